What follows belongs to an exercise in optimizing a design on an open flow for small area, a short achievable clock period and few clock cycles; a production flow would make more cautious choices.
At most, simulation tests tie the RTL to the original design; equivalence was not proved.
Order is by start time. A run may have started before the one above it ended, and the first run may already hold edits.
Some runs may be left out. An edit can pass the tests and still lose a function that they never use.
Function not checked in runs 3 to 6, 8, 9, 12, 14 and 15: the RTL went through the layout flow alone.

[flow/run.sh]
#!/bin/bash
# synth_recipe.tcl (not shown) runs the flow's synth.tcl, then flattens the netlist and writes it again
# the make line also repeats each setting of config.mk as NAME=value (left out here)
make -C /OpenROAD-flow-scripts/flow DESIGN_CONFIG=/design/flow/config.mk WORK_HOME=/design/flow/orfs CLKGATE_MAP_FILE= SYNTH_SCRIPT=/design/flow/synth_recipe.tcl finish
[flow/config.mk]
export PLATFORM = sky130hd
export DESIGN_NAME = viterbi_top
export DESIGN_NICKNAME = viterbi_top
export VERILOG_FILES = /design/flow/design.v
export SDC_FILE = /design/flow/constraint.sdc
export NUM_CORES = 4
export LEC_CHECK = 0
export CAP_MARGIN = 20
export CORE_MARGIN = 2
export CORE_UTILIZATION = 40
export SLEW_MARGIN = 20
[flow/constraint.sdc]
create_clock -name core_clock -period 12.0 [get_ports {clk}]
set_input_delay 2.4000 -clock core_clock [delete_from_list [all_inputs] [get_ports {clk}]]
set_output_delay 2.4000 -clock core_clock [all_outputs]
set_load 0.01 [all_outputs]
[flow/design.v]
`timescale 1ns/1ps
module viterbi_top #(
    parameter N = 8,    
    parameter I = 3,    
    parameter K = 3,    
    parameter W = 16    
)(
    input                      clk,
    input                      rst_n,
    input                      start,
    input  [2:0]               length,
    input  [1:0]               obs_in,
    input                      obs_valid,
    input  signed [W-1:0]      logA_0,  logA_1,  logA_2,
    input  signed [W-1:0]      logA_3,  logA_4,  logA_5,
    input  signed [W-1:0]      logA_6,  logA_7,  logA_8,
    input  signed [W-1:0]      logC_0,  logC_1,  logC_2,
    input  signed [W-1:0]      logB_0,  logB_1,  logB_2,
    input  signed [W-1:0]      logB_3,  logB_4,  logB_5,
    input  signed [W-1:0]      logB_6,  logB_7,  logB_8,
    output reg [1:0]           path_0,
    output reg [1:0]           path_1,
    output reg [1:0]           path_2,
    output reg [1:0]           path_3,
    output reg [1:0]           path_4,
    output reg [1:0]           path_5,
    output reg [1:0]           path_6,
    output reg [1:0]           path_7,
    output reg                 done
);
  localparam IDLE = 2'd0, FORWARD = 2'd1, BACKWARD = 2'd2, DONE = 2'd3;
  reg [1:0] state;
  reg [3:0] t;                    
  reg [2:0] back_t;               
  reg signed [W-1:0] delta_0, delta_1, delta_2;
  reg [1:0] psi_1_0, psi_1_1, psi_1_2;  
  reg [1:0] psi_2_0, psi_2_1, psi_2_2;  
  reg [1:0] psi_3_0, psi_3_1, psi_3_2;  
  reg [1:0] psi_4_0, psi_4_1, psi_4_2;  
  reg [1:0] psi_5_0, psi_5_1, psi_5_2;  
  reg [1:0] psi_6_0, psi_6_1, psi_6_2;  
  reg [1:0] psi_7_0, psi_7_1, psi_7_2;  
  always @(posedge clk or negedge rst_n) begin
    if (!rst_n) begin
      state <= IDLE;
      done <= 0;
      t <= 0;
      back_t <= 0;
      delta_0 <= 0;
      delta_1 <= 0;
      delta_2 <= 0;
      path_0 <= 0; path_1 <= 0; path_2 <= 0; path_3 <= 0;
      path_4 <= 0; path_5 <= 0; path_6 <= 0; path_7 <= 0;
      psi_1_0 <= 0; psi_1_1 <= 0; psi_1_2 <= 0;
      psi_2_0 <= 0; psi_2_1 <= 0; psi_2_2 <= 0;
      psi_3_0 <= 0; psi_3_1 <= 0; psi_3_2 <= 0;
      psi_4_0 <= 0; psi_4_1 <= 0; psi_4_2 <= 0;
      psi_5_0 <= 0; psi_5_1 <= 0; psi_5_2 <= 0;
      psi_6_0 <= 0; psi_6_1 <= 0; psi_6_2 <= 0;
      psi_7_0 <= 0; psi_7_1 <= 0; psi_7_2 <= 0;
    end else begin
      case (state)
        IDLE: begin
          done <= 0;
          if (start) begin
            case (obs_in)
              2'd0: begin
                delta_0 <= logC_0 + logB_0;   
                delta_1 <= logC_1 + logB_3;   
                delta_2 <= logC_2 + logB_6;   
              end
              2'd1: begin
                delta_0 <= logC_0 + logB_1;   
                delta_1 <= logC_1 + logB_4;   
                delta_2 <= logC_2 + logB_7;   
              end
              2'd2: begin
                delta_0 <= logC_0 + logB_2;   
                delta_1 <= logC_1 + logB_5;   
                delta_2 <= logC_2 + logB_8;   
              end
              default: begin
                delta_0 <= logC_0 + logB_0;
                delta_1 <= logC_1 + logB_3;
                delta_2 <= logC_2 + logB_6;
              end
            endcase
            t <= 1;
            state <= FORWARD;
          end
        end
        FORWARD: begin
          if (t >= ((length == 3'd0) ? 4'd8 : {1'b0, length})) begin
            if (delta_0 >= delta_1 && delta_0 >= delta_2) begin
              case (length)
                3'd1: path_0 <= 0;
                3'd2: path_1 <= 0;
                3'd3: path_2 <= 0;
                3'd4: path_3 <= 0;
                3'd5: path_4 <= 0;
                3'd6: path_5 <= 0;
                3'd7: path_6 <= 0;
                default: path_7 <= 0;
              endcase
            end else if (delta_1 >= delta_2) begin
              case (length)
                3'd1: path_0 <= 1;
                3'd2: path_1 <= 1;
                3'd3: path_2 <= 1;
                3'd4: path_3 <= 1;
                3'd5: path_4 <= 1;
                3'd6: path_5 <= 1;
                3'd7: path_6 <= 1;
                default: path_7 <= 1;
              endcase
            end else begin
              case (length)
                3'd1: path_0 <= 2;
                3'd2: path_1 <= 2;
                3'd3: path_2 <= 2;
                3'd4: path_3 <= 2;
                3'd5: path_4 <= 2;
                3'd6: path_5 <= 2;
                3'd7: path_6 <= 2;
                default: path_7 <= 2;
              endcase
            end
            back_t <= length - 1;
            state <= BACKWARD;
          end else if (obs_valid) begin
            reg signed [W-1:0] new_delta_0, new_delta_1, new_delta_2;
            reg [1:0] new_psi_0, new_psi_1, new_psi_2;
            reg signed [W-1:0] emission_0, emission_1, emission_2;
            case (obs_in)
              2'd0: begin
                emission_0 = logB_0; emission_1 = logB_3; emission_2 = logB_6;
              end
              2'd1: begin
                emission_0 = logB_1; emission_1 = logB_4; emission_2 = logB_7;
              end
              2'd2: begin
                emission_0 = logB_2; emission_1 = logB_5; emission_2 = logB_8;
              end
              default: begin
                emission_0 = logB_0; emission_1 = logB_3; emission_2 = logB_6;
              end
            endcase
            new_delta_0 = delta_0 + logA_0;  
            new_psi_0 = 0;
            if (delta_1 + logA_3 > new_delta_0) begin  
              new_delta_0 = delta_1 + logA_3;
              new_psi_0 = 1;
            end
            if (delta_2 + logA_6 > new_delta_0) begin  
              new_delta_0 = delta_2 + logA_6;
              new_psi_0 = 2;
            end
            new_delta_0 = new_delta_0 + emission_0;
            new_delta_1 = delta_0 + logA_1;  
            new_psi_1 = 0;
            if (delta_1 + logA_4 > new_delta_1) begin  
              new_delta_1 = delta_1 + logA_4;
              new_psi_1 = 1;
            end
            if (delta_2 + logA_7 > new_delta_1) begin  
              new_delta_1 = delta_2 + logA_7;
              new_psi_1 = 2;
            end
            new_delta_1 = new_delta_1 + emission_1;
            new_delta_2 = delta_0 + logA_2;  
            new_psi_2 = 0;
            if (delta_1 + logA_5 > new_delta_2) begin  
              new_delta_2 = delta_1 + logA_5;
              new_psi_2 = 1;
            end
            if (delta_2 + logA_8 > new_delta_2) begin  
              new_delta_2 = delta_2 + logA_8;
              new_psi_2 = 2;
            end
            new_delta_2 = new_delta_2 + emission_2;
            delta_0 <= new_delta_0;
            delta_1 <= new_delta_1;
            delta_2 <= new_delta_2;
            case (t)
              3'd1: begin
                psi_1_0 <= new_psi_0; psi_1_1 <= new_psi_1; psi_1_2 <= new_psi_2;
              end
              3'd2: begin
                psi_2_0 <= new_psi_0; psi_2_1 <= new_psi_1; psi_2_2 <= new_psi_2;
              end
              3'd3: begin
                psi_3_0 <= new_psi_0; psi_3_1 <= new_psi_1; psi_3_2 <= new_psi_2;
              end
              3'd4: begin
                psi_4_0 <= new_psi_0; psi_4_1 <= new_psi_1; psi_4_2 <= new_psi_2;
              end
              3'd5: begin
                psi_5_0 <= new_psi_0; psi_5_1 <= new_psi_1; psi_5_2 <= new_psi_2;
              end
              3'd6: begin
                psi_6_0 <= new_psi_0; psi_6_1 <= new_psi_1; psi_6_2 <= new_psi_2;
              end
              3'd7: begin
                psi_7_0 <= new_psi_0; psi_7_1 <= new_psi_1; psi_7_2 <= new_psi_2;
              end
            endcase
            t <= t + 1;
          end
        end
        BACKWARD: begin
          if (back_t == 0) begin
            state <= DONE;
            done <= 1;
          end else begin
            case (back_t)
              3'd1: begin
                case (path_1)
                  2'd0: path_0 <= psi_1_0;
                  2'd1: path_0 <= psi_1_1;
                  2'd2: path_0 <= psi_1_2;
                  default: path_0 <= 0;
                endcase
              end
              3'd2: begin
                case (path_2)
                  2'd0: path_1 <= psi_2_0;
                  2'd1: path_1 <= psi_2_1;
                  2'd2: path_1 <= psi_2_2;
                  default: path_1 <= 0;
                endcase
              end
              3'd3: begin
                case (path_3)
                  2'd0: path_2 <= psi_3_0;
                  2'd1: path_2 <= psi_3_1;
                  2'd2: path_2 <= psi_3_2;
                  default: path_2 <= 0;
                endcase
              end
              3'd4: begin
                case (path_4)
                  2'd0: path_3 <= psi_4_0;
                  2'd1: path_3 <= psi_4_1;
                  2'd2: path_3 <= psi_4_2;
                  default: path_3 <= 0;
                endcase
              end
              3'd5: begin
                case (path_5)
                  2'd0: path_4 <= psi_5_0;
                  2'd1: path_4 <= psi_5_1;
                  2'd2: path_4 <= psi_5_2;
                  default: path_4 <= 0;
                endcase
              end
              3'd6: begin
                case (path_6)
                  2'd0: path_5 <= psi_6_0;
                  2'd1: path_5 <= psi_6_1;
                  2'd2: path_5 <= psi_6_2;
                  default: path_5 <= 0;
                endcase
              end
              3'd7: begin
                case (path_7)
                  2'd0: path_6 <= psi_7_0;
                  2'd1: path_6 <= psi_7_1;
                  2'd2: path_6 <= psi_7_2;
                  default: path_6 <= 0;
                endcase
              end
            endcase
            back_t <= back_t - 1;
          end
        end
        DONE: begin
          if (!start) begin
            state <= IDLE;
            t <= 0;
            back_t <= 0;
          end
        end
      endcase
    end
  end
endmodule
==> parameters.txt, run 1 <==
Parameter                              Value

Outcome
  Status    finished clean

Cells and area
  Post-Route Utilization    50.79%
  # nets final    3480
  Fill cell count    4627
  Area delta synth->final    25.36%
  Fraction of final layout cells with drive strength greater than 1    5.163%

Detailed routing
  First-pass iteration count of the detailed router    5
  Detailed-route via count    19840
  Drt total wl    77800 um
  Via-per-instance ratio    5.825
  DRC    0
  Drt first-iter violations    1415
  Remaining antenna violation count after routing    0
  Detail-routed net length per standard cell    22.85 um

Floorplanning
  Core footprint    47750 um2
  # rows    80
  I/O Pins    362
  Horizontal die dimension    223.9 um
  Die outline area    50130 um2
  Die span in y    223.9 um
  Starting utilization of the core area    40.51%

Clock network
  Clock insertion delay at the later pin of the skew report    440 ps
  Clock buffers created by TritonCTS    17
  Clock Root Buffer    sky130_fd_sc_hd__clkbuf_16
  Post-CTS Hold Buffers    0
  Clock slew at the register clock pins of the worst setup and hold paths    60 ps
  Number of sinks handled by clock tree synthesis    116
  Number of H-tree levels    4
  CTS tree    yes
  Worst-case clock buffer depth    2

Hold path
  Startpoint of the lowest-slack hold path    psi_1_2[0]$_DFFE_PN0P_
  Depth of the worst hold-timing path    2
  Terminating pin of the worst hold path    psi_1_2[0]$_DFFE_PN0P_
  Hold Path Class    flop to flop

GRT
  Maximum number of pins on one net before global-route repair    94
  All-layer global routing usage    30.50%
  Global-route wire length before repair    115200 um
  Via count of the first global-routing pass    19650
  Total grt overflow    0
  Initial antenna violation count    2

Critical path
  Max incr delay on CP    490 ps
  Cell count of the worst reg-to-reg path    44
  Arrival time at the worst endpoint    11720 ps
  Kind of start point of the critical path    input port
  Crit path capture type    flop
  Reg2reg start    delta_0[0]$_DFFE_PN0P_
  Most Frequent Cell on Critical Path    sky130_fd_sc_hd__a21o_1
  Maximum fanout along the worst path    20
  Critical path start-end classification    input port to flop
  Worst-case register-to-register setup slack    2360 ps
  Critical-path cell with the highest stage delay    sky130_fd_sc_hd__or4_1
  Critical path required time    12370 ps
  RR Endpoint    delta_1[14]$_DFFE_PN0P_

Run
  Max-Cap Viols    0

Logic synthesis
  Post-Synthesis Cell Area    19340 um2
  Synthesized instance count    2439
  EDFF count, synth    0
  Share of synthesized registers carrying an async set or reset    100.0%
  Syn Area/Cell    7.931 um2
  #FFs+latches synth    116
  Sequential fraction of the synthesis area    15.01%
  Total number of yosys warnings    1
  Main flop type after synthesis    sky130_fd_sc_hd__dfrtp_1
  Post-Syn Nets    3142
  Number of unique standard cell types used by synthesis    91

Timing
  Final critical delay including setup and external delays    11350 ps
  Clock tree skew after final layout    17.10 ps
  Final-report max-slew violation count    0
  Final period util    94.56%
  Post-Route Setup TNS    0 ps
  Maximum clock frequency    0.08813 GHz
  Worst path setup slack after routing    653.3 ps
  Worst Tran Pin Value    1028 ps
  Tightest slew margin relative to the limit    31.46%
  Worst hold slack    476.2 ps
  Setup violation total in the final timing report    0
  Final hold viol count    0
  RSZ-0062 raised after global routing    false

Placement
  DP Wirelength    64340 um
  Weighted congestion reported at the end of routability-driven placement    0.9693
  Place WS    197.1 ps
  Count of buffers from port buffering    361
cell type report:
class                           count  area, um2  area share, %
Sequential cell                   116       2903          11.97
Antenna cell                        1      2.502        0.01032
Inverter                          165      619.3          2.554
Clock inverter                     12      98.84         0.4076
Clock buffer                       19      442.9          1.827
Timing Repair Buffer              389       3837          15.82
Tap cell                          615      769.5          3.173
Multi-Input combinational cell   2088      15580          64.23
cells in the mapped netlist (8+ instances only):
cell,count,area [um2]
sky130_fd_sc_hd__a22oi_1,52,390.4
sky130_fd_sc_hd__nand3b_1,16,120.1
sky130_fd_sc_hd__a21o_1,77,578.1
sky130_fd_sc_hd__o21ai_0,211,1056
sky130_fd_sc_hd__a211oi_1,21,157.7
sky130_fd_sc_hd__a31oi_1,16,100.1
sky130_fd_sc_hd__o21ai_1,22,110.1
sky130_fd_sc_hd__nand2_1,260,975.9
sky130_fd_sc_hd__or3_1,8,50.05
sky130_fd_sc_hd__nand2b_1,24,150.1
sky130_fd_sc_hd__dfrtp_1,116,2903
sky130_fd_sc_hd__nand4_1,29,181.4
sky130_fd_sc_hd__nor2_1,122,457.9
sky130_fd_sc_hd__xnor2_1,100,875.8
sky130_fd_sc_hd__o21a_1,50,375.4
sky130_fd_sc_hd__o221ai_1,8,70.07
sky130_fd_sc_hd__nor2b_1,32,200.2
sky130_fd_sc_hd__xor2_1,56,490.5
sky130_fd_sc_hd__o211ai_1,13,97.59
sky130_fd_sc_hd__nor3b_1,11,82.58
sky130_fd_sc_hd__nor3_1,44,220.2
sky130_fd_sc_hd__ha_1,346,4329
sky130_fd_sc_hd__nand3_1,58,290.3
sky130_fd_sc_hd__mux2_2,31,349.1
sky130_fd_sc_hd__inv_1,165,619.3
sky130_fd_sc_hd__and3_1,14,87.58
sky130_fd_sc_hd__and2_1,13,81.33
sky130_fd_sc_hd__clkbuf_1,58,217.7
sky130_fd_sc_hd__fa_1,12,240.2
sky130_fd_sc_hd__o21bai_1,33,247.7
sky130_fd_sc_hd__mux2i_1,58,580.6
sky130_fd_sc_hd__o31ai_1,37,277.8
sky130_fd_sc_hd__a21oi_1,168,840.8
cell families after synthesis:
logic type	share of synthesized area, %
AOI/OAI and AO/OA	27.68
xor gates and xnor gates	7.290
adders and majority gates	23.68
buffers and inverters	4.735
DFF	15.01
muxes	5.162
and+or+nand+nor	16.44
layer usage:
metal,part of all wire [%],wire (um),global-route usage (%)
met5,0.033,26,0
met1,42,32530,37.26
met3,5.6,4337,3.909
met2,48,37060,53.11
met4,4.9,3843,14.32
worst max-delay path, delay by kind of cell:
| family | cells | cell delay [ps] |
|---|---|---|
| fa+ha+maj | 6 | 1630 |
| mux | 2 | 320 |
| simple gates | 9 | 1890 |
| compound gates | 23 | 4320 |
| buf+inv | 5 | 920 |
| xor+xnor | 1 | 220 |
worst max path at each step:
stage | startpoint | depth (start not counted) | end | slack, ps
global route | logA_4[0] | 48 | delta_1[12]$_DFFE_PN0P_ | 20
floorplan | logA_4[0] | 46 | delta_1[14]$_DFFE_PN0P_ | 1060
global placement | logA_4[0] | 48 | delta_1[14]$_DFFE_PN0P_ | 330
detailed placement | logA_2[0] | 42 | delta_2[15]$_DFFE_PN0P_ | 200
finish | logA_4[0] | 46 | delta_1[14]$_DFFE_PN0P_ | 650
CTS | logA_2[0] | 42 | delta_2[15]$_DFFE_PN0P_ | 610
sequential cells by signal (all words and copies together), names as in the netlist, 3 cells and up:
| signal | cells |
|---|---|
| delta_0 | 16 |
| t | 4 |
| delta_2 | 16 |
| delta_1 | 16 |
| back_t | 3 |
cell usage in the layout (no fill, tap or decap), drive strengths merged, types with 14 or more instances in the layout:
master,instances
inv,170
nand4,29
o21bai,33
xor2,57
nor3,45
a21oi,169
buf,29
nand2b,24
nand3,58
mux2,34
nor2,122
xnor2,101
a21o,77
and2,14
nor2b,32
ha,346
o21a,50
o211ai,15
and3,14
o21ai,236
a31oi,18
a211oi,22
a22oi,52
clkbuf,19
nand3b,16
mux2i,60
nand2,260
clkdlybuf4s50,360
dfrtp,116
o31ai,37
per-stage QoR:
stage	instance area, um2	instances
finish	24250	3405
global route	24250	3404
CTS	24170	3399
detailed placement	23630	3368
global placement	23630	3368
floorplan	19340	2439
what timing repair did:
item                       in CTS  in global routing
resized for setup               0                  7
setup endpoints to repair       0                  5
buffers inserted                0                  5
Testbench counts, summed over its fixed seeds: cycles 88,444.
Power of run 1 is left out: the tool's default activity adds up to more than one toggle a clock period on the data nets, which glitch-free logic cannot reach.
==> run 2, diff against run 1 <==
==> flow/design.v (replaced) <==
`timescale 1ns/1ps
module viterbi_top #(
    parameter N = 8,    
    parameter I = 3,    
    parameter K = 3,    
    parameter W = 16    
)(
    input                      clk,
    input                      rst_n,
    input                      start,
    input  [2:0]               length,
    input  [1:0]               obs_in,
    input                      obs_valid,
    input  signed [W-1:0]      logA_0,  logA_1,  logA_2,
    input  signed [W-1:0]      logA_3,  logA_4,  logA_5,
    input  signed [W-1:0]      logA_6,  logA_7,  logA_8,
    input  signed [W-1:0]      logC_0,  logC_1,  logC_2,
    input  signed [W-1:0]      logB_0,  logB_1,  logB_2,
    input  signed [W-1:0]      logB_3,  logB_4,  logB_5,
    input  signed [W-1:0]      logB_6,  logB_7,  logB_8,
    output [1:0]               path_0,
    output [1:0]               path_1,
    output [1:0]               path_2,
    output [1:0]               path_3,
    output [1:0]               path_4,
    output [1:0]               path_5,
    output [1:0]               path_6,
    output [1:0]               path_7,
    output reg                 done
);
  reg        busy;           
  reg  [2:0] cnt;            
  reg signed [W-1:0] delta_0, delta_1, delta_2;
  reg [13:0] surv_0, surv_1, surv_2;
  wire step = busy & obs_valid;
  wire last = ((cnt + 3'd1) == length);
  wire load = start | step;
  always @(posedge clk or negedge rst_n) begin
    if (!rst_n) begin
      busy <= 1'b0;
      done <= 1'b0;
      cnt  <= 3'd0;
    end else if (start) begin
      busy <= (length != 3'd1);
      done <= (length == 3'd1);
      cnt  <= 3'd1;
    end else if (step) begin
      cnt <= cnt + 3'd1;
      if (last) begin
        busy <= 1'b0;
        done <= 1'b1;
      end
    end
  end
  reg signed [W-1:0] e_0, e_1, e_2;
  always @(*) begin
    case (obs_in)
      2'd1:    begin e_0 = logB_1; e_1 = logB_4; e_2 = logB_7; end
      2'd2:    begin e_0 = logB_2; e_1 = logB_5; e_2 = logB_8; end
      default: begin e_0 = logB_0; e_1 = logB_3; e_2 = logB_6; end
    endcase
  end
  wire signed [W-1:0] c00 = delta_0 + logA_0;
  wire signed [W-1:0] c01 = delta_0 + logA_1;
  wire signed [W-1:0] c02 = delta_0 + logA_2;
  wire signed [W-1:0] c10 = delta_1 + logA_3;
  wire signed [W-1:0] c11 = delta_1 + logA_4;
  wire signed [W-1:0] c12 = delta_1 + logA_5;
  wire signed [W-1:0] c20 = delta_2 + logA_6;
  wire signed [W-1:0] c21 = delta_2 + logA_7;
  wire signed [W-1:0] c22 = delta_2 + logA_8;
  wire g10_0 = c10 > c00, g20_0 = c20 > c00, g21_0 = c20 > c10;
  wire g10_1 = c11 > c01, g20_1 = c21 > c01, g21_1 = c21 > c11;
  wire g10_2 = c12 > c02, g20_2 = c22 > c02, g21_2 = c22 > c12;
  wire s2_0 = g10_0 ? g21_0 : g20_0;
  wire s1_0 = g10_0 & ~g21_0;
  wire s2_1 = g10_1 ? g21_1 : g20_1;
  wire s1_1 = g10_1 & ~g21_1;
  wire s2_2 = g10_2 ? g21_2 : g20_2;
  wire s1_2 = g10_2 & ~g21_2;
  wire signed [W-1:0] m_0 = s2_0 ? c20 : s1_0 ? c10 : c00;
  wire signed [W-1:0] m_1 = s2_1 ? c21 : s1_1 ? c11 : c01;
  wire signed [W-1:0] m_2 = s2_2 ? c22 : s1_2 ? c12 : c02;
  wire signed [W-1:0] b_0 = busy ? m_0 : logC_0;
  wire signed [W-1:0] b_1 = busy ? m_1 : logC_1;
  wire signed [W-1:0] b_2 = busy ? m_2 : logC_2;
  wire [13:0] mask = busy ? {{2{cnt > 3'd6}}, {2{cnt > 3'd5}}, {2{cnt > 3'd4}},
                             {2{cnt > 3'd3}}, {2{cnt > 3'd2}}, {2{cnt > 3'd1}},
                             2'b11} : 14'd0;
  wire [13:0] p_0 = s2_0 ? surv_2 : s1_0 ? surv_1 : surv_0;
  wire [13:0] p_1 = s2_1 ? surv_2 : s1_1 ? surv_1 : surv_0;
  wire [13:0] p_2 = s2_2 ? surv_2 : s1_2 ? surv_1 : surv_0;
  always @(posedge clk) begin
    if (load) begin
      delta_0 <= b_0 + e_0;
      delta_1 <= b_1 + e_1;
      delta_2 <= b_2 + e_2;
      surv_0 <= p_0 & mask;
      surv_1 <= (p_1 & mask) | (~mask & {7{2'd1}});
      surv_2 <= (p_2 & mask) | (~mask & {7{2'd2}});
    end
  end
  wire best0 = (delta_0 >= delta_1) && (delta_0 >= delta_2);
  wire best1 = ~best0 && (delta_1 >= delta_2);
  wire [1:0] best = best0 ? 2'd0 : best1 ? 2'd1 : 2'd2;
  wire [13:0] sp = best0 ? surv_0 : best1 ? surv_1 : surv_2;
  assign path_0 = sp[1:0];
  assign path_1 = sp[3:2];
  assign path_2 = sp[5:4];
  assign path_3 = sp[7:6];
  assign path_4 = sp[9:8];
  assign path_5 = sp[11:10];
  assign path_6 = sp[13:12];
  assign path_7 = best;
endmodule
==> parameters.txt, run 2 <==
Parameter                              Value

Cells and area
  Most frequent standard cell in the layout excluding fill and tap cells    sky130_fd_sc_hd__clkdlybuf4s50_1
  Fill cell count    4890 (+5.7%)
  Number of standard cells in the final layout excluding fillers    3480 (+2.2%)
  Sequential cell area    2829 um2 (-2.5%)
  Post-Route Utilization    49.57% (-1.2 points)
  Total area of multi-input combinational cells    16220 um2 (+4.1%)
  Fraction of final layout cells with drive strength greater than 1    5.561% (+0.40 points)
  Most frequent cells in the layout    361 x sky130_fd_sc_hd__clkdlybuf4s50_1, 345 x sky130_fd_sc_hd__ha_1, 194 x sky130_fd_sc_hd__inv_1, 181 x sky130_fd_sc_hd__o21ai_0, 166 x sky130_fd_sc_hd__a21oi_1
  # nets final    3504 (+0.69%)
  Area delta synth->final    23.29%
  Top Registers    delta_0 x16, delta_1 x16, delta_2 x16

Logic synthesis
  Number of unique standard cell types used by synthesis    100 (+9.9%)
  Post-Syn Nets    3178 (+1.1%)
  Top cells by count, synth    347 x sky130_fd_sc_hd__ha_1, 195 x sky130_fd_sc_hd__inv_1, 181 x sky130_fd_sc_hd__o21ai_0, 166 x sky130_fd_sc_hd__a21oi_1, 164 x sky130_fd_sc_hd__nand2_1
  Post-Synthesis Cell Area    20050 um2 (+3.6%)
  Total number of yosys warnings    1 (unchanged)
  EDFF count, synth    90 (+90)
  Share of synthesized registers carrying an async set or reset    5.263% (-95 points)
  Top cell type by total area after synthesis    sky130_fd_sc_hd__ha_1
  Sequential fraction of the synthesis area    14.11% (-0.90 points)
  Main flop type after synthesis    sky130_fd_sc_hd__edfxtp_1
  #FFs+latches synth    95 (-18%)
  Cell types with the largest area share after synthesis    sky130_fd_sc_hd__ha_1 22%, sky130_fd_sc_hd__edfxtp_1 13%, sky130_fd_sc_hd__xnor2_1 4.8%
  Yosys top cell area share    21.66% (-0.72 points)
  Most used standard cell by instance count after synthesis    sky130_fd_sc_hd__ha_1
  Syn Area/Cell    8.103 um2 (+2.2%)
  Synthesized instance count    2474 (+1.4%)

GRT
  Met1 demand-to-capacity share in global routing    39.81% (+2.6 points)
  Total grt overflow    0 (unchanged)
  Routing layer with the top usage in global route    met2
  Global-route wire length before repair    123200 um (+6.9%)
  Global-route met2 utilization    51.91% (-1.2 points)
  All-layer global routing usage    31.15% (+0.65 points)
  Via count of the first global-routing pass    20060 (+2.1%)
  Maximum number of pins on one net before global-route repair    56 (-40%)
  GR Util met3    5.000% (+1.1 points)
  Initial antenna violation count    6 (+4)

Critical path
  Most Frequent Cell on Critical Path    sky130_fd_sc_hd__o21ai_0
  Critical path start-end classification    input port to flop
  Critical-path cell with the highest stage delay    sky130_fd_sc_hd__or4_1
  Largest delay share family, worst path    compound AO/OA/AOI/OAI gates
  Crit path capture type    flop
  Kind of start point of the critical path    input port
  Arrival time at the worst endpoint    10880 ps (-840 ps)
  Number of buffer and inverter stages on the critical path    5 (unchanged)
  Max incr delay on CP    530 ps (+40 ps)
  Critical path required time    12240 ps (-130 ps)
  Worst-case register-to-register setup slack    3090 ps (+730 ps)
  Maximum fanout along the worst path    13 (-35%)

Clock network
  CTS tree    yes
  Worst-case clock buffer depth    2 (unchanged)
  Clock insertion delay at the later pin of the skew report    400 ps (-40 ps)
  Clock Root Buffer    sky130_fd_sc_hd__clkbuf_16
  Number of H-tree levels    3 (-1)
  Setup Buffers After CTS    0 (unchanged)
  Number of sinks handled by clock tree synthesis    95 (-18%)
  Clock slew at the register clock pins of the worst setup and hold paths    70 ps (about the same)
  Quantity of gates resized following cts    0 (unchanged)
  Post-CTS Hold Buffers    0 (unchanged)
  Clock buffers created by TritonCTS    9 (-8)

Run
  Max-Cap Viols    0 (unchanged)

Floorplanning
  I/O Pins    362 (unchanged)
  Die span in y    227.9 um (+1.8%)
  # rows    82 (+2.5%)
  Horizontal die dimension    227.9 um (+1.8%)
  Starting utilization of the core area    40.20% (-0.31 points)
  Core footprint    49860 um2 (+4.4%)
  Die outline area    51920 um2 (+3.6%)

Timing
  Final-report max-slew violation count    0 (unchanged)
  Final hold viol count    0 (unchanged)
  RSZ-0062 raised after global routing    false
  Clock tree skew after final layout    12.41 ps (-4.689 ps)
  Final critical delay including setup and external delays    10640 ps (-709.5 ps)
  Tightest slew margin relative to the limit    19.65% (-12 points)
  Post-Route Setup TNS    0 ps (unchanged)
  Maximum clock frequency    0.09401 GHz (+6.7%)
  Worst Tran Pin Value    1204 ps (+176.1 ps)
  Final period util    88.64% (-5.9 points)
  Setup violation total in the final timing report    0 (unchanged)

Detailed routing
  Detailed-route via count    20730 (+4.5%)
  Via-per-instance ratio    5.956 (+2.2%)
  Drt first-iter violations    1844 (+30%)
  First-pass iteration count of the detailed router    6 (+1)
  Detail-routed net length per standard cell    23.81 um (+4.2%)
  Remaining antenna violation count after routing    0 (unchanged)
  Drt total wl    82860 um (+6.5%)
  DRC    0 (unchanged)

Placement
  DP Wirelength    66660 um (+3.6%)
  Weighted congestion reported at the end of routability-driven placement    0.9519 (-1.8%)
  Count of buffers from port buffering    361 (unchanged)
  Number of placed instances with taps included    3461 (+2.8%)

Outcome
  Status    finished clean

Hold path
  Hold Path Class    flop to flop
## run 2: logic make-up after synthesis
group	share of synthesized area (%)
DFF	14.11
and+or+nand+nor	15.20
AOI/OAI and AO/OA	28.69
muxes	5.817
xor gates and xnor gates	7.658
adders and majority gates	23.31
buffers and inverters	5.218
## run 2: path summary, 6_finish.rpt
| kind | start | end | cells past startpoint |
|---|---|---|---|
| hold / removal | done$_DFFE_PN0P_ | done$_DFFE_PN0P_ | 1 |
| setup reg to reg | delta_0[0]$_DFFE_PP_ | delta_0[14]$_DFFE_PP_ | 36 |
| setup / recovery | logA_0[0] | delta_0[14]$_DFFE_PP_ | 37 |
| min in group asynchronous | rst_n | cnt[0]$_DFFE_PN0P_ | 1 |
| max in group asynchronous | rst_n | busy$_DFFE_PN0P_ | 1 |
| hold reg to reg | done$_DFFE_PN0P_ | done$_DFFE_PN0P_ | 1 |
## run 2: per-layer routing
metal	wire, um	vias up	share of wire (%)
li1	-	9962	-
met1	34430	9742	42
met2	38050	889	46
met3	7001	135	8.4
met4	3383	0	4.1
met5	0	-	0
## run 2: area by class of cell
| cell class | count | share of cell area (%) |
|---|---|---|
| inverter | 195 | 2.962 |
| timing repair buffer | 388 | 15.44 |
| clock inverter | 5 | 0.1671 |
| multi-input combinational | 2111 | 65.61 |
| antenna | 3 | 0.03038 |
| sequential | 95 | 11.45 |
| clock buffer | 11 | 0.9416 |
| tap | 672 | 3.402 |
## run 2: through the flow
step | hold WS [ps] | setup WS [ps] | cell area (um2)
floorplan | 538.3 | 2547 | 20050
global placement | 513.7 | 1118 | 24430
detailed placement | 508.2 | 1035 | 24430
CTS | 525.2 | 1400 | 24710
global route | 545.2 | 640.3 | 24710
finish | 525.2 | 1363 | 24720
Testbench counts for the RTL of run 2, summed over its fixed seeds: cycles 44,222.
Power of run 2 is left out for the same reason.
==> run 3: too many edits to list; what changed since run 2 <==
flow/design.v: 115 -> 1840 lines; modules unchanged: 0
  viterbi_top: edited, 114 -> 1839 lines, shown in part
==> module viterbi_top, changes in run 3, first 40 of 1796 lines <==
@@ -61,26 +61,1751 @@
   end
-  wire signed [W-1:0] c00 = delta_0 + logA_0;
-  wire signed [W-1:0] c01 = delta_0 + logA_1;
-  wire signed [W-1:0] c02 = delta_0 + logA_2;
-  wire signed [W-1:0] c10 = delta_1 + logA_3;
-  wire signed [W-1:0] c11 = delta_1 + logA_4;
-  wire signed [W-1:0] c12 = delta_1 + logA_5;
-  wire signed [W-1:0] c20 = delta_2 + logA_6;
-  wire signed [W-1:0] c21 = delta_2 + logA_7;
-  wire signed [W-1:0] c22 = delta_2 + logA_8;
-  wire g10_0 = c10 > c00, g20_0 = c20 > c00, g21_0 = c20 > c10;
-  wire g10_1 = c11 > c01, g20_1 = c21 > c01, g21_1 = c21 > c11;
-  wire g10_2 = c12 > c02, g20_2 = c22 > c02, g21_2 = c22 > c12;
-  wire s2_0 = g10_0 ? g21_0 : g20_0;
-  wire s1_0 = g10_0 & ~g21_0;
-  wire s2_1 = g10_1 ? g21_1 : g20_1;
-  wire s1_1 = g10_1 & ~g21_1;
-  wire s2_2 = g10_2 ? g21_2 : g20_2;
-  wire s1_2 = g10_2 & ~g21_2;
-  wire signed [W-1:0] m_0 = s2_0 ? c20 : s1_0 ? c10 : c00;
-  wire signed [W-1:0] m_1 = s2_1 ? c21 : s1_1 ? c11 : c01;
-  wire signed [W-1:0] m_2 = s2_2 ? c22 : s1_2 ? c12 : c02;
-  wire signed [W-1:0] b_0 = busy ? m_0 : logC_0;
-  wire signed [W-1:0] b_1 = busy ? m_1 : logC_1;
-  wire signed [W-1:0] b_2 = busy ? m_2 : logC_2;
+  wire [15:0] a00 = busy ? logA_0 : logC_0;
+  wire [15:0] d00 = busy ? delta_0 : 16'd0;
+  wire [15:0] c00;
+  wire [15:0] c00_p = d00 ^ a00;
+  wire [15:0] c00_g = d00 & a00;
+  wire c00_G0_1 = c00_g[1] | (c00_p[1] & c00_g[0]);
+  wire c00_P0_1 = c00_p[1] & c00_p[0];
+  wire c00_G0_3 = c00_g[3] | (c00_p[3] & c00_g[2]);
+  wire c00_P0_3 = c00_p[3] & c00_p[2];
+  wire c00_G0_5 = c00_g[5] | (c00_p[5] & c00_g[4]);
+  wire c00_P0_5 = c00_p[5] & c00_p[4];
+  wire c00_G0_7 = c00_g[7] | (c00_p[7] & c00_g[6]);
+  wire c00_P0_7 = c00_p[7] & c00_p[6];
+  wire c00_G0_9 = c00_g[9] | (c00_p[9] & c00_g[8]);
--- a/flow/config.mk
+++ b/flow/config.mk
@@ -7,2 +7,3 @@
 export LEC_CHECK = 0
+export ABC_AREA = 1
 export CAP_MARGIN = 20
==> parameters.txt, run 3 <==
Parameter                              Value

Outcome
  Status    finished clean

GRT
  Maximum number of pins on one net before global-route repair    66 (+18%)
  Initial antenna violation count    2 (-4)
  Via count of the first global-routing pass    22440 (+12%)
  Global-route wire length before repair    129300 um (+5.0%)
  Total grt overflow    0 (unchanged)
  All-layer global routing usage    29.38% (-1.8 points)

Cells and area
  Top Registers    delta_0 x16, delta_1 x16, delta_2 x16
  Area delta synth->final    20.47%
  Most frequent standard cell in the layout excluding fill and tap cells    sky130_fd_sc_hd__nand2_1
  # nets final    4583 (+31%)
  Fill cell count    5789 (+18%)
  Most frequent cells in the layout    1216 x sky130_fd_sc_hd__nand2_1, 554 x sky130_fd_sc_hd__inv_1, 361 x sky130_fd_sc_hd__clkdlybuf4s50_1, 265 x sky130_fd_sc_hd__nand3_1, 254 x sky130_fd_sc_hd__nor2_1
  Fraction of final layout cells with drive strength greater than 1    3.492% (-2.1 points)

Logic synthesis
  Main flop type after synthesis    sky130_fd_sc_hd__edfxtp_1
  Cell types with the largest area share after synthesis    sky130_fd_sc_hd__nand2_1 21%, sky130_fd_sc_hd__ha_1 14%, sky130_fd_sc_hd__edfxtp_1 12%
  Total number of yosys warnings    1 (unchanged)
  Number of unique standard cell types used by synthesis    60 (-40%)
  Yosys top cell area share    20.60% (-1.1 points)
  Synthesized instance count    3609 (+46%)
  EDFF count, synth    90 (unchanged)
  Top cells by count, synth    1217 x sky130_fd_sc_hd__nand2_1, 556 x sky130_fd_sc_hd__inv_1, 265 x sky130_fd_sc_hd__nand3_1, 254 x sky130_fd_sc_hd__nor2_1, 251 x sky130_fd_sc_hd__ha_1
  Sequential fraction of the synthesis area    12.75% (-1.4 points)
  Syn Area/Cell    6.145 um2 (-24%)
  #FFs+latches synth    95 (unchanged)
  Top cell type by total area after synthesis    sky130_fd_sc_hd__nand2_1
  Most used standard cell by instance count after synthesis    sky130_fd_sc_hd__nand2_1
  Post-Syn Nets    4274 (+34%)
  Post-Synthesis Cell Area    22180 um2 (+11%)
  Share of synthesized registers carrying an async set or reset    5.263% (unchanged)

Clock network
  Clock Root Buffer    sky130_fd_sc_hd__clkbuf_16
  Clock slew at the register clock pins of the worst setup and hold paths    70 ps (about the same)
  Quantity of gates resized following cts    0 (unchanged)
  Worst-case clock buffer depth    2 (unchanged)
  CTS tree    yes
  Clock buffers created by TritonCTS    9 (unchanged)
  Number of sinks handled by clock tree synthesis    95 (unchanged)
  Post-CTS Hold Buffers    0 (unchanged)
  Number of H-tree levels    3 (unchanged)
  Setup Buffers After CTS    0 (unchanged)
  Clock insertion delay at the later pin of the skew report    380 ps (-20 ps)

Detailed routing
  Drt total wl    84650 um (+2.2%)
  Detailed-route via count    24220 (+17%)
  Via-per-instance ratio    5.184 (-13%)
  Detail-routed net length per standard cell    18.12 um (-24%)
  DRC    0 (unchanged)
  Remaining antenna violation count after routing    0 (unchanged)
  First-pass iteration count of the detailed router    6 (unchanged)
  Drt first-iter violations    2236 (+21%)

Timing
  Final-report max-slew violation count    0 (unchanged)
  Post-Route Setup TNS    0 ps (unchanged)
  Setup violation total in the final timing report    0 (unchanged)
  Maximum clock frequency    0.1341 GHz (+43%)
  Worst path setup slack after routing    4544 ps (+3181 ps)
  RSZ-0062 raised after global routing    false
  Final hold viol count    0 (unchanged)
  Worst Tran Pin Value    1099 ps (-105.1 ps)
  Tightest slew margin relative to the limit    26.65% (+7.0 points)
  Final period util    62.13% (-27 points)
  Clock tree skew after final layout    16.29 ps (+3.885 ps)
  Final critical delay including setup and external delays    7456 ps (-3181 ps)

Critical path
  Crit path capture type    flop
  RR Endpoint    delta_0[1]$_DFFE_PP_
  Cell count of the worst reg-to-reg path    28 (-22%)
  Worst-case register-to-register setup slack    5450 ps (+2360 ps)
  Critical path required time    12120 ps (-120 ps)
  Maximum fanout along the worst path    41 (+28)
  Critical path start-end classification    input port to flop
  Kind of start point of the critical path    input port
  Reg2reg start    busy$_DFFE_PN0P_
  Arrival time at the worst endpoint    7580 ps (-3300 ps)

Hold path
  Hold Path Class    flop to flop
  Depth of the worst hold-timing path    1 (unchanged)
  Startpoint of the lowest-slack hold path    done$_DFFE_PN0P_
  Terminating pin of the worst hold path    done$_DFFE_PN0P_

Floorplanning
  Horizontal die dimension    239.5 um (+5.1%)
  Die span in y    239.5 um (+5.1%)
  Core footprint    54990 um2 (+10%)
  I/O Pins    362 (unchanged)
  Die outline area    57350 um2 (+10%)
  # rows    86 (+4.9%)
  Starting utilization of the core area    40.34% (+0.13 points)

Placement
  Place WS    4257 ps (+3223 ps)
  Count of buffers from port buffering    361 (unchanged)
  DP Wirelength    69120 um (+3.7%)
  Weighted congestion reported at the end of routability-driven placement    0.9495 (-0.25%)

Run
  Max-Cap Viols    0 (unchanged)
==> run 3: changes by cell type after synthesis, sizes merged, moves of 49 or more <==
cell	previous run	this run
fa	12	69
nand3	49	283
nand2	166	1252
a22oi	54	4
mux2	57	0
mux2i	52	3
a21o	64	6
xnor2	111	52
nor2	155	266
inv	195	566
o21a	59	7
ha	347	251
==> run 3: cells by family (layout without fill, tap and decap cells) <==
logic type                 after synthesis  in the layout  share of synthesized area [%]
xor gates and xnor gates               118            118                          4.660
DFF                                     95             95                          12.75
AOI/OAI and AO/OA                      522            522                          13.93
muxes                                    3              3                         0.1354
and+or+nand+nor                       1908           1908                          36.71
buffers and inverters                  643            957                          11.42
adders and majority gates              320            320                          20.39
other                                    0              1                              0
==> run 3: worst max path at each step <==
stage | from | endpoint | slack, ps | cells after the start
CTS | logA_7[0] | delta_1[1]$_DFFE_PP_ | 4660 | 24
global route | obs_in[0] | delta_2[15]$_DFFE_PP_ | 4270 | 22
detailed placement | logA_7[0] | delta_1[1]$_DFFE_PP_ | 4260 | 24
global placement | logA_7[0] | delta_1[1]$_DFFE_PP_ | 4320 | 24
finish | logA_7[0] | delta_1[1]$_DFFE_PP_ | 4540 | 24
floorplan | obs_in[0] | delta_0[9]$_DFFE_PP_ | 5750 | 23
==> run 3: per-layer routing <==
metal / part of all wire (%) / vias to the layer above / track usage, %
li1: - / 12340 / -
met1: 46 / 10860 / 40.22
met2: 45 / 918 / 48.67
met3: 6.8 / 104 / 3.480
met4: 2.8 / 0 / 8.144
met5: 0 / - / 0
==> run 3: final cells by class <==
cell class,count,area (um2),share of cell area (%)
multi-input combinational,2871,16830,62.99
timing repair buffer,374,3711,13.89
sequential,95,2831,10.60
inverter,567,2131,7.975
tap,748,935.9,3.503
clock buffer,12,246.5,0.9225
clock inverter,4,31.28,0.1171
antenna,1,2.502,0.009365
==> run 3: worst max-delay path, stage by stage <==
cell and delay, ps:
sky130_fd_sc_hd__clkdlybuf4s50_1 460, sky130_fd_sc_hd__ha_1 140, sky130_fd_sc_hd__inv_1 50, sky130_fd_sc_hd__fa_1 390, sky130_fd_sc_hd__nand3b_1 170, sky130_fd_sc_hd__nand2_1 160
sky130_fd_sc_hd__nand3_1 90, sky130_fd_sc_hd__nand2_1 370, sky130_fd_sc_hd__inv_1 110, sky130_fd_sc_hd__fa_1 620, sky130_fd_sc_hd__inv_1 120, sky130_fd_sc_hd__o21ai_0 230
sky130_fd_sc_hd__a21oi_1 60, sky130_fd_sc_hd__nand2_1 100, sky130_fd_sc_hd__nor2_1 60, sky130_fd_sc_hd__nand2_1 60, sky130_fd_sc_hd__nand2_1 60, sky130_fd_sc_hd__nor2_2 820
sky130_fd_sc_hd__nand3_2 120, sky130_fd_sc_hd__buf_4 330, sky130_fd_sc_hd__inv_1 300, sky130_fd_sc_hd__nand2_1 150, sky130_fd_sc_hd__nand3_1 120, sky130_fd_sc_hd__nand2_1 70
==> run 3: stage by stage <==
step                utilization, %  instances  cell area [um2]  hold slack (ps)
finish                       48.59       4672            26720            509.2
global placement             48.08       4655            26440            490.3
floorplan                        -       3609            22180            530.5
detailed placement           48.08       4655            26440            489.5
CTS                          48.59       4671            26720            509.6
global route                 48.59       4672            26720            540.6
Power of run 3 is left out for the same reason.
==> run 4, diff against run 3 <==
--- a/flow/config.mk
+++ b/flow/config.mk
@@ -11,2 +11,3 @@
 export CORE_UTILIZATION = 40
+export SETUP_SLACK_MARGIN = 4
 export SLEW_MARGIN = 20
==> parameters.txt, run 4 <==
Parameter                              Value

Outcome
  Status    finished clean

Logic synthesis
  Number of unique standard cell types used by synthesis    60 (unchanged)
  Yosys top cell area share    20.60% (unchanged)
  Cell types with the largest area share after synthesis    sky130_fd_sc_hd__nand2_1 21%, sky130_fd_sc_hd__ha_1 14%, sky130_fd_sc_hd__edfxtp_1 12%
  Main flop type after synthesis    sky130_fd_sc_hd__edfxtp_1
  Post-Synthesis Cell Area    22180 um2 (unchanged)
  Sequential fraction of the synthesis area    12.75% (unchanged)
  EDFF count, synth    90 (unchanged)
  Most used standard cell by instance count after synthesis    sky130_fd_sc_hd__nand2_1
  #FFs+latches synth    95 (unchanged)
  Top cells by count, synth    1217 x sky130_fd_sc_hd__nand2_1, 556 x sky130_fd_sc_hd__inv_1, 265 x sky130_fd_sc_hd__nand3_1, 254 x sky130_fd_sc_hd__nor2_1, 251 x sky130_fd_sc_hd__ha_1
  Synthesized instance count    3609 (unchanged)
  Post-Syn Nets    4274 (unchanged)
  Syn Area/Cell    6.145 um2 (unchanged)
  Top cell type by total area after synthesis    sky130_fd_sc_hd__nand2_1
  Share of synthesized registers carrying an async set or reset    5.263% (unchanged)
  Total number of yosys warnings    1 (unchanged)

Timing
  Tightest slew margin relative to the limit    26.65% (unchanged)
  RSZ-0062 raised after global routing    false
  Final period util    62.13% (unchanged)
  Maximum clock frequency    0.1341 GHz (unchanged)
  Worst Tran Pin Value    1099 ps (unchanged)
  Final-report max-slew violation count    0 (unchanged)
  Clock tree skew after final layout    16.29 ps (unchanged)
  Post-Route Setup TNS    0 ps (unchanged)
  Setup violation total in the final timing report    0 (unchanged)
  Final critical delay including setup and external delays    7456 ps (unchanged)
  Final hold viol count    0 (unchanged)

Floorplanning
  # rows    86 (unchanged)
  I/O Pins    362 (unchanged)
  Horizontal die dimension    239.5 um (unchanged)
  Starting utilization of the core area    40.34% (unchanged)
  Core footprint    54990 um2 (unchanged)
  Die outline area    57350 um2 (unchanged)
  Die span in y    239.5 um (unchanged)

Clock network
  Clock insertion delay at the later pin of the skew report    380 ps (about the same)
  CTS tree    yes
  Number of sinks handled by clock tree synthesis    95 (unchanged)
  Clock Root Buffer    sky130_fd_sc_hd__clkbuf_16
  Worst-case clock buffer depth    2 (unchanged)
  Setup Buffers After CTS    0 (unchanged)
  Clock slew at the register clock pins of the worst setup and hold paths    70 ps (about the same)
  Quantity of gates resized following cts    0 (unchanged)
  Number of H-tree levels    3 (unchanged)
  Clock buffers created by TritonCTS    9 (unchanged)
  Post-CTS Hold Buffers    0 (unchanged)

Placement
  Count of buffers from port buffering    361 (unchanged)
  DP Wirelength    69120 um (unchanged)
  Weighted congestion reported at the end of routability-driven placement    0.9495 (unchanged)

GRT
  Via count of the first global-routing pass    22440 (unchanged)
  All-layer global routing usage    29.38% (unchanged)
  Global-route wire length before repair    129300 um (unchanged)
  Initial antenna violation count    2 (unchanged)
  Total grt overflow    0 (unchanged)
  Maximum number of pins on one net before global-route repair    66 (unchanged)

Cells and area
  # nets final    4583 (unchanged)
  Fill cell count    5789 (unchanged)
  Post-Route Utilization    48.59% (unchanged)
  Top Registers    delta_0 x16, delta_1 x16, delta_2 x16
  Most frequent standard cell in the layout excluding fill and tap cells    sky130_fd_sc_hd__nand2_1
  Fraction of final layout cells with drive strength greater than 1    3.492% (unchanged)
  Most frequent cells in the layout    1216 x sky130_fd_sc_hd__nand2_1, 554 x sky130_fd_sc_hd__inv_1, 361 x sky130_fd_sc_hd__clkdlybuf4s50_1, 265 x sky130_fd_sc_hd__nand3_1, 254 x sky130_fd_sc_hd__nor2_1
  Area delta synth->final    20.47% (unchanged)

Critical path
  Most Frequent Cell on Critical Path    sky130_fd_sc_hd__nand2_1
  Critical path required time    12120 ps (about the same)
  Cell-by-cell listing of the critical path    clkdlybuf4s50_1 -> ha_1 -> inv_1 -> fa_1 -> nand3b_1 -> nand2_1 -> nand3_1 -> nand2_1 -> inv_1 -> fa_1 -> inv_1 -> o21ai_0 -> a21oi_1 -> nand2_1 -> nor2_1 -> nand2_1 -> nand2_1 -> nor2_2 -> nand3_2 -> buf_4 -> inv_1 -> nand2_1 -> nand3_1 -> nand2_1
  Maximum fanout along the worst path    41 (unchanged)
  Max incr delay on CP    820 ps (about the same)
  Kind of start point of the critical path    input port
  Critical-path cell with the highest stage delay    sky130_fd_sc_hd__nor2_2
  Arrival time at the worst endpoint    7580 ps (about the same)
  Crit path capture type    flop
  Critical path start-end classification    input port to flop

Detailed routing
  Drt total wl    84650 um (unchanged)
  DRC    0 (unchanged)
  Detail-routed net length per standard cell    18.12 um (unchanged)
  First-pass iteration count of the detailed router    6 (unchanged)
  Drt first-iter violations    2236 (unchanged)
  Remaining antenna violation count after routing    0 (unchanged)
  Detailed-route via count    24220 (unchanged)
  Via-per-instance ratio    5.184 (unchanged)

Run
  Max-Cap Viols    0 (unchanged)

Hold path
  Hold Path Class    flop to flop
run 4: cell counts in the layout (fill, tap and decap cells not counted):
Identical to the previous run, type by type.
run 4: kinds of logic after synthesis:
logic type               synth area share [%]
multiplexers                           0.1354
flip-flops                              12.75
buffers and inverters                   11.42
AO/OA/AOI/OAI                           13.93
adder cells (fa/ha/maj)                 20.39
XOR/XNOR                                4.660
AND/OR/NAND/NOR                         36.71
run 4: critical path: cells and delay by family:
family          cells  cell delay, ps
buf+inv             6            1370
compound gates      2             290
simple gates       13            2350
fa+ha+maj           3            1150
run 4: metrics by stage:
stage	cell area (um2)	setup WS, ps	hold slack (ps)	cells
after floorplan	22180	5748	530.5	3609
after global placement	26440	4325	490.3	4655
after detailed placement	26440	4257	489.5	4655
after CTS	26720	4660	509.6	4671
after global routing	26720	4275	540.6	4672
final	26720	4544	509.2	4672
run 4: layer usage:
layer / share of wire, % / vias to the layer above / GRT usage, %
met5: 0 / - / 0
li1: - / 12340 / -
met2: 45 / 918 / 48.67
met1: 46 / 10860 / 40.22
met4: 2.8 / 0 / 8.144
met3: 6.8 / 104 / 3.480
run 4: path summary, 6_finish.rpt:
check | cells past startpoint | endpoint | startpoint | slack (ps)
worst min register to register | 1 | done$_DFFE_PN0P_ | done$_DFFE_PN0P_ | 510
worst max register to register | 28 | delta_0[1]$_DFFE_PP_ | busy$_DFFE_PN0P_ | 5450
max in group asynchronous | 1 | busy$_DFFE_PN0P_ | rst_n | 9520
min in group asynchronous | 1 | done$_DFFE_PN0P_ | rst_n | 2250
worst max-delay path | 24 | delta_1[1]$_DFFE_PP_ | logA_7[0] | 4540
worst min-delay path | 1 | done$_DFFE_PN0P_ | done$_DFFE_PN0P_ | 510
run 4: final cells by class:
| type | count | area (um2) | area share, % |
|---|---|---|---|
| clock inverter | 4 | 31.28 | 0.1171 |
| inverter | 567 | 2131 | 7.975 |
| tap | 748 | 935.9 | 3.503 |
| timing repair buffer | 374 | 3711 | 13.89 |
| sequential | 95 | 2831 | 10.60 |
| antenna | 1 | 2.502 | 0.009365 |
| multi-input combinational | 2871 | 16830 | 62.99 |
| clock buffer | 12 | 246.5 | 0.9225 |
Power of run 4 is left out for the same reason.
==> run 5, diff against run 4 <==
==> flow/flow/run.sh (new file) <==
#!/bin/bash
# Standard layout, with plain buffers on the ports and timing repair aimed
# below the clock period.
set -euo pipefail
bash standard.sh \
  "BUFFER_PORTS_ARGS=-buffer_cell sky130_fd_sc_hd__buf_2" \
  SETUP_SLACK_MARGIN=6.5 \
  finish > standard.log 2>&1
==> flow/standard.sh (new file) <==
#!/bin/bash
# synth_recipe.tcl (not shown) runs the flow's synth.tcl, then flattens the netlist and writes it again
# the make line also repeats each setting of config.mk as NAME=value (left out here)
make -C /OpenROAD-flow-scripts/flow DESIGN_CONFIG=/design/flow/config.mk WORK_HOME=/design/flow/orfs CLKGATE_MAP_FILE= SYNTH_SCRIPT=/design/flow/synth_recipe.tcl "${@:-finish}"
--- a/flow/config.mk
+++ b/flow/config.mk
@@ -11,3 +11,2 @@
 export CORE_UTILIZATION = 40
-export SETUP_SLACK_MARGIN = 4
 export SLEW_MARGIN = 20
removed: flow/run.sh
==> parameters.txt, run 5 <==
Parameter                              Value

Outcome
  Status    finished clean

Logic synthesis
  #FFs+latches synth    95 (unchanged)
  Top cells by count, synth    1217 x sky130_fd_sc_hd__nand2_1, 556 x sky130_fd_sc_hd__inv_1, 265 x sky130_fd_sc_hd__nand3_1, 254 x sky130_fd_sc_hd__nor2_1, 251 x sky130_fd_sc_hd__ha_1
  Post-Syn Nets    4274 (unchanged)
  Top cell type by total area after synthesis    sky130_fd_sc_hd__nand2_1
  Total number of yosys warnings    1 (unchanged)
  Yosys top cell area share    20.60% (unchanged)
  Share of synthesized registers carrying an async set or reset    5.263% (unchanged)
  Main flop type after synthesis    sky130_fd_sc_hd__edfxtp_1
  Synthesized instance count    3609 (unchanged)
  Number of unique standard cell types used by synthesis    60 (unchanged)
  Sequential fraction of the synthesis area    12.75% (unchanged)
  Post-Synthesis Cell Area    22180 um2 (unchanged)
  Syn Area/Cell    6.145 um2 (unchanged)
  Most used standard cell by instance count after synthesis    sky130_fd_sc_hd__nand2_1
  Cell types with the largest area share after synthesis    sky130_fd_sc_hd__nand2_1 21%, sky130_fd_sc_hd__ha_1 14%, sky130_fd_sc_hd__edfxtp_1 12%
  EDFF count, synth    90 (unchanged)

Floorplanning
  Die outline area    57350 um2 (unchanged)
  I/O Pins    362 (unchanged)
  Core footprint    54990 um2 (unchanged)
  # rows    86 (unchanged)
  Die span in y    239.5 um (unchanged)
  Horizontal die dimension    239.5 um (unchanged)
  Starting utilization of the core area    40.34% (unchanged)

Placement
  DP Wirelength    68010 um (-1.6%)
  Place WS    4805 ps (+548.4 ps)
  Weighted congestion reported at the end of routability-driven placement    0.9367 (-1.3%)
  Count of buffers from port buffering    361 (unchanged)

GRT
  All-layer global routing usage    32.62% (+3.2 points)
  Maximum number of pins on one net before global-route repair    74 (+12%)
  Global-route wire length before repair    141400 um (+9.3%)
  Total grt overflow    0 (unchanged)
  Via count of the first global-routing pass    24320 (+8.4%)
  Initial antenna violation count    0 (-2)

Cells and area
  Most frequent cells in the layout    1042 x sky130_fd_sc_hd__nand2_1, 476 x sky130_fd_sc_hd__inv_1, 350 x sky130_fd_sc_hd__buf_2, 222 x sky130_fd_sc_hd__ha_1, 220 x sky130_fd_sc_hd__nor2_1
  # nets final    4861 (+6.1%)
  Fill cell count    5277 (-8.8%)
  Fraction of final layout cells with drive strength greater than 1    31.14% (+28 points)
  Area delta synth->final    39.55%
  Top Registers    delta_0 x16, delta_1 x16, delta_2 x16
  Most frequent standard cell in the layout excluding fill and tap cells    sky130_fd_sc_hd__nand2_1

Timing
  Maximum clock frequency    0.1730 GHz (+29%)
  Final critical delay including setup and external delays    5779 ps (-1677 ps)
  Final hold viol count    0 (unchanged)
  Final-report max-slew violation count    0 (unchanged)
  Worst Tran Pin Value    953.8 ps (-145.3 ps)
  Tightest slew margin relative to the limit    35.74% (+9.1 points)
  Clock tree skew after final layout    19.42 ps (+3.129 ps)
  Setup violation total in the final timing report    0 (unchanged)
  Final period util    48.16% (-14 points)
  RSZ-0062 raised after global routing    true
  Post-Route Setup TNS    0 ps (unchanged)
  Worst path setup slack after routing    6221 ps (+1677 ps)

Critical path
  Crit path capture type    flop
  Arrival time at the worst endpoint    5890 ps (-1690 ps)
  Critical path required time    12110 ps (about the same)
  Maximum fanout along the worst path    5 (-88%)
  Critical path start-end classification    input port to flop
  Kind of start point of the critical path    input port
  Cell count of the worst reg-to-reg path    25 (-11%)

Run
  Max-Cap Viols    0 (unchanged)

Detailed routing
  First-pass iteration count of the detailed router    6 (unchanged)
  DRC    0 (unchanged)
  Detail-routed net length per standard cell    19.88 um (+9.7%)
  Via-per-instance ratio    5.390 (+4.0%)
  Drt first-iter violations    2618 (+17%)
  Drt total wl    98440 um (+16%)
  Detailed-route via count    26680 (+10%)
  Remaining antenna violation count after routing    0 (unchanged)

Hold path
  Hold Path Class    flop to flop
  Depth of the worst hold-timing path    1 (unchanged)

Clock network
  Clock slew at the register clock pins of the worst setup and hold paths    80 ps (about the same)
  Clock insertion delay at the later pin of the skew report    400 ps (+20 ps)
  CTS tree    yes
  Number of sinks handled by clock tree synthesis    95 (unchanged)
  Clock Root Buffer    sky130_fd_sc_hd__clkbuf_16
  Worst-case clock buffer depth    2 (unchanged)
  Clock buffers created by TritonCTS    9 (unchanged)
  Number of H-tree levels    3 (unchanged)
==> run 5: cell counts after synthesis <==
Identical to the previous run, type by type.
==> run 5: critical path, cell delays in order <==
cell and delay [ps]:
sky130_fd_sc_hd__buf_6 80, sky130_fd_sc_hd__nand2_4 50, sky130_fd_sc_hd__nand2_2 100, sky130_fd_sc_hd__ha_2 170, sky130_fd_sc_hd__inv_2 40, sky130_fd_sc_hd__fa_2 350, sky130_fd_sc_hd__nor2_2 80, sky130_fd_sc_hd__nand4_1 140
sky130_fd_sc_hd__nand2_4 160, sky130_fd_sc_hd__fa_2 510, sky130_fd_sc_hd__inv_2 120, sky130_fd_sc_hd__o22ai_1 90, sky130_fd_sc_hd__a31oi_1 320, sky130_fd_sc_hd__nand3_1 120, sky130_fd_sc_hd__nand2_1 80, sky130_fd_sc_hd__nor2_1 90
sky130_fd_sc_hd__nor2_2 170, sky130_fd_sc_hd__nor2_4 60, sky130_fd_sc_hd__nand2_8 110, sky130_fd_sc_hd__buf_6 130, sky130_fd_sc_hd__nand3_4 170, sky130_fd_sc_hd__buf_12 230, sky130_fd_sc_hd__nand3_4 50, sky130_fd_sc_hd__nand3_2 60
==> run 5: metrics by stage <==
step | hold slack [ps] | utilization, % | area (um2) | cells
finish | 495.4 | 56.29 | 30950 | 4951
global route | 527.3 | 56.28 | 30950 | 4949
CTS | 498.7 | 52.62 | 28930 | 4859
detailed placement | 478.7 | 45.92 | 25250 | 4654
global placement | 478.7 | 45.92 | 25250 | 4654
floorplan | 530.5 | - | 22950 | 3609
==> run 5: cell families after synthesis <==
family	count (synthesis)	synth area share (%)
xor+xnor	118	4.660
buf+inv	643	11.42
mux	3	0.1354
simple gates	1908	36.71
compound gates	522	13.93
flops	95	12.75
fa+ha+maj	320	20.39
==> run 5: metal layers <==
| layer | vias to the layer above | wire length [um] | global-route usage (%) |
|---|---|---|---|
| li1 | 12930 | - | - |
| met1 | 12210 | 40570 | 43.42 |
| met2 | 1303 | 43700 | 52.97 |
| met3 | 248 | 8966 | 4.575 |
| met4 | 0 | 5199 | 13.48 |
| met5 | - | 0 | 0 |
==> run 5: cell type report <==
| cell class | instances | area (um2) | area share (%) |
|---|---|---|---|
| multi-input combinational | 2884 | 19630 | 63.43 |
| timing repair inverter | 4 | 47.55 | 0.1536 |
| tap | 748 | 935.9 | 3.024 |
| timing repair buffer | 635 | 4990 | 16.12 |
| antenna | 2 | 5.005 | 0.01617 |
| sequential | 95 | 2831 | 9.148 |
| clock inverter | 6 | 52.55 | 0.1698 |
| clock buffer | 10 | 229.0 | 0.7398 |
| inverter | 567 | 2227 | 7.196 |
==> run 5: worst paths after layout <==
kind	from	to	slack, ps
max in group asynchronous	rst_n	busy$_DFFE_PN0P_	10030
max	logA_2[0]	surv_2[11]$_DFFE_PP_	6220
min	done$_DFFE_PN0P_	done$_DFFE_PN0P_	500
min in group asynchronous	rst_n	cnt[0]$_DFFE_PN0P_	1820
max reg2reg	busy$_DFFE_PN0P_	surv_2[11]$_DFFE_PP_	6530
min reg2reg	done$_DFFE_PN0P_	done$_DFFE_PN0P_	500
==> run 5: timing repair <==
action | 4_1_cts | 5_1_grt
resized for setup | 358 | 337
gates cloned | 28 | 6
buffers inserted | 161 | 83
endpoints found under the setup margin | 106 | 104
hold buffers | 0 | 0
pin swaps | 153 | 226
Power of run 5 is left out for the same reason.
==> run 6, diff against run 5 <==
==> flow/run.sh (new file) <==
#!/bin/bash
# synth_recipe.tcl (not shown) runs the flow's synth.tcl, then flattens the netlist and writes it again
# the make line also repeats each setting of config.mk as NAME=value (left out here)
make -C /OpenROAD-flow-scripts/flow DESIGN_CONFIG=/design/flow/config.mk WORK_HOME=/design/flow/orfs CLKGATE_MAP_FILE= SYNTH_SCRIPT=/design/flow/synth_recipe.tcl finish
--- a/flow/config.mk
+++ b/flow/config.mk
@@ -11,2 +11,3 @@
 export CORE_UTILIZATION = 40
+export SETUP_SLACK_MARGIN = 5
 export SLEW_MARGIN = 20
removed: flow/flow/run.sh
removed: flow/standard.sh
==> parameters.txt, run 6 <==
Parameter                              Value

Floorplanning
  Starting utilization of the core area    40.34% (unchanged)
  Horizontal die dimension    239.5 um (unchanged)
  Die span in y    239.5 um (unchanged)
  # rows    86 (unchanged)
  Core footprint    54990 um2 (unchanged)
  Die outline area    57350 um2 (unchanged)
  I/O Pins    362 (unchanged)

Clock network
  Clock insertion delay at the later pin of the skew report    380 ps (-20 ps)
  Number of H-tree levels    3 (unchanged)
  Number of sinks handled by clock tree synthesis    95 (unchanged)
  Post-CTS Hold Buffers    0 (unchanged)
  Worst-case clock buffer depth    2 (unchanged)
  CTS tree    yes
  Clock slew at the register clock pins of the worst setup and hold paths    80 ps (about the same)
  Clock buffers created by TritonCTS    9 (unchanged)
  Clock Root Buffer    sky130_fd_sc_hd__clkbuf_16

GRT
  All-layer global routing usage    29.52% (-3.1 points)
  Initial antenna violation count    2 (+2)
  Total grt overflow    0 (unchanged)
  Via count of the first global-routing pass    22480 (-7.6%)
  Maximum number of pins on one net before global-route repair    66 (-11%)
  Global-route wire length before repair    129700 um (-8.3%)

Timing
  Final hold viol count    0 (unchanged)
  Final critical delay including setup and external delays    6732 ps (+953.3 ps)
  Final period util    56.10% (+7.9 points)
  Tightest slew margin relative to the limit    31.33% (-4.4 points)
  Clock tree skew after final layout    13.78 ps (-5.643 ps)
  Setup violation total in the final timing report    0 (unchanged)
  Maximum clock frequency    0.1485 GHz (-14%)
  Worst Tran Pin Value    1019 ps (+65.44 ps)
  Post-Route Setup TNS    0 ps (unchanged)
  Final-report max-slew violation count    0 (unchanged)
  RSZ-0062 raised after global routing    false

Logic synthesis
  EDFF count, synth    90 (unchanged)
  Number of unique standard cell types used by synthesis    60 (unchanged)
  Syn Area/Cell    6.145 um2 (unchanged)
  Most used standard cell by instance count after synthesis    sky130_fd_sc_hd__nand2_1
  Top cells by count, synth    1217 x sky130_fd_sc_hd__nand2_1, 556 x sky130_fd_sc_hd__inv_1, 265 x sky130_fd_sc_hd__nand3_1, 254 x sky130_fd_sc_hd__nor2_1, 251 x sky130_fd_sc_hd__ha_1
  Post-Synthesis Cell Area    22180 um2 (unchanged)
  Yosys top cell area share    20.60% (unchanged)
  Cell types with the largest area share after synthesis    sky130_fd_sc_hd__nand2_1 21%, sky130_fd_sc_hd__ha_1 14%, sky130_fd_sc_hd__edfxtp_1 12%
  Share of synthesized registers carrying an async set or reset    5.263% (unchanged)
  Total number of yosys warnings    1 (unchanged)
  #FFs+latches synth    95 (unchanged)
  Sequential fraction of the synthesis area    12.75% (unchanged)
  Post-Syn Nets    4274 (unchanged)
  Top cell type by total area after synthesis    sky130_fd_sc_hd__nand2_1
  Synthesized instance count    3609 (unchanged)
  Main flop type after synthesis    sky130_fd_sc_hd__edfxtp_1

Detailed routing
  Detail-routed net length per standard cell    18.41 um (-7.4%)
  Remaining antenna violation count after routing    0 (unchanged)
  DRC    0 (unchanged)
  Drt total wl    86490 um (-12%)
  Detailed-route via count    24580 (-7.9%)
  First-pass iteration count of the detailed router    5 (-1)
  Via-per-instance ratio    5.234 (-2.9%)
  Drt first-iter violations    2214 (-15%)

Critical path
  Cell count of the worst reg-to-reg path    27 (+8.0%)
  RR Endpoint    delta_2[2]$_DFFE_PP_
  Reg2reg start    busy$_DFFE_PN0P_
  Arrival time at the worst endpoint    6970 ps (+1080 ps)
  Crit path capture type    flop
  Critical path required time    12240 ps (+130 ps)
  Maximum fanout along the worst path    6 (+1)
  Critical Path Sink    delta_0[15]$_DFFE_PP_
  Worst-case register-to-register setup slack    5920 ps (-610 ps)
  Worst setup path start    logA_6[0]
  Kind of start point of the critical path    input port
  Critical path start-end classification    input port to flop

Cells and area
  Area delta synth->final    22.70%
  Fraction of final layout cells with drive strength greater than 1    4.509% (-27 points)
  Most frequent cells in the layout    1214 x sky130_fd_sc_hd__nand2_1, 554 x sky130_fd_sc_hd__inv_1, 361 x sky130_fd_sc_hd__clkdlybuf4s50_1, 265 x sky130_fd_sc_hd__nand3_1, 252 x sky130_fd_sc_hd__nor2_1
  Most frequent standard cell in the layout excluding fill and tap cells    sky130_fd_sc_hd__nand2_1
  Post-Route Utilization    49.49% (-6.8 points)
  # nets final    4608 (-5.2%)
  Top Registers    delta_0 x16, delta_1 x16, delta_2 x16

Hold path
  Hold Path Class    flop to flop

Outcome
  Status    finished clean

Placement
  Weighted congestion reported at the end of routability-driven placement    0.9495 (+1.4%)
  DP Wirelength    69120 um (+1.6%)
  Count of buffers from port buffering    361 (unchanged)

Run
  Max-Cap Viols    0 (unchanged)
[run 6: cell counts after synthesis]
Identical to the previous run, type by type.
[run 6: worst min path at each step]
stage                          start                to  slack [ps]  cells past startpoint
floorplan           done$_DFFE_PN0P_  done$_DFFE_PN0P_         530                      1
global placement    done$_DFFE_PN0P_  done$_DFFE_PN0P_         490                      1
detailed placement  done$_DFFE_PN0P_  done$_DFFE_PN0P_         490                      1
CTS                 done$_DFFE_PN0P_  done$_DFFE_PN0P_         510                      1
global route        done$_DFFE_PN0P_  done$_DFFE_PN0P_         540                      1
finish              done$_DFFE_PN0P_  done$_DFFE_PN0P_         510                      1
[run 6: final cells by class]
type / count / area [um2]
clock buffer: 12 / 246.5
tap: 748 / 935.9
sequential: 95 / 2831
inverter: 567 / 2142
clock inverter: 4 / 31.28
fill: 5730 / 27770
timing repair buffer: 393 / 3973
multi-input combinational: 2877 / 17050
antenna: 1 / 2.502
[run 6: kinds of logic after synthesis]
group / count (synthesis) / share of synthesized area [%]
simple gates: 1908 / 36.71
flops: 95 / 12.75
xor+xnor: 118 / 4.660
compound gates: 522 / 13.93
mux: 3 / 0.1354
buf+inv: 643 / 11.42
fa+ha+maj: 320 / 20.39
[run 6: timing repair]
| item | 4_1_cts | 5_1_grt |
|---|---|---|
| cloned | 1 | 5 |
| setup endpoints to repair | 67 | 97 |
| resized for setup | 12 | 40 |
| setup buffers | 0 | 19 |
| pin swaps | 0 | 10 |
[run 6: stage by stage]
| stage | hold WS [ps] | instance area, um2 | std cells | setup WS, ps |
|---|---|---|---|---|
| floorplan | 530.5 | 22180 | 3609 | 5748 |
| global placement | 490.3 | 26440 | 4655 | 4325 |
| detailed placement | 489.5 | 26440 | 4655 | 4257 |
| CTS | 509.6 | 26770 | 4672 | 5001 |
| global route | 540.6 | 27210 | 4697 | 5002 |
| finish | 509.1 | 27210 | 4697 | 5268 |
[run 6: worst max-delay path, stage by stage]
cell and delay (ps):
sky130_fd_sc_hd__clkdlybuf4s50_1 470, sky130_fd_sc_hd__ha_1 150, sky130_fd_sc_hd__inv_1 50, sky130_fd_sc_hd__fa_1 430, sky130_fd_sc_hd__nand3b_1 190, sky130_fd_sc_hd__nand2_1 160, sky130_fd_sc_hd__inv_1 70, sky130_fd_sc_hd__fa_1 400
sky130_fd_sc_hd__xor2_2 260, sky130_fd_sc_hd__inv_1 80, sky130_fd_sc_hd__ha_1 320, sky130_fd_sc_hd__a21oi_1 160, sky130_fd_sc_hd__nand2_1 120, sky130_fd_sc_hd__a21oi_1 230, sky130_fd_sc_hd__inv_1 60, sky130_fd_sc_hd__a21oi_1 300
sky130_fd_sc_hd__inv_1 90, sky130_fd_sc_hd__a21oi_2 270, sky130_fd_sc_hd__o21ai_0 180, sky130_fd_sc_hd__a21oi_1 190, sky130_fd_sc_hd__xor2_1 220, sky130_fd_sc_hd__nand2_1 70, sky130_fd_sc_hd__o21ai_1 70
[run 6: routing by layer]
metal | share of wire (%) | vias up | GRT usage [%]
met5 | 0 | - | 0
met4 | 3.0 | 0 | 8.125
met3 | 7.1 | 113 | 3.584
met2 | 44 | 976 | 48.92
met1 | 45 | 11090 | 40.35
li1 | - | 12410 | -
Power of run 6 is left out for the same reason.
==> run 7, diff against run 6 <==
--- a/flow/design.v
+++ b/flow/design.v
@@ -62,7 +62,25 @@
   end
-  wire [15:0] a00 = busy ? logA_0 : logC_0;
-  wire [15:0] d00 = busy ? delta_0 : 16'd0;
+  reg [15:0] ra_0;
+  reg [15:0] ra_1;
+  reg [15:0] ra_2;
+  reg [15:0] ra_3;
+  reg [15:0] ra_4;
+  reg [15:0] ra_5;
+  reg [15:0] ra_6;
+  reg [15:0] ra_7;
+  reg [15:0] ra_8;
+  always @(posedge clk) begin
+    ra_0 <= logA_0;
+    ra_1 <= logA_1;
+    ra_2 <= logA_2;
+    ra_3 <= logA_3;
+    ra_4 <= logA_4;
+    ra_5 <= logA_5;
+    ra_6 <= logA_6;
+    ra_7 <= logA_7;
+    ra_8 <= logA_8;
+  end
   wire [15:0] c00;
-  wire [15:0] c00_p = d00 ^ a00;
-  wire [15:0] c00_g = d00 & a00;
+  wire [15:0] c00_p = delta_0 ^ ra_0;
+  wire [15:0] c00_g = delta_0 & ra_0;
   wire c00_G0_1 = c00_g[1] | (c00_p[1] & c00_g[0]);
@@ -139,7 +157,5 @@
   assign c00[15] = c00_p[15] ^ c00_G3_14;
-  wire [15:0] a01 = busy ? logA_1 : logC_1;
-  wire [15:0] d01 = busy ? delta_0 : 16'd0;
   wire [15:0] c01;
-  wire [15:0] c01_p = d01 ^ a01;
-  wire [15:0] c01_g = d01 & a01;
+  wire [15:0] c01_p = delta_0 ^ ra_1;
+  wire [15:0] c01_g = delta_0 & ra_1;
   wire c01_G0_1 = c01_g[1] | (c01_p[1] & c01_g[0]);
@@ -216,7 +232,5 @@
   assign c01[15] = c01_p[15] ^ c01_G3_14;
-  wire [15:0] a02 = busy ? logA_2 : logC_2;
-  wire [15:0] d02 = busy ? delta_0 : 16'd0;
   wire [15:0] c02;
-  wire [15:0] c02_p = d02 ^ a02;
-  wire [15:0] c02_g = d02 & a02;
+  wire [15:0] c02_p = delta_0 ^ ra_2;
+  wire [15:0] c02_g = delta_0 & ra_2;
   wire c02_G0_1 = c02_g[1] | (c02_p[1] & c02_g[0]);
@@ -294,4 +308,4 @@
   wire [15:0] c10;
-  wire [15:0] c10_p = delta_1 ^ logA_3;
-  wire [15:0] c10_g = delta_1 & logA_3;
+  wire [15:0] c10_p = delta_1 ^ ra_3;
+  wire [15:0] c10_g = delta_1 & ra_3;
   wire c10_G0_1 = c10_g[1] | (c10_p[1] & c10_g[0]);
@@ -369,4 +383,4 @@
   wire [15:0] c11;
-  wire [15:0] c11_p = delta_1 ^ logA_4;
-  wire [15:0] c11_g = delta_1 & logA_4;
+  wire [15:0] c11_p = delta_1 ^ ra_4;
+  wire [15:0] c11_g = delta_1 & ra_4;
   wire c11_G0_1 = c11_g[1] | (c11_p[1] & c11_g[0]);
@@ -444,4 +458,4 @@
   wire [15:0] c12;
-  wire [15:0] c12_p = delta_1 ^ logA_5;
-  wire [15:0] c12_g = delta_1 & logA_5;
+  wire [15:0] c12_p = delta_1 ^ ra_5;
+  wire [15:0] c12_g = delta_1 & ra_5;
   wire c12_G0_1 = c12_g[1] | (c12_p[1] & c12_g[0]);
@@ -519,4 +533,4 @@
   wire [15:0] c20;
-  wire [15:0] c20_p = delta_2 ^ logA_6;
-  wire [15:0] c20_g = delta_2 & logA_6;
+  wire [15:0] c20_p = delta_2 ^ ra_6;
+  wire [15:0] c20_g = delta_2 & ra_6;
   wire c20_G0_1 = c20_g[1] | (c20_p[1] & c20_g[0]);
@@ -594,4 +608,4 @@
   wire [15:0] c21;
-  wire [15:0] c21_p = delta_2 ^ logA_7;
-  wire [15:0] c21_g = delta_2 & logA_7;
+  wire [15:0] c21_p = delta_2 ^ ra_7;
+  wire [15:0] c21_g = delta_2 & ra_7;
   wire c21_G0_1 = c21_g[1] | (c21_p[1] & c21_g[0]);
@@ -669,4 +683,4 @@
   wire [15:0] c22;
-  wire [15:0] c22_p = delta_2 ^ logA_8;
-  wire [15:0] c22_g = delta_2 & logA_8;
+  wire [15:0] c22_p = delta_2 ^ ra_8;
+  wire [15:0] c22_g = delta_2 & ra_8;
   wire c22_G0_1 = c22_g[1] | (c22_p[1] & c22_g[0]);
@@ -841,228 +855,78 @@
   wire s1_0 = busy & g10_0 & ~g21_0;
-  wire [15:0] t00;
-  wire [15:0] t00_p = c00 ^ e_0;
-  wire [15:0] t00_g = c00 & e_0;
-  wire t00_G0_1 = t00_g[1] | (t00_p[1] & t00_g[0]);
-  wire t00_P0_1 = t00_p[1] & t00_p[0];
-  wire t00_G0_3 = t00_g[3] | (t00_p[3] & t00_g[2]);
-  wire t00_P0_3 = t00_p[3] & t00_p[2];
-  wire t00_G0_5 = t00_g[5] | (t00_p[5] & t00_g[4]);
-  wire t00_P0_5 = t00_p[5] & t00_p[4];
-  wire t00_G0_7 = t00_g[7] | (t00_p[7] & t00_g[6]);
-  wire t00_P0_7 = t00_p[7] & t00_p[6];
-  wire t00_G0_9 = t00_g[9] | (t00_p[9] & t00_g[8]);
-  wire t00_P0_9 = t00_p[9] & t00_p[8];
-  wire t00_G0_11 = t00_g[11] | (t00_p[11] & t00_g[10]);
-  wire t00_P0_11 = t00_p[11] & t00_p[10];
-  wire t00_G0_13 = t00_g[13] | (t00_p[13] & t00_g[12]);
-  wire t00_P0_13 = t00_p[13] & t00_p[12];
-  wire t00_G1_2 = t00_g[2] | (t00_p[2] & t00_G0_1);
-  wire t00_P1_2 = t00_p[2] & t00_P0_1;
-  wire t00_G1_3 = t00_G0_3 | (t00_P0_3 & t00_G0_1);
-  wire t00_P1_3 = t00_P0_3 & t00_P0_1;
-  wire t00_G1_6 = t00_g[6] | (t00_p[6] & t00_G0_5);
-  wire t00_P1_6 = t00_p[6] & t00_P0_5;
-  wire t00_G1_7 = t00_G0_7 | (t00_P0_7 & t00_G0_5);
-  wire t00_P1_7 = t00_P0_7 & t00_P0_5;
-  wire t00_G1_10 = t00_g[10] | (t00_p[10] & t00_G0_9);
-  wire t00_P1_10 = t00_p[10] & t00_P0_9;
-  wire t00_G1_11 = t00_G0_11 | (t00_P0_11 & t00_G0_9);
-  wire t00_P1_11 = t00_P0_11 & t00_P0_9;
-  wire t00_G1_14 = t00_g[14] | (t00_p[14] & t00_G0_13);
-  wire t00_P1_14 = t00_p[14] & t00_P0_13;
-  wire t00_G2_4 = t00_g[4] | (t00_p[4] & t00_G1_3);
-  wire t00_P2_4 = t00_p[4] & t00_P1_3;
-  wire t00_G2_5 = t00_G0_5 | (t00_P0_5 & t00_G1_3);
-  wire t00_P2_5 = t00_P0_5 & t00_P1_3;
-  wire t00_G2_6 = t00_G1_6 | (t00_P1_6 & t00_G1_3);
-  wire t00_P2_6 = t00_P1_6 & t00_P1_3;
-  wire t00_G2_7 = t00_G1_7 | (t00_P1_7 & t00_G1_3);
-  wire t00_P2_7 = t00_P1_7 & t00_P1_3;
-  wire t00_G2_12 = t00_g[12] | (t00_p[12] & t00_G1_11);
-  wire t00_P2_12 = t00_p[12] & t00_P1_11;
-  wire t00_G2_13 = t00_G0_13 | (t00_P0_13 & t00_G1_11);
-  wire t00_P2_13 = t00_P0_13 & t00_P1_11;
-  wire t00_G2_14 = t00_G1_14 | (t00_P1_14 & t00_G1_11);
-  wire t00_P2_14 = t00_P1_14 & t00_P1_11;
-  wire t00_G3_8 = t00_g[8] | (t00_p[8] & t00_G2_7);
-  wire t00_P3_8 = t00_p[8] & t00_P2_7;
-  wire t00_G3_9 = t00_G0_9 | (t00_P0_9 & t00_G2_7);
-  wire t00_P3_9 = t00_P0_9 & t00_P2_7;
-  wire t00_G3_10 = t00_G1_10 | (t00_P1_10 & t00_G2_7);
-  wire t00_P3_10 = t00_P1_10 & t00_P2_7;
-  wire t00_G3_11 = t00_G1_11 | (t00_P1_11 & t00_G2_7);
-  wire t00_P3_11 = t00_P1_11 & t00_P2_7;
-  wire t00_G3_12 = t00_G2_12 | (t00_P2_12 & t00_G2_7);
-  wire t00_P3_12 = t00_P2_12 & t00_P2_7;
-  wire t00_G3_13 = t00_G2_13 | (t00_P2_13 & t00_G2_7);
-  wire t00_P3_13 = t00_P2_13 & t00_P2_7;
-  wire t00_G3_14 = t00_G2_14 | (t00_P2_14 & t00_G2_7);
-  wire t00_P3_14 = t00_P2_14 & t00_P2_7;
-  assign t00[0] = t00_p[0];
-  assign t00[1] = t00_p[1] ^ t00_g[0];
-  assign t00[2] = t00_p[2] ^ t00_G0_1;
-  assign t00[3] = t00_p[3] ^ t00_G1_2;
-  assign t00[4] = t00_p[4] ^ t00_G1_3;
-  assign t00[5] = t00_p[5] ^ t00_G2_4;
-  assign t00[6] = t00_p[6] ^ t00_G2_5;
-  assign t00[7] = t00_p[7] ^ t00_G2_6;
-  assign t00[8] = t00_p[8] ^ t00_G2_7;
-  assign t00[9] = t00_p[9] ^ t00_G3_8;
-  assign t00[10] = t00_p[10] ^ t00_G3_9;
-  assign t00[11] = t00_p[11] ^ t00_G3_10;
-  assign t00[12] = t00_p[12] ^ t00_G3_11;
-  assign t00[13] = t00_p[13] ^ t00_G3_12;
-  assign t00[14] = t00_p[14] ^ t00_G3_13;
-  assign t00[15] = t00_p[15] ^ t00_G3_14;
-  wire [15:0] t10;
-  wire [15:0] t10_p = c10 ^ e_0;
-  wire [15:0] t10_g = c10 & e_0;
-  wire t10_G0_1 = t10_g[1] | (t10_p[1] & t10_g[0]);
-  wire t10_P0_1 = t10_p[1] & t10_p[0];
-  wire t10_G0_3 = t10_g[3] | (t10_p[3] & t10_g[2]);
-  wire t10_P0_3 = t10_p[3] & t10_p[2];
-  wire t10_G0_5 = t10_g[5] | (t10_p[5] & t10_g[4]);
-  wire t10_P0_5 = t10_p[5] & t10_p[4];
-  wire t10_G0_7 = t10_g[7] | (t10_p[7] & t10_g[6]);
-  wire t10_P0_7 = t10_p[7] & t10_p[6];
-  wire t10_G0_9 = t10_g[9] | (t10_p[9] & t10_g[8]);
-  wire t10_P0_9 = t10_p[9] & t10_p[8];
-  wire t10_G0_11 = t10_g[11] | (t10_p[11] & t10_g[10]);
-  wire t10_P0_11 = t10_p[11] & t10_p[10];
-  wire t10_G0_13 = t10_g[13] | (t10_p[13] & t10_g[12]);
-  wire t10_P0_13 = t10_p[13] & t10_p[12];
-  wire t10_G1_2 = t10_g[2] | (t10_p[2] & t10_G0_1);
-  wire t10_P1_2 = t10_p[2] & t10_P0_1;
-  wire t10_G1_3 = t10_G0_3 | (t10_P0_3 & t10_G0_1);
-  wire t10_P1_3 = t10_P0_3 & t10_P0_1;
-  wire t10_G1_6 = t10_g[6] | (t10_p[6] & t10_G0_5);
-  wire t10_P1_6 = t10_p[6] & t10_P0_5;
-  wire t10_G1_7 = t10_G0_7 | (t10_P0_7 & t10_G0_5);
-  wire t10_P1_7 = t10_P0_7 & t10_P0_5;
-  wire t10_G1_10 = t10_g[10] | (t10_p[10] & t10_G0_9);
-  wire t10_P1_10 = t10_p[10] & t10_P0_9;
-  wire t10_G1_11 = t10_G0_11 | (t10_P0_11 & t10_G0_9);
-  wire t10_P1_11 = t10_P0_11 & t10_P0_9;
-  wire t10_G1_14 = t10_g[14] | (t10_p[14] & t10_G0_13);
-  wire t10_P1_14 = t10_p[14] & t10_P0_13;
-  wire t10_G2_4 = t10_g[4] | (t10_p[4] & t10_G1_3);
-  wire t10_P2_4 = t10_p[4] & t10_P1_3;
-  wire t10_G2_5 = t10_G0_5 | (t10_P0_5 & t10_G1_3);
-  wire t10_P2_5 = t10_P0_5 & t10_P1_3;
-  wire t10_G2_6 = t10_G1_6 | (t10_P1_6 & t10_G1_3);
-  wire t10_P2_6 = t10_P1_6 & t10_P1_3;
-  wire t10_G2_7 = t10_G1_7 | (t10_P1_7 & t10_G1_3);
-  wire t10_P2_7 = t10_P1_7 & t10_P1_3;
-  wire t10_G2_12 = t10_g[12] | (t10_p[12] & t10_G1_11);
-  wire t10_P2_12 = t10_p[12] & t10_P1_11;
-  wire t10_G2_13 = t10_G0_13 | (t10_P0_13 & t10_G1_11);
-  wire t10_P2_13 = t10_P0_13 & t10_P1_11;
-  wire t10_G2_14 = t10_G1_14 | (t10_P1_14 & t10_G1_11);
-  wire t10_P2_14 = t10_P1_14 & t10_P1_11;
-  wire t10_G3_8 = t10_g[8] | (t10_p[8] & t10_G2_7);
-  wire t10_P3_8 = t10_p[8] & t10_P2_7;
-  wire t10_G3_9 = t10_G0_9 | (t10_P0_9 & t10_G2_7);
-  wire t10_P3_9 = t10_P0_9 & t10_P2_7;
-  wire t10_G3_10 = t10_G1_10 | (t10_P1_10 & t10_G2_7);
-  wire t10_P3_10 = t10_P1_10 & t10_P2_7;
-  wire t10_G3_11 = t10_G1_11 | (t10_P1_11 & t10_G2_7);
-  wire t10_P3_11 = t10_P1_11 & t10_P2_7;
-  wire t10_G3_12 = t10_G2_12 | (t10_P2_12 & t10_G2_7);
-  wire t10_P3_12 = t10_P2_12 & t10_P2_7;
-  wire t10_G3_13 = t10_G2_13 | (t10_P2_13 & t10_G2_7);
-  wire t10_P3_13 = t10_P2_13 & t10_P2_7;
-  wire t10_G3_14 = t10_G2_14 | (t10_P2_14 & t10_G2_7);
-  wire t10_P3_14 = t10_P2_14 & t10_P2_7;
-  assign t10[0] = t10_p[0];
-  assign t10[1] = t10_p[1] ^ t10_g[0];
-  assign t10[2] = t10_p[2] ^ t10_G0_1;
-  assign t10[3] = t10_p[3] ^ t10_G1_2;
-  assign t10[4] = t10_p[4] ^ t10_G1_3;
-  assign t10[5] = t10_p[5] ^ t10_G2_4;
-  assign t10[6] = t10_p[6] ^ t10_G2_5;
-  assign t10[7] = t10_p[7] ^ t10_G2_6;
-  assign t10[8] = t10_p[8] ^ t10_G2_7;
-  assign t10[9] = t10_p[9] ^ t10_G3_8;
-  assign t10[10] = t10_p[10] ^ t10_G3_9;
-  assign t10[11] = t10_p[11] ^ t10_G3_10;
-  assign t10[12] = t10_p[12] ^ t10_G3_11;
-  assign t10[13] = t10_p[13] ^ t10_G3_12;
-  assign t10[14] = t10_p[14] ^ t10_G3_13;
-  assign t10[15] = t10_p[15] ^ t10_G3_14;
-  wire [15:0] t20;
-  wire [15:0] t20_p = c20 ^ e_0;
-  wire [15:0] t20_g = c20 & e_0;
-  wire t20_G0_1 = t20_g[1] | (t20_p[1] & t20_g[0]);
-  wire t20_P0_1 = t20_p[1] & t20_p[0];
-  wire t20_G0_3 = t20_g[3] | (t20_p[3] & t20_g[2]);
-  wire t20_P0_3 = t20_p[3] & t20_p[2];
-  wire t20_G0_5 = t20_g[5] | (t20_p[5] & t20_g[4]);
-  wire t20_P0_5 = t20_p[5] & t20_p[4];
-  wire t20_G0_7 = t20_g[7] | (t20_p[7] & t20_g[6]);
-  wire t20_P0_7 = t20_p[7] & t20_p[6];
-  wire t20_G0_9 = t20_g[9] | (t20_p[9] & t20_g[8]);
-  wire t20_P0_9 = t20_p[9] & t20_p[8];
-  wire t20_G0_11 = t20_g[11] | (t20_p[11] & t20_g[10]);
-  wire t20_P0_11 = t20_p[11] & t20_p[10];
-  wire t20_G0_13 = t20_g[13] | (t20_p[13] & t20_g[12]);
-  wire t20_P0_13 = t20_p[13] & t20_p[12];
-  wire t20_G1_2 = t20_g[2] | (t20_p[2] & t20_G0_1);
-  wire t20_P1_2 = t20_p[2] & t20_P0_1;
-  wire t20_G1_3 = t20_G0_3 | (t20_P0_3 & t20_G0_1);
-  wire t20_P1_3 = t20_P0_3 & t20_P0_1;
-  wire t20_G1_6 = t20_g[6] | (t20_p[6] & t20_G0_5);
-  wire t20_P1_6 = t20_p[6] & t20_P0_5;
-  wire t20_G1_7 = t20_G0_7 | (t20_P0_7 & t20_G0_5);
-  wire t20_P1_7 = t20_P0_7 & t20_P0_5;
-  wire t20_G1_10 = t20_g[10] | (t20_p[10] & t20_G0_9);
-  wire t20_P1_10 = t20_p[10] & t20_P0_9;
-  wire t20_G1_11 = t20_G0_11 | (t20_P0_11 & t20_G0_9);
-  wire t20_P1_11 = t20_P0_11 & t20_P0_9;
-  wire t20_G1_14 = t20_g[14] | (t20_p[14] & t20_G0_13);
-  wire t20_P1_14 = t20_p[14] & t20_P0_13;
-  wire t20_G2_4 = t20_g[4] | (t20_p[4] & t20_G1_3);
-  wire t20_P2_4 = t20_p[4] & t20_P1_3;
-  wire t20_G2_5 = t20_G0_5 | (t20_P0_5 & t20_G1_3);
-  wire t20_P2_5 = t20_P0_5 & t20_P1_3;
-  wire t20_G2_6 = t20_G1_6 | (t20_P1_6 & t20_G1_3);
-  wire t20_P2_6 = t20_P1_6 & t20_P1_3;
-  wire t20_G2_7 = t20_G1_7 | (t20_P1_7 & t20_G1_3);
-  wire t20_P2_7 = t20_P1_7 & t20_P1_3;
-  wire t20_G2_12 = t20_g[12] | (t20_p[12] & t20_G1_11);
-  wire t20_P2_12 = t20_p[12] & t20_P1_11;
-  wire t20_G2_13 = t20_G0_13 | (t20_P0_13 & t20_G1_11);
-  wire t20_P2_13 = t20_P0_13 & t20_P1_11;
-  wire t20_G2_14 = t20_G1_14 | (t20_P1_14 & t20_G1_11);
-  wire t20_P2_14 = t20_P1_14 & t20_P1_11;
-  wire t20_G3_8 = t20_g[8] | (t20_p[8] & t20_G2_7);
-  wire t20_P3_8 = t20_p[8] & t20_P2_7;
-  wire t20_G3_9 = t20_G0_9 | (t20_P0_9 & t20_G2_7);
-  wire t20_P3_9 = t20_P0_9 & t20_P2_7;
-  wire t20_G3_10 = t20_G1_10 | (t20_P1_10 & t20_G2_7);
-  wire t20_P3_10 = t20_P1_10 & t20_P2_7;
-  wire t20_G3_11 = t20_G1_11 | (t20_P1_11 & t20_G2_7);
-  wire t20_P3_11 = t20_P1_11 & t20_P2_7;
-  wire t20_G3_12 = t20_G2_12 | (t20_P2_12 & t20_G2_7);
-  wire t20_P3_12 = t20_P2_12 & t20_P2_7;
-  wire t20_G3_13 = t20_G2_13 | (t20_P2_13 & t20_G2_7);
-  wire t20_P3_13 = t20_P2_13 & t20_P2_7;
-  wire t20_G3_14 = t20_G2_14 | (t20_P2_14 & t20_G2_7);
-  wire t20_P3_14 = t20_P2_14 & t20_P2_7;
-  assign t20[0] = t20_p[0];
-  assign t20[1] = t20_p[1] ^ t20_g[0];
-  assign t20[2] = t20_p[2] ^ t20_G0_1;
-  assign t20[3] = t20_p[3] ^ t20_G1_2;
-  assign t20[4] = t20_p[4] ^ t20_G1_3;
-  assign t20[5] = t20_p[5] ^ t20_G2_4;
-  assign t20[6] = t20_p[6] ^ t20_G2_5;
-  assign t20[7] = t20_p[7] ^ t20_G2_6;
-  assign t20[8] = t20_p[8] ^ t20_G2_7;
-  assign t20[9] = t20_p[9] ^ t20_G3_8;
-  assign t20[10] = t20_p[10] ^ t20_G3_9;
-  assign t20[11] = t20_p[11] ^ t20_G3_10;
-  assign t20[12] = t20_p[12] ^ t20_G3_11;
-  assign t20[13] = t20_p[13] ^ t20_G3_12;
-  assign t20[14] = t20_p[14] ^ t20_G3_13;
-  assign t20[15] = t20_p[15] ^ t20_G3_14;
-  wire [15:0] m_0 = s2_0 ? t20 : s1_0 ? t10 : t00;
+  wire [15:0] x_0 = s2_0 ? c20 : s1_0 ? c10 : busy ? c00 : logC_0;
+  wire [15:0] m_0;
+  wire [15:0] m_0_p = x_0 ^ e_0;
+  wire [15:0] m_0_g = x_0 & e_0;
+  wire m_0_G0_1 = m_0_g[1] | (m_0_p[1] & m_0_g[0]);
+  wire m_0_P0_1 = m_0_p[1] & m_0_p[0];
+  wire m_0_G0_3 = m_0_g[3] | (m_0_p[3] & m_0_g[2]);
+  wire m_0_P0_3 = m_0_p[3] & m_0_p[2];
+  wire m_0_G0_5 = m_0_g[5] | (m_0_p[5] & m_0_g[4]);
+  wire m_0_P0_5 = m_0_p[5] & m_0_p[4];
+  wire m_0_G0_7 = m_0_g[7] | (m_0_p[7] & m_0_g[6]);
+  wire m_0_P0_7 = m_0_p[7] & m_0_p[6];
+  wire m_0_G0_9 = m_0_g[9] | (m_0_p[9] & m_0_g[8]);
+  wire m_0_P0_9 = m_0_p[9] & m_0_p[8];
+  wire m_0_G0_11 = m_0_g[11] | (m_0_p[11] & m_0_g[10]);
+  wire m_0_P0_11 = m_0_p[11] & m_0_p[10];
+  wire m_0_G0_13 = m_0_g[13] | (m_0_p[13] & m_0_g[12]);
+  wire m_0_P0_13 = m_0_p[13] & m_0_p[12];
+  wire m_0_G1_2 = m_0_g[2] | (m_0_p[2] & m_0_G0_1);
+  wire m_0_P1_2 = m_0_p[2] & m_0_P0_1;
+  wire m_0_G1_3 = m_0_G0_3 | (m_0_P0_3 & m_0_G0_1);
+  wire m_0_P1_3 = m_0_P0_3 & m_0_P0_1;
+  wire m_0_G1_6 = m_0_g[6] | (m_0_p[6] & m_0_G0_5);
+  wire m_0_P1_6 = m_0_p[6] & m_0_P0_5;
+  wire m_0_G1_7 = m_0_G0_7 | (m_0_P0_7 & m_0_G0_5);
+  wire m_0_P1_7 = m_0_P0_7 & m_0_P0_5;
+  wire m_0_G1_10 = m_0_g[10] | (m_0_p[10] & m_0_G0_9);
+  wire m_0_P1_10 = m_0_p[10] & m_0_P0_9;
+  wire m_0_G1_11 = m_0_G0_11 | (m_0_P0_11 & m_0_G0_9);
+  wire m_0_P1_11 = m_0_P0_11 & m_0_P0_9;
+  wire m_0_G1_14 = m_0_g[14] | (m_0_p[14] & m_0_G0_13);
+  wire m_0_P1_14 = m_0_p[14] & m_0_P0_13;
+  wire m_0_G2_4 = m_0_g[4] | (m_0_p[4] & m_0_G1_3);
+  wire m_0_P2_4 = m_0_p[4] & m_0_P1_3;
+  wire m_0_G2_5 = m_0_G0_5 | (m_0_P0_5 & m_0_G1_3);
+  wire m_0_P2_5 = m_0_P0_5 & m_0_P1_3;
+  wire m_0_G2_6 = m_0_G1_6 | (m_0_P1_6 & m_0_G1_3);
+  wire m_0_P2_6 = m_0_P1_6 & m_0_P1_3;
+  wire m_0_G2_7 = m_0_G1_7 | (m_0_P1_7 & m_0_G1_3);
+  wire m_0_P2_7 = m_0_P1_7 & m_0_P1_3;
+  wire m_0_G2_12 = m_0_g[12] | (m_0_p[12] & m_0_G1_11);
+  wire m_0_P2_12 = m_0_p[12] & m_0_P1_11;
+  wire m_0_G2_13 = m_0_G0_13 | (m_0_P0_13 & m_0_G1_11);
+  wire m_0_P2_13 = m_0_P0_13 & m_0_P1_11;
+  wire m_0_G2_14 = m_0_G1_14 | (m_0_P1_14 & m_0_G1_11);
+  wire m_0_P2_14 = m_0_P1_14 & m_0_P1_11;
+  wire m_0_G3_8 = m_0_g[8] | (m_0_p[8] & m_0_G2_7);
+  wire m_0_P3_8 = m_0_p[8] & m_0_P2_7;
+  wire m_0_G3_9 = m_0_G0_9 | (m_0_P0_9 & m_0_G2_7);
+  wire m_0_P3_9 = m_0_P0_9 & m_0_P2_7;
+  wire m_0_G3_10 = m_0_G1_10 | (m_0_P1_10 & m_0_G2_7);
+  wire m_0_P3_10 = m_0_P1_10 & m_0_P2_7;
+  wire m_0_G3_11 = m_0_G1_11 | (m_0_P1_11 & m_0_G2_7);
+  wire m_0_P3_11 = m_0_P1_11 & m_0_P2_7;
+  wire m_0_G3_12 = m_0_G2_12 | (m_0_P2_12 & m_0_G2_7);
+  wire m_0_P3_12 = m_0_P2_12 & m_0_P2_7;
+  wire m_0_G3_13 = m_0_G2_13 | (m_0_P2_13 & m_0_G2_7);
+  wire m_0_P3_13 = m_0_P2_13 & m_0_P2_7;
+  wire m_0_G3_14 = m_0_G2_14 | (m_0_P2_14 & m_0_G2_7);
+  wire m_0_P3_14 = m_0_P2_14 & m_0_P2_7;
+  assign m_0[0] = m_0_p[0];
+  assign m_0[1] = m_0_p[1] ^ m_0_g[0];
+  assign m_0[2] = m_0_p[2] ^ m_0_G0_1;
+  assign m_0[3] = m_0_p[3] ^ m_0_G1_2;
+  assign m_0[4] = m_0_p[4] ^ m_0_G1_3;
+  assign m_0[5] = m_0_p[5] ^ m_0_G2_4;
+  assign m_0[6] = m_0_p[6] ^ m_0_G2_5;
+  assign m_0[7] = m_0_p[7] ^ m_0_G2_6;
+  assign m_0[8] = m_0_p[8] ^ m_0_G2_7;
+  assign m_0[9] = m_0_p[9] ^ m_0_G3_8;
+  assign m_0[10] = m_0_p[10] ^ m_0_G3_9;
+  assign m_0[11] = m_0_p[11] ^ m_0_G3_10;
+  assign m_0[12] = m_0_p[12] ^ m_0_G3_11;
+  assign m_0[13] = m_0_p[13] ^ m_0_G3_12;
+  assign m_0[14] = m_0_p[14] ^ m_0_G3_13;
+  assign m_0[15] = m_0_p[15] ^ m_0_G3_14;
   wire [15:0] g10_1_x = {~c11[15], c11[14:0]};
@@ -1165,228 +1029,78 @@
   wire s1_1 = busy & g10_1 & ~g21_1;
-  wire [15:0] t01;
-  wire [15:0] t01_p = c01 ^ e_1;
-  wire [15:0] t01_g = c01 & e_1;
-  wire t01_G0_1 = t01_g[1] | (t01_p[1] & t01_g[0]);
-  wire t01_P0_1 = t01_p[1] & t01_p[0];
-  wire t01_G0_3 = t01_g[3] | (t01_p[3] & t01_g[2]);
-  wire t01_P0_3 = t01_p[3] & t01_p[2];
-  wire t01_G0_5 = t01_g[5] | (t01_p[5] & t01_g[4]);
-  wire t01_P0_5 = t01_p[5] & t01_p[4];
-  wire t01_G0_7 = t01_g[7] | (t01_p[7] & t01_g[6]);
-  wire t01_P0_7 = t01_p[7] & t01_p[6];
-  wire t01_G0_9 = t01_g[9] | (t01_p[9] & t01_g[8]);
-  wire t01_P0_9 = t01_p[9] & t01_p[8];
-  wire t01_G0_11 = t01_g[11] | (t01_p[11] & t01_g[10]);
-  wire t01_P0_11 = t01_p[11] & t01_p[10];
-  wire t01_G0_13 = t01_g[13] | (t01_p[13] & t01_g[12]);
-  wire t01_P0_13 = t01_p[13] & t01_p[12];
-  wire t01_G1_2 = t01_g[2] | (t01_p[2] & t01_G0_1);
-  wire t01_P1_2 = t01_p[2] & t01_P0_1;
-  wire t01_G1_3 = t01_G0_3 | (t01_P0_3 & t01_G0_1);
-  wire t01_P1_3 = t01_P0_3 & t01_P0_1;
-  wire t01_G1_6 = t01_g[6] | (t01_p[6] & t01_G0_5);
-  wire t01_P1_6 = t01_p[6] & t01_P0_5;
-  wire t01_G1_7 = t01_G0_7 | (t01_P0_7 & t01_G0_5);
-  wire t01_P1_7 = t01_P0_7 & t01_P0_5;
-  wire t01_G1_10 = t01_g[10] | (t01_p[10] & t01_G0_9);
-  wire t01_P1_10 = t01_p[10] & t01_P0_9;
-  wire t01_G1_11 = t01_G0_11 | (t01_P0_11 & t01_G0_9);
-  wire t01_P1_11 = t01_P0_11 & t01_P0_9;
-  wire t01_G1_14 = t01_g[14] | (t01_p[14] & t01_G0_13);
-  wire t01_P1_14 = t01_p[14] & t01_P0_13;
-  wire t01_G2_4 = t01_g[4] | (t01_p[4] & t01_G1_3);
-  wire t01_P2_4 = t01_p[4] & t01_P1_3;
-  wire t01_G2_5 = t01_G0_5 | (t01_P0_5 & t01_G1_3);
-  wire t01_P2_5 = t01_P0_5 & t01_P1_3;
-  wire t01_G2_6 = t01_G1_6 | (t01_P1_6 & t01_G1_3);
-  wire t01_P2_6 = t01_P1_6 & t01_P1_3;
-  wire t01_G2_7 = t01_G1_7 | (t01_P1_7 & t01_G1_3);
-  wire t01_P2_7 = t01_P1_7 & t01_P1_3;
-  wire t01_G2_12 = t01_g[12] | (t01_p[12] & t01_G1_11);
-  wire t01_P2_12 = t01_p[12] & t01_P1_11;
-  wire t01_G2_13 = t01_G0_13 | (t01_P0_13 & t01_G1_11);
-  wire t01_P2_13 = t01_P0_13 & t01_P1_11;
-  wire t01_G2_14 = t01_G1_14 | (t01_P1_14 & t01_G1_11);
-  wire t01_P2_14 = t01_P1_14 & t01_P1_11;
-  wire t01_G3_8 = t01_g[8] | (t01_p[8] & t01_G2_7);
-  wire t01_P3_8 = t01_p[8] & t01_P2_7;
-  wire t01_G3_9 = t01_G0_9 | (t01_P0_9 & t01_G2_7);
-  wire t01_P3_9 = t01_P0_9 & t01_P2_7;
-  wire t01_G3_10 = t01_G1_10 | (t01_P1_10 & t01_G2_7);
-  wire t01_P3_10 = t01_P1_10 & t01_P2_7;
-  wire t01_G3_11 = t01_G1_11 | (t01_P1_11 & t01_G2_7);
-  wire t01_P3_11 = t01_P1_11 & t01_P2_7;
-  wire t01_G3_12 = t01_G2_12 | (t01_P2_12 & t01_G2_7);
-  wire t01_P3_12 = t01_P2_12 & t01_P2_7;
-  wire t01_G3_13 = t01_G2_13 | (t01_P2_13 & t01_G2_7);
-  wire t01_P3_13 = t01_P2_13 & t01_P2_7;
-  wire t01_G3_14 = t01_G2_14 | (t01_P2_14 & t01_G2_7);
-  wire t01_P3_14 = t01_P2_14 & t01_P2_7;
-  assign t01[0] = t01_p[0];
-  assign t01[1] = t01_p[1] ^ t01_g[0];
-  assign t01[2] = t01_p[2] ^ t01_G0_1;
-  assign t01[3] = t01_p[3] ^ t01_G1_2;
-  assign t01[4] = t01_p[4] ^ t01_G1_3;
-  assign t01[5] = t01_p[5] ^ t01_G2_4;
-  assign t01[6] = t01_p[6] ^ t01_G2_5;
-  assign t01[7] = t01_p[7] ^ t01_G2_6;
-  assign t01[8] = t01_p[8] ^ t01_G2_7;
-  assign t01[9] = t01_p[9] ^ t01_G3_8;
-  assign t01[10] = t01_p[10] ^ t01_G3_9;
-  assign t01[11] = t01_p[11] ^ t01_G3_10;
-  assign t01[12] = t01_p[12] ^ t01_G3_11;
-  assign t01[13] = t01_p[13] ^ t01_G3_12;
-  assign t01[14] = t01_p[14] ^ t01_G3_13;
-  assign t01[15] = t01_p[15] ^ t01_G3_14;
-  wire [15:0] t11;
-  wire [15:0] t11_p = c11 ^ e_1;
-  wire [15:0] t11_g = c11 & e_1;
-  wire t11_G0_1 = t11_g[1] | (t11_p[1] & t11_g[0]);
-  wire t11_P0_1 = t11_p[1] & t11_p[0];
-  wire t11_G0_3 = t11_g[3] | (t11_p[3] & t11_g[2]);
-  wire t11_P0_3 = t11_p[3] & t11_p[2];
-  wire t11_G0_5 = t11_g[5] | (t11_p[5] & t11_g[4]);
-  wire t11_P0_5 = t11_p[5] & t11_p[4];
-  wire t11_G0_7 = t11_g[7] | (t11_p[7] & t11_g[6]);
-  wire t11_P0_7 = t11_p[7] & t11_p[6];
-  wire t11_G0_9 = t11_g[9] | (t11_p[9] & t11_g[8]);
-  wire t11_P0_9 = t11_p[9] & t11_p[8];
-  wire t11_G0_11 = t11_g[11] | (t11_p[11] & t11_g[10]);
-  wire t11_P0_11 = t11_p[11] & t11_p[10];
-  wire t11_G0_13 = t11_g[13] | (t11_p[13] & t11_g[12]);
-  wire t11_P0_13 = t11_p[13] & t11_p[12];
-  wire t11_G1_2 = t11_g[2] | (t11_p[2] & t11_G0_1);
-  wire t11_P1_2 = t11_p[2] & t11_P0_1;
-  wire t11_G1_3 = t11_G0_3 | (t11_P0_3 & t11_G0_1);
-  wire t11_P1_3 = t11_P0_3 & t11_P0_1;
-  wire t11_G1_6 = t11_g[6] | (t11_p[6] & t11_G0_5);
-  wire t11_P1_6 = t11_p[6] & t11_P0_5;
-  wire t11_G1_7 = t11_G0_7 | (t11_P0_7 & t11_G0_5);
-  wire t11_P1_7 = t11_P0_7 & t11_P0_5;
-  wire t11_G1_10 = t11_g[10] | (t11_p[10] & t11_G0_9);
-  wire t11_P1_10 = t11_p[10] & t11_P0_9;
-  wire t11_G1_11 = t11_G0_11 | (t11_P0_11 & t11_G0_9);
-  wire t11_P1_11 = t11_P0_11 & t11_P0_9;
-  wire t11_G1_14 = t11_g[14] | (t11_p[14] & t11_G0_13);
-  wire t11_P1_14 = t11_p[14] & t11_P0_13;
-  wire t11_G2_4 = t11_g[4] | (t11_p[4] & t11_G1_3);
-  wire t11_P2_4 = t11_p[4] & t11_P1_3;
-  wire t11_G2_5 = t11_G0_5 | (t11_P0_5 & t11_G1_3);
-  wire t11_P2_5 = t11_P0_5 & t11_P1_3;
-  wire t11_G2_6 = t11_G1_6 | (t11_P1_6 & t11_G1_3);
-  wire t11_P2_6 = t11_P1_6 & t11_P1_3;
-  wire t11_G2_7 = t11_G1_7 | (t11_P1_7 & t11_G1_3);
-  wire t11_P2_7 = t11_P1_7 & t11_P1_3;
-  wire t11_G2_12 = t11_g[12] | (t11_p[12] & t11_G1_11);
-  wire t11_P2_12 = t11_p[12] & t11_P1_11;
-  wire t11_G2_13 = t11_G0_13 | (t11_P0_13 & t11_G1_11);
-  wire t11_P2_13 = t11_P0_13 & t11_P1_11;
-  wire t11_G2_14 = t11_G1_14 | (t11_P1_14 & t11_G1_11);
-  wire t11_P2_14 = t11_P1_14 & t11_P1_11;
-  wire t11_G3_8 = t11_g[8] | (t11_p[8] & t11_G2_7);
-  wire t11_P3_8 = t11_p[8] & t11_P2_7;
-  wire t11_G3_9 = t11_G0_9 | (t11_P0_9 & t11_G2_7);
-  wire t11_P3_9 = t11_P0_9 & t11_P2_7;
-  wire t11_G3_10 = t11_G1_10 | (t11_P1_10 & t11_G2_7);
-  wire t11_P3_10 = t11_P1_10 & t11_P2_7;
-  wire t11_G3_11 = t11_G1_11 | (t11_P1_11 & t11_G2_7);
-  wire t11_P3_11 = t11_P1_11 & t11_P2_7;
-  wire t11_G3_12 = t11_G2_12 | (t11_P2_12 & t11_G2_7);
-  wire t11_P3_12 = t11_P2_12 & t11_P2_7;
-  wire t11_G3_13 = t11_G2_13 | (t11_P2_13 & t11_G2_7);
-  wire t11_P3_13 = t11_P2_13 & t11_P2_7;
-  wire t11_G3_14 = t11_G2_14 | (t11_P2_14 & t11_G2_7);
-  wire t11_P3_14 = t11_P2_14 & t11_P2_7;
-  assign t11[0] = t11_p[0];
-  assign t11[1] = t11_p[1] ^ t11_g[0];
-  assign t11[2] = t11_p[2] ^ t11_G0_1;
-  assign t11[3] = t11_p[3] ^ t11_G1_2;
-  assign t11[4] = t11_p[4] ^ t11_G1_3;
-  assign t11[5] = t11_p[5] ^ t11_G2_4;
-  assign t11[6] = t11_p[6] ^ t11_G2_5;
-  assign t11[7] = t11_p[7] ^ t11_G2_6;
-  assign t11[8] = t11_p[8] ^ t11_G2_7;
-  assign t11[9] = t11_p[9] ^ t11_G3_8;
-  assign t11[10] = t11_p[10] ^ t11_G3_9;
-  assign t11[11] = t11_p[11] ^ t11_G3_10;
-  assign t11[12] = t11_p[12] ^ t11_G3_11;
-  assign t11[13] = t11_p[13] ^ t11_G3_12;
-  assign t11[14] = t11_p[14] ^ t11_G3_13;
-  assign t11[15] = t11_p[15] ^ t11_G3_14;
-  wire [15:0] t21;
-  wire [15:0] t21_p = c21 ^ e_1;
-  wire [15:0] t21_g = c21 & e_1;
-  wire t21_G0_1 = t21_g[1] | (t21_p[1] & t21_g[0]);
-  wire t21_P0_1 = t21_p[1] & t21_p[0];
-  wire t21_G0_3 = t21_g[3] | (t21_p[3] & t21_g[2]);
-  wire t21_P0_3 = t21_p[3] & t21_p[2];
-  wire t21_G0_5 = t21_g[5] | (t21_p[5] & t21_g[4]);
-  wire t21_P0_5 = t21_p[5] & t21_p[4];
-  wire t21_G0_7 = t21_g[7] | (t21_p[7] & t21_g[6]);
-  wire t21_P0_7 = t21_p[7] & t21_p[6];
-  wire t21_G0_9 = t21_g[9] | (t21_p[9] & t21_g[8]);
-  wire t21_P0_9 = t21_p[9] & t21_p[8];
-  wire t21_G0_11 = t21_g[11] | (t21_p[11] & t21_g[10]);
-  wire t21_P0_11 = t21_p[11] & t21_p[10];
-  wire t21_G0_13 = t21_g[13] | (t21_p[13] & t21_g[12]);
-  wire t21_P0_13 = t21_p[13] & t21_p[12];
-  wire t21_G1_2 = t21_g[2] | (t21_p[2] & t21_G0_1);
-  wire t21_P1_2 = t21_p[2] & t21_P0_1;
-  wire t21_G1_3 = t21_G0_3 | (t21_P0_3 & t21_G0_1);
-  wire t21_P1_3 = t21_P0_3 & t21_P0_1;
-  wire t21_G1_6 = t21_g[6] | (t21_p[6] & t21_G0_5);
-  wire t21_P1_6 = t21_p[6] & t21_P0_5;
-  wire t21_G1_7 = t21_G0_7 | (t21_P0_7 & t21_G0_5);
-  wire t21_P1_7 = t21_P0_7 & t21_P0_5;
-  wire t21_G1_10 = t21_g[10] | (t21_p[10] & t21_G0_9);
-  wire t21_P1_10 = t21_p[10] & t21_P0_9;
-  wire t21_G1_11 = t21_G0_11 | (t21_P0_11 & t21_G0_9);
-  wire t21_P1_11 = t21_P0_11 & t21_P0_9;
-  wire t21_G1_14 = t21_g[14] | (t21_p[14] & t21_G0_13);
-  wire t21_P1_14 = t21_p[14] & t21_P0_13;
-  wire t21_G2_4 = t21_g[4] | (t21_p[4] & t21_G1_3);
-  wire t21_P2_4 = t21_p[4] & t21_P1_3;
-  wire t21_G2_5 = t21_G0_5 | (t21_P0_5 & t21_G1_3);
-  wire t21_P2_5 = t21_P0_5 & t21_P1_3;
-  wire t21_G2_6 = t21_G1_6 | (t21_P1_6 & t21_G1_3);
-  wire t21_P2_6 = t21_P1_6 & t21_P1_3;
-  wire t21_G2_7 = t21_G1_7 | (t21_P1_7 & t21_G1_3);
-  wire t21_P2_7 = t21_P1_7 & t21_P1_3;
-  wire t21_G2_12 = t21_g[12] | (t21_p[12] & t21_G1_11);
-  wire t21_P2_12 = t21_p[12] & t21_P1_11;
-  wire t21_G2_13 = t21_G0_13 | (t21_P0_13 & t21_G1_11);
-  wire t21_P2_13 = t21_P0_13 & t21_P1_11;
-  wire t21_G2_14 = t21_G1_14 | (t21_P1_14 & t21_G1_11);
-  wire t21_P2_14 = t21_P1_14 & t21_P1_11;
-  wire t21_G3_8 = t21_g[8] | (t21_p[8] & t21_G2_7);
-  wire t21_P3_8 = t21_p[8] & t21_P2_7;
-  wire t21_G3_9 = t21_G0_9 | (t21_P0_9 & t21_G2_7);
-  wire t21_P3_9 = t21_P0_9 & t21_P2_7;
-  wire t21_G3_10 = t21_G1_10 | (t21_P1_10 & t21_G2_7);
-  wire t21_P3_10 = t21_P1_10 & t21_P2_7;
-  wire t21_G3_11 = t21_G1_11 | (t21_P1_11 & t21_G2_7);
-  wire t21_P3_11 = t21_P1_11 & t21_P2_7;
-  wire t21_G3_12 = t21_G2_12 | (t21_P2_12 & t21_G2_7);
-  wire t21_P3_12 = t21_P2_12 & t21_P2_7;
-  wire t21_G3_13 = t21_G2_13 | (t21_P2_13 & t21_G2_7);
-  wire t21_P3_13 = t21_P2_13 & t21_P2_7;
-  wire t21_G3_14 = t21_G2_14 | (t21_P2_14 & t21_G2_7);
-  wire t21_P3_14 = t21_P2_14 & t21_P2_7;
-  assign t21[0] = t21_p[0];
-  assign t21[1] = t21_p[1] ^ t21_g[0];
-  assign t21[2] = t21_p[2] ^ t21_G0_1;
-  assign t21[3] = t21_p[3] ^ t21_G1_2;
-  assign t21[4] = t21_p[4] ^ t21_G1_3;
-  assign t21[5] = t21_p[5] ^ t21_G2_4;
-  assign t21[6] = t21_p[6] ^ t21_G2_5;
-  assign t21[7] = t21_p[7] ^ t21_G2_6;
-  assign t21[8] = t21_p[8] ^ t21_G2_7;
-  assign t21[9] = t21_p[9] ^ t21_G3_8;
-  assign t21[10] = t21_p[10] ^ t21_G3_9;
-  assign t21[11] = t21_p[11] ^ t21_G3_10;
-  assign t21[12] = t21_p[12] ^ t21_G3_11;
-  assign t21[13] = t21_p[13] ^ t21_G3_12;
-  assign t21[14] = t21_p[14] ^ t21_G3_13;
-  assign t21[15] = t21_p[15] ^ t21_G3_14;
-  wire [15:0] m_1 = s2_1 ? t21 : s1_1 ? t11 : t01;
+  wire [15:0] x_1 = s2_1 ? c21 : s1_1 ? c11 : busy ? c01 : logC_1;
+  wire [15:0] m_1;
+  wire [15:0] m_1_p = x_1 ^ e_1;
+  wire [15:0] m_1_g = x_1 & e_1;
+  wire m_1_G0_1 = m_1_g[1] | (m_1_p[1] & m_1_g[0]);
+  wire m_1_P0_1 = m_1_p[1] & m_1_p[0];
+  wire m_1_G0_3 = m_1_g[3] | (m_1_p[3] & m_1_g[2]);
+  wire m_1_P0_3 = m_1_p[3] & m_1_p[2];
+  wire m_1_G0_5 = m_1_g[5] | (m_1_p[5] & m_1_g[4]);
+  wire m_1_P0_5 = m_1_p[5] & m_1_p[4];
+  wire m_1_G0_7 = m_1_g[7] | (m_1_p[7] & m_1_g[6]);
+  wire m_1_P0_7 = m_1_p[7] & m_1_p[6];
+  wire m_1_G0_9 = m_1_g[9] | (m_1_p[9] & m_1_g[8]);
+  wire m_1_P0_9 = m_1_p[9] & m_1_p[8];
+  wire m_1_G0_11 = m_1_g[11] | (m_1_p[11] & m_1_g[10]);
+  wire m_1_P0_11 = m_1_p[11] & m_1_p[10];
+  wire m_1_G0_13 = m_1_g[13] | (m_1_p[13] & m_1_g[12]);
+  wire m_1_P0_13 = m_1_p[13] & m_1_p[12];
+  wire m_1_G1_2 = m_1_g[2] | (m_1_p[2] & m_1_G0_1);
+  wire m_1_P1_2 = m_1_p[2] & m_1_P0_1;
+  wire m_1_G1_3 = m_1_G0_3 | (m_1_P0_3 & m_1_G0_1);
+  wire m_1_P1_3 = m_1_P0_3 & m_1_P0_1;
+  wire m_1_G1_6 = m_1_g[6] | (m_1_p[6] & m_1_G0_5);
+  wire m_1_P1_6 = m_1_p[6] & m_1_P0_5;
+  wire m_1_G1_7 = m_1_G0_7 | (m_1_P0_7 & m_1_G0_5);
+  wire m_1_P1_7 = m_1_P0_7 & m_1_P0_5;
+  wire m_1_G1_10 = m_1_g[10] | (m_1_p[10] & m_1_G0_9);
+  wire m_1_P1_10 = m_1_p[10] & m_1_P0_9;
+  wire m_1_G1_11 = m_1_G0_11 | (m_1_P0_11 & m_1_G0_9);
+  wire m_1_P1_11 = m_1_P0_11 & m_1_P0_9;
+  wire m_1_G1_14 = m_1_g[14] | (m_1_p[14] & m_1_G0_13);
+  wire m_1_P1_14 = m_1_p[14] & m_1_P0_13;
+  wire m_1_G2_4 = m_1_g[4] | (m_1_p[4] & m_1_G1_3);
+  wire m_1_P2_4 = m_1_p[4] & m_1_P1_3;
+  wire m_1_G2_5 = m_1_G0_5 | (m_1_P0_5 & m_1_G1_3);
+  wire m_1_P2_5 = m_1_P0_5 & m_1_P1_3;
+  wire m_1_G2_6 = m_1_G1_6 | (m_1_P1_6 & m_1_G1_3);
+  wire m_1_P2_6 = m_1_P1_6 & m_1_P1_3;
+  wire m_1_G2_7 = m_1_G1_7 | (m_1_P1_7 & m_1_G1_3);
+  wire m_1_P2_7 = m_1_P1_7 & m_1_P1_3;
+  wire m_1_G2_12 = m_1_g[12] | (m_1_p[12] & m_1_G1_11);
+  wire m_1_P2_12 = m_1_p[12] & m_1_P1_11;
+  wire m_1_G2_13 = m_1_G0_13 | (m_1_P0_13 & m_1_G1_11);
+  wire m_1_P2_13 = m_1_P0_13 & m_1_P1_11;
+  wire m_1_G2_14 = m_1_G1_14 | (m_1_P1_14 & m_1_G1_11);
+  wire m_1_P2_14 = m_1_P1_14 & m_1_P1_11;
+  wire m_1_G3_8 = m_1_g[8] | (m_1_p[8] & m_1_G2_7);
+  wire m_1_P3_8 = m_1_p[8] & m_1_P2_7;
+  wire m_1_G3_9 = m_1_G0_9 | (m_1_P0_9 & m_1_G2_7);
+  wire m_1_P3_9 = m_1_P0_9 & m_1_P2_7;
+  wire m_1_G3_10 = m_1_G1_10 | (m_1_P1_10 & m_1_G2_7);
+  wire m_1_P3_10 = m_1_P1_10 & m_1_P2_7;
+  wire m_1_G3_11 = m_1_G1_11 | (m_1_P1_11 & m_1_G2_7);
+  wire m_1_P3_11 = m_1_P1_11 & m_1_P2_7;
+  wire m_1_G3_12 = m_1_G2_12 | (m_1_P2_12 & m_1_G2_7);
+  wire m_1_P3_12 = m_1_P2_12 & m_1_P2_7;
+  wire m_1_G3_13 = m_1_G2_13 | (m_1_P2_13 & m_1_G2_7);
+  wire m_1_P3_13 = m_1_P2_13 & m_1_P2_7;
+  wire m_1_G3_14 = m_1_G2_14 | (m_1_P2_14 & m_1_G2_7);
+  wire m_1_P3_14 = m_1_P2_14 & m_1_P2_7;
+  assign m_1[0] = m_1_p[0];
+  assign m_1[1] = m_1_p[1] ^ m_1_g[0];
+  assign m_1[2] = m_1_p[2] ^ m_1_G0_1;
+  assign m_1[3] = m_1_p[3] ^ m_1_G1_2;
+  assign m_1[4] = m_1_p[4] ^ m_1_G1_3;
+  assign m_1[5] = m_1_p[5] ^ m_1_G2_4;
+  assign m_1[6] = m_1_p[6] ^ m_1_G2_5;
+  assign m_1[7] = m_1_p[7] ^ m_1_G2_6;
+  assign m_1[8] = m_1_p[8] ^ m_1_G2_7;
+  assign m_1[9] = m_1_p[9] ^ m_1_G3_8;
+  assign m_1[10] = m_1_p[10] ^ m_1_G3_9;
+  assign m_1[11] = m_1_p[11] ^ m_1_G3_10;
+  assign m_1[12] = m_1_p[12] ^ m_1_G3_11;
+  assign m_1[13] = m_1_p[13] ^ m_1_G3_12;
+  assign m_1[14] = m_1_p[14] ^ m_1_G3_13;
+  assign m_1[15] = m_1_p[15] ^ m_1_G3_14;
   wire [15:0] g10_2_x = {~c12[15], c12[14:0]};
@@ -1489,228 +1203,78 @@
   wire s1_2 = busy & g10_2 & ~g21_2;
-  wire [15:0] t02;
-  wire [15:0] t02_p = c02 ^ e_2;
-  wire [15:0] t02_g = c02 & e_2;
-  wire t02_G0_1 = t02_g[1] | (t02_p[1] & t02_g[0]);
-  wire t02_P0_1 = t02_p[1] & t02_p[0];
-  wire t02_G0_3 = t02_g[3] | (t02_p[3] & t02_g[2]);
-  wire t02_P0_3 = t02_p[3] & t02_p[2];
-  wire t02_G0_5 = t02_g[5] | (t02_p[5] & t02_g[4]);
-  wire t02_P0_5 = t02_p[5] & t02_p[4];
-  wire t02_G0_7 = t02_g[7] | (t02_p[7] & t02_g[6]);
-  wire t02_P0_7 = t02_p[7] & t02_p[6];
-  wire t02_G0_9 = t02_g[9] | (t02_p[9] & t02_g[8]);
-  wire t02_P0_9 = t02_p[9] & t02_p[8];
-  wire t02_G0_11 = t02_g[11] | (t02_p[11] & t02_g[10]);
-  wire t02_P0_11 = t02_p[11] & t02_p[10];
-  wire t02_G0_13 = t02_g[13] | (t02_p[13] & t02_g[12]);
-  wire t02_P0_13 = t02_p[13] & t02_p[12];
-  wire t02_G1_2 = t02_g[2] | (t02_p[2] & t02_G0_1);
-  wire t02_P1_2 = t02_p[2] & t02_P0_1;
-  wire t02_G1_3 = t02_G0_3 | (t02_P0_3 & t02_G0_1);
-  wire t02_P1_3 = t02_P0_3 & t02_P0_1;
-  wire t02_G1_6 = t02_g[6] | (t02_p[6] & t02_G0_5);
-  wire t02_P1_6 = t02_p[6] & t02_P0_5;
-  wire t02_G1_7 = t02_G0_7 | (t02_P0_7 & t02_G0_5);
-  wire t02_P1_7 = t02_P0_7 & t02_P0_5;
-  wire t02_G1_10 = t02_g[10] | (t02_p[10] & t02_G0_9);
-  wire t02_P1_10 = t02_p[10] & t02_P0_9;
-  wire t02_G1_11 = t02_G0_11 | (t02_P0_11 & t02_G0_9);
-  wire t02_P1_11 = t02_P0_11 & t02_P0_9;
-  wire t02_G1_14 = t02_g[14] | (t02_p[14] & t02_G0_13);
-  wire t02_P1_14 = t02_p[14] & t02_P0_13;
-  wire t02_G2_4 = t02_g[4] | (t02_p[4] & t02_G1_3);
-  wire t02_P2_4 = t02_p[4] & t02_P1_3;
-  wire t02_G2_5 = t02_G0_5 | (t02_P0_5 & t02_G1_3);
-  wire t02_P2_5 = t02_P0_5 & t02_P1_3;
-  wire t02_G2_6 = t02_G1_6 | (t02_P1_6 & t02_G1_3);
-  wire t02_P2_6 = t02_P1_6 & t02_P1_3;
-  wire t02_G2_7 = t02_G1_7 | (t02_P1_7 & t02_G1_3);
-  wire t02_P2_7 = t02_P1_7 & t02_P1_3;
-  wire t02_G2_12 = t02_g[12] | (t02_p[12] & t02_G1_11);
-  wire t02_P2_12 = t02_p[12] & t02_P1_11;
-  wire t02_G2_13 = t02_G0_13 | (t02_P0_13 & t02_G1_11);
-  wire t02_P2_13 = t02_P0_13 & t02_P1_11;
-  wire t02_G2_14 = t02_G1_14 | (t02_P1_14 & t02_G1_11);
-  wire t02_P2_14 = t02_P1_14 & t02_P1_11;
-  wire t02_G3_8 = t02_g[8] | (t02_p[8] & t02_G2_7);
-  wire t02_P3_8 = t02_p[8] & t02_P2_7;
-  wire t02_G3_9 = t02_G0_9 | (t02_P0_9 & t02_G2_7);
-  wire t02_P3_9 = t02_P0_9 & t02_P2_7;
-  wire t02_G3_10 = t02_G1_10 | (t02_P1_10 & t02_G2_7);
-  wire t02_P3_10 = t02_P1_10 & t02_P2_7;
-  wire t02_G3_11 = t02_G1_11 | (t02_P1_11 & t02_G2_7);
-  wire t02_P3_11 = t02_P1_11 & t02_P2_7;
-  wire t02_G3_12 = t02_G2_12 | (t02_P2_12 & t02_G2_7);
-  wire t02_P3_12 = t02_P2_12 & t02_P2_7;
-  wire t02_G3_13 = t02_G2_13 | (t02_P2_13 & t02_G2_7);
-  wire t02_P3_13 = t02_P2_13 & t02_P2_7;
-  wire t02_G3_14 = t02_G2_14 | (t02_P2_14 & t02_G2_7);
-  wire t02_P3_14 = t02_P2_14 & t02_P2_7;
-  assign t02[0] = t02_p[0];
-  assign t02[1] = t02_p[1] ^ t02_g[0];
-  assign t02[2] = t02_p[2] ^ t02_G0_1;
-  assign t02[3] = t02_p[3] ^ t02_G1_2;
-  assign t02[4] = t02_p[4] ^ t02_G1_3;
-  assign t02[5] = t02_p[5] ^ t02_G2_4;
-  assign t02[6] = t02_p[6] ^ t02_G2_5;
-  assign t02[7] = t02_p[7] ^ t02_G2_6;
-  assign t02[8] = t02_p[8] ^ t02_G2_7;
-  assign t02[9] = t02_p[9] ^ t02_G3_8;
-  assign t02[10] = t02_p[10] ^ t02_G3_9;
-  assign t02[11] = t02_p[11] ^ t02_G3_10;
-  assign t02[12] = t02_p[12] ^ t02_G3_11;
-  assign t02[13] = t02_p[13] ^ t02_G3_12;
-  assign t02[14] = t02_p[14] ^ t02_G3_13;
-  assign t02[15] = t02_p[15] ^ t02_G3_14;
-  wire [15:0] t12;
-  wire [15:0] t12_p = c12 ^ e_2;
-  wire [15:0] t12_g = c12 & e_2;
-  wire t12_G0_1 = t12_g[1] | (t12_p[1] & t12_g[0]);
-  wire t12_P0_1 = t12_p[1] & t12_p[0];
-  wire t12_G0_3 = t12_g[3] | (t12_p[3] & t12_g[2]);
-  wire t12_P0_3 = t12_p[3] & t12_p[2];
-  wire t12_G0_5 = t12_g[5] | (t12_p[5] & t12_g[4]);
-  wire t12_P0_5 = t12_p[5] & t12_p[4];
-  wire t12_G0_7 = t12_g[7] | (t12_p[7] & t12_g[6]);
-  wire t12_P0_7 = t12_p[7] & t12_p[6];
-  wire t12_G0_9 = t12_g[9] | (t12_p[9] & t12_g[8]);
-  wire t12_P0_9 = t12_p[9] & t12_p[8];
-  wire t12_G0_11 = t12_g[11] | (t12_p[11] & t12_g[10]);
-  wire t12_P0_11 = t12_p[11] & t12_p[10];
-  wire t12_G0_13 = t12_g[13] | (t12_p[13] & t12_g[12]);
-  wire t12_P0_13 = t12_p[13] & t12_p[12];
-  wire t12_G1_2 = t12_g[2] | (t12_p[2] & t12_G0_1);
-  wire t12_P1_2 = t12_p[2] & t12_P0_1;
-  wire t12_G1_3 = t12_G0_3 | (t12_P0_3 & t12_G0_1);
-  wire t12_P1_3 = t12_P0_3 & t12_P0_1;
-  wire t12_G1_6 = t12_g[6] | (t12_p[6] & t12_G0_5);
-  wire t12_P1_6 = t12_p[6] & t12_P0_5;
-  wire t12_G1_7 = t12_G0_7 | (t12_P0_7 & t12_G0_5);
-  wire t12_P1_7 = t12_P0_7 & t12_P0_5;
-  wire t12_G1_10 = t12_g[10] | (t12_p[10] & t12_G0_9);
-  wire t12_P1_10 = t12_p[10] & t12_P0_9;
-  wire t12_G1_11 = t12_G0_11 | (t12_P0_11 & t12_G0_9);
-  wire t12_P1_11 = t12_P0_11 & t12_P0_9;
-  wire t12_G1_14 = t12_g[14] | (t12_p[14] & t12_G0_13);
-  wire t12_P1_14 = t12_p[14] & t12_P0_13;
-  wire t12_G2_4 = t12_g[4] | (t12_p[4] & t12_G1_3);
-  wire t12_P2_4 = t12_p[4] & t12_P1_3;
-  wire t12_G2_5 = t12_G0_5 | (t12_P0_5 & t12_G1_3);
-  wire t12_P2_5 = t12_P0_5 & t12_P1_3;
-  wire t12_G2_6 = t12_G1_6 | (t12_P1_6 & t12_G1_3);
-  wire t12_P2_6 = t12_P1_6 & t12_P1_3;
-  wire t12_G2_7 = t12_G1_7 | (t12_P1_7 & t12_G1_3);
-  wire t12_P2_7 = t12_P1_7 & t12_P1_3;
-  wire t12_G2_12 = t12_g[12] | (t12_p[12] & t12_G1_11);
-  wire t12_P2_12 = t12_p[12] & t12_P1_11;
-  wire t12_G2_13 = t12_G0_13 | (t12_P0_13 & t12_G1_11);
-  wire t12_P2_13 = t12_P0_13 & t12_P1_11;
-  wire t12_G2_14 = t12_G1_14 | (t12_P1_14 & t12_G1_11);
-  wire t12_P2_14 = t12_P1_14 & t12_P1_11;
-  wire t12_G3_8 = t12_g[8] | (t12_p[8] & t12_G2_7);
-  wire t12_P3_8 = t12_p[8] & t12_P2_7;
-  wire t12_G3_9 = t12_G0_9 | (t12_P0_9 & t12_G2_7);
-  wire t12_P3_9 = t12_P0_9 & t12_P2_7;
-  wire t12_G3_10 = t12_G1_10 | (t12_P1_10 & t12_G2_7);
-  wire t12_P3_10 = t12_P1_10 & t12_P2_7;
-  wire t12_G3_11 = t12_G1_11 | (t12_P1_11 & t12_G2_7);
-  wire t12_P3_11 = t12_P1_11 & t12_P2_7;
-  wire t12_G3_12 = t12_G2_12 | (t12_P2_12 & t12_G2_7);
-  wire t12_P3_12 = t12_P2_12 & t12_P2_7;
-  wire t12_G3_13 = t12_G2_13 | (t12_P2_13 & t12_G2_7);
-  wire t12_P3_13 = t12_P2_13 & t12_P2_7;
-  wire t12_G3_14 = t12_G2_14 | (t12_P2_14 & t12_G2_7);
-  wire t12_P3_14 = t12_P2_14 & t12_P2_7;
-  assign t12[0] = t12_p[0];
-  assign t12[1] = t12_p[1] ^ t12_g[0];
-  assign t12[2] = t12_p[2] ^ t12_G0_1;
-  assign t12[3] = t12_p[3] ^ t12_G1_2;
-  assign t12[4] = t12_p[4] ^ t12_G1_3;
-  assign t12[5] = t12_p[5] ^ t12_G2_4;
-  assign t12[6] = t12_p[6] ^ t12_G2_5;
-  assign t12[7] = t12_p[7] ^ t12_G2_6;
-  assign t12[8] = t12_p[8] ^ t12_G2_7;
-  assign t12[9] = t12_p[9] ^ t12_G3_8;
-  assign t12[10] = t12_p[10] ^ t12_G3_9;
-  assign t12[11] = t12_p[11] ^ t12_G3_10;
-  assign t12[12] = t12_p[12] ^ t12_G3_11;
-  assign t12[13] = t12_p[13] ^ t12_G3_12;
-  assign t12[14] = t12_p[14] ^ t12_G3_13;
-  assign t12[15] = t12_p[15] ^ t12_G3_14;
-  wire [15:0] t22;
-  wire [15:0] t22_p = c22 ^ e_2;
-  wire [15:0] t22_g = c22 & e_2;
-  wire t22_G0_1 = t22_g[1] | (t22_p[1] & t22_g[0]);
-  wire t22_P0_1 = t22_p[1] & t22_p[0];
-  wire t22_G0_3 = t22_g[3] | (t22_p[3] & t22_g[2]);
-  wire t22_P0_3 = t22_p[3] & t22_p[2];
-  wire t22_G0_5 = t22_g[5] | (t22_p[5] & t22_g[4]);
-  wire t22_P0_5 = t22_p[5] & t22_p[4];
-  wire t22_G0_7 = t22_g[7] | (t22_p[7] & t22_g[6]);
-  wire t22_P0_7 = t22_p[7] & t22_p[6];
-  wire t22_G0_9 = t22_g[9] | (t22_p[9] & t22_g[8]);
-  wire t22_P0_9 = t22_p[9] & t22_p[8];
-  wire t22_G0_11 = t22_g[11] | (t22_p[11] & t22_g[10]);
-  wire t22_P0_11 = t22_p[11] & t22_p[10];
-  wire t22_G0_13 = t22_g[13] | (t22_p[13] & t22_g[12]);
-  wire t22_P0_13 = t22_p[13] & t22_p[12];
-  wire t22_G1_2 = t22_g[2] | (t22_p[2] & t22_G0_1);
-  wire t22_P1_2 = t22_p[2] & t22_P0_1;
-  wire t22_G1_3 = t22_G0_3 | (t22_P0_3 & t22_G0_1);
-  wire t22_P1_3 = t22_P0_3 & t22_P0_1;
-  wire t22_G1_6 = t22_g[6] | (t22_p[6] & t22_G0_5);
-  wire t22_P1_6 = t22_p[6] & t22_P0_5;
-  wire t22_G1_7 = t22_G0_7 | (t22_P0_7 & t22_G0_5);
-  wire t22_P1_7 = t22_P0_7 & t22_P0_5;
-  wire t22_G1_10 = t22_g[10] | (t22_p[10] & t22_G0_9);
-  wire t22_P1_10 = t22_p[10] & t22_P0_9;
-  wire t22_G1_11 = t22_G0_11 | (t22_P0_11 & t22_G0_9);
-  wire t22_P1_11 = t22_P0_11 & t22_P0_9;
-  wire t22_G1_14 = t22_g[14] | (t22_p[14] & t22_G0_13);
-  wire t22_P1_14 = t22_p[14] & t22_P0_13;
-  wire t22_G2_4 = t22_g[4] | (t22_p[4] & t22_G1_3);
-  wire t22_P2_4 = t22_p[4] & t22_P1_3;
-  wire t22_G2_5 = t22_G0_5 | (t22_P0_5 & t22_G1_3);
-  wire t22_P2_5 = t22_P0_5 & t22_P1_3;
-  wire t22_G2_6 = t22_G1_6 | (t22_P1_6 & t22_G1_3);
-  wire t22_P2_6 = t22_P1_6 & t22_P1_3;
-  wire t22_G2_7 = t22_G1_7 | (t22_P1_7 & t22_G1_3);
-  wire t22_P2_7 = t22_P1_7 & t22_P1_3;
-  wire t22_G2_12 = t22_g[12] | (t22_p[12] & t22_G1_11);
-  wire t22_P2_12 = t22_p[12] & t22_P1_11;
-  wire t22_G2_13 = t22_G0_13 | (t22_P0_13 & t22_G1_11);
-  wire t22_P2_13 = t22_P0_13 & t22_P1_11;
-  wire t22_G2_14 = t22_G1_14 | (t22_P1_14 & t22_G1_11);
-  wire t22_P2_14 = t22_P1_14 & t22_P1_11;
-  wire t22_G3_8 = t22_g[8] | (t22_p[8] & t22_G2_7);
-  wire t22_P3_8 = t22_p[8] & t22_P2_7;
-  wire t22_G3_9 = t22_G0_9 | (t22_P0_9 & t22_G2_7);
-  wire t22_P3_9 = t22_P0_9 & t22_P2_7;
-  wire t22_G3_10 = t22_G1_10 | (t22_P1_10 & t22_G2_7);
-  wire t22_P3_10 = t22_P1_10 & t22_P2_7;
-  wire t22_G3_11 = t22_G1_11 | (t22_P1_11 & t22_G2_7);
-  wire t22_P3_11 = t22_P1_11 & t22_P2_7;
-  wire t22_G3_12 = t22_G2_12 | (t22_P2_12 & t22_G2_7);
-  wire t22_P3_12 = t22_P2_12 & t22_P2_7;
-  wire t22_G3_13 = t22_G2_13 | (t22_P2_13 & t22_G2_7);
-  wire t22_P3_13 = t22_P2_13 & t22_P2_7;
-  wire t22_G3_14 = t22_G2_14 | (t22_P2_14 & t22_G2_7);
-  wire t22_P3_14 = t22_P2_14 & t22_P2_7;
-  assign t22[0] = t22_p[0];
-  assign t22[1] = t22_p[1] ^ t22_g[0];
-  assign t22[2] = t22_p[2] ^ t22_G0_1;
-  assign t22[3] = t22_p[3] ^ t22_G1_2;
-  assign t22[4] = t22_p[4] ^ t22_G1_3;
-  assign t22[5] = t22_p[5] ^ t22_G2_4;
-  assign t22[6] = t22_p[6] ^ t22_G2_5;
-  assign t22[7] = t22_p[7] ^ t22_G2_6;
-  assign t22[8] = t22_p[8] ^ t22_G2_7;
-  assign t22[9] = t22_p[9] ^ t22_G3_8;
-  assign t22[10] = t22_p[10] ^ t22_G3_9;
-  assign t22[11] = t22_p[11] ^ t22_G3_10;
-  assign t22[12] = t22_p[12] ^ t22_G3_11;
-  assign t22[13] = t22_p[13] ^ t22_G3_12;
-  assign t22[14] = t22_p[14] ^ t22_G3_13;
-  assign t22[15] = t22_p[15] ^ t22_G3_14;
-  wire [15:0] m_2 = s2_2 ? t22 : s1_2 ? t12 : t02;
+  wire [15:0] x_2 = s2_2 ? c22 : s1_2 ? c12 : busy ? c02 : logC_2;
+  wire [15:0] m_2;
+  wire [15:0] m_2_p = x_2 ^ e_2;
+  wire [15:0] m_2_g = x_2 & e_2;
+  wire m_2_G0_1 = m_2_g[1] | (m_2_p[1] & m_2_g[0]);
+  wire m_2_P0_1 = m_2_p[1] & m_2_p[0];
+  wire m_2_G0_3 = m_2_g[3] | (m_2_p[3] & m_2_g[2]);
+  wire m_2_P0_3 = m_2_p[3] & m_2_p[2];
+  wire m_2_G0_5 = m_2_g[5] | (m_2_p[5] & m_2_g[4]);
+  wire m_2_P0_5 = m_2_p[5] & m_2_p[4];
+  wire m_2_G0_7 = m_2_g[7] | (m_2_p[7] & m_2_g[6]);
+  wire m_2_P0_7 = m_2_p[7] & m_2_p[6];
+  wire m_2_G0_9 = m_2_g[9] | (m_2_p[9] & m_2_g[8]);
+  wire m_2_P0_9 = m_2_p[9] & m_2_p[8];
+  wire m_2_G0_11 = m_2_g[11] | (m_2_p[11] & m_2_g[10]);
+  wire m_2_P0_11 = m_2_p[11] & m_2_p[10];
+  wire m_2_G0_13 = m_2_g[13] | (m_2_p[13] & m_2_g[12]);
+  wire m_2_P0_13 = m_2_p[13] & m_2_p[12];
+  wire m_2_G1_2 = m_2_g[2] | (m_2_p[2] & m_2_G0_1);
+  wire m_2_P1_2 = m_2_p[2] & m_2_P0_1;
+  wire m_2_G1_3 = m_2_G0_3 | (m_2_P0_3 & m_2_G0_1);
+  wire m_2_P1_3 = m_2_P0_3 & m_2_P0_1;
+  wire m_2_G1_6 = m_2_g[6] | (m_2_p[6] & m_2_G0_5);
+  wire m_2_P1_6 = m_2_p[6] & m_2_P0_5;
+  wire m_2_G1_7 = m_2_G0_7 | (m_2_P0_7 & m_2_G0_5);
+  wire m_2_P1_7 = m_2_P0_7 & m_2_P0_5;
+  wire m_2_G1_10 = m_2_g[10] | (m_2_p[10] & m_2_G0_9);
+  wire m_2_P1_10 = m_2_p[10] & m_2_P0_9;
+  wire m_2_G1_11 = m_2_G0_11 | (m_2_P0_11 & m_2_G0_9);
+  wire m_2_P1_11 = m_2_P0_11 & m_2_P0_9;
+  wire m_2_G1_14 = m_2_g[14] | (m_2_p[14] & m_2_G0_13);
+  wire m_2_P1_14 = m_2_p[14] & m_2_P0_13;
+  wire m_2_G2_4 = m_2_g[4] | (m_2_p[4] & m_2_G1_3);
+  wire m_2_P2_4 = m_2_p[4] & m_2_P1_3;
+  wire m_2_G2_5 = m_2_G0_5 | (m_2_P0_5 & m_2_G1_3);
+  wire m_2_P2_5 = m_2_P0_5 & m_2_P1_3;
+  wire m_2_G2_6 = m_2_G1_6 | (m_2_P1_6 & m_2_G1_3);
+  wire m_2_P2_6 = m_2_P1_6 & m_2_P1_3;
+  wire m_2_G2_7 = m_2_G1_7 | (m_2_P1_7 & m_2_G1_3);
+  wire m_2_P2_7 = m_2_P1_7 & m_2_P1_3;
+  wire m_2_G2_12 = m_2_g[12] | (m_2_p[12] & m_2_G1_11);
+  wire m_2_P2_12 = m_2_p[12] & m_2_P1_11;
+  wire m_2_G2_13 = m_2_G0_13 | (m_2_P0_13 & m_2_G1_11);
+  wire m_2_P2_13 = m_2_P0_13 & m_2_P1_11;
+  wire m_2_G2_14 = m_2_G1_14 | (m_2_P1_14 & m_2_G1_11);
+  wire m_2_P2_14 = m_2_P1_14 & m_2_P1_11;
+  wire m_2_G3_8 = m_2_g[8] | (m_2_p[8] & m_2_G2_7);
+  wire m_2_P3_8 = m_2_p[8] & m_2_P2_7;
+  wire m_2_G3_9 = m_2_G0_9 | (m_2_P0_9 & m_2_G2_7);
+  wire m_2_P3_9 = m_2_P0_9 & m_2_P2_7;
+  wire m_2_G3_10 = m_2_G1_10 | (m_2_P1_10 & m_2_G2_7);
+  wire m_2_P3_10 = m_2_P1_10 & m_2_P2_7;
+  wire m_2_G3_11 = m_2_G1_11 | (m_2_P1_11 & m_2_G2_7);
+  wire m_2_P3_11 = m_2_P1_11 & m_2_P2_7;
+  wire m_2_G3_12 = m_2_G2_12 | (m_2_P2_12 & m_2_G2_7);
+  wire m_2_P3_12 = m_2_P2_12 & m_2_P2_7;
+  wire m_2_G3_13 = m_2_G2_13 | (m_2_P2_13 & m_2_G2_7);
+  wire m_2_P3_13 = m_2_P2_13 & m_2_P2_7;
+  wire m_2_G3_14 = m_2_G2_14 | (m_2_P2_14 & m_2_G2_7);
+  wire m_2_P3_14 = m_2_P2_14 & m_2_P2_7;
+  assign m_2[0] = m_2_p[0];
+  assign m_2[1] = m_2_p[1] ^ m_2_g[0];
+  assign m_2[2] = m_2_p[2] ^ m_2_G0_1;
+  assign m_2[3] = m_2_p[3] ^ m_2_G1_2;
+  assign m_2[4] = m_2_p[4] ^ m_2_G1_3;
+  assign m_2[5] = m_2_p[5] ^ m_2_G2_4;
+  assign m_2[6] = m_2_p[6] ^ m_2_G2_5;
+  assign m_2[7] = m_2_p[7] ^ m_2_G2_6;
+  assign m_2[8] = m_2_p[8] ^ m_2_G2_7;
+  assign m_2[9] = m_2_p[9] ^ m_2_G3_8;
+  assign m_2[10] = m_2_p[10] ^ m_2_G3_9;
+  assign m_2[11] = m_2_p[11] ^ m_2_G3_10;
+  assign m_2[12] = m_2_p[12] ^ m_2_G3_11;
+  assign m_2[13] = m_2_p[13] ^ m_2_G3_12;
+  assign m_2[14] = m_2_p[14] ^ m_2_G3_13;
+  assign m_2[15] = m_2_p[15] ^ m_2_G3_14;
   wire [15:0] f10_x = {~delta_1[15], delta_1[14:0]};
==> flow/flow/run.sh (new file) <==
#!/bin/bash
# The standard layout (standard.sh), with plain buffers on the ports and
# timing repair aimed below the clock period.
set -euo pipefail
bash standard.sh \
  "BUFFER_PORTS_ARGS=-buffer_cell sky130_fd_sc_hd__buf_2" \
  SETUP_SLACK_MARGIN=6.5  \
  finish > standard.log 2>&1
==> flow/standard.sh (new file) <==
#!/bin/bash
# synth_recipe.tcl (not shown) runs the flow's synth.tcl, then flattens the netlist and writes it again
# the make line also repeats each setting of config.mk as NAME=value (left out here)
make -C /OpenROAD-flow-scripts/flow DESIGN_CONFIG=/design/flow/config.mk WORK_HOME=/design/flow/orfs CLKGATE_MAP_FILE= SYNTH_SCRIPT=/design/flow/synth_recipe.tcl "${@:-finish}"
--- a/flow/config.mk
+++ b/flow/config.mk
@@ -11,3 +11,2 @@
 export CORE_UTILIZATION = 40
-export SETUP_SLACK_MARGIN = 5
 export SLEW_MARGIN = 20
removed: flow/run.sh
==> parameters.txt, run 7 <==
Parameter                              Value

GRT
  Initial antenna violation count    0 (-2)
  All-layer global routing usage    29.04% (-0.47 points)
  Total grt overflow    0 (unchanged)
  Global-route wire length before repair    123600 um (-4.7%)
  Maximum number of pins on one net before global-route repair    68 (+3.0%)
  Via count of the first global-routing pass    21310 (-5.2%)

Detailed routing
  DRC    0 (unchanged)
  Via-per-instance ratio    5.244 (+0.19%)
  Drt first-iter violations    2284 (+3.2%)
  Detailed-route via count    23360 (-5.0%)
  Drt total wl    85070 um (-1.6%)
  Detail-routed net length per standard cell    19.10 um (+3.7%)
  First-pass iteration count of the detailed router    6 (+1)
  Remaining antenna violation count after routing    0 (unchanged)

Clock network
  Post-CTS Hold Buffers    0 (unchanged)
  Worst-case clock buffer depth    3 (+1)
  CTS tree    yes
  Number of H-tree levels    1 (-2)
  Number of sinks handled by clock tree synthesis    239 (+150%)
  Clock Root Buffer    sky130_fd_sc_hd__clkbuf_16
  Clock insertion delay at the later pin of the skew report    610 ps (+230 ps)
  Clock slew at the register clock pins of the worst setup and hold paths    60 ps (-20 ps)
  Clock buffers created by TritonCTS    29 (+20)

Logic synthesis
  Cell types with the largest area share after synthesis    sky130_fd_sc_hd__nand2_1 17%, sky130_fd_sc_hd__dfxtp_1 13%, sky130_fd_sc_hd__edfxtp_1 13%
  Synthesized instance count    3183 (-12%)
  Post-Synthesis Cell Area    21520 um2 (-3.0%)
  Yosys top cell area share    16.80% (-3.8 points)
  Most used standard cell by instance count after synthesis    sky130_fd_sc_hd__nand2_1
  Sequential fraction of the synthesis area    26.54% (+14 points)
  Top cells by count, synth    963 x sky130_fd_sc_hd__nand2_1, 502 x sky130_fd_sc_hd__inv_1, 234 x sky130_fd_sc_hd__nor2_1, 216 x sky130_fd_sc_hd__o21ai_0, 173 x sky130_fd_sc_hd__ha_1
  Number of unique standard cell types used by synthesis    60 (unchanged)
  EDFF count, synth    90 (unchanged)
  #FFs+latches synth    239 (+150%)
  Syn Area/Cell    6.760 um2 (+10%)
  Top cell type by total area after synthesis    sky130_fd_sc_hd__nand2_1
  Share of synthesized registers carrying an async set or reset    2.092% (-3.2 points)
  Post-Syn Nets    3749 (-12%)
  Main flop type after synthesis    sky130_fd_sc_hd__dfxtp_1
  Total number of yosys warnings    1 (unchanged)

Hold path
  Startpoint of the lowest-slack hold path    done$_DFFE_PN0P_
  Terminating pin of the worst hold path    done$_DFFE_PN0P_
  Depth of the worst hold-timing path    1 (unchanged)
  Hold Path Class    flop to flop

Cells and area
  # nets final    4302 (-6.6%)
  Most frequent cells in the layout    908 x sky130_fd_sc_hd__nand2_1, 450 x sky130_fd_sc_hd__inv_1, 359 x sky130_fd_sc_hd__buf_2, 219 x sky130_fd_sc_hd__nor2_1, 182 x sky130_fd_sc_hd__buf_4
  Final instance area    28230 um2 (+3.7%)
  Number of diodes    0 (-1)
  Area delta synth->final    31.19%
  Fraction of final layout cells with drive strength greater than 1    27.59% (+23 points)
  Most frequent standard cell in the layout excluding fill and tap cells    sky130_fd_sc_hd__nand2_1
  Fill cell count    5255 (-8.3%)
  Post-Route Utilization    52.77% (+3.3 points)

Floorplanning
  # rows    85 (-1.2%)
  Die span in y    235.9 um (-1.5%)
  Starting utilization of the core area    40.22% (-0.12 points)
  I/O Pins    362 (unchanged)
  Horizontal die dimension    235.9 um (-1.5%)
  Core footprint    53500 um2 (-2.7%)
  Die outline area    55660 um2 (-2.9%)

Critical path
  Cell count of the worst reg-to-reg path    39 (+44%)
  Worst-case register-to-register setup slack    6320 ps (+400 ps)
  Reg2reg start    delta_1[0]$_DFFE_PP_
  Critical-path cell with the highest stage delay    sky130_fd_sc_hd__fa_2
  Crit path capture type    flop
  Critical path start-end classification    flop to flop
  Arrival time at the worst endpoint    6040 ps (-930 ps)
  Max incr delay on CP    510 ps (+40 ps)
  Critical path required time    12360 ps (+120 ps)
  Kind of start point of the critical path    flop
  Maximum fanout along the worst path    5 (-1)
  RR Endpoint    delta_2[8]$_DFFE_PP_

Timing
  Final critical delay including setup and external delays    5676 ps (-1056 ps)
  Clock tree skew after final layout    16.84 ps (+3.063 ps)
  Final hold viol count    0 (unchanged)
  Tightest slew margin relative to the limit    31.38% (+0.052 points)
  Final-report max-slew violation count    0 (unchanged)
  Worst Tran Pin Value    1029 ps (+9.986 ps)
  RSZ-0062 raised after global routing    true
  Maximum clock frequency    0.1762 GHz (+19%)
  Setup violation total in the final timing report    0 (unchanged)
  Final period util    47.30% (-8.8 points)
  Post-Route Setup TNS    0 ps (unchanged)

Placement
  Area post-placement    23850 um2 (-9.8%)
  Weighted congestion reported at the end of routability-driven placement    0.9569 (+0.78%)
  DP Wirelength    60400 um (-13%)
  Count of buffers from port buffering    361 (unchanged)

Run
  Max-Cap Viols    0 (unchanged)

Outcome
  Status    finished clean
## run 7: cell types whose count changed in the layout (fill, tap and decap cells not counted), moves of 43 or more
cell | before | now
sky130_fd_sc_hd__nand3_1 | 265 | 148
sky130_fd_sc_hd__buf_2 | 0 | 359
sky130_fd_sc_hd__dfxtp_1 | 0 | 143
sky130_fd_sc_hd__nand2_1 | 1214 | 908
sky130_fd_sc_hd__inv_2 | 9 | 57
sky130_fd_sc_hd__fa_1 | 69 | 17
sky130_fd_sc_hd__inv_1 | 554 | 450
sky130_fd_sc_hd__buf_4 | 20 | 182
sky130_fd_sc_hd__ha_1 | 249 | 157
sky130_fd_sc_hd__nand2_2 | 26 | 69
sky130_fd_sc_hd__clkdlybuf4s50_1 | 361 | 0
## run 7: routing by layer
layer | global-route usage, % | part of all wire, %
met1 | 39.27 | 43
met2 | 47.02 | 45
met4 | 10.23 | 3.9
met5 | 0 | 0
met3 | 4.529 | 8.2
## run 7: area by class of cell
class / count / area [um2] / area share [%]
tap: 696 / 870.8 / 3.085
multi-input combinational: 2362 / 14820 / 52.52
timing repair inverter: 3 / 21.27 / 0.07535
sequential: 239 / 5713 / 20.24
clock buffer: 32 / 789.5 / 2.797
timing repair buffer: 582 / 3847 / 13.63
inverter: 519 / 2006 / 7.105
clock inverter: 22 / 155.1 / 0.5496
## run 7: worst max path at each step
stage / start / endpoint / slack, ps / cells after the start
2_1_floorplan: obs_in[0] / delta_1[9]$_DFFE_PP_ / 6510 / 20
3_3_place_gp: obs_in[0] / delta_2[14]$_DFFE_PP_ / 4920 / 21
3_5_place_dp: obs_in[0] / delta_2[14]$_DFFE_PP_ / 4890 / 21
4_1_cts: delta_0[0]$_DFFE_PP_ / delta_1[14]$_DFFE_PP_ / 6410 / 39
5_1_grt: delta_1[0]$_DFFE_PP_ / delta_2[14]$_DFFE_PP_ / 6070 / 42
6_report: delta_1[0]$_DFFE_PP_ / delta_2[8]$_DFFE_PP_ / 6320 / 39
## run 7: worst max-delay path, delay by kind of cell, from the launching register on
kind | cells | cell delay, ps
fa+ha+maj | 6 | 2020
simple gates | 16 | 1500
compound gates | 6 | 700
buf+inv | 10 | 670
flops | 1 | 350
xor+xnor | 1 | 180
## run 7: through the flow
stage,setup WS (ps),hold slack [ps],instances
final,6324,523.8,4455
after global routing,6074,558.3,4455
after CTS,6413,523.9,4374
after detailed placement,4890,509.7,4176
after global placement,4924,514.9,4176
after floorplan,6505,530.5,3183
## run 7: kinds of logic (layout without fill, tap and decap cells)
| family | Yosys count | after routing | share of synthesized area, % |
|---|---|---|---|
| simple gates | 1470 | 1481 | 28.35 |
| buf+inv | 593 | 1158 | 11.16 |
| compound gates | 577 | 577 | 16.01 |
| flops | 239 | 239 | 26.54 |
| fa+ha+maj | 225 | 225 | 14.71 |
| xor+xnor | 77 | 77 | 3.134 |
| mux | 2 | 2 | 0.09305 |
## run 7: timing repair
| action | 4_1_cts | 5_1_grt |
|---|---|---|
| buffers inserted | 129 | 78 |
| pin swaps | 116 | 141 |
| gates cloned | 15 | 3 |
| resized for setup | 249 | 193 |
| endpoints found under the setup margin | 58 | 44 |
Testbench counts for the RTL of run 7, summed over its fixed seeds: cycles 44,222.
Power of run 7 is left out for the same reason.
==> run 8, diff against run 7 <==
--- a/flow/design.v
+++ b/flow/design.v
@@ -62,25 +62,5 @@
   end
-  reg [15:0] ra_0;
-  reg [15:0] ra_1;
-  reg [15:0] ra_2;
-  reg [15:0] ra_3;
-  reg [15:0] ra_4;
-  reg [15:0] ra_5;
-  reg [15:0] ra_6;
-  reg [15:0] ra_7;
-  reg [15:0] ra_8;
-  always @(posedge clk) begin
-    ra_0 <= logA_0;
-    ra_1 <= logA_1;
-    ra_2 <= logA_2;
-    ra_3 <= logA_3;
-    ra_4 <= logA_4;
-    ra_5 <= logA_5;
-    ra_6 <= logA_6;
-    ra_7 <= logA_7;
-    ra_8 <= logA_8;
-  end
   wire [15:0] c00;
-  wire [15:0] c00_p = delta_0 ^ ra_0;
-  wire [15:0] c00_g = delta_0 & ra_0;
+  wire [15:0] c00_p = delta_0 ^ logA_0;
+  wire [15:0] c00_g = delta_0 & logA_0;
   wire c00_G0_1 = c00_g[1] | (c00_p[1] & c00_g[0]);
@@ -158,4 +138,4 @@
   wire [15:0] c01;
-  wire [15:0] c01_p = delta_0 ^ ra_1;
-  wire [15:0] c01_g = delta_0 & ra_1;
+  wire [15:0] c01_p = delta_0 ^ logA_1;
+  wire [15:0] c01_g = delta_0 & logA_1;
   wire c01_G0_1 = c01_g[1] | (c01_p[1] & c01_g[0]);
@@ -233,4 +213,4 @@
   wire [15:0] c02;
-  wire [15:0] c02_p = delta_0 ^ ra_2;
-  wire [15:0] c02_g = delta_0 & ra_2;
+  wire [15:0] c02_p = delta_0 ^ logA_2;
+  wire [15:0] c02_g = delta_0 & logA_2;
   wire c02_G0_1 = c02_g[1] | (c02_p[1] & c02_g[0]);
@@ -308,4 +288,4 @@
   wire [15:0] c10;
-  wire [15:0] c10_p = delta_1 ^ ra_3;
-  wire [15:0] c10_g = delta_1 & ra_3;
+  wire [15:0] c10_p = delta_1 ^ logA_3;
+  wire [15:0] c10_g = delta_1 & logA_3;
   wire c10_G0_1 = c10_g[1] | (c10_p[1] & c10_g[0]);
@@ -383,4 +363,4 @@
   wire [15:0] c11;
-  wire [15:0] c11_p = delta_1 ^ ra_4;
-  wire [15:0] c11_g = delta_1 & ra_4;
+  wire [15:0] c11_p = delta_1 ^ logA_4;
+  wire [15:0] c11_g = delta_1 & logA_4;
   wire c11_G0_1 = c11_g[1] | (c11_p[1] & c11_g[0]);
@@ -458,4 +438,4 @@
   wire [15:0] c12;
-  wire [15:0] c12_p = delta_1 ^ ra_5;
-  wire [15:0] c12_g = delta_1 & ra_5;
+  wire [15:0] c12_p = delta_1 ^ logA_5;
+  wire [15:0] c12_g = delta_1 & logA_5;
   wire c12_G0_1 = c12_g[1] | (c12_p[1] & c12_g[0]);
@@ -533,4 +513,4 @@
   wire [15:0] c20;
-  wire [15:0] c20_p = delta_2 ^ ra_6;
-  wire [15:0] c20_g = delta_2 & ra_6;
+  wire [15:0] c20_p = delta_2 ^ logA_6;
+  wire [15:0] c20_g = delta_2 & logA_6;
   wire c20_G0_1 = c20_g[1] | (c20_p[1] & c20_g[0]);
@@ -608,4 +588,4 @@
   wire [15:0] c21;
-  wire [15:0] c21_p = delta_2 ^ ra_7;
-  wire [15:0] c21_g = delta_2 & ra_7;
+  wire [15:0] c21_p = delta_2 ^ logA_7;
+  wire [15:0] c21_g = delta_2 & logA_7;
   wire c21_G0_1 = c21_g[1] | (c21_p[1] & c21_g[0]);
@@ -683,4 +663,4 @@
   wire [15:0] c22;
-  wire [15:0] c22_p = delta_2 ^ ra_8;
-  wire [15:0] c22_g = delta_2 & ra_8;
+  wire [15:0] c22_p = delta_2 ^ logA_8;
+  wire [15:0] c22_g = delta_2 & logA_8;
   wire c22_G0_1 = c22_g[1] | (c22_p[1] & c22_g[0]);
@@ -855,78 +835,229 @@
   wire s1_0 = busy & g10_0 & ~g21_0;
-  wire [15:0] x_0 = s2_0 ? c20 : s1_0 ? c10 : busy ? c00 : logC_0;
-  wire [15:0] m_0;
-  wire [15:0] m_0_p = x_0 ^ e_0;
-  wire [15:0] m_0_g = x_0 & e_0;
-  wire m_0_G0_1 = m_0_g[1] | (m_0_p[1] & m_0_g[0]);
-  wire m_0_P0_1 = m_0_p[1] & m_0_p[0];
-  wire m_0_G0_3 = m_0_g[3] | (m_0_p[3] & m_0_g[2]);
-  wire m_0_P0_3 = m_0_p[3] & m_0_p[2];
-  wire m_0_G0_5 = m_0_g[5] | (m_0_p[5] & m_0_g[4]);
-  wire m_0_P0_5 = m_0_p[5] & m_0_p[4];
-  wire m_0_G0_7 = m_0_g[7] | (m_0_p[7] & m_0_g[6]);
-  wire m_0_P0_7 = m_0_p[7] & m_0_p[6];
-  wire m_0_G0_9 = m_0_g[9] | (m_0_p[9] & m_0_g[8]);
-  wire m_0_P0_9 = m_0_p[9] & m_0_p[8];
-  wire m_0_G0_11 = m_0_g[11] | (m_0_p[11] & m_0_g[10]);
-  wire m_0_P0_11 = m_0_p[11] & m_0_p[10];
-  wire m_0_G0_13 = m_0_g[13] | (m_0_p[13] & m_0_g[12]);
-  wire m_0_P0_13 = m_0_p[13] & m_0_p[12];
-  wire m_0_G1_2 = m_0_g[2] | (m_0_p[2] & m_0_G0_1);
-  wire m_0_P1_2 = m_0_p[2] & m_0_P0_1;
-  wire m_0_G1_3 = m_0_G0_3 | (m_0_P0_3 & m_0_G0_1);
-  wire m_0_P1_3 = m_0_P0_3 & m_0_P0_1;
-  wire m_0_G1_6 = m_0_g[6] | (m_0_p[6] & m_0_G0_5);
-  wire m_0_P1_6 = m_0_p[6] & m_0_P0_5;
-  wire m_0_G1_7 = m_0_G0_7 | (m_0_P0_7 & m_0_G0_5);
-  wire m_0_P1_7 = m_0_P0_7 & m_0_P0_5;
-  wire m_0_G1_10 = m_0_g[10] | (m_0_p[10] & m_0_G0_9);
-  wire m_0_P1_10 = m_0_p[10] & m_0_P0_9;
-  wire m_0_G1_11 = m_0_G0_11 | (m_0_P0_11 & m_0_G0_9);
-  wire m_0_P1_11 = m_0_P0_11 & m_0_P0_9;
-  wire m_0_G1_14 = m_0_g[14] | (m_0_p[14] & m_0_G0_13);
-  wire m_0_P1_14 = m_0_p[14] & m_0_P0_13;
-  wire m_0_G2_4 = m_0_g[4] | (m_0_p[4] & m_0_G1_3);
-  wire m_0_P2_4 = m_0_p[4] & m_0_P1_3;
-  wire m_0_G2_5 = m_0_G0_5 | (m_0_P0_5 & m_0_G1_3);
-  wire m_0_P2_5 = m_0_P0_5 & m_0_P1_3;
-  wire m_0_G2_6 = m_0_G1_6 | (m_0_P1_6 & m_0_G1_3);
-  wire m_0_P2_6 = m_0_P1_6 & m_0_P1_3;
-  wire m_0_G2_7 = m_0_G1_7 | (m_0_P1_7 & m_0_G1_3);
-  wire m_0_P2_7 = m_0_P1_7 & m_0_P1_3;
-  wire m_0_G2_12 = m_0_g[12] | (m_0_p[12] & m_0_G1_11);
-  wire m_0_P2_12 = m_0_p[12] & m_0_P1_11;
-  wire m_0_G2_13 = m_0_G0_13 | (m_0_P0_13 & m_0_G1_11);
-  wire m_0_P2_13 = m_0_P0_13 & m_0_P1_11;
-  wire m_0_G2_14 = m_0_G1_14 | (m_0_P1_14 & m_0_G1_11);
-  wire m_0_P2_14 = m_0_P1_14 & m_0_P1_11;
-  wire m_0_G3_8 = m_0_g[8] | (m_0_p[8] & m_0_G2_7);
-  wire m_0_P3_8 = m_0_p[8] & m_0_P2_7;
-  wire m_0_G3_9 = m_0_G0_9 | (m_0_P0_9 & m_0_G2_7);
-  wire m_0_P3_9 = m_0_P0_9 & m_0_P2_7;
-  wire m_0_G3_10 = m_0_G1_10 | (m_0_P1_10 & m_0_G2_7);
-  wire m_0_P3_10 = m_0_P1_10 & m_0_P2_7;
-  wire m_0_G3_11 = m_0_G1_11 | (m_0_P1_11 & m_0_G2_7);
-  wire m_0_P3_11 = m_0_P1_11 & m_0_P2_7;
-  wire m_0_G3_12 = m_0_G2_12 | (m_0_P2_12 & m_0_G2_7);
-  wire m_0_P3_12 = m_0_P2_12 & m_0_P2_7;
-  wire m_0_G3_13 = m_0_G2_13 | (m_0_P2_13 & m_0_G2_7);
-  wire m_0_P3_13 = m_0_P2_13 & m_0_P2_7;
-  wire m_0_G3_14 = m_0_G2_14 | (m_0_P2_14 & m_0_G2_7);
-  wire m_0_P3_14 = m_0_P2_14 & m_0_P2_7;
-  assign m_0[0] = m_0_p[0];
-  assign m_0[1] = m_0_p[1] ^ m_0_g[0];
-  assign m_0[2] = m_0_p[2] ^ m_0_G0_1;
-  assign m_0[3] = m_0_p[3] ^ m_0_G1_2;
-  assign m_0[4] = m_0_p[4] ^ m_0_G1_3;
-  assign m_0[5] = m_0_p[5] ^ m_0_G2_4;
-  assign m_0[6] = m_0_p[6] ^ m_0_G2_5;
-  assign m_0[7] = m_0_p[7] ^ m_0_G2_6;
-  assign m_0[8] = m_0_p[8] ^ m_0_G2_7;
-  assign m_0[9] = m_0_p[9] ^ m_0_G3_8;
-  assign m_0[10] = m_0_p[10] ^ m_0_G3_9;
-  assign m_0[11] = m_0_p[11] ^ m_0_G3_10;
-  assign m_0[12] = m_0_p[12] ^ m_0_G3_11;
-  assign m_0[13] = m_0_p[13] ^ m_0_G3_12;
-  assign m_0[14] = m_0_p[14] ^ m_0_G3_13;
-  assign m_0[15] = m_0_p[15] ^ m_0_G3_14;
+  wire [15:0] u00 = busy ? c00 : logC_0;
+  wire [15:0] t00;
+  wire [15:0] t00_p = u00 ^ e_0;
+  wire [15:0] t00_g = u00 & e_0;
+  wire t00_G0_1 = t00_g[1] | (t00_p[1] & t00_g[0]);
+  wire t00_P0_1 = t00_p[1] & t00_p[0];
+  wire t00_G0_3 = t00_g[3] | (t00_p[3] & t00_g[2]);
+  wire t00_P0_3 = t00_p[3] & t00_p[2];
+  wire t00_G0_5 = t00_g[5] | (t00_p[5] & t00_g[4]);
+  wire t00_P0_5 = t00_p[5] & t00_p[4];
+  wire t00_G0_7 = t00_g[7] | (t00_p[7] & t00_g[6]);
+  wire t00_P0_7 = t00_p[7] & t00_p[6];
+  wire t00_G0_9 = t00_g[9] | (t00_p[9] & t00_g[8]);
+  wire t00_P0_9 = t00_p[9] & t00_p[8];
+  wire t00_G0_11 = t00_g[11] | (t00_p[11] & t00_g[10]);
+  wire t00_P0_11 = t00_p[11] & t00_p[10];
+  wire t00_G0_13 = t00_g[13] | (t00_p[13] & t00_g[12]);
+  wire t00_P0_13 = t00_p[13] & t00_p[12];
+  wire t00_G1_2 = t00_g[2] | (t00_p[2] & t00_G0_1);
+  wire t00_P1_2 = t00_p[2] & t00_P0_1;
+  wire t00_G1_3 = t00_G0_3 | (t00_P0_3 & t00_G0_1);
+  wire t00_P1_3 = t00_P0_3 & t00_P0_1;
+  wire t00_G1_6 = t00_g[6] | (t00_p[6] & t00_G0_5);
+  wire t00_P1_6 = t00_p[6] & t00_P0_5;
+  wire t00_G1_7 = t00_G0_7 | (t00_P0_7 & t00_G0_5);
+  wire t00_P1_7 = t00_P0_7 & t00_P0_5;
+  wire t00_G1_10 = t00_g[10] | (t00_p[10] & t00_G0_9);
+  wire t00_P1_10 = t00_p[10] & t00_P0_9;
+  wire t00_G1_11 = t00_G0_11 | (t00_P0_11 & t00_G0_9);
+  wire t00_P1_11 = t00_P0_11 & t00_P0_9;
+  wire t00_G1_14 = t00_g[14] | (t00_p[14] & t00_G0_13);
+  wire t00_P1_14 = t00_p[14] & t00_P0_13;
+  wire t00_G2_4 = t00_g[4] | (t00_p[4] & t00_G1_3);
+  wire t00_P2_4 = t00_p[4] & t00_P1_3;
+  wire t00_G2_5 = t00_G0_5 | (t00_P0_5 & t00_G1_3);
+  wire t00_P2_5 = t00_P0_5 & t00_P1_3;
+  wire t00_G2_6 = t00_G1_6 | (t00_P1_6 & t00_G1_3);
+  wire t00_P2_6 = t00_P1_6 & t00_P1_3;
+  wire t00_G2_7 = t00_G1_7 | (t00_P1_7 & t00_G1_3);
+  wire t00_P2_7 = t00_P1_7 & t00_P1_3;
+  wire t00_G2_12 = t00_g[12] | (t00_p[12] & t00_G1_11);
+  wire t00_P2_12 = t00_p[12] & t00_P1_11;
+  wire t00_G2_13 = t00_G0_13 | (t00_P0_13 & t00_G1_11);
+  wire t00_P2_13 = t00_P0_13 & t00_P1_11;
+  wire t00_G2_14 = t00_G1_14 | (t00_P1_14 & t00_G1_11);
+  wire t00_P2_14 = t00_P1_14 & t00_P1_11;
+  wire t00_G3_8 = t00_g[8] | (t00_p[8] & t00_G2_7);
+  wire t00_P3_8 = t00_p[8] & t00_P2_7;
+  wire t00_G3_9 = t00_G0_9 | (t00_P0_9 & t00_G2_7);
+  wire t00_P3_9 = t00_P0_9 & t00_P2_7;
+  wire t00_G3_10 = t00_G1_10 | (t00_P1_10 & t00_G2_7);
+  wire t00_P3_10 = t00_P1_10 & t00_P2_7;
+  wire t00_G3_11 = t00_G1_11 | (t00_P1_11 & t00_G2_7);
+  wire t00_P3_11 = t00_P1_11 & t00_P2_7;
+  wire t00_G3_12 = t00_G2_12 | (t00_P2_12 & t00_G2_7);
+  wire t00_P3_12 = t00_P2_12 & t00_P2_7;
+  wire t00_G3_13 = t00_G2_13 | (t00_P2_13 & t00_G2_7);
+  wire t00_P3_13 = t00_P2_13 & t00_P2_7;
+  wire t00_G3_14 = t00_G2_14 | (t00_P2_14 & t00_G2_7);
+  wire t00_P3_14 = t00_P2_14 & t00_P2_7;
+  assign t00[0] = t00_p[0];
+  assign t00[1] = t00_p[1] ^ t00_g[0];
+  assign t00[2] = t00_p[2] ^ t00_G0_1;
+  assign t00[3] = t00_p[3] ^ t00_G1_2;
+  assign t00[4] = t00_p[4] ^ t00_G1_3;
+  assign t00[5] = t00_p[5] ^ t00_G2_4;
+  assign t00[6] = t00_p[6] ^ t00_G2_5;
+  assign t00[7] = t00_p[7] ^ t00_G2_6;
+  assign t00[8] = t00_p[8] ^ t00_G2_7;
+  assign t00[9] = t00_p[9] ^ t00_G3_8;
+  assign t00[10] = t00_p[10] ^ t00_G3_9;
+  assign t00[11] = t00_p[11] ^ t00_G3_10;
+  assign t00[12] = t00_p[12] ^ t00_G3_11;
+  assign t00[13] = t00_p[13] ^ t00_G3_12;
+  assign t00[14] = t00_p[14] ^ t00_G3_13;
+  assign t00[15] = t00_p[15] ^ t00_G3_14;
+  wire [15:0] t10;
+  wire [15:0] t10_p = c10 ^ e_0;
+  wire [15:0] t10_g = c10 & e_0;
+  wire t10_G0_1 = t10_g[1] | (t10_p[1] & t10_g[0]);
+  wire t10_P0_1 = t10_p[1] & t10_p[0];
+  wire t10_G0_3 = t10_g[3] | (t10_p[3] & t10_g[2]);
+  wire t10_P0_3 = t10_p[3] & t10_p[2];
+  wire t10_G0_5 = t10_g[5] | (t10_p[5] & t10_g[4]);
+  wire t10_P0_5 = t10_p[5] & t10_p[4];
+  wire t10_G0_7 = t10_g[7] | (t10_p[7] & t10_g[6]);
+  wire t10_P0_7 = t10_p[7] & t10_p[6];
+  wire t10_G0_9 = t10_g[9] | (t10_p[9] & t10_g[8]);
+  wire t10_P0_9 = t10_p[9] & t10_p[8];
+  wire t10_G0_11 = t10_g[11] | (t10_p[11] & t10_g[10]);
+  wire t10_P0_11 = t10_p[11] & t10_p[10];
+  wire t10_G0_13 = t10_g[13] | (t10_p[13] & t10_g[12]);
+  wire t10_P0_13 = t10_p[13] & t10_p[12];
+  wire t10_G1_2 = t10_g[2] | (t10_p[2] & t10_G0_1);
+  wire t10_P1_2 = t10_p[2] & t10_P0_1;
+  wire t10_G1_3 = t10_G0_3 | (t10_P0_3 & t10_G0_1);
+  wire t10_P1_3 = t10_P0_3 & t10_P0_1;
+  wire t10_G1_6 = t10_g[6] | (t10_p[6] & t10_G0_5);
+  wire t10_P1_6 = t10_p[6] & t10_P0_5;
+  wire t10_G1_7 = t10_G0_7 | (t10_P0_7 & t10_G0_5);
+  wire t10_P1_7 = t10_P0_7 & t10_P0_5;
+  wire t10_G1_10 = t10_g[10] | (t10_p[10] & t10_G0_9);
+  wire t10_P1_10 = t10_p[10] & t10_P0_9;
+  wire t10_G1_11 = t10_G0_11 | (t10_P0_11 & t10_G0_9);
+  wire t10_P1_11 = t10_P0_11 & t10_P0_9;
+  wire t10_G1_14 = t10_g[14] | (t10_p[14] & t10_G0_13);
+  wire t10_P1_14 = t10_p[14] & t10_P0_13;
+  wire t10_G2_4 = t10_g[4] | (t10_p[4] & t10_G1_3);
+  wire t10_P2_4 = t10_p[4] & t10_P1_3;
+  wire t10_G2_5 = t10_G0_5 | (t10_P0_5 & t10_G1_3);
+  wire t10_P2_5 = t10_P0_5 & t10_P1_3;
+  wire t10_G2_6 = t10_G1_6 | (t10_P1_6 & t10_G1_3);
+  wire t10_P2_6 = t10_P1_6 & t10_P1_3;
+  wire t10_G2_7 = t10_G1_7 | (t10_P1_7 & t10_G1_3);
+  wire t10_P2_7 = t10_P1_7 & t10_P1_3;
+  wire t10_G2_12 = t10_g[12] | (t10_p[12] & t10_G1_11);
+  wire t10_P2_12 = t10_p[12] & t10_P1_11;
+  wire t10_G2_13 = t10_G0_13 | (t10_P0_13 & t10_G1_11);
+  wire t10_P2_13 = t10_P0_13 & t10_P1_11;
+  wire t10_G2_14 = t10_G1_14 | (t10_P1_14 & t10_G1_11);
+  wire t10_P2_14 = t10_P1_14 & t10_P1_11;
+  wire t10_G3_8 = t10_g[8] | (t10_p[8] & t10_G2_7);
+  wire t10_P3_8 = t10_p[8] & t10_P2_7;
+  wire t10_G3_9 = t10_G0_9 | (t10_P0_9 & t10_G2_7);
+  wire t10_P3_9 = t10_P0_9 & t10_P2_7;
+  wire t10_G3_10 = t10_G1_10 | (t10_P1_10 & t10_G2_7);
+  wire t10_P3_10 = t10_P1_10 & t10_P2_7;
+  wire t10_G3_11 = t10_G1_11 | (t10_P1_11 & t10_G2_7);
+  wire t10_P3_11 = t10_P1_11 & t10_P2_7;
+  wire t10_G3_12 = t10_G2_12 | (t10_P2_12 & t10_G2_7);
+  wire t10_P3_12 = t10_P2_12 & t10_P2_7;
+  wire t10_G3_13 = t10_G2_13 | (t10_P2_13 & t10_G2_7);
+  wire t10_P3_13 = t10_P2_13 & t10_P2_7;
+  wire t10_G3_14 = t10_G2_14 | (t10_P2_14 & t10_G2_7);
+  wire t10_P3_14 = t10_P2_14 & t10_P2_7;
+  assign t10[0] = t10_p[0];
+  assign t10[1] = t10_p[1] ^ t10_g[0];
+  assign t10[2] = t10_p[2] ^ t10_G0_1;
+  assign t10[3] = t10_p[3] ^ t10_G1_2;
+  assign t10[4] = t10_p[4] ^ t10_G1_3;
+  assign t10[5] = t10_p[5] ^ t10_G2_4;
+  assign t10[6] = t10_p[6] ^ t10_G2_5;
+  assign t10[7] = t10_p[7] ^ t10_G2_6;
+  assign t10[8] = t10_p[8] ^ t10_G2_7;
+  assign t10[9] = t10_p[9] ^ t10_G3_8;
+  assign t10[10] = t10_p[10] ^ t10_G3_9;
+  assign t10[11] = t10_p[11] ^ t10_G3_10;
+  assign t10[12] = t10_p[12] ^ t10_G3_11;
+  assign t10[13] = t10_p[13] ^ t10_G3_12;
+  assign t10[14] = t10_p[14] ^ t10_G3_13;
+  assign t10[15] = t10_p[15] ^ t10_G3_14;
+  wire [15:0] t20;
+  wire [15:0] t20_p = c20 ^ e_0;
+  wire [15:0] t20_g = c20 & e_0;
+  wire t20_G0_1 = t20_g[1] | (t20_p[1] & t20_g[0]);
+  wire t20_P0_1 = t20_p[1] & t20_p[0];
+  wire t20_G0_3 = t20_g[3] | (t20_p[3] & t20_g[2]);
+  wire t20_P0_3 = t20_p[3] & t20_p[2];
+  wire t20_G0_5 = t20_g[5] | (t20_p[5] & t20_g[4]);
+  wire t20_P0_5 = t20_p[5] & t20_p[4];
+  wire t20_G0_7 = t20_g[7] | (t20_p[7] & t20_g[6]);
+  wire t20_P0_7 = t20_p[7] & t20_p[6];
+  wire t20_G0_9 = t20_g[9] | (t20_p[9] & t20_g[8]);
+  wire t20_P0_9 = t20_p[9] & t20_p[8];
+  wire t20_G0_11 = t20_g[11] | (t20_p[11] & t20_g[10]);
+  wire t20_P0_11 = t20_p[11] & t20_p[10];
+  wire t20_G0_13 = t20_g[13] | (t20_p[13] & t20_g[12]);
+  wire t20_P0_13 = t20_p[13] & t20_p[12];
+  wire t20_G1_2 = t20_g[2] | (t20_p[2] & t20_G0_1);
+  wire t20_P1_2 = t20_p[2] & t20_P0_1;
+  wire t20_G1_3 = t20_G0_3 | (t20_P0_3 & t20_G0_1);
+  wire t20_P1_3 = t20_P0_3 & t20_P0_1;
+  wire t20_G1_6 = t20_g[6] | (t20_p[6] & t20_G0_5);
+  wire t20_P1_6 = t20_p[6] & t20_P0_5;
+  wire t20_G1_7 = t20_G0_7 | (t20_P0_7 & t20_G0_5);
+  wire t20_P1_7 = t20_P0_7 & t20_P0_5;
+  wire t20_G1_10 = t20_g[10] | (t20_p[10] & t20_G0_9);
+  wire t20_P1_10 = t20_p[10] & t20_P0_9;
+  wire t20_G1_11 = t20_G0_11 | (t20_P0_11 & t20_G0_9);
+  wire t20_P1_11 = t20_P0_11 & t20_P0_9;
+  wire t20_G1_14 = t20_g[14] | (t20_p[14] & t20_G0_13);
+  wire t20_P1_14 = t20_p[14] & t20_P0_13;
+  wire t20_G2_4 = t20_g[4] | (t20_p[4] & t20_G1_3);
+  wire t20_P2_4 = t20_p[4] & t20_P1_3;
+  wire t20_G2_5 = t20_G0_5 | (t20_P0_5 & t20_G1_3);
+  wire t20_P2_5 = t20_P0_5 & t20_P1_3;
+  wire t20_G2_6 = t20_G1_6 | (t20_P1_6 & t20_G1_3);
+  wire t20_P2_6 = t20_P1_6 & t20_P1_3;
+  wire t20_G2_7 = t20_G1_7 | (t20_P1_7 & t20_G1_3);
+  wire t20_P2_7 = t20_P1_7 & t20_P1_3;
+  wire t20_G2_12 = t20_g[12] | (t20_p[12] & t20_G1_11);
+  wire t20_P2_12 = t20_p[12] & t20_P1_11;
+  wire t20_G2_13 = t20_G0_13 | (t20_P0_13 & t20_G1_11);
+  wire t20_P2_13 = t20_P0_13 & t20_P1_11;
+  wire t20_G2_14 = t20_G1_14 | (t20_P1_14 & t20_G1_11);
+  wire t20_P2_14 = t20_P1_14 & t20_P1_11;
+  wire t20_G3_8 = t20_g[8] | (t20_p[8] & t20_G2_7);
+  wire t20_P3_8 = t20_p[8] & t20_P2_7;
+  wire t20_G3_9 = t20_G0_9 | (t20_P0_9 & t20_G2_7);
+  wire t20_P3_9 = t20_P0_9 & t20_P2_7;
+  wire t20_G3_10 = t20_G1_10 | (t20_P1_10 & t20_G2_7);
+  wire t20_P3_10 = t20_P1_10 & t20_P2_7;
+  wire t20_G3_11 = t20_G1_11 | (t20_P1_11 & t20_G2_7);
+  wire t20_P3_11 = t20_P1_11 & t20_P2_7;
+  wire t20_G3_12 = t20_G2_12 | (t20_P2_12 & t20_G2_7);
+  wire t20_P3_12 = t20_P2_12 & t20_P2_7;
+  wire t20_G3_13 = t20_G2_13 | (t20_P2_13 & t20_G2_7);
+  wire t20_P3_13 = t20_P2_13 & t20_P2_7;
+  wire t20_G3_14 = t20_G2_14 | (t20_P2_14 & t20_G2_7);
+  wire t20_P3_14 = t20_P2_14 & t20_P2_7;
+  assign t20[0] = t20_p[0];
+  assign t20[1] = t20_p[1] ^ t20_g[0];
+  assign t20[2] = t20_p[2] ^ t20_G0_1;
+  assign t20[3] = t20_p[3] ^ t20_G1_2;
+  assign t20[4] = t20_p[4] ^ t20_G1_3;
+  assign t20[5] = t20_p[5] ^ t20_G2_4;
+  assign t20[6] = t20_p[6] ^ t20_G2_5;
+  assign t20[7] = t20_p[7] ^ t20_G2_6;
+  assign t20[8] = t20_p[8] ^ t20_G2_7;
+  assign t20[9] = t20_p[9] ^ t20_G3_8;
+  assign t20[10] = t20_p[10] ^ t20_G3_9;
+  assign t20[11] = t20_p[11] ^ t20_G3_10;
+  assign t20[12] = t20_p[12] ^ t20_G3_11;
+  assign t20[13] = t20_p[13] ^ t20_G3_12;
+  assign t20[14] = t20_p[14] ^ t20_G3_13;
+  assign t20[15] = t20_p[15] ^ t20_G3_14;
+  wire [15:0] m_0 = s2_0 ? t20 : s1_0 ? t10 : t00;
   wire [15:0] g10_1_x = {~c11[15], c11[14:0]};
@@ -1029,78 +1160,229 @@
   wire s1_1 = busy & g10_1 & ~g21_1;
-  wire [15:0] x_1 = s2_1 ? c21 : s1_1 ? c11 : busy ? c01 : logC_1;
-  wire [15:0] m_1;
-  wire [15:0] m_1_p = x_1 ^ e_1;
-  wire [15:0] m_1_g = x_1 & e_1;
-  wire m_1_G0_1 = m_1_g[1] | (m_1_p[1] & m_1_g[0]);
-  wire m_1_P0_1 = m_1_p[1] & m_1_p[0];
-  wire m_1_G0_3 = m_1_g[3] | (m_1_p[3] & m_1_g[2]);
-  wire m_1_P0_3 = m_1_p[3] & m_1_p[2];
-  wire m_1_G0_5 = m_1_g[5] | (m_1_p[5] & m_1_g[4]);
-  wire m_1_P0_5 = m_1_p[5] & m_1_p[4];
-  wire m_1_G0_7 = m_1_g[7] | (m_1_p[7] & m_1_g[6]);
-  wire m_1_P0_7 = m_1_p[7] & m_1_p[6];
-  wire m_1_G0_9 = m_1_g[9] | (m_1_p[9] & m_1_g[8]);
-  wire m_1_P0_9 = m_1_p[9] & m_1_p[8];
-  wire m_1_G0_11 = m_1_g[11] | (m_1_p[11] & m_1_g[10]);
-  wire m_1_P0_11 = m_1_p[11] & m_1_p[10];
-  wire m_1_G0_13 = m_1_g[13] | (m_1_p[13] & m_1_g[12]);
-  wire m_1_P0_13 = m_1_p[13] & m_1_p[12];
-  wire m_1_G1_2 = m_1_g[2] | (m_1_p[2] & m_1_G0_1);
-  wire m_1_P1_2 = m_1_p[2] & m_1_P0_1;
-  wire m_1_G1_3 = m_1_G0_3 | (m_1_P0_3 & m_1_G0_1);
-  wire m_1_P1_3 = m_1_P0_3 & m_1_P0_1;
-  wire m_1_G1_6 = m_1_g[6] | (m_1_p[6] & m_1_G0_5);
-  wire m_1_P1_6 = m_1_p[6] & m_1_P0_5;
-  wire m_1_G1_7 = m_1_G0_7 | (m_1_P0_7 & m_1_G0_5);
-  wire m_1_P1_7 = m_1_P0_7 & m_1_P0_5;
-  wire m_1_G1_10 = m_1_g[10] | (m_1_p[10] & m_1_G0_9);
-  wire m_1_P1_10 = m_1_p[10] & m_1_P0_9;
-  wire m_1_G1_11 = m_1_G0_11 | (m_1_P0_11 & m_1_G0_9);
-  wire m_1_P1_11 = m_1_P0_11 & m_1_P0_9;
-  wire m_1_G1_14 = m_1_g[14] | (m_1_p[14] & m_1_G0_13);
-  wire m_1_P1_14 = m_1_p[14] & m_1_P0_13;
-  wire m_1_G2_4 = m_1_g[4] | (m_1_p[4] & m_1_G1_3);
-  wire m_1_P2_4 = m_1_p[4] & m_1_P1_3;
-  wire m_1_G2_5 = m_1_G0_5 | (m_1_P0_5 & m_1_G1_3);
-  wire m_1_P2_5 = m_1_P0_5 & m_1_P1_3;
-  wire m_1_G2_6 = m_1_G1_6 | (m_1_P1_6 & m_1_G1_3);
-  wire m_1_P2_6 = m_1_P1_6 & m_1_P1_3;
-  wire m_1_G2_7 = m_1_G1_7 | (m_1_P1_7 & m_1_G1_3);
-  wire m_1_P2_7 = m_1_P1_7 & m_1_P1_3;
-  wire m_1_G2_12 = m_1_g[12] | (m_1_p[12] & m_1_G1_11);
-  wire m_1_P2_12 = m_1_p[12] & m_1_P1_11;
-  wire m_1_G2_13 = m_1_G0_13 | (m_1_P0_13 & m_1_G1_11);
-  wire m_1_P2_13 = m_1_P0_13 & m_1_P1_11;
-  wire m_1_G2_14 = m_1_G1_14 | (m_1_P1_14 & m_1_G1_11);
-  wire m_1_P2_14 = m_1_P1_14 & m_1_P1_11;
-  wire m_1_G3_8 = m_1_g[8] | (m_1_p[8] & m_1_G2_7);
-  wire m_1_P3_8 = m_1_p[8] & m_1_P2_7;
-  wire m_1_G3_9 = m_1_G0_9 | (m_1_P0_9 & m_1_G2_7);
-  wire m_1_P3_9 = m_1_P0_9 & m_1_P2_7;
-  wire m_1_G3_10 = m_1_G1_10 | (m_1_P1_10 & m_1_G2_7);
-  wire m_1_P3_10 = m_1_P1_10 & m_1_P2_7;
-  wire m_1_G3_11 = m_1_G1_11 | (m_1_P1_11 & m_1_G2_7);
-  wire m_1_P3_11 = m_1_P1_11 & m_1_P2_7;
-  wire m_1_G3_12 = m_1_G2_12 | (m_1_P2_12 & m_1_G2_7);
-  wire m_1_P3_12 = m_1_P2_12 & m_1_P2_7;
-  wire m_1_G3_13 = m_1_G2_13 | (m_1_P2_13 & m_1_G2_7);
-  wire m_1_P3_13 = m_1_P2_13 & m_1_P2_7;
-  wire m_1_G3_14 = m_1_G2_14 | (m_1_P2_14 & m_1_G2_7);
-  wire m_1_P3_14 = m_1_P2_14 & m_1_P2_7;
-  assign m_1[0] = m_1_p[0];
-  assign m_1[1] = m_1_p[1] ^ m_1_g[0];
-  assign m_1[2] = m_1_p[2] ^ m_1_G0_1;
-  assign m_1[3] = m_1_p[3] ^ m_1_G1_2;
-  assign m_1[4] = m_1_p[4] ^ m_1_G1_3;
-  assign m_1[5] = m_1_p[5] ^ m_1_G2_4;
-  assign m_1[6] = m_1_p[6] ^ m_1_G2_5;
-  assign m_1[7] = m_1_p[7] ^ m_1_G2_6;
-  assign m_1[8] = m_1_p[8] ^ m_1_G2_7;
-  assign m_1[9] = m_1_p[9] ^ m_1_G3_8;
-  assign m_1[10] = m_1_p[10] ^ m_1_G3_9;
-  assign m_1[11] = m_1_p[11] ^ m_1_G3_10;
-  assign m_1[12] = m_1_p[12] ^ m_1_G3_11;
-  assign m_1[13] = m_1_p[13] ^ m_1_G3_12;
-  assign m_1[14] = m_1_p[14] ^ m_1_G3_13;
-  assign m_1[15] = m_1_p[15] ^ m_1_G3_14;
+  wire [15:0] u01 = busy ? c01 : logC_1;
+  wire [15:0] t01;
+  wire [15:0] t01_p = u01 ^ e_1;
+  wire [15:0] t01_g = u01 & e_1;
+  wire t01_G0_1 = t01_g[1] | (t01_p[1] & t01_g[0]);
+  wire t01_P0_1 = t01_p[1] & t01_p[0];
+  wire t01_G0_3 = t01_g[3] | (t01_p[3] & t01_g[2]);
+  wire t01_P0_3 = t01_p[3] & t01_p[2];
+  wire t01_G0_5 = t01_g[5] | (t01_p[5] & t01_g[4]);
+  wire t01_P0_5 = t01_p[5] & t01_p[4];
+  wire t01_G0_7 = t01_g[7] | (t01_p[7] & t01_g[6]);
+  wire t01_P0_7 = t01_p[7] & t01_p[6];
+  wire t01_G0_9 = t01_g[9] | (t01_p[9] & t01_g[8]);
+  wire t01_P0_9 = t01_p[9] & t01_p[8];
+  wire t01_G0_11 = t01_g[11] | (t01_p[11] & t01_g[10]);
+  wire t01_P0_11 = t01_p[11] & t01_p[10];
+  wire t01_G0_13 = t01_g[13] | (t01_p[13] & t01_g[12]);
+  wire t01_P0_13 = t01_p[13] & t01_p[12];
+  wire t01_G1_2 = t01_g[2] | (t01_p[2] & t01_G0_1);
+  wire t01_P1_2 = t01_p[2] & t01_P0_1;
+  wire t01_G1_3 = t01_G0_3 | (t01_P0_3 & t01_G0_1);
+  wire t01_P1_3 = t01_P0_3 & t01_P0_1;
+  wire t01_G1_6 = t01_g[6] | (t01_p[6] & t01_G0_5);
+  wire t01_P1_6 = t01_p[6] & t01_P0_5;
+  wire t01_G1_7 = t01_G0_7 | (t01_P0_7 & t01_G0_5);
+  wire t01_P1_7 = t01_P0_7 & t01_P0_5;
+  wire t01_G1_10 = t01_g[10] | (t01_p[10] & t01_G0_9);
+  wire t01_P1_10 = t01_p[10] & t01_P0_9;
+  wire t01_G1_11 = t01_G0_11 | (t01_P0_11 & t01_G0_9);
+  wire t01_P1_11 = t01_P0_11 & t01_P0_9;
+  wire t01_G1_14 = t01_g[14] | (t01_p[14] & t01_G0_13);
+  wire t01_P1_14 = t01_p[14] & t01_P0_13;
+  wire t01_G2_4 = t01_g[4] | (t01_p[4] & t01_G1_3);
+  wire t01_P2_4 = t01_p[4] & t01_P1_3;
+  wire t01_G2_5 = t01_G0_5 | (t01_P0_5 & t01_G1_3);
+  wire t01_P2_5 = t01_P0_5 & t01_P1_3;
+  wire t01_G2_6 = t01_G1_6 | (t01_P1_6 & t01_G1_3);
+  wire t01_P2_6 = t01_P1_6 & t01_P1_3;
+  wire t01_G2_7 = t01_G1_7 | (t01_P1_7 & t01_G1_3);
+  wire t01_P2_7 = t01_P1_7 & t01_P1_3;
+  wire t01_G2_12 = t01_g[12] | (t01_p[12] & t01_G1_11);
+  wire t01_P2_12 = t01_p[12] & t01_P1_11;
+  wire t01_G2_13 = t01_G0_13 | (t01_P0_13 & t01_G1_11);
+  wire t01_P2_13 = t01_P0_13 & t01_P1_11;
+  wire t01_G2_14 = t01_G1_14 | (t01_P1_14 & t01_G1_11);
+  wire t01_P2_14 = t01_P1_14 & t01_P1_11;
+  wire t01_G3_8 = t01_g[8] | (t01_p[8] & t01_G2_7);
+  wire t01_P3_8 = t01_p[8] & t01_P2_7;
+  wire t01_G3_9 = t01_G0_9 | (t01_P0_9 & t01_G2_7);
+  wire t01_P3_9 = t01_P0_9 & t01_P2_7;
+  wire t01_G3_10 = t01_G1_10 | (t01_P1_10 & t01_G2_7);
+  wire t01_P3_10 = t01_P1_10 & t01_P2_7;
+  wire t01_G3_11 = t01_G1_11 | (t01_P1_11 & t01_G2_7);
+  wire t01_P3_11 = t01_P1_11 & t01_P2_7;
+  wire t01_G3_12 = t01_G2_12 | (t01_P2_12 & t01_G2_7);
+  wire t01_P3_12 = t01_P2_12 & t01_P2_7;
+  wire t01_G3_13 = t01_G2_13 | (t01_P2_13 & t01_G2_7);
+  wire t01_P3_13 = t01_P2_13 & t01_P2_7;
+  wire t01_G3_14 = t01_G2_14 | (t01_P2_14 & t01_G2_7);
+  wire t01_P3_14 = t01_P2_14 & t01_P2_7;
+  assign t01[0] = t01_p[0];
+  assign t01[1] = t01_p[1] ^ t01_g[0];
+  assign t01[2] = t01_p[2] ^ t01_G0_1;
+  assign t01[3] = t01_p[3] ^ t01_G1_2;
+  assign t01[4] = t01_p[4] ^ t01_G1_3;
+  assign t01[5] = t01_p[5] ^ t01_G2_4;
+  assign t01[6] = t01_p[6] ^ t01_G2_5;
+  assign t01[7] = t01_p[7] ^ t01_G2_6;
+  assign t01[8] = t01_p[8] ^ t01_G2_7;
+  assign t01[9] = t01_p[9] ^ t01_G3_8;
+  assign t01[10] = t01_p[10] ^ t01_G3_9;
+  assign t01[11] = t01_p[11] ^ t01_G3_10;
+  assign t01[12] = t01_p[12] ^ t01_G3_11;
+  assign t01[13] = t01_p[13] ^ t01_G3_12;
+  assign t01[14] = t01_p[14] ^ t01_G3_13;
+  assign t01[15] = t01_p[15] ^ t01_G3_14;
+  wire [15:0] t11;
+  wire [15:0] t11_p = c11 ^ e_1;
+  wire [15:0] t11_g = c11 & e_1;
+  wire t11_G0_1 = t11_g[1] | (t11_p[1] & t11_g[0]);
+  wire t11_P0_1 = t11_p[1] & t11_p[0];
+  wire t11_G0_3 = t11_g[3] | (t11_p[3] & t11_g[2]);
+  wire t11_P0_3 = t11_p[3] & t11_p[2];
+  wire t11_G0_5 = t11_g[5] | (t11_p[5] & t11_g[4]);
+  wire t11_P0_5 = t11_p[5] & t11_p[4];
+  wire t11_G0_7 = t11_g[7] | (t11_p[7] & t11_g[6]);
+  wire t11_P0_7 = t11_p[7] & t11_p[6];
+  wire t11_G0_9 = t11_g[9] | (t11_p[9] & t11_g[8]);
+  wire t11_P0_9 = t11_p[9] & t11_p[8];
+  wire t11_G0_11 = t11_g[11] | (t11_p[11] & t11_g[10]);
+  wire t11_P0_11 = t11_p[11] & t11_p[10];
+  wire t11_G0_13 = t11_g[13] | (t11_p[13] & t11_g[12]);
+  wire t11_P0_13 = t11_p[13] & t11_p[12];
+  wire t11_G1_2 = t11_g[2] | (t11_p[2] & t11_G0_1);
+  wire t11_P1_2 = t11_p[2] & t11_P0_1;
+  wire t11_G1_3 = t11_G0_3 | (t11_P0_3 & t11_G0_1);
+  wire t11_P1_3 = t11_P0_3 & t11_P0_1;
+  wire t11_G1_6 = t11_g[6] | (t11_p[6] & t11_G0_5);
+  wire t11_P1_6 = t11_p[6] & t11_P0_5;
+  wire t11_G1_7 = t11_G0_7 | (t11_P0_7 & t11_G0_5);
+  wire t11_P1_7 = t11_P0_7 & t11_P0_5;
+  wire t11_G1_10 = t11_g[10] | (t11_p[10] & t11_G0_9);
+  wire t11_P1_10 = t11_p[10] & t11_P0_9;
+  wire t11_G1_11 = t11_G0_11 | (t11_P0_11 & t11_G0_9);
+  wire t11_P1_11 = t11_P0_11 & t11_P0_9;
+  wire t11_G1_14 = t11_g[14] | (t11_p[14] & t11_G0_13);
+  wire t11_P1_14 = t11_p[14] & t11_P0_13;
+  wire t11_G2_4 = t11_g[4] | (t11_p[4] & t11_G1_3);
+  wire t11_P2_4 = t11_p[4] & t11_P1_3;
+  wire t11_G2_5 = t11_G0_5 | (t11_P0_5 & t11_G1_3);
+  wire t11_P2_5 = t11_P0_5 & t11_P1_3;
+  wire t11_G2_6 = t11_G1_6 | (t11_P1_6 & t11_G1_3);
+  wire t11_P2_6 = t11_P1_6 & t11_P1_3;
+  wire t11_G2_7 = t11_G1_7 | (t11_P1_7 & t11_G1_3);
+  wire t11_P2_7 = t11_P1_7 & t11_P1_3;
+  wire t11_G2_12 = t11_g[12] | (t11_p[12] & t11_G1_11);
+  wire t11_P2_12 = t11_p[12] & t11_P1_11;
+  wire t11_G2_13 = t11_G0_13 | (t11_P0_13 & t11_G1_11);
+  wire t11_P2_13 = t11_P0_13 & t11_P1_11;
+  wire t11_G2_14 = t11_G1_14 | (t11_P1_14 & t11_G1_11);
+  wire t11_P2_14 = t11_P1_14 & t11_P1_11;
+  wire t11_G3_8 = t11_g[8] | (t11_p[8] & t11_G2_7);
+  wire t11_P3_8 = t11_p[8] & t11_P2_7;
+  wire t11_G3_9 = t11_G0_9 | (t11_P0_9 & t11_G2_7);
+  wire t11_P3_9 = t11_P0_9 & t11_P2_7;
+  wire t11_G3_10 = t11_G1_10 | (t11_P1_10 & t11_G2_7);
+  wire t11_P3_10 = t11_P1_10 & t11_P2_7;
+  wire t11_G3_11 = t11_G1_11 | (t11_P1_11 & t11_G2_7);
+  wire t11_P3_11 = t11_P1_11 & t11_P2_7;
+  wire t11_G3_12 = t11_G2_12 | (t11_P2_12 & t11_G2_7);
+  wire t11_P3_12 = t11_P2_12 & t11_P2_7;
+  wire t11_G3_13 = t11_G2_13 | (t11_P2_13 & t11_G2_7);
+  wire t11_P3_13 = t11_P2_13 & t11_P2_7;
+  wire t11_G3_14 = t11_G2_14 | (t11_P2_14 & t11_G2_7);
+  wire t11_P3_14 = t11_P2_14 & t11_P2_7;
+  assign t11[0] = t11_p[0];
+  assign t11[1] = t11_p[1] ^ t11_g[0];
+  assign t11[2] = t11_p[2] ^ t11_G0_1;
+  assign t11[3] = t11_p[3] ^ t11_G1_2;
+  assign t11[4] = t11_p[4] ^ t11_G1_3;
+  assign t11[5] = t11_p[5] ^ t11_G2_4;
+  assign t11[6] = t11_p[6] ^ t11_G2_5;
+  assign t11[7] = t11_p[7] ^ t11_G2_6;
+  assign t11[8] = t11_p[8] ^ t11_G2_7;
+  assign t11[9] = t11_p[9] ^ t11_G3_8;
+  assign t11[10] = t11_p[10] ^ t11_G3_9;
+  assign t11[11] = t11_p[11] ^ t11_G3_10;
+  assign t11[12] = t11_p[12] ^ t11_G3_11;
+  assign t11[13] = t11_p[13] ^ t11_G3_12;
+  assign t11[14] = t11_p[14] ^ t11_G3_13;
+  assign t11[15] = t11_p[15] ^ t11_G3_14;
+  wire [15:0] t21;
+  wire [15:0] t21_p = c21 ^ e_1;
+  wire [15:0] t21_g = c21 & e_1;
+  wire t21_G0_1 = t21_g[1] | (t21_p[1] & t21_g[0]);
+  wire t21_P0_1 = t21_p[1] & t21_p[0];
+  wire t21_G0_3 = t21_g[3] | (t21_p[3] & t21_g[2]);
+  wire t21_P0_3 = t21_p[3] & t21_p[2];
+  wire t21_G0_5 = t21_g[5] | (t21_p[5] & t21_g[4]);
+  wire t21_P0_5 = t21_p[5] & t21_p[4];
+  wire t21_G0_7 = t21_g[7] | (t21_p[7] & t21_g[6]);
+  wire t21_P0_7 = t21_p[7] & t21_p[6];
+  wire t21_G0_9 = t21_g[9] | (t21_p[9] & t21_g[8]);
+  wire t21_P0_9 = t21_p[9] & t21_p[8];
+  wire t21_G0_11 = t21_g[11] | (t21_p[11] & t21_g[10]);
+  wire t21_P0_11 = t21_p[11] & t21_p[10];
+  wire t21_G0_13 = t21_g[13] | (t21_p[13] & t21_g[12]);
+  wire t21_P0_13 = t21_p[13] & t21_p[12];
+  wire t21_G1_2 = t21_g[2] | (t21_p[2] & t21_G0_1);
+  wire t21_P1_2 = t21_p[2] & t21_P0_1;
+  wire t21_G1_3 = t21_G0_3 | (t21_P0_3 & t21_G0_1);
+  wire t21_P1_3 = t21_P0_3 & t21_P0_1;
+  wire t21_G1_6 = t21_g[6] | (t21_p[6] & t21_G0_5);
+  wire t21_P1_6 = t21_p[6] & t21_P0_5;
+  wire t21_G1_7 = t21_G0_7 | (t21_P0_7 & t21_G0_5);
+  wire t21_P1_7 = t21_P0_7 & t21_P0_5;
+  wire t21_G1_10 = t21_g[10] | (t21_p[10] & t21_G0_9);
+  wire t21_P1_10 = t21_p[10] & t21_P0_9;
+  wire t21_G1_11 = t21_G0_11 | (t21_P0_11 & t21_G0_9);
+  wire t21_P1_11 = t21_P0_11 & t21_P0_9;
+  wire t21_G1_14 = t21_g[14] | (t21_p[14] & t21_G0_13);
+  wire t21_P1_14 = t21_p[14] & t21_P0_13;
+  wire t21_G2_4 = t21_g[4] | (t21_p[4] & t21_G1_3);
+  wire t21_P2_4 = t21_p[4] & t21_P1_3;
+  wire t21_G2_5 = t21_G0_5 | (t21_P0_5 & t21_G1_3);
+  wire t21_P2_5 = t21_P0_5 & t21_P1_3;
+  wire t21_G2_6 = t21_G1_6 | (t21_P1_6 & t21_G1_3);
+  wire t21_P2_6 = t21_P1_6 & t21_P1_3;
+  wire t21_G2_7 = t21_G1_7 | (t21_P1_7 & t21_G1_3);
+  wire t21_P2_7 = t21_P1_7 & t21_P1_3;
+  wire t21_G2_12 = t21_g[12] | (t21_p[12] & t21_G1_11);
+  wire t21_P2_12 = t21_p[12] & t21_P1_11;
+  wire t21_G2_13 = t21_G0_13 | (t21_P0_13 & t21_G1_11);
+  wire t21_P2_13 = t21_P0_13 & t21_P1_11;
+  wire t21_G2_14 = t21_G1_14 | (t21_P1_14 & t21_G1_11);
+  wire t21_P2_14 = t21_P1_14 & t21_P1_11;
+  wire t21_G3_8 = t21_g[8] | (t21_p[8] & t21_G2_7);
+  wire t21_P3_8 = t21_p[8] & t21_P2_7;
+  wire t21_G3_9 = t21_G0_9 | (t21_P0_9 & t21_G2_7);
+  wire t21_P3_9 = t21_P0_9 & t21_P2_7;
+  wire t21_G3_10 = t21_G1_10 | (t21_P1_10 & t21_G2_7);
+  wire t21_P3_10 = t21_P1_10 & t21_P2_7;
+  wire t21_G3_11 = t21_G1_11 | (t21_P1_11 & t21_G2_7);
+  wire t21_P3_11 = t21_P1_11 & t21_P2_7;
+  wire t21_G3_12 = t21_G2_12 | (t21_P2_12 & t21_G2_7);
+  wire t21_P3_12 = t21_P2_12 & t21_P2_7;
+  wire t21_G3_13 = t21_G2_13 | (t21_P2_13 & t21_G2_7);
+  wire t21_P3_13 = t21_P2_13 & t21_P2_7;
+  wire t21_G3_14 = t21_G2_14 | (t21_P2_14 & t21_G2_7);
+  wire t21_P3_14 = t21_P2_14 & t21_P2_7;
+  assign t21[0] = t21_p[0];
+  assign t21[1] = t21_p[1] ^ t21_g[0];
+  assign t21[2] = t21_p[2] ^ t21_G0_1;
+  assign t21[3] = t21_p[3] ^ t21_G1_2;
+  assign t21[4] = t21_p[4] ^ t21_G1_3;
+  assign t21[5] = t21_p[5] ^ t21_G2_4;
+  assign t21[6] = t21_p[6] ^ t21_G2_5;
+  assign t21[7] = t21_p[7] ^ t21_G2_6;
+  assign t21[8] = t21_p[8] ^ t21_G2_7;
+  assign t21[9] = t21_p[9] ^ t21_G3_8;
+  assign t21[10] = t21_p[10] ^ t21_G3_9;
+  assign t21[11] = t21_p[11] ^ t21_G3_10;
+  assign t21[12] = t21_p[12] ^ t21_G3_11;
+  assign t21[13] = t21_p[13] ^ t21_G3_12;
+  assign t21[14] = t21_p[14] ^ t21_G3_13;
+  assign t21[15] = t21_p[15] ^ t21_G3_14;
+  wire [15:0] m_1 = s2_1 ? t21 : s1_1 ? t11 : t01;
   wire [15:0] g10_2_x = {~c12[15], c12[14:0]};
@@ -1203,78 +1485,229 @@
   wire s1_2 = busy & g10_2 & ~g21_2;
-  wire [15:0] x_2 = s2_2 ? c22 : s1_2 ? c12 : busy ? c02 : logC_2;
-  wire [15:0] m_2;
-  wire [15:0] m_2_p = x_2 ^ e_2;
-  wire [15:0] m_2_g = x_2 & e_2;
-  wire m_2_G0_1 = m_2_g[1] | (m_2_p[1] & m_2_g[0]);
-  wire m_2_P0_1 = m_2_p[1] & m_2_p[0];
-  wire m_2_G0_3 = m_2_g[3] | (m_2_p[3] & m_2_g[2]);
-  wire m_2_P0_3 = m_2_p[3] & m_2_p[2];
-  wire m_2_G0_5 = m_2_g[5] | (m_2_p[5] & m_2_g[4]);
-  wire m_2_P0_5 = m_2_p[5] & m_2_p[4];
-  wire m_2_G0_7 = m_2_g[7] | (m_2_p[7] & m_2_g[6]);
-  wire m_2_P0_7 = m_2_p[7] & m_2_p[6];
-  wire m_2_G0_9 = m_2_g[9] | (m_2_p[9] & m_2_g[8]);
-  wire m_2_P0_9 = m_2_p[9] & m_2_p[8];
-  wire m_2_G0_11 = m_2_g[11] | (m_2_p[11] & m_2_g[10]);
-  wire m_2_P0_11 = m_2_p[11] & m_2_p[10];
-  wire m_2_G0_13 = m_2_g[13] | (m_2_p[13] & m_2_g[12]);
-  wire m_2_P0_13 = m_2_p[13] & m_2_p[12];
-  wire m_2_G1_2 = m_2_g[2] | (m_2_p[2] & m_2_G0_1);
-  wire m_2_P1_2 = m_2_p[2] & m_2_P0_1;
-  wire m_2_G1_3 = m_2_G0_3 | (m_2_P0_3 & m_2_G0_1);
-  wire m_2_P1_3 = m_2_P0_3 & m_2_P0_1;
-  wire m_2_G1_6 = m_2_g[6] | (m_2_p[6] & m_2_G0_5);
-  wire m_2_P1_6 = m_2_p[6] & m_2_P0_5;
-  wire m_2_G1_7 = m_2_G0_7 | (m_2_P0_7 & m_2_G0_5);
-  wire m_2_P1_7 = m_2_P0_7 & m_2_P0_5;
-  wire m_2_G1_10 = m_2_g[10] | (m_2_p[10] & m_2_G0_9);
-  wire m_2_P1_10 = m_2_p[10] & m_2_P0_9;
-  wire m_2_G1_11 = m_2_G0_11 | (m_2_P0_11 & m_2_G0_9);
-  wire m_2_P1_11 = m_2_P0_11 & m_2_P0_9;
-  wire m_2_G1_14 = m_2_g[14] | (m_2_p[14] & m_2_G0_13);
-  wire m_2_P1_14 = m_2_p[14] & m_2_P0_13;
-  wire m_2_G2_4 = m_2_g[4] | (m_2_p[4] & m_2_G1_3);
-  wire m_2_P2_4 = m_2_p[4] & m_2_P1_3;
-  wire m_2_G2_5 = m_2_G0_5 | (m_2_P0_5 & m_2_G1_3);
-  wire m_2_P2_5 = m_2_P0_5 & m_2_P1_3;
-  wire m_2_G2_6 = m_2_G1_6 | (m_2_P1_6 & m_2_G1_3);
-  wire m_2_P2_6 = m_2_P1_6 & m_2_P1_3;
-  wire m_2_G2_7 = m_2_G1_7 | (m_2_P1_7 & m_2_G1_3);
-  wire m_2_P2_7 = m_2_P1_7 & m_2_P1_3;
-  wire m_2_G2_12 = m_2_g[12] | (m_2_p[12] & m_2_G1_11);
-  wire m_2_P2_12 = m_2_p[12] & m_2_P1_11;
-  wire m_2_G2_13 = m_2_G0_13 | (m_2_P0_13 & m_2_G1_11);
-  wire m_2_P2_13 = m_2_P0_13 & m_2_P1_11;
-  wire m_2_G2_14 = m_2_G1_14 | (m_2_P1_14 & m_2_G1_11);
-  wire m_2_P2_14 = m_2_P1_14 & m_2_P1_11;
-  wire m_2_G3_8 = m_2_g[8] | (m_2_p[8] & m_2_G2_7);
-  wire m_2_P3_8 = m_2_p[8] & m_2_P2_7;
-  wire m_2_G3_9 = m_2_G0_9 | (m_2_P0_9 & m_2_G2_7);
-  wire m_2_P3_9 = m_2_P0_9 & m_2_P2_7;
-  wire m_2_G3_10 = m_2_G1_10 | (m_2_P1_10 & m_2_G2_7);
-  wire m_2_P3_10 = m_2_P1_10 & m_2_P2_7;
-  wire m_2_G3_11 = m_2_G1_11 | (m_2_P1_11 & m_2_G2_7);
-  wire m_2_P3_11 = m_2_P1_11 & m_2_P2_7;
-  wire m_2_G3_12 = m_2_G2_12 | (m_2_P2_12 & m_2_G2_7);
-  wire m_2_P3_12 = m_2_P2_12 & m_2_P2_7;
-  wire m_2_G3_13 = m_2_G2_13 | (m_2_P2_13 & m_2_G2_7);
-  wire m_2_P3_13 = m_2_P2_13 & m_2_P2_7;
-  wire m_2_G3_14 = m_2_G2_14 | (m_2_P2_14 & m_2_G2_7);
-  wire m_2_P3_14 = m_2_P2_14 & m_2_P2_7;
-  assign m_2[0] = m_2_p[0];
-  assign m_2[1] = m_2_p[1] ^ m_2_g[0];
-  assign m_2[2] = m_2_p[2] ^ m_2_G0_1;
-  assign m_2[3] = m_2_p[3] ^ m_2_G1_2;
-  assign m_2[4] = m_2_p[4] ^ m_2_G1_3;
-  assign m_2[5] = m_2_p[5] ^ m_2_G2_4;
-  assign m_2[6] = m_2_p[6] ^ m_2_G2_5;
-  assign m_2[7] = m_2_p[7] ^ m_2_G2_6;
-  assign m_2[8] = m_2_p[8] ^ m_2_G2_7;
-  assign m_2[9] = m_2_p[9] ^ m_2_G3_8;
-  assign m_2[10] = m_2_p[10] ^ m_2_G3_9;
-  assign m_2[11] = m_2_p[11] ^ m_2_G3_10;
-  assign m_2[12] = m_2_p[12] ^ m_2_G3_11;
-  assign m_2[13] = m_2_p[13] ^ m_2_G3_12;
-  assign m_2[14] = m_2_p[14] ^ m_2_G3_13;
-  assign m_2[15] = m_2_p[15] ^ m_2_G3_14;
+  wire [15:0] u02 = busy ? c02 : logC_2;
+  wire [15:0] t02;
+  wire [15:0] t02_p = u02 ^ e_2;
+  wire [15:0] t02_g = u02 & e_2;
+  wire t02_G0_1 = t02_g[1] | (t02_p[1] & t02_g[0]);
+  wire t02_P0_1 = t02_p[1] & t02_p[0];
+  wire t02_G0_3 = t02_g[3] | (t02_p[3] & t02_g[2]);
+  wire t02_P0_3 = t02_p[3] & t02_p[2];
+  wire t02_G0_5 = t02_g[5] | (t02_p[5] & t02_g[4]);
+  wire t02_P0_5 = t02_p[5] & t02_p[4];
+  wire t02_G0_7 = t02_g[7] | (t02_p[7] & t02_g[6]);
+  wire t02_P0_7 = t02_p[7] & t02_p[6];
+  wire t02_G0_9 = t02_g[9] | (t02_p[9] & t02_g[8]);
+  wire t02_P0_9 = t02_p[9] & t02_p[8];
+  wire t02_G0_11 = t02_g[11] | (t02_p[11] & t02_g[10]);
+  wire t02_P0_11 = t02_p[11] & t02_p[10];
+  wire t02_G0_13 = t02_g[13] | (t02_p[13] & t02_g[12]);
+  wire t02_P0_13 = t02_p[13] & t02_p[12];
+  wire t02_G1_2 = t02_g[2] | (t02_p[2] & t02_G0_1);
+  wire t02_P1_2 = t02_p[2] & t02_P0_1;
+  wire t02_G1_3 = t02_G0_3 | (t02_P0_3 & t02_G0_1);
+  wire t02_P1_3 = t02_P0_3 & t02_P0_1;
+  wire t02_G1_6 = t02_g[6] | (t02_p[6] & t02_G0_5);
+  wire t02_P1_6 = t02_p[6] & t02_P0_5;
+  wire t02_G1_7 = t02_G0_7 | (t02_P0_7 & t02_G0_5);
+  wire t02_P1_7 = t02_P0_7 & t02_P0_5;
+  wire t02_G1_10 = t02_g[10] | (t02_p[10] & t02_G0_9);
+  wire t02_P1_10 = t02_p[10] & t02_P0_9;
+  wire t02_G1_11 = t02_G0_11 | (t02_P0_11 & t02_G0_9);
+  wire t02_P1_11 = t02_P0_11 & t02_P0_9;
+  wire t02_G1_14 = t02_g[14] | (t02_p[14] & t02_G0_13);
+  wire t02_P1_14 = t02_p[14] & t02_P0_13;
+  wire t02_G2_4 = t02_g[4] | (t02_p[4] & t02_G1_3);
+  wire t02_P2_4 = t02_p[4] & t02_P1_3;
+  wire t02_G2_5 = t02_G0_5 | (t02_P0_5 & t02_G1_3);
+  wire t02_P2_5 = t02_P0_5 & t02_P1_3;
+  wire t02_G2_6 = t02_G1_6 | (t02_P1_6 & t02_G1_3);
+  wire t02_P2_6 = t02_P1_6 & t02_P1_3;
+  wire t02_G2_7 = t02_G1_7 | (t02_P1_7 & t02_G1_3);
+  wire t02_P2_7 = t02_P1_7 & t02_P1_3;
+  wire t02_G2_12 = t02_g[12] | (t02_p[12] & t02_G1_11);
+  wire t02_P2_12 = t02_p[12] & t02_P1_11;
+  wire t02_G2_13 = t02_G0_13 | (t02_P0_13 & t02_G1_11);
+  wire t02_P2_13 = t02_P0_13 & t02_P1_11;
+  wire t02_G2_14 = t02_G1_14 | (t02_P1_14 & t02_G1_11);
+  wire t02_P2_14 = t02_P1_14 & t02_P1_11;
+  wire t02_G3_8 = t02_g[8] | (t02_p[8] & t02_G2_7);
+  wire t02_P3_8 = t02_p[8] & t02_P2_7;
+  wire t02_G3_9 = t02_G0_9 | (t02_P0_9 & t02_G2_7);
+  wire t02_P3_9 = t02_P0_9 & t02_P2_7;
+  wire t02_G3_10 = t02_G1_10 | (t02_P1_10 & t02_G2_7);
+  wire t02_P3_10 = t02_P1_10 & t02_P2_7;
+  wire t02_G3_11 = t02_G1_11 | (t02_P1_11 & t02_G2_7);
+  wire t02_P3_11 = t02_P1_11 & t02_P2_7;
+  wire t02_G3_12 = t02_G2_12 | (t02_P2_12 & t02_G2_7);
+  wire t02_P3_12 = t02_P2_12 & t02_P2_7;
+  wire t02_G3_13 = t02_G2_13 | (t02_P2_13 & t02_G2_7);
+  wire t02_P3_13 = t02_P2_13 & t02_P2_7;
+  wire t02_G3_14 = t02_G2_14 | (t02_P2_14 & t02_G2_7);
+  wire t02_P3_14 = t02_P2_14 & t02_P2_7;
+  assign t02[0] = t02_p[0];
+  assign t02[1] = t02_p[1] ^ t02_g[0];
+  assign t02[2] = t02_p[2] ^ t02_G0_1;
+  assign t02[3] = t02_p[3] ^ t02_G1_2;
+  assign t02[4] = t02_p[4] ^ t02_G1_3;
+  assign t02[5] = t02_p[5] ^ t02_G2_4;
+  assign t02[6] = t02_p[6] ^ t02_G2_5;
+  assign t02[7] = t02_p[7] ^ t02_G2_6;
+  assign t02[8] = t02_p[8] ^ t02_G2_7;
+  assign t02[9] = t02_p[9] ^ t02_G3_8;
+  assign t02[10] = t02_p[10] ^ t02_G3_9;
+  assign t02[11] = t02_p[11] ^ t02_G3_10;
+  assign t02[12] = t02_p[12] ^ t02_G3_11;
+  assign t02[13] = t02_p[13] ^ t02_G3_12;
+  assign t02[14] = t02_p[14] ^ t02_G3_13;
+  assign t02[15] = t02_p[15] ^ t02_G3_14;
+  wire [15:0] t12;
+  wire [15:0] t12_p = c12 ^ e_2;
+  wire [15:0] t12_g = c12 & e_2;
+  wire t12_G0_1 = t12_g[1] | (t12_p[1] & t12_g[0]);
+  wire t12_P0_1 = t12_p[1] & t12_p[0];
+  wire t12_G0_3 = t12_g[3] | (t12_p[3] & t12_g[2]);
+  wire t12_P0_3 = t12_p[3] & t12_p[2];
+  wire t12_G0_5 = t12_g[5] | (t12_p[5] & t12_g[4]);
+  wire t12_P0_5 = t12_p[5] & t12_p[4];
+  wire t12_G0_7 = t12_g[7] | (t12_p[7] & t12_g[6]);
+  wire t12_P0_7 = t12_p[7] & t12_p[6];
+  wire t12_G0_9 = t12_g[9] | (t12_p[9] & t12_g[8]);
+  wire t12_P0_9 = t12_p[9] & t12_p[8];
+  wire t12_G0_11 = t12_g[11] | (t12_p[11] & t12_g[10]);
+  wire t12_P0_11 = t12_p[11] & t12_p[10];
+  wire t12_G0_13 = t12_g[13] | (t12_p[13] & t12_g[12]);
+  wire t12_P0_13 = t12_p[13] & t12_p[12];
+  wire t12_G1_2 = t12_g[2] | (t12_p[2] & t12_G0_1);
+  wire t12_P1_2 = t12_p[2] & t12_P0_1;
+  wire t12_G1_3 = t12_G0_3 | (t12_P0_3 & t12_G0_1);
+  wire t12_P1_3 = t12_P0_3 & t12_P0_1;
+  wire t12_G1_6 = t12_g[6] | (t12_p[6] & t12_G0_5);
+  wire t12_P1_6 = t12_p[6] & t12_P0_5;
+  wire t12_G1_7 = t12_G0_7 | (t12_P0_7 & t12_G0_5);
+  wire t12_P1_7 = t12_P0_7 & t12_P0_5;
+  wire t12_G1_10 = t12_g[10] | (t12_p[10] & t12_G0_9);
+  wire t12_P1_10 = t12_p[10] & t12_P0_9;
+  wire t12_G1_11 = t12_G0_11 | (t12_P0_11 & t12_G0_9);
+  wire t12_P1_11 = t12_P0_11 & t12_P0_9;
+  wire t12_G1_14 = t12_g[14] | (t12_p[14] & t12_G0_13);
+  wire t12_P1_14 = t12_p[14] & t12_P0_13;
+  wire t12_G2_4 = t12_g[4] | (t12_p[4] & t12_G1_3);
+  wire t12_P2_4 = t12_p[4] & t12_P1_3;
+  wire t12_G2_5 = t12_G0_5 | (t12_P0_5 & t12_G1_3);
+  wire t12_P2_5 = t12_P0_5 & t12_P1_3;
+  wire t12_G2_6 = t12_G1_6 | (t12_P1_6 & t12_G1_3);
+  wire t12_P2_6 = t12_P1_6 & t12_P1_3;
+  wire t12_G2_7 = t12_G1_7 | (t12_P1_7 & t12_G1_3);
+  wire t12_P2_7 = t12_P1_7 & t12_P1_3;
+  wire t12_G2_12 = t12_g[12] | (t12_p[12] & t12_G1_11);
+  wire t12_P2_12 = t12_p[12] & t12_P1_11;
+  wire t12_G2_13 = t12_G0_13 | (t12_P0_13 & t12_G1_11);
+  wire t12_P2_13 = t12_P0_13 & t12_P1_11;
+  wire t12_G2_14 = t12_G1_14 | (t12_P1_14 & t12_G1_11);
+  wire t12_P2_14 = t12_P1_14 & t12_P1_11;
+  wire t12_G3_8 = t12_g[8] | (t12_p[8] & t12_G2_7);
+  wire t12_P3_8 = t12_p[8] & t12_P2_7;
+  wire t12_G3_9 = t12_G0_9 | (t12_P0_9 & t12_G2_7);
+  wire t12_P3_9 = t12_P0_9 & t12_P2_7;
+  wire t12_G3_10 = t12_G1_10 | (t12_P1_10 & t12_G2_7);
+  wire t12_P3_10 = t12_P1_10 & t12_P2_7;
+  wire t12_G3_11 = t12_G1_11 | (t12_P1_11 & t12_G2_7);
+  wire t12_P3_11 = t12_P1_11 & t12_P2_7;
+  wire t12_G3_12 = t12_G2_12 | (t12_P2_12 & t12_G2_7);
+  wire t12_P3_12 = t12_P2_12 & t12_P2_7;
+  wire t12_G3_13 = t12_G2_13 | (t12_P2_13 & t12_G2_7);
+  wire t12_P3_13 = t12_P2_13 & t12_P2_7;
+  wire t12_G3_14 = t12_G2_14 | (t12_P2_14 & t12_G2_7);
+  wire t12_P3_14 = t12_P2_14 & t12_P2_7;
+  assign t12[0] = t12_p[0];
+  assign t12[1] = t12_p[1] ^ t12_g[0];
+  assign t12[2] = t12_p[2] ^ t12_G0_1;
+  assign t12[3] = t12_p[3] ^ t12_G1_2;
+  assign t12[4] = t12_p[4] ^ t12_G1_3;
+  assign t12[5] = t12_p[5] ^ t12_G2_4;
+  assign t12[6] = t12_p[6] ^ t12_G2_5;
+  assign t12[7] = t12_p[7] ^ t12_G2_6;
+  assign t12[8] = t12_p[8] ^ t12_G2_7;
+  assign t12[9] = t12_p[9] ^ t12_G3_8;
+  assign t12[10] = t12_p[10] ^ t12_G3_9;
+  assign t12[11] = t12_p[11] ^ t12_G3_10;
+  assign t12[12] = t12_p[12] ^ t12_G3_11;
+  assign t12[13] = t12_p[13] ^ t12_G3_12;
+  assign t12[14] = t12_p[14] ^ t12_G3_13;
+  assign t12[15] = t12_p[15] ^ t12_G3_14;
+  wire [15:0] t22;
+  wire [15:0] t22_p = c22 ^ e_2;
+  wire [15:0] t22_g = c22 & e_2;
+  wire t22_G0_1 = t22_g[1] | (t22_p[1] & t22_g[0]);
+  wire t22_P0_1 = t22_p[1] & t22_p[0];
+  wire t22_G0_3 = t22_g[3] | (t22_p[3] & t22_g[2]);
+  wire t22_P0_3 = t22_p[3] & t22_p[2];
+  wire t22_G0_5 = t22_g[5] | (t22_p[5] & t22_g[4]);
+  wire t22_P0_5 = t22_p[5] & t22_p[4];
+  wire t22_G0_7 = t22_g[7] | (t22_p[7] & t22_g[6]);
+  wire t22_P0_7 = t22_p[7] & t22_p[6];
+  wire t22_G0_9 = t22_g[9] | (t22_p[9] & t22_g[8]);
+  wire t22_P0_9 = t22_p[9] & t22_p[8];
+  wire t22_G0_11 = t22_g[11] | (t22_p[11] & t22_g[10]);
+  wire t22_P0_11 = t22_p[11] & t22_p[10];
+  wire t22_G0_13 = t22_g[13] | (t22_p[13] & t22_g[12]);
+  wire t22_P0_13 = t22_p[13] & t22_p[12];
+  wire t22_G1_2 = t22_g[2] | (t22_p[2] & t22_G0_1);
+  wire t22_P1_2 = t22_p[2] & t22_P0_1;
+  wire t22_G1_3 = t22_G0_3 | (t22_P0_3 & t22_G0_1);
+  wire t22_P1_3 = t22_P0_3 & t22_P0_1;
+  wire t22_G1_6 = t22_g[6] | (t22_p[6] & t22_G0_5);
+  wire t22_P1_6 = t22_p[6] & t22_P0_5;
+  wire t22_G1_7 = t22_G0_7 | (t22_P0_7 & t22_G0_5);
+  wire t22_P1_7 = t22_P0_7 & t22_P0_5;
+  wire t22_G1_10 = t22_g[10] | (t22_p[10] & t22_G0_9);
+  wire t22_P1_10 = t22_p[10] & t22_P0_9;
+  wire t22_G1_11 = t22_G0_11 | (t22_P0_11 & t22_G0_9);
+  wire t22_P1_11 = t22_P0_11 & t22_P0_9;
+  wire t22_G1_14 = t22_g[14] | (t22_p[14] & t22_G0_13);
+  wire t22_P1_14 = t22_p[14] & t22_P0_13;
+  wire t22_G2_4 = t22_g[4] | (t22_p[4] & t22_G1_3);
+  wire t22_P2_4 = t22_p[4] & t22_P1_3;
+  wire t22_G2_5 = t22_G0_5 | (t22_P0_5 & t22_G1_3);
+  wire t22_P2_5 = t22_P0_5 & t22_P1_3;
+  wire t22_G2_6 = t22_G1_6 | (t22_P1_6 & t22_G1_3);
+  wire t22_P2_6 = t22_P1_6 & t22_P1_3;
+  wire t22_G2_7 = t22_G1_7 | (t22_P1_7 & t22_G1_3);
+  wire t22_P2_7 = t22_P1_7 & t22_P1_3;
+  wire t22_G2_12 = t22_g[12] | (t22_p[12] & t22_G1_11);
+  wire t22_P2_12 = t22_p[12] & t22_P1_11;
+  wire t22_G2_13 = t22_G0_13 | (t22_P0_13 & t22_G1_11);
+  wire t22_P2_13 = t22_P0_13 & t22_P1_11;
+  wire t22_G2_14 = t22_G1_14 | (t22_P1_14 & t22_G1_11);
+  wire t22_P2_14 = t22_P1_14 & t22_P1_11;
+  wire t22_G3_8 = t22_g[8] | (t22_p[8] & t22_G2_7);
+  wire t22_P3_8 = t22_p[8] & t22_P2_7;
+  wire t22_G3_9 = t22_G0_9 | (t22_P0_9 & t22_G2_7);
+  wire t22_P3_9 = t22_P0_9 & t22_P2_7;
+  wire t22_G3_10 = t22_G1_10 | (t22_P1_10 & t22_G2_7);
+  wire t22_P3_10 = t22_P1_10 & t22_P2_7;
+  wire t22_G3_11 = t22_G1_11 | (t22_P1_11 & t22_G2_7);
+  wire t22_P3_11 = t22_P1_11 & t22_P2_7;
+  wire t22_G3_12 = t22_G2_12 | (t22_P2_12 & t22_G2_7);
+  wire t22_P3_12 = t22_P2_12 & t22_P2_7;
+  wire t22_G3_13 = t22_G2_13 | (t22_P2_13 & t22_G2_7);
+  wire t22_P3_13 = t22_P2_13 & t22_P2_7;
+  wire t22_G3_14 = t22_G2_14 | (t22_P2_14 & t22_G2_7);
+  wire t22_P3_14 = t22_P2_14 & t22_P2_7;
+  assign t22[0] = t22_p[0];
+  assign t22[1] = t22_p[1] ^ t22_g[0];
+  assign t22[2] = t22_p[2] ^ t22_G0_1;
+  assign t22[3] = t22_p[3] ^ t22_G1_2;
+  assign t22[4] = t22_p[4] ^ t22_G1_3;
+  assign t22[5] = t22_p[5] ^ t22_G2_4;
+  assign t22[6] = t22_p[6] ^ t22_G2_5;
+  assign t22[7] = t22_p[7] ^ t22_G2_6;
+  assign t22[8] = t22_p[8] ^ t22_G2_7;
+  assign t22[9] = t22_p[9] ^ t22_G3_8;
+  assign t22[10] = t22_p[10] ^ t22_G3_9;
+  assign t22[11] = t22_p[11] ^ t22_G3_10;
+  assign t22[12] = t22_p[12] ^ t22_G3_11;
+  assign t22[13] = t22_p[13] ^ t22_G3_12;
+  assign t22[14] = t22_p[14] ^ t22_G3_13;
+  assign t22[15] = t22_p[15] ^ t22_G3_14;
+  wire [15:0] m_2 = s2_2 ? t22 : s1_2 ? t12 : t02;
   wire [15:0] f10_x = {~delta_1[15], delta_1[14:0]};
==> parameters.txt, run 8 <==
Parameter                              Value

Outcome
  Status    finished clean

Logic synthesis
  Main flop type after synthesis    sky130_fd_sc_hd__edfxtp_1
  Top cell type by total area after synthesis    sky130_fd_sc_hd__nand2_1
  Synthesized instance count    3546 (+11%)
  Top cells by count, synth    1105 x sky130_fd_sc_hd__nand2_1, 548 x sky130_fd_sc_hd__inv_1, 266 x sky130_fd_sc_hd__nor2_1, 254 x sky130_fd_sc_hd__ha_1, 239 x sky130_fd_sc_hd__nand3_1
  Yosys top cell area share    18.87% (+2.1 points)
  Post-Synthesis Cell Area    21980 um2 (+2.2%)
  Syn Area/Cell    6.200 um2 (-8.3%)
  Number of unique standard cell types used by synthesis    56 (-6.7%)
  Cell types with the largest area share after synthesis    sky130_fd_sc_hd__nand2_1 19%, sky130_fd_sc_hd__ha_1 14%, sky130_fd_sc_hd__edfxtp_1 12%
  Post-Syn Nets    4217 (+12%)
  EDFF count, synth    90 (unchanged)
  #FFs+latches synth    95 (-60%)
  Share of synthesized registers carrying an async set or reset    5.263% (+3.2 points)
  Total number of yosys warnings    1 (unchanged)
  Most used standard cell by instance count after synthesis    sky130_fd_sc_hd__nand2_1
  Sequential fraction of the synthesis area    12.86% (-14 points)

Timing
  Worst Tran Pin Value    1035 ps (+6.190 ps)
  Tightest slew margin relative to the limit    30.24% (-1.1 points)
  Maximum clock frequency    0.1752 GHz (-0.53%)
  RSZ-0062 raised after global routing    true
  Post-Route Setup TNS    0 ps (unchanged)
  Clock tree skew after final layout    11.73 ps (-5.115 ps)
  Worst path setup slack after routing    6294 ps (-30.50 ps)
  Final critical delay including setup and external delays    5706 ps (+30.50 ps)
  Final hold viol count    0 (unchanged)
  Final-report max-slew violation count    0 (unchanged)
  Setup violation total in the final timing report    0 (unchanged)
  Final period util    47.55% (+0.25 points)

Placement
  DP Wirelength    67450 um (+12%)
  Place WS    5017 ps (+127.0 ps)
  Count of buffers from port buffering    361 (unchanged)
  Weighted congestion reported at the end of routability-driven placement    0.9517 (-0.54%)

Clock network
  Worst-case clock buffer depth    2 (-1)
  Clock buffers created by TritonCTS    9 (-69%)
  Clock Root Buffer    sky130_fd_sc_hd__clkbuf_16
  CTS tree    yes
  Number of H-tree levels    3 (+2)
  Clock slew at the register clock pins of the worst setup and hold paths    80 ps (+20 ps)
  Clock insertion delay at the later pin of the skew report    390 ps (-220 ps)
  Number of sinks handled by clock tree synthesis    95 (-60%)

GRT
  Maximum number of pins on one net before global-route repair    56 (-18%)
  All-layer global routing usage    31.32% (+2.3 points)
  Via count of the first global-routing pass    22790 (+7.0%)
  Total grt overflow    0 (unchanged)
  Initial antenna violation count    2 (+2)
  Global-route wire length before repair    135000 um (+9.2%)

Floorplanning
  I/O Pins    362 (unchanged)
  # rows    85 (unchanged)
  Horizontal die dimension    238.4 um (+1.1%)
  Die span in y    238.4 um (+1.1%)
  Die outline area    56850 um2 (+2.1%)
  Starting utilization of the core area    40.61% (+0.39 points)
  Core footprint    54130 um2 (+1.2%)

Detailed routing
  Via-per-instance ratio    5.401 (+3.0%)
  DRC    0 (unchanged)
  Detail-routed net length per standard cell    19.74 um (+3.4%)
  Drt total wl    95020 um (+12%)
  First-pass iteration count of the detailed router    6 (unchanged)
  Detailed-route via count    25990 (+11%)
  Drt first-iter violations    2668 (+17%)
  Remaining antenna violation count after routing    0 (unchanged)

Critical path
  Maximum fanout along the worst path    8 (+3)
  Number of buffer and inverter stages on the critical path    9 (-1)
  Critical path start-end classification    input port to flop
  Arrival time at the worst endpoint    5860 ps (-180 ps)
  Cell-by-cell listing of the critical path    buf_8 -> ha_4 -> inv_2 -> fa_2 -> nand3b_1 -> nand2_2 -> inv_2 -> fa_2 -> xor2_4 -> buf_4 -> buf_4 -> o21ai_2 -> nor2_2 -> nor2_2 -> nor2_2 -> nor2_4 -> buf_4 -> nand2_2 -> nand3_4 -> buf_12 -> clkinv_16 -> buf_4 -> nand2_1 -> o21ai_1
  Kind of start point of the critical path    input port
  Largest delay share family, worst path    simple AND/OR/NAND/NOR gates
  Crit path capture type    flop
  Critical-path cell with the highest stage delay    sky130_fd_sc_hd__fa_2
  Max incr delay on CP    390 ps (-120 ps)
  Worst-case register-to-register setup slack    7600 ps (+1280 ps)
  Critical path required time    12150 ps (-210 ps)
  Most Frequent Cell on Critical Path    sky130_fd_sc_hd__buf_4

Cells and area
  Fraction of final layout cells with drive strength greater than 1    28.51% (+0.93 points)
  # nets final    4780 (+11%)
  Most frequent cells in the layout    1013 x sky130_fd_sc_hd__nand2_1, 483 x sky130_fd_sc_hd__inv_1, 353 x sky130_fd_sc_hd__buf_2, 235 x sky130_fd_sc_hd__nor2_1, 233 x sky130_fd_sc_hd__ha_1
  Top Registers    delta_0 x16, delta_1 x16, delta_2 x16
  Area delta synth->final    35.83%
  Most frequent standard cell in the layout excluding fill and tap cells    sky130_fd_sc_hd__nand2_1

Hold path
  Hold Path Class    flop to flop

Run
  Max-Cap Viols    0 (unchanged)
-- run 8: changes by cell type after synthesis, sizes merged, moves of 24 or more --
cell	delta
nor2	+37
inv	+56
ha	+81
dfxtp	-144
nand3	+72
xor2	+37
fa	+24
nand2	+148
a21oi	+37
-- run 8: path summary, 6_finish.rpt --
path / from / end / depth (start not counted)
min in group asynchronous: rst_n / cnt[1]$_DFFE_PN0P_ / 1
max in group asynchronous: rst_n / busy$_DFFE_PN0P_ / 1
hold / removal: done$_DFFE_PN0P_ / done$_DFFE_PN0P_ / 1
hold reg to reg: done$_DFFE_PN0P_ / done$_DFFE_PN0P_ / 1
setup / recovery: logA_5[0] / delta_2[4]$_DFFE_PP_ / 24
setup reg to reg: busy$_DFFE_PN0P_ / delta_1[14]$_DFFE_PP_ / 21
-- run 8: metal layers --
layer | track usage, % | up-vias | wire length [um]
met5 | 0 | - | 0
met4 | 11.34 | 0 | 4172
met3 | 3.390 | 185 | 8329
met2 | 50.52 | 1258 | 41870
met1 | 43.24 | 11860 | 40650
li1 | - | 12690 | -
-- run 8: cells by family after synthesis --
family                   count (synthesis)  synth area share [%]
AND/OR/NAND/NOR                       1757                 33.66
buffers and inverters                  648                 11.71
AO/OA/AOI/OAI                          583                 15.26
adder cells (fa/ha/maj)                328                 21.10
XOR/XNOR                               135                 5.412
flip-flops                              95                 12.86
-- run 8: repair_timing --
item                                    in CTS  in global routing
pin swaps                                   86                150
endpoints found under the setup margin     106                104
buffers inserted                           130                 89
hold buffers                                 0                  0
gates cloned                                22                 12
gates resized for setup                    232                392
-- run 8: area by class of cell --
cell class	instances	area, um2
fillers	5335	24270
inverters	575	2282
clock buffers	9	225.2
well taps	696	870.8
repair buffers	607	4612
multi-input cells	2816	18870
flip-flops and latches	95	2829
diodes	3	7.507
repair inverters	5	63.81
clock inverters	7	97.59
-- run 8: metrics by stage --
step | util [%] | hold WS [ps] | std cells | instance area, um2
after global routing | 55.16 | 522.7 | 4811 | 29860
after floorplan | - | 530.4 | 3546 | 22370
final | 55.16 | 495.7 | 4813 | 29860
after global placement | 45.56 | 473.7 | 4541 | 24660
after CTS | 50.75 | 497.3 | 4709 | 27470
after detailed placement | 45.56 | 478.4 | 4541 | 24660
Power of run 8 is left out for the same reason.
==> run 9, diff against run 8 <==
--- a/flow/design.v
+++ b/flow/design.v
@@ -62,5 +62,25 @@
   end
+  reg [15:0] ra_0;
+  reg [15:0] ra_1;
+  reg [15:0] ra_2;
+  reg [15:0] ra_3;
+  reg [15:0] ra_4;
+  reg [15:0] ra_5;
+  reg [15:0] ra_6;
+  reg [15:0] ra_7;
+  reg [15:0] ra_8;
+  always @(posedge clk) begin
+    ra_0 <= logA_0;
+    ra_1 <= logA_1;
+    ra_2 <= logA_2;
+    ra_3 <= logA_3;
+    ra_4 <= logA_4;
+    ra_5 <= logA_5;
+    ra_6 <= logA_6;
+    ra_7 <= logA_7;
+    ra_8 <= logA_8;
+  end
   wire [15:0] c00;
-  wire [15:0] c00_p = delta_0 ^ logA_0;
-  wire [15:0] c00_g = delta_0 & logA_0;
+  wire [15:0] c00_p = delta_0 ^ ra_0;
+  wire [15:0] c00_g = delta_0 & ra_0;
   wire c00_G0_1 = c00_g[1] | (c00_p[1] & c00_g[0]);
@@ -138,4 +158,4 @@
   wire [15:0] c01;
-  wire [15:0] c01_p = delta_0 ^ logA_1;
-  wire [15:0] c01_g = delta_0 & logA_1;
+  wire [15:0] c01_p = delta_0 ^ ra_1;
+  wire [15:0] c01_g = delta_0 & ra_1;
   wire c01_G0_1 = c01_g[1] | (c01_p[1] & c01_g[0]);
@@ -213,4 +233,4 @@
   wire [15:0] c02;
-  wire [15:0] c02_p = delta_0 ^ logA_2;
-  wire [15:0] c02_g = delta_0 & logA_2;
+  wire [15:0] c02_p = delta_0 ^ ra_2;
+  wire [15:0] c02_g = delta_0 & ra_2;
   wire c02_G0_1 = c02_g[1] | (c02_p[1] & c02_g[0]);
@@ -288,4 +308,4 @@
   wire [15:0] c10;
-  wire [15:0] c10_p = delta_1 ^ logA_3;
-  wire [15:0] c10_g = delta_1 & logA_3;
+  wire [15:0] c10_p = delta_1 ^ ra_3;
+  wire [15:0] c10_g = delta_1 & ra_3;
   wire c10_G0_1 = c10_g[1] | (c10_p[1] & c10_g[0]);
@@ -363,4 +383,4 @@
   wire [15:0] c11;
-  wire [15:0] c11_p = delta_1 ^ logA_4;
-  wire [15:0] c11_g = delta_1 & logA_4;
+  wire [15:0] c11_p = delta_1 ^ ra_4;
+  wire [15:0] c11_g = delta_1 & ra_4;
   wire c11_G0_1 = c11_g[1] | (c11_p[1] & c11_g[0]);
@@ -438,4 +458,4 @@
   wire [15:0] c12;
-  wire [15:0] c12_p = delta_1 ^ logA_5;
-  wire [15:0] c12_g = delta_1 & logA_5;
+  wire [15:0] c12_p = delta_1 ^ ra_5;
+  wire [15:0] c12_g = delta_1 & ra_5;
   wire c12_G0_1 = c12_g[1] | (c12_p[1] & c12_g[0]);
@@ -513,4 +533,4 @@
   wire [15:0] c20;
-  wire [15:0] c20_p = delta_2 ^ logA_6;
-  wire [15:0] c20_g = delta_2 & logA_6;
+  wire [15:0] c20_p = delta_2 ^ ra_6;
+  wire [15:0] c20_g = delta_2 & ra_6;
   wire c20_G0_1 = c20_g[1] | (c20_p[1] & c20_g[0]);
@@ -588,4 +608,4 @@
   wire [15:0] c21;
-  wire [15:0] c21_p = delta_2 ^ logA_7;
-  wire [15:0] c21_g = delta_2 & logA_7;
+  wire [15:0] c21_p = delta_2 ^ ra_7;
+  wire [15:0] c21_g = delta_2 & ra_7;
   wire c21_G0_1 = c21_g[1] | (c21_p[1] & c21_g[0]);
@@ -663,4 +683,4 @@
   wire [15:0] c22;
-  wire [15:0] c22_p = delta_2 ^ logA_8;
-  wire [15:0] c22_g = delta_2 & logA_8;
+  wire [15:0] c22_p = delta_2 ^ ra_8;
+  wire [15:0] c22_g = delta_2 & ra_8;
   wire c22_G0_1 = c22_g[1] | (c22_p[1] & c22_g[0]);
==> parameters.txt, run 9 <==
Parameter                              Value

Outcome
  Status    finished clean

Floorplanning
  Starting utilization of the core area    40.18% (-0.44 points)
  I/O Pins    362 (unchanged)
  Horizontal die dimension    255.0 um (+7.0%)
  Die outline area    65040 um2 (+14%)
  Die span in y    255.0 um (+7.0%)
  # rows    92 (+8.2%)
  Core footprint    62740 um2 (+16%)

Placement
  Place WS    4905 ps (-112.9 ps)
  Weighted congestion reported at the end of routability-driven placement    0.9286 (-2.4%)
  Count of buffers from port buffering    361 (unchanged)
  DP Wirelength    70380 um (+4.3%)
  Number of placed instances with taps included    4864 (+7.1%)

Clock network
  Number of H-tree levels    1 (-2)
  Number of sinks handled by clock tree synthesis    239 (+150%)
  Clock Root Buffer    sky130_fd_sc_hd__clkbuf_16
  Clock slew at the register clock pins of the worst setup and hold paths    60 ps (-20 ps)
  Clock buffers created by TritonCTS    31 (+22)
  Worst-case clock buffer depth    3 (+1)
  CTS tree    yes
  Post-CTS Hold Buffers    0 (unchanged)
  Clock insertion delay at the later pin of the skew report    630 ps (+240 ps)

Timing
  Worst path setup slack after routing    6317 ps (+23.53 ps)
  Final period util    47.36% (-0.20 points)
  Final hold viol count    0 (unchanged)
  Final critical delay including setup and external delays    5683 ps (-23.53 ps)
  Maximum clock frequency    0.1760 GHz (+0.41%)
  Worst hold slack    489.2 ps (-6.511 ps)
  Worst Tran Pin Value    1197 ps (+161.1 ps)
  Post-Route Setup TNS    0 ps (unchanged)
  Tightest slew margin relative to the limit    19.38% (-11 points)
  Setup violation total in the final timing report    0 (unchanged)
  Clock tree skew after final layout    25.46 ps (+13.74 ps)
  RSZ-0062 raised after global routing    true
  Final-report max-slew violation count    0 (unchanged)

Logic synthesis
  Number of unique standard cell types used by synthesis    60 (+7.1%)
  Synth Area in Simple Gates    31.34% (-2.3 points)
  Fraction of synthesized cell area in xor and xnor cells    4.651% (-0.76 points)
  Most used standard cell by instance count after synthesis    sky130_fd_sc_hd__nand2_1
  Multiplexer share of the synthesized area    0% (unchanged)
  Main flop type after synthesis    sky130_fd_sc_hd__dfxtp_1
  Cell types with the largest area share after synthesis    sky130_fd_sc_hd__nand2_1 17%, sky130_fd_sc_hd__ha_1 13%, sky130_fd_sc_hd__dfxtp_1 11%
  Top cell type by total area after synthesis    sky130_fd_sc_hd__nand2_1
  Synthesized instance count    3724 (+5.0%)
  Post-synthesis compound-gate area fraction    12.59% (-2.7 points)
  Combinational family with the most area after synthesis    simple AND/OR/NAND/NOR gates
  Share of synthesized registers carrying an async set or reset    2.092% (-3.2 points)
  Yosys top cell area share    17.02% (-1.8 points)
  EDFF count, synth    90 (unchanged)
  Post-Synthesis Cell Area    25210 um2 (+15%)
  Post-Syn Nets    4395 (+4.2%)
  Arithmetic-cell share of the synthesized area counting full adders, half adders and majority gates    18.37% (-2.7 points)
  Top cells by count, synth    1143 x sky130_fd_sc_hd__nand2_1, 547 x sky130_fd_sc_hd__inv_1, 277 x sky130_fd_sc_hd__nor2_1, 254 x sky130_fd_sc_hd__ha_1, 243 x sky130_fd_sc_hd__nand3_1
  #FFs+latches synth    239 (+150%)
  Sequential fraction of the synthesis area    22.66% (+9.8 points)
  Syn Area/Cell    6.768 um2 (+9.2%)
  Total number of yosys warnings    1 (unchanged)

GRT
  Global-route wire length before repair    135600 um (+0.41%)
  Total grt overflow    0 (unchanged)
  Maximum number of pins on one net before global-route repair    93 (+66%)
  Via count of the first global-routing pass    23390 (+2.6%)
  Routing layer with the top usage in global route    met2
  All-layer global routing usage    27.55% (-3.8 points)
  Met1 demand-to-capacity share in global routing    36.67% (-6.6 points)
  Global-route met2 utilization    43.54% (-7.0 points)
  Initial antenna violation count    1 (-1)
  GR Util met3    5.298% (+1.9 points)

Critical path
  Reg2reg start    delta_1[1]$_DFFE_PP_
  Worst-case register-to-register setup slack    6820 ps (-780 ps)
  Crit path capture type    output port
  Arrival time at the worst endpoint    3280 ps (-2580 ps)
  Critical path start-end classification    flop to output port
  Kind of start point of the critical path    flop
  Critical path required time    9600 ps (-2550 ps)
  RR Endpoint    delta_1[13]$_DFFE_PP_
  Cell count of the worst reg-to-reg path    24 (+14%)
  Maximum fanout along the worst path    15 (+7)

Detailed routing
  Drt total wl    94000 um (-1.1%)
  Remaining antenna violation count after routing    0 (unchanged)
  DRC    0 (unchanged)
  First-pass iteration count of the detailed router    6 (unchanged)
  Via-per-instance ratio    5.113 (-5.3%)
  Detail-routed net length per standard cell    18.83 um (-4.6%)
  Detailed-route via count    25520 (-1.8%)
  Drt first-iter violations    2230 (-16%)

Run
  Max-Cap Viols    0 (unchanged)

Cells and area
  Fraction of final layout cells with drive strength greater than 1    18.12% (-10 points)
  # nets final    4791 (+0.23%)
  Number of standard cells in the final layout excluding fillers    4991 (+3.7%)
  Number of diodes    0 (-3)
  Area delta synth->final    19.49%
  Most frequent cells in the layout    1096 x sky130_fd_sc_hd__nand2_1, 528 x sky130_fd_sc_hd__inv_1, 349 x sky130_fd_sc_hd__buf_2, 274 x sky130_fd_sc_hd__nor2_1, 251 x sky130_fd_sc_hd__ha_1
  Most frequent standard cell in the layout excluding fill and tap cells    sky130_fd_sc_hd__nand2_1

Hold path
  Terminating pin of the worst hold path    done$_DFFE_PN0P_
  Startpoint of the lowest-slack hold path    done$_DFFE_PN0P_
  Hold Path Class    flop to flop
  Depth of the worst hold-timing path    1 (unchanged)
## run 9: changes by cell type in the layout (fill, tap and decap cells not counted), moves of 33 or more
cell,change
sky130_fd_sc_hd__dfxtp_1,+144
sky130_fd_sc_hd__buf_4,-102
sky130_fd_sc_hd__nand2_1,+83
sky130_fd_sc_hd__nand3_1,+48
sky130_fd_sc_hd__inv_1,+45
sky130_fd_sc_hd__inv_2,-45
sky130_fd_sc_hd__nor2_1,+39
sky130_fd_sc_hd__o21ai_1,-36
sky130_fd_sc_hd__nand2_4,-33
## run 9: worst max path at each step
stage                               startpoint                    end  slack [ps]  cells past startpoint
after floorplan                      obs_in[0]   delta_2[8]$_DFFE_PP_        6470                     25
after global placement               obs_in[0]  delta_0[14]$_DFFE_PP_        4990                     20
after detailed placement             obs_in[0]  delta_0[14]$_DFFE_PP_        4900                     20
after CTS                 delta_1[1]$_DFFE_PP_              path_5[1]        6330                     21
after global routing      delta_1[0]$_DFFE_PP_              path_5[0]        6160                     21
final                     delta_1[1]$_DFFE_PP_              path_6[1]        6320                     16
## run 9: critical path, stage by stage, from the launching register on
cell	delay, ps
sky130_fd_sc_hd__edfxtp_1	370
sky130_fd_sc_hd__clkinvlp_4	190
sky130_fd_sc_hd__buf_6	170
sky130_fd_sc_hd__o2111ai_1	190
sky130_fd_sc_hd__nand3_1	150
sky130_fd_sc_hd__nand2_1	130
sky130_fd_sc_hd__o2111ai_4	190
sky130_fd_sc_hd__a221oi_4	340
sky130_fd_sc_hd__inv_1	100
sky130_fd_sc_hd__nand2_2	80
sky130_fd_sc_hd__nand2_2	60
sky130_fd_sc_hd__buf_12	140
sky130_fd_sc_hd__buf_12	120
sky130_fd_sc_hd__buf_12	140
sky130_fd_sc_hd__nand2_1	70
sky130_fd_sc_hd__nand2_2	70
sky130_fd_sc_hd__buf_6	130
## run 9: timing repair
action	in CTS	in global routing
pin swaps	27	36
cloned	3	7
setup endpoints to repair	85	96
setup buffers	32	27
gates resized for setup	84	93
## run 9: through the flow
step | cell area (um2) | utilization (%)
floorplan | 25310 | -
global placement | 27750 | 44.24
detailed placement | 27770 | 44.26
CTS | 29440 | 46.92
global route | 30120 | 48.01
finish | 30120 | 48.01
## run 9: layout make-up
class	instances	area, um2
Clock buffer	34	828.3
Clock inverter	24	254.0
Fill cell	6429	32620
Inverter	571	2195
Multi-Input combinational cell	2840	17390
Sequential cell	239	5712
Tap cell	846	1059
Timing Repair Buffer	436	2668
Timing Repair inverter	1	11.26
## run 9: logic make-up after synthesis
logic type      Yosys count
xor+xnor                133
flops                   239
simple gates           1844
compound gates          531
fa+ha+maj               327
buf+inv                 650
## run 9: per-layer routing
layer  routed length (um)  vias to the layer above
met5                   13                        -
met2                41090                     1016
li1                     -                    12880
met4                 4711                        2
met1                40150                    11460
met3                 8041                      152
Power of run 9 is left out for the same reason.
==> run 10, diff against run 9 <==
==> flow/design.v: back to that of run 7 <==
--- a/flow/flow/run.sh
+++ b/flow/flow/run.sh
@@ -6,3 +6,3 @@
   "BUFFER_PORTS_ARGS=-buffer_cell sky130_fd_sc_hd__buf_2" \
-  SETUP_SLACK_MARGIN=6.5  \
+  SETUP_SLACK_MARGIN=6.5  "ADDER_MAP_FILE=" \
   finish > standard.log 2>&1
--- a/flow/config.mk
+++ b/flow/config.mk
@@ -7,3 +7,2 @@
 export LEC_CHECK = 0
-export ABC_AREA = 1
 export CAP_MARGIN = 20
==> parameters.txt, run 10 <==
Parameter                              Value

Placement
  Count of buffers from port buffering    361 (unchanged)
  DP Wirelength    69970 um (-0.58%)
  Weighted congestion reported at the end of routability-driven placement    0.9609 (+3.5%)
  Place WS    2970 ps (-1934 ps)

Timing
  Setup violation total in the final timing report    0 (unchanged)
  Tightest slew margin relative to the limit    22.79% (+3.4 points)
  RSZ-0062 raised after global routing    true
  Maximum clock frequency    0.1087 GHz (-38%)
  Worst path setup slack after routing    2798 ps (-3519 ps)
  Clock tree skew after final layout    18.86 ps (-6.605 ps)
  Final period util    76.68% (+29 points)
  Post-Route Setup TNS    0 ps (unchanged)
  Final critical delay including setup and external delays    9202 ps (+3519 ps)
  Final hold viol count    0 (unchanged)
  Final-report max-slew violation count    0 (unchanged)
  Worst Tran Pin Value    1146 ps (-50.48 ps)

Logic synthesis
  Main flop type after synthesis    sky130_fd_sc_hd__dfxtp_1
  Total number of yosys warnings    1 (unchanged)
  Cell types with the largest area share after synthesis    sky130_fd_sc_hd__dfxtp_1 13%, sky130_fd_sc_hd__edfxtp_1 12%, sky130_fd_sc_hd__xnor2_1 9.5%
  Synthesized instance count    2724 (-27%)
  Post-Syn Nets    3069 (-30%)
  Top cells by count, synth    256 x sky130_fd_sc_hd__nor2_1, 239 x sky130_fd_sc_hd__xnor2_1, 210 x sky130_fd_sc_hd__nand2_1, 190 x sky130_fd_sc_hd__a21oi_1, 144 x sky130_fd_sc_hd__dfxtp_1
  Most used standard cell by instance count after synthesis    sky130_fd_sc_hd__nor2_1
  Number of unique standard cell types used by synthesis    95 (+58%)
  Post-Synthesis Cell Area    22030 um2 (-13%)
  Syn Area/Cell    8.087 um2 (+19%)
  Sequential fraction of the synthesis area    25.92% (+3.3 points)
  Yosys top cell area share    13.09% (-3.9 points)
  Share of synthesized registers carrying an async set or reset    2.092% (unchanged)
  EDFF count, synth    90 (unchanged)
  #FFs+latches synth    239 (unchanged)
  Top cell type by total area after synthesis    sky130_fd_sc_hd__dfxtp_1

Critical path
  Most Frequent Cell on Critical Path    sky130_fd_sc_hd__maj3_2
  Largest delay share family, worst path    adder cells
  Critical-path cell with the highest stage delay    sky130_fd_sc_hd__edfxtp_1
  Kind of start point of the critical path    flop
  Crit path capture type    output port
  Maximum fanout along the worst path    15 (unchanged)
  Cell-by-cell listing of the critical path    nor2b_4 -> maj3_2 -> maj3_2 -> maj3_2 -> maj3_2 -> maj3_2 -> maj3_2 -> maj3_2 -> maj3_2 -> maj3_2 -> maj3_2 -> maj3_2 -> maj3_2 -> maj3_2 -> maj3_2 -> maj3_2 -> nor2_8 -> buf_12 -> mux2i_2 -> a21oi_2 -> buf_2
  Critical path start-end classification    flop to output port
  Number of buffer and inverter stages on the critical path    2 (-5)
  Max incr delay on CP    440 ps (+70 ps)
  Reg2reg start    delta_0[0]$_DFFE_PP_
  Critical path required time    9600 ps (about the same)
  Worst setup path start    delta_1[0]$_DFFE_PP_
  Worst-case register-to-register setup slack    5470 ps (-1350 ps)
  Arrival time at the worst endpoint    6800 ps (+3520 ps)

Detailed routing
  Via-per-instance ratio    6.144 (+20%)
  DRC    0 (unchanged)
  First-pass iteration count of the detailed router    8 (+2)
  Drt first-iter violations    2112 (-5.3%)
  Detailed-route via count    23900 (-6.4%)
  Drt total wl    94450 um (+0.48%)
  Detail-routed net length per standard cell    24.29 um (+29%)
  Remaining antenna violation count after routing    0 (unchanged)

Clock network
  Number of sinks handled by clock tree synthesis    239 (unchanged)
  Number of H-tree levels    1 (unchanged)
  Clock insertion delay at the later pin of the skew report    610 ps (-20 ps)
  CTS tree    yes
  Clock slew at the register clock pins of the worst setup and hold paths    60 ps (about the same)
  Post-CTS Hold Buffers    0 (unchanged)
  Worst-case clock buffer depth    3 (unchanged)
  Clock buffers created by TritonCTS    29 (-6.5%)
  Clock Root Buffer    sky130_fd_sc_hd__clkbuf_16

GRT
  Maximum number of pins on one net before global-route repair    86 (-7.5%)
  Initial antenna violation count    2 (+1)
  Via count of the first global-routing pass    22900 (-2.1%)
  Global-route wire length before repair    136800 um (+0.94%)
  All-layer global routing usage    31.59% (+4.0 points)
  Total grt overflow    0 (unchanged)

Cells and area
  Most frequent cells in the layout    358 x sky130_fd_sc_hd__buf_2, 250 x sky130_fd_sc_hd__nor2_1, 204 x sky130_fd_sc_hd__nand2_1, 190 x sky130_fd_sc_hd__xnor2_1, 178 x sky130_fd_sc_hd__buf_4
  Area delta synth->final    32.46%
  Most frequent standard cell in the layout excluding fill and tap cells    sky130_fd_sc_hd__buf_2
  Fill cell count    5068 (-21%)
  Fraction of final layout cells with drive strength greater than 1    32.39% (+14 points)
  # nets final    3507 (-27%)

Floorplanning
  Die outline area    56970 um2 (-12%)
  Die span in y    238.7 um (-6.4%)
  Core footprint    54770 um2 (-13%)
  I/O Pins    362 (unchanged)
  # rows    86 (-6.5%)
  Horizontal die dimension    238.7 um (-6.4%)
  Starting utilization of the core area    40.22% (+0.043 points)

Outcome
  Status    finished clean

Hold path
  Startpoint of the lowest-slack hold path    done$_DFFE_PN0P_
  Hold Path Class    flop to flop

Run
  Max-Cap Viols    0 (unchanged)
run 10: cell types whose count changed after synthesis, moves of 110 or more:
cell,previous run,this run
sky130_fd_sc_hd__inv_1,547,66
sky130_fd_sc_hd__xnor2_1,71,239
sky130_fd_sc_hd__mux2i_1,0,112
sky130_fd_sc_hd__nand2_1,1143,210
sky130_fd_sc_hd__maj3_1,1,111
sky130_fd_sc_hd__ha_1,254,0
sky130_fd_sc_hd__nand3_1,243,67
run 10: cell type report:
class	instances	area [um2]	area share, %
timing repair buffer	563	3562	12.21
inverter	68	257.7	0.8833
tap	704	880.8	3.019
multi-input combinational	2261	17760	60.88
clock buffer	42	909.6	3.117
sequential	239	5714	19.58
antenna	2	5.005	0.01715
clock inverter	10	85.08	0.2916
run 10: worst paths after layout:
| kind | to | depth (start not counted) |
|---|---|---|
| max | path_0[0] | 21 |
| min in group asynchronous | cnt[2]$_DFFE_PN0P_ | 1 |
| max reg2reg | delta_1[15]$_DFFE_PP_ | 23 |
| min reg2reg | done$_DFFE_PN0P_ | 1 |
| max in group asynchronous | busy$_DFFE_PN0P_ | 1 |
| min | done$_DFFE_PN0P_ | 1 |
run 10: through the flow:
| step | cells | area (um2) | hold WS, ps | utilization [%] |
|---|---|---|---|---|
| after floorplan | 2724 | 22470 | 537.9 | - |
| after global placement | 3652 | 24550 | 539.2 | 44.83 |
| after detailed placement | 3652 | 24550 | 547.1 | 44.83 |
| after CTS | 3832 | 28010 | 570.0 | 51.14 |
| after global routing | 3888 | 29180 | 590.2 | 53.27 |
| final | 3889 | 29180 | 593.9 | 53.28 |
run 10: routing by layer:
metal,global-route usage (%),vias to the layer above,wire [um]
met5,0,-,27
met4,11.40,4,3805
met3,4.804,210,7423
met2,52.08,1174,42840
met1,41.86,11540,40360
li1,-,10970,-
run 10: cells by family after synthesis:
group                    share of synthesized area (%)
AND/OR/NAND/NOR                                  17.32
adder cells (fa/ha/maj)                          5.913
multiplexers                                     6.367
AO/OA/AOI/OAI                                    25.47
buffers and inverters                            4.209
flip-flops                                       25.92
XOR/XNOR                                         14.79
run 10: timing repair:
item / CTS / global route
pin swaps: 69 / 47
buffers inserted: 125 / 53
setup endpoints to repair: 106 / 85
resized for setup: 258 / 131
hold endpoints to repair: 0 / 0
cloned: 3 / 2
Testbench counts for the RTL of run 10, summed over its fixed seeds: cycles 44,222.
Power of run 10 is left out for the same reason.
==> run 11, diff against run 10 <==
--- a/flow/flow/run.sh
+++ b/flow/flow/run.sh
@@ -6,3 +6,3 @@
   "BUFFER_PORTS_ARGS=-buffer_cell sky130_fd_sc_hd__buf_2" \
-  SETUP_SLACK_MARGIN=6.5  "ADDER_MAP_FILE=" \
+  SETUP_SLACK_MARGIN=7.0  "ADDER_MAP_FILE=" \
   finish > standard.log 2>&1
--- a/flow/config.mk
+++ b/flow/config.mk
@@ -7,2 +7,3 @@
 export LEC_CHECK = 0
+export ABC_AREA = 1
 export CAP_MARGIN = 20
==> parameters.txt, run 11 <==
Parameter                              Value

Outcome
  Status    finished clean

Critical path
  Largest delay share family, worst path    compound AO/OA/AOI/OAI gates
  Critical path start-end classification    flop to output port
  Kind of start point of the critical path    flop
  Cell count of the worst reg-to-reg path    33 (+43%)
  Max incr delay on CP    490 ps (+50 ps)
  Arrival time at the worst endpoint    3470 ps (-3330 ps)
  Maximum fanout along the worst path    5 (-10)
  Worst-case register-to-register setup slack    7330 ps (+1860 ps)
  Number of buffer and inverter stages on the critical path    3 (+1)
  Crit path capture type    output port
  Critical-path cell with the highest stage delay    sky130_fd_sc_hd__edfxtp_1
  Critical path required time    9600 ps (about the same)
  Cell-by-cell listing of the critical path    o211ai_1 -> a31oi_1 -> a21oi_1 -> a21oi_1 -> o22ai_1 -> nand2_1 -> o21ai_2 -> o21ai_1 -> a21oi_2 -> a21oi_1 -> o211ai_1 -> nand3_2 -> buf_4 -> nand2_8 -> nand2_8 -> buf_6 -> o221ai_2 -> buf_2
  Reg2reg start    delta_1[5]$_DFFE_PP_
  Most Frequent Cell on Critical Path    sky130_fd_sc_hd__a21oi_1
  RR Endpoint    delta_1[15]$_DFFE_PP_

Clock network
  Number of H-tree levels    1 (unchanged)
  Clock buffers created by TritonCTS    31 (+6.9%)
  Clock Root Buffer    sky130_fd_sc_hd__clkbuf_16
  CTS tree    yes
  Post-CTS Hold Buffers    0 (unchanged)
  Clock insertion delay at the later pin of the skew report    620 ps (about the same)
  Worst-case clock buffer depth    3 (unchanged)
  Clock slew at the register clock pins of the worst setup and hold paths    60 ps (about the same)
  Number of sinks handled by clock tree synthesis    239 (unchanged)

Logic synthesis
  Synthesized instance count    4116 (+51%)
  Number of unique standard cell types used by synthesis    60 (-37%)
  Post-Synthesis Cell Area    23360 um2 (+6.1%)
  Top cells by count, synth    1604 x sky130_fd_sc_hd__nand2_1, 517 x sky130_fd_sc_hd__inv_1, 471 x sky130_fd_sc_hd__nor2_1, 276 x sky130_fd_sc_hd__nand3_1, 152 x sky130_fd_sc_hd__a21oi_1
  Syn Area/Cell    5.676 um2 (-30%)
  Cell types with the largest area share after synthesis    sky130_fd_sc_hd__nand2_1 26%, sky130_fd_sc_hd__dfxtp_1 12%, sky130_fd_sc_hd__edfxtp_1 12%
  Main flop type after synthesis    sky130_fd_sc_hd__dfxtp_1
  Yosys top cell area share    25.77% (+13 points)
  EDFF count, synth    90 (unchanged)
  Total number of yosys warnings    1 (unchanged)
  #FFs+latches synth    239 (unchanged)
  Top cell type by total area after synthesis    sky130_fd_sc_hd__nand2_1
  Sequential fraction of the synthesis area    24.44% (-1.5 points)
  Share of synthesized registers carrying an async set or reset    2.092% (unchanged)
  Most used standard cell by instance count after synthesis    sky130_fd_sc_hd__nand2_1
  Post-Syn Nets    4461 (+45%)

GRT
  Via count of the first global-routing pass    23540 (+2.8%)
  Maximum number of pins on one net before global-route repair    57 (-34%)
  All-layer global routing usage    27.37% (-4.2 points)
  Total grt overflow    0 (unchanged)
  Global-route wire length before repair    128400 um (-6.2%)
  Initial antenna violation count    2 (unchanged)

Placement
  DP Wirelength    67000 um (-4.2%)
  Weighted congestion reported at the end of routability-driven placement    0.9567 (-0.44%)
  Count of buffers from port buffering    361 (unchanged)

Hold path
  Terminating pin of the worst hold path    done$_DFFE_PN0P_
  Depth of the worst hold-timing path    1 (unchanged)
  Hold Path Class    flop to flop
  Startpoint of the lowest-slack hold path    done$_DFFE_PN0P_

Cells and area
  Most frequent cells in the layout    1588 x sky130_fd_sc_hd__nand2_1, 513 x sky130_fd_sc_hd__inv_1, 466 x sky130_fd_sc_hd__nor2_1, 361 x sky130_fd_sc_hd__buf_2, 274 x sky130_fd_sc_hd__nand3_1
  Fill cell count    6237 (+23%)
  Area delta synth->final    18.07%
  Total area of multi-input combinational cells    15180 um2 (-15%)
  # nets final    4839 (+38%)
  Sequential cell area    5714 um2 (unchanged)
  Most frequent standard cell in the layout excluding fill and tap cells    sky130_fd_sc_hd__nand2_1
  Fraction of final layout cells with drive strength greater than 1    18.77% (-14 points)

Timing
  Final period util    48.91% (-28 points)
  Final critical delay including setup and external delays    5869 ps (-3334 ps)
  Final hold viol count    0 (unchanged)
  Tightest slew margin relative to the limit    42.56% (+20 points)
  Worst Tran Pin Value    861.5 ps (-284.6 ps)
  Clock tree skew after final layout    27.30 ps (+8.444 ps)
  RSZ-0062 raised after global routing    true
  Post-Route Setup TNS    0 ps (unchanged)
  Final-report max-slew violation count    0 (unchanged)
  Worst hold slack    498.9 ps (-94.98 ps)
  Maximum clock frequency    0.1704 GHz (+57%)
  Setup violation total in the final timing report    0 (unchanged)

Floorplanning
  Horizontal die dimension    245.7 um (+2.9%)
  Die span in y    245.7 um (+2.9%)
  Core footprint    57700 um2 (+5.3%)
  Starting utilization of the core area    40.49% (+0.27 points)
  I/O Pins    362 (unchanged)
  Die outline area    60360 um2 (+6.0%)
  # rows    88 (+2.3%)

Run
  Max-Cap Viols    0 (unchanged)

Detailed routing
  Drt total wl    87200 um (-7.7%)
  Remaining antenna violation count after routing    0 (unchanged)
  Detail-routed net length per standard cell    16.49 um (-32%)
  Drt first-iter violations    2033 (-3.7%)
  DRC    0 (unchanged)
  First-pass iteration count of the detailed router    5 (-3)
  Detailed-route via count    26530 (+11%)
  Via-per-instance ratio    5.017 (-18%)
run 11: changes by cell type after synthesis, moves of 108 or more:
cell                      before   now
sky130_fd_sc_hd__nand2_1     210  1604
sky130_fd_sc_hd__nor2_1      256   471
sky130_fd_sc_hd__nand3_1      67   276
sky130_fd_sc_hd__inv_1        66   517
sky130_fd_sc_hd__xor2_1      133    25
sky130_fd_sc_hd__xnor2_1     239    21
sky130_fd_sc_hd__maj3_1      111     0
sky130_fd_sc_hd__mux2i_1     112     3
run 11: kinds of logic (layout without fill, tap and decap cells):
logic type	count (synthesis)	count (layout)	synth area share, %
simple gates	2674	2685	49.07
buf+inv	675	1067	11.96
compound gates	473	473	12.28
flops	239	239	24.44
xor+xnor	51	51	2.073
mux	4	4	0.1767
other cells	0	4	0
run 11: cell type report:
type                    count  area share [%]
clock buffers              34           2.926
repair buffers            437           9.054
well taps                 765           3.470
diodes                      4         0.03629
multi-input cells        3213           55.04
inverters                 570           7.843
flip-flops and latches    239           20.72
repair inverters            2         0.07258
clock inverters            24          0.8392
run 11: worst max-delay path by stage:
stage,startpoint,to,slack (ps),cells after the start
5_1_grt,delta_1[1]$_DFFE_PP_,path_6[1],6000,19
4_1_cts,delta_1[1]$_DFFE_PP_,path_1[0],6120,19
3_5_place_dp,delta_0[1]$_DFFE_PP_,path_1[0],5330,20
6_report,delta_1[1]$_DFFE_PP_,path_3[0],6130,18
2_1_floorplan,delta_0[1]$_DFFE_PP_,path_1[0],7050,20
3_3_place_gp,delta_0[1]$_DFFE_PP_,path_4[0],5430,20
run 11: routing by layer:
layer / GRT usage (%) / routed length (um) / vias up
met2: 47.11 / 40760 / 845
li1: - / - / 13760
met3: 3.187 / 6441 / 118
met1: 35.69 / 37530 / 11810
met5: 0 / 0 / -
met4: 8.378 / 2460 / 0
run 11: per-stage QoR:
stage                     instances  area [um2]  worst slack, ps  util, %
after floorplan                4116       23360             7054        -
after global placement         5144       25540             5429    44.27
after detailed placement       5144       25540             5328    44.27
after CTS                      5229       26920             6118    46.67
after global routing           5284       27570             6001    47.79
final                          5288       27580             6131    47.81
run 11: worst reg2reg max path, delay by kind of cell, from the launching register on:
family                 cells  cell delay (ps)
AND/OR/NAND/NOR           27             2930
flip-flops                 1              630
buffers and inverters      4              430
AO/OA/AOI/OAI              2              410
run 11: repair_timing:
item / in CTS / in global routing
pin swaps: 14 / 21
setup buffers: 21 / 46
gates resized for setup: 34 / 37
endpoints found under the setup margin: 47 / 50
cloned: 6 / 9
Power of run 11 is left out for the same reason.
==> run 12, diff against run 11 <==
--- a/flow/design.v
+++ b/flow/design.v
@@ -1279,98 +1279,8 @@
   assign m_2[15] = m_2_p[15] ^ m_2_G3_14;
-  wire [15:0] f10_x = {~delta_1[15], delta_1[14:0]};
-  wire [15:0] f10_y = {delta_0[15], ~delta_0[14:0]};
-  wire f10_g0_0 = (f10_x[1] & f10_y[1]) | ((f10_x[1] | f10_y[1]) & (f10_x[0] & f10_y[0]));
-  wire f10_p0_0 = (f10_x[1] | f10_y[1]) & (f10_x[0] | f10_y[0]);
-  wire f10_g0_2 = (f10_x[3] & f10_y[3]) | ((f10_x[3] | f10_y[3]) & (f10_x[2] & f10_y[2]));
-  wire f10_p0_2 = (f10_x[3] | f10_y[3]) & (f10_x[2] | f10_y[2]);
-  wire f10_g0_4 = (f10_x[5] & f10_y[5]) | ((f10_x[5] | f10_y[5]) & (f10_x[4] & f10_y[4]));
-  wire f10_p0_4 = (f10_x[5] | f10_y[5]) & (f10_x[4] | f10_y[4]);
-  wire f10_g0_6 = (f10_x[7] & f10_y[7]) | ((f10_x[7] | f10_y[7]) & (f10_x[6] & f10_y[6]));
-  wire f10_p0_6 = (f10_x[7] | f10_y[7]) & (f10_x[6] | f10_y[6]);
-  wire f10_g0_8 = (f10_x[9] & f10_y[9]) | ((f10_x[9] | f10_y[9]) & (f10_x[8] & f10_y[8]));
-  wire f10_p0_8 = (f10_x[9] | f10_y[9]) & (f10_x[8] | f10_y[8]);
-  wire f10_g0_10 = (f10_x[11] & f10_y[11]) | ((f10_x[11] | f10_y[11]) & (f10_x[10] & f10_y[10]));
-  wire f10_p0_10 = (f10_x[11] | f10_y[11]) & (f10_x[10] | f10_y[10]);
-  wire f10_g0_12 = (f10_x[13] & f10_y[13]) | ((f10_x[13] | f10_y[13]) & (f10_x[12] & f10_y[12]));
-  wire f10_p0_12 = (f10_x[13] | f10_y[13]) & (f10_x[12] | f10_y[12]);
-  wire f10_g0_14 = (f10_x[15] & f10_y[15]) | ((f10_x[15] | f10_y[15]) & (f10_x[14] & f10_y[14]));
-  wire f10_p0_14 = (f10_x[15] | f10_y[15]) & (f10_x[14] | f10_y[14]);
-  wire f10_g1_0 = f10_g0_2 | (f10_p0_2 & f10_g0_0);
-  wire f10_p1_0 = f10_p0_2 & f10_p0_0;
-  wire f10_g1_2 = f10_g0_6 | (f10_p0_6 & f10_g0_4);
-  wire f10_p1_2 = f10_p0_6 & f10_p0_4;
-  wire f10_g1_4 = f10_g0_10 | (f10_p0_10 & f10_g0_8);
-  wire f10_p1_4 = f10_p0_10 & f10_p0_8;
-  wire f10_g1_6 = f10_g0_14 | (f10_p0_14 & f10_g0_12);
-  wire f10_p1_6 = f10_p0_14 & f10_p0_12;
-  wire f10_g2_0 = f10_g1_2 | (f10_p1_2 & f10_g1_0);
-  wire f10_p2_0 = f10_p1_2 & f10_p1_0;
-  wire f10_g2_2 = f10_g1_6 | (f10_p1_6 & f10_g1_4);
-  wire f10_p2_2 = f10_p1_6 & f10_p1_4;
-  wire f10_g3_0 = f10_g2_2 | (f10_p2_2 & f10_g2_0);
-  wire f10 = f10_g3_0;
-  wire [15:0] f20_x = {~delta_2[15], delta_2[14:0]};
-  wire [15:0] f20_y = {delta_0[15], ~delta_0[14:0]};
-  wire f20_g0_0 = (f20_x[1] & f20_y[1]) | ((f20_x[1] | f20_y[1]) & (f20_x[0] & f20_y[0]));
-  wire f20_p0_0 = (f20_x[1] | f20_y[1]) & (f20_x[0] | f20_y[0]);
-  wire f20_g0_2 = (f20_x[3] & f20_y[3]) | ((f20_x[3] | f20_y[3]) & (f20_x[2] & f20_y[2]));
-  wire f20_p0_2 = (f20_x[3] | f20_y[3]) & (f20_x[2] | f20_y[2]);
-  wire f20_g0_4 = (f20_x[5] & f20_y[5]) | ((f20_x[5] | f20_y[5]) & (f20_x[4] & f20_y[4]));
-  wire f20_p0_4 = (f20_x[5] | f20_y[5]) & (f20_x[4] | f20_y[4]);
-  wire f20_g0_6 = (f20_x[7] & f20_y[7]) | ((f20_x[7] | f20_y[7]) & (f20_x[6] & f20_y[6]));
-  wire f20_p0_6 = (f20_x[7] | f20_y[7]) & (f20_x[6] | f20_y[6]);
-  wire f20_g0_8 = (f20_x[9] & f20_y[9]) | ((f20_x[9] | f20_y[9]) & (f20_x[8] & f20_y[8]));
-  wire f20_p0_8 = (f20_x[9] | f20_y[9]) & (f20_x[8] | f20_y[8]);
-  wire f20_g0_10 = (f20_x[11] & f20_y[11]) | ((f20_x[11] | f20_y[11]) & (f20_x[10] & f20_y[10]));
-  wire f20_p0_10 = (f20_x[11] | f20_y[11]) & (f20_x[10] | f20_y[10]);
-  wire f20_g0_12 = (f20_x[13] & f20_y[13]) | ((f20_x[13] | f20_y[13]) & (f20_x[12] & f20_y[12]));
-  wire f20_p0_12 = (f20_x[13] | f20_y[13]) & (f20_x[12] | f20_y[12]);
-  wire f20_g0_14 = (f20_x[15] & f20_y[15]) | ((f20_x[15] | f20_y[15]) & (f20_x[14] & f20_y[14]));
-  wire f20_p0_14 = (f20_x[15] | f20_y[15]) & (f20_x[14] | f20_y[14]);
-  wire f20_g1_0 = f20_g0_2 | (f20_p0_2 & f20_g0_0);
-  wire f20_p1_0 = f20_p0_2 & f20_p0_0;
-  wire f20_g1_2 = f20_g0_6 | (f20_p0_6 & f20_g0_4);
-  wire f20_p1_2 = f20_p0_6 & f20_p0_4;
-  wire f20_g1_4 = f20_g0_10 | (f20_p0_10 & f20_g0_8);
-  wire f20_p1_4 = f20_p0_10 & f20_p0_8;
-  wire f20_g1_6 = f20_g0_14 | (f20_p0_14 & f20_g0_12);
-  wire f20_p1_6 = f20_p0_14 & f20_p0_12;
-  wire f20_g2_0 = f20_g1_2 | (f20_p1_2 & f20_g1_0);
-  wire f20_p2_0 = f20_p1_2 & f20_p1_0;
-  wire f20_g2_2 = f20_g1_6 | (f20_p1_6 & f20_g1_4);
-  wire f20_p2_2 = f20_p1_6 & f20_p1_4;
-  wire f20_g3_0 = f20_g2_2 | (f20_p2_2 & f20_g2_0);
-  wire f20 = f20_g3_0;
-  wire [15:0] f21_x = {~delta_2[15], delta_2[14:0]};
-  wire [15:0] f21_y = {delta_1[15], ~delta_1[14:0]};
-  wire f21_g0_0 = (f21_x[1] & f21_y[1]) | ((f21_x[1] | f21_y[1]) & (f21_x[0] & f21_y[0]));
-  wire f21_p0_0 = (f21_x[1] | f21_y[1]) & (f21_x[0] | f21_y[0]);
-  wire f21_g0_2 = (f21_x[3] & f21_y[3]) | ((f21_x[3] | f21_y[3]) & (f21_x[2] & f21_y[2]));
-  wire f21_p0_2 = (f21_x[3] | f21_y[3]) & (f21_x[2] | f21_y[2]);
-  wire f21_g0_4 = (f21_x[5] & f21_y[5]) | ((f21_x[5] | f21_y[5]) & (f21_x[4] & f21_y[4]));
-  wire f21_p0_4 = (f21_x[5] | f21_y[5]) & (f21_x[4] | f21_y[4]);
-  wire f21_g0_6 = (f21_x[7] & f21_y[7]) | ((f21_x[7] | f21_y[7]) & (f21_x[6] & f21_y[6]));
-  wire f21_p0_6 = (f21_x[7] | f21_y[7]) & (f21_x[6] | f21_y[6]);
-  wire f21_g0_8 = (f21_x[9] & f21_y[9]) | ((f21_x[9] | f21_y[9]) & (f21_x[8] & f21_y[8]));
-  wire f21_p0_8 = (f21_x[9] | f21_y[9]) & (f21_x[8] | f21_y[8]);
-  wire f21_g0_10 = (f21_x[11] & f21_y[11]) | ((f21_x[11] | f21_y[11]) & (f21_x[10] & f21_y[10]));
-  wire f21_p0_10 = (f21_x[11] | f21_y[11]) & (f21_x[10] | f21_y[10]);
-  wire f21_g0_12 = (f21_x[13] & f21_y[13]) | ((f21_x[13] | f21_y[13]) & (f21_x[12] & f21_y[12]));
-  wire f21_p0_12 = (f21_x[13] | f21_y[13]) & (f21_x[12] | f21_y[12]);
-  wire f21_g0_14 = (f21_x[15] & f21_y[15]) | ((f21_x[15] | f21_y[15]) & (f21_x[14] & f21_y[14]));
-  wire f21_p0_14 = (f21_x[15] | f21_y[15]) & (f21_x[14] | f21_y[14]);
-  wire f21_g1_0 = f21_g0_2 | (f21_p0_2 & f21_g0_0);
-  wire f21_p1_0 = f21_p0_2 & f21_p0_0;
-  wire f21_g1_2 = f21_g0_6 | (f21_p0_6 & f21_g0_4);
-  wire f21_p1_2 = f21_p0_6 & f21_p0_4;
-  wire f21_g1_4 = f21_g0_10 | (f21_p0_10 & f21_g0_8);
-  wire f21_p1_4 = f21_p0_10 & f21_p0_8;
-  wire f21_g1_6 = f21_g0_14 | (f21_p0_14 & f21_g0_12);
-  wire f21_p1_6 = f21_p0_14 & f21_p0_12;
-  wire f21_g2_0 = f21_g1_2 | (f21_p1_2 & f21_g1_0);
-  wire f21_p2_0 = f21_p1_2 & f21_p1_0;
-  wire f21_g2_2 = f21_g1_6 | (f21_p1_6 & f21_g1_4);
-  wire f21_p2_2 = f21_p1_6 & f21_p1_4;
-  wire f21_g3_0 = f21_g2_2 | (f21_p2_2 & f21_g2_0);
-  wire f21 = f21_g3_0;
+  wire f10;
+  vit_sgt u_f10 (.x(delta_1), .y(delta_0), .gt(f10));
+  wire f20;
+  vit_sgt u_f20 (.x(delta_2), .y(delta_0), .gt(f20));
+  wire f21;
+  vit_sgt u_f21 (.x(delta_2), .y(delta_1), .gt(f21));
   wire [13:0] mask = busy ? {{2{cnt > 3'd6}}, {2{cnt > 3'd5}}, {2{cnt > 3'd4}},
@@ -1404 +1314,37 @@
 endmodule
+module vit_sgt (
+    input  [15:0] x,
+    input  [15:0] y,
+    output        gt
+);
+  wire [15:0] xa = {~x[15], x[14:0]};
+  wire [15:0] yb = {y[15], ~y[14:0]};
+  wire [3:0] g, p;
+  vit_cmp4 u0 (.a(xa[3:0]),   .b(yb[3:0]),   .g(g[0]), .p(p[0]));
+  vit_cmp4 u1 (.a(xa[7:4]),   .b(yb[7:4]),   .g(g[1]), .p(p[1]));
+  vit_cmp4 u2 (.a(xa[11:8]),  .b(yb[11:8]),  .g(g[2]), .p(p[2]));
+  vit_cmp4 u3 (.a(xa[15:12]), .b(yb[15:12]), .g(g[3]), .p(p[3]));
+  vit_gp4 uc (.g(g), .p(p), .go(gt));
+endmodule
+module vit_cmp4 (
+    input  [3:0] a,
+    input  [3:0] b,
+    output       g,
+    output       p
+);
+  wire [3:0] gi = a & b;
+  wire [3:0] pi = a | b;
+  wire g10 = gi[1] | (pi[1] & gi[0]);
+  wire g32 = gi[3] | (pi[3] & gi[2]);
+  assign g = g32 | (pi[3] & pi[2] & g10);
+  assign p = &pi;
+endmodule
+module vit_gp4 (
+    input  [3:0] g,
+    input  [3:0] p,
+    output       go
+);
+  wire g10 = g[1] | (p[1] & g[0]);
+  wire g32 = g[3] | (p[3] & g[2]);
+  assign go = g32 | (p[3] & p[2] & g10);
+endmodule
--- a/flow/flow/run.sh
+++ b/flow/flow/run.sh
@@ -6,3 +6,3 @@
   "BUFFER_PORTS_ARGS=-buffer_cell sky130_fd_sc_hd__buf_2" \
-  SETUP_SLACK_MARGIN=7.0  "ADDER_MAP_FILE=" \
+  SETUP_SLACK_MARGIN=6.5  "ADDER_MAP_FILE=" \
   finish > standard.log 2>&1
--- a/flow/config.mk
+++ b/flow/config.mk
@@ -12 +12,2 @@
 export SLEW_MARGIN = 20
+export SYNTH_HIERARCHICAL = 1
==> parameters.txt, run 12 <==
Parameter                              Value

Outcome
  Status    finished clean

Cells and area
  # nets final    4999 (+3.3%)
  Number of diodes    0 (-4)
  Fill cell count    6239 (+0.032%)
  Area delta synth->final    19.00%
  Most frequent standard cell in the layout excluding fill and tap cells    sky130_fd_sc_hd__nand2_1
  Total area of multi-input combinational cells    15130 um2 (-0.37%)
  Final instance area    27770 um2 (+0.67%)
  Most frequent cells in the layout    1711 x sky130_fd_sc_hd__nand2_1, 566 x sky130_fd_sc_hd__inv_1, 538 x sky130_fd_sc_hd__nor2_1, 361 x sky130_fd_sc_hd__buf_2, 274 x sky130_fd_sc_hd__nand3_1
  Sequential cell area    5714 um2 (unchanged)
  Fraction of final layout cells with drive strength greater than 1    16.55% (-2.2 points)

Floorplanning
  Die span in y    245.5 um (about the same)
  Starting utilization of the core area    40.45% (-0.046 points)
  I/O Pins    362 (unchanged)
  # rows    88 (unchanged)
  Core footprint    57700 um2 (unchanged)
  Horizontal die dimension    245.5 um (about the same)
  Die outline area    60290 um2 (-0.11%)

GRT
  All-layer global routing usage    27.63% (+0.25 points)
  GR Util met3    2.586% (-0.60 points)
  Maximum number of pins on one net before global-route repair    68 (+19%)
  Routing layer with the top usage in global route    met2
  Global-route met2 utilization    45.63% (-1.5 points)
  Initial antenna violation count    1 (-1)
  Total grt overflow    0 (unchanged)
  Global-route wire length before repair    129300 um (+0.75%)
  Via count of the first global-routing pass    23830 (+1.2%)
  Met1 demand-to-capacity share in global routing    37.84% (+2.2 points)

Timing
  Maximum clock frequency    0.1853 GHz (+8.7%)
  Final hold viol count    0 (unchanged)
  Clock tree skew after final layout    15.27 ps (-12.03 ps)
  Final period util    44.98% (-3.9 points)
  Post-Route Setup TNS    0 ps (unchanged)
  Setup violation total in the final timing report    0 (unchanged)
  Final critical delay including setup and external delays    5397 ps (-471.7 ps)
  Tightest slew margin relative to the limit    24.91% (-18 points)
  Worst path setup slack after routing    6603 ps (+471.7 ps)
  Final-report max-slew violation count    0 (unchanged)
  Worst Tran Pin Value    1126 ps (+264.8 ps)
  RSZ-0062 raised after global routing    true

Detailed routing
  Drt first-iter violations    2208 (+8.6%)
  Drt total wl    87960 um (+0.88%)
  Remaining antenna violation count after routing    0 (unchanged)
  Detail-routed net length per standard cell    16.16 um (-2.0%)
  First-pass iteration count of the detailed router    6 (+1)
  DRC    0 (unchanged)
  Via-per-instance ratio    4.977 (-0.78%)
  Detailed-route via count    27090 (+2.1%)

Logic synthesis
  Syn Area/Cell    5.526 um2 (-2.6%)
  Total number of yosys warnings    7 (+6)
  Synthesized instance count    4223 (+2.6%)
  Post-Syn Nets    4568 (+2.4%)
  Post-Synthesis Cell Area    23340 um2 (-0.11%)

Critical path
  Kind of start point of the critical path    flop
  Critical path start-end classification    flop to output port
  Maximum fanout along the worst path    6 (+1)
  Crit path capture type    output port
  Critical path required time    9600 ps (about the same)
  Arrival time at the worst endpoint    3000 ps (-470 ps)

Placement
  Count of buffers from port buffering    361 (unchanged)
  Weighted congestion reported at the end of routability-driven placement    0.9293 (-2.9%)
  Area post-placement    25780 um2 (+0.93%)
  Place WS    5729 ps (+400.5 ps)
  DP Wirelength    68240 um (+1.9%)

Hold path
  Hold Path Class    flop to flop

Clock network
  Number of H-tree levels    1 (unchanged)
  Worst-case clock buffer depth    3 (unchanged)
  Clock slew at the register clock pins of the worst setup and hold paths    60 ps (about the same)
  Clock insertion delay at the later pin of the skew report    600 ps (-20 ps)
  Clock Root Buffer    sky130_fd_sc_hd__clkbuf_16
  Number of sinks handled by clock tree synthesis    239 (unchanged)
  Clock buffers created by TritonCTS    30 (-3.2%)
  CTS tree    yes

Run
  Max-Cap Viols    0 (unchanged)
[run 12: critical path, stage by stage (launching register included)]
cell and delay [ps]:
sky130_fd_sc_hd__edfxtp_1 440, sky130_fd_sc_hd__buf_4 180, sky130_fd_sc_hd__nor2_1 40, sky130_fd_sc_hd__nor2_1 110, sky130_fd_sc_hd__nand2_1 60, sky130_fd_sc_hd__nor2_1 80
sky130_fd_sc_hd__nand2_1 70, sky130_fd_sc_hd__nand2_2 100, sky130_fd_sc_hd__nand2_2 70, sky130_fd_sc_hd__nand2_4 120, sky130_fd_sc_hd__inv_2 60, sky130_fd_sc_hd__nor2_4 120
sky130_fd_sc_hd__clkinv_4 80, sky130_fd_sc_hd__o21ai_2 60, sky130_fd_sc_hd__buf_6 140, sky130_fd_sc_hd__clkinvlp_4 170, sky130_fd_sc_hd__clkbuf_16 210, sky130_fd_sc_hd__nand2_1 50
sky130_fd_sc_hd__o21ai_0 80, sky130_fd_sc_hd__buf_2 150
[run 12: final cells by class]
class                           instances  share of cell area (%)
Multi-Input combinational cell       3315                   54.47
Clock buffer                           39                   3.280
Sequential cell                       239                   20.58
Timing Repair Buffer                  470                   9.656
Tap cell                              765                   3.447
Clock inverter                         17                  0.4461
Inverter                              598                   8.119
[run 12: repair_timing]
item / 4_1_cts / 5_1_grt
hold buffers: 0 / 0
gates cloned: 0 / 8
endpoints found under the setup margin: 22 / 46
pin swaps: 1 / 15
gates resized for setup: 8 / 23
endpoints found under the hold margin: 0 / 0
setup buffers: 48 / 51
[run 12: final timing paths]
kind,depth (start not counted),startpoint,endpoint,slack [ps]
max,19,delta_1[7]$_DFFE_PP_,path_3[0],6600
min,1,done$_DFFE_PN0P_,done$_DFFE_PN0P_,490
max reg2reg,32,delta_1[3]$_DFFE_PP_,delta_2[9]$_DFFE_PP_,6980
min reg2reg,1,done$_DFFE_PN0P_,done$_DFFE_PN0P_,490
max in group asynchronous,1,rst_n,busy$_DFFE_PN0P_,10250
min in group asynchronous,1,rst_n,done$_DFFE_PN0P_,1600
[run 12: metrics by stage]
step	instances	util, %	hold WS [ps]
floorplan	4223	-	530.4
global placement	5280	44.68	470.3
detailed placement	5280	44.68	479.0
CTS	5384	47.18	494.4
global route	5443	48.13	509.1
finish	5443	48.13	490.5
[run 12: routing by layer]
metal | wire length, um | vias up
met2 | 39290 | 840
met5 | 0 | -
li1 | - | 14080
met1 | 39720 | 12040
met3 | 6293 | 137
met4 | 2654 | 0
Power of run 12 is left out for the same reason.
==> run 13, diff against run 12 <==
==> flow/design.v: back to that of run 7 <==
--- a/flow/config.mk
+++ b/flow/config.mk
@@ -12,2 +12 @@
 export SLEW_MARGIN = 20
-export SYNTH_HIERARCHICAL = 1
==> parameters.txt, run 13 <==
Parameter                              Value

Outcome
  Status    finished clean

GRT
  Maximum number of pins on one net before global-route repair    58 (-15%)
  Via count of the first global-routing pass    23460 (-1.5%)
  Met1 demand-to-capacity share in global routing    36.46% (-1.4 points)
  Initial antenna violation count    3 (+2)
  Global-route wire length before repair    127900 um (-1.1%)
  Total grt overflow    0 (unchanged)
  All-layer global routing usage    27.36% (-0.27 points)
  Global-route met2 utilization    46.27% (+0.65 points)
  Routing layer with the top usage in global route    met2
  GR Util met3    2.499% (-0.087 points)

Floorplanning
  Die span in y    245.7 um (about the same)
  # rows    88 (unchanged)
  I/O Pins    362 (unchanged)
  Die outline area    60360 um2 (+0.11%)
  Starting utilization of the core area    40.49% (+0.046 points)
  Horizontal die dimension    245.7 um (about the same)
  Core footprint    57700 um2 (unchanged)

Cells and area
  # nets final    4794 (-4.1%)
  Most frequent standard cell in the layout excluding fill and tap cells    sky130_fd_sc_hd__nand2_1
  Number of standard cells in the final layout excluding fillers    5241 (-3.7%)
  Area delta synth->final    15.71%
  Most frequent cells in the layout    1595 x sky130_fd_sc_hd__nand2_1, 513 x sky130_fd_sc_hd__inv_1, 469 x sky130_fd_sc_hd__nor2_1, 360 x sky130_fd_sc_hd__buf_2, 275 x sky130_fd_sc_hd__nand3_1
  Fraction of final layout cells with drive strength greater than 1    17.39% (+0.84 points)

Logic synthesis
  Top cells by count, synth    1604 x sky130_fd_sc_hd__nand2_1, 517 x sky130_fd_sc_hd__inv_1, 471 x sky130_fd_sc_hd__nor2_1, 276 x sky130_fd_sc_hd__nand3_1, 152 x sky130_fd_sc_hd__a21oi_1
  Post-synthesis compound-gate area fraction    12.28%
  #FFs+latches synth    239
  Post-Syn Nets    4461 (-2.3%)
  Main flop type after synthesis    sky130_fd_sc_hd__dfxtp_1
  Synthesized instance count    4116 (-2.5%)
  Multiplexer share of the synthesized area    0.1767%
  Syn Area/Cell    5.676 um2 (+2.7%)
  Synth Area in Simple Gates    49.07%
  Post-Synthesis Cell Area    23360 um2 (+0.11%)
  Most used standard cell by instance count after synthesis    sky130_fd_sc_hd__nand2_1
  Yosys top cell area share    25.77%
  EDFF count, synth    90
  Cell types with the largest area share after synthesis    sky130_fd_sc_hd__nand2_1 26%, sky130_fd_sc_hd__dfxtp_1 12%, sky130_fd_sc_hd__edfxtp_1 12%
  Top cell type by total area after synthesis    sky130_fd_sc_hd__nand2_1
  Sequential fraction of the synthesis area    24.44%
  Share of synthesized registers carrying an async set or reset    2.092%
  Arithmetic-cell share of the synthesized area counting full adders, half adders and majority gates    0%
  Combinational family with the most area after synthesis    simple AND/OR/NAND/NOR gates
  Number of unique standard cell types used by synthesis    60
  Fraction of synthesized cell area in xor and xnor cells    2.073%
  Total number of yosys warnings    1 (-6)

Placement
  Count of buffers from port buffering    361 (unchanged)
  Weighted congestion reported at the end of routability-driven placement    0.9463 (+1.8%)
  Number of placed instances with taps included    5144 (-2.6%)
  Place WS    5345 ps (-384.1 ps)
  DP Wirelength    67150 um (-1.6%)

Critical path
  Worst-case register-to-register setup slack    6920 ps (-60 ps)
  Maximum fanout along the worst path    5 (-1)
  Critical-path cell with the highest stage delay    sky130_fd_sc_hd__edfxtp_1
  Max incr delay on CP    480 ps (+40 ps)
  Cell-by-cell listing of the critical path    o211ai_1 -> a31oi_1 -> a21oi_1 -> a21oi_1 -> o22ai_1 -> nand2_1 -> o21ai_1 -> o21ai_1 -> a21oi_2 -> a21oi_1 -> o211ai_1 -> nand3_2 -> nor2_4 -> inv_2 -> nand2_4 -> clkinv_4 -> nand2_1 -> o211ai_1 -> buf_2
  Critical path start-end classification    flop to output port
  Crit path capture type    output port
  Kind of start point of the critical path    flop
  Arrival time at the worst endpoint    3480 ps (+480 ps)
  Critical path required time    9600 ps (about the same)
  Number of buffer and inverter stages on the critical path    3 (-4)
  Largest delay share family, worst path    compound AO/OA/AOI/OAI gates

Timing
  Worst path setup slack after routing    6120 ps (-482.5 ps)
  Post-Route Setup TNS    0 ps (unchanged)
  Maximum clock frequency    0.1701 GHz (-8.2%)
  Worst hold slack    492.4 ps (+1.957 ps)
  Final-report max-slew violation count    0 (unchanged)
  Final period util    49.00% (+4.0 points)
  Final hold viol count    0 (unchanged)
  RSZ-0062 raised after global routing    true
  Clock tree skew after final layout    44.30 ps (+29.03 ps)
  Final critical delay including setup and external delays    5880 ps (+482.5 ps)
  Tightest slew margin relative to the limit    45.40% (+20 points)
  Worst Tran Pin Value    817.0 ps (-309.3 ps)
  Setup violation total in the final timing report    0 (unchanged)

Detailed routing
  First-pass iteration count of the detailed router    6 (unchanged)
  Drt total wl    85680 um (-2.6%)
  Drt first-iter violations    1871 (-15%)
  Detailed-route via count    26260 (-3.1%)
  Via-per-instance ratio    5.011 (+0.68%)
  Detail-routed net length per standard cell    16.35 um (+1.2%)
  DRC    0 (unchanged)
  Remaining antenna violation count after routing    0 (unchanged)

Clock network
  Post-CTS Hold Buffers    0 (unchanged)
  Worst-case clock buffer depth    3 (unchanged)
  Clock buffers created by TritonCTS    31 (+3.3%)
  Number of sinks handled by clock tree synthesis    239 (unchanged)
  CTS tree    yes
  Clock slew at the register clock pins of the worst setup and hold paths    60 ps (about the same)
  Clock Root Buffer    sky130_fd_sc_hd__clkbuf_16
  Number of H-tree levels    1 (unchanged)
  Clock insertion delay at the later pin of the skew report    620 ps (+20 ps)

Hold path
  Hold Path Class    flop to flop

Run
  Max-Cap Viols    0 (unchanged)
[run 13: cell types whose count changed in the layout (fill, tap and decap cells not counted), moves of 12 or more]
cell                       change
sky130_fd_sc_hd__o22ai_1      +17
sky130_fd_sc_hd__inv_2        +24
sky130_fd_sc_hd__inv_1        -53
sky130_fd_sc_hd__a21oi_1      +18
sky130_fd_sc_hd__nand2_2      +29
sky130_fd_sc_hd__nor2_1       -69
sky130_fd_sc_hd__nor2_2       +22
sky130_fd_sc_hd__buf_4        -66
sky130_fd_sc_hd__o211ai_1     +12
sky130_fd_sc_hd__o21ai_0      -32
sky130_fd_sc_hd__nand2_1     -116
[run 13: cell type report]
| class | instances | area (um2) |
|---|---|---|
| fill | 6236 | 30660 |
| multi-input combinational | 3206 | 15010 |
| sequential | 239 | 5714 |
| inverter | 570 | 2153 |
| timing repair buffer | 400 | 2122 |
| tap | 765 | 957.2 |
| clock buffer | 40 | 892.1 |
| clock inverter | 18 | 170.2 |
| timing repair inverter | 1 | 8.758 |
| antenna | 2 | 5.005 |
[run 13: worst paths after layout]
path	from	end	cells past startpoint
worst max-delay path	delta_1[1]$_DFFE_PP_	path_4[0]	19
worst min-delay path	done$_DFFE_PN0P_	done$_DFFE_PN0P_	1
worst max register to register	delta_2[8]$_DFFE_PP_	delta_2[14]$_DFFE_PP_	27
worst min register to register	done$_DFFE_PN0P_	done$_DFFE_PN0P_	1
max in group asynchronous	rst_n	busy$_DFFE_PN0P_	1
min in group asynchronous	rst_n	cnt[1]$_DFFE_PN0P_	1
[run 13: stage by stage]
step                util (%)  area, um2
detailed placement     44.27      25540
global route           46.85      27030
finish                 46.86      27030
global placement       44.27      25540
CTS                    46.63      26910
floorplan                  -      23360
[run 13: kinds of logic (layout without fill, tap and decap cells)]
logic type / Yosys count / in the layout
DFF: 239 / 239
buffers and inverters: 675 / 1029
xor gates and xnor gates: 51 / 51
other: 0 / 2
muxes: 4 / 4
and+or+nand+nor: 2674 / 2678
AOI/OAI and AO/OA: 473 / 473
[run 13: repair_timing]
action / 4_1_cts / 5_1_grt
pin swaps: 8 / 9
gates cloned: 3 / 3
endpoints found under the setup margin: 28 / 44
buffers inserted: 23 / 8
gates resized for setup: 28 / 7
[run 13: routing by layer]
layer  up-vias  routed length [um]
li1      13640                   -
met5         -                  11
met3       115                5368
met2       780               39320
met1     11720               37840
met4         2                3137
Testbench counts for the RTL of run 13, summed over its fixed seeds: cycles 44,222.
Power of run 13 is left out for the same reason.
==> run 14, diff against run 13 <==
--- a/flow/design.v
+++ b/flow/design.v
@@ -757,98 +757,8 @@
   assign c22[15] = c22_p[15] ^ c22_G3_14;
-  wire [15:0] g10_0_x = {~c10[15], c10[14:0]};
-  wire [15:0] g10_0_y = {c00[15], ~c00[14:0]};
-  wire g10_0_g0_0 = (g10_0_x[1] & g10_0_y[1]) | ((g10_0_x[1] | g10_0_y[1]) & (g10_0_x[0] & g10_0_y[0]));
-  wire g10_0_p0_0 = (g10_0_x[1] | g10_0_y[1]) & (g10_0_x[0] | g10_0_y[0]);
-  wire g10_0_g0_2 = (g10_0_x[3] & g10_0_y[3]) | ((g10_0_x[3] | g10_0_y[3]) & (g10_0_x[2] & g10_0_y[2]));
-  wire g10_0_p0_2 = (g10_0_x[3] | g10_0_y[3]) & (g10_0_x[2] | g10_0_y[2]);
-  wire g10_0_g0_4 = (g10_0_x[5] & g10_0_y[5]) | ((g10_0_x[5] | g10_0_y[5]) & (g10_0_x[4] & g10_0_y[4]));
-  wire g10_0_p0_4 = (g10_0_x[5] | g10_0_y[5]) & (g10_0_x[4] | g10_0_y[4]);
-  wire g10_0_g0_6 = (g10_0_x[7] & g10_0_y[7]) | ((g10_0_x[7] | g10_0_y[7]) & (g10_0_x[6] & g10_0_y[6]));
-  wire g10_0_p0_6 = (g10_0_x[7] | g10_0_y[7]) & (g10_0_x[6] | g10_0_y[6]);
-  wire g10_0_g0_8 = (g10_0_x[9] & g10_0_y[9]) | ((g10_0_x[9] | g10_0_y[9]) & (g10_0_x[8] & g10_0_y[8]));
-  wire g10_0_p0_8 = (g10_0_x[9] | g10_0_y[9]) & (g10_0_x[8] | g10_0_y[8]);
-  wire g10_0_g0_10 = (g10_0_x[11] & g10_0_y[11]) | ((g10_0_x[11] | g10_0_y[11]) & (g10_0_x[10] & g10_0_y[10]));
-  wire g10_0_p0_10 = (g10_0_x[11] | g10_0_y[11]) & (g10_0_x[10] | g10_0_y[10]);
-  wire g10_0_g0_12 = (g10_0_x[13] & g10_0_y[13]) | ((g10_0_x[13] | g10_0_y[13]) & (g10_0_x[12] & g10_0_y[12]));
-  wire g10_0_p0_12 = (g10_0_x[13] | g10_0_y[13]) & (g10_0_x[12] | g10_0_y[12]);
-  wire g10_0_g0_14 = (g10_0_x[15] & g10_0_y[15]) | ((g10_0_x[15] | g10_0_y[15]) & (g10_0_x[14] & g10_0_y[14]));
-  wire g10_0_p0_14 = (g10_0_x[15] | g10_0_y[15]) & (g10_0_x[14] | g10_0_y[14]);
-  wire g10_0_g1_0 = g10_0_g0_2 | (g10_0_p0_2 & g10_0_g0_0);
-  wire g10_0_p1_0 = g10_0_p0_2 & g10_0_p0_0;
-  wire g10_0_g1_2 = g10_0_g0_6 | (g10_0_p0_6 & g10_0_g0_4);
-  wire g10_0_p1_2 = g10_0_p0_6 & g10_0_p0_4;
-  wire g10_0_g1_4 = g10_0_g0_10 | (g10_0_p0_10 & g10_0_g0_8);
-  wire g10_0_p1_4 = g10_0_p0_10 & g10_0_p0_8;
-  wire g10_0_g1_6 = g10_0_g0_14 | (g10_0_p0_14 & g10_0_g0_12);
-  wire g10_0_p1_6 = g10_0_p0_14 & g10_0_p0_12;
-  wire g10_0_g2_0 = g10_0_g1_2 | (g10_0_p1_2 & g10_0_g1_0);
-  wire g10_0_p2_0 = g10_0_p1_2 & g10_0_p1_0;
-  wire g10_0_g2_2 = g10_0_g1_6 | (g10_0_p1_6 & g10_0_g1_4);
-  wire g10_0_p2_2 = g10_0_p1_6 & g10_0_p1_4;
-  wire g10_0_g3_0 = g10_0_g2_2 | (g10_0_p2_2 & g10_0_g2_0);
-  wire g10_0 = g10_0_g3_0;
-  wire [15:0] g20_0_x = {~c20[15], c20[14:0]};
-  wire [15:0] g20_0_y = {c00[15], ~c00[14:0]};
-  wire g20_0_g0_0 = (g20_0_x[1] & g20_0_y[1]) | ((g20_0_x[1] | g20_0_y[1]) & (g20_0_x[0] & g20_0_y[0]));
-  wire g20_0_p0_0 = (g20_0_x[1] | g20_0_y[1]) & (g20_0_x[0] | g20_0_y[0]);
-  wire g20_0_g0_2 = (g20_0_x[3] & g20_0_y[3]) | ((g20_0_x[3] | g20_0_y[3]) & (g20_0_x[2] & g20_0_y[2]));
-  wire g20_0_p0_2 = (g20_0_x[3] | g20_0_y[3]) & (g20_0_x[2] | g20_0_y[2]);
-  wire g20_0_g0_4 = (g20_0_x[5] & g20_0_y[5]) | ((g20_0_x[5] | g20_0_y[5]) & (g20_0_x[4] & g20_0_y[4]));
-  wire g20_0_p0_4 = (g20_0_x[5] | g20_0_y[5]) & (g20_0_x[4] | g20_0_y[4]);
-  wire g20_0_g0_6 = (g20_0_x[7] & g20_0_y[7]) | ((g20_0_x[7] | g20_0_y[7]) & (g20_0_x[6] & g20_0_y[6]));
-  wire g20_0_p0_6 = (g20_0_x[7] | g20_0_y[7]) & (g20_0_x[6] | g20_0_y[6]);
-  wire g20_0_g0_8 = (g20_0_x[9] & g20_0_y[9]) | ((g20_0_x[9] | g20_0_y[9]) & (g20_0_x[8] & g20_0_y[8]));
-  wire g20_0_p0_8 = (g20_0_x[9] | g20_0_y[9]) & (g20_0_x[8] | g20_0_y[8]);
-  wire g20_0_g0_10 = (g20_0_x[11] & g20_0_y[11]) | ((g20_0_x[11] | g20_0_y[11]) & (g20_0_x[10] & g20_0_y[10]));
-  wire g20_0_p0_10 = (g20_0_x[11] | g20_0_y[11]) & (g20_0_x[10] | g20_0_y[10]);
-  wire g20_0_g0_12 = (g20_0_x[13] & g20_0_y[13]) | ((g20_0_x[13] | g20_0_y[13]) & (g20_0_x[12] & g20_0_y[12]));
-  wire g20_0_p0_12 = (g20_0_x[13] | g20_0_y[13]) & (g20_0_x[12] | g20_0_y[12]);
-  wire g20_0_g0_14 = (g20_0_x[15] & g20_0_y[15]) | ((g20_0_x[15] | g20_0_y[15]) & (g20_0_x[14] & g20_0_y[14]));
-  wire g20_0_p0_14 = (g20_0_x[15] | g20_0_y[15]) & (g20_0_x[14] | g20_0_y[14]);
-  wire g20_0_g1_0 = g20_0_g0_2 | (g20_0_p0_2 & g20_0_g0_0);
-  wire g20_0_p1_0 = g20_0_p0_2 & g20_0_p0_0;
-  wire g20_0_g1_2 = g20_0_g0_6 | (g20_0_p0_6 & g20_0_g0_4);
-  wire g20_0_p1_2 = g20_0_p0_6 & g20_0_p0_4;
-  wire g20_0_g1_4 = g20_0_g0_10 | (g20_0_p0_10 & g20_0_g0_8);
-  wire g20_0_p1_4 = g20_0_p0_10 & g20_0_p0_8;
-  wire g20_0_g1_6 = g20_0_g0_14 | (g20_0_p0_14 & g20_0_g0_12);
-  wire g20_0_p1_6 = g20_0_p0_14 & g20_0_p0_12;
-  wire g20_0_g2_0 = g20_0_g1_2 | (g20_0_p1_2 & g20_0_g1_0);
-  wire g20_0_p2_0 = g20_0_p1_2 & g20_0_p1_0;
-  wire g20_0_g2_2 = g20_0_g1_6 | (g20_0_p1_6 & g20_0_g1_4);
-  wire g20_0_p2_2 = g20_0_p1_6 & g20_0_p1_4;
-  wire g20_0_g3_0 = g20_0_g2_2 | (g20_0_p2_2 & g20_0_g2_0);
-  wire g20_0 = g20_0_g3_0;
-  wire [15:0] g21_0_x = {~c20[15], c20[14:0]};
-  wire [15:0] g21_0_y = {c10[15], ~c10[14:0]};
-  wire g21_0_g0_0 = (g21_0_x[1] & g21_0_y[1]) | ((g21_0_x[1] | g21_0_y[1]) & (g21_0_x[0] & g21_0_y[0]));
-  wire g21_0_p0_0 = (g21_0_x[1] | g21_0_y[1]) & (g21_0_x[0] | g21_0_y[0]);
-  wire g21_0_g0_2 = (g21_0_x[3] & g21_0_y[3]) | ((g21_0_x[3] | g21_0_y[3]) & (g21_0_x[2] & g21_0_y[2]));
-  wire g21_0_p0_2 = (g21_0_x[3] | g21_0_y[3]) & (g21_0_x[2] | g21_0_y[2]);
-  wire g21_0_g0_4 = (g21_0_x[5] & g21_0_y[5]) | ((g21_0_x[5] | g21_0_y[5]) & (g21_0_x[4] & g21_0_y[4]));
-  wire g21_0_p0_4 = (g21_0_x[5] | g21_0_y[5]) & (g21_0_x[4] | g21_0_y[4]);
-  wire g21_0_g0_6 = (g21_0_x[7] & g21_0_y[7]) | ((g21_0_x[7] | g21_0_y[7]) & (g21_0_x[6] & g21_0_y[6]));
-  wire g21_0_p0_6 = (g21_0_x[7] | g21_0_y[7]) & (g21_0_x[6] | g21_0_y[6]);
-  wire g21_0_g0_8 = (g21_0_x[9] & g21_0_y[9]) | ((g21_0_x[9] | g21_0_y[9]) & (g21_0_x[8] & g21_0_y[8]));
-  wire g21_0_p0_8 = (g21_0_x[9] | g21_0_y[9]) & (g21_0_x[8] | g21_0_y[8]);
-  wire g21_0_g0_10 = (g21_0_x[11] & g21_0_y[11]) | ((g21_0_x[11] | g21_0_y[11]) & (g21_0_x[10] & g21_0_y[10]));
-  wire g21_0_p0_10 = (g21_0_x[11] | g21_0_y[11]) & (g21_0_x[10] | g21_0_y[10]);
-  wire g21_0_g0_12 = (g21_0_x[13] & g21_0_y[13]) | ((g21_0_x[13] | g21_0_y[13]) & (g21_0_x[12] & g21_0_y[12]));
-  wire g21_0_p0_12 = (g21_0_x[13] | g21_0_y[13]) & (g21_0_x[12] | g21_0_y[12]);
-  wire g21_0_g0_14 = (g21_0_x[15] & g21_0_y[15]) | ((g21_0_x[15] | g21_0_y[15]) & (g21_0_x[14] & g21_0_y[14]));
-  wire g21_0_p0_14 = (g21_0_x[15] | g21_0_y[15]) & (g21_0_x[14] | g21_0_y[14]);
-  wire g21_0_g1_0 = g21_0_g0_2 | (g21_0_p0_2 & g21_0_g0_0);
-  wire g21_0_p1_0 = g21_0_p0_2 & g21_0_p0_0;
-  wire g21_0_g1_2 = g21_0_g0_6 | (g21_0_p0_6 & g21_0_g0_4);
-  wire g21_0_p1_2 = g21_0_p0_6 & g21_0_p0_4;
-  wire g21_0_g1_4 = g21_0_g0_10 | (g21_0_p0_10 & g21_0_g0_8);
-  wire g21_0_p1_4 = g21_0_p0_10 & g21_0_p0_8;
-  wire g21_0_g1_6 = g21_0_g0_14 | (g21_0_p0_14 & g21_0_g0_12);
-  wire g21_0_p1_6 = g21_0_p0_14 & g21_0_p0_12;
-  wire g21_0_g2_0 = g21_0_g1_2 | (g21_0_p1_2 & g21_0_g1_0);
-  wire g21_0_p2_0 = g21_0_p1_2 & g21_0_p1_0;
-  wire g21_0_g2_2 = g21_0_g1_6 | (g21_0_p1_6 & g21_0_g1_4);
-  wire g21_0_p2_2 = g21_0_p1_6 & g21_0_p1_4;
-  wire g21_0_g3_0 = g21_0_g2_2 | (g21_0_p2_2 & g21_0_g2_0);
-  wire g21_0 = g21_0_g3_0;
+  wire g10_0;
+  vit_sgt u_g10_0 (.x(c10), .y(c00), .gt(g10_0));
+  wire g20_0;
+  vit_sgt u_g20_0 (.x(c20), .y(c00), .gt(g20_0));
+  wire g21_0;
+  vit_sgt u_g21_0 (.x(c20), .y(c10), .gt(g21_0));
   wire s2_0 = busy & (g10_0 ? g21_0 : g20_0);
@@ -931,98 +841,8 @@
   assign m_0[15] = m_0_p[15] ^ m_0_G3_14;
-  wire [15:0] g10_1_x = {~c11[15], c11[14:0]};
-  wire [15:0] g10_1_y = {c01[15], ~c01[14:0]};
-  wire g10_1_g0_0 = (g10_1_x[1] & g10_1_y[1]) | ((g10_1_x[1] | g10_1_y[1]) & (g10_1_x[0] & g10_1_y[0]));
-  wire g10_1_p0_0 = (g10_1_x[1] | g10_1_y[1]) & (g10_1_x[0] | g10_1_y[0]);
-  wire g10_1_g0_2 = (g10_1_x[3] & g10_1_y[3]) | ((g10_1_x[3] | g10_1_y[3]) & (g10_1_x[2] & g10_1_y[2]));
-  wire g10_1_p0_2 = (g10_1_x[3] | g10_1_y[3]) & (g10_1_x[2] | g10_1_y[2]);
-  wire g10_1_g0_4 = (g10_1_x[5] & g10_1_y[5]) | ((g10_1_x[5] | g10_1_y[5]) & (g10_1_x[4] & g10_1_y[4]));
-  wire g10_1_p0_4 = (g10_1_x[5] | g10_1_y[5]) & (g10_1_x[4] | g10_1_y[4]);
-  wire g10_1_g0_6 = (g10_1_x[7] & g10_1_y[7]) | ((g10_1_x[7] | g10_1_y[7]) & (g10_1_x[6] & g10_1_y[6]));
-  wire g10_1_p0_6 = (g10_1_x[7] | g10_1_y[7]) & (g10_1_x[6] | g10_1_y[6]);
-  wire g10_1_g0_8 = (g10_1_x[9] & g10_1_y[9]) | ((g10_1_x[9] | g10_1_y[9]) & (g10_1_x[8] & g10_1_y[8]));
-  wire g10_1_p0_8 = (g10_1_x[9] | g10_1_y[9]) & (g10_1_x[8] | g10_1_y[8]);
-  wire g10_1_g0_10 = (g10_1_x[11] & g10_1_y[11]) | ((g10_1_x[11] | g10_1_y[11]) & (g10_1_x[10] & g10_1_y[10]));
-  wire g10_1_p0_10 = (g10_1_x[11] | g10_1_y[11]) & (g10_1_x[10] | g10_1_y[10]);
-  wire g10_1_g0_12 = (g10_1_x[13] & g10_1_y[13]) | ((g10_1_x[13] | g10_1_y[13]) & (g10_1_x[12] & g10_1_y[12]));
-  wire g10_1_p0_12 = (g10_1_x[13] | g10_1_y[13]) & (g10_1_x[12] | g10_1_y[12]);
-  wire g10_1_g0_14 = (g10_1_x[15] & g10_1_y[15]) | ((g10_1_x[15] | g10_1_y[15]) & (g10_1_x[14] & g10_1_y[14]));
-  wire g10_1_p0_14 = (g10_1_x[15] | g10_1_y[15]) & (g10_1_x[14] | g10_1_y[14]);
-  wire g10_1_g1_0 = g10_1_g0_2 | (g10_1_p0_2 & g10_1_g0_0);
-  wire g10_1_p1_0 = g10_1_p0_2 & g10_1_p0_0;
-  wire g10_1_g1_2 = g10_1_g0_6 | (g10_1_p0_6 & g10_1_g0_4);
-  wire g10_1_p1_2 = g10_1_p0_6 & g10_1_p0_4;
-  wire g10_1_g1_4 = g10_1_g0_10 | (g10_1_p0_10 & g10_1_g0_8);
-  wire g10_1_p1_4 = g10_1_p0_10 & g10_1_p0_8;
-  wire g10_1_g1_6 = g10_1_g0_14 | (g10_1_p0_14 & g10_1_g0_12);
-  wire g10_1_p1_6 = g10_1_p0_14 & g10_1_p0_12;
-  wire g10_1_g2_0 = g10_1_g1_2 | (g10_1_p1_2 & g10_1_g1_0);
-  wire g10_1_p2_0 = g10_1_p1_2 & g10_1_p1_0;
-  wire g10_1_g2_2 = g10_1_g1_6 | (g10_1_p1_6 & g10_1_g1_4);
-  wire g10_1_p2_2 = g10_1_p1_6 & g10_1_p1_4;
-  wire g10_1_g3_0 = g10_1_g2_2 | (g10_1_p2_2 & g10_1_g2_0);
-  wire g10_1 = g10_1_g3_0;
-  wire [15:0] g20_1_x = {~c21[15], c21[14:0]};
-  wire [15:0] g20_1_y = {c01[15], ~c01[14:0]};
-  wire g20_1_g0_0 = (g20_1_x[1] & g20_1_y[1]) | ((g20_1_x[1] | g20_1_y[1]) & (g20_1_x[0] & g20_1_y[0]));
-  wire g20_1_p0_0 = (g20_1_x[1] | g20_1_y[1]) & (g20_1_x[0] | g20_1_y[0]);
-  wire g20_1_g0_2 = (g20_1_x[3] & g20_1_y[3]) | ((g20_1_x[3] | g20_1_y[3]) & (g20_1_x[2] & g20_1_y[2]));
-  wire g20_1_p0_2 = (g20_1_x[3] | g20_1_y[3]) & (g20_1_x[2] | g20_1_y[2]);
-  wire g20_1_g0_4 = (g20_1_x[5] & g20_1_y[5]) | ((g20_1_x[5] | g20_1_y[5]) & (g20_1_x[4] & g20_1_y[4]));
-  wire g20_1_p0_4 = (g20_1_x[5] | g20_1_y[5]) & (g20_1_x[4] | g20_1_y[4]);
-  wire g20_1_g0_6 = (g20_1_x[7] & g20_1_y[7]) | ((g20_1_x[7] | g20_1_y[7]) & (g20_1_x[6] & g20_1_y[6]));
-  wire g20_1_p0_6 = (g20_1_x[7] | g20_1_y[7]) & (g20_1_x[6] | g20_1_y[6]);
-  wire g20_1_g0_8 = (g20_1_x[9] & g20_1_y[9]) | ((g20_1_x[9] | g20_1_y[9]) & (g20_1_x[8] & g20_1_y[8]));
-  wire g20_1_p0_8 = (g20_1_x[9] | g20_1_y[9]) & (g20_1_x[8] | g20_1_y[8]);
-  wire g20_1_g0_10 = (g20_1_x[11] & g20_1_y[11]) | ((g20_1_x[11] | g20_1_y[11]) & (g20_1_x[10] & g20_1_y[10]));
-  wire g20_1_p0_10 = (g20_1_x[11] | g20_1_y[11]) & (g20_1_x[10] | g20_1_y[10]);
-  wire g20_1_g0_12 = (g20_1_x[13] & g20_1_y[13]) | ((g20_1_x[13] | g20_1_y[13]) & (g20_1_x[12] & g20_1_y[12]));
-  wire g20_1_p0_12 = (g20_1_x[13] | g20_1_y[13]) & (g20_1_x[12] | g20_1_y[12]);
-  wire g20_1_g0_14 = (g20_1_x[15] & g20_1_y[15]) | ((g20_1_x[15] | g20_1_y[15]) & (g20_1_x[14] & g20_1_y[14]));
-  wire g20_1_p0_14 = (g20_1_x[15] | g20_1_y[15]) & (g20_1_x[14] | g20_1_y[14]);
-  wire g20_1_g1_0 = g20_1_g0_2 | (g20_1_p0_2 & g20_1_g0_0);
-  wire g20_1_p1_0 = g20_1_p0_2 & g20_1_p0_0;
-  wire g20_1_g1_2 = g20_1_g0_6 | (g20_1_p0_6 & g20_1_g0_4);
-  wire g20_1_p1_2 = g20_1_p0_6 & g20_1_p0_4;
-  wire g20_1_g1_4 = g20_1_g0_10 | (g20_1_p0_10 & g20_1_g0_8);
-  wire g20_1_p1_4 = g20_1_p0_10 & g20_1_p0_8;
-  wire g20_1_g1_6 = g20_1_g0_14 | (g20_1_p0_14 & g20_1_g0_12);
-  wire g20_1_p1_6 = g20_1_p0_14 & g20_1_p0_12;
-  wire g20_1_g2_0 = g20_1_g1_2 | (g20_1_p1_2 & g20_1_g1_0);
-  wire g20_1_p2_0 = g20_1_p1_2 & g20_1_p1_0;
-  wire g20_1_g2_2 = g20_1_g1_6 | (g20_1_p1_6 & g20_1_g1_4);
-  wire g20_1_p2_2 = g20_1_p1_6 & g20_1_p1_4;
-  wire g20_1_g3_0 = g20_1_g2_2 | (g20_1_p2_2 & g20_1_g2_0);
-  wire g20_1 = g20_1_g3_0;
-  wire [15:0] g21_1_x = {~c21[15], c21[14:0]};
-  wire [15:0] g21_1_y = {c11[15], ~c11[14:0]};
-  wire g21_1_g0_0 = (g21_1_x[1] & g21_1_y[1]) | ((g21_1_x[1] | g21_1_y[1]) & (g21_1_x[0] & g21_1_y[0]));
-  wire g21_1_p0_0 = (g21_1_x[1] | g21_1_y[1]) & (g21_1_x[0] | g21_1_y[0]);
-  wire g21_1_g0_2 = (g21_1_x[3] & g21_1_y[3]) | ((g21_1_x[3] | g21_1_y[3]) & (g21_1_x[2] & g21_1_y[2]));
-  wire g21_1_p0_2 = (g21_1_x[3] | g21_1_y[3]) & (g21_1_x[2] | g21_1_y[2]);
-  wire g21_1_g0_4 = (g21_1_x[5] & g21_1_y[5]) | ((g21_1_x[5] | g21_1_y[5]) & (g21_1_x[4] & g21_1_y[4]));
-  wire g21_1_p0_4 = (g21_1_x[5] | g21_1_y[5]) & (g21_1_x[4] | g21_1_y[4]);
-  wire g21_1_g0_6 = (g21_1_x[7] & g21_1_y[7]) | ((g21_1_x[7] | g21_1_y[7]) & (g21_1_x[6] & g21_1_y[6]));
-  wire g21_1_p0_6 = (g21_1_x[7] | g21_1_y[7]) & (g21_1_x[6] | g21_1_y[6]);
-  wire g21_1_g0_8 = (g21_1_x[9] & g21_1_y[9]) | ((g21_1_x[9] | g21_1_y[9]) & (g21_1_x[8] & g21_1_y[8]));
-  wire g21_1_p0_8 = (g21_1_x[9] | g21_1_y[9]) & (g21_1_x[8] | g21_1_y[8]);
-  wire g21_1_g0_10 = (g21_1_x[11] & g21_1_y[11]) | ((g21_1_x[11] | g21_1_y[11]) & (g21_1_x[10] & g21_1_y[10]));
-  wire g21_1_p0_10 = (g21_1_x[11] | g21_1_y[11]) & (g21_1_x[10] | g21_1_y[10]);
-  wire g21_1_g0_12 = (g21_1_x[13] & g21_1_y[13]) | ((g21_1_x[13] | g21_1_y[13]) & (g21_1_x[12] & g21_1_y[12]));
-  wire g21_1_p0_12 = (g21_1_x[13] | g21_1_y[13]) & (g21_1_x[12] | g21_1_y[12]);
-  wire g21_1_g0_14 = (g21_1_x[15] & g21_1_y[15]) | ((g21_1_x[15] | g21_1_y[15]) & (g21_1_x[14] & g21_1_y[14]));
-  wire g21_1_p0_14 = (g21_1_x[15] | g21_1_y[15]) & (g21_1_x[14] | g21_1_y[14]);
-  wire g21_1_g1_0 = g21_1_g0_2 | (g21_1_p0_2 & g21_1_g0_0);
-  wire g21_1_p1_0 = g21_1_p0_2 & g21_1_p0_0;
-  wire g21_1_g1_2 = g21_1_g0_6 | (g21_1_p0_6 & g21_1_g0_4);
-  wire g21_1_p1_2 = g21_1_p0_6 & g21_1_p0_4;
-  wire g21_1_g1_4 = g21_1_g0_10 | (g21_1_p0_10 & g21_1_g0_8);
-  wire g21_1_p1_4 = g21_1_p0_10 & g21_1_p0_8;
-  wire g21_1_g1_6 = g21_1_g0_14 | (g21_1_p0_14 & g21_1_g0_12);
-  wire g21_1_p1_6 = g21_1_p0_14 & g21_1_p0_12;
-  wire g21_1_g2_0 = g21_1_g1_2 | (g21_1_p1_2 & g21_1_g1_0);
-  wire g21_1_p2_0 = g21_1_p1_2 & g21_1_p1_0;
-  wire g21_1_g2_2 = g21_1_g1_6 | (g21_1_p1_6 & g21_1_g1_4);
-  wire g21_1_p2_2 = g21_1_p1_6 & g21_1_p1_4;
-  wire g21_1_g3_0 = g21_1_g2_2 | (g21_1_p2_2 & g21_1_g2_0);
-  wire g21_1 = g21_1_g3_0;
+  wire g10_1;
+  vit_sgt u_g10_1 (.x(c11), .y(c01), .gt(g10_1));
+  wire g20_1;
+  vit_sgt u_g20_1 (.x(c21), .y(c01), .gt(g20_1));
+  wire g21_1;
+  vit_sgt u_g21_1 (.x(c21), .y(c11), .gt(g21_1));
   wire s2_1 = busy & (g10_1 ? g21_1 : g20_1);
@@ -1105,98 +925,8 @@
   assign m_1[15] = m_1_p[15] ^ m_1_G3_14;
-  wire [15:0] g10_2_x = {~c12[15], c12[14:0]};
-  wire [15:0] g10_2_y = {c02[15], ~c02[14:0]};
-  wire g10_2_g0_0 = (g10_2_x[1] & g10_2_y[1]) | ((g10_2_x[1] | g10_2_y[1]) & (g10_2_x[0] & g10_2_y[0]));
-  wire g10_2_p0_0 = (g10_2_x[1] | g10_2_y[1]) & (g10_2_x[0] | g10_2_y[0]);
-  wire g10_2_g0_2 = (g10_2_x[3] & g10_2_y[3]) | ((g10_2_x[3] | g10_2_y[3]) & (g10_2_x[2] & g10_2_y[2]));
-  wire g10_2_p0_2 = (g10_2_x[3] | g10_2_y[3]) & (g10_2_x[2] | g10_2_y[2]);
-  wire g10_2_g0_4 = (g10_2_x[5] & g10_2_y[5]) | ((g10_2_x[5] | g10_2_y[5]) & (g10_2_x[4] & g10_2_y[4]));
-  wire g10_2_p0_4 = (g10_2_x[5] | g10_2_y[5]) & (g10_2_x[4] | g10_2_y[4]);
-  wire g10_2_g0_6 = (g10_2_x[7] & g10_2_y[7]) | ((g10_2_x[7] | g10_2_y[7]) & (g10_2_x[6] & g10_2_y[6]));
-  wire g10_2_p0_6 = (g10_2_x[7] | g10_2_y[7]) & (g10_2_x[6] | g10_2_y[6]);
-  wire g10_2_g0_8 = (g10_2_x[9] & g10_2_y[9]) | ((g10_2_x[9] | g10_2_y[9]) & (g10_2_x[8] & g10_2_y[8]));
-  wire g10_2_p0_8 = (g10_2_x[9] | g10_2_y[9]) & (g10_2_x[8] | g10_2_y[8]);
-  wire g10_2_g0_10 = (g10_2_x[11] & g10_2_y[11]) | ((g10_2_x[11] | g10_2_y[11]) & (g10_2_x[10] & g10_2_y[10]));
-  wire g10_2_p0_10 = (g10_2_x[11] | g10_2_y[11]) & (g10_2_x[10] | g10_2_y[10]);
-  wire g10_2_g0_12 = (g10_2_x[13] & g10_2_y[13]) | ((g10_2_x[13] | g10_2_y[13]) & (g10_2_x[12] & g10_2_y[12]));
-  wire g10_2_p0_12 = (g10_2_x[13] | g10_2_y[13]) & (g10_2_x[12] | g10_2_y[12]);
-  wire g10_2_g0_14 = (g10_2_x[15] & g10_2_y[15]) | ((g10_2_x[15] | g10_2_y[15]) & (g10_2_x[14] & g10_2_y[14]));
-  wire g10_2_p0_14 = (g10_2_x[15] | g10_2_y[15]) & (g10_2_x[14] | g10_2_y[14]);
-  wire g10_2_g1_0 = g10_2_g0_2 | (g10_2_p0_2 & g10_2_g0_0);
-  wire g10_2_p1_0 = g10_2_p0_2 & g10_2_p0_0;
-  wire g10_2_g1_2 = g10_2_g0_6 | (g10_2_p0_6 & g10_2_g0_4);
-  wire g10_2_p1_2 = g10_2_p0_6 & g10_2_p0_4;
-  wire g10_2_g1_4 = g10_2_g0_10 | (g10_2_p0_10 & g10_2_g0_8);
-  wire g10_2_p1_4 = g10_2_p0_10 & g10_2_p0_8;
-  wire g10_2_g1_6 = g10_2_g0_14 | (g10_2_p0_14 & g10_2_g0_12);
-  wire g10_2_p1_6 = g10_2_p0_14 & g10_2_p0_12;
-  wire g10_2_g2_0 = g10_2_g1_2 | (g10_2_p1_2 & g10_2_g1_0);
-  wire g10_2_p2_0 = g10_2_p1_2 & g10_2_p1_0;
-  wire g10_2_g2_2 = g10_2_g1_6 | (g10_2_p1_6 & g10_2_g1_4);
-  wire g10_2_p2_2 = g10_2_p1_6 & g10_2_p1_4;
-  wire g10_2_g3_0 = g10_2_g2_2 | (g10_2_p2_2 & g10_2_g2_0);
-  wire g10_2 = g10_2_g3_0;
-  wire [15:0] g20_2_x = {~c22[15], c22[14:0]};
-  wire [15:0] g20_2_y = {c02[15], ~c02[14:0]};
-  wire g20_2_g0_0 = (g20_2_x[1] & g20_2_y[1]) | ((g20_2_x[1] | g20_2_y[1]) & (g20_2_x[0] & g20_2_y[0]));
-  wire g20_2_p0_0 = (g20_2_x[1] | g20_2_y[1]) & (g20_2_x[0] | g20_2_y[0]);
-  wire g20_2_g0_2 = (g20_2_x[3] & g20_2_y[3]) | ((g20_2_x[3] | g20_2_y[3]) & (g20_2_x[2] & g20_2_y[2]));
-  wire g20_2_p0_2 = (g20_2_x[3] | g20_2_y[3]) & (g20_2_x[2] | g20_2_y[2]);
-  wire g20_2_g0_4 = (g20_2_x[5] & g20_2_y[5]) | ((g20_2_x[5] | g20_2_y[5]) & (g20_2_x[4] & g20_2_y[4]));
-  wire g20_2_p0_4 = (g20_2_x[5] | g20_2_y[5]) & (g20_2_x[4] | g20_2_y[4]);
-  wire g20_2_g0_6 = (g20_2_x[7] & g20_2_y[7]) | ((g20_2_x[7] | g20_2_y[7]) & (g20_2_x[6] & g20_2_y[6]));
-  wire g20_2_p0_6 = (g20_2_x[7] | g20_2_y[7]) & (g20_2_x[6] | g20_2_y[6]);
-  wire g20_2_g0_8 = (g20_2_x[9] & g20_2_y[9]) | ((g20_2_x[9] | g20_2_y[9]) & (g20_2_x[8] & g20_2_y[8]));
-  wire g20_2_p0_8 = (g20_2_x[9] | g20_2_y[9]) & (g20_2_x[8] | g20_2_y[8]);
-  wire g20_2_g0_10 = (g20_2_x[11] & g20_2_y[11]) | ((g20_2_x[11] | g20_2_y[11]) & (g20_2_x[10] & g20_2_y[10]));
-  wire g20_2_p0_10 = (g20_2_x[11] | g20_2_y[11]) & (g20_2_x[10] | g20_2_y[10]);
-  wire g20_2_g0_12 = (g20_2_x[13] & g20_2_y[13]) | ((g20_2_x[13] | g20_2_y[13]) & (g20_2_x[12] & g20_2_y[12]));
-  wire g20_2_p0_12 = (g20_2_x[13] | g20_2_y[13]) & (g20_2_x[12] | g20_2_y[12]);
-  wire g20_2_g0_14 = (g20_2_x[15] & g20_2_y[15]) | ((g20_2_x[15] | g20_2_y[15]) & (g20_2_x[14] & g20_2_y[14]));
-  wire g20_2_p0_14 = (g20_2_x[15] | g20_2_y[15]) & (g20_2_x[14] | g20_2_y[14]);
-  wire g20_2_g1_0 = g20_2_g0_2 | (g20_2_p0_2 & g20_2_g0_0);
-  wire g20_2_p1_0 = g20_2_p0_2 & g20_2_p0_0;
-  wire g20_2_g1_2 = g20_2_g0_6 | (g20_2_p0_6 & g20_2_g0_4);
-  wire g20_2_p1_2 = g20_2_p0_6 & g20_2_p0_4;
-  wire g20_2_g1_4 = g20_2_g0_10 | (g20_2_p0_10 & g20_2_g0_8);
-  wire g20_2_p1_4 = g20_2_p0_10 & g20_2_p0_8;
-  wire g20_2_g1_6 = g20_2_g0_14 | (g20_2_p0_14 & g20_2_g0_12);
-  wire g20_2_p1_6 = g20_2_p0_14 & g20_2_p0_12;
-  wire g20_2_g2_0 = g20_2_g1_2 | (g20_2_p1_2 & g20_2_g1_0);
-  wire g20_2_p2_0 = g20_2_p1_2 & g20_2_p1_0;
-  wire g20_2_g2_2 = g20_2_g1_6 | (g20_2_p1_6 & g20_2_g1_4);
-  wire g20_2_p2_2 = g20_2_p1_6 & g20_2_p1_4;
-  wire g20_2_g3_0 = g20_2_g2_2 | (g20_2_p2_2 & g20_2_g2_0);
-  wire g20_2 = g20_2_g3_0;
-  wire [15:0] g21_2_x = {~c22[15], c22[14:0]};
-  wire [15:0] g21_2_y = {c12[15], ~c12[14:0]};
-  wire g21_2_g0_0 = (g21_2_x[1] & g21_2_y[1]) | ((g21_2_x[1] | g21_2_y[1]) & (g21_2_x[0] & g21_2_y[0]));
-  wire g21_2_p0_0 = (g21_2_x[1] | g21_2_y[1]) & (g21_2_x[0] | g21_2_y[0]);
-  wire g21_2_g0_2 = (g21_2_x[3] & g21_2_y[3]) | ((g21_2_x[3] | g21_2_y[3]) & (g21_2_x[2] & g21_2_y[2]));
-  wire g21_2_p0_2 = (g21_2_x[3] | g21_2_y[3]) & (g21_2_x[2] | g21_2_y[2]);
-  wire g21_2_g0_4 = (g21_2_x[5] & g21_2_y[5]) | ((g21_2_x[5] | g21_2_y[5]) & (g21_2_x[4] & g21_2_y[4]));
-  wire g21_2_p0_4 = (g21_2_x[5] | g21_2_y[5]) & (g21_2_x[4] | g21_2_y[4]);
-  wire g21_2_g0_6 = (g21_2_x[7] & g21_2_y[7]) | ((g21_2_x[7] | g21_2_y[7]) & (g21_2_x[6] & g21_2_y[6]));
-  wire g21_2_p0_6 = (g21_2_x[7] | g21_2_y[7]) & (g21_2_x[6] | g21_2_y[6]);
-  wire g21_2_g0_8 = (g21_2_x[9] & g21_2_y[9]) | ((g21_2_x[9] | g21_2_y[9]) & (g21_2_x[8] & g21_2_y[8]));
-  wire g21_2_p0_8 = (g21_2_x[9] | g21_2_y[9]) & (g21_2_x[8] | g21_2_y[8]);
-  wire g21_2_g0_10 = (g21_2_x[11] & g21_2_y[11]) | ((g21_2_x[11] | g21_2_y[11]) & (g21_2_x[10] & g21_2_y[10]));
-  wire g21_2_p0_10 = (g21_2_x[11] | g21_2_y[11]) & (g21_2_x[10] | g21_2_y[10]);
-  wire g21_2_g0_12 = (g21_2_x[13] & g21_2_y[13]) | ((g21_2_x[13] | g21_2_y[13]) & (g21_2_x[12] & g21_2_y[12]));
-  wire g21_2_p0_12 = (g21_2_x[13] | g21_2_y[13]) & (g21_2_x[12] | g21_2_y[12]);
-  wire g21_2_g0_14 = (g21_2_x[15] & g21_2_y[15]) | ((g21_2_x[15] | g21_2_y[15]) & (g21_2_x[14] & g21_2_y[14]));
-  wire g21_2_p0_14 = (g21_2_x[15] | g21_2_y[15]) & (g21_2_x[14] | g21_2_y[14]);
-  wire g21_2_g1_0 = g21_2_g0_2 | (g21_2_p0_2 & g21_2_g0_0);
-  wire g21_2_p1_0 = g21_2_p0_2 & g21_2_p0_0;
-  wire g21_2_g1_2 = g21_2_g0_6 | (g21_2_p0_6 & g21_2_g0_4);
-  wire g21_2_p1_2 = g21_2_p0_6 & g21_2_p0_4;
-  wire g21_2_g1_4 = g21_2_g0_10 | (g21_2_p0_10 & g21_2_g0_8);
-  wire g21_2_p1_4 = g21_2_p0_10 & g21_2_p0_8;
-  wire g21_2_g1_6 = g21_2_g0_14 | (g21_2_p0_14 & g21_2_g0_12);
-  wire g21_2_p1_6 = g21_2_p0_14 & g21_2_p0_12;
-  wire g21_2_g2_0 = g21_2_g1_2 | (g21_2_p1_2 & g21_2_g1_0);
-  wire g21_2_p2_0 = g21_2_p1_2 & g21_2_p1_0;
-  wire g21_2_g2_2 = g21_2_g1_6 | (g21_2_p1_6 & g21_2_g1_4);
-  wire g21_2_p2_2 = g21_2_p1_6 & g21_2_p1_4;
-  wire g21_2_g3_0 = g21_2_g2_2 | (g21_2_p2_2 & g21_2_g2_0);
-  wire g21_2 = g21_2_g3_0;
+  wire g10_2;
+  vit_sgt u_g10_2 (.x(c12), .y(c02), .gt(g10_2));
+  wire g20_2;
+  vit_sgt u_g20_2 (.x(c22), .y(c02), .gt(g20_2));
+  wire g21_2;
+  vit_sgt u_g21_2 (.x(c22), .y(c12), .gt(g21_2));
   wire s2_2 = busy & (g10_2 ? g21_2 : g20_2);
@@ -1279,98 +1009,8 @@
   assign m_2[15] = m_2_p[15] ^ m_2_G3_14;
-  wire [15:0] f10_x = {~delta_1[15], delta_1[14:0]};
-  wire [15:0] f10_y = {delta_0[15], ~delta_0[14:0]};
-  wire f10_g0_0 = (f10_x[1] & f10_y[1]) | ((f10_x[1] | f10_y[1]) & (f10_x[0] & f10_y[0]));
-  wire f10_p0_0 = (f10_x[1] | f10_y[1]) & (f10_x[0] | f10_y[0]);
-  wire f10_g0_2 = (f10_x[3] & f10_y[3]) | ((f10_x[3] | f10_y[3]) & (f10_x[2] & f10_y[2]));
-  wire f10_p0_2 = (f10_x[3] | f10_y[3]) & (f10_x[2] | f10_y[2]);
-  wire f10_g0_4 = (f10_x[5] & f10_y[5]) | ((f10_x[5] | f10_y[5]) & (f10_x[4] & f10_y[4]));
-  wire f10_p0_4 = (f10_x[5] | f10_y[5]) & (f10_x[4] | f10_y[4]);
-  wire f10_g0_6 = (f10_x[7] & f10_y[7]) | ((f10_x[7] | f10_y[7]) & (f10_x[6] & f10_y[6]));
-  wire f10_p0_6 = (f10_x[7] | f10_y[7]) & (f10_x[6] | f10_y[6]);
-  wire f10_g0_8 = (f10_x[9] & f10_y[9]) | ((f10_x[9] | f10_y[9]) & (f10_x[8] & f10_y[8]));
-  wire f10_p0_8 = (f10_x[9] | f10_y[9]) & (f10_x[8] | f10_y[8]);
-  wire f10_g0_10 = (f10_x[11] & f10_y[11]) | ((f10_x[11] | f10_y[11]) & (f10_x[10] & f10_y[10]));
-  wire f10_p0_10 = (f10_x[11] | f10_y[11]) & (f10_x[10] | f10_y[10]);
-  wire f10_g0_12 = (f10_x[13] & f10_y[13]) | ((f10_x[13] | f10_y[13]) & (f10_x[12] & f10_y[12]));
-  wire f10_p0_12 = (f10_x[13] | f10_y[13]) & (f10_x[12] | f10_y[12]);
-  wire f10_g0_14 = (f10_x[15] & f10_y[15]) | ((f10_x[15] | f10_y[15]) & (f10_x[14] & f10_y[14]));
-  wire f10_p0_14 = (f10_x[15] | f10_y[15]) & (f10_x[14] | f10_y[14]);
-  wire f10_g1_0 = f10_g0_2 | (f10_p0_2 & f10_g0_0);
-  wire f10_p1_0 = f10_p0_2 & f10_p0_0;
-  wire f10_g1_2 = f10_g0_6 | (f10_p0_6 & f10_g0_4);
-  wire f10_p1_2 = f10_p0_6 & f10_p0_4;
-  wire f10_g1_4 = f10_g0_10 | (f10_p0_10 & f10_g0_8);
-  wire f10_p1_4 = f10_p0_10 & f10_p0_8;
-  wire f10_g1_6 = f10_g0_14 | (f10_p0_14 & f10_g0_12);
-  wire f10_p1_6 = f10_p0_14 & f10_p0_12;
-  wire f10_g2_0 = f10_g1_2 | (f10_p1_2 & f10_g1_0);
-  wire f10_p2_0 = f10_p1_2 & f10_p1_0;
-  wire f10_g2_2 = f10_g1_6 | (f10_p1_6 & f10_g1_4);
-  wire f10_p2_2 = f10_p1_6 & f10_p1_4;
-  wire f10_g3_0 = f10_g2_2 | (f10_p2_2 & f10_g2_0);
-  wire f10 = f10_g3_0;
-  wire [15:0] f20_x = {~delta_2[15], delta_2[14:0]};
-  wire [15:0] f20_y = {delta_0[15], ~delta_0[14:0]};
-  wire f20_g0_0 = (f20_x[1] & f20_y[1]) | ((f20_x[1] | f20_y[1]) & (f20_x[0] & f20_y[0]));
-  wire f20_p0_0 = (f20_x[1] | f20_y[1]) & (f20_x[0] | f20_y[0]);
-  wire f20_g0_2 = (f20_x[3] & f20_y[3]) | ((f20_x[3] | f20_y[3]) & (f20_x[2] & f20_y[2]));
-  wire f20_p0_2 = (f20_x[3] | f20_y[3]) & (f20_x[2] | f20_y[2]);
-  wire f20_g0_4 = (f20_x[5] & f20_y[5]) | ((f20_x[5] | f20_y[5]) & (f20_x[4] & f20_y[4]));
-  wire f20_p0_4 = (f20_x[5] | f20_y[5]) & (f20_x[4] | f20_y[4]);
-  wire f20_g0_6 = (f20_x[7] & f20_y[7]) | ((f20_x[7] | f20_y[7]) & (f20_x[6] & f20_y[6]));
-  wire f20_p0_6 = (f20_x[7] | f20_y[7]) & (f20_x[6] | f20_y[6]);
-  wire f20_g0_8 = (f20_x[9] & f20_y[9]) | ((f20_x[9] | f20_y[9]) & (f20_x[8] & f20_y[8]));
-  wire f20_p0_8 = (f20_x[9] | f20_y[9]) & (f20_x[8] | f20_y[8]);
-  wire f20_g0_10 = (f20_x[11] & f20_y[11]) | ((f20_x[11] | f20_y[11]) & (f20_x[10] & f20_y[10]));
-  wire f20_p0_10 = (f20_x[11] | f20_y[11]) & (f20_x[10] | f20_y[10]);
-  wire f20_g0_12 = (f20_x[13] & f20_y[13]) | ((f20_x[13] | f20_y[13]) & (f20_x[12] & f20_y[12]));
-  wire f20_p0_12 = (f20_x[13] | f20_y[13]) & (f20_x[12] | f20_y[12]);
-  wire f20_g0_14 = (f20_x[15] & f20_y[15]) | ((f20_x[15] | f20_y[15]) & (f20_x[14] & f20_y[14]));
-  wire f20_p0_14 = (f20_x[15] | f20_y[15]) & (f20_x[14] | f20_y[14]);
-  wire f20_g1_0 = f20_g0_2 | (f20_p0_2 & f20_g0_0);
-  wire f20_p1_0 = f20_p0_2 & f20_p0_0;
-  wire f20_g1_2 = f20_g0_6 | (f20_p0_6 & f20_g0_4);
-  wire f20_p1_2 = f20_p0_6 & f20_p0_4;
-  wire f20_g1_4 = f20_g0_10 | (f20_p0_10 & f20_g0_8);
-  wire f20_p1_4 = f20_p0_10 & f20_p0_8;
-  wire f20_g1_6 = f20_g0_14 | (f20_p0_14 & f20_g0_12);
-  wire f20_p1_6 = f20_p0_14 & f20_p0_12;
-  wire f20_g2_0 = f20_g1_2 | (f20_p1_2 & f20_g1_0);
-  wire f20_p2_0 = f20_p1_2 & f20_p1_0;
-  wire f20_g2_2 = f20_g1_6 | (f20_p1_6 & f20_g1_4);
-  wire f20_p2_2 = f20_p1_6 & f20_p1_4;
-  wire f20_g3_0 = f20_g2_2 | (f20_p2_2 & f20_g2_0);
-  wire f20 = f20_g3_0;
-  wire [15:0] f21_x = {~delta_2[15], delta_2[14:0]};
-  wire [15:0] f21_y = {delta_1[15], ~delta_1[14:0]};
-  wire f21_g0_0 = (f21_x[1] & f21_y[1]) | ((f21_x[1] | f21_y[1]) & (f21_x[0] & f21_y[0]));
-  wire f21_p0_0 = (f21_x[1] | f21_y[1]) & (f21_x[0] | f21_y[0]);
-  wire f21_g0_2 = (f21_x[3] & f21_y[3]) | ((f21_x[3] | f21_y[3]) & (f21_x[2] & f21_y[2]));
-  wire f21_p0_2 = (f21_x[3] | f21_y[3]) & (f21_x[2] | f21_y[2]);
-  wire f21_g0_4 = (f21_x[5] & f21_y[5]) | ((f21_x[5] | f21_y[5]) & (f21_x[4] & f21_y[4]));
-  wire f21_p0_4 = (f21_x[5] | f21_y[5]) & (f21_x[4] | f21_y[4]);
-  wire f21_g0_6 = (f21_x[7] & f21_y[7]) | ((f21_x[7] | f21_y[7]) & (f21_x[6] & f21_y[6]));
-  wire f21_p0_6 = (f21_x[7] | f21_y[7]) & (f21_x[6] | f21_y[6]);
-  wire f21_g0_8 = (f21_x[9] & f21_y[9]) | ((f21_x[9] | f21_y[9]) & (f21_x[8] & f21_y[8]));
-  wire f21_p0_8 = (f21_x[9] | f21_y[9]) & (f21_x[8] | f21_y[8]);
-  wire f21_g0_10 = (f21_x[11] & f21_y[11]) | ((f21_x[11] | f21_y[11]) & (f21_x[10] & f21_y[10]));
-  wire f21_p0_10 = (f21_x[11] | f21_y[11]) & (f21_x[10] | f21_y[10]);
-  wire f21_g0_12 = (f21_x[13] & f21_y[13]) | ((f21_x[13] | f21_y[13]) & (f21_x[12] & f21_y[12]));
-  wire f21_p0_12 = (f21_x[13] | f21_y[13]) & (f21_x[12] | f21_y[12]);
-  wire f21_g0_14 = (f21_x[15] & f21_y[15]) | ((f21_x[15] | f21_y[15]) & (f21_x[14] & f21_y[14]));
-  wire f21_p0_14 = (f21_x[15] | f21_y[15]) & (f21_x[14] | f21_y[14]);
-  wire f21_g1_0 = f21_g0_2 | (f21_p0_2 & f21_g0_0);
-  wire f21_p1_0 = f21_p0_2 & f21_p0_0;
-  wire f21_g1_2 = f21_g0_6 | (f21_p0_6 & f21_g0_4);
-  wire f21_p1_2 = f21_p0_6 & f21_p0_4;
-  wire f21_g1_4 = f21_g0_10 | (f21_p0_10 & f21_g0_8);
-  wire f21_p1_4 = f21_p0_10 & f21_p0_8;
-  wire f21_g1_6 = f21_g0_14 | (f21_p0_14 & f21_g0_12);
-  wire f21_p1_6 = f21_p0_14 & f21_p0_12;
-  wire f21_g2_0 = f21_g1_2 | (f21_p1_2 & f21_g1_0);
-  wire f21_p2_0 = f21_p1_2 & f21_p1_0;
-  wire f21_g2_2 = f21_g1_6 | (f21_p1_6 & f21_g1_4);
-  wire f21_p2_2 = f21_p1_6 & f21_p1_4;
-  wire f21_g3_0 = f21_g2_2 | (f21_p2_2 & f21_g2_0);
-  wire f21 = f21_g3_0;
+  wire f10;
+  vit_sgt u_f10 (.x(delta_1), .y(delta_0), .gt(f10));
+  wire f20;
+  vit_sgt u_f20 (.x(delta_2), .y(delta_0), .gt(f20));
+  wire f21;
+  vit_sgt u_f21 (.x(delta_2), .y(delta_1), .gt(f21));
   wire [13:0] mask = busy ? {{2{cnt > 3'd6}}, {2{cnt > 3'd5}}, {2{cnt > 3'd4}},
@@ -1404 +1044,37 @@
 endmodule
+module vit_sgt (
+    input  [15:0] x,
+    input  [15:0] y,
+    output        gt
+);
+  wire [15:0] xa = {~x[15], x[14:0]};
+  wire [15:0] yb = {y[15], ~y[14:0]};
+  wire [3:0] g, p;
+  vit_cmp4 u0 (.a(xa[3:0]),   .b(yb[3:0]),   .g(g[0]), .p(p[0]));
+  vit_cmp4 u1 (.a(xa[7:4]),   .b(yb[7:4]),   .g(g[1]), .p(p[1]));
+  vit_cmp4 u2 (.a(xa[11:8]),  .b(yb[11:8]),  .g(g[2]), .p(p[2]));
+  vit_cmp4 u3 (.a(xa[15:12]), .b(yb[15:12]), .g(g[3]), .p(p[3]));
+  vit_gp4 uc (.g(g), .p(p), .go(gt));
+endmodule
+module vit_cmp4 (
+    input  [3:0] a,
+    input  [3:0] b,
+    output       g,
+    output       p
+);
+  wire [3:0] gi = a & b;
+  wire [3:0] pi = a | b;
+  wire g10 = gi[1] | (pi[1] & gi[0]);
+  wire g32 = gi[3] | (pi[3] & gi[2]);
+  assign g = g32 | (pi[3] & pi[2] & g10);
+  assign p = &pi;
+endmodule
+module vit_gp4 (
+    input  [3:0] g,
+    input  [3:0] p,
+    output       go
+);
+  wire g10 = g[1] | (p[1] & g[0]);
+  wire g32 = g[3] | (p[3] & g[2]);
+  assign go = g32 | (p[3] & p[2] & g10);
+endmodule
--- a/flow/flow/run.sh
+++ b/flow/flow/run.sh
@@ -6,3 +6,3 @@
   "BUFFER_PORTS_ARGS=-buffer_cell sky130_fd_sc_hd__buf_2" \
-  SETUP_SLACK_MARGIN=6.5  "ADDER_MAP_FILE=" \
+  SETUP_SLACK_MARGIN=7.5  "ADDER_MAP_FILE=" \
   finish > standard.log 2>&1
--- a/flow/config.mk
+++ b/flow/config.mk
@@ -12 +12,2 @@
 export SLEW_MARGIN = 20
+export SYNTH_HIERARCHICAL = 1
==> parameters.txt, run 14 <==
Parameter                              Value

Placement
  DP Wirelength    65130 um (-3.0%)
  Area post-placement    25210 um2 (-1.3%)
  Weighted congestion reported at the end of routability-driven placement    0.9448 (-0.16%)
  Count of buffers from port buffering    361 (unchanged)

Critical path
  Max incr delay on CP    480 ps (about the same)
  Arrival time at the worst endpoint    3010 ps (-470 ps)
  Largest delay share family, worst path    buffers and inverters
  Critical path start-end classification    flop to output port
  Critical path required time    9600 ps (about the same)
  Maximum fanout along the worst path    7 (+2)
  Reg2reg start    delta_1[8]$_DFFE_PP_
  Most Frequent Cell on Critical Path    sky130_fd_sc_hd__nand2_1
  Kind of start point of the critical path    flop
  Worst setup path start    delta_1[3]$_DFFE_PP_
  Crit path capture type    output port
  Cell-by-cell listing of the critical path    inv_1 -> nor2_1 -> nor2_1 -> nand3_1 -> nand2_1 -> nand2_1 -> nand2_2 -> nand2_1 -> nand2_2 -> nor2_4 -> clkinvlp_4 -> o21ai_4 -> buf_6 -> clkinvlp_4 -> buf_4 -> nand2_1 -> o21ai_2 -> buf_2
  Number of buffer and inverter stages on the critical path    6 (+3)
  Critical-path cell with the highest stage delay    sky130_fd_sc_hd__edfxtp_1

Run
  Max-Cap Viols    0 (unchanged)

GRT
  Global-route met2 utilization    49.92% (+3.6 points)
  GR Util met3    4.040% (+1.5 points)
  All-layer global routing usage    29.74% (+2.4 points)
  Met1 demand-to-capacity share in global routing    37.79% (+1.3 points)
  Routing layer with the top usage in global route    met2
  Global-route wire length before repair    135100 um (+5.6%)
  Initial antenna violation count    0 (-3)
  Via count of the first global-routing pass    24750 (+5.5%)
  Total grt overflow    0 (unchanged)
  Maximum number of pins on one net before global-route repair    60 (+3.4%)

Clock network
  Post-CTS Hold Buffers    0 (unchanged)
  CTS tree    yes
  Clock insertion delay at the later pin of the skew report    560 ps (-60 ps)
  Number of H-tree levels    2 (+1)
  Clock Root Buffer    sky130_fd_sc_hd__clkbuf_16
  Worst-case clock buffer depth    3 (unchanged)
  Clock slew at the register clock pins of the worst setup and hold paths    60 ps (about the same)
  Clock buffers created by TritonCTS    34 (+9.7%)
  Number of sinks handled by clock tree synthesis    239 (unchanged)

Floorplanning
  # rows    87 (-1.1%)
  Starting utilization of the core area    40.28% (-0.21 points)
  Horizontal die dimension    241.8 um (-1.6%)
  Die outline area    58480 um2 (-3.1%)
  Core footprint    56170 um2 (-2.6%)
  I/O Pins    362 (unchanged)
  Die span in y    241.8 um (-1.6%)

Hold path
  Startpoint of the lowest-slack hold path    done$_DFFE_PN0P_
  Hold Path Class    flop to flop

Detailed routing
  Remaining antenna violation count after routing    0 (unchanged)
  Drt first-iter violations    2325 (+24%)
  Drt total wl    92720 um (+8.2%)
  Detailed-route via count    27510 (+4.8%)
  Detail-routed net length per standard cell    16.98 um (+3.9%)
  DRC    0 (unchanged)
  Via-per-instance ratio    5.038 (+0.54%)
  First-pass iteration count of the detailed router    7 (+1)

Cells and area
  Fill cell count    5574 (-11%)
  Area delta synth->final    41.79%
  Number of diodes    0 (-2)
  Fraction of final layout cells with drive strength greater than 1    31.88% (+14 points)
  # nets final    5025 (+4.8%)
  Final instance area    32080 um2 (+19%)
  Post-Route Utilization    57.11% (+10 points)
  Most frequent standard cell in the layout excluding fill and tap cells    sky130_fd_sc_hd__nand2_1
  Most frequent cells in the layout    1156 x sky130_fd_sc_hd__nand2_1, 565 x sky130_fd_sc_hd__inv_1, 444 x sky130_fd_sc_hd__nor2_1, 358 x sky130_fd_sc_hd__buf_2, 283 x sky130_fd_sc_hd__buf_4

Logic synthesis
  Post-Synthesis Cell Area    22630 um2 (-3.2%)
  Total number of yosys warnings    7 (+6)
  Post-Syn Nets    4296 (-3.7%)
  Syn Area/Cell    5.727 um2 (+0.89%)
  Synthesized instance count    3951 (-4.0%)

Timing
  Tightest slew margin relative to the limit    37.69% (-7.7 points)
  Maximum clock frequency    0.1848 GHz (+8.7%)
  Final-report max-slew violation count    0 (unchanged)
  RSZ-0062 raised after global routing    true
  Post-Route Setup TNS    0 ps (unchanged)
  Worst Tran Pin Value    934.6 ps (+117.6 ps)
  Clock tree skew after final layout    21.07 ps (-23.23 ps)
  Final period util    45.09% (-3.9 points)
  Final critical delay including setup and external delays    5411 ps (-469.0 ps)
  Final hold viol count    0 (unchanged)
  Setup violation total in the final timing report    0 (unchanged)

Outcome
  Status    finished clean
## run 14: final timing paths
path | depth (start not counted) | slack, ps | end
max | 18 | 6590 | path_4[1]
min | 1 | 490 | done$_DFFE_PN0P_
max reg2reg | 42 | 6900 | delta_1[12]$_DFFE_PP_
min reg2reg | 1 | 490 | done$_DFFE_PN0P_
max in group asynchronous | 1 | 10210 | done$_DFFE_PN0P_
min in group asynchronous | 1 | 1660 | busy$_DFFE_PN0P_
## run 14: per-layer routing
layer / wire, um / up-vias
met4: 5237 / 0
met3: 6874 / 220
met1: 38350 / 12310
li1: - / 13840
met5: 0 / -
met2: 42260 / 1147
## run 14: area by class of cell
class | count | area [um2] | share of cell area [%]
repair inverters | 8 | 80.08 | 0.2496
flip-flops and latches | 239 | 5710 | 17.80
clock buffers | 45 | 954.7 | 2.976
multi-input cells | 3028 | 16520 | 51.48
well taps | 756 | 945.9 | 2.949
repair buffers | 746 | 5274 | 16.44
clock inverters | 16 | 170.2 | 0.5304
inverters | 623 | 2430 | 7.574
## run 14: what timing repair did
| item | in CTS | in global routing |
|---|---|---|
| setup endpoints to repair | 94 | 79 |
| setup buffers | 277 | 89 |
| resized for setup | 418 | 382 |
| pin swaps | 134 | 205 |
| gates cloned | 14 | 1 |
## run 14: through the flow
stage	instances	setup slack [ps]	hold WS (ps)
finish	5461	6589	488.3
detailed placement	5019	5525	483.3
global route	5461	6474	529.9
global placement	5019	5631	480.8
CTS	5371	6520	497.8
floorplan	3951	7507	530.4
Power of run 14 is left out for the same reason.
==> run 15, diff against run 14 <==
==> flow/design.v: back to that of run 12 <==
--- a/flow/flow/run.sh
+++ b/flow/flow/run.sh
@@ -6,3 +6,3 @@
   "BUFFER_PORTS_ARGS=-buffer_cell sky130_fd_sc_hd__buf_2" \
-  SETUP_SLACK_MARGIN=7.5  "ADDER_MAP_FILE=" \
+  SETUP_SLACK_MARGIN=7.0  "ADDER_MAP_FILE=" \
   finish > standard.log 2>&1
--- a/flow/config.mk
+++ b/flow/config.mk
@@ -13 +13,2 @@
 export SYNTH_HIERARCHICAL = 1
+export TNS_END_PERCENT = 0
==> parameters.txt, run 15 <==
Parameter                              Value

Critical path
  Arrival time at the worst endpoint    2980 ps (-30 ps)
  Number of buffer and inverter stages on the critical path    8 (+2)
  Critical Path Sink    path_7[1]
  Reg2reg start    delta_1[3]$_DFFE_PP_
  Maximum fanout along the worst path    7 (unchanged)
  Kind of start point of the critical path    flop
  Critical-path cell with the highest stage delay    sky130_fd_sc_hd__edfxtp_1
  Max incr delay on CP    550 ps (+70 ps)
  Worst setup path start    delta_1[7]$_DFFE_PP_
  Critical path start-end classification    flop to output port
  Worst-case register-to-register setup slack    6980 ps (+80 ps)
  RR Endpoint    delta_2[15]$_DFFE_PP_
  Stages on worst setup path    18 (unchanged)
  Cell count of the worst reg-to-reg path    31 (-26%)
  Cell-by-cell listing of the critical path    buf_6 -> inv_2 -> nor2_1 -> nor2_1 -> nand2_1 -> nor2_1 -> nand2_1 -> nand2_2 -> nand2_2 -> nand2_4 -> nor2_4 -> clkinv_4 -> o21ai_2 -> buf_6 -> clkinvlp_4 -> clkbuf_16 -> buf_4 -> buf_6
  Largest delay share family, worst path    buffers and inverters
  Critical path required time    9600 ps (about the same)
  Crit path capture type    output port

Detailed routing
  Drt total wl    87400 um (-5.7%)
  Drt first-iter violations    2056 (-12%)
  Detail-routed net length per standard cell    16.09 um (-5.2%)
  Via-per-instance ratio    4.948 (-1.8%)
  Remaining antenna violation count after routing    0 (unchanged)
  Detailed-route via count    26870 (-2.3%)
  Met3 Wirelength    6475 um (-5.8%)
  First-pass iteration count of the detailed router    9 (+2)
  DRC    0 (unchanged)
  Wire length the detailed router placed on met1    38070 um (-0.72%)
  Met2 wire length    39390 um (-6.8%)
  Highest routed metal layer    met4

Timing
  Final hold viol count    0 (unchanged)
  Worst path setup slack after routing    6621 ps (+31.34 ps)
  Post-Route Setup TNS    0 ps (unchanged)
  Maximum clock frequency    0.1859 GHz (+0.58%)
  RSZ-0062 raised after global routing    true
  Final period util    44.83% (-0.26 points)
  Tightest slew margin relative to the limit    46.38% (+8.7 points)
  Final-report max-slew violation count    0 (unchanged)
  Clock tree skew after final layout    12.47 ps (-8.601 ps)
  Setup violation total in the final timing report    0 (unchanged)
  Final critical delay including setup and external delays    5379 ps (-31.34 ps)
  Worst Tran Pin Value    804.3 ps (-130.4 ps)

Floorplanning
  Horizontal die dimension    245.5 um (+1.5%)
  Starting utilization of the core area    40.45% (+0.17 points)
  I/O Pins    362 (unchanged)
  Core footprint    57700 um2 (+2.7%)
  Die span in y    245.5 um (+1.5%)
  Die outline area    60290 um2 (+3.1%)
  # rows    88 (+1.1%)

Clock network
  Clock buffers created by TritonCTS    29 (-15%)
  Clock insertion delay at the later pin of the skew report    610 ps (+50 ps)
  Number of sinks handled by clock tree synthesis    239 (unchanged)
  Number of H-tree levels    1 (-1)
  Clock slew at the register clock pins of the worst setup and hold paths    60 ps (about the same)
  Post-CTS Hold Buffers    0 (unchanged)
  CTS tree    yes
  Clock Root Buffer    sky130_fd_sc_hd__clkbuf_16
  Worst-case clock buffer depth    3 (unchanged)

GRT
  Initial antenna violation count    1 (+1)
  All-layer global routing usage    27.82% (-1.9 points)
  Total grt overflow    0 (unchanged)
  Maximum number of pins on one net before global-route repair    55 (-8.3%)
  Global-route wire length before repair    129800 um (-3.9%)
  Via count of the first global-routing pass    24130 (-2.5%)

Outcome
  Status    finished clean

Logic synthesis
  Synthesized instance count    4223 (+6.9%)
  Post-Syn Nets    4568 (+6.3%)
  Syn Area/Cell    5.526 um2 (-3.5%)
  Total number of yosys warnings    7 (unchanged)
  Post-Synthesis Cell Area    23340 um2 (+3.1%)

Cells and area
  Fraction of final layout cells with drive strength greater than 1    16.63% (-15 points)
  # nets final    4988 (-0.74%)
  Most frequent cells in the layout    1703 x sky130_fd_sc_hd__nand2_1, 564 x sky130_fd_sc_hd__inv_1, 537 x sky130_fd_sc_hd__nor2_1, 360 x sky130_fd_sc_hd__buf_2, 274 x sky130_fd_sc_hd__nand3_1
  Number of diodes    0 (unchanged)
  Most frequent standard cell in the layout excluding fill and tap cells    sky130_fd_sc_hd__nand2_1
  Area delta synth->final    19.04%

Run
  Max-Cap Viols    0 (unchanged)

Placement
  Count of buffers from port buffering    361 (unchanged)
  DP Wirelength    67640 um (+3.9%)
  Weighted congestion reported at the end of routability-driven placement    0.9451 (about the same)
  Place WS    5775 ps (+249.8 ps)

Hold path
  Hold Path Class    flop to flop
[run 15: final cells by class]
| cell class | instances | area (um2) |
|---|---|---|
| clock buffers | 41 | 980.9 |
| fillers | 6179 | 29910 |
| multi-input cells | 3316 | 15160 |
| well taps | 765 | 957.2 |
| inverters | 598 | 2255 |
| repair buffers | 459 | 2608 |
| clock inverters | 13 | 105.1 |
| flip-flops and latches | 239 | 5714 |
[run 15: worst min path at each step]
stage / startpoint / endpoint / slack [ps] / cells after the start
6_report: done$_DFFE_PN0P_ / done$_DFFE_PN0P_ / 480 / 1
5_1_grt: done$_DFFE_PN0P_ / done$_DFFE_PN0P_ / 520 / 1
4_1_cts: done$_DFFE_PN0P_ / done$_DFFE_PN0P_ / 490 / 1
3_5_place_dp: done$_DFFE_PN0P_ / done$_DFFE_PN0P_ / 480 / 1
3_3_place_gp: done$_DFFE_PN0P_ / done$_DFFE_PN0P_ / 480 / 1
2_1_floorplan: done$_DFFE_PN0P_ / done$_DFFE_PN0P_ / 530 / 1
[run 15: repair_timing]
action	4_1_cts	5_1_grt
cloned	1	8
endpoints found under the setup margin	51	58
setup buffers	60	28
pin swaps	6	24
resized for setup	15	45
endpoints found under the hold margin	0	0
[run 15: per-stage QoR]
| stage | cell area [um2] | util [%] | hold slack, ps | cells |
|---|---|---|---|---|
| 2_1_floorplan | 23340 | - | 530.4 | 4223 |
| 3_3_place_gp | 25780 | 44.68 | 479.1 | 5280 |
| 3_5_place_dp | 25780 | 44.68 | 478.5 | 5280 |
| 4_1_cts | 27390 | 47.46 | 492.1 | 5395 |
| 5_1_grt | 27780 | 48.15 | 520.2 | 5431 |
| 6_report | 27780 | 48.15 | 484.7 | 5431 |
[run 15: per-layer routing]
metal / vias up / global-route usage, %
met4: 0 / 11.03
met5: - / 0
met3: 136 / 3.700
met1: 11840 / 36.44
met2: 839 / 46.16
li1: 14060 / -
Power of run 15 is left out for the same reason.

separate check: timing with driven ports:
Ports are ideal in the flow. The routed layouts listed here were re-timed in OpenROAD.
Step 1 assumes that a clkbuf_16 drives the clock port and a buf_2 every other input.
Step 2 times the ports against the registers' clock, not the clock port: input delays grow and output delays shrink by t, the midpoint of the rising clock arrivals with the driver on.
a / b / c = no drivers / after step 1 / after step 2; a / b = the first two.
run	shift t [ns]	setup slack, ns	hold WS [ns]	slew at the worst register clock pin (ns)	worst slew at a driven data input, ns
run 1	0.497	0.653 / 0.684 / 0.187	0.476 / 0.476 / 0.476	0.07 / 0.07	0.09
run 2	0.453	1.363 / 1.377 / 0.924	0.525 / 0.525 / 0.525	0.08 / 0.08	0.07
run 3	0.433	4.544 / 4.570 / 4.137	0.509 / 0.509 / 0.509	0.08 / 0.08	0.07
run 4	0.433	4.544 / 4.570 / 4.137	0.509 / 0.509 / 0.509	0.08 / 0.08	0.07
run 5	0.441	6.221 / 6.221 / 5.781	0.495 / 0.495 / 0.495	0.09 / 0.09	0.06
run 6	0.435	5.268 / 5.302 / 4.868	0.509 / 0.509 / 0.509	0.08 / 0.08	0.08
run 7	0.658	6.324 / 6.320 / 5.766	0.524 / 0.524 / 0.524	0.07 / 0.07	0.06
run 8	0.450	6.294 / 6.306 / 5.856	0.496 / 0.496 / 0.496	0.09 / 0.09	0.08
run 9	0.682	6.317 / 6.255 / 6.033	0.489 / 0.489 / 0.489	0.08 / 0.08	0.09
run 10	0.671	2.798 / 2.732 / 3.402	0.594 / 0.594 / 0.594	0.07 / 0.07	0.09
run 11	0.664	6.131 / 6.072 / 6.564	0.499 / 0.499 / 0.499	0.07 / 0.07	0.07
run 12	0.657	6.603 / 6.542 / 6.289	0.490 / 0.490 / 0.490	0.07 / 0.07	0.07
run 13	0.652	6.120 / 6.062 / 6.194	0.492 / 0.492 / 0.492	0.07 / 0.07	0.08
run 14	0.611	6.589 / 6.531 / 6.641	0.488 / 0.488 / 0.488	0.07 / 0.07	0.05
run 15	0.667	6.621 / 6.555 / 6.184	0.485 / 0.485 / 0.485	0.07 / 0.07	0.07
After both steps setup and hold are still met in every run listed. For run 7, which loses most, drivers alone change the setup slack by -0.004 ns; drivers and shift together by -0.558 ns.
